Source: an optimization exercise on an open RTL-to-GDS flow (aim: small area and a short achievable clock period). Production flows keep margins and buffers that such runs may drop.
At most, simulation tests tie the RTL to the original design; equivalence was not proved.
Runs are listed by start time; runs that overlapped did not see each other's results, and the first one shown may already differ from the original design.
Some runs may be left out. An edit can pass the tests and still lose a function that they never use.
The RTL of runs 2 to 4, 15, 19, 27, 28, 32 and 34 was laid out without a check of its function.
Power figures rest on the tool's default switching activity, not on a simulated workload.

## flow/config.mk

```make
export PLATFORM = sky130hd
export DESIGN_NAME = MIPS_cpu
export DESIGN_NICKNAME = MIPS_cpu
export VERILOG_FILES = /design/flow/design.v
export SDC_FILE = /design/flow/constraint.sdc
export NUM_CORES = 8
export LEC_CHECK = 0
export CAP_MARGIN = 30
export CORE_MARGIN = 2
export CORE_UTILIZATION = 35
export SLEW_MARGIN = 30
```

## flow/constraint.sdc

```tcl
create_clock -name core_clock -period 8.0 [get_ports {clock}]
set_input_delay 1.6000 -clock core_clock [delete_from_list [all_inputs] [get_ports {clock}]]
set_output_delay 1.6000 -clock core_clock [all_outputs]
set_load 0.01 [all_outputs]
```

## flow/design.v

```verilog
`timescale 1ns / 1ps
module MIPS_cpu(
    input clock,
    input reset,
    output [31:0] imem_addr,
    input [31:0] imem_rdata,
    output [31:0] dmem_addr,
    output [31:0] dmem_wdata,
    output dmem_we,
    input [31:0] dmem_rdata,
    output wb_en,
    output [4:0] wb_addr,
    output [31:0] wb_data
    );
    reg [31:0] pc1, pc2, pc3;
    reg [31:0] instr_reg;
    reg [21:0] control_signal1;
    reg [7:0] control_signal2;
    reg [31:0] valA_reg, valB_reg;
    reg [64:0] func_unit_reg;
    reg [3:0] status_bit_reg;
    wire [31:0] instr_wire, data_mem_out, func_unit_out, muxD_out, branch_add_out;
    wire [31:0] regFileA_out, regFileB_out, const_unit_out, muxA_out, muxB_out, muxC_out, pc1_to_2;
    wire [4:0] addrA_wire, addrB_wire, addrD_wire, fs;
    wire [1:0] muxD_wire, muxC_sel, bs;
    wire muxC_lsb, cs, rw, ps, mw, n_xor_v_status, muxA_sig_wire, muxB_sig_wire, z_out_wire, c_out_wire, n_out_wire, v_out_wire;
    assign imem_addr = pc1;
    assign instr_wire = imem_rdata;
    assign dmem_addr = valA_reg;
    assign dmem_wdata = valB_reg;
    assign dmem_we = control_signal1[10];
    assign data_mem_out = dmem_rdata;
    assign wb_en = control_signal2[7];
    assign wb_addr = control_signal2[6:2];
    assign wb_data = muxD_out;
    MIPS_constant_unit constant_unit(cs, instr_reg[14:0], const_unit_out);
    MIPS_Instr_Decode instr_decode(instr_reg, muxA_sig_wire, muxB_sig_wire, addrA_wire, addrB_wire, cs, rw,
                                   addrD_wire, muxD_wire, bs, ps, mw, fs);
    MIPS_function_unit func_unit(control_signal1[4:0], control_signal1[9:5], valA_reg, valB_reg, status_bit_reg[0],
                                 z_out_wire, n_out_wire, c_out_wire, v_out_wire, n_xor_v_status, func_unit_out);
    MIPS_registerFile reg_file(clock, reset, addrA_wire, addrB_wire, control_signal2[7], control_signal2[6:2],
                               muxD_out, regFileA_out, regFileB_out);
    mux_2_to_1_32bit muxA(regFileA_out, pc2, muxA_sig_wire, muxA_out),
                     muxB(regFileB_out, const_unit_out, muxB_sig_wire, muxB_out);
    mux_4_to_1_32bit muxC(pc1_to_2, branch_add_out, valA_reg, branch_add_out, muxC_sel, muxC_out),
                     muxD(func_unit_reg[63:32], func_unit_reg[31:0], {31'b0, func_unit_reg[64]}, {32'b0},
                          control_signal2[1:0], muxD_out);
    assign pc1_to_2 = pc1 + 32'b1;
    assign branch_add_out = pc3 + valB_reg;
    assign muxC_lsb = ((control_signal1[11] ^ z_out_wire) | control_signal1[13]) & control_signal1[12];
    assign muxC_sel = {control_signal1[13], muxC_lsb};
    always@(posedge clock) begin
        if(reset)
            {pc1, pc2, pc3, instr_reg, control_signal1, control_signal2, valA_reg, valB_reg, func_unit_reg} <= 0;
        else begin
            pc1 <= muxC_out;
            pc2 <= pc1_to_2;
            pc3 <= pc2;
            instr_reg <= instr_wire;
            control_signal1 <= {rw, addrD_wire, muxD_wire, bs, ps, mw, fs, instr_reg[4:0]};
            control_signal2 <= control_signal1[21:14];
            valA_reg <= muxA_out;
            valB_reg <= muxB_out;
            func_unit_reg <= {n_xor_v_status, func_unit_out, data_mem_out};
            status_bit_reg <= {z_out_wire, v_out_wire, n_out_wire, c_out_wire};
        end
    end
endmodule
`timescale 1ns / 1ps
module MIPS_Instr_Decode(
    input [31:0] instruction,
    output reg mux_A,
    output reg mux_B,
    output reg [4:0] addr_A,
    output reg [4:0] addr_B,
    output reg const_Select,
    output reg reg_Write,
    output reg [4:0] addr_D,
    output reg [1:0] mux_D,
    output reg [1:0] branch_Select,
    output reg polarity_Select,
    output reg mem_Write,
    output reg [4:0] func_Select
    );
    always @ (*) begin
        case(instruction[31:25])
            0:  begin
                    {reg_Write, mux_D, branch_Select, polarity_Select, mem_Write, func_Select, mux_B, mux_A, const_Select, addr_A, addr_B, addr_D} = 0;
                end
            1:  begin
                    addr_A = instruction[19:15];
                    addr_B = instruction[14:10];
                    addr_D = instruction[24:20];
                    mem_Write = 1;
                    {func_Select, reg_Write, mux_D, branch_Select, polarity_Select, mux_B, mux_A, const_Select} = 0; 
                end
            2:  begin
                    reg_Write = 1;
                    func_Select = 2;
                    addr_A = instruction[19:15];
                    addr_B = instruction[14:10];
                    addr_D = instruction[24:20];
                    {mux_D, branch_Select, polarity_Select, mem_Write, mux_B, mux_A, const_Select} = 0;
                end
            5:  begin
                    reg_Write = 1;
                    func_Select = 5;
                    addr_A = instruction[19:15];
                    addr_B = instruction[14:10];
                    addr_D = instruction[24:20];
                    {mux_D, branch_Select, polarity_Select, mem_Write, mux_B, mux_A, const_Select} = 0; 
                end
            7:  begin
                    addr_A = instruction[19:15];
                    addr_B = instruction[14:10];
                    addr_D = instruction[24:20];
                    branch_Select = 3;
                    mux_B = 1;
                    mux_A = 1;
                    const_Select = 1;
                    func_Select = 7;
                    reg_Write = 1;
                    {mem_Write, mux_D, polarity_Select} = 0;
                end
            8:  begin
                    reg_Write = 1;
                    func_Select = 8;
                    addr_A = instruction[19:15];
                    addr_B = instruction[14:10];
                    addr_D = instruction[24:20];
                    {mux_D, branch_Select, polarity_Select, mem_Write, mux_B, mux_A, const_Select} = 0;
                end
            10: begin
                    reg_Write = 1;
                    func_Select = 10;
                    addr_A = instruction[19:15];
                    addr_B = instruction[14:10];
                    addr_D = instruction[24:20];
                    {mux_D, branch_Select, polarity_Select, mem_Write, mux_B, mux_A, const_Select} = 0;
                end
            12: begin
                    reg_Write = 1;
                    func_Select = 12;
                    addr_A = instruction[19:15];
                    addr_B = instruction[14:10];
                    addr_D = instruction[24:20];
                    {mux_D, branch_Select, polarity_Select, mem_Write, mux_B, mux_A, const_Select} = 0;
                end
            32: begin
                    addr_A = instruction[19:15];
                    addr_B = instruction[14:10];
                    addr_D = instruction[24:20];
                    branch_Select = 1;
                    mux_B = 1;
                    const_Select = 1;
                    {mem_Write, mux_D, polarity_Select, mux_A, reg_Write, func_Select} = 0;
                end    
            33: begin
                    reg_Write = 1;
                    mux_D = 1;
                    addr_A = instruction[19:15];
                    addr_B = instruction[14:10];
                    addr_D = instruction[24:20];
                    {func_Select, branch_Select, polarity_Select, mem_Write, mux_B, mux_A, const_Select} = 0; 
                end
            34: begin
                    reg_Write = 1;
                    func_Select = 2;
                    mux_B = 1;
                    const_Select = 1;
                    addr_A = instruction[19:15];
                    addr_B = instruction[14:10];
                    addr_D = instruction[24:20];
                    {mux_D, branch_Select, polarity_Select, mem_Write, mux_A} = 0; 
                end
            35: begin
                    reg_Write = 1;
                    func_Select = 3;
                    mux_B = 1;
                    const_Select = 1;
                    addr_A = instruction[19:15];
                    addr_B = instruction[14:10];
                    addr_D = instruction[24:20];
                    {mux_D, branch_Select, polarity_Select, mem_Write, mux_A} = 0;
                end
            37: begin
                    reg_Write = 1;
                    func_Select = 5;
                    mux_B = 1;
                    const_Select = 1;
                    addr_A = instruction[19:15];
                    addr_B = instruction[14:10];
                    addr_D = instruction[24:20];
                    {mux_D, branch_Select, polarity_Select, mem_Write, mux_A} = 0; 
                end
            40: begin
                    reg_Write = 1;
                    func_Select = 8;
                    mux_B = 1;
                    addr_A = instruction[19:15];
                    addr_B = instruction[14:10];
                    addr_D = instruction[24:20];
                    {mux_D, branch_Select, polarity_Select, mem_Write, mux_A, const_Select} = 0;
                end
            42: begin
                    reg_Write = 1;
                    func_Select = 10;
                    mux_B = 1;
                    addr_A = instruction[19:15];
                    addr_B = instruction[14:10];
                    addr_D = instruction[24:20];
                    {mux_D, branch_Select, polarity_Select, mem_Write, mux_A, const_Select} = 0;
                end
            44: begin
                    reg_Write = 1;
                    func_Select = 12;
                    mux_B = 1;
                    addr_A = instruction[19:15];
                    addr_B = instruction[14:10];
                    addr_D = instruction[24:20];
                    {mux_D, branch_Select, polarity_Select, mem_Write, mux_A, const_Select} = 0;
                end  
            46: begin
                    reg_Write = 1;
                    func_Select = 14;
                    addr_A = instruction[19:15];
                    addr_B = instruction[14:10];
                    addr_D = instruction[24:20];
                    {mux_D, branch_Select, polarity_Select, mem_Write, mux_B, mux_A, const_Select} = 0;
                end
            48: begin
                    addr_A = instruction[19:15];
                    addr_B = instruction[14:10];
                    addr_D = instruction[24:20];
                    reg_Write = 1;
                    func_Select = 16;
                    {mem_Write, mux_D, branch_Select, polarity_Select, mux_B, mux_A, const_Select} = 0;
                end
            49: begin
                    addr_A = instruction[19:15];
                    addr_B = instruction[14:10];
                    addr_D = instruction[24:20];
                    reg_Write = 1;
                    func_Select = 17;
                    {mem_Write, mux_D, branch_Select, polarity_Select, mux_B, mux_A, const_Select} = 0;
                end
            50: begin
                    addr_A = instruction[19:15];
                    addr_B = instruction[14:10];
                    addr_D = instruction[24:20];
                    reg_Write = 1;
                    func_Select = 18;
                    {mem_Write, mux_D, branch_Select, polarity_Select, mux_B, mux_A, const_Select} = 0;
                end
            51: begin
                    addr_A = instruction[19:15];
                    addr_B = instruction[14:10];
                    addr_D = instruction[24:20];
                    reg_Write = 1;
                    func_Select = 19;
                    {mem_Write, mux_D, branch_Select, polarity_Select, mux_B, mux_A, const_Select} = 0;
                end   
            64: begin
                    addr_A = instruction[19:15];
                    addr_B = instruction[14:10];
                    addr_D = instruction[24:20];
                    reg_Write = 1;
                    {func_Select, mem_Write, mux_D, branch_Select, polarity_Select, mux_B, mux_A, const_Select} = 0; 
                end
            68: begin
                    addr_A = instruction[19:15];
                    addr_B = instruction[14:10];
                    addr_D = instruction[24:20];
                    branch_Select = 3;
                    mux_B = 1;
                    const_Select = 1;
                    {polarity_Select, reg_Write, func_Select, mem_Write, mux_D, mux_A} = 0;
                end     
            69: begin
                    reg_Write = 1;
                    func_Select = 5;
                    mux_B = 1;
                    addr_A = instruction[19:15];
                    addr_B = instruction[14:10];
                    addr_D = instruction[24:20];
                    {mux_D, branch_Select, polarity_Select, mem_Write, mux_A, const_Select} = 0;
                end
            96: begin
                    addr_A = instruction[19:15];
                    addr_B = instruction[14:10];
                    addr_D = instruction[24:20];
                    polarity_Select = 1;
                    branch_Select = 1;
                    mux_B = 1;
                    const_Select = 1;
                    {reg_Write, func_Select, mem_Write, mux_D, mux_A} = 0;
                end
            97: begin
                    addr_A = instruction[19:15];
                    addr_B = instruction[14:10];
                    addr_D = instruction[24:20];
                    branch_Select = 2;
                    {mem_Write, mux_D, func_Select, reg_Write, polarity_Select, mux_B, mux_A, const_Select} = 0;
                end     
            98: begin
                    reg_Write = 1;
                    func_Select = 2;
                    mux_B = 1;
                    addr_A = instruction[19:15];
                    addr_B = instruction[14:10];
                    addr_D = instruction[24:20];
                    {mux_D, branch_Select, polarity_Select, mem_Write, mux_A, const_Select} = 0;
                end   
            101:
                begin
                    reg_Write = 1;
                    func_Select = 5;
                    addr_A = instruction[19:15];
                    addr_B = instruction[14:10];
                    addr_D = instruction[24:20];
                    mux_D = 2;
                    {branch_Select, polarity_Select, mem_Write, mux_B, mux_A, const_Select} = 0;
                end
            127:
                begin
                    reg_Write = 1;
                    func_Select = 31;
                    addr_A = instruction[19:15];
                    addr_B = instruction[14:10];
                    addr_D = instruction[24:20];
                    mux_A = 1;
                    mux_B = 1;
                    const_Select = 1;
                    {mux_D, branch_Select, polarity_Select, mem_Write} = 0;
                end
            default:
                begin
                    {reg_Write, mux_D, branch_Select, polarity_Select, mem_Write, func_Select, mux_B, mux_A, const_Select, addr_A, addr_B, addr_D} = 0;
                end
        endcase
    end
endmodule
`timescale 1ns / 1ps
module MIPS_constant_unit(
    input const_sign,
    input [14:0] const_in,
    output reg [31:0] const_out
    );
    always @ (*) begin
        if (const_sign & const_in[14])
            const_out = {{17{1'b1}}, const_in};
        else
            const_out = {17'b0, const_in};
        end
endmodule
`timescale 1ns / 1ps
module MIPS_function_unit(
    input [4:0] shift,
    input [4:0] func_sel,
    input [31:0] in_A,
    input [31:0] in_B,
    input c_in,
    output z,
    output reg n,
    output reg c_out,
    output reg v,
    output n_xor_v_or_z,
    output reg [31:0] func_out
    );
    reg [31:0] not_B;
    reg [63:0] shift_right;
    always @ (*) begin
        v = 0;
        c_out = 0;
        shift_right = 64'b0;
        not_B = ~in_B + 1;
        if((!func_sel[4] & !func_sel[3] & func_sel[2] & func_sel[1] & func_sel[0]) | (~(|func_sel))) begin
            func_out = in_A;
            n = func_out[31];
        end
        else begin
            case(func_sel)  
                2:  begin
                        func_out = in_A + in_B;
                        v = (in_A[31] & in_B[31] & !func_out[31]) ? 1 :
                            (!in_A[31] & !in_B[31] & func_out[31]) ? 1 : 0;
                        c_out = ((in_A[31] | in_B[31]) & !func_out[31]) ? 1 : 0;
                        n = func_out[31];
                    end
                3:  begin
                        func_out = in_A + in_B + c_in;
                        v = (in_A[31] & in_B[31] & !func_out[31]) ? 1 :
                            (!in_A[31] & !in_B[31] & func_out[31]) ? 1 : 0;
                        c_out = ((in_A[31] | in_B[31]) & !func_out[31]) ? 1 : 0;
                        n = func_out[31];
                    end
                5:  begin
                        func_out = in_A + not_B;
                        n = func_out[31];
                        v = (in_A[31] & not_B[31] & !func_out[31]) ? 1 :
                            (!in_A[31] & !not_B[31] & func_out[31]) ? 1 : 0;
                        if(in_B[31] & (~(|in_B[30:0]))) begin
                            if(in_A[31])
                                v = 0;
                            else begin
                                v = 1;
                            end
                        end
                    end
                8:  begin
                        func_out = in_A & in_B;
                        n = func_out[31];
                    end 
                10: begin
                        func_out = in_A | in_B;
                        n = func_out[31];
                    end
                12: begin
                        func_out = in_A ^ in_B;
                        n = func_out[31];
                    end
                14: begin
                        func_out = ~in_A;
                        n = func_out[31];
                    end
                16: begin
                        shift_right = {32'b0, in_A} << shift;
                        c_out = shift_right[32];
                        func_out = shift_right[31:0];
                        n = func_out[31];
                    end
                17: begin
                        shift_right = {32'b0, in_A} << (6'd32 - shift);
                        c_out = shift_right[31];
                        func_out = shift_right[63:32];
                        n = func_out[31];
                    end
                18: begin
                        c_out = in_A[31];
                        func_out = {in_A[30:0], c_in};
                        n = func_out[31];
                    end
                19: begin
                        c_out = in_A[0];
                        func_out = {c_in, in_A[31:1]};
                        n = func_out[31];
                    end
                31: begin
                        func_out = in_A + in_B;
                        n = func_out[31];
                    end
                default:
                    begin
                        func_out = in_A;
                        n = func_out[31];
                    end
            endcase
        end
    end
    assign n_xor_v_or_z = (n ^ v) | z;
    assign z = !(|func_out);
endmodule
`timescale 1ns / 1ps
module MIPS_registerFile(
    input clk,
    input reset,
    input [4:0] aReg_select,
    input [4:0] bReg_select,
    input load_enable,
    input [4:0] dest_select,
    input [31:0] reg_data,
    output [31:0] operandA,
    output [31:0] operandB
    );
    wire [31:0] output_data [31:0];
    wire [31:0] load_split = {32{load_enable}};
    wire [31:0] load_signals = load_split & (32'b1 << dest_select);
    register_32bit register0 (clk, reset, load_signals[0] & 1'b0, reg_data, output_data[0]),
                   register1 (clk, reset, load_signals[1], reg_data, output_data[1]),
                   register2 (clk, reset, load_signals[2], reg_data, output_data[2]),
                   register3 (clk, reset, load_signals[3], reg_data, output_data[3]),
                   register4 (clk, reset, load_signals[4], reg_data, output_data[4]),
                   register5 (clk, reset, load_signals[5], reg_data, output_data[5]),
                   register6 (clk, reset, load_signals[6], reg_data, output_data[6]),
                   register7 (clk, reset, load_signals[7], reg_data, output_data[7]),
                   register8 (clk, reset, load_signals[8], reg_data, output_data[8]),
                   register9 (clk, reset, load_signals[9], reg_data, output_data[9]),
                   register10 (clk, reset, load_signals[10], reg_data, output_data[10]),
                   register11 (clk, reset, load_signals[11], reg_data, output_data[11]),
                   register12 (clk, reset, load_signals[12], reg_data, output_data[12]),
                   register13 (clk, reset, load_signals[13], reg_data, output_data[13]),
                   register14 (clk, reset, load_signals[14], reg_data, output_data[14]),
                   register15 (clk, reset, load_signals[15], reg_data, output_data[15]),
                   register16 (clk, reset, load_signals[16], reg_data, output_data[16]),
                   register17 (clk, reset, load_signals[17], reg_data, output_data[17]),
                   register18 (clk, reset, load_signals[18], reg_data, output_data[18]),
                   register19 (clk, reset, load_signals[19], reg_data, output_data[19]),
                   register20 (clk, reset, load_signals[20], reg_data, output_data[20]),
                   register21 (clk, reset, load_signals[21], reg_data, output_data[21]),
                   register22 (clk, reset, load_signals[22], reg_data, output_data[22]),
                   register23 (clk, reset, load_signals[23], reg_data, output_data[23]),
                   register24 (clk, reset, load_signals[24], reg_data, output_data[24]),
                   register25 (clk, reset, load_signals[25], reg_data, output_data[25]),
                   register26 (clk, reset, load_signals[26], reg_data, output_data[26]),
                   register27 (clk, reset, load_signals[27], reg_data, output_data[27]),
                   register28 (clk, reset, load_signals[28], reg_data, output_data[28]),
                   register29 (clk, reset, load_signals[29], reg_data, output_data[29]),
                   register30 (clk, reset, load_signals[30], reg_data, output_data[30]),
                   register31 (clk, reset, load_signals[31], reg_data, output_data[31]);
    wire bypassA = load_enable & (dest_select != 5'd0) & (dest_select == aReg_select);
    wire bypassB = load_enable & (dest_select != 5'd0) & (dest_select == bReg_select);
    assign operandA = bypassA ? reg_data : output_data[aReg_select];
    assign operandB = bypassB ? reg_data : output_data[bReg_select];
endmodule
`timescale 1ns / 1ps
module register_32bit(
    input clk,
    input reset,
    input write_enable,
    input [31:0] in_data,
    output reg [31:0] out_data
    );
    always @ (posedge clk) begin
        if(reset)
            out_data <= 0;
        else begin
            if(write_enable)
                out_data <= in_data;
        end
    end              
endmodule
`timescale 1ns / 1ps
module mux_2_to_1_32bit(
    input [31:0] r0,
    input [31:0] r1,
    input select,
    output [31:0] operand
    );
     assign operand = select ? r1 : r0;
endmodule
`timescale 1ns / 1ps
module mux_4_to_1_32bit(
    input [31:0] r0,
    input [31:0] r1,
    input [31:0] r2,
    input [31:0] r3,
    input [1:0] select,
    output [31:0] operand
    );
     assign operand = (select[1] & select[0]) ? r3 : 
                      (select[1] & !select[0]) ? r2 :
                      (!select[1] & select[0]) ? r1 : r0;
endmodule
```

## flow/run.sh

```bash
#!/bin/bash
# synth_recipe.tcl (not shown) runs the flow's synth.tcl, then flattens the netlist and writes it again
# the make line also repeats each setting of config.mk as NAME=value (left out here)
make -C /OpenROAD-flow-scripts/flow DESIGN_CONFIG=/design/flow/config.mk WORK_HOME=/design/flow/orfs CLKGATE_MAP_FILE= SYNTH_SCRIPT=/design/flow/synth_recipe.tcl finish
```

==> results.txt, run 1 <==
* CP Cell Sequence: inv_1 -> ha_1 -> nand4_1 -> or4_1 -> or4_1 -> or4_1 -> nand3b_1 -> xnor2_1 -> ha_1 -> inv_1 -> and3_1 -> a31oi_1 -> o2111ai_1 -> nor4_1 -> o31ai_1 -> a21oi_1 -> o21ai_0 -> o22ai_1 -> nand4_1 -> or4_1 -> nand3_4 -> o221ai_1
* Mean cell area of the mapped netlist at 7.59 um2
* Initial antenna violation count at 28
* Number of cells in the finished layout apart from fillers at 11700
* Status: complete, no violations
* Final hold violation count at 0
* Cell repeated most along the worst path: sky130_fd_sc_hd__or4_1
* Clk network pwr share at 0.468
* Count of filler cells inserted in the layout at 20000
* GR Overflow Total at 0
* Wire length on met1 at 134 mm
* Worst-path fanout max at 14
* Post-synth top area share at 0.369
* Net switching fraction of the power at 0.264
* Start-to-end type of the worst setup path: reg -> reg
* Number of maximum-capacitance constraint violations at 0
* Routed length on met2 at 159 mm
* Number of placed I/O pins at 201
* Worst ir drop on vdd at 151 uV
* Placed wire-length estimate after detailed placement at 243 mm
* Util after Layout at 0.407
* Vias at 77900
* Full die area at 0.202 mm2
* Slowest-stage cell, CP: sky130_fd_sc_hd__or4_1
* Most common cell after layout, fill and taps aside: sky130_fd_sc_hd__nand2_1
* Fraction of layout cells with a size suffix above 1 at 0.0945
* Mux cell area share after synthesis at 0.0359
* Placed instance count at 11500
* Highest routed layer: met5
* Compound-Gate Fraction of Synth Area at 0.276
* Global-route wire length before repair at 532 mm
* Worst-Margin Slew at 1.15 ns
* Synth top area cells: sky130_fd_sc_hd__dfxtp_1 (37%), sky130_fd_sc_hd__nand2_1 (12%), sky130_fd_sc_hd__a21oi_1 (8.5%)
* Number of warnings reported in the yosys synthesis log at 6
* Final setup fails at 0
* Signal arrival time at the worst endpoint at 8.36 ns
* Site Rows at 163
* Category of cells accounting for the largest share of critical-path delay: simple AND/OR/NAND/NOR gates
* Delay of the slowest cell on the worst path at 0.87 ns
* Area of the core at 0.197 mm2
* Final critical-path required period at 7.68 ns
* Distinct cell type count of the synthesized netlist at 94
* Seq pwr share at 0.450
* Overall track demand over capacity in global routing at 0.359
* Synth Instances at 9138
* Wire length after detailed routing at 384 mm
* Sequential share of the synthesized area at 0.370
* Final max-slew violation count at 0
* Cell Area, Synth at 0.0693 mm2
* Lkg Pwr at 25.9 nW
* Dominant synthesized flop cell: sky130_fd_sc_hd__dfxtp_1
* Count of flip-flops with a built-in enable after synthesis at 1
* I/O Buffers at 200
* Clock tree from TritonCTS: done
* Critical path endpoint category: flip-flop
* Fin nets at 9192
* PwrDens at 180 mW/mm2
* Residual DRC count at 0
* Maximum clock path buffer count at 3
* Nature of the critical path startpoint: flip-flop
* Data required time of the worst path at 8.68 ns
* Min setup slack post-route at 0.318 ns
* Clock-pin slew of the registers on the worst-case setup and hold paths at 0.06 ns
* Relative area change from synthesis to final layout at 15.5%
* Main combinational cell family by area after synthesis: compound AO/OA/AOI/OAI gates
* Clk_skew at 0.0378 ns
* ANT nets after route at 0
* Vertical die dimension at 449 um
* Die Wd at 449 um
* Setup TNS after final layout at 0 ns
* Synth Register Bits at 1280
* Met3 Routed Length at 53.8 mm
* Largest net degree at the start of global routing at 200
* Root Buffer: sky130_fd_sc_hd__clkbuf_16
* Inserted Clock Buffers at 143
* Number of H-tree branching levels at 4
* Slew HR at 0.228
* Path type of the worst min-delay path: reg -> reg
* Basic-gate share of the synthesized area counting and, or, nand and nor cells at 0.219
* Number of flip-flops under the largest register name at 65
* Top library cells by usage in the layout, fill and taps aside: sky130_fd_sc_hd__nand2_1 (2217), sky130_fd_sc_hd__dfxtp_1 (1272), sky130_fd_sc_hd__a21oi_1 (1177)
* Number of global-route vias before repair at 72300
* Combinational group share of total power at 0.082
* Initial standard-cell utilization of the core at 0.352
* Detailed Routing Iterations Pass 1 at 10
* Final clock period utilization by the worst path at 0.960
* FFs w/ async S/R, synth at 0
* Insertion delay to the later sink of the worst-skew pair at 0.83 ns
* Number of nets in the synthesized netlist at 9350
* Number of vias per cell at 6.64
* Adder-cell share of the synthesized area at 0.0267
* Total net switching power at 3.80 mW
* Buffer count from post-CTS setup fixing at 0
* XOR/XNOR share of the synthesized area at 0.0190
* Crit path buffers/inverters at 2
* Worst setup slack before clock tree synthesis at 0.314 ns
* Average routed wire per standard cell at 32.7 um
* Final Wtd Congestion at 1.05
* Peak clock frequency supported by timing at 0.130 GHz
* Total number of clock tree sinks at 1280
* Int Pwr at 10.6 mW
* Most area-hungry cell type in the Yosys netlist: sky130_fd_sc_hd__dfxtp_1
* First-iteration detailed-routing DRC count at 14800
final timing paths:
path / from / endpoint / slack [ns] / depth (start not counted)
worst max-delay path: valB_reg[1] / pc1[26] / 0.32 / 22
worst min-delay path: control_signal1[16] / control_signal2[2] / 0.44 / 1
worst max register to register: valB_reg[1] / pc1[26] / 0.32 / 22
worst min register to register: control_signal1[16] / control_signal2[2] / 0.44 / 1
power by group through the flow:
stage | clock network, mW | logic [mW] | registers [mW]
final | 6.74 | 1.18 | 6.48
after global routing | 7.01 | 1.23 | 6.48
after CTS | 6.75 | 1.13 | 6.48
after detailed placement | 0 | 1.12 | 6.62
after global placement | 0 | 1.12 | 6.62
after floorplan | 0 | 0.713 | 6.58
routing by layer:
layer	track usage	up-vias
li1	-	32600
met1	0.423	36600
met2	0.533	6703
met3	0.129	2032
met4	0.272	24
met5	0.00189	-
cell families (layout without fill, tap and decap cells):
family | after synthesis | count (layout)
simple gates | 3519 | 3520
compound gates | 2879 | 2879
flops | 1280 | 1280
buf+inv | 966 | 908
mux | 198 | 198
xor+xnor | 150 | 150
fa+ha+maj | 146 | 146
other cells | 0 | 11
synth_stat cells, types with 32 or more instances:
| library cell | instances |
|---|---|
| sky130_fd_sc_hd__mux2_2 | 43 |
| sky130_fd_sc_hd__mux2i_1 | 119 |
| sky130_fd_sc_hd__a221oi_1 | 200 |
| sky130_fd_sc_hd__dfxtp_1 | 1279 |
| sky130_fd_sc_hd__and2_1 | 34 |
| sky130_fd_sc_hd__xor2_1 | 59 |
| sky130_fd_sc_hd__a21oi_1 | 1177 |
| sky130_fd_sc_hd__a22oi_1 | 567 |
| sky130_fd_sc_hd__a2bb2oi_1 | 32 |
| sky130_fd_sc_hd__o22ai_1 | 35 |
| sky130_fd_sc_hd__buf_1 | 39 |
| sky130_fd_sc_hd__a22o_1 | 190 |
| sky130_fd_sc_hd__a222oi_1 | 63 |
| sky130_fd_sc_hd__nand2_1 | 2231 |
| sky130_fd_sc_hd__mux4_2 | 35 |
| sky130_fd_sc_hd__o21ai_0 | 173 |
| sky130_fd_sc_hd__nand4_1 | 134 |
| sky130_fd_sc_hd__nor2_1 | 400 |
| sky130_fd_sc_hd__a21o_1 | 32 |
| sky130_fd_sc_hd__inv_1 | 131 |
| sky130_fd_sc_hd__nor2b_1 | 137 |
| sky130_fd_sc_hd__a31oi_1 | 67 |
| sky130_fd_sc_hd__nand3_1 | 177 |
| sky130_fd_sc_hd__nor4_1 | 76 |
| sky130_fd_sc_hd__nor3_1 | 155 |
| sky130_fd_sc_hd__and3_1 | 39 |
| sky130_fd_sc_hd__xnor2_1 | 91 |
| sky130_fd_sc_hd__a211oi_1 | 78 |
| sky130_fd_sc_hd__clkbuf_1 | 759 |
| sky130_fd_sc_hd__ha_1 | 143 |
layout make-up:
| cell class | count | area, um2 | area share |
|---|---|---|---|
| clock buffers | 198 | 4090 | 0.0510 |
| clock inverters | 48 | 626 | 0.00781 |
| diodes | 11 | 27.5 | 0.000344 |
| well taps | 2640 | 3300 | 0.0412 |
| flip-flops and latches | 1280 | 25600 | 0.320 |
| inverters | 133 | 499 | 0.00623 |
| repair buffers | 529 | 4850 | 0.0605 |
| multi-input cells | 6893 | 41100 | 0.513 |
worst reg2reg max path, cell delays in order, from the launching register on:
cell,delay (ns)
sky130_fd_sc_hd__dfxtp_1,0.36
sky130_fd_sc_hd__inv_1,0.20
sky130_fd_sc_hd__ha_1,0.24
sky130_fd_sc_hd__nand4_1,0.20
sky130_fd_sc_hd__or4_1,0.59
sky130_fd_sc_hd__or4_1,0.64
sky130_fd_sc_hd__or4_1,0.57
sky130_fd_sc_hd__nand3b_1,0.29
sky130_fd_sc_hd__xnor2_1,0.17
sky130_fd_sc_hd__ha_1,0.36
sky130_fd_sc_hd__inv_1,0.11
sky130_fd_sc_hd__and3_1,0.17
sky130_fd_sc_hd__a31oi_1,0.20
sky130_fd_sc_hd__o2111ai_1,0.27
sky130_fd_sc_hd__nor4_1,0.34
sky130_fd_sc_hd__o31ai_1,0.12
sky130_fd_sc_hd__a21oi_1,0.32
sky130_fd_sc_hd__o21ai_0,0.31
sky130_fd_sc_hd__o22ai_1,0.28
sky130_fd_sc_hd__nand4_1,0.43
sky130_fd_sc_hd__or4_1,0.87
sky130_fd_sc_hd__nand3_4,0.30
sky130_fd_sc_hd__o221ai_1,0.19
repair_timing:
action,4_1_cts,5_1_grt
setup endpoints to repair,0,29
resized for setup,0,4
hold buffers,0,0
per-stage QoR:
| step | power (mW) | hold WS (ns) | instance area (um2) |
|---|---|---|---|
| floorplan | 7.29 | 0.414 | 69300 |
| global placement | 7.74 | 0.415 | 74900 |
| detailed placement | 7.75 | 0.426 | 75100 |
| CTS | 14.4 | 0.435 | 79900 |
| global route | 14.7 | 0.449 | 80100 |
| finish | 14.4 | 0.436 | 80100 |
==> run 2, diff against run 1 <==
==> flow/design.v (replaced) <==
`timescale 1ns / 1ps
module MIPS_cpu(
    input clock,
    input reset,
    output [31:0] imem_addr,
    input [31:0] imem_rdata,
    output [31:0] dmem_addr,
    output [31:0] dmem_wdata,
    output dmem_we,
    input [31:0] dmem_rdata,
    output wb_en,
    output [4:0] wb_addr,
    output [31:0] wb_data
    );
    reg  [31:0] pc;           
    reg  [31:0] pc_d;         
    reg  [31:0] ir;           
    wire [31:0] pc_inc = pc + 32'd1;
    wire [31:0] pc_next;
    reg  [31:0] a_q, b_q;     
    reg         z_q;          
    reg  [4:0]  k_q;          
    reg         x_rw, x_we, x_ld, x_add, x_slt, x_cg, x_c1, x_cc;
    reg  [3:0]  x_tt;         
    reg         x_shl, x_shr, x_slc, x_src;
    reg         x_bz, x_bnz, x_jmp, x_jmr;
    reg  [4:0]  x_wa;
    reg         carry_q;
    reg         wb_en_q;
    reg  [4:0]  wb_addr_q;
    reg  [31:0] wb_data_q;
    assign imem_addr  = pc;
    assign dmem_addr  = a_q;
    assign dmem_wdata = b_q;
    assign dmem_we    = x_we;
    assign wb_en      = wb_en_q;
    assign wb_addr    = wb_addr_q;
    assign wb_data    = wb_data_q;
    always @(posedge clock) begin
        if (reset) begin
            pc <= 32'd0;
            ir <= 32'd0;
        end else begin
            pc <= pc_next;
            ir <= imem_rdata;
        end
        pc_d <= pc_inc;
    end
    wire [6:0]  op  = ir[31:25];
    wire [4:0]  fd  = ir[24:20];
    wire [4:0]  fa  = ir[19:15];
    wire [4:0]  fb  = ir[14:10];
    wire [14:0] imm = ir[14:0];
    wire o_st   = op == 7'd1;
    wire o_add  = op == 7'd2;
    wire o_sub  = op == 7'd5;
    wire o_jml  = op == 7'd7;
    wire o_and  = op == 7'd8;
    wire o_or   = op == 7'd10;
    wire o_xor  = op == 7'd12;
    wire o_bz   = op == 7'd32;
    wire o_ld   = op == 7'd33;
    wire o_adi  = op == 7'd34;
    wire o_adci = op == 7'd35;
    wire o_sbi  = op == 7'd37;
    wire o_ani  = op == 7'd40;
    wire o_ori  = op == 7'd42;
    wire o_xri  = op == 7'd44;
    wire o_not  = op == 7'd46;
    wire o_lsl  = op == 7'd48;
    wire o_lsr  = op == 7'd49;
    wire o_shlc = op == 7'd50;
    wire o_shrc = op == 7'd51;
    wire o_mov  = op == 7'd64;
    wire o_jmp  = op == 7'd68;
    wire o_siu  = op == 7'd69;
    wire o_bnz  = op == 7'd96;
    wire o_jmr  = op == 7'd97;
    wire o_aiu  = op == 7'd98;
    wire o_slt  = op == 7'd101;
    wire o_pcst = op == 7'd127;
    wire d_and = o_and | o_ani;
    wire d_or  = o_or  | o_ori;
    wire d_xor = o_xor | o_xri;
    wire d_pass = o_mov | o_jml;
    wire d_rw  = o_add | o_sub | o_jml | d_and | d_or | d_xor | o_ld | o_adi |
                 o_adci | o_sbi | o_not | o_lsl | o_lsr | o_shlc | o_shrc |
                 o_mov | o_siu | o_aiu | o_slt | o_pcst;
    wire use_pc  = o_jml | o_pcst | o_bz | o_bnz | o_jmp;
    wire imm_se  = o_jml | o_pcst | o_bz | o_bnz | o_jmp | o_adi | o_adci | o_sbi;
    wire use_imm = imm_se | o_ani | o_ori | o_xri | o_siu | o_aiu;
    wire inv_b   = o_sub | o_sbi | o_siu | o_slt;
    wire [31:0] immx = {{17{imm_se & imm[14]}}, imm};
    wire [31:0] rfa, rfb;
    MIPS_registerFile rf(clock, reset, fa, fb, wb_en_q, wb_addr_q, wb_data_q, rfa, rfb);
    wire byp_a = wb_en_q & (wb_addr_q != 5'd0) & (wb_addr_q == fa);
    wire byp_b = wb_en_q & (wb_addr_q != 5'd0) & (wb_addr_q == fb);
    wire [31:0] ra_v = byp_a ? wb_data_q : rfa;
    wire [31:0] rb_v = byp_b ? wb_data_q : rfb;
    wire [4:0] sh = imm[4:0];
    always @(posedge clock) begin
        a_q  <= use_pc ? pc_d : ra_v;
        b_q  <= (use_imm ? immx : rb_v) ^ {32{inv_b}};
        z_q  <= ~|ra_v;
        k_q  <= o_lsl ? sh : o_lsr ? (5'd0 - sh) : o_shlc ? 5'd1 : 5'd31;
        x_wa <= fd;
        if (reset) begin
            {x_rw, x_we, x_ld, x_add, x_slt, x_cg, x_c1, x_cc} <= 8'd0;
            x_tt <= 4'd0;
            {x_shl, x_shr, x_slc, x_src} <= 4'd0;
            {x_bz, x_bnz, x_jmp, x_jmr} <= 4'd0;
        end else begin
            x_rw  <= d_rw;
            x_we  <= o_st;
            x_ld  <= o_ld;
            x_add <= o_add | o_sub | o_adi | o_adci | o_sbi | o_siu | o_aiu | o_pcst;
            x_slt <= o_slt;
            x_cg  <= o_add | o_adi | o_adci | o_aiu;
            x_c1  <= o_sub | o_sbi | o_siu;
            x_cc  <= o_adci;
            x_tt  <= {d_and | d_or | d_pass, d_or | d_xor | d_pass, d_or | d_xor | o_not, o_not};
            x_shl <= o_lsl;
            x_shr <= o_lsr;
            x_slc <= o_shlc;
            x_src <= o_shrc;
            x_bz  <= o_bz;
            x_bnz <= o_bnz;
            x_jmp <= o_jmp | o_jml;
            x_jmr <= o_jmr;
        end
    end
    wire cin = x_c1 | (x_cc & carry_q);
    wire [33:0] s34 = {a_q[31], a_q, 1'b1} + {b_q[31], b_q, cin};
    wire [31:0] sum = s34[32:1];
    wire        le  = s34[33];    
    reg [31:0] lres;
    integer i;
    always @(*)
        for (i = 0; i < 32; i = i + 1)
            lres[i] = x_tt[{a_q[i], b_q[i]}];
    wire [31:0] r1  = k_q[0] ? {a_q[30:0], a_q[31]}    : a_q;
    wire [31:0] r2  = k_q[1] ? {r1[29:0],  r1[31:30]}  : r1;
    wire [31:0] r4  = k_q[2] ? {r2[27:0],  r2[31:28]}  : r2;
    wire [31:0] r8  = k_q[3] ? {r4[23:0],  r4[31:24]}  : r4;
    wire [31:0] rot = k_q[4] ? {r8[15:0],  r8[31:16]}  : r8;
    wire kz = k_q == 5'd0;
    reg [31:0] mask;
    always @(*)
        for (i = 0; i < 32; i = i + 1)
            mask[i] = x_shl ? (i >= k_q) : x_shr ? (kz | (i < k_q)) : (x_slc | x_src);
    wire [31:0] shm = rot & mask;
    wire [31:0] shres = {x_src ? carry_q : shm[31], shm[30:1], x_slc ? carry_q : shm[0]};
    wire x_sh = x_shl | x_shr | x_slc | x_src;
    wire [31:0] res = ({32{x_add}} & sum) | lres | ({32{x_sh}} & shres) | {31'd0, x_slt & le};
    wire cout = (x_cg & (a_q[31] | b_q[31]) & ~sum[31]) |
                (((x_shl | x_slc) & rot[0]) | ((x_shr | x_src) & rot[31])) & ~kz;
    wire taken = x_jmp | (x_bz & z_q) | (x_bnz & ~z_q);
    assign pc_next = taken ? sum : x_jmr ? a_q : pc_inc;
    always @(posedge clock) begin
        carry_q   <= cout;
        wb_addr_q <= x_wa;
        wb_data_q <= x_ld ? dmem_rdata : res;
        if (reset)
            wb_en_q <= 1'b0;
        else
            wb_en_q <= x_rw;
    end
endmodule
`timescale 1ns / 1ps
module MIPS_registerFile(
    input clk,
    input reset,
    input [4:0] aReg_select,
    input [4:0] bReg_select,
    input load_enable,
    input [4:0] dest_select,
    input [31:0] reg_data,
    output reg [31:0] operandA,
    output reg [31:0] operandB
    );
    wire [31:0] wdata = reg_data & {32{~reset}};
    wire [31:0] regs [0:31];
    assign regs[0] = 32'd0;
    genvar i;
    generate
        for (i = 1; i < 32; i = i + 1) begin : r
            reg [31:0] q;
            always @(posedge clk)
                if (reset | (load_enable & (dest_select == i)))
                    q <= wdata;
            assign regs[i] = q;
        end
    endgenerate
    integer j;
    always @(*) begin
        operandA = 32'd0;
        operandB = 32'd0;
        for (j = 1; j < 32; j = j + 1) begin
            operandA = operandA | (regs[j] & {32{aReg_select == j}});
            operandB = operandB | (regs[j] & {32{bReg_select == j}});
        end
    end
endmodule
--- a/flow/config.mk
+++ b/flow/config.mk
@@ -7,5 +7,6 @@
 export LEC_CHECK = 0
 export CAP_MARGIN = 30
 export CORE_MARGIN = 2
-export CORE_UTILIZATION = 35
+export CORE_UTILIZATION = 50
+export SETUP_SLACK_MARGIN = 4.5
 export SLEW_MARGIN = 30
==> results.txt, run 2 <==
* Synth Instances at 4257
* Die Wd at 336 um
* Synth Register Bits at 1222
* Most common cell after layout, fill and taps aside: sky130_fd_sc_hd__edfxtp_1
* Post-synth top area share at 0.540
* Start-to-end type of the worst setup path: reg -> reg
* Number of global-route vias before repair at 44500
* Cell repeated most along the worst path: sky130_fd_sc_hd__nand4_1
* Final max-slew violation count at 0
* Peak clock frequency supported by timing at 0.265 GHz
* Global-route wire length before repair at 372 mm
* Relative area change from synthesis to final layout at 18.5%
* Mux cell area share after synthesis at 0.0433
* Number of H-tree branching levels at 4
* ANT nets after route at 0
* Top library cells by usage in the layout, fill and taps aside: sky130_fd_sc_hd__edfxtp_1 (992), sky130_fd_sc_hd__a22oi_1 (421), sky130_fd_sc_hd__a221oi_1 (242)
* Met1 usage in global routing at 0.585
* Overall track demand over capacity in global routing at 0.483
* Residual DRC count at 0
* CP Cell Sequence: or3b_2 -> nor2_4 -> buf_6 -> a22o_1 -> a221oi_1 -> nand4_1 -> nor3_1 -> a21oi_1 -> nor4_2 -> nand4_1 -> nor2_1
* Data required time of the worst path at 8.64 ns
* Insertion delay to the later sink of the worst-skew pair at 0.79 ns
* Synth top area cells: sky130_fd_sc_hd__edfxtp_1 (54%), sky130_fd_sc_hd__dfxtp_1 (8.3%), sky130_fd_sc_hd__a22oi_1 (5.7%)
* First-iteration detailed-routing DRC count at 11800
* Slowest-stage cell, CP: sky130_fd_sc_hd__or3b_2
* PwrDens at 242 mW/mm2
* Nature of the critical path startpoint: flip-flop
* Placed wire-length estimate after detailed placement at 158 mm
* Fraction of layout cells with a size suffix above 1 at 0.178
* Full die area at 0.113 mm2
* Count of flip-flops with a built-in enable after synthesis at 992
* Compound-Gate Fraction of Synth Area at 0.199
* Power Total at 15.9 mW
* Worst-path fanout max at 22
* Cell with the most instances after synthesis: sky130_fd_sc_hd__edfxtp_1
* Initial standard-cell utilization of the core at 0.506
* Final critical-path required period at 3.78 ns
* Sequential share of the synthesized area at 0.623
* Detailed Routing Iterations Pass 1 at 13
* Worst reg-to-reg path cell count at 11
* Vertical die dimension at 336 um
* Maximum clock path buffer count at 3
* Lkg Pwr at 23.0 nW
* Final setup fails at 0
* Cts-stage hold buffer count at 0
* Clk_skew at 0.0323 ns
* Number of placed I/O pins at 201
* FFs w/ async S/R, synth at 0
* Root Buffer: sky130_fd_sc_hd__clkbuf_16
* Distinct cell type count of the synthesized netlist at 78
* Area of the core at 0.109 mm2
* Vias at 48100
* Setup TNS after final layout at 0 ns
* Worst-Margin Slew at 1.12 ns
* Setup repair after global routing missed its margin: yes
* Global-route track usage on met2 at 0.675
* Mean cell area of the mapped netlist at 13.0 um2
* Slew HR at 0.251
* Initial antenna violation count at 12
* Critical path endpoint category: flip-flop
* Worst ir drop on vdd at 207 uV
* Number of nets in the synthesized netlist at 4359
* Number of flip-flops under the largest register name at 992
* I/O Buffers at 200
* Worst hold path cell count at 0
* Adder-cell share of the synthesized area at 0.00848
* Dominant synthesized flop cell: sky130_fd_sc_hd__edfxtp_1
* Basic-gate share of the synthesized area counting and, or, nand and nor cells at 0.0837
* XOR/XNOR share of the synthesized area at 0.0155
* Fin nets at 4570
* Final clock period utilization by the worst path at 0.472
* Highest-utilization routing layer at the global route stage: met2
* Clock-pin slew of the registers on the worst-case setup and hold paths at 0.06 ns
* Average routed wire per standard cell at 45.8 um
* Total number of clock tree sinks at 1222
* Number of maximum-capacitance constraint violations at 0
* Main combinational cell family by area after synthesis: compound AO/OA/AOI/OAI gates
* Number of vias per cell at 7.94
* Cell Area, Synth at 0.0552 mm2
* Most common library cells after synthesis: sky130_fd_sc_hd__edfxtp_1 (992), sky130_fd_sc_hd__a22oi_1 (421), sky130_fd_sc_hd__clkbuf_1 (260), sky130_fd_sc_hd__a221oi_1 (244), sky130_fd_sc_hd__a22o_1 (241)
* Most area-hungry cell type in the Yosys netlist: sky130_fd_sc_hd__edfxtp_1
* Clock tree from TritonCTS: done
* Largest net degree at the start of global routing at 74
* Path type of the worst min-delay path: reg -> reg
* Signal arrival time at the worst endpoint at 4.42 ns
* Wire length after detailed routing at 277 mm
* Site Rows at 121
* Number of warnings reported in the yosys synthesis log at 2
* Delay of the slowest cell on the worst path at 0.61 ns
* Met3 Use GR at 0.239
* Final hold violation count at 0
* Inserted Clock Buffers at 132
* Util after Layout at 0.600
* Final Wtd Congestion at 0.997
* GR Overflow Total at 0
* Status: complete, no violations
==> run 2: cell count changes after synthesis, moves of 66 or more <==
cell and change:
sky130_fd_sc_hd__nand3_1 -66, sky130_fd_sc_hd__nor2_1 -173, sky130_fd_sc_hd__ha_1 -108, sky130_fd_sc_hd__nor3_1 -78
sky130_fd_sc_hd__nand2_1 -2085, sky130_fd_sc_hd__clkbuf_1 -499, sky130_fd_sc_hd__a21oi_1 -996, sky130_fd_sc_hd__edfxtp_1 +991
sky130_fd_sc_hd__mux2i_1 -78, sky130_fd_sc_hd__dfxtp_1 -1049, sky130_fd_sc_hd__inv_1 -84, sky130_fd_sc_hd__a22oi_1 -146
==> run 2: repair_timing <==
item                                    4_1_cts  5_1_grt
gates resized for setup                     154       81
setup buffers                                40        9
endpoints found under the setup margin      146       71
pin swaps                                    15        7
==> run 2: kinds of logic (layout without fill, tap and decap cells) <==
kind of cell             Yosys count  count (layout)
adder cells (fa/ha/maj)           37              37
flip-flops                      1222            1222
XOR/XNOR                          98              98
buffers and inverters            380             695
other                              0               9
multiplexers                     153             153
AND/OR/NAND/NOR                  917             917
AO/OA/AOI/OAI                   1450            1450
==> run 2: worst paths after layout <==
| check | slack (ns) | start | to |
|---|---|---|---|
| max | 4.22 | ir[17] | z_q |
| max reg2reg | 4.22 | ir[17] | z_q |
| min | 0.32 | x_wa[0] | wb_addr_q[0] |
| min reg2reg | 0.32 | x_wa[0] | wb_addr_q[0] |
==> run 2: area by class of cell <==
cell class	count	area, um2
antenna	9	22.5
clock buffer	163	3520
clock inverter	75	803
fill	8558	43700
inverter	48	180
multi-input combinational	2655	20700
sequential	1222	34500
tap	1476	1850
timing repair buffer	409	3790
==> run 2: per-layer routing <==
| metal | up-vias | share of wire |
|---|---|---|
| met3 | 1647 | 0.18 |
| met2 | 5538 | 0.40 |
| li1 | 17900 | - |
| met4 | 12 | 0.092 |
| met1 | 23000 | 0.33 |
| met5 | - | 0.00083 |
==> run 2: through the flow <==
stage	area (um2)	std cells	setup WS, ns	hold WS [ns]
finish	65400	6057	4.22	0.322
global route	65400	6048	4.34	0.321
CTS	65000	6039	4.25	0.315
detailed placement	59900	5761	3.21	0.312
global placement	59800	5760	3.23	0.310
floorplan	55200	4257	4.08	0.310
==> run 2: critical path: cells and delay by family (launching register included) <==
family / cells / cell delay (ns)
AND/OR/NAND/NOR: 7 / 1.89
flip-flops: 1 / 0.44
buffers and inverters: 1 / 0.48
AO/OA/AOI/OAI: 3 / 0.81
==> run 2: report_power, final <==
group	switching [mW]	internal [mW]
combinational	1.22	0.649
sequential	0.451	7.30
clock	2.66	3.57
==> run 3, diff against run 2 <==
--- a/flow/design.v
+++ b/flow/design.v
@@ -18,7 +18,6 @@
     wire [31:0] pc_inc = pc + 32'd1;
     wire [31:0] pc_next;
     reg  [31:0] a_q, b_q;     
-    reg         z_q;          
     reg  [4:0]  k_q;          
     reg         x_rw, x_we, x_ld, x_add, x_slt, x_cg, x_c1, x_cc;
     reg  [3:0]  x_tt;         
@@ -86,7 +85,8 @@
     wire d_rw  = o_add | o_sub | o_jml | d_and | d_or | d_xor | o_ld | o_adi |
                  o_adci | o_sbi | o_not | o_lsl | o_lsr | o_shlc | o_shrc |
                  o_mov | o_siu | o_aiu | o_slt | o_pcst;
-    wire use_pc  = o_jml | o_pcst | o_bz | o_bnz | o_jmp;
+    wire use_pc  = o_jml;
+    wire use_tgt = o_jml | o_pcst | o_bz | o_bnz | o_jmp;
     wire imm_se  = o_jml | o_pcst | o_bz | o_bnz | o_jmp | o_adi | o_adci | o_sbi;
     wire use_imm = imm_se | o_ani | o_ori | o_xri | o_siu | o_aiu;
     wire inv_b   = o_sub | o_sbi | o_siu | o_slt;
@@ -98,10 +98,10 @@
     wire [31:0] ra_v = byp_a ? wb_data_q : rfa;
     wire [31:0] rb_v = byp_b ? wb_data_q : rfb;
     wire [4:0] sh = imm[4:0];
+    wire [31:0] tgt = pc_d + immx;
     always @(posedge clock) begin
         a_q  <= use_pc ? pc_d : ra_v;
-        b_q  <= (use_imm ? immx : rb_v) ^ {32{inv_b}};
-        z_q  <= ~|ra_v;
+        b_q  <= use_tgt ? tgt : (use_imm ? immx : rb_v) ^ {32{inv_b}};
         k_q  <= o_lsl ? sh : o_lsr ? (5'd0 - sh) : o_shlc ? 5'd1 : 5'd31;
         x_wa <= fd;
         if (reset) begin
@@ -113,12 +113,12 @@
             x_rw  <= d_rw;
             x_we  <= o_st;
             x_ld  <= o_ld;
-            x_add <= o_add | o_sub | o_adi | o_adci | o_sbi | o_siu | o_aiu | o_pcst;
+            x_add <= o_add | o_sub | o_adi | o_adci | o_sbi | o_siu | o_aiu;
             x_slt <= o_slt;
             x_cg  <= o_add | o_adi | o_adci | o_aiu;
             x_c1  <= o_sub | o_sbi | o_siu;
             x_cc  <= o_adci;
-            x_tt  <= {d_and | d_or | d_pass, d_or | d_xor | d_pass, d_or | d_xor | o_not, o_not};
+            x_tt  <= {d_and | d_or | d_pass | o_pcst, d_or | d_xor | d_pass, d_or | d_xor | o_not | o_pcst, o_not};
             x_shl <= o_lsl;
             x_shr <= o_lsr;
             x_slc <= o_shlc;
@@ -154,8 +154,9 @@
     wire [31:0] res = ({32{x_add}} & sum) | lres | ({32{x_sh}} & shres) | {31'd0, x_slt & le};
     wire cout = (x_cg & (a_q[31] | b_q[31]) & ~sum[31]) |
                 (((x_shl | x_slc) & rot[0]) | ((x_shr | x_src) & rot[31])) & ~kz;
-    wire taken = x_jmp | (x_bz & z_q) | (x_bnz & ~z_q);
-    assign pc_next = taken ? sum : x_jmr ? a_q : pc_inc;
+    wire z = ~|a_q;
+    wire taken = x_jmp | (x_bz & z) | (x_bnz & ~z);
+    assign pc_next = taken ? b_q : x_jmr ? a_q : pc_inc;
     always @(posedge clock) begin
         carry_q   <= cout;
         wb_addr_q <= x_wa;
--- a/flow/config.mk
+++ b/flow/config.mk
@@ -8,5 +8,5 @@
 export CAP_MARGIN = 30
 export CORE_MARGIN = 2
 export CORE_UTILIZATION = 50
-export SETUP_SLACK_MARGIN = 4.5
+export SETUP_SLACK_MARGIN = 5
 export SLEW_MARGIN = 30
==> results.txt, run 3 <==
* Mean cell area of the mapped netlist at 12.3 um2
* Critical path endpoint category: flip-flop
* Maximum clock path buffer count at 3
* Number of maximum-capacitance constraint violations at 0
* Worst ir drop on vdd at 218 uV
* Peak clock frequency supported by timing at 0.285 GHz
* Nature of the critical path startpoint: flip-flop
* Synth Instances at 4688
* Area of the core at 0.115 mm2
* Slew HR at 0.221
* Top library cells by usage in the layout, fill and taps aside: sky130_fd_sc_hd__edfxtp_1 (992), sky130_fd_sc_hd__a22oi_1 (592), sky130_fd_sc_hd__buf_4 (286)
* Synth Register Bits at 1221
* Die Wd at 344 um
* Lkg Pwr at 25.9 nW
* Cell Area, Synth at 0.0579 mm2
* Signal arrival time at the worst endpoint at 4.16 ns
* Sequential share of the synthesized area at 0.594
* I/O Buffers at 200
* Delay of the slowest cell on the worst path at 0.42 ns
* Relative area change from synthesis to final layout at 22.9%
* Wire length after detailed routing at 300 mm
* Placed instance count at 6194
* Largest net degree at the start of global routing at 65
* Count of flip-flops with a built-in enable after synthesis at 992
* Number of flip-flops under the largest register name at 992
* Inserted Clock Buffers at 134
* Worst-path fanout max at 7
* Final clock period utilization by the worst path at 0.438
* Dominant synthesized flop cell: sky130_fd_sc_hd__edfxtp_1
* Final hold violation count at 0
* Number of cells in the finished layout apart from fillers at 6697
* Full die area at 0.118 mm2
* Setup TNS after final layout at 0 ns
* Vias at 52600
* Clk_skew at 0.0238 ns
* Residual DRC count at 0
* Number of warnings reported in the yosys synthesis log at 2
* ANT nets after route at 0
* Status: complete, no violations
* Initial antenna violation count at 34
* Number of placed I/O pins at 201
* Fin nets at 5200
* Root Buffer: sky130_fd_sc_hd__clkbuf_16
* Cell repeated most along the worst path: sky130_fd_sc_hd__a21oi_2
* Number of nets in the synthesized netlist at 4822
* Initial standard-cell utilization of the core at 0.505
* Site Rows at 124
* Final setup fails at 0
* Most common library cells after synthesis: sky130_fd_sc_hd__edfxtp_1 (992), sky130_fd_sc_hd__a22oi_1 (593), sky130_fd_sc_hd__nand2_1 (285), sky130_fd_sc_hd__dfxtp_1 (229), sky130_fd_sc_hd__nor2_1 (226)
* FFs w/ async S/R, synth at 0
* First-iteration detailed-routing DRC count at 12100
* Synth top area cells: sky130_fd_sc_hd__edfxtp_1 (51%), sky130_fd_sc_hd__dfxtp_1 (7.9%), sky130_fd_sc_hd__a22oi_1 (7.7%)
* Worst-Margin Slew at 1.17 ns
* Area of the multi-input gates at 0.0241 mm2
* Total number of clock tree sinks at 1221
* Most common cell after layout, fill and taps aside: sky130_fd_sc_hd__edfxtp_1
* Detailed Routing Iterations Pass 1 at 13
* Final Wtd Congestion at 1.02
* Number of vias per cell at 7.86
* Slowest-stage cell, CP: sky130_fd_sc_hd__or3_4
* Clock-pin slew of the registers on the worst-case setup and hold paths at 0.07 ns
* Most area-hungry cell type in the Yosys netlist: sky130_fd_sc_hd__edfxtp_1
* Average routed wire per standard cell at 44.8 um
* CP Cell Sequence: or3_4 -> nor3_4 -> a311oi_4 -> buf_12 -> o31ai_4 -> and2_4 -> buf_12 -> ha_4 -> a21o_1 -> a21o_1 -> a21oi_2 -> o21ai_2 -> a21oi_2 -> a21oi_2 -> o41ai_2 -> xor2_1 -> mux2i_1
* Fraction of layout cells with a size suffix above 1 at 0.255
* Distinct cell type count of the synthesized netlist at 94
* Start-to-end type of the worst setup path: reg -> reg
* GR Overflow Total at 0
* Final max-slew violation count at 0
* Placed wire-length estimate after detailed placement at 162 mm
* Data required time of the worst path at 8.65 ns
* Post-synth top area share at 0.515
* Overall track demand over capacity in global routing at 0.492
* Count of filler cells inserted in the layout at 8822
* Util after Layout at 0.621
* Setup repair after global routing missed its margin: yes
* Sequential cell area at 0.0349 mm2
* Final critical-path required period at 3.50 ns
* Number of global-route vias before repair at 48600
* Cell with the most instances after synthesis: sky130_fd_sc_hd__edfxtp_1
* Number of H-tree branching levels at 4
* Clock tree from TritonCTS: done
* Vertical die dimension at 344 um
* Insertion delay to the later sink of the worst-skew pair at 0.77 ns
* Path type of the worst min-delay path: reg -> reg
* Global-route wire length before repair at 398 mm
* PwrDens at 228 mW/mm2
## run 3: cell count changes in the layout (fill, tap and decap cells not counted), sizes merged, moves of 36 or more
cell	before	now
a221oi	245	128
clkdlybuf4s50	184	64
nand2	146	285
a31oi	13	50
a22o	241	131
buf	210	461
mux2i	41	77
a22oi	421	593
nand3	111	181
clkdlybuf4s15	0	54
o21ai	123	165
## run 3: area by class of cell
cell class / instances / share of cell area
flip-flops and latches: 1221 / 0.490
multi-input cells: 3058 / 0.339
repair buffers: 597 / 0.0789
clock buffers: 169 / 0.0506
well taps: 1512 / 0.0266
clock inverters: 71 / 0.0110
inverters: 54 / 0.00297
diodes: 15 / 0.000528
## run 3: path summary, 6_finish.rpt
| path | slack (ns) | startpoint | endpoint | cells past startpoint |
|---|---|---|---|---|
| max | 4.50 | ir[27] | b_q[28] | 17 |
| min | 0.32 | x_wa[1] | wb_addr_q[1] | 0 |
| max reg2reg | 4.50 | ir[27] | b_q[28] | 17 |
| min reg2reg | 0.32 | x_wa[1] | wb_addr_q[1] | 0 |
## run 3: through the flow
step | worst slack (ns) | power [mW] | hold WS [ns] | cell area, um2
final | 4.50 | 16.2 | 0.323 | 71100
after global routing | 4.42 | 16.5 | 0.329 | 71100
after CTS | 4.55 | 16.0 | 0.325 | 69900
after detailed placement | 3.34 | 9.59 | 0.312 | 62300
after global placement | 3.12 | 9.59 | 0.310 | 62200
after floorplan | 4.19 | 8.56 | 0.310 | 58300
## run 3: per-layer routing
metal,global-route usage,part of all wire,vias to the layer above
li1,-,-,19700
met1,0.585,0.32,25200
met2,0.687,0.40,5864
met3,0.226,0.17,1848
met4,0.386,0.10,28
met5,0.00962,0.0012,-
## run 3: repair_timing
action / 4_1_cts / 5_1_grt
hold buffers: 0 / 0
endpoints found under the setup margin: 1341 / 497
gates resized for setup: 983 / 171
hold endpoints to repair: 0 / 0
buffers inserted: 202 / 36
gates cloned: 5 / 3
pin swaps: 62 / 41
## run 3: where the power goes
part	switching, mW	leakage [nW]	total [mW]	internal (mW)
combinational	1.49	11.6	2.32	0.831
sequential	0.354	12.2	7.65	7.30
clock	2.70	2.13	6.27	3.57
total	4.54	25.9	16.2	11.7
## run 3: cells by family (layout without fill, tap and decap cells)
| kind of cell | Yosys count | count (layout) | share of synthesized area |
|---|---|---|---|
| and+or+nand+nor | 1213 | 1216 | 0.105 |
| muxes | 184 | 184 | 0.0484 |
| DFF | 1221 | 1221 | 0.594 |
| other | 0 | 15 | 0 |
| adders and majority gates | 69 | 69 | 0.0151 |
| xor gates and xnor gates | 119 | 119 | 0.0181 |
| AOI/OAI and AO/OA | 1470 | 1470 | 0.188 |
| buffers and inverters | 412 | 891 | 0.0312 |
## run 3: worst max-delay path, delay by kind of cell, from the launching register on
kind / cells / cell delay (ns)
flip-flops: 1 / 0.36
adder cells (fa/ha/maj): 1 / 0.23
buffers and inverters: 2 / 0.29
AO/OA/AOI/OAI: 9 / 1.40
multiplexers: 1 / 0.08
XOR/XNOR: 1 / 0.17
AND/OR/NAND/NOR: 3 / 0.85
==> run 4, diff against run 3 <==
--- a/flow/design.v
+++ b/flow/design.v
@@ -15,16 +15,18 @@
     reg  [31:0] pc;           
     reg  [31:0] pc_d;         
     reg  [31:0] ir;           
+    reg         byp_a, byp_b;  
     wire [31:0] pc_inc = pc + 32'd1;
     wire [31:0] pc_next;
     reg  [31:0] a_q, b_q;     
     reg  [4:0]  k_q;          
-    reg         x_rw, x_we, x_ld, x_add, x_slt, x_cg, x_c1, x_cc;
+    reg         x_rw, x_we, x_ld, x_add, x_slt, x_cg;
     reg  [3:0]  x_tt;         
     reg         x_shl, x_shr, x_slc, x_src;
     reg         x_bz, x_bnz, x_jmp, x_jmr;
     reg  [4:0]  x_wa;
     reg         carry_q;
+    reg         cin_q;        
     reg         wb_en_q;
     reg  [4:0]  wb_addr_q;
     reg  [31:0] wb_data_q;
@@ -39,9 +41,13 @@
         if (reset) begin
             pc <= 32'd0;
             ir <= 32'd0;
+            byp_a <= 1'b0;
+            byp_b <= 1'b0;
         end else begin
             pc <= pc_next;
             ir <= imem_rdata;
+            byp_a <= x_rw & (x_wa != 5'd0) & (x_wa == imem_rdata[19:15]);
+            byp_b <= x_rw & (x_wa != 5'd0) & (x_wa == imem_rdata[14:10]);
         end
         pc_d <= pc_inc;
     end
@@ -91,21 +97,19 @@
     wire use_imm = imm_se | o_ani | o_ori | o_xri | o_siu | o_aiu;
     wire inv_b   = o_sub | o_sbi | o_siu | o_slt;
     wire [31:0] immx = {{17{imm_se & imm[14]}}, imm};
-    wire [31:0] rfa, rfb;
-    MIPS_registerFile rf(clock, reset, fa, fb, wb_en_q, wb_addr_q, wb_data_q, rfa, rfb);
-    wire byp_a = wb_en_q & (wb_addr_q != 5'd0) & (wb_addr_q == fa);
-    wire byp_b = wb_en_q & (wb_addr_q != 5'd0) & (wb_addr_q == fb);
-    wire [31:0] ra_v = byp_a ? wb_data_q : rfa;
-    wire [31:0] rb_v = byp_b ? wb_data_q : rfb;
+    wire        use_rb  = ~use_tgt & ~use_imm;
+    wire [31:0] ra_v, rb_v;
+    MIPS_registerFile rf(clock, reset, fa, fb, byp_a, byp_b, wb_en_q, wb_addr_q, wb_data_q, ra_v, rb_v);
     wire [4:0] sh = imm[4:0];
-    wire [31:0] tgt = pc_d + immx;
+    wire [31:0] tgt = pc_d + {{17{imm[14]}}, imm};
+    wire [31:0] b_other = use_tgt ? tgt : immx ^ {32{inv_b}};
     always @(posedge clock) begin
         a_q  <= use_pc ? pc_d : ra_v;
-        b_q  <= use_tgt ? tgt : (use_imm ? immx : rb_v) ^ {32{inv_b}};
+        b_q  <= use_rb ? rb_v ^ {32{inv_b}} : b_other;
         k_q  <= o_lsl ? sh : o_lsr ? (5'd0 - sh) : o_shlc ? 5'd1 : 5'd31;
         x_wa <= fd;
         if (reset) begin
-            {x_rw, x_we, x_ld, x_add, x_slt, x_cg, x_c1, x_cc} <= 8'd0;
+            {x_rw, x_we, x_ld, x_add, x_slt, x_cg} <= 6'd0;
             x_tt <= 4'd0;
             {x_shl, x_shr, x_slc, x_src} <= 4'd0;
             {x_bz, x_bnz, x_jmp, x_jmr} <= 4'd0;
@@ -116,8 +120,6 @@
             x_add <= o_add | o_sub | o_adi | o_adci | o_sbi | o_siu | o_aiu;
             x_slt <= o_slt;
             x_cg  <= o_add | o_adi | o_adci | o_aiu;
-            x_c1  <= o_sub | o_sbi | o_siu;
-            x_cc  <= o_adci;
             x_tt  <= {d_and | d_or | d_pass | o_pcst, d_or | d_xor | d_pass, d_or | d_xor | o_not | o_pcst, o_not};
             x_shl <= o_lsl;
             x_shr <= o_lsr;
@@ -129,7 +131,7 @@
             x_jmr <= o_jmr;
         end
     end
-    wire cin = x_c1 | (x_cc & carry_q);
+    wire cin = cin_q;
     wire [33:0] s34 = {a_q[31], a_q, 1'b1} + {b_q[31], b_q, cin};
     wire [31:0] sum = s34[32:1];
     wire        le  = s34[33];    
@@ -155,12 +157,14 @@
     wire cout = (x_cg & (a_q[31] | b_q[31]) & ~sum[31]) |
                 (((x_shl | x_slc) & rot[0]) | ((x_shr | x_src) & rot[31])) & ~kz;
     wire z = ~|a_q;
+    wire [31:0] wbd = x_ld ? dmem_rdata : res;
     wire taken = x_jmp | (x_bz & z) | (x_bnz & ~z);
     assign pc_next = taken ? b_q : x_jmr ? a_q : pc_inc;
     always @(posedge clock) begin
         carry_q   <= cout;
+        cin_q     <= (o_sub | o_sbi | o_siu) | (o_adci & cout);
         wb_addr_q <= x_wa;
-        wb_data_q <= x_ld ? dmem_rdata : res;
+        wb_data_q <= wbd;
         if (reset)
             wb_en_q <= 1'b0;
         else
@@ -173,6 +177,8 @@
     input reset,
     input [4:0] aReg_select,
     input [4:0] bReg_select,
+    input bypA,                 
+    input bypB,                 
     input load_enable,
     input [4:0] dest_select,
     input [31:0] reg_data,
@@ -181,24 +187,27 @@
     );
     wire [31:0] wdata = reg_data & {32{~reset}};
     wire [31:0] regs [0:31];
+    wire [31:0] wen;
     assign regs[0] = 32'd0;
+    assign wen[0] = 1'b0;
     genvar i;
     generate
         for (i = 1; i < 32; i = i + 1) begin : r
             reg [31:0] q;
+            assign wen[i] = load_enable & (dest_select == i);
             always @(posedge clk)
-                if (reset | (load_enable & (dest_select == i)))
+                if (reset | wen[i])
                     q <= wdata;
             assign regs[i] = q;
         end
     endgenerate
     integer j;
     always @(*) begin
-        operandA = 32'd0;
-        operandB = 32'd0;
+        operandA = reg_data & {32{bypA}};
+        operandB = reg_data & {32{bypB}};
         for (j = 1; j < 32; j = j + 1) begin
-            operandA = operandA | (regs[j] & {32{aReg_select == j}});
-            operandB = operandB | (regs[j] & {32{bReg_select == j}});
+            operandA = operandA | (regs[j] & {32{(aReg_select == j) & ~bypA}});
+            operandB = operandB | (regs[j] & {32{(bReg_select == j) & ~bypB}});
         end
     end
 endmodule
--- a/flow/config.mk
+++ b/flow/config.mk
@@ -7,6 +7,8 @@
 export LEC_CHECK = 0
 export CAP_MARGIN = 30
 export CORE_MARGIN = 2
-export CORE_UTILIZATION = 50
+export CORE_UTILIZATION = 45
+export CTS_CLUSTER_DIAMETER = 100
+export CTS_CLUSTER_SIZE = 20
 export SETUP_SLACK_MARGIN = 5
 export SLEW_MARGIN = 30
==> results.txt, run 4 <==
* Initial antenna violation count at 16
* Synth Instances at 4569
* Worst setup slack before clock tree synthesis at 3.63 ns
* I/O Buffers at 200
* Root Buffer: sky130_fd_sc_hd__clkbuf_16
* Count of filler cells inserted in the layout at 10500
* Detailed Routing Iterations Pass 1 at 12
* Cts-stage hold buffer count at 0
* Wire length after detailed routing at 298 mm
* Mean cell area of the mapped netlist at 12.5 um2
* Final Wtd Congestion at 1.01
* Cell with the most instances after synthesis: sky130_fd_sc_hd__edfxtp_1
* Overall track demand over capacity in global routing at 0.444
* ANT nets after route at 0
* Worst hold slack after final layout at 0.330 ns
* CP Cell Sequence: buf_4 -> nor4b_4 -> and3_4 -> buf_6 -> buf_6 -> a22oi_1 -> nand3_1 -> nor3_1 -> a31oi_2 -> xnor2_1 -> mux2i_1
* Clock-pin slew of the registers on the worst-case setup and hold paths at 0.10 ns
* Largest net degree at the start of global routing at 68
* Maximum clock path buffer count at 3
* Number of nets in the synthesized netlist at 4703
* Final clock period utilization by the worst path at 0.396
* Die Wd at 360 um
* FFs w/ async S/R, synth at 0
* Distinct cell type count of the synthesized netlist at 79
* Number of warnings reported in the yosys synthesis log at 2
* Setup TNS after final layout at 0 ns
* Placed wire-length estimate after detailed placement at 173 mm
* Slew HR at 0.271
* Final hold violation count at 0
* Slowest-stage cell, CP: sky130_fd_sc_hd__a31oi_2
* Vertical die dimension at 360 um
* Number of H-tree branching levels at 3
* Most area-hungry cell type in the Yosys netlist: sky130_fd_sc_hd__edfxtp_1
* Most common library cells after synthesis: sky130_fd_sc_hd__edfxtp_1 (992), sky130_fd_sc_hd__a22oi_1 (684), sky130_fd_sc_hd__nand2_1 (309), sky130_fd_sc_hd__clkbuf_1 (262), sky130_fd_sc_hd__dfxtp_1 (230)
* Synth top area cells: sky130_fd_sc_hd__edfxtp_1 (52%), sky130_fd_sc_hd__a22oi_1 (9.0%), sky130_fd_sc_hd__dfxtp_1 (8.1%)
* Fin nets at 4961
* Total number of clock tree sinks at 1222
* Final critical-path required period at 3.17 ns
* Cell Area, Synth at 0.0571 mm2
* Number of cells in the finished layout apart from fillers at 6516
* Lkg Pwr at 24.4 nW
* Inserted Clock Buffers at 73
* Min setup slack post-route at 4.83 ns
* Fraction of layout cells with a size suffix above 1 at 0.213
* Number of vias per cell at 7.94
* Top library cells by usage in the layout, fill and taps aside: sky130_fd_sc_hd__edfxtp_1 (992), sky130_fd_sc_hd__a22oi_1 (679), sky130_fd_sc_hd__nand2_1 (287)
* Vias at 51700
* Number of maximum-capacitance constraint violations at 0
* PwrDens at 206 mW/mm2
* Worst-path fanout max at 14
* Number of placed I/O pins at 201
* Dpl cell area at 0.0617 mm2
* Residual DRC count at 0
* Cell repeated most along the worst path: sky130_fd_sc_hd__buf_6
* Clk_skew at 0.0367 ns
* Post-route cell area at 0.0677 mm2
* First-iteration detailed-routing DRC count at 11000
* Clock tree from TritonCTS: done
* Insertion delay to the later sink of the worst-skew pair at 0.72 ns
* Final setup fails at 0
* Worst ir drop on vdd at 143 uV
* Number of global-route vias before repair at 47700
* Average routed wire per standard cell at 45.8 um
* Worst-Margin Slew at 1.09 ns
* Delay of the slowest cell on the worst path at 0.56 ns
* Full die area at 0.130 mm2
* Initial standard-cell utilization of the core at 0.454
* Crit path buffers/inverters at 3
* Most common cell after layout, fill and taps aside: sky130_fd_sc_hd__edfxtp_1
* Util after Layout at 0.538
* Site Rows at 130
* Placed instance count at 6219
* Sequential share of the synthesized area at 0.602
* Status: complete, no violations
* Area of the core at 0.126 mm2
* Power Total at 13.9 mW
* Relative area change from synthesis to final layout at 18.5%
* Dominant synthesized flop cell: sky130_fd_sc_hd__edfxtp_1
* Critical path endpoint category: flip-flop
* Start-to-end type of the worst setup path: reg -> reg
* Final max-slew violation count at 0
* Category of cells accounting for the largest share of critical-path delay: simple AND/OR/NAND/NOR gates
* Synth Register Bits at 1222
* Path type of the worst min-delay path: reg -> reg
* Nature of the critical path startpoint: flip-flop
* GR Overflow Total at 0
* Data required time of the worst path at 8.58 ns
* Post-synth top area share at 0.522
* Number of flip-flops under the largest register name at 992
* Count of flip-flops with a built-in enable after synthesis at 992
* Setup repair after global routing missed its margin: yes
* Peak clock frequency supported by timing at 0.315 GHz
* Signal arrival time at the worst endpoint at 3.75 ns
* Global-route wire length before repair at 398 mm
## run 4: cell count changes after synthesis, moves of 22 or more
cell | before | now
sky130_fd_sc_hd__a221oi_1 | 128 | 187
sky130_fd_sc_hd__a222oi_1 | 61 | 0
sky130_fd_sc_hd__a22oi_1 | 593 | 684
sky130_fd_sc_hd__a31oi_1 | 50 | 28
sky130_fd_sc_hd__buf_1 | 21 | 43
sky130_fd_sc_hd__buf_2 | 128 | 42
sky130_fd_sc_hd__clkbuf_1 | 190 | 262
sky130_fd_sc_hd__mux2i_1 | 76 | 50
sky130_fd_sc_hd__nand2_1 | 285 | 309
sky130_fd_sc_hd__nand3_1 | 179 | 91
sky130_fd_sc_hd__nor3_1 | 103 | 46
sky130_fd_sc_hd__nor4_1 | 27 | 58
sky130_fd_sc_hd__o21ai_0 | 149 | 82
sky130_fd_sc_hd__o32a_1 | 0 | 28
## run 4: path summary, 6_finish.rpt
check,start,to,slack (ns),cells after the start
setup / recovery,byp_b,b_q[6],4.83,11
hold reg to reg,ir[22],x_wa[2],0.33,0
setup reg to reg,byp_b,b_q[6],4.83,11
hold / removal,ir[22],x_wa[2],0.33,0
## run 4: layout make-up
cell class              instances  area [um2]  area share
inverters                      47         179     0.00264
multi-input cells            2954       23500       0.346
flip-flops and latches       1222       34900       0.515
clock buffers                  90        1940      0.0287
clock inverters                11         166     0.00246
repair buffers                529        4960      0.0733
diodes                         13        32.5    0.000481
well taps                    1650        2060      0.0305
## run 4: report_power, final
group | total (mW) | leakage (nW) | switching (mW) | internal (mW)
sequential | 7.72 | 12.2 | 0.417 | 7.30
combinational | 2.19 | 11.1 | 1.41 | 0.781
clock | 4.04 | 1.02 | 2.26 | 1.78
total | 13.9 | 24.4 | 4.09 | 9.86
## run 4: logic make-up after synthesis
family	after synthesis	share of synthesized area
DFF	1222	0.602
buffers and inverters	394	0.0268
muxes	147	0.0425
xor gates and xnor gates	123	0.0189
AOI/OAI and AO/OA	1520	0.199
and+or+nand+nor	1095	0.0949
adders and majority gates	68	0.0152
## run 4: repair_timing
action                      CTS  global route
pin swaps                    52            67
gates cloned                  1             1
setup endpoints to repair  1628           572
setup buffers               126            55
resized for setup           750           203
## run 4: metal layers
layer | wire (um) | up-vias | GRT usage
li1 | - | 19000 | -
met1 | 96100 | 25000 | 0.521
met2 | 121000 | 5919 | 0.635
met3 | 52600 | 1808 | 0.223
met4 | 27800 | 19 | 0.297
met5 | 663 | - | 0.0178
==> run 5, diff against run 4 <==
--- a/flow/design.v
+++ b/flow/design.v
@@ -16,7 +16,14 @@
     reg  [31:0] pc_d;         
     reg  [31:0] ir;           
     reg         byp_a, byp_b;  
-    wire [31:0] pc_inc = pc + 32'd1;
+    reg  [31:0] ones;         
+    integer n;
+    always @(*) begin
+        ones = {pc[30:0], 1'b1};
+        for (n = 1; n < 32; n = n * 2)
+            ones = ones & ((ones << n) | ((32'd1 << n) - 32'd1));
+    end
+    wire [31:0] pc_inc = pc ^ ones;
     wire [31:0] pc_next;
     reg  [31:0] a_q, b_q;     
     reg  [4:0]  k_q;          
@@ -98,8 +105,10 @@
     wire inv_b   = o_sub | o_sbi | o_siu | o_slt;
     wire [31:0] immx = {{17{imm_se & imm[14]}}, imm};
     wire        use_rb  = ~use_tgt & ~use_imm;
-    wire [31:0] ra_v, rb_v;
-    MIPS_registerFile rf(clock, reset, fa, fb, byp_a, byp_b, wb_en_q, wb_addr_q, wb_data_q, ra_v, rb_v);
+    wire [31:0] ra_n, rb_n;
+    MIPS_registerFile rf(clock, reset, fa, fb, byp_a, byp_b, wb_en_q, wb_addr_q, wb_data_q, ra_n, rb_n);
+    wire [31:0] ra_v = ~ra_n;
+    wire [31:0] rb_v = ~rb_n;
     wire [4:0] sh = imm[4:0];
     wire [31:0] tgt = pc_d + {{17{imm[14]}}, imm};
     wire [31:0] b_other = use_tgt ? tgt : immx ^ {32{inv_b}};
@@ -153,11 +162,11 @@
     wire [31:0] shm = rot & mask;
     wire [31:0] shres = {x_src ? carry_q : shm[31], shm[30:1], x_slc ? carry_q : shm[0]};
     wire x_sh = x_shl | x_shr | x_slc | x_src;
-    wire [31:0] res = ({32{x_add}} & sum) | lres | ({32{x_sh}} & shres) | {31'd0, x_slt & le};
+    wire [31:0] res_other = lres | ({32{x_sh}} & shres) | {31'd0, x_slt & le};
     wire cout = (x_cg & (a_q[31] | b_q[31]) & ~sum[31]) |
                 (((x_shl | x_slc) & rot[0]) | ((x_shr | x_src) & rot[31])) & ~kz;
     wire z = ~|a_q;
-    wire [31:0] wbd = x_ld ? dmem_rdata : res;
+    wire [31:0] wbd = x_add ? sum : x_ld ? dmem_rdata : res_other;
     wire taken = x_jmp | (x_bz & z) | (x_bnz & ~z);
     assign pc_next = taken ? b_q : x_jmr ? a_q : pc_inc;
     always @(posedge clock) begin
@@ -177,37 +186,74 @@
     input reset,
     input [4:0] aReg_select,
     input [4:0] bReg_select,
-    input bypA,                 
-    input bypB,                 
+    input bypA,
+    input bypB,
     input load_enable,
     input [4:0] dest_select,
     input [31:0] reg_data,
-    output reg [31:0] operandA,
-    output reg [31:0] operandB
+    output [31:0] operandA_n,
+    output [31:0] operandB_n
     );
     wire [31:0] wdata = reg_data & {32{~reset}};
-    wire [31:0] regs [0:31];
-    wire [31:0] wen;
-    assign regs[0] = 32'd0;
-    assign wen[0] = 1'b0;
-    genvar i;
+    wire [31:0] regs [1:31];
+    genvar i, b;
     generate
         for (i = 1; i < 32; i = i + 1) begin : r
             reg [31:0] q;
-            assign wen[i] = load_enable & (dest_select == i);
             always @(posedge clk)
-                if (reset | wen[i])
+                if (reset | (load_enable & (dest_select == i)))
                     q <= wdata;
             assign regs[i] = q;
         end
     endgenerate
-    integer j;
-    always @(*) begin
-        operandA = reg_data & {32{bypA}};
-        operandB = reg_data & {32{bypB}};
-        for (j = 1; j < 32; j = j + 1) begin
-            operandA = operandA | (regs[j] & {32{(aReg_select == j) & ~bypA}});
-            operandB = operandB | (regs[j] & {32{(bReg_select == j) & ~bypB}});
-        end
-    end
-endmodule
+    wire [31:0] sa, sb;
+    generate
+        for (i = 1; i < 32; i = i + 1) begin : s
+            assign sa[i-1] = (aReg_select == i) & ~bypA;
+            assign sb[i-1] = (bReg_select == i) & ~bypB;
+        end
+    endgenerate
+    assign sa[31] = bypA;
+    assign sb[31] = bypB;
+    generate
+        for (b = 0; b < 32; b = b + 1) begin : rd
+            wire [31:0] col;
+            for (i = 1; i < 32; i = i + 1) begin : c
+                assign col[i-1] = regs[i][b];
+            end
+            assign col[31] = reg_data[b];
+            rf_read32 pa(col, sa, operandA_n[b]);
+            rf_read32 pb(col, sb, operandB_n[b]);
+        end
+    endgenerate
+endmodule
+module rf_read32(input [31:0] d, input [31:0] s, output yn);
+    wire [10:0] n;
+    genvar k;
+    generate
+        for (k = 0; k < 10; k = k + 1) begin : g
+            rf_aoi222 a(d[3*k], s[3*k], d[3*k+1], s[3*k+1], d[3*k+2], s[3*k+2], n[k]);
+        end
+    endgenerate
+    rf_aoi22 l(d[30], s[30], d[31], s[31], n[10]);
+    wire o1, o2, o3;
+    rf_nand4 x1(n[0], n[1], n[2], n[3], o1);
+    rf_nand4 x2(n[4], n[5], n[6], n[7], o2);
+    rf_nand3 x3(n[8], n[9], n[10], o3);
+    rf_nor3  x4(o1, o2, o3, yn);
+endmodule
+module rf_aoi222(input a1, input a2, input b1, input b2, input c1, input c2, output y);
+    assign y = ~((a1 & a2) | (b1 & b2) | (c1 & c2));
+endmodule
+module rf_aoi22(input a1, input a2, input b1, input b2, output y);
+    assign y = ~((a1 & a2) | (b1 & b2));
+endmodule
+module rf_nand4(input a, input b, input c, input d, output y);
+    assign y = ~(a & b & c & d);
+endmodule
+module rf_nand3(input a, input b, input c, output y);
+    assign y = ~(a & b & c);
+endmodule
+module rf_nor3(input a, input b, input c, output y);
+    assign y = ~(a | b | c);
+endmodule
--- a/flow/config.mk
+++ b/flow/config.mk
@@ -12,3 +12,4 @@
 export CTS_CLUSTER_SIZE = 20
 export SETUP_SLACK_MARGIN = 5
 export SLEW_MARGIN = 30
+export SYNTH_HIERARCHICAL = 1
==> results.txt, run 5 <==
* Number of flip-flops under the largest register name at 992
* Count of filler cells inserted in the layout at 10300
* Initial antenna violation count at 18
* Insertion delay to the later sink of the worst-skew pair at 0.72 ns
* Number of nets in the synthesized netlist at 4139
* Inserted Clock Buffers at 72
* Number of warnings reported in the yosys synthesis log at 8
* Fraction of layout cells with a size suffix above 1 at 0.234
* Worst setup slack before clock tree synthesis at 4.00 ns
* Average routed wire per standard cell at 42.5 um
* Total number of clock tree sinks at 1222
* Residual DRC count at 0
* GR Overflow Total at 0
* Path type of the worst min-delay path: reg -> reg
* Worst flop-to-flop path endpoint: b_q[11]
* Final critical-path required period at 3.09 ns
* Number of vias per cell at 7.78
* Number of H-tree branching levels at 3
* Clk network pwr share at 0.286
* Data required time of the worst path at 8.60 ns
* Routed length on met2 at 109 mm
* Relative area change from synthesis to final layout at 18.4%
* FFs w/ async S/R, synth at 0
* Maximum clock path buffer count at 3
* Post-synth top area share at 0.534
* Combinational group share of total power at 0.161
* Cell Area, Synth at 0.0558 mm2
* Slowest-stage cell, CP: sky130_fd_sc_hd__a222oi_1
* Lkg Pwr at 23.0 nW
* Signal arrival time at the worst endpoint at 3.69 ns
* Overall track demand over capacity in global routing at 0.397
* Slew HR at 0.294
* Fin nets at 4601
* Number of placed I/O pins at 201
* Seq pwr share at 0.552
* Cell repeated most along the worst path: sky130_fd_sc_hd__nor2_2
* Number of maximum-capacitance constraint violations at 0
* Wire length after detailed routing at 262 mm
* Status: complete, no violations
* Die Wd at 356 um
* Worst-path fanout max at 22
* Reg-to-reg setup timing slack at 4.91 ns
* Delay of the slowest cell on the worst path at 0.50 ns
* Worst R2R Start: ir[12]
* CP Cell Sequence: nand4bb_2 -> nor2_2 -> buf_4 -> buf_6 -> a222oi_1 -> nand4_1 -> nor3_4 -> nor2_2 -> a21oi_2 -> xnor2_1 -> o21ai_0
* Final max-slew violation count at 0
* Vias at 48000
* Start-to-end type of the worst setup path: reg -> reg
* PwrDens at 210 mW/mm2
* Clk_skew at 0.0508 ns
* Synth Instances at 4005
* I/O Buffers at 200
* ANT nets after route at 0
* Final clock period utilization by the worst path at 0.387
* Int Pwr at 9.86 mW
* Final hold violation count at 0
* Sequential cell area at 0.0348 mm2
* Detailed Routing Iterations Pass 1 at 17
* Synth Register Bits at 1222
* Area of the multi-input gates at 0.0222 mm2
* Clock-pin slew of the registers on the worst-case setup and hold paths at 0.09 ns
* Worst-Margin Slew at 1.05 ns
* Total net switching power at 4.02 mW
* Global-route wire length before repair at 349 mm
* Setup TNS after final layout at 0 ns
* Highest routed layer: met5
* Mean cell area of the mapped netlist at 13.9 um2
* First-iteration detailed-routing DRC count at 12500
* Dominant synthesized flop cell: sky130_fd_sc_hd__edfxtp_1
* Min setup slack post-route at 4.91 ns
* Root Buffer: sky130_fd_sc_hd__clkbuf_16
* Wire length on met1 at 86.2 mm
* Largest net degree at the start of global routing at 77
* Most common cell after layout, fill and taps aside: sky130_fd_sc_hd__edfxtp_1
* Top library cells by usage in the layout, fill and taps aside: sky130_fd_sc_hd__edfxtp_1 (992), sky130_fd_sc_hd__a222oi_1 (640), sky130_fd_sc_hd__buf_4 (266)
* Peak clock frequency supported by timing at 0.323 GHz
* Synth top area cells: sky130_fd_sc_hd__edfxtp_1 (53%), sky130_fd_sc_hd__a222oi_1 (11%), sky130_fd_sc_hd__dfxtp_1 (8.3%)
* Site Rows at 129
* Most area-hungry cell type in the Yosys netlist: sky130_fd_sc_hd__edfxtp_1
* Distinct cell type count of the synthesized netlist at 89
* Met3 Routed Length at 43.4 mm
* Full die area at 0.127 mm2
* Net switching fraction of the power at 0.290
* Count of flip-flops with a built-in enable after synthesis at 992
* Worst reg-to-reg path cell count at 11
* Vertical die dimension at 356 um
* Nature of the critical path startpoint: flip-flop
* Worst hold path cell count at 0
* Clock tree from TritonCTS: done
* Number of global-route vias before repair at 44800
* Placed wire-length estimate after detailed placement at 147 mm
* Post-route cell area at 0.0661 mm2
* Sequential share of the synthesized area at 0.616
* Capturing instance or port of the critical path: b_q[11]
* Setup repair after global routing missed its margin: yes
* Final Wtd Congestion at 0.942
* Origin of the worst setup path: ir[12]
* Area of the core at 0.123 mm2
* Most common library cells after synthesis: sky130_fd_sc_hd__edfxtp_1 (992), sky130_fd_sc_hd__a222oi_1 (640), sky130_fd_sc_hd__nor2_1 (244), sky130_fd_sc_hd__dfxtp_1 (230), sky130_fd_sc_hd__a21oi_1 (185)
* Cell with the most instances after synthesis: sky130_fd_sc_hd__edfxtp_1
* Dpl cell area at 0.0610 mm2
* Worst ir drop on vdd at 172 uV
* Critical path endpoint category: flip-flop
* Initial standard-cell utilization of the core at 0.452
* Final setup fails at 0
## run 5: changes by cell type after synthesis, moves of 65 or more
cell                       previous run  this run
sky130_fd_sc_hd__nand2_1            309       153
sky130_fd_sc_hd__a222oi_1             0       640
sky130_fd_sc_hd__nor3_2               0        65
sky130_fd_sc_hd__a22o_1             152         2
sky130_fd_sc_hd__clkbuf_1           262       102
sky130_fd_sc_hd__a221oi_1           187         8
sky130_fd_sc_hd__a22oi_1            684         2
## run 5: through the flow
stage                     instances  hold WS (ns)  power [mW]   util
after floorplan                4005         0.310        8.57      -
after global placement         5839         0.310        9.58  0.494
after CTS                      6114         0.329        13.7  0.528
final                          6163         0.330        13.9  0.536
after global routing           6157         0.335        14.1  0.536
after detailed placement       5839         0.315        9.59  0.495
## run 5: worst max-delay path: cells and delay by family (launching register included)
kind | cells | cell delay (ns)
compound gates | 3 | 0.77
xor+xnor | 1 | 0.13
buf+inv | 2 | 0.46
flops | 1 | 0.47
simple gates | 5 | 1.12
## run 5: what timing repair did
| action | CTS | global route |
|---|---|---|
| hold buffers | 0 | 0 |
| setup endpoints to repair | 253 | 123 |
| buffers inserted | 150 | 38 |
| pin swaps | 19 | 44 |
| gates resized for setup | 550 | 153 |
| hold endpoints to repair | 0 | 0 |
| cloned | 1 | 2 |
## run 5: worst min path at each step
stage / startpoint / endpoint / slack, ns
floorplan: ir[20] / x_wa[0] / 0.31
global placement: ir[24] / x_wa[4] / 0.31
detailed placement: ir[22] / x_wa[2] / 0.32
CTS: ir[24] / x_wa[4] / 0.33
global route: ir[24] / x_wa[4] / 0.33
finish: ir[24] / x_wa[4] / 0.33
## run 5: power by group through the flow
stage               Combinational [mW]  Clock (mW)  Sequential [mW]
CTS                               2.06        3.96             7.64
finish                            2.24        3.98             7.66
floorplan                        0.905           0             7.66
detailed placement                1.70           0             7.89
global placement                  1.69           0             7.88
global route                      2.27        4.19             7.68
## run 5: area by class of cell
class,instances,area share
clock inverter,8,0.00206
clock buffer,116,0.0304
timing repair buffer,528,0.0705
timing repair inverter,1,0.0000757
inverter,54,0.00312
antenna,9,0.000341
multi-input combinational,2588,0.336
tap,1637,0.0310
sequential,1222,0.527
## run 5: Yosys stat by module (local to each module, per instance), excerpt
module | times used | area (um2) | flops+latches | cells inside
rf_nand3 | 64 | 5.00 | 0 | 1
MIPS_cpu | 1 | 15900 | 230 | 1874
MIPS_registerFile | 1 | 30900 | 992 | 1171
rf_nand4 | 128 | 6.26 | 0 | 1
rf_aoi222 | 640 | 10.0 | 0 | 1
rf_aoi22 | 64 | 12.5 | 0 | 1
rf_nor3 | 64 | 10.0 | 0 | 1
## run 5: cells by family (layout without fill, tap and decap cells)
logic type / Yosys count / count (layout) / share of synthesized area
simple gates: 982 / 982 / 0.0965
compound gates: 1257 / 1257 / 0.192
xor+xnor: 117 / 117 / 0.0184
flops: 1222 / 1222 / 0.616
fa+ha+maj: 68 / 68 / 0.0155
other cells: 0 / 9 / 0
mux: 164 / 164 / 0.0466
buf+inv: 195 / 707 / 0.0145
## run 5: metal layers
| metal | track usage | vias to the layer above |
|---|---|---|
| li1 | - | 18400 |
| met1 | 0.494 | 23400 |
| met2 | 0.574 | 4894 |
| met3 | 0.146 | 1248 |
| met4 | 0.277 | 20 |
| met5 | 0.00630 | - |
==> run 6, diff against run 5 <==
--- a/flow/design.v
+++ b/flow/design.v
@@ -15,7 +15,7 @@
     reg  [31:0] pc;           
     reg  [31:0] pc_d;         
     reg  [31:0] ir;           
-    reg         byp_a, byp_b;  
+    reg  [31:0] sel_a, sel_b;  
     reg  [31:0] ones;         
     integer n;
     always @(*) begin
@@ -44,24 +44,32 @@
     assign wb_en      = wb_en_q;
     assign wb_addr    = wb_addr_q;
     assign wb_data    = wb_data_q;
+    function [31:0] onehot(input [4:0] r);
+        reg byp;
+        integer k;
+        begin
+            byp = x_rw & (x_wa != 5'd0) & (x_wa == r);
+            for (k = 1; k < 32; k = k + 1)
+                onehot[k-1] = (r == k) & ~byp;
+            onehot[31] = byp;
+        end
+    endfunction
     always @(posedge clock) begin
         if (reset) begin
             pc <= 32'd0;
             ir <= 32'd0;
-            byp_a <= 1'b0;
-            byp_b <= 1'b0;
+            sel_a <= 32'd0;
+            sel_b <= 32'd0;
         end else begin
             pc <= pc_next;
             ir <= imem_rdata;
-            byp_a <= x_rw & (x_wa != 5'd0) & (x_wa == imem_rdata[19:15]);
-            byp_b <= x_rw & (x_wa != 5'd0) & (x_wa == imem_rdata[14:10]);
+            sel_a <= onehot(imem_rdata[19:15]);
+            sel_b <= onehot(imem_rdata[14:10]);
         end
         pc_d <= pc_inc;
     end
     wire [6:0]  op  = ir[31:25];
     wire [4:0]  fd  = ir[24:20];
-    wire [4:0]  fa  = ir[19:15];
-    wire [4:0]  fb  = ir[14:10];
     wire [14:0] imm = ir[14:0];
     wire o_st   = op == 7'd1;
     wire o_add  = op == 7'd2;
@@ -106,7 +114,7 @@
     wire [31:0] immx = {{17{imm_se & imm[14]}}, imm};
     wire        use_rb  = ~use_tgt & ~use_imm;
     wire [31:0] ra_n, rb_n;
-    MIPS_registerFile rf(clock, reset, fa, fb, byp_a, byp_b, wb_en_q, wb_addr_q, wb_data_q, ra_n, rb_n);
+    MIPS_registerFile rf(clock, reset, sel_a, sel_b, wb_en_q, wb_addr_q, wb_data_q, ra_n, rb_n);
     wire [31:0] ra_v = ~ra_n;
     wire [31:0] rb_v = ~rb_n;
     wire [4:0] sh = imm[4:0];
@@ -184,10 +192,8 @@
 module MIPS_registerFile(
     input clk,
     input reset,
-    input [4:0] aReg_select,
-    input [4:0] bReg_select,
-    input bypA,
-    input bypB,
+    input [31:0] selA,
+    input [31:0] selB,
     input load_enable,
     input [4:0] dest_select,
     input [31:0] reg_data,
@@ -206,15 +212,6 @@
             assign regs[i] = q;
         end
     endgenerate
-    wire [31:0] sa, sb;
-    generate
-        for (i = 1; i < 32; i = i + 1) begin : s
-            assign sa[i-1] = (aReg_select == i) & ~bypA;
-            assign sb[i-1] = (bReg_select == i) & ~bypB;
-        end
-    endgenerate
-    assign sa[31] = bypA;
-    assign sb[31] = bypB;
     generate
         for (b = 0; b < 32; b = b + 1) begin : rd
             wire [31:0] col;
@@ -222,8 +219,8 @@
                 assign col[i-1] = regs[i][b];
             end
             assign col[31] = reg_data[b];
-            rf_read32 pa(col, sa, operandA_n[b]);
-            rf_read32 pb(col, sb, operandB_n[b]);
+            rf_read32 pa(col, selA, operandA_n[b]);
+            rf_read32 pb(col, selB, operandB_n[b]);
         end
     endgenerate
 endmodule
==> flow/flow/run.sh (new file) <==
#!/bin/bash
# Layout flow: the standard flow (standard.sh), run in two parts.
#  1. synthesis, unchanged;
#  2. floorplan to final layout with the delay cells (dlygate*, clkdlybuf*,
#     dlymetal*) added to the platform's don't-use list, so that port
#     buffers and repair buffers are plain buffers that timing repair can
#     resize.
# Each part's full output goes to its own log file here.
set -euo pipefail
DU="$(cat flow/dont_use.txt)"
bash standard.sh synth > synth.log 2>&1
bash standard.sh "DONT_USE_CELLS=$DU" finish > layout.log 2>&1
==> flow/flow/dont_use.txt (new file) <==
sky130_fd_sc_hd__probe_p_8 sky130_fd_sc_hd__probec_p_8 sky130_fd_sc_hd__lpflow_bleeder_1 sky130_fd_sc_hd__lpflow_clkbufkapwr_1 sky130_fd_sc_hd__lpflow_clkbufkapwr_16 sky130_fd_sc_hd__lpflow_clkbufkapwr_2 sky130_fd_sc_hd__lpflow_clkbufkapwr_4 sky130_fd_sc_hd__lpflow_clkbufkapwr_8 sky130_fd_sc_hd__lpflow_clkinvkapwr_1 sky130_fd_sc_hd__lpflow_clkinvkapwr_16 sky130_fd_sc_hd__lpflow_clkinvkapwr_2 sky130_fd_sc_hd__lpflow_clkinvkapwr_4 sky130_fd_sc_hd__lpflow_clkinvkapwr_8 sky130_fd_sc_hd__lpflow_decapkapwr_12 sky130_fd_sc_hd__lpflow_decapkapwr_3 sky130_fd_sc_hd__lpflow_decapkapwr_4 sky130_fd_sc_hd__lpflow_decapkapwr_6 sky130_fd_sc_hd__lpflow_decapkapwr_8 sky130_fd_sc_hd__lpflow_inputiso0n_1 sky130_fd_sc_hd__lpflow_inputiso0p_1 sky130_fd_sc_hd__lpflow_inputiso1n_1 sky130_fd_sc_hd__lpflow_inputiso1p_1 sky130_fd_sc_hd__lpflow_inputisolatch_1 sky130_fd_sc_hd__lpflow_isobufsrc_1 sky130_fd_sc_hd__lpflow_isobufsrc_16 sky130_fd_sc_hd__lpflow_isobufsrc_2 sky130_fd_sc_hd__lpflow_isobufsrc_4 sky130_fd_sc_hd__lpflow_isobufsrc_8 sky130_fd_sc_hd__lpflow_isobufsrckapwr_16 sky130_fd_sc_hd__lpflow_lsbuf_lh_hl_isowell_tap_1 sky130_fd_sc_hd__lpflow_lsbuf_lh_hl_isowell_tap_2 sky130_fd_sc_hd__lpflow_lsbuf_lh_hl_isowell_tap_4 sky130_fd_sc_hd__lpflow_lsbuf_lh_isowell_4 sky130_fd_sc_hd__lpflow_lsbuf_lh_isowell_tap_1 sky130_fd_sc_hd__lpflow_lsbuf_lh_isowell_tap_2 sky130_fd_sc_hd__lpflow_lsbuf_lh_isowell_tap_4 sky130_fd_sc_hd__clkdlybuf4s15_1 sky130_fd_sc_hd__clkdlybuf4s15_2 sky130_fd_sc_hd__clkdlybuf4s18_1 sky130_fd_sc_hd__clkdlybuf4s18_2 sky130_fd_sc_hd__clkdlybuf4s25_1 sky130_fd_sc_hd__clkdlybuf4s25_2 sky130_fd_sc_hd__clkdlybuf4s50_1 sky130_fd_sc_hd__clkdlybuf4s50_2 sky130_fd_sc_hd__dlygate4sd1_1 sky130_fd_sc_hd__dlygate4sd2_1 sky130_fd_sc_hd__dlygate4sd3_1 sky130_fd_sc_hd__dlymetal6s2s_1 sky130_fd_sc_hd__dlymetal6s4s_1 sky130_fd_sc_hd__dlymetal6s6s_1
==> flow/standard.sh (new file) <==
#!/bin/bash
# synth_recipe.tcl (not shown) runs the flow's synth.tcl, then flattens the netlist and writes it again
# the make line also repeats each setting of config.mk as NAME=value (left out here)
make -C /OpenROAD-flow-scripts/flow DESIGN_CONFIG=/design/flow/config.mk WORK_HOME=/design/flow/orfs CLKGATE_MAP_FILE= SYNTH_SCRIPT=/design/flow/synth_recipe.tcl "${@:-finish}"
removed: flow/run.sh
==> results.txt, run 6 <==
* Status: complete, no violations
* Overall track demand over capacity in global routing at 0.338
* Final setup fails at 0
* Seq pwr share at 0.602
* Full die area at 0.129 mm2
* Data required time of the worst path at 8.60 ns
* I/O Buffers at 200
* Slew HR at 0.255
* Number of H-tree branching levels at 3
* Number of global-route vias before repair at 41500
* Site Rows at 130
* Cell Area, Synth at 0.0567 mm2
* ANT nets after route at 0
* Clk_skew at 0.0449 ns
* Peak clock frequency supported by timing at 0.321 GHz
* Clk network pwr share at 0.303
* Synth top area cells: sky130_fd_sc_hd__edfxtp_1 (52%), sky130_fd_sc_hd__a222oi_1 (11%), sky130_fd_sc_hd__dfxtp_1 (10%)
* Number of vias per cell at 7.33
* Detailed Routing Iterations Pass 1 at 14
* Start-to-end type of the worst setup path: in -> reg
* Setup TNS after final layout at 0 ns
* Most area-hungry cell type in the Yosys netlist: sky130_fd_sc_hd__edfxtp_1
* Area of the core at 0.125 mm2
* PwrDens at 207 mW/mm2
* Util after Layout at 0.509
* Initial standard-cell utilization of the core at 0.452
* Root Buffer: sky130_fd_sc_hd__clkbuf_16
* Lkg Pwr at 21.8 nW
* Combinational group share of total power at 0.096
* Total number of clock tree sinks at 1279
* Synth Register Bits at 1279
* Cts-stage hold buffer count at 0
* Residual DRC count at 0
* Placed instance count at 5950
* Relative area change from synthesis to final layout at 12.4%
* Power Total at 13.2 mW
* Int Pwr at 9.73 mW
* Worst-path fanout max at 46
* Worst-Margin Slew at 1.12 ns
* Number of placed I/O pins at 201
* Number of flip-flops under the largest register name at 992
* Mean cell area of the mapped netlist at 13.8 um2
* Most common cell after layout, fill and taps aside: sky130_fd_sc_hd__edfxtp_1
* Number of cells in the finished layout apart from fillers at 6167
* Post-synth top area share at 0.525
* Synth Instances at 4103
* Distinct cell type count of the synthesized netlist at 91
* Average routed wire per standard cell at 36.9 um
* Initial antenna violation count at 19
* First-iteration detailed-routing DRC count at 10200
* Number of warnings reported in the yosys synthesis log at 8
* Signal arrival time at the worst endpoint at 3.71 ns
* Placed wire-length estimate after detailed placement at 151 mm
* Count of flip-flops with a built-in enable after synthesis at 992
* GR Overflow Total at 0
* Net switching fraction of the power at 0.264
* Wire length after detailed routing at 228 mm
* Total net switching power at 3.50 mW
* Final max-slew violation count at 0
* Final hold violation count at 0
* Final critical-path required period at 3.11 ns
* Fraction of layout cells with a size suffix above 1 at 0.172
* Maximum clock path buffer count at 3
* Final Wtd Congestion at 0.976
* Vias at 45200
* Path type of the worst min-delay path: reg -> reg
* FFs w/ async S/R, synth at 0
* Inserted Clock Buffers at 74
* Global-route wire length before repair at 313 mm
* Die Wd at 359 um
* Number of nets in the synthesized netlist at 4237
* Clock-pin slew of the registers on the worst-case setup and hold paths at 0.08 ns
* Top library cells by usage in the layout, fill and taps aside: sky130_fd_sc_hd__edfxtp_1 (992), sky130_fd_sc_hd__a222oi_1 (640), sky130_fd_sc_hd__nand2_1 (264)
* Final clock period utilization by the worst path at 0.389
* Critical path endpoint category: flip-flop
* Setup repair after global routing missed its margin: yes
* Worst ir drop on vdd at 152 uV
* Cell with the most instances after synthesis: sky130_fd_sc_hd__edfxtp_1
* Insertion delay to the later sink of the worst-skew pair at 0.70 ns
* Vertical die dimension at 359 um
* Clock tree from TritonCTS: done
* Nature of the critical path startpoint: primary input
* Fin nets at 4595
* Number of maximum-capacitance constraint violations at 0
* Largest net degree at the start of global routing at 92
* Most common library cells after synthesis: sky130_fd_sc_hd__edfxtp_1 (992), sky130_fd_sc_hd__a222oi_1 (640), sky130_fd_sc_hd__dfxtp_1 (287), sky130_fd_sc_hd__nand2_1 (266), sky130_fd_sc_hd__nor2_1 (208)
* Sequential share of the synthesized area at 0.626
* Dominant synthesized flop cell: sky130_fd_sc_hd__edfxtp_1
run 6: cell count changes in the layout (fill, tap and decap cells not counted), sizes merged, moves of 11 or more:
cell | previous run | this run
xor2 | 26 | 39
a211oi | 31 | 44
a21oi | 185 | 172
o21bai | 21 | 7
nand2 | 153 | 266
clkbuf | 126 | 139
dlygate4sd2 | 69 | 0
clkdlybuf4s15 | 43 | 0
o21ai | 113 | 164
nor2 | 248 | 209
dfxtp | 230 | 287
mux2 | 35 | 24
buf | 342 | 395
clkdlybuf4s50 | 64 | 0
run 6: cells by family after synthesis:
logic type      share of synthesized area
compound gates                      0.186
xor+xnor                           0.0187
fa+ha+maj                          0.0153
buf+inv                            0.0136
flops                               0.626
mux                                0.0419
simple gates                       0.0983
run 6: per-stage QoR:
step	hold WS (ns)	worst slack, ns	cell area [um2]
6_report	0.333	4.89	63800
5_1_grt	0.334	4.95	63800
4_1_cts	0.332	4.82	63200
3_5_place_dp	0.313	3.07	60100
3_3_place_gp	0.315	3.07	59900
2_1_floorplan	0.310	4.42	56800
run 6: worst max-delay path, stage by stage:
cell,delay [ns]
sky130_fd_sc_hd__clkbuf_8,0.28
sky130_fd_sc_hd__buf_16,0.26
sky130_fd_sc_hd__nor2b_2,0.73
sky130_fd_sc_hd__nand3_1,0.18
sky130_fd_sc_hd__or2_2,0.33
sky130_fd_sc_hd__nor3_1,0.15
run 6: path summary, 6_finish.rpt:
check	startpoint	end	slack [ns]	cells past startpoint
worst max-delay path	reset	sel_b[27]	4.89	6
worst min-delay path	ir[22]	x_wa[2]	0.33	0
worst max register to register	a_q[1]	wb_data_q[10]	4.98	9
worst min register to register	ir[22]	x_wa[2]	0.33	0
run 6: per-layer routing:
layer,GRT usage,wire [um],part of all wire
met5,0.00333,105,0.00046
met4,0.188,14400,0.063
met3,0.0794,31300,0.14
met2,0.489,96000,0.42
met1,0.469,86000,0.38
run 6: final cells by class:
class,instances,area [um2]
diodes,4,10.0
clock buffers,121,2060
clock inverters,7,100
fillers,10700,61600
inverters,49,191
multi-input cells,2643,21300
flip-flops and latches,1279,35900
well taps,1650,2060
repair buffers,413,2130
repair inverters,1,5.00
run 6: power by group through the flow:
stage	clock [mW]	combinational [mW]	sequential, mW
final	4.00	1.26	7.96
after global routing	4.26	1.33	7.98
after detailed placement	0	1.14	8.08
after floorplan	0	0.669	7.89
after global placement	0	1.13	8.07
after CTS	4.02	1.21	7.93
run 6: what timing repair did:
action	in CTS	in global routing
pin swaps	11	17
gates resized for setup	302	78
setup endpoints to repair	1548	238
buffers inserted	37	33
cloned	8	3
run 6: per-module statistics from Yosys (local to each module, per instance), a selection:
| module | cells | times used | area, um2 | flip-flops and latches |
|---|---|---|---|---|
| rf_aoi222 | 1 | 640 | 10.0 | 0 |
| rf_aoi22 | 1 | 64 | 12.5 | 0 |
| rf_nand3 | 1 | 64 | 5.00 | 0 |
| rf_nor3 | 1 | 64 | 10.0 | 0 |
| MIPS_registerFile | 1086 | 1 | 30400 | 992 |
| MIPS_cpu | 2057 | 1 | 17400 | 287 |
==> run 7, diff against run 6 <==
--- a/flow/design.v
+++ b/flow/design.v
@@ -57,15 +57,14 @@
     always @(posedge clock) begin
         if (reset) begin
             pc <= 32'd0;
-            ir <= 32'd0;
-            sel_a <= 32'd0;
-            sel_b <= 32'd0;
+            ir[31:25] <= 7'd0;
         end else begin
             pc <= pc_next;
-            ir <= imem_rdata;
-            sel_a <= onehot(imem_rdata[19:15]);
-            sel_b <= onehot(imem_rdata[14:10]);
-        end
+            ir[31:25] <= imem_rdata[31:25];
+        end
+        ir[24:0] <= imem_rdata[24:0];
+        sel_a <= onehot(imem_rdata[19:15]);
+        sel_b <= onehot(imem_rdata[14:10]);
         pc_d <= pc_inc;
     end
     wire [6:0]  op  = ir[31:25];
==> results.txt, run 7 <==
* Status: complete, no violations
* Synth top area cells: sky130_fd_sc_hd__edfxtp_1 (53%), sky130_fd_sc_hd__a222oi_1 (11%), sky130_fd_sc_hd__dfxtp_1 (10%)
* Slowest-stage cell, CP: sky130_fd_sc_hd__dfxtp_1
* Synth Register Bits at 1279
* Worst flop-to-flop path endpoint: b_q[23]
* Data required time of the worst path at 8.59 ns
* Cts-stage hold buffer count at 0
* PwrDens at 220 mW/mm2
* Most common cell after layout, fill and taps aside: sky130_fd_sc_hd__edfxtp_1
* Power Total at 13.9 mW
* Worst-path fanout max at 17
* Delay of the slowest cell on the worst path at 0.61 ns
* Sequential share of the synthesized area at 0.632
* Worst hold path cell count at 0
* First-iteration detailed-routing DRC count at 9705
* Inserted Clock Buffers at 75
* Cell Area, Synth at 0.0562 mm2
* Distinct cell type count of the synthesized netlist at 88
* Insertion delay to the later sink of the worst-skew pair at 0.70 ns
* Final setup fails at 0
* Number of vias per cell at 7.26
* Critical path endpoint category: flip-flop
* Site Rows at 129
* Top library cells by usage in the layout, fill and taps aside: sky130_fd_sc_hd__edfxtp_1 (992), sky130_fd_sc_hd__a222oi_1 (640), sky130_fd_sc_hd__buf_1 (225)
* Path type of the worst min-delay path: reg -> reg
* Area of the core at 0.124 mm2
* Count of flip-flops with a built-in enable after synthesis at 992
* Average routed wire per standard cell at 37.0 um
* Signal arrival time at the worst endpoint at 3.64 ns
* CP Cell Sequence: clkbuf_4 -> a222oi_1 -> nand4_1 -> nor3_4 -> xnor2_1 -> nor2_1 -> a211oi_1
* Residual DRC count at 0
* Initial antenna violation count at 11
* Worst-Margin Slew at 1.03 ns
* Nature of the critical path startpoint: flip-flop
* Detailed Routing Iterations Pass 1 at 14
* Number of global-route vias before repair at 41500
* Cell with the most instances after synthesis: sky130_fd_sc_hd__edfxtp_1
* Worst R2R Start: sel_b[17]
* Number of flip-flops under the largest register name at 992
* Setup TNS after final layout at 0 ns
* Mean cell area of the mapped netlist at 14.1 um2
* Clock-pin slew of the registers on the worst-case setup and hold paths at 0.08 ns
* Die Wd at 357 um
* Vertical die dimension at 357 um
* Reg-to-reg setup timing slack at 4.95 ns
* Synth Instances at 3999
* Initial standard-cell utilization of the core at 0.454
* Full die area at 0.128 mm2
* Number of placed I/O pins at 201
* Endpoint, Worst Hold: x_wa[0]
* GR Overflow Total at 0
* Dominant synthesized flop cell: sky130_fd_sc_hd__edfxtp_1
* Number of maximum-capacitance constraint violations at 0
* Most common library cells after synthesis: sky130_fd_sc_hd__edfxtp_1 (992), sky130_fd_sc_hd__a222oi_1 (640), sky130_fd_sc_hd__dfxtp_1 (287), sky130_fd_sc_hd__nor2_1 (214), sky130_fd_sc_hd__nand2_1 (200)
* Vias at 44000
* Overall track demand over capacity in global routing at 0.338
* Maximum clock path buffer count at 3
* Most area-hungry cell type in the Yosys netlist: sky130_fd_sc_hd__edfxtp_1
* Final max-slew violation count at 0
* Final clock period utilization by the worst path at 0.381
* FFs w/ async S/R, synth at 0
* Placed wire-length estimate after detailed placement at 154 mm
* I/O Buffers at 200
* Peak clock frequency supported by timing at 0.328 GHz
* Util after Layout at 0.511
* Setup repair after global routing missed its margin: yes
* Number of warnings reported in the yosys synthesis log at 8
* Largest net degree at the start of global routing at 65
* Clk_skew at 0.0355 ns
* Global-route wire length before repair at 308 mm
* Start-to-end type of the worst setup path: reg -> reg
* Post-synth top area share at 0.530
* Relative area change from synthesis to final layout at 12.4%
* Final hold violation count at 0
* Slew HR at 0.311
* Worst reg-to-reg path cell count at 7
* Fin nets at 4500
* Number of nets in the synthesized netlist at 4133
* Final Wtd Congestion at 1.03
* Lkg Pwr at 21.6 nW
* Number of H-tree branching levels at 3
* Wire length after detailed routing at 224 mm
* Final critical-path required period at 3.05 ns
* Fraction of layout cells with a size suffix above 1 at 0.173
* Worst ir drop on vdd at 161 uV
* ANT nets after route at 0
* Worst hold path startpoint: ir[20]
* Total number of clock tree sinks at 1279
* Root Buffer: sky130_fd_sc_hd__clkbuf_16
* Clock tree from TritonCTS: done
-- run 7: worst max-delay path by stage --
stage	start	endpoint	slack, ns	depth (start not counted)
2_1_floorplan	wb_addr_q[3]	rf.r[26].q[0]	4.42	3
3_3_place_gp	reset	rf.r[14].q[0]	3.41	4
3_5_place_dp	reset	rf.r[17].q[4]	3.24	4
4_1_cts	a_q[3]	pc[24]	4.95	9
5_1_grt	reset	rf.r[15].q[6]	4.96	5
6_report	sel_b[17]	b_q[23]	4.95	7
-- run 7: final cells by class --
cell class / count / area, um2
Antenna cell: 2 / 5.00
Clock buffer: 119 / 2080
Clock inverter: 9 / 109
Fill cell: 10600 / 60600
Inverter: 43 / 171
Multi-Input combinational cell: 2556 / 20900
Sequential cell: 1279 / 35800
Tap cell: 1637 / 2050
Timing Repair Buffer: 410 / 2110
Timing Repair inverter: 1 / 5.00
-- run 7: metal layers --
| metal | wire length, um | vias up | GRT usage |
|---|---|---|---|
| li1 | - | 18200 | - |
| met1 | 80000 | 22100 | 0.430 |
| met2 | 101000 | 3220 | 0.525 |
| met3 | 27700 | 545 | 0.0780 |
| met4 | 16000 | 6 | 0.210 |
| met5 | 41 | - | 0 |
-- run 7: cells by family (layout without fill, tap and decap cells) --
kind of cell / count (synthesis) / after routing / share of synthesized area
adder cells (fa/ha/maj): 69 / 69 / 0.0156
buffers and inverters: 170 / 582 / 0.0127
flip-flops: 1279 / 1279 / 0.632
other: 0 / 2 / 0
AO/OA/AOI/OAI: 1230 / 1236 / 0.186
multiplexers: 189 / 189 / 0.0455
XOR/XNOR: 128 / 128 / 0.0199
AND/OR/NAND/NOR: 934 / 934 / 0.0882
-- run 7: per-stage QoR --
stage	instance area, um2	setup slack (ns)	cells	hold slack (ns)
after floorplan	56300	4.42	3999	0.310
after global placement	59500	3.41	5853	0.311
after detailed placement	59800	3.24	5863	0.314
after CTS	62800	4.95	6022	0.334
after global routing	63200	4.96	6054	0.336
final	63200	4.95	6056	0.331
-- run 7: per-module statistics from Yosys (local to each module, per instance), excerpt --
module	area [um2]	cells
rf_aoi22	12.5	1
rf_nand3	5.00	1
rf_aoi222	10.0	1
MIPS_cpu	16800	1953
MIPS_registerFile	30400	1086
rf_nor3	10.0	1
rf_nand4	6.26	1
-- run 7: timing repair --
action | in CTS | in global routing
setup endpoints to repair | 1028 | 274
gates cloned | 2 | 5
setup buffers | 29 | 27
pin swaps | 13 | 23
resized for setup | 295 | 83
-- run 7: critical path, delay by kind of cell, from the launching register on --
kind	cells	cell delay, ns
buffers and inverters	1	0.45
XOR/XNOR	1	0.16
flip-flops	1	0.61
AO/OA/AOI/OAI	2	0.71
AND/OR/NAND/NOR	3	1.01
-- run 7: where the power goes --
group          internal, mW  switching, mW  total [mW]
Combinational         0.597           1.22        1.82
Clock                  1.82           2.23        4.06
Sequential             7.60          0.454        8.05
==> run 8, diff against run 7 <==
==> flow/flow/run.sh (replaced) <==
#!/bin/bash
# Layout flow: the standard flow (standard.sh), run in two parts.
#  1. synthesis, unchanged;
#  2. floorplan to final layout, with
#     - the delay cells (dlygate*, clkdlybuf*, dlymetal*) added to the
#       platform's don't-use list, so that port buffers and repair buffers
#       are plain buffers that timing repair can resize;
#     - flow/downsize.tcl run right after the netlist is loaded: every
#       combinational cell is set to the smallest drive strength of its
#       family, and the flow's timing repair upsizes only what needs it.
# Each part's full output goes to its own log file here.
set -euo pipefail
DU="$(cat flow/dont_use.txt)"
bash standard.sh synth > synth.log 2>&1
bash standard.sh "DONT_USE_CELLS=$DU" "PRE_FLOORPLAN_TCL=$PWD/flow/downsize.tcl" finish > layout.log 2>&1
==> flow/flow/downsize.tcl (new file) <==
# Downsize every combinational cell to the smallest cell of its family
# (same function and pins); timing repair later upsizes what needs it.
set db [ord::get_db]
set block [ord::get_db_block]
array set best {}
foreach lib [$db getLibs] {
  foreach m [$lib getMasters] {
    set n [$m getName]
    if {[regexp {^(sky130_fd_sc_hd__[a-z0-9]+)_([0-9]+)$} $n -> fam sz]} {
      set a [expr {[$m getWidth] * [$m getHeight]}]
      if {![info exists best($fam)] || $a < [lindex $best($fam) 1]} {
        set best($fam) [list $n $a]
      }
    }
  }
}
set cnt 0
foreach inst [$block getInsts] {
  set n [[$inst getMaster] getName]
  if {![regexp {^(sky130_fd_sc_hd__[a-z0-9]+)_([0-9]+)$} $n -> fam sz]} { continue }
  if {[regexp {__(df|edf|sdf|dl|conb|tap|fill|decap|clk)} $fam]} { continue }
  set b [lindex $best($fam) 0]
  if {$b ne $n} {
    replace_cell [get_cells [$inst getName]] [get_lib_cells $b]
    incr cnt
  }
}
puts "downsize: replaced $cnt cells"
==> results.txt, run 8 <==
* Status: complete, no violations
* Initial standard-cell utilization of the core at 0.455
* Routed length on met2 at 96.1 mm
* Slowest-stage cell, CP: sky130_fd_sc_hd__dfxtp_1
* GR Overflow Total at 0
* Sequential cell area at 0.0358 mm2
* Worst-path fanout max at 17
* Maximum clock path buffer count at 3
* Wire length on met1 at 80.0 mm
* Global-route wire length before repair at 302 mm
* Area of the core at 0.122 mm2
* Root Buffer: sky130_fd_sc_hd__clkbuf_16
* Final clock period utilization by the worst path at 0.386
* First-iteration detailed-routing DRC count at 10200
* Worst-Margin Slew at 1.12 ns
* Signal arrival time at the worst endpoint at 3.70 ns
* Vias at 44100
* Highest routed layer: met5
* Number of flip-flops under the largest register name at 992
* Net switching fraction of the power at 0.276
* Placed wire-length estimate after detailed placement at 147 mm
* Path type of the worst min-delay path: reg -> reg
* Top library cells by usage in the layout, fill and taps aside: sky130_fd_sc_hd__edfxtp_1 (992), sky130_fd_sc_hd__a222oi_1 (640), sky130_fd_sc_hd__buf_1 (217)
* Fin nets at 4463
* Synth Instances at 3999
* Vertical die dimension at 355 um
* Met3 Routed Length at 32.0 mm
* Most common cell after layout, fill and taps aside: sky130_fd_sc_hd__edfxtp_1
* Number of global-route vias before repair at 40600
* Full die area at 0.126 mm2
* Site Rows at 128
* Int Pwr at 10.0 mW
* Initial antenna violation count at 10
* Slew HR at 0.251
* Wire length after detailed routing at 218 mm
* Number of vias per cell at 7.33
* Total net switching power at 3.83 mW
* I/O Buffers at 200
* Worst ir drop on vdd at 153 uV
* CP Cell Sequence: buf_2 -> a222oi_1 -> nand4_1 -> nor3_1 -> xnor2_1 -> nor2_1 -> a211oi_1
* Final hold violation count at 0
* Final Wtd Congestion at 1.00
* Total number of clock tree sinks at 1279
* Insertion delay to the later sink of the worst-skew pair at 0.70 ns
* Number of nets in the synthesized netlist at 4133
* Final critical-path required period at 3.09 ns
* Detailed Routing Iterations Pass 1 at 14
* Fraction of layout cells with a size suffix above 1 at 0.131
* Average routed wire per standard cell at 36.3 um
* Start-to-end type of the worst setup path: reg -> reg
* PwrDens at 222 mW/mm2
* Clk_skew at 0.0325 ns
* Number of maximum-capacitance constraint violations at 0
* Data required time of the worst path at 8.61 ns
* Area of the multi-input gates at 0.0202 mm2
* Number of placed I/O pins at 201
* Die Wd at 355 um
* Seq pwr share at 0.583
* Largest net degree at the start of global routing at 54
* Worst hold slack after final layout at 0.331 ns
* Residual DRC count at 0
* Clk network pwr share at 0.298
* Final setup fails at 0
* ANT nets after route at 0
* Peak clock frequency supported by timing at 0.324 GHz
* Setup repair after global routing missed its margin: yes
* Final max-slew violation count at 0
* Clock-pin slew of the registers on the worst-case setup and hold paths at 0.10 ns
* Lkg Pwr at 21.4 nW
* Count of filler cells inserted in the layout at 10500
* Cts-stage hold buffer count at 0
* Inserted Clock Buffers at 75
* Delay of the slowest cell on the worst path at 0.67 ns
* Number of warnings reported in the yosys synthesis log at 8
* Setup TNS after final layout at 0 ns
* Nature of the critical path startpoint: flip-flop
* Combinational group share of total power at 0.119
* Critical path endpoint category: flip-flop
* Overall track demand over capacity in global routing at 0.333
* Number of H-tree branching levels at 3
* Clock tree from TritonCTS: done
==> run 8: final timing paths <==
| kind | start | to | slack, ns | depth (start not counted) |
|---|---|---|---|---|
| hold / removal | ir[20] | x_wa[0] | 0.33 | 0 |
| setup / recovery | sel_b[17] | b_q[19] | 4.91 | 7 |
| hold reg to reg | ir[20] | x_wa[0] | 0.33 | 0 |
| setup reg to reg | sel_b[17] | b_q[19] | 4.91 | 7 |
==> run 8: critical path, delay by kind of cell (launching register included) <==
family | cells | cell delay [ns]
AOI/OAI and AO/OA | 2 | 0.82
xor gates and xnor gates | 1 | 0.18
buffers and inverters | 1 | 0.46
DFF | 1 | 0.67
and+or+nand+nor | 3 | 0.87
==> run 8: final cells by class <==
cell class                 count  area share
multi-input combinational   2550       0.323
clock buffer                 120      0.0334
timing repair buffer         380      0.0318
tap                         1625      0.0325
sequential                  1279       0.574
antenna                        7    0.000280
inverter                      43     0.00276
clock inverter                11     0.00264
==> run 8: per-layer routing <==
layer | track usage | up-vias
met4 | 0.126 | 6
met1 | 0.447 | 22100
met3 | 0.103 | 493
met2 | 0.507 | 3419
li1 | - | 18100
met5 | 0 | -
==> run 8: timing repair <==
action,in CTS,in global routing
gates resized for setup,254,100
pin swaps,16,25
hold endpoints to repair,0,0
buffers inserted,32,11
endpoints found under the setup margin,1252,197
==> run 8: power groups by stage <==
| stage | Clock (mW) | Sequential, mW | Combinational, mW |
|---|---|---|---|
| final | 4.13 | 8.10 | 1.65 |
| after global routing | 4.38 | 8.12 | 1.75 |
| after CTS | 4.14 | 8.07 | 1.59 |
| after floorplan | 0 | 8.01 | 0.895 |
| after detailed placement | 0 | 8.21 | 1.52 |
| after global placement | 0 | 8.19 | 1.50 |
==> run 8: metrics by stage <==
stage	power, mW	std cells	setup slack, ns	utilization	cell area (um2)
finish	13.9	6015	4.91	0.512	62500
global route	14.3	6012	4.95	0.512	62500
detailed placement	9.73	5834	2.94	0.484	59100
CTS	13.8	5997	4.94	0.509	62100
floorplan	8.90	3999	4.55	-	55700
global placement	9.69	5823	2.71	0.482	58800
==> run 9, diff against run 8 <==
==> flow/flow/run.sh (replaced) <==
#!/bin/bash
# Layout flow: the standard flow (standard.sh), run in three parts.
#  1. synthesis, unchanged;
#  2. floorplan to clock tree, with the delay cells (dlygate*, clkdlybuf*,
#     dlymetal*) added to the platform's don't-use list, so that port
#     buffers and repair buffers are plain buffers that timing repair can
#     resize;
#  3. global route to final layout, the same, with the setup margin of the
#     repair after global routing raised a little (5.15 ns instead of 5),
#     for the parasitics of the final routing, which are a little worse than
#     global routing's estimate.
# Each part's full output goes to its own log file here.
set -euo pipefail
DU="$(cat flow/dont_use.txt)"
bash standard.sh synth > synth.log 2>&1
bash standard.sh "DONT_USE_CELLS=$DU" cts > layout_cts.log 2>&1
bash standard.sh "DONT_USE_CELLS=$DU" SETUP_SLACK_MARGIN=5.15 finish > layout_route.log 2>&1
removed: flow/flow/downsize.tcl
==> results.txt, run 9 <==
* Worst-Margin Slew at 1.05 ns
* Nature of the critical path startpoint: flip-flop
* Count of filler cells inserted in the layout at 10500
* Placed wire-length estimate after detailed placement at 154 mm
* I/O Buffers at 200
* Vertical die dimension at 357 um
* Peak clock frequency supported by timing at 0.331 GHz
* Insertion delay to the later sink of the worst-skew pair at 0.70 ns
* Initial standard-cell utilization of the core at 0.454
* Synth Register Bits at 1279
* Root Buffer: sky130_fd_sc_hd__clkbuf_16
* Number of vias per cell at 7.19
* Delay of the slowest cell on the worst path at 0.54 ns
* Number of H-tree branching levels at 3
* GR Overflow Total at 0
* Number of flip-flops under the largest register name at 992
* Setup TNS after final layout at 0 ns
* Fraction of layout cells with a size suffix above 1 at 0.218
* Worst ir drop on vdd at 161 uV
* Number of warnings reported in the yosys synthesis log at 8
* Slew HR at 0.301
* Inserted Clock Buffers at 75
* Synth top area cells: sky130_fd_sc_hd__edfxtp_1 (53%), sky130_fd_sc_hd__a222oi_1 (11%), sky130_fd_sc_hd__dfxtp_1 (10%)
* Final max-slew violation count at 0
* Detailed Routing Iterations Pass 1 at 13
* ANT nets after route at 0
* Vias at 44800
* Sequential cell area at 0.0361 mm2
* Dominant synthesized flop cell: sky130_fd_sc_hd__edfxtp_1
* Category of cells accounting for the largest share of critical-path delay: multiplexers
* Sequential share of the synthesized area at 0.632
* Path type of the worst min-delay path: reg -> reg
* CP Cell Sequence: buf_12 -> buf_1 -> mux2_2 -> mux2i_1 -> mux2i_1 -> mux2i_2 -> mux2i_1 -> a21oi_1 -> o21ai_0 -> mux2_2
* Most common cell after layout, fill and taps aside: sky130_fd_sc_hd__edfxtp_1
* Overall track demand over capacity in global routing at 0.338
* Initial antenna violation count at 8
* Cell Area, Synth at 0.0562 mm2
* Util after Layout at 0.526
* Final critical-path required period at 3.02 ns
* Final hold violation count at 0
* Full die area at 0.128 mm2
* Final Wtd Congestion at 1.03
* Lkg Pwr at 22.5 nW
* Global-route wire length before repair at 308 mm
* Clock tree from TritonCTS: done
* Worst-path fanout max at 4
* Status: complete, no violations
* Average routed wire per standard cell at 36.5 um
* Wire length after detailed routing at 227 mm
* Cell with the most instances after synthesis: sky130_fd_sc_hd__edfxtp_1
* Number of nets in the synthesized netlist at 4133
* Final clock period utilization by the worst path at 0.377
* Fin nets at 4674
* Largest net degree at the start of global routing at 65
* Slowest-stage cell, CP: sky130_fd_sc_hd__mux2i_2
* Residual DRC count at 0
* Number of global-route vias before repair at 41500
* Top library cells by usage in the layout, fill and taps aside: sky130_fd_sc_hd__edfxtp_1 (992), sky130_fd_sc_hd__a222oi_1 (640), sky130_fd_sc_hd__buf_1 (252)
* Worst hold slack after final layout at 0.330 ns
* PwrDens at 217 mW/mm2
* Most common library cells after synthesis: sky130_fd_sc_hd__edfxtp_1 (992), sky130_fd_sc_hd__a222oi_1 (640), sky130_fd_sc_hd__dfxtp_1 (287), sky130_fd_sc_hd__nor2_1 (214), sky130_fd_sc_hd__nand2_1 (200)
* Signal arrival time at the worst endpoint at 3.59 ns
* Start-to-end type of the worst setup path: reg -> reg
* Clk_skew at 0.0343 ns
* Most area-hungry cell type in the Yosys netlist: sky130_fd_sc_hd__edfxtp_1
* Synth Instances at 3999
* Die Wd at 357 um
* Cell repeated most along the worst path: sky130_fd_sc_hd__mux2i_1
* Post-synth top area share at 0.530
* First-iteration detailed-routing DRC count at 9566
* Area of the core at 0.124 mm2
* Number of maximum-capacitance constraint violations at 0
* Area of the multi-input gates at 0.0212 mm2
* Site Rows at 129
* Critical path endpoint category: flip-flop
* Mean cell area of the mapped netlist at 14.1 um2
* Relative area change from synthesis to final layout at 15.9%
* Data required time of the worst path at 8.57 ns
* Count of flip-flops with a built-in enable after synthesis at 992
* Setup repair after global routing missed its margin: yes
* Total number of clock tree sinks at 1279
* Clock-pin slew of the registers on the worst-case setup and hold paths at 0.09 ns
* Maximum clock path buffer count at 3
* Distinct cell type count of the synthesized netlist at 88
* FFs w/ async S/R, synth at 0
* Crit path buffers/inverters at 2
* Number of placed I/O pins at 201
* Final setup fails at 0
run 9: routing by layer:
| metal | global-route usage | vias up | share of wire |
|---|---|---|---|
| li1 | - | 18500 | - |
| met3 | 0.0780 | 570 | 0.12 |
| met2 | 0.525 | 3307 | 0.45 |
| met4 | 0.210 | 6 | 0.073 |
| met5 | 0 | - | 0.00018 |
| met1 | 0.430 | 22400 | 0.36 |
run 9: power by group:
part / internal (mW) / switching [mW] / total [mW] / leakage (nW)
combinational: 0.747 / 1.35 / 2.09 / 8.74
sequential: 7.60 / 0.409 / 8.01 / 12.7
clock: 1.82 / 2.23 / 4.05 / 1.05
total: 10.2 / 3.98 / 14.2 / 22.5
run 9: cell type report:
cell class                      instances  share of cell area
Antenna cell                            1           0.0000384
Timing Repair Buffer                  581              0.0530
Tap cell                             1637              0.0314
Clock buffer                          119              0.0320
Inverter                               43             0.00271
Sequential cell                      1279               0.553
Timing Repair inverter                  1           0.0000768
Clock inverter                          9             0.00167
Multi-Input combinational cell       2559               0.326
run 9: repair_timing:
item	in CTS	in global routing
pin swaps	13	46
resized for setup	295	591
setup buffers	29	197
cloned	2	9
setup endpoints to repair	1028	663
hold buffers	0	0
run 9: final timing paths:
check / startpoint / endpoint / slack [ns] / depth (start not counted)
worst max-delay path: a_q[6] / wb_data_q[25] / 4.98 / 10
worst min-delay path: ir[20] / x_wa[0] / 0.33 / 0
worst min register to register: ir[20] / x_wa[0] / 0.33 / 0
worst max register to register: a_q[6] / wb_data_q[25] / 4.98 / 10
run 9: modules after synthesis, one instance, submodules excluded, excerpt:
module | flip-flops and latches | times used
rf_nor3 | 0 | 64
rf_nand3 | 0 | 64
MIPS_cpu | 287 | 1
MIPS_registerFile | 992 | 1
rf_nand4 | 0 | 128
rf_aoi22 | 0 | 64
rf_aoi222 | 0 | 640
run 9: kinds of logic after synthesis:
logic type      after synthesis  synth area share
xor+xnor                    128            0.0199
simple gates                934            0.0882
mux                         189            0.0455
compound gates             1230             0.186
flops                      1279             0.632
fa+ha+maj                    69            0.0156
buf+inv                     170            0.0127
run 9: stage by stage:
| step | setup WS [ns] | instances | area (um2) | power (mW) |
|---|---|---|---|---|
| after global placement | 3.41 | 5853 | 59500 | 9.79 |
| after detailed placement | 3.24 | 5863 | 59800 | 9.83 |
| final | 4.98 | 6229 | 65200 | 14.2 |
| after CTS | 4.95 | 6022 | 62800 | 13.8 |
| after floorplan | 4.42 | 3999 | 56300 | 8.94 |
| after global routing | 4.97 | 6228 | 65200 | 14.5 |
==> run 10, diff against run 9 <==
==> flow/flow/run.sh (replaced) <==
#!/bin/bash
# Layout flow: the standard flow (standard.sh), run in two parts.
#  1. synthesis, unchanged;
#  2. floorplan to final layout with the delay cells (dlygate*, clkdlybuf*,
#     dlymetal*) added to the platform's don't-use list, so that port
#     buffers and repair buffers are plain buffers that timing repair can
#     resize.
# Each part's full output goes to its own log file here.
set -euo pipefail
DU="$(cat flow/dont_use.txt)"
bash standard.sh synth > synth.log 2>&1
bash standard.sh "DONT_USE_CELLS=$DU" finish > layout.log 2>&1
--- a/flow/config.mk
+++ b/flow/config.mk
@@ -7,7 +7,7 @@
 export LEC_CHECK = 0
 export CAP_MARGIN = 30
 export CORE_MARGIN = 2
-export CORE_UTILIZATION = 45
+export CORE_UTILIZATION = 55
 export CTS_CLUSTER_DIAMETER = 100
 export CTS_CLUSTER_SIZE = 20
 export SETUP_SLACK_MARGIN = 5
==> results.txt, run 10 <==
* Status: complete, no violations
* Final critical-path required period at 3.05 ns
* Most common cell after layout, fill and taps aside: sky130_fd_sc_hd__edfxtp_1
* Slew HR at 0.263
* Setup repair after global routing missed its margin: yes
* Final setup fails at 0
* Number of flip-flops under the largest register name at 992
* Lkg Pwr at 21.9 nW
* Clock-pin slew of the registers on the worst-case setup and hold paths at 0.08 ns
* Peak clock frequency supported by timing at 0.328 GHz
* Area of the core at 0.102 mm2
* Most area-hungry cell type in the Yosys netlist: sky130_fd_sc_hd__edfxtp_1
* Start-to-end type of the worst setup path: reg -> reg
* Wire length after detailed routing at 228 mm
* Largest net degree at the start of global routing at 47
* Die Wd at 324 um
* Root Buffer: sky130_fd_sc_hd__clkbuf_16
* Synth top area cells: sky130_fd_sc_hd__edfxtp_1 (53%), sky130_fd_sc_hd__a222oi_1 (11%), sky130_fd_sc_hd__dfxtp_1 (10%)
* Initial standard-cell utilization of the core at 0.553
* Worst-Margin Slew at 1.10 ns
* Signal arrival time at the worst endpoint at 3.60 ns
* Final hold violation count at 0
* Count of flip-flops with a built-in enable after synthesis at 992
* Top library cells by usage in the layout, fill and taps aside: sky130_fd_sc_hd__edfxtp_1 (992), sky130_fd_sc_hd__a222oi_1 (640), sky130_fd_sc_hd__buf_1 (239)
* Number of maximum-capacitance constraint violations at 0
* Maximum clock path buffer count at 3
* ANT nets after route at 0
* Power Total at 14.0 mW
* Final clock period utilization by the worst path at 0.382
* Number of H-tree branching levels at 3
* Total number of clock tree sinks at 1279
* Worst reg-to-reg path cell count at 5
* Worst R2R Start: sel_a[3]
* Path type of the worst min-delay path: reg -> reg
* Vias at 44800
* Cell with the most instances after synthesis: sky130_fd_sc_hd__edfxtp_1
* Inserted Clock Buffers at 75
* Post-synth top area share at 0.530
* Setup TNS after final layout at 0 ns
* Placed wire-length estimate after detailed placement at 156 mm
* Final max-slew violation count at 0
* Clk_skew at 0.0338 ns
* Synth Instances at 3999
* Sequential share of the synthesized area at 0.632
* Detailed Routing Iterations Pass 1 at 13
* Number of vias per cell at 7.69
* Number of placed I/O pins at 201
* Overall track demand over capacity in global routing at 0.425
* Site Rows at 117
* Insertion delay to the later sink of the worst-skew pair at 0.69 ns
* Global-route wire length before repair at 312 mm
* Relative area change from synthesis to final layout at 13.1%
* Mean cell area of the mapped netlist at 14.1 um2
* First-iteration detailed-routing DRC count at 9782
* Data required time of the worst path at 8.55 ns
* FFs w/ async S/R, synth at 0
* Nature of the critical path startpoint: flip-flop
* Cell Area, Synth at 0.0562 mm2
* Worst-path fanout max at 17
* Initial antenna violation count at 15
* Most common library cells after synthesis: sky130_fd_sc_hd__edfxtp_1 (992), sky130_fd_sc_hd__a222oi_1 (640), sky130_fd_sc_hd__dfxtp_1 (287), sky130_fd_sc_hd__nor2_1 (214), sky130_fd_sc_hd__nand2_1 (200)
* Capturing instance or port of the critical path: a_q[24]
* Number of nets in the synthesized netlist at 4133
* Number of warnings reported in the yosys synthesis log at 8
* Number of global-route vias before repair at 41400
* Worst hold path startpoint: ir[21]
* Worst ir drop on vdd at 174 uV
* Reg-to-reg setup timing slack at 4.95 ns
* Dominant synthesized flop cell: sky130_fd_sc_hd__edfxtp_1
* Full die area at 0.105 mm2
* Average routed wire per standard cell at 39.2 um
* Fraction of layout cells with a size suffix above 1 at 0.183
* Vertical die dimension at 324 um
* Fin nets at 4536
* GR Overflow Total at 0
* Distinct cell type count of the synthesized netlist at 88
* Synth Register Bits at 1279
* Worst hold slack after final layout at 0.331 ns
* Final Wtd Congestion at 0.999
* I/O Buffers at 200
* Residual DRC count at 0
* Clock tree from TritonCTS: done
* Origin of the worst setup path: sel_a[3]
* Worst flop-to-flop path endpoint: a_q[24]
* Critical path endpoint category: flip-flop
* PwrDens at 221 mW/mm2
## run 10: cell counts after synthesis
Identical to the previous run, type by type.
## run 10: cells by family (layout without fill, tap and decap cells)
kind of cell / count (synthesis) / in the layout / share of synthesized area
xor+xnor: 128 / 128 / 0.0199
simple gates: 934 / 934 / 0.0882
other cells: 0 / 6 / 0
fa+ha+maj: 69 / 69 / 0.0156
compound gates: 1230 / 1232 / 0.186
flops: 1279 / 1279 / 0.632
mux: 189 / 189 / 0.0455
buf+inv: 170 / 623 / 0.0127
## run 10: how the worst min path moves through the flow
stage                     endpoint  cells past startpoint
after floorplan            x_wa[0]                      0
after global placement     x_wa[3]                      0
after detailed placement   x_wa[1]                      0
after CTS                  x_wa[1]                      0
after global routing       x_wa[0]                      0
final                      x_wa[1]                      0
## run 10: routing by layer
| layer | share of wire | vias to the layer above | track usage |
|---|---|---|---|
| met5 | 0.0010 | - | 0 |
| met4 | 0.079 | 10 | 0.280 |
| met3 | 0.14 | 629 | 0.123 |
| met2 | 0.43 | 3518 | 0.633 |
| met1 | 0.35 | 22400 | 0.543 |
| li1 | - | 18200 | - |
## run 10: worst max-delay path: stages, from the launching register on
cell	delay, ns
sky130_fd_sc_hd__dfxtp_2	0.51
sky130_fd_sc_hd__buf_2	0.37
sky130_fd_sc_hd__a222oi_1	0.39
sky130_fd_sc_hd__nand4_1	0.89
sky130_fd_sc_hd__nor3_2	0.57
sky130_fd_sc_hd__o21ai_0	0.15
## run 10: modules after synthesis (local to each module, per instance), a selection
module / copies in the design / flops+latches / cell area [um2]
MIPS_registerFile: 1 / 992 / 30400
MIPS_cpu: 1 / 287 / 16800
rf_aoi22: 64 / 0 / 12.5
rf_aoi222: 640 / 0 / 10.0
rf_nor3: 64 / 0 / 10.0
rf_nand4: 128 / 0 / 6.26
rf_nand3: 64 / 0 / 5.00
## run 10: area by class of cell
type / instances / area [um2]
Sequential cell: 1279 / 35800
Multi-Input combinational cell: 2552 / 21000
Antenna cell: 6 / 15.0
Tap cell: 1368 / 1710
Clock buffer: 119 / 2070
Fill cell: 7949 / 38000
Inverter: 43 / 171
Clock inverter: 10 / 156
Timing Repair inverter: 1 / 5.00
Timing Repair Buffer: 450 / 2630
## run 10: power by group
group	switching, mW	internal, mW	leakage, nW
Sequential	0.456	7.60	12.7
Clock	2.25	1.83	1.06
Combinational	1.27	0.636	8.14
## run 10: timing repair
item	4_1_cts	5_1_grt
gates resized for setup	311	146
buffers inserted	44	54
pin swaps	26	29
hold buffers	0	0
endpoints found under the setup margin	1318	244
endpoints found under the hold margin	0	0
cloned	3	1
## run 10: metrics by stage
stage | instance area, um2 | instances | setup WS, ns | utilization
after global placement | 59100 | 5575 | 3.08 | 0.582
after floorplan | 56300 | 3999 | 4.42 | -
after global routing | 63600 | 5822 | 4.91 | 0.626
after CTS | 62800 | 5765 | 4.94 | 0.618
after detailed placement | 59600 | 5589 | 3.06 | 0.586
final | 63600 | 5828 | 4.95 | 0.626
==> run 11, diff against run 10 <==
--- a/flow/config.mk
+++ b/flow/config.mk
@@ -7,9 +7,10 @@
 export LEC_CHECK = 0
 export CAP_MARGIN = 30
 export CORE_MARGIN = 2
-export CORE_UTILIZATION = 55
+export CORE_UTILIZATION = 45
 export CTS_CLUSTER_DIAMETER = 100
 export CTS_CLUSTER_SIZE = 20
+export PLACE_DENSITY = 0.75
 export SETUP_SLACK_MARGIN = 5
 export SLEW_MARGIN = 30
 export SYNTH_HIERARCHICAL = 1
==> results.txt, run 11 <==
* Cell with the most instances after synthesis: sky130_fd_sc_hd__edfxtp_1
* Category of cells accounting for the largest share of critical-path delay: simple AND/OR/NAND/NOR gates
* Path type of the worst min-delay path: reg -> reg
* Clock-pin slew of the registers on the worst-case setup and hold paths at 0.09 ns
* Cell Area, Synth at 0.0562 mm2
* Peak clock frequency supported by timing at 0.313 GHz
* PwrDens at 220 mW/mm2
* Final Wtd Congestion at 1.04
* Final max-slew violation count at 0
* Post-synth top area share at 0.530
* Largest net degree at the start of global routing at 61
* Top library cells by usage in the layout, fill and taps aside: sky130_fd_sc_hd__edfxtp_1 (992), sky130_fd_sc_hd__a222oi_1 (640), sky130_fd_sc_hd__buf_1 (234)
* Detailed Routing Iterations Pass 1 at 17
* Vertical die dimension at 357 um
* Wire length after detailed routing at 214 mm
* Number of global-route vias before repair at 42000
* Final setup fails at 0
* Average routed wire per standard cell at 35.7 um
* Worst-Margin Slew at 1.12 ns
* Worst ir drop on vdd at 185 uV
* Final hold violation count at 0
* Total number of clock tree sinks at 1279
* Residual DRC count at 0
* Full die area at 0.128 mm2
* Worst-path fanout max at 17
* FFs w/ async S/R, synth at 0
* Capturing instance or port of the critical path: b_q[25]
* Final clock period utilization by the worst path at 0.400
* Cts-stage hold buffer count at 0
* ANT nets after route at 0
* Initial antenna violation count at 17
* Clk_skew at 0.0537 ns
* Data required time of the worst path at 8.52 ns
* CP Cell Sequence: buf_4 -> a222oi_1 -> nand4_1 -> nor3_4 -> xor2_1 -> o21ai_0 -> nor2_1 -> o311ai_0
* I/O Buffers at 200
* Sequential share of the synthesized area at 0.632
* Most common cell after layout, fill and taps aside: sky130_fd_sc_hd__edfxtp_1
* Setup TNS after final layout at 0 ns
* Status: complete, no violations
* Signal arrival time at the worst endpoint at 3.72 ns
* Fraction of layout cells with a size suffix above 1 at 0.162
* Synth top area cells: sky130_fd_sc_hd__edfxtp_1 (53%), sky130_fd_sc_hd__a222oi_1 (11%), sky130_fd_sc_hd__dfxtp_1 (10%)
* Number of warnings reported in the yosys synthesis log at 8
* Number of maximum-capacitance constraint violations at 0
* Insertion delay to the later sink of the worst-skew pair at 0.70 ns
* Setup repair after global routing missed its margin: yes
* Global-route wire length before repair at 299 mm
* Vias at 45100
* Synth Register Bits at 1279
* Site Rows at 129
* Slew HR at 0.254
* Most common library cells after synthesis: sky130_fd_sc_hd__edfxtp_1 (992), sky130_fd_sc_hd__a222oi_1 (640), sky130_fd_sc_hd__dfxtp_1 (287), sky130_fd_sc_hd__nor2_1 (214), sky130_fd_sc_hd__nand2_1 (200)
* Inserted Clock Buffers at 74
* Number of flip-flops under the largest register name at 992
* Initial standard-cell utilization of the core at 0.454
* Nature of the critical path startpoint: flip-flop
* Reg-to-reg setup timing slack at 4.80 ns
* Area of the core at 0.124 mm2
* First-iteration detailed-routing DRC count at 11500
* Worst flop-to-flop path endpoint: b_q[25]
* Die Wd at 357 um
* Worst hold path cell count at 0
* Crit path buffers/inverters at 1
* Mean cell area of the mapped netlist at 14.1 um2
* Number of H-tree branching levels at 3
* Fin nets at 4466
* Final critical-path required period at 3.20 ns
* Worst reg-to-reg path cell count at 8
* Count of flip-flops with a built-in enable after synthesis at 992
* Overall track demand over capacity in global routing at 0.323
* Number of nets in the synthesized netlist at 4133
* Root Buffer: sky130_fd_sc_hd__clkbuf_16
* Most area-hungry cell type in the Yosys netlist: sky130_fd_sc_hd__edfxtp_1
* Start-to-end type of the worst setup path: reg -> reg
* Number of placed I/O pins at 201
* GR Overflow Total at 0
* Dominant synthesized flop cell: sky130_fd_sc_hd__edfxtp_1
* Slowest-stage cell, CP: sky130_fd_sc_hd__nor3_4
* Placed wire-length estimate after detailed placement at 147 mm
* Delay of the slowest cell on the worst path at 0.59 ns
* Worst R2R Start: sel_b[15]
* Origin of the worst setup path: sel_b[15]
* Number of vias per cell at 7.50
* Synth Instances at 3999
* Maximum clock path buffer count at 3
* Relative area change from synthesis to final layout at 12.2%
* Util after Layout at 0.510
* Number of cells on the critical path at 8
* Clock tree from TritonCTS: done
* Distinct cell type count of the synthesized netlist at 88
* Critical path endpoint category: flip-flop
* Lkg Pwr at 21.5 nW
-- run 11: changes by cell type in the layout (fill, tap and decap cells not counted), sizes merged --
cell	change
diode	-4
a21oi	+1
inv	-2
clkinv	-1
clkinvlp	-2
buf	-78
o21ai	-2
-- run 11: final cells by class --
cell class                 count  area [um2]
multi-input combinational   2551       20800
tap                         1637        2050
timing repair buffer         383        2080
inverter                      43         168
fill                       10300       60700
sequential                  1279       35900
antenna                        2        5.00
clock buffer                 108        2020
clock inverter                 6         133
-- run 11: per-stage QoR --
| step | worst slack [ns] | hold slack [ns] | power, mW | std cells | cell area (um2) |
|---|---|---|---|---|---|
| 2_1_floorplan | 4.42 | 0.310 | 8.94 | 3999 | 56300 |
| 3_3_place_gp | 2.99 | 0.310 | 9.74 | 5830 | 59300 |
| 3_5_place_dp | 3.14 | 0.314 | 9.82 | 5849 | 59800 |
| 4_1_cts | 4.96 | 0.333 | 13.7 | 5989 | 62700 |
| 5_1_grt | 4.88 | 0.337 | 14.2 | 6008 | 63100 |
| 6_report | 4.80 | 0.331 | 13.9 | 6009 | 63100 |
-- run 11: how the worst min path moves through the flow --
| stage | startpoint | to | slack [ns] |
|---|---|---|---|
| final | ir[20] | x_wa[0] | 0.33 |
| after global routing | ir[20] | x_wa[0] | 0.34 |
| after CTS | ir[22] | x_wa[2] | 0.33 |
| after detailed placement | ir[22] | x_wa[2] | 0.31 |
| after global placement | ir[23] | x_wa[3] | 0.31 |
| after floorplan | ir[20] | x_wa[0] | 0.31 |
-- run 11: timing repair --
| item | in CTS | in global routing |
|---|---|---|
| resized for setup | 265 | 77 |
| endpoints found under the setup margin | 1400 | 131 |
| setup buffers | 25 | 15 |
| pin swaps | 14 | 13 |
| cloned | 1 | 0 |
-- run 11: cells by family (layout without fill, tap and decap cells) --
group	after synthesis	count (layout)	synth area share
AOI/OAI and AO/OA	1230	1231	0.186
adders and majority gates	69	69	0.0156
muxes	189	189	0.0455
DFF	1279	1279	0.632
xor gates and xnor gates	128	128	0.0199
and+or+nand+nor	934	934	0.0882
buffers and inverters	170	540	0.0127
other	0	2	0
-- run 11: Yosys stat by module (local to each module, per instance), a selection --
module | copies in the design | area [um2] | cells | flops+latches
rf_aoi222 | 640 | 10.0 | 1 | 0
rf_aoi22 | 64 | 12.5 | 1 | 0
rf_nand3 | 64 | 5.00 | 1 | 0
MIPS_cpu | 1 | 16800 | 1953 | 287
MIPS_registerFile | 1 | 30400 | 1086 | 992
rf_nor3 | 64 | 10.0 | 1 | 0
rf_nand4 | 128 | 6.26 | 1 | 0
-- run 11: power by group --
group          switching [mW]  internal [mW]  total (mW)  leakage [nW]
clock                    2.19           1.79        3.98          1.03
sequential              0.524           7.60        8.12          12.7
combinational            1.17          0.594        1.76          7.80
-- run 11: routing by layer --
layer / global-route usage / routed length [um] / up-vias
met5: 0 / 258 / -
met4: 0.192 / 17200 / 24
met3: 0.118 / 35900 / 831
met2: 0.484 / 91200 / 4346
met1: 0.401 / 69900 / 21800
li1: - / - / 18000
==> run 12, diff against run 11 <==
--- a/flow/config.mk
+++ b/flow/config.mk
@@ -10,7 +10,7 @@
 export CORE_UTILIZATION = 45
 export CTS_CLUSTER_DIAMETER = 100
 export CTS_CLUSTER_SIZE = 20
-export PLACE_DENSITY = 0.75
+export PLACE_DENSITY = 0.5
 export SETUP_SLACK_MARGIN = 5
 export SLEW_MARGIN = 30
 export SYNTH_HIERARCHICAL = 1
==> results.txt, run 12 <==
* Lkg Pwr at 21.7 nW
* Main combinational cell family by area after synthesis: compound AO/OA/AOI/OAI gates
* Util after Layout at 0.513
* Mean cell area of the mapped netlist at 14.1 um2
* Fin nets at 4507
* Final critical-path required period at 3.12 ns
* Dominant synthesized flop cell: sky130_fd_sc_hd__edfxtp_1
* Global-route track usage on met2 at 0.559
* Number of cells on the critical path at 5
* Synth top area cells: sky130_fd_sc_hd__edfxtp_1 (53%), sky130_fd_sc_hd__a222oi_1 (11%), sky130_fd_sc_hd__dfxtp_1 (10%)
* Area of the core at 0.124 mm2
* Area of the multi-input gates at 0.0209 mm2
* PwrDens at 220 mW/mm2
* Final setup fails at 0
* Number of warnings reported in the yosys synthesis log at 8
* Largest net degree at the start of global routing at 44
* Count of filler cells inserted in the layout at 10800
* Inserted Clock Buffers at 75
* Average routed wire per standard cell at 39.4 um
* Number of maximum-capacitance constraint violations at 0
* Overall track demand over capacity in global routing at 0.366
* Final max-slew violation count at 0
* Worst flop-to-flop path endpoint: a_q[0]
* Site Rows at 129
* Category of cells accounting for the largest share of critical-path delay: compound AO/OA/AOI/OAI gates
* Placed instance count at 5842
* Cell Area, Synth at 0.0562 mm2
* Adder-cell share of the synthesized area at 0.0156
* Global-route wire length before repair at 326 mm
* Dpl cell area at 0.0597 mm2
* Wire length after detailed routing at 239 mm
* Initial antenna violation count at 19
* Peak clock frequency supported by timing at 0.320 GHz
* Top library cells by usage in the layout, fill and taps aside: sky130_fd_sc_hd__edfxtp_1 (992), sky130_fd_sc_hd__a222oi_1 (640), sky130_fd_sc_hd__buf_1 (235)
* Data required time of the worst path at 8.55 ns
* XOR/XNOR share of the synthesized area at 0.0199
* Setup repair after global routing missed its margin: yes
* Power Total at 14.0 mW
* Fraction of layout cells with a size suffix above 1 at 0.184
* Worst reg-to-reg path cell count at 5
* Basic-gate share of the synthesized area counting and, or, nand and nor cells at 0.0882
* ANT nets after route at 0
* Number of nets in the synthesized netlist at 4133
* Number of flip-flops under the largest register name at 992
* Nature of the critical path startpoint: flip-flop
* Met1 usage in global routing at 0.482
* GR Overflow Total at 0
* Residual DRC count at 0
* Final clock period utilization by the worst path at 0.390
* Capturing instance or port of the critical path: a_q[0]
* Worst-path fanout max at 18
* Post-route cell area at 0.0635 mm2
* Number of vias per cell at 7.22
* Met3 Use GR at 0.0812
* Worst hold slack after final layout at 0.331 ns
* Root Buffer: sky130_fd_sc_hd__clkbuf_16
* Number of placed I/O pins at 201
* Die Wd at 357 um
* Detailed Routing Iterations Pass 1 at 14
* Sequential share of the synthesized area at 0.632
* I/O Buffers at 200
* Number of H-tree branching levels at 3
* Vertical die dimension at 357 um
* Sequential cell area at 0.0360 mm2
* Relative area change from synthesis to final layout at 12.9%
* Compound-Gate Fraction of Synth Area at 0.186
* Status: complete, no violations
* Slowest-stage cell, CP: sky130_fd_sc_hd__a222oi_1
* Highest-utilization routing layer at the global route stage: met2
* Slew HR at 0.254
* Worst R2R Start: sel_a[15]
* Final Wtd Congestion at 0.959
* Clk_skew at 0.0524 ns
* Signal arrival time at the worst endpoint at 3.68 ns
* Maximum clock path buffer count at 3
* Placed wire-length estimate after detailed placement at 165 mm
* Delay of the slowest cell on the worst path at 0.78 ns
* Reg-to-reg setup timing slack at 4.88 ns
* Worst setup slack before clock tree synthesis at 3.11 ns
* Min setup slack post-route at 4.88 ns
* Clock tree from TritonCTS: done
* Final hold violation count at 0
* Worst-Margin Slew at 1.11 ns
* Most common cell after layout, fill and taps aside: sky130_fd_sc_hd__edfxtp_1
* Mux cell area share after synthesis at 0.0455
* Distinct cell type count of the synthesized netlist at 88
* CP Cell Sequence: buf_2 -> a222oi_1 -> nand4_1 -> nor3_2 -> o21ai_0
* Post-synth top area share at 0.530
* Start-to-end type of the worst setup path: reg -> reg
* Most common library cells after synthesis: sky130_fd_sc_hd__edfxtp_1 (992), sky130_fd_sc_hd__a222oi_1 (640), sky130_fd_sc_hd__dfxtp_1 (287), sky130_fd_sc_hd__nor2_1 (214), sky130_fd_sc_hd__nand2_1 (200)
* FFs w/ async S/R, synth at 0
* Setup TNS after final layout at 0 ns
* Crit path buffers/inverters at 1
* Most area-hungry cell type in the Yosys netlist: sky130_fd_sc_hd__edfxtp_1
* Cell with the most instances after synthesis: sky130_fd_sc_hd__edfxtp_1
* Clock-pin slew of the registers on the worst-case setup and hold paths at 0.08 ns
* Number of global-route vias before repair at 41200
* Insertion delay to the later sink of the worst-skew pair at 0.74 ns
* Number of cells in the finished layout apart from fillers at 6059
* Synth Register Bits at 1279
* Vias at 43800
* Initial standard-cell utilization of the core at 0.454
* Total number of clock tree sinks at 1279
* Critical path endpoint category: flip-flop
* Origin of the worst setup path: sel_a[15]
* Count of flip-flops with a built-in enable after synthesis at 992
* Synth Instances at 3999
* First-iteration detailed-routing DRC count at 8691
* Worst ir drop on vdd at 175 uV
* Full die area at 0.128 mm2
* Path type of the worst min-delay path: reg -> reg
==> run 12: area by class of cell <==
cell class / instances / share of cell area
sequential: 1279 / 0.566
multi-input combinational: 2551 / 0.329
timing repair buffer: 423 / 0.0352
tap: 1637 / 0.0323
clock buffer: 114 / 0.0322
inverter: 43 / 0.00274
clock inverter: 8 / 0.00219
antenna: 4 / 0.000158
==> run 12: worst min path at each step <==
stage	start	endpoint	slack [ns]	depth (start not counted)
floorplan	ir[20]	x_wa[0]	0.31	0
global placement	ir[20]	x_wa[0]	0.31	0
detailed placement	ir[20]	x_wa[0]	0.31	0
CTS	ir[20]	x_wa[0]	0.33	0
global route	ir[21]	x_wa[1]	0.34	0
finish	ir[20]	x_wa[0]	0.33	0
==> run 12: repair_timing <==
item                       in CTS  in global routing
pin swaps                      35                 23
setup endpoints to repair    1050                203
hold buffers                    0                  0
resized for setup             363                 87
cloned                          1                  0
setup buffers                  79                 10
==> run 12: per-module statistics from Yosys, one instance, submodules excluded, a selection <==
| module | cells | copies in the design | area [um2] | flip-flops and latches |
|---|---|---|---|---|
| rf_nor3 | 1 | 64 | 10.0 | 0 |
| MIPS_registerFile | 1086 | 1 | 30400 | 992 |
| rf_nand4 | 1 | 128 | 6.26 | 0 |
| MIPS_cpu | 1953 | 1 | 16800 | 287 |
| rf_nand3 | 1 | 64 | 5.00 | 0 |
| rf_aoi22 | 1 | 64 | 12.5 | 0 |
| rf_aoi222 | 1 | 640 | 10.0 | 0 |
==> run 12: worst reg2reg max path, cell delays in order, from the launching register on <==
cell and delay (ns):
sky130_fd_sc_hd__dfxtp_1 0.59, sky130_fd_sc_hd__buf_2 0.49, sky130_fd_sc_hd__a222oi_1 0.82, sky130_fd_sc_hd__nand4_1 0.49
sky130_fd_sc_hd__nor3_2 0.34, sky130_fd_sc_hd__o21ai_0 0.23
==> run 12: kinds of logic after synthesis <==
kind of cell,count (synthesis)
xor+xnor,128
buf+inv,170
fa+ha+maj,69
compound gates,1230
simple gates,934
mux,189
flops,1279
==> run 12: routing by layer <==
metal	vias up	wire [um]
met5	-	63
met4	10	15900
met3	476	25300
met2	2790	106000
met1	22300	91500
li1	18200	-
==> run 12: power breakdown <==
| part | total, mW | internal, mW | switching, mW |
|---|---|---|---|
| clock network | 4.12 | 1.83 | 2.29 |
| logic | 1.75 | 0.585 | 1.17 |
| registers | 8.11 | 7.60 | 0.515 |
| total | 14.0 | 10.0 | 3.98 |
==> run 13, diff against run 12 <==
==> flow/config.mk (replaced) <==
export PLATFORM = sky130hd
export DESIGN_NAME = MIPS_cpu
export DESIGN_NICKNAME = MIPS_cpu
export VERILOG_FILES = /design/flow/design.v
export SDC_FILE = /design/flow/constraint.sdc
export NUM_CORES = 8
export LEC_CHECK = 0
export CAP_MARGIN = 10
export CORE_MARGIN = 2
export CORE_UTILIZATION = 45
export CTS_CLUSTER_DIAMETER = 100
export CTS_CLUSTER_SIZE = 20
export SETUP_SLACK_MARGIN = 5
export SLEW_MARGIN = 10
export SYNTH_HIERARCHICAL = 1
==> results.txt, run 13 <==
* Number of H-tree branching levels at 3
* Clk_skew at 0.0265 ns
* Synth Instances at 3999
* Final setup fails at 0
* FFs w/ async S/R, synth at 0
* Post-synth top area share at 0.530
* Vertical die dimension at 357 um
* I/O Buffers at 200
* Maximum clock path buffer count at 3
* Worst-Margin Slew at 1.30 ns
* Worst-path fanout max at 17
* Nature of the critical path startpoint: flip-flop
* Overall track demand over capacity in global routing at 0.341
* Number of nets in the synthesized netlist at 4133
* Synth Register Bits at 1279
* Setup TNS after final layout at 0 ns
* Relative area change from synthesis to final layout at 12.3%
* Initial standard-cell utilization of the core at 0.454
* First-iteration detailed-routing DRC count at 9576
* Most common library cells after synthesis: sky130_fd_sc_hd__edfxtp_1 (992), sky130_fd_sc_hd__a222oi_1 (640), sky130_fd_sc_hd__dfxtp_1 (287), sky130_fd_sc_hd__nor2_1 (214), sky130_fd_sc_hd__nand2_1 (200)
* Wire length after detailed routing at 225 mm
* Initial antenna violation count at 9
* Synth top area cells: sky130_fd_sc_hd__edfxtp_1 (53%), sky130_fd_sc_hd__a222oi_1 (11%), sky130_fd_sc_hd__dfxtp_1 (10%)
* Worst ir drop on vdd at 145 uV
* Final hold violation count at 0
* Residual DRC count at 0
* Signal arrival time at the worst endpoint at 3.71 ns
* Start-to-end type of the worst setup path: reg -> reg
* Final clock period utilization by the worst path at 0.398
* Placed instance count at 5853
* Fin nets at 4490
* Detailed Routing Iterations Pass 1 at 14
* Number of maximum-capacitance constraint violations at 0
* Critical path endpoint category: flip-flop
* Site Rows at 129
* Sequential share of the synthesized area at 0.632
* Mean cell area of the mapped netlist at 14.1 um2
* Number of cells in the finished layout apart from fillers at 6051
* Cell Area, Synth at 0.0562 mm2
* Peak clock frequency supported by timing at 0.314 GHz
* Insertion delay to the later sink of the worst-skew pair at 0.69 ns
* Final critical-path required period at 3.18 ns
* Fraction of layout cells with a size suffix above 1 at 0.169
* Number of placed I/O pins at 201
* Slew HR at 0.135
* Inserted Clock Buffers at 75
* Placed wire-length estimate after detailed placement at 153 mm
* Full die area at 0.128 mm2
* ANT nets after route at 0
* Number of warnings reported in the yosys synthesis log at 8
* Status: complete, no violations
* Global-route wire length before repair at 311 mm
* Die Wd at 357 um
* Largest net degree at the start of global routing at 65
* PwrDens at 221 mW/mm2
* Cell with the most instances after synthesis: sky130_fd_sc_hd__edfxtp_1
* Area of the core at 0.124 mm2
* Dominant synthesized flop cell: sky130_fd_sc_hd__edfxtp_1
* Data required time of the worst path at 8.53 ns
* Most area-hungry cell type in the Yosys netlist: sky130_fd_sc_hd__edfxtp_1
* Vias at 44300
* Count of flip-flops with a built-in enable after synthesis at 992
* Cts-stage hold buffer count at 0
* Most common cell after layout, fill and taps aside: sky130_fd_sc_hd__edfxtp_1
* Number of global-route vias before repair at 41800
* Number of vias per cell at 7.32
* Average routed wire per standard cell at 37.2 um
* Final max-slew violation count at 0
* Number of flip-flops under the largest register name at 992
* Lkg Pwr at 21.5 nW
* Root Buffer: sky130_fd_sc_hd__clkbuf_16
* Path type of the worst min-delay path: reg -> reg
* Clock tree from TritonCTS: done
* Top library cells by usage in the layout, fill and taps aside: sky130_fd_sc_hd__edfxtp_1 (992), sky130_fd_sc_hd__a222oi_1 (640), sky130_fd_sc_hd__buf_1 (226)
* GR Overflow Total at 0
* Distinct cell type count of the synthesized netlist at 88
* Clock-pin slew of the registers on the worst-case setup and hold paths at 0.08 ns
* Final Wtd Congestion at 1.03
* Setup repair after global routing missed its margin: yes
* Total number of clock tree sinks at 1279
run 13: where the power goes:
part,internal (mW),switching [mW],total [mW]
Clock,1.85,2.23,4.08
Combinational,0.594,1.22,1.82
Sequential,7.60,0.463,8.06
run 13: metal layers:
layer | up-vias | wire length (um) | GRT usage
met4 | 4 | 16900 | 0.211
met3 | 582 | 27600 | 0.0772
met2 | 3331 | 101000 | 0.531
met5 | - | 22 | 0
met1 | 22200 | 79500 | 0.433
li1 | 18200 | - | -
run 13: what timing repair did:
action / 4_1_cts / 5_1_grt
pin swaps: 22 / 21
setup endpoints to repair: 1123 / 308
gates resized for setup: 295 / 108
cloned: 6 / 7
setup buffers: 42 / 5
run 13: final cells by class:
class                      instances  area, um2
fill                           10700      60600
sequential                      1279      35800
multi-input combinational       2562      20900
clock buffer                     121       2110
tap                             1637       2050
timing repair buffer             394       2010
inverter                          43        171
clock inverter                    10        109
antenna                            4       10.0
timing repair inverter             1       5.00
run 13: critical path: stages (launching register included):
cell,delay (ns)
sky130_fd_sc_hd__dfxtp_1,0.69
sky130_fd_sc_hd__buf_2,0.45
sky130_fd_sc_hd__a222oi_1,0.40
sky130_fd_sc_hd__nand4_1,0.54
sky130_fd_sc_hd__nor3_2,0.75
sky130_fd_sc_hd__o21ai_0,0.18
run 13: worst paths after layout:
check | endpoint | slack (ns) | depth (start not counted) | startpoint
setup / recovery | a_q[24] | 4.82 | 5 | sel_a[17]
hold / removal | x_wa[4] | 0.33 | 0 | ir[24]
setup reg to reg | a_q[24] | 4.82 | 5 | sel_a[17]
hold reg to reg | x_wa[4] | 0.33 | 0 | ir[24]
run 13: stage by stage:
stage               hold WS, ns  power [mW]  setup WS, ns  area [um2]  utilization
floorplan                 0.310        8.94          4.42       56300            -
global placement          0.311        9.79          3.41       59500        0.480
detailed placement        0.314        9.82          3.32       59500        0.480
CTS                       0.333        13.9          4.88       62700        0.506
global route              0.337        14.3          4.97       63200        0.510
finish                    0.330        14.0          4.82       63200        0.510
run 13: Yosys stat by module, one instance, submodules excluded, excerpt:
module             copies in the design  flip-flops and latches  cells inside
rf_nand4                            128                       0             1
rf_nand3                             64                       0             1
MIPS_cpu                              1                     287          1953
rf_aoi222                           640                       0             1
MIPS_registerFile                     1                     992          1086
rf_aoi22                             64                       0             1
rf_nor3                              64                       0             1
run 13: cells by family (layout without fill, tap and decap cells):
logic type	after synthesis	in the layout	synth area share
DFF	1279	1279	0.632
muxes	189	189	0.0455
adders and majority gates	69	69	0.0156
AOI/OAI and AO/OA	1230	1241	0.186
other	0	4	0
xor gates and xnor gates	128	128	0.0199
buffers and inverters	170	569	0.0127
and+or+nand+nor	934	935	0.0882
==> run 14, diff against run 13 <==
--- a/flow/design.v
+++ b/flow/design.v
@@ -26,6 +26,7 @@
     wire [31:0] pc_inc = pc ^ ones;
     wire [31:0] pc_next;
     reg  [31:0] a_q, b_q;     
+    reg         z_q;          
     reg  [4:0]  k_q;          
     reg         x_rw, x_we, x_ld, x_add, x_slt, x_cg;
     reg  [3:0]  x_tt;         
@@ -105,23 +106,23 @@
     wire d_rw  = o_add | o_sub | o_jml | d_and | d_or | d_xor | o_ld | o_adi |
                  o_adci | o_sbi | o_not | o_lsl | o_lsr | o_shlc | o_shrc |
                  o_mov | o_siu | o_aiu | o_slt | o_pcst;
-    wire use_pc  = o_jml;
-    wire use_tgt = o_jml | o_pcst | o_bz | o_bnz | o_jmp;
+    wire use_pc  = o_jml | o_pcst | o_bz | o_bnz | o_jmp;
     wire imm_se  = o_jml | o_pcst | o_bz | o_bnz | o_jmp | o_adi | o_adci | o_sbi;
     wire use_imm = imm_se | o_ani | o_ori | o_xri | o_siu | o_aiu;
     wire inv_b   = o_sub | o_sbi | o_siu | o_slt;
     wire [31:0] immx = {{17{imm_se & imm[14]}}, imm};
-    wire        use_rb  = ~use_tgt & ~use_imm;
+    wire        use_rb  = ~use_imm;
     wire [31:0] ra_n, rb_n;
-    MIPS_registerFile rf(clock, reset, sel_a, sel_b, wb_en_q, wb_addr_q, wb_data_q, ra_n, rb_n);
+    wire        ra_zero;
+    MIPS_registerFile rf(clock, reset, sel_a, sel_b, wb_en_q, wb_addr_q, wb_data_q, ra_n, rb_n, ra_zero);
     wire [31:0] ra_v = ~ra_n;
     wire [31:0] rb_v = ~rb_n;
     wire [4:0] sh = imm[4:0];
-    wire [31:0] tgt = pc_d + {{17{imm[14]}}, imm};
-    wire [31:0] b_other = use_tgt ? tgt : immx ^ {32{inv_b}};
+    wire [31:0] b_other = immx ^ {32{inv_b}};
     always @(posedge clock) begin
         a_q  <= use_pc ? pc_d : ra_v;
         b_q  <= use_rb ? rb_v ^ {32{inv_b}} : b_other;
+        z_q  <= ra_zero;
         k_q  <= o_lsl ? sh : o_lsr ? (5'd0 - sh) : o_shlc ? 5'd1 : 5'd31;
         x_wa <= fd;
         if (reset) begin
@@ -133,10 +134,10 @@
             x_rw  <= d_rw;
             x_we  <= o_st;
             x_ld  <= o_ld;
-            x_add <= o_add | o_sub | o_adi | o_adci | o_sbi | o_siu | o_aiu;
+            x_add <= o_add | o_sub | o_adi | o_adci | o_sbi | o_siu | o_aiu | o_pcst;
             x_slt <= o_slt;
             x_cg  <= o_add | o_adi | o_adci | o_aiu;
-            x_tt  <= {d_and | d_or | d_pass | o_pcst, d_or | d_xor | d_pass, d_or | d_xor | o_not | o_pcst, o_not};
+            x_tt  <= {d_and | d_or | d_pass, d_or | d_xor | d_pass, d_or | d_xor | o_not, o_not};
             x_shl <= o_lsl;
             x_shr <= o_lsr;
             x_slc <= o_shlc;
@@ -172,10 +173,9 @@
     wire [31:0] res_other = lres | ({32{x_sh}} & shres) | {31'd0, x_slt & le};
     wire cout = (x_cg & (a_q[31] | b_q[31]) & ~sum[31]) |
                 (((x_shl | x_slc) & rot[0]) | ((x_shr | x_src) & rot[31])) & ~kz;
-    wire z = ~|a_q;
     wire [31:0] wbd = x_add ? sum : x_ld ? dmem_rdata : res_other;
-    wire taken = x_jmp | (x_bz & z) | (x_bnz & ~z);
-    assign pc_next = taken ? b_q : x_jmr ? a_q : pc_inc;
+    wire taken = x_jmp | (x_bz & z_q) | (x_bnz & ~z_q);
+    assign pc_next = taken ? sum : x_jmr ? a_q : pc_inc;
     always @(posedge clock) begin
         carry_q   <= cout;
         cin_q     <= (o_sub | o_sbi | o_siu) | (o_adci & cout);
@@ -197,20 +197,33 @@
     input [4:0] dest_select,
     input [31:0] reg_data,
     output [31:0] operandA_n,
-    output [31:0] operandB_n
+    output [31:0] operandB_n,
+    output reg zeroA            
     );
     wire [31:0] wdata = reg_data & {32{~reset}};
+    wire        wzero = ~|wdata;
     wire [31:0] regs [1:31];
+    wire [31:1] zf;             
     genvar i, b;
     generate
         for (i = 1; i < 32; i = i + 1) begin : r
             reg [31:0] q;
+            reg z;
             always @(posedge clk)
-                if (reset | (load_enable & (dest_select == i)))
+                if (reset | (load_enable & (dest_select == i))) begin
                     q <= wdata;
+                    z <= wzero;
+                end
             assign regs[i] = q;
+            assign zf[i] = z;
         end
     endgenerate
+    integer j;
+    always @(*) begin
+        zeroA = ~|selA | (selA[31] & ~|reg_data);
+        for (j = 1; j < 32; j = j + 1)
+            zeroA = zeroA | (selA[j-1] & zf[j]);
+    end
     generate
         for (b = 0; b < 32; b = b + 1) begin : rd
             wire [31:0] col;
--- a/flow/config.mk
+++ b/flow/config.mk
@@ -5,11 +5,11 @@
 export SDC_FILE = /design/flow/constraint.sdc
 export NUM_CORES = 8
 export LEC_CHECK = 0
-export CAP_MARGIN = 10
+export CAP_MARGIN = 30
 export CORE_MARGIN = 2
 export CORE_UTILIZATION = 45
 export CTS_CLUSTER_DIAMETER = 100
 export CTS_CLUSTER_SIZE = 20
 export SETUP_SLACK_MARGIN = 5
-export SLEW_MARGIN = 10
+export SLEW_MARGIN = 30
 export SYNTH_HIERARCHICAL = 1
==> results.txt, run 14 <==
* Number of nets in the synthesized netlist at 3883
* Sequential share of the synthesized area at 0.655
* Peak clock frequency supported by timing at 0.328 GHz
* Relative area change from synthesis to final layout at 11.8%
* Site Rows at 129
* Area of the core at 0.123 mm2
* Detailed Routing Iterations Pass 1 at 13
* Final clock period utilization by the worst path at 0.382
* Category of cells accounting for the largest share of critical-path delay: compound AO/OA/AOI/OAI gates
* Final critical-path required period at 3.05 ns
* Overall track demand over capacity in global routing at 0.331
* Worst ir drop on vdd at 176 uV
* Crit path buffers/inverters at 1
* Placed wire-length estimate after detailed placement at 144 mm
* Global-route track usage on met2 at 0.502
* Slew HR at 0.300
* Wire length after detailed routing at 217 mm
* Inserted Clock Buffers at 77
* Delay of the slowest cell on the worst path at 0.40 ns
* Final hold violation count at 0
* Dominant synthesized flop cell: sky130_fd_sc_hd__edfxtp_1
* Fraction of layout cells with a size suffix above 1 at 0.172
* Highest-utilization routing layer at the global route stage: met2
* Worst R2R Start: a_q[22]
* Number of flip-flops under the largest register name at 992
* Residual DRC count at 0
* Nature of the critical path startpoint: flip-flop
* I/O Buffers at 200
* GR Overflow Total at 0
* CP Cell Sequence: buf_1 -> ha_1 -> nand2_1 -> o21ai_0 -> nor2_1 -> a32o_1 -> a31o_2 -> o21ai_4 -> xor2_1 -> o41ai_1
* Util after Layout at 0.505
* Worst-path fanout max at 6
* Setup TNS after final layout at 0 ns
* Vertical die dimension at 356 um
* Average routed wire per standard cell at 37.4 um
* Slowest-stage cell, CP: sky130_fd_sc_hd__dfxtp_4
* Global-route wire length before repair at 299 mm
* Full die area at 0.127 mm2
* Synth Instances at 3781
* Setup repair after global routing missed its margin: yes
* Worst-Margin Slew at 1.05 ns
* Distinct cell type count of the synthesized netlist at 80
* Initial antenna violation count at 9
* Capturing instance or port of the critical path: cin_q
* Maximum clock path buffer count at 3
* Cell with the most instances after synthesis: sky130_fd_sc_hd__edfxtp_1
* Path type of the worst min-delay path: reg -> reg
* Clk_skew at 0.0396 ns
* Vias at 42700
* Cell Area, Synth at 0.0557 mm2
* Insertion delay to the later sink of the worst-skew pair at 0.70 ns
* Met1 usage in global routing at 0.456
* FFs w/ async S/R, synth at 0
* Root Buffer: sky130_fd_sc_hd__clkbuf_16
* Worst reg-to-reg path cell count at 10
* Mean cell area of the mapped netlist at 14.7 um2
* Post-synth top area share at 0.551
* Number of maximum-capacitance constraint violations at 0
* ANT nets after route at 0
* Worst flop-to-flop path endpoint: cin_q
* Number of global-route vias before repair at 39300
* Worst hold slack after final layout at 0.322 ns
* Most area-hungry cell type in the Yosys netlist: sky130_fd_sc_hd__edfxtp_1
* PwrDens at 231 mW/mm2
* Most common cell after layout, fill and taps aside: sky130_fd_sc_hd__edfxtp_1
* Start-to-end type of the worst setup path: reg -> reg
* Final setup fails at 0
* Lkg Pwr at 20.8 nW
* Number of vias per cell at 7.37
* Status: complete, no violations
* Final Wtd Congestion at 0.961
* Most common library cells after synthesis: sky130_fd_sc_hd__edfxtp_1 (1023), sky130_fd_sc_hd__a222oi_1 (641), sky130_fd_sc_hd__dfxtp_1 (288), sky130_fd_sc_hd__nor2_1 (169), sky130_fd_sc_hd__nand2_1 (163)
* Number of placed I/O pins at 201
* Die Wd at 356 um
* First-iteration detailed-routing DRC count at 9391
* Total number of clock tree sinks at 1311
* Largest net degree at the start of global routing at 54
* Cts-stage hold buffer count at 0
* Fin nets at 4208
* Clock-pin slew of the registers on the worst-case setup and hold paths at 0.09 ns
* Data required time of the worst path at 8.58 ns
* Final max-slew violation count at 0
* Reg-to-reg setup timing slack at 4.95 ns
* Synth Register Bits at 1311
* Signal arrival time at the worst endpoint at 3.63 ns
* Clock tree from TritonCTS: done
* Synth top area cells: sky130_fd_sc_hd__edfxtp_1 (55%), sky130_fd_sc_hd__a222oi_1 (12%), sky130_fd_sc_hd__dfxtp_1 (10%)
* Number of cells on the critical path at 10
* Initial standard-cell utilization of the core at 0.452
* Critical path endpoint category: flip-flop
* Number of H-tree branching levels at 3
* Origin of the worst setup path: a_q[22]
* Count of flip-flops with a built-in enable after synthesis at 1023
* Top library cells by usage in the layout, fill and taps aside: sky130_fd_sc_hd__edfxtp_1 (1023), sky130_fd_sc_hd__a222oi_1 (641), sky130_fd_sc_hd__buf_1 (227)
* Number of warnings reported in the yosys synthesis log at 8
* Met3 Use GR at 0.0916
==> run 14: routing by layer <==
| metal | part of all wire | wire length [um] | vias up |
|---|---|---|---|
| met5 | 0.00026 | 57 | - |
| met1 | 0.38 | 81800 | 21600 |
| met4 | 0.044 | 9580 | 8 |
| met3 | 0.14 | 30000 | 452 |
| li1 | - | - | 17300 |
| met2 | 0.44 | 95200 | 3312 |
==> run 14: Yosys stat by module, one instance, submodules excluded, a selection <==
module,area [um2],cells,flip-flops and latches,copies in the design
rf_nor3,10.0,1,0,64
MIPS_cpu,15200,1657,288,1
MIPS_registerFile,31600,1164,1023,1
rf_aoi222,10.0,1,0,640
rf_aoi22,12.5,1,0,64
rf_nand4,6.26,1,0,128
rf_nand3,5.00,1,0,64
==> run 14: power breakdown <==
group	internal, mW	leakage (nW)	switching [mW]
logic	0.580	6.77	1.22
clock network	1.87	1.08	2.31
registers	7.86	13.0	0.529
total	10.3	20.8	4.06
==> run 14: how the worst min path moves through the flow <==
stage,start,to,cells after the start
floorplan,ir[20],x_wa[0],0
global placement,ir[24],x_wa[4],0
detailed placement,ir[24],x_wa[4],0
CTS,ir[20],x_wa[0],0
global route,ir[20],x_wa[0],0
finish,ir[20],x_wa[0],0
==> run 14: cell type report <==
cell class | count | area, um2
Fill cell | 10500 | 61000
Sequential cell | 1311 | 36800
Multi-Input combinational cell | 2313 | 19300
Clock buffer | 118 | 2110
Tap cell | 1637 | 2050
Timing Repair Buffer | 371 | 1750
Clock inverter | 8 | 154
Inverter | 31 | 131
Timing Repair inverter | 1 | 5.00
Antenna cell | 1 | 2.50
==> run 14: timing repair <==
item	in CTS	in global routing
setup endpoints to repair	1259	372
pin swaps	15	3
cloned	3	0
buffers inserted	32	3
resized for setup	214	68
==> run 14: logic make-up after synthesis <==
kind of cell / count (synthesis) / synth area share
AO/OA/AOI/OAI: 1162 / 0.182
XOR/XNOR: 104 / 0.0163
adder cells (fa/ha/maj): 37 / 0.00840
buffers and inverters: 159 / 0.0116
flip-flops: 1311 / 0.655
multiplexers: 144 / 0.0428
AND/OR/NAND/NOR: 864 / 0.0845
==> run 14: through the flow <==
stage | cell area (um2) | instances | total power [mW] | setup slack [ns]
6_report | 62300 | 5791 | 14.4 | 4.95
5_1_grt | 62300 | 5790 | 14.7 | 4.83
4_1_cts | 62100 | 5787 | 14.3 | 4.90
3_5_place_dp | 59200 | 5626 | 10.2 | 3.47
3_3_place_gp | 59000 | 5623 | 10.1 | 3.22
2_1_floorplan | 55900 | 3781 | 9.25 | 4.14
==> run 15, diff against run 14 <==
--- a/flow/design.v
+++ b/flow/design.v
@@ -31,7 +31,7 @@
     reg         x_rw, x_we, x_ld, x_add, x_slt, x_cg;
     reg  [3:0]  x_tt;         
     reg         x_shl, x_shr, x_slc, x_src;
-    reg         x_bz, x_bnz, x_jmp, x_jmr;
+    reg         x_bz, x_bnz, x_jmp;
     reg  [4:0]  x_wa;
     reg         carry_q;
     reg         cin_q;        
@@ -108,7 +108,7 @@
                  o_mov | o_siu | o_aiu | o_slt | o_pcst;
     wire use_pc  = o_jml | o_pcst | o_bz | o_bnz | o_jmp;
     wire imm_se  = o_jml | o_pcst | o_bz | o_bnz | o_jmp | o_adi | o_adci | o_sbi;
-    wire use_imm = imm_se | o_ani | o_ori | o_xri | o_siu | o_aiu;
+    wire use_imm = imm_se | o_ani | o_ori | o_xri | o_siu | o_aiu | o_jmr;
     wire inv_b   = o_sub | o_sbi | o_siu | o_slt;
     wire [31:0] immx = {{17{imm_se & imm[14]}}, imm};
     wire        use_rb  = ~use_imm;
@@ -118,7 +118,7 @@
     wire [31:0] ra_v = ~ra_n;
     wire [31:0] rb_v = ~rb_n;
     wire [4:0] sh = imm[4:0];
-    wire [31:0] b_other = immx ^ {32{inv_b}};
+    wire [31:0] b_other = (immx & {32{~o_jmr}}) ^ {32{inv_b}};
     always @(posedge clock) begin
         a_q  <= use_pc ? pc_d : ra_v;
         b_q  <= use_rb ? rb_v ^ {32{inv_b}} : b_other;
@@ -129,7 +129,7 @@
             {x_rw, x_we, x_ld, x_add, x_slt, x_cg} <= 6'd0;
             x_tt <= 4'd0;
             {x_shl, x_shr, x_slc, x_src} <= 4'd0;
-            {x_bz, x_bnz, x_jmp, x_jmr} <= 4'd0;
+            {x_bz, x_bnz, x_jmp} <= 3'd0;
         end else begin
             x_rw  <= d_rw;
             x_we  <= o_st;
@@ -144,8 +144,7 @@
             x_src <= o_shrc;
             x_bz  <= o_bz;
             x_bnz <= o_bnz;
-            x_jmp <= o_jmp | o_jml;
-            x_jmr <= o_jmr;
+            x_jmp <= o_jmp | o_jml | o_jmr;
         end
     end
     wire cin = cin_q;
@@ -175,7 +174,7 @@
                 (((x_shl | x_slc) & rot[0]) | ((x_shr | x_src) & rot[31])) & ~kz;
     wire [31:0] wbd = x_add ? sum : x_ld ? dmem_rdata : res_other;
     wire taken = x_jmp | (x_bz & z_q) | (x_bnz & ~z_q);
-    assign pc_next = taken ? sum : x_jmr ? a_q : pc_inc;
+    assign pc_next = taken ? sum : pc_inc;
     always @(posedge clock) begin
         carry_q   <= cout;
         cin_q     <= (o_sub | o_sbi | o_siu) | (o_adci & cout);
==> results.txt, run 15 <==
* Global-route wire length before repair at 302 mm
* Synth Instances at 3843
* Clock tree from TritonCTS: done
* Post-route cell area at 0.0628 mm2
* First-iteration detailed-routing DRC count at 9295
* Overall track demand over capacity in global routing at 0.330
* Path type of the worst min-delay path: reg -> reg
* FFs w/ async S/R, synth at 0
* Final critical-path required period at 3.12 ns
* Final hold violation count at 0
* Critical path endpoint category: flip-flop
* Setup TNS after final layout at 0 ns
* Maximum clock path buffer count at 3
* Average routed wire per standard cell at 37.0 um
* Number of global-route vias before repair at 40800
* Number of nets in the synthesized netlist at 3945
* Synth top area cells: sky130_fd_sc_hd__edfxtp_1 (55%), sky130_fd_sc_hd__a222oi_1 (11%), sky130_fd_sc_hd__dfxtp_1 (10%)
* Worst-Margin Slew at 1.11 ns
* Mean cell area of the mapped netlist at 14.6 um2
* Slowest-stage cell, CP: sky130_fd_sc_hd__a222oi_1
* Worst ir drop on vdd at 208 uV
* Worst-path fanout max at 23
* Count of filler cells inserted in the layout at 10600
* Inserted Clock Buffers at 76
* Vertical die dimension at 357 um
* Nature of the critical path startpoint: flip-flop
* Start-to-end type of the worst setup path: reg -> reg
* Total number of clock tree sinks at 1310
* Cts-stage hold buffer count at 0
* I/O Buffers at 200
* Synth Register Bits at 1310
* Cell Area, Synth at 0.0560 mm2
* Clk_skew at 0.0456 ns
* Lkg Pwr at 21.1 nW
* Vias at 43300
* Die Wd at 357 um
* Final max-slew violation count at 0
* PwrDens at 227 mW/mm2
* GR Overflow Total at 0
* Root Buffer: sky130_fd_sc_hd__clkbuf_16
* Status: complete, no violations
* Final setup fails at 0
* Post-synth top area share at 0.549
* Placed wire-length estimate after detailed placement at 145 mm
* Dominant synthesized flop cell: sky130_fd_sc_hd__edfxtp_1
* Distinct cell type count of the synthesized netlist at 80
* Number of maximum-capacitance constraint violations at 0
* Detailed Routing Iterations Pass 1 at 12
* ANT nets after route at 0
* Site Rows at 129
* Most common cell after layout, fill and taps aside: sky130_fd_sc_hd__edfxtp_1
* Full die area at 0.127 mm2
* Main combinational cell family by area after synthesis: compound AO/OA/AOI/OAI gates
* Number of H-tree branching levels at 3
* Clock-pin slew of the registers on the worst-case setup and hold paths at 0.08 ns
* Initial standard-cell utilization of the core at 0.453
* Cell with the most instances after synthesis: sky130_fd_sc_hd__edfxtp_1
* Number of placed I/O pins at 201
* Dpl cell area at 0.0595 mm2
* Largest net degree at the start of global routing at 44
* Number of flip-flops under the largest register name at 992
* Initial antenna violation count at 14
* Relative area change from synthesis to final layout at 12.2%
* Final Wtd Congestion at 0.954
* Number of warnings reported in the yosys synthesis log at 8
* Setup repair after global routing missed its margin: yes
* Adder-cell share of the synthesized area at 0.00818
* Mux cell area share after synthesis at 0.0416
* Fraction of layout cells with a size suffix above 1 at 0.175
* Number of vias per cell at 7.41
* Delay of the slowest cell on the worst path at 0.67 ns
* XOR/XNOR share of the synthesized area at 0.0144
* Final clock period utilization by the worst path at 0.391
* Crit path buffers/inverters at 1
* CP Cell Sequence: buf_2 -> a222oi_1 -> nand4_1 -> nor3_2 -> o21ai_0 -> xor2_1
* Fin nets at 4271
* Insertion delay to the later sink of the worst-skew pair at 0.72 ns
* Most area-hungry cell type in the Yosys netlist: sky130_fd_sc_hd__edfxtp_1
* Signal arrival time at the worst endpoint at 3.67 ns
* Category of cells accounting for the largest share of critical-path delay: simple AND/OR/NAND/NOR gates
* Count of flip-flops with a built-in enable after synthesis at 1023
* Most common library cells after synthesis: sky130_fd_sc_hd__edfxtp_1 (1023), sky130_fd_sc_hd__a222oi_1 (641), sky130_fd_sc_hd__dfxtp_1 (287), sky130_fd_sc_hd__nand2_1 (197), sky130_fd_sc_hd__nor2_1 (183)
* Sequential share of the synthesized area at 0.652
* Wire length after detailed routing at 217 mm
* Data required time of the worst path at 8.55 ns
* Compound-Gate Fraction of Synth Area at 0.182
* Top library cells by usage in the layout, fill and taps aside: sky130_fd_sc_hd__edfxtp_1 (1023), sky130_fd_sc_hd__a222oi_1 (641), sky130_fd_sc_hd__buf_1 (236)
* Basic-gate share of the synthesized area counting and, or, nand and nor cells at 0.0902
* Area of the core at 0.124 mm2
* Residual DRC count at 0
* Slew HR at 0.262
* Peak clock frequency supported by timing at 0.320 GHz
[run 15: changes by cell type after synthesis, sizes merged, moves of 9 or more]
cell / change
o21ai: -10
nor3: -9
mux2i: -18
nand2b: -13
nor2: +14
nand3: +32
nand2: +34
a21o: -13
xnor2: -15
clkbuf: +9
[run 15: metal layers]
metal | wire (um) | vias to the layer above | track usage
li1 | - | 17500 | -
met1 | 80800 | 21800 | 0.454
met2 | 96300 | 3425 | 0.506
met3 | 29400 | 527 | 0.0777
met4 | 10000 | 10 | 0.132
met5 | 67 | - | 0
[run 15: layout make-up]
cell class / instances / area [um2] / share of cell area
clock inverter: 11 / 203 / 0.00323
inverter: 34 / 139 / 0.00221
timing repair inverter: 1 / 7.51 / 0.000120
antenna: 3 / 7.51 / 0.000120
timing repair buffer: 381 / 1890 / 0.0302
clock buffer: 105 / 2010 / 0.0320
sequential: 1310 / 36800 / 0.586
tap: 1637 / 2050 / 0.0326
multi-input combinational: 2365 / 19700 / 0.313
[run 15: worst register-to-register path: stages (launching register included)]
cell and delay, ns:
sky130_fd_sc_hd__dfxtp_1 0.52, sky130_fd_sc_hd__buf_2 0.41, sky130_fd_sc_hd__a222oi_1 0.68, sky130_fd_sc_hd__nand4_1 0.53, sky130_fd_sc_hd__nor3_2 0.49, sky130_fd_sc_hd__o21ai_0 0.17
sky130_fd_sc_hd__xor2_1 0.16
[run 15: repair_timing]
action | CTS | global route
setup endpoints to repair | 1291 | 86
setup buffers | 31 | 15
resized for setup | 224 | 57
pin swaps | 20 | 9
cloned | 1 | 1
[run 15: worst paths after layout]
check,end,slack [ns],cells after the start,from
worst max register to register,b_q[23],4.88,6,sel_b[20]
worst min-delay path,x_wa[0],0.31,0,ir[20]
worst max-delay path,b_q[23],4.88,6,sel_b[20]
worst min register to register,x_wa[0],0.31,0,ir[20]
[run 15: through the flow]
stage / cells / power, mW / hold WS, ns / utilization / setup slack (ns)
after floorplan: 3843 / 9.18 / 0.310 / - / 4.14
after global placement: 5667 / 10.0 / 0.314 / 0.479 / 3.27
after detailed placement: 5677 / 10.1 / 0.318 / 0.481 / 3.10
after CTS: 5825 / 14.1 / 0.315 / 0.505 / 4.97
after global routing: 5845 / 14.6 / 0.325 / 0.508 / 4.95
final: 5847 / 14.2 / 0.311 / 0.508 / 4.88
[run 15: where the power goes]
part	leakage, nW	internal (mW)	switching [mW]
Clock	1.05	1.80	2.30
Sequential	13.0	7.83	0.522
Combinational	7.15	0.583	1.19
Total	21.1	10.2	4.01
[run 15: kinds of logic (layout without fill, tap and decap cells)]
group,count (synthesis),after routing
other,0,3
and+or+nand+nor,943,943
AOI/OAI and AO/OA,1159,1160
adders and majority gates,36,36
xor gates and xnor gates,92,92
muxes,134,134
DFF,1310,1310
buffers and inverters,169,532
[run 15: modules after synthesis (local to each module, per instance), excerpt]
module / flops+latches / copies in the design / area, um2
MIPS_registerFile: 1023 / 1 / 31600
MIPS_cpu: 287 / 1 / 15400
rf_aoi22: 0 / 64 / 12.5
rf_aoi222: 0 / 640 / 10.0
rf_nor3: 0 / 64 / 10.0
rf_nand4: 0 / 128 / 6.26
rf_nand3: 0 / 64 / 5.00
==> run 16, diff against run 15 <==
--- a/flow/design.v
+++ b/flow/design.v
@@ -31,7 +31,7 @@
     reg         x_rw, x_we, x_ld, x_add, x_slt, x_cg;
     reg  [3:0]  x_tt;         
     reg         x_shl, x_shr, x_slc, x_src;
-    reg         x_bz, x_bnz, x_jmp;
+    reg         x_bz, x_bnz, x_jmp, x_jmr;
     reg  [4:0]  x_wa;
     reg         carry_q;
     reg         cin_q;        
@@ -108,7 +108,7 @@
                  o_mov | o_siu | o_aiu | o_slt | o_pcst;
     wire use_pc  = o_jml | o_pcst | o_bz | o_bnz | o_jmp;
     wire imm_se  = o_jml | o_pcst | o_bz | o_bnz | o_jmp | o_adi | o_adci | o_sbi;
-    wire use_imm = imm_se | o_ani | o_ori | o_xri | o_siu | o_aiu | o_jmr;
+    wire use_imm = imm_se | o_ani | o_ori | o_xri | o_siu | o_aiu;
     wire inv_b   = o_sub | o_sbi | o_siu | o_slt;
     wire [31:0] immx = {{17{imm_se & imm[14]}}, imm};
     wire        use_rb  = ~use_imm;
@@ -118,7 +118,7 @@
     wire [31:0] ra_v = ~ra_n;
     wire [31:0] rb_v = ~rb_n;
     wire [4:0] sh = imm[4:0];
-    wire [31:0] b_other = (immx & {32{~o_jmr}}) ^ {32{inv_b}};
+    wire [31:0] b_other = immx ^ {32{inv_b}};
     always @(posedge clock) begin
         a_q  <= use_pc ? pc_d : ra_v;
         b_q  <= use_rb ? rb_v ^ {32{inv_b}} : b_other;
@@ -129,7 +129,7 @@
             {x_rw, x_we, x_ld, x_add, x_slt, x_cg} <= 6'd0;
             x_tt <= 4'd0;
             {x_shl, x_shr, x_slc, x_src} <= 4'd0;
-            {x_bz, x_bnz, x_jmp} <= 3'd0;
+            {x_bz, x_bnz, x_jmp, x_jmr} <= 4'd0;
         end else begin
             x_rw  <= d_rw;
             x_we  <= o_st;
@@ -144,7 +144,8 @@
             x_src <= o_shrc;
             x_bz  <= o_bz;
             x_bnz <= o_bnz;
-            x_jmp <= o_jmp | o_jml | o_jmr;
+            x_jmp <= o_jmp | o_jml;
+            x_jmr <= o_jmr;
         end
     end
     wire cin = cin_q;
@@ -174,7 +175,7 @@
                 (((x_shl | x_slc) & rot[0]) | ((x_shr | x_src) & rot[31])) & ~kz;
     wire [31:0] wbd = x_add ? sum : x_ld ? dmem_rdata : res_other;
     wire taken = x_jmp | (x_bz & z_q) | (x_bnz & ~z_q);
-    assign pc_next = taken ? sum : pc_inc;
+    assign pc_next = taken ? sum : x_jmr ? a_q : pc_inc;
     always @(posedge clock) begin
         carry_q   <= cout;
         cin_q     <= (o_sub | o_sbi | o_siu) | (o_adci & cout);
--- a/flow/config.mk
+++ b/flow/config.mk
@@ -9,7 +9,7 @@
 export CORE_MARGIN = 2
 export CORE_UTILIZATION = 45
 export CTS_CLUSTER_DIAMETER = 100
-export CTS_CLUSTER_SIZE = 20
+export CTS_CLUSTER_SIZE = 25
 export SETUP_SLACK_MARGIN = 5
 export SLEW_MARGIN = 30
 export SYNTH_HIERARCHICAL = 1
==> results.txt, run 16 <==
* Status: complete, no violations
* Wire length after detailed routing at 216 mm
* Lkg Pwr at 20.8 nW
* CP Cell Sequence: buf_6
* Final hold violation count at 0
* I/O Buffers at 200
* Most common library cells after synthesis: sky130_fd_sc_hd__edfxtp_1 (1023), sky130_fd_sc_hd__a222oi_1 (641), sky130_fd_sc_hd__dfxtp_1 (288), sky130_fd_sc_hd__nor2_1 (169), sky130_fd_sc_hd__nand2_1 (163)
* Site Rows at 129
* Worst-Margin Slew at 1.15 ns
* Die Wd at 356 um
* Detailed Routing Iterations Pass 1 at 14
* Number of global-route vias before repair at 39300
* Relative area change from synthesis to final layout at 11.9%
* Synth top area cells: sky130_fd_sc_hd__edfxtp_1 (55%), sky130_fd_sc_hd__a222oi_1 (12%), sky130_fd_sc_hd__dfxtp_1 (10%)
* Number of H-tree branching levels at 2
* Worst ir drop on vdd at 198 uV
* Worst hold path startpoint: ir[20]
* Initial standard-cell utilization of the core at 0.452
* Dpl cell area at 0.0592 mm2
* Signal arrival time at the worst endpoint at 1.43 ns
* Most common cell after layout, fill and taps aside: sky130_fd_sc_hd__edfxtp_1
* Capturing instance or port of the critical path: wb_data[12]
* Clock tree from TritonCTS: done
* Worst hold slack after final layout at 0.334 ns
* Worst flop-to-flop path endpoint: wb_data_q[18]
* Category of cells accounting for the largest share of critical-path delay: flip-flops
* Number of nets in the synthesized netlist at 3883
* Full die area at 0.127 mm2
* Setup repair after global routing missed its margin: yes
* Mean cell area of the mapped netlist at 14.7 um2
* Clk_skew at 0.0738 ns
* Total number of clock tree sinks at 1311
* Nature of the critical path startpoint: flip-flop
* Most area-hungry cell type in the Yosys netlist: sky130_fd_sc_hd__edfxtp_1
* Synth Instances at 3781
* Average routed wire per standard cell at 36.9 um
* Largest net degree at the start of global routing at 54
* Root Buffer: sky130_fd_sc_hd__clkbuf_16
* Dominant synthesized flop cell: sky130_fd_sc_hd__edfxtp_1
* Reg-to-reg setup timing slack at 4.99 ns
* Slowest-stage cell, CP: sky130_fd_sc_hd__dfxtp_4
* Fin nets at 4258
* Clk network pwr share at 0.270
* Number of maximum-capacitance constraint violations at 0
* Placed instance count at 5626
* Number of placed I/O pins at 201
* Final max-slew violation count at 0
* Overall track demand over capacity in global routing at 0.329
* Seq pwr share at 0.598
* Count of flip-flops with a built-in enable after synthesis at 1023
* Util after Layout at 0.505
* Area of the multi-input gates at 0.0193 mm2
* Path type of the worst min-delay path: reg -> reg
* Setup TNS after final layout at 0 ns
* Slew HR at 0.235
* Number of cells in the finished layout apart from fillers at 5847
* Top library cells by usage in the layout, fill and taps aside: sky130_fd_sc_hd__edfxtp_1 (1023), sky130_fd_sc_hd__a222oi_1 (641), sky130_fd_sc_hd__buf_1 (275)
* Peak clock frequency supported by timing at 0.330 GHz
* Post-synth top area share at 0.551
* Final critical-path required period at 3.03 ns
* Number of warnings reported in the yosys synthesis log at 8
* Global-route wire length before repair at 298 mm
* First-iteration detailed-routing DRC count at 9607
* Clock-pin slew of the registers on the worst-case setup and hold paths at 0.11 ns
* Placed wire-length estimate after detailed placement at 144 mm
* Start-to-end type of the worst setup path: reg -> out
* Origin of the worst setup path: wb_data_q[12]
* Residual DRC count at 0
* Sequential share of the synthesized area at 0.655
* FFs w/ async S/R, synth at 0
* Vertical die dimension at 356 um
* Data required time of the worst path at 6.40 ns
* Final setup fails at 0
* Number of vias per cell at 7.34
* Number of flip-flops under the largest register name at 992
* Combinational group share of total power at 0.131
* Initial antenna violation count at 10
* Net switching fraction of the power at 0.285
* GR Overflow Total at 0
* Count of filler cells inserted in the layout at 10600
* Distinct cell type count of the synthesized netlist at 80
* Delay of the slowest cell on the worst path at 0.52 ns
* Int Pwr at 10.0 mW
* Power Total at 14.0 mW
* Vias at 42900
* Insertion delay to the later sink of the worst-skew pair at 0.78 ns
* Worst setup slack before clock tree synthesis at 3.47 ns
* Fraction of layout cells with a size suffix above 1 at 0.174
* Synth Register Bits at 1311
* Critical path endpoint category: output pin
* Sequential cell area at 0.0369 mm2
* Final clock period utilization by the worst path at 0.378
* Post-route cell area at 0.0623 mm2
* Inserted Clock Buffers at 61
* Worst R2R Start: a_q[6]
* Final Wtd Congestion at 0.961
* Crit path buffers/inverters at 1
* Total net switching power at 3.99 mW
* Cell with the most instances after synthesis: sky130_fd_sc_hd__edfxtp_1
* Area of the core at 0.123 mm2
* Maximum clock path buffer count at 3
* Cell Area, Synth at 0.0557 mm2
* Number of cells on the critical path at 1
* PwrDens at 225 mW/mm2
* ANT nets after route at 0
* Worst reg-to-reg path cell count at 9
* Min setup slack post-route at 4.97 ns
* Worst-path fanout max at 5
-- run 16: changes by cell type in the layout (fill, tap and decap cells not counted), sizes merged, moves of 15 or more --
| cell | before | now |
|---|---|---|
| buf | 362 | 418 |
| nand2 | 197 | 163 |
| nand3 | 126 | 94 |
| mux2i | 38 | 56 |
| xnor2 | 44 | 59 |
-- run 16: worst min-delay path by stage --
stage                    to  slack (ns)  cells after the start
floorplan           x_wa[0]        0.31                      0
global placement    x_wa[4]        0.31                      0
detailed placement  x_wa[4]        0.31                      0
CTS                 x_wa[0]        0.33                      0
global route        x_wa[0]        0.34                      0
finish              x_wa[0]        0.33                      0
-- run 16: area by class of cell --
| type | instances | share of cell area |
|---|---|---|
| diodes | 2 | 0.0000803 |
| repair buffers | 437 | 0.0325 |
| clock buffers | 104 | 0.0274 |
| flip-flops and latches | 1311 | 0.592 |
| repair inverters | 1 | 0.0000803 |
| well taps | 1637 | 0.0329 |
| multi-input cells | 2313 | 0.310 |
| clock inverters | 11 | 0.00347 |
| inverters | 31 | 0.00207 |
-- run 16: repair_timing --
| action | CTS | global route |
|---|---|---|
| hold buffers | 0 | 0 |
| setup endpoints to repair | 1233 | 419 |
| gates resized for setup | 258 | 73 |
| pin swaps | 11 | 8 |
| cloned | 3 | 0 |
| setup buffers | 41 | 60 |
-- run 16: per-layer routing --
metal / global-route usage / vias to the layer above / routed length (um)
li1: - / 17400 / -
met1: 0.454 / 21700 / 81500
met2: 0.499 / 3309 / 95200
met3: 0.0883 / 428 / 29800
met4: 0.123 / 8 / 9150
met5: 0 / - / 58
-- run 16: modules after synthesis, one instance, submodules excluded, excerpt --
module,area [um2],times used,flops+latches
MIPS_registerFile,31600,1,1023
MIPS_cpu,15200,1,288
rf_aoi22,12.5,64,0
rf_aoi222,10.0,640,0
rf_nor3,10.0,64,0
rf_nand4,6.26,128,0
rf_nand3,5.00,64,0
-- run 16: power groups by stage --
stage	clock network, mW	registers (mW)	logic (mW)
2_1_floorplan	0	8.30	0.943
3_5_place_dp	0	8.51	1.66
4_1_cts	3.80	8.35	1.73
6_report	3.79	8.37	1.84
5_1_grt	4.03	8.40	1.93
3_3_place_gp	0	8.49	1.65
-- run 16: kinds of logic after synthesis --
kind of cell | after synthesis | share of synthesized area
simple gates | 864 | 0.0845
flops | 1311 | 0.655
compound gates | 1162 | 0.182
mux | 144 | 0.0428
buf+inv | 159 | 0.0116
xor+xnor | 104 | 0.0163
fa+ha+maj | 37 | 0.00840
==> run 17, diff against run 16 <==
--- a/flow/config.mk
+++ b/flow/config.mk
@@ -7,9 +7,9 @@
 export LEC_CHECK = 0
 export CAP_MARGIN = 30
 export CORE_MARGIN = 2
-export CORE_UTILIZATION = 45
+export CORE_UTILIZATION = 40
 export CTS_CLUSTER_DIAMETER = 100
-export CTS_CLUSTER_SIZE = 25
+export CTS_CLUSTER_SIZE = 20
 export SETUP_SLACK_MARGIN = 5
 export SLEW_MARGIN = 30
 export SYNTH_HIERARCHICAL = 1
==> results.txt, run 17 <==
* CP Cell Sequence: buf_2 -> a222oi_1 -> nand4_1 -> nor3_2 -> nor3_1 -> a21oi_1 -> xnor2_1
* Number of warnings reported in the yosys synthesis log at 8
* Site Rows at 136
* Fraction of layout cells with a size suffix above 1 at 0.179
* Vias at 43100
* Detailed Routing Iterations Pass 1 at 14
* Maximum clock path buffer count at 3
* Delay of the slowest cell on the worst path at 0.97 ns
* First-iteration detailed-routing DRC count at 9800
* Status: complete, no violations
* Placed instance count at 5773
* Util after Layout at 0.456
* Residual DRC count at 0
* Cell with the most instances after synthesis: sky130_fd_sc_hd__edfxtp_1
* Peak clock frequency supported by timing at 0.318 GHz
* Number of maximum-capacitance constraint violations at 0
* Category of cells accounting for the largest share of critical-path delay: flip-flops
* Initial standard-cell utilization of the core at 0.404
* Clk_skew at 0.0399 ns
* Full die area at 0.142 mm2
* Number of cells on the critical path at 7
* Average routed wire per standard cell at 36.9 um
* Cts-stage hold buffer count at 0
* Overall track demand over capacity in global routing at 0.297
* Top library cells by usage in the layout, fill and taps aside: sky130_fd_sc_hd__edfxtp_1 (1023), sky130_fd_sc_hd__a222oi_1 (641), sky130_fd_sc_hd__buf_1 (242)
* Final critical-path required period at 3.14 ns
* Insertion delay to the later sink of the worst-skew pair at 0.73 ns
* Synth top area cells: sky130_fd_sc_hd__edfxtp_1 (55%), sky130_fd_sc_hd__a222oi_1 (12%), sky130_fd_sc_hd__dfxtp_1 (10%)
* Total number of clock tree sinks at 1311
* Number of cells in the finished layout apart from fillers at 5971
* Synth Instances at 3781
* Count of flip-flops with a built-in enable after synthesis at 1023
* Int Pwr at 10.3 mW
* Global-route wire length before repair at 301 mm
* Nature of the critical path startpoint: flip-flop
* Mean cell area of the mapped netlist at 14.7 um2
* Root Buffer: sky130_fd_sc_hd__clkbuf_16
* Number of flip-flops under the largest register name at 992
* Sequential share of the synthesized area at 0.655
* Slowest-stage cell, CP: sky130_fd_sc_hd__dfxtp_1
* Setup TNS after final layout at 0 ns
* Start-to-end type of the worst setup path: reg -> reg
* Lkg Pwr at 20.9 nW
* Number of placed I/O pins at 201
* Synth Register Bits at 1311
* Worst setup slack before clock tree synthesis at 3.26 ns
* Final max-slew violation count at 0
* Number of H-tree branching levels at 3
* Combinational group share of total power at 0.128
* Post-synth top area share at 0.551
* I/O Buffers at 200
* FFs w/ async S/R, synth at 0
* Most area-hungry cell type in the Yosys netlist: sky130_fd_sc_hd__edfxtp_1
* Clk network pwr share at 0.289
* Most common library cells after synthesis: sky130_fd_sc_hd__edfxtp_1 (1023), sky130_fd_sc_hd__a222oi_1 (641), sky130_fd_sc_hd__dfxtp_1 (288), sky130_fd_sc_hd__nor2_1 (169), sky130_fd_sc_hd__nand2_1 (163)
* Area of the core at 0.138 mm2
* Worst reg-to-reg path cell count at 7
* Min setup slack post-route at 4.86 ns
* Number of vias per cell at 7.22
* Cell Area, Synth at 0.0557 mm2
* ANT nets after route at 0
* Placed wire-length estimate after detailed placement at 143 mm
* Wire length after detailed routing at 220 mm
* Worst-path fanout max at 18
* Number of global-route vias before repair at 39700
* Worst-Margin Slew at 1.13 ns
* Final setup fails at 0
* Largest net degree at the start of global routing at 65
* Fin nets at 4228
* Most common cell after layout, fill and taps aside: sky130_fd_sc_hd__edfxtp_1
* Distinct cell type count of the synthesized netlist at 80
* Clock-pin slew of the registers on the worst-case setup and hold paths at 0.08 ns
* Final hold violation count at 0
* Data required time of the worst path at 8.58 ns
* Clock tree from TritonCTS: done
* Setup repair after global routing missed its margin: yes
* Signal arrival time at the worst endpoint at 3.72 ns
* Inserted Clock Buffers at 77
* Final clock period utilization by the worst path at 0.392
* Die Wd at 377 um
* Slew HR at 0.245
* Path type of the worst min-delay path: reg -> reg
* Relative area change from synthesis to final layout at 12.8%
* Seq pwr share at 0.582
* Crit path buffers/inverters at 1
* Net switching fraction of the power at 0.283
* Worst hold path cell count at 0
* Initial antenna violation count at 6
* Total net switching power at 4.07 mW
* PwrDens at 229 mW/mm2
* Dominant synthesized flop cell: sky130_fd_sc_hd__edfxtp_1
* Power Total at 14.4 mW
* Critical path endpoint category: flip-flop
* Number of nets in the synthesized netlist at 3883
* GR Overflow Total at 0
* Worst ir drop on vdd at 159 uV
* Final Wtd Congestion at 0.965
* Vertical die dimension at 377 um
## run 17: cell types whose count changed in the layout (fill, tap and decap cells not counted), sizes merged
| cell | change |
|---|---|
| buf | -43 |
| clkbuf | +9 |
| inv | +4 |
| clkinv | -3 |
| bufinv | -2 |
| diode | +2 |
| nor2 | -1 |
| or2 | +1 |
## run 17: cell families (layout without fill, tap and decap cells)
| logic type | count (synthesis) | after routing | synth area share |
|---|---|---|---|
| other cells | 0 | 4 | 0 |
| buf+inv | 159 | 549 | 0.0116 |
| simple gates | 864 | 865 | 0.0845 |
| flops | 1311 | 1311 | 0.655 |
| xor+xnor | 104 | 104 | 0.0163 |
| compound gates | 1162 | 1163 | 0.182 |
| fa+ha+maj | 37 | 37 | 0.00840 |
| mux | 144 | 144 | 0.0428 |
## run 17: metrics by stage
stage | hold slack [ns] | instance area [um2]
after floorplan | 0.310 | 55900
after global placement | 0.313 | 59200
after detailed placement | 0.312 | 59400
after CTS | 0.331 | 62500
after global routing | 0.340 | 62800
final | 0.325 | 62900
## run 17: per-module statistics from Yosys (local to each module, per instance), a selection
| module | flip-flops and latches | cells | area [um2] |
|---|---|---|---|
| rf_nor3 | 0 | 1 | 10.0 |
| rf_aoi222 | 0 | 1 | 10.0 |
| rf_nand4 | 0 | 1 | 6.26 |
| rf_nand3 | 0 | 1 | 5.00 |
| MIPS_cpu | 288 | 1657 | 15200 |
| rf_aoi22 | 0 | 1 | 12.5 |
| MIPS_registerFile | 1023 | 1164 | 31600 |
## run 17: final timing paths
check             startpoint  slack (ns)  endpoint
setup reg to reg   sel_b[20]        4.86    b_q[9]
hold reg to reg       ir[20]        0.32   x_wa[0]
setup / recovery   sel_b[20]        4.86    b_q[9]
hold / removal        ir[20]        0.32   x_wa[0]
## run 17: area by class of cell
type / count / area (um2)
fillers: 12300 / 75000
well taps: 1794 / 2240
clock buffers: 115 / 2110
repair buffers: 392 / 1950
clock inverters: 11 / 155
flip-flops and latches: 1311 / 36900
diodes: 4 / 10.0
multi-input cells: 2313 / 19400
inverters: 31 / 131
## run 17: power by group through the flow
stage | Clock (mW) | Sequential [mW] | Combinational (mW)
after floorplan | 0 | 8.30 | 0.943
after global placement | 0 | 8.50 | 1.65
after detailed placement | 0 | 8.52 | 1.67
after CTS | 4.19 | 8.36 | 1.75
after global routing | 4.43 | 8.41 | 1.93
final | 4.17 | 8.39 | 1.85
## run 17: what timing repair did
| item | CTS | global route |
|---|---|---|
| setup buffers | 34 | 28 |
| resized for setup | 247 | 65 |
| setup endpoints to repair | 946 | 311 |
| gates cloned | 1 | 1 |
| pin swaps | 11 | 9 |
## run 17: per-layer routing
layer  track usage  wire, um  vias up
li1              -         -    17400
met2         0.455     97900     3450
met5       0.00412       129        -
met3        0.0863     31300      489
met4         0.117      9900       10
met1         0.398     80900    21800
==> run 18, diff against run 17 <==
==> flow/flow/run.sh (replaced) <==
#!/bin/bash
# Layout flow: the standard flow (standard.sh), run in two parts.
#  1. synthesis, unchanged;
#  2. floorplan to final layout, with
#     - the delay cells (dlygate*, clkdlybuf*, dlymetal*) added to the
#       platform's don't-use list, so that port buffers and repair buffers
#       are plain buffers that timing repair can resize;
#     - flow/downsize.tcl run right after the netlist is loaded: every
#       combinational cell is set to the smallest drive strength of its
#       family, and the flow's timing repair upsizes only what needs it.
# Each part's full output goes to its own log file here.
set -euo pipefail
DU="$(cat flow/dont_use.txt)"
bash standard.sh synth > synth.log 2>&1
bash standard.sh "DONT_USE_CELLS=$DU" "PRE_FLOORPLAN_TCL=$PWD/flow/downsize.tcl" finish > layout.log 2>&1
==> flow/flow/downsize.tcl (new file) <==
# Downsize every combinational cell (but the NOR3 / AOI22 cells, the last
# stages of the register file read trees, which drive long wires) to the smallest cell of its family
# (same function and pins); timing repair later upsizes what needs it.
set db [ord::get_db]
set block [ord::get_db_block]
array set best {}
foreach lib [$db getLibs] {
  foreach m [$lib getMasters] {
    set n [$m getName]
    if {[regexp {^(sky130_fd_sc_hd__[a-z0-9]+)_([0-9]+)$} $n -> fam sz]} {
      set a [expr {[$m getWidth] * [$m getHeight]}]
      if {![info exists best($fam)] || $a < [lindex $best($fam) 1]} {
        set best($fam) [list $n $a]
      }
    }
  }
}
set cnt 0
foreach inst [$block getInsts] {
  set n [[$inst getMaster] getName]
  if {![regexp {^(sky130_fd_sc_hd__[a-z0-9]+)_([0-9]+)$} $n -> fam sz]} { continue }
  if {[regexp {__(df|edf|sdf|dl|conb|tap|fill|decap|clk|nor3|a22oi)} $fam]} { continue }
  set b [lindex $best($fam) 0]
  if {$b ne $n} {
    replace_cell [get_cells [$inst getName]] [get_lib_cells $b]
    incr cnt
  }
}
puts "downsize: replaced $cnt cells"
--- a/flow/config.mk
+++ b/flow/config.mk
@@ -7,7 +7,7 @@
 export LEC_CHECK = 0
 export CAP_MARGIN = 30
 export CORE_MARGIN = 2
-export CORE_UTILIZATION = 40
+export CORE_UTILIZATION = 45
 export CTS_CLUSTER_DIAMETER = 100
 export CTS_CLUSTER_SIZE = 20
 export SETUP_SLACK_MARGIN = 5
==> results.txt, run 18 <==
* XOR/XNOR share of the synthesized area at 0.0163
* Worst hold path startpoint: ir[21]
* Most area-hungry cell type in the Yosys netlist: sky130_fd_sc_hd__edfxtp_1
* Critical path endpoint category: flip-flop
* Number of H-tree branching levels at 3
* Sequential share of the synthesized area at 0.655
* Peak clock frequency supported by timing at 0.322 GHz
* Site Rows at 128
* Final critical-path required period at 3.11 ns
* Main combinational cell family by area after synthesis: compound AO/OA/AOI/OAI gates
* Total cell area reported by yosys after synthesis at 0.0557 mm2
* Compound-Gate Fraction of Synth Area at 0.182
* Detailed Routing Iterations Pass 1 at 14
* Placed wire-length estimate after detailed placement at 144 mm
* Slew HR at 0.261
* ANT nets after route at 0
* Number of flip-flops under the largest register name at 992
* Status: complete, no violations
* Final Wtd Congestion at 0.972
* Worst hold path cell count at 0
* PwrDens at 231 mW/mm2
* Setup repair after global routing missed its margin: yes
* CP Cell Sequence: buf_2 -> a222oi_1 -> nand3_1 -> nor3_2 -> nor3_1 -> a21oi_1 -> xnor2_1
* Worst setup slack before clock tree synthesis at 3.12 ns
* Clock-pin slew of the registers on the worst-case setup and hold paths at 0.09 ns
* Category of cells accounting for the largest share of critical-path delay: flip-flops
* Overall track demand over capacity in global routing at 0.343
* Fraction of layout cells with a size suffix above 1 at 0.165
* Inserted Clock Buffers at 76
* Basic-gate share of the synthesized area counting and, or, nand and nor cells at 0.0845
* Die Wd at 356 um
* Origin of the worst setup path: sel_b[29]
* Worst-path fanout max at 18
* Most common library cells after synthesis: sky130_fd_sc_hd__edfxtp_1 (1023), sky130_fd_sc_hd__a222oi_1 (641), sky130_fd_sc_hd__dfxtp_1 (288), sky130_fd_sc_hd__nor2_1 (169), sky130_fd_sc_hd__nand2_1 (163)
* Worst-Margin Slew at 1.11 ns
* Number of cells in the finished layout apart from fillers at 5805
* Cell with the most instances after synthesis: sky130_fd_sc_hd__edfxtp_1
* Average routed wire per standard cell at 38.8 um
* Most common cell after layout, fill and taps aside: sky130_fd_sc_hd__edfxtp_1
* Maximum clock path buffer count at 3
* Number of cells on the critical path at 7
* Mean cell area of the mapped netlist at 14.7 um2
* Number of global-route vias before repair at 40700
* Area of the core at 0.122 mm2
* Dominant synthesized flop cell: sky130_fd_sc_hd__edfxtp_1
* Final clock period utilization by the worst path at 0.388
* Number of nets in the synthesized netlist at 3883
* Path type of the worst min-delay path: reg -> reg
* Final hold violation count at 0
* Clk_skew at 0.0481 ns
* Count of flip-flops with a built-in enable after synthesis at 1023
* Count of filler cells inserted in the layout at 10300
* Start-to-end type of the worst setup path: reg -> reg
* Number of vias per cell at 7.49
* Root Buffer: sky130_fd_sc_hd__clkbuf_16
* Data required time of the worst path at 8.53 ns
* Cts-stage hold buffer count at 0
* Final setup fails at 0
* Insertion delay to the later sink of the worst-skew pair at 0.70 ns
* Setup TNS after final layout at 0 ns
* Final max-slew violation count at 0
* Vias at 43500
* Clock tree from TritonCTS: done
* Fin nets at 4222
* Largest net degree at the start of global routing at 54
* Worst reg-to-reg path cell count at 7
* Placed instance count at 5616
* Synth top area cells: sky130_fd_sc_hd__edfxtp_1 (55%), sky130_fd_sc_hd__a222oi_1 (12%), sky130_fd_sc_hd__dfxtp_1 (10%)
* Full die area at 0.126 mm2
* FFs w/ async S/R, synth at 0
* Number of placed I/O pins at 201
* Cell Area, Synth at 0.0556 mm2
* Lkg Pwr at 20.8 nW
* Initial antenna violation count at 5
* Global-route wire length before repair at 309 mm
* Relative area change from synthesis to final layout at 12.2%
* Power Total at 14.4 mW
* Number of warnings reported in the yosys synthesis log at 8
* Synth Instances at 3781
* Adder-cell share of the synthesized area at 0.00840
* Top library cells by usage in the layout, fill and taps aside: sky130_fd_sc_hd__edfxtp_1 (1023), sky130_fd_sc_hd__a222oi_1 (641), sky130_fd_sc_hd__buf_1 (235)
* I/O Buffers at 200
* Crit path buffers/inverters at 1
* Distinct cell type count of the synthesized netlist at 80
* GR Overflow Total at 0
* Post-synth top area share at 0.551
* Worst R2R Start: sel_b[29]
* Number of maximum-capacitance constraint violations at 0
* Min setup slack post-route at 4.89 ns
* Initial standard-cell utilization of the core at 0.455
* Signal arrival time at the worst endpoint at 3.64 ns
* Worst ir drop on vdd at 209 uV
* Nature of the critical path startpoint: flip-flop
* Total number of clock tree sinks at 1311
* Vertical die dimension at 356 um
* First-iteration detailed-routing DRC count at 10100
* Residual DRC count at 0
* Wire length after detailed routing at 225 mm
* Slowest-stage cell, CP: sky130_fd_sc_hd__dfxtp_1
* Delay of the slowest cell on the worst path at 1.06 ns
* Synth Register Bits at 1311
* Mux cell area share after synthesis at 0.0428
## run 18: power by group
part           internal, mW  switching [mW]  leakage, nW
registers              7.86           0.510         13.0
logic                 0.586            1.26         6.80
clock network          1.90            2.28         1.09
total                  10.3            4.05         20.8
## run 18: cell type report
cell class | count | area [um2] | area share
flip-flops and latches | 1311 | 36800 | 0.589
multi-input cells | 2313 | 19300 | 0.310
clock buffers | 122 | 2140 | 0.0343
well taps | 1625 | 2030 | 0.0326
repair buffers | 386 | 1830 | 0.0293
clock inverters | 10 | 161 | 0.00259
inverters | 31 | 126 | 0.00202
diodes | 6 | 15.0 | 0.000241
repair inverters | 1 | 5.00 | 0.0000802
## run 18: metrics by stage
step / hold WS, ns / utilization / instance area, um2
CTS: 0.331 / 0.509 / 62100
global placement: 0.311 / 0.483 / 59000
finish: 0.331 / 0.511 / 62400
floorplan: 0.310 / - / 55700
detailed placement: 0.314 / 0.484 / 59200
global route: 0.339 / 0.511 / 62400
## run 18: cells by family (layout without fill, tap and decap cells)
logic type                 Yosys count  count (layout)
and+or+nand+nor                    864             864
other                                0               6
buffers and inverters              159             550
AOI/OAI and AO/OA                 1162            1164
adders and majority gates           37              37
DFF                               1311            1311
xor gates and xnor gates           104             104
muxes                              144             144
## run 18: worst paths after layout
kind / endpoint / slack [ns]
setup reg to reg: b_q[14] / 4.89
hold reg to reg: x_wa[1] / 0.33
hold / removal: x_wa[1] / 0.33
setup / recovery: b_q[14] / 4.89
## run 18: per-layer routing
layer  up-vias  part of all wire  GRT usage
met3       650              0.14      0.103
met2      3563              0.44      0.528
met1     21900              0.36      0.450
met4         2             0.057      0.153
met5         -          0.000031          0
li1      17400                 -          -
## run 18: timing repair
item | 4_1_cts | 5_1_grt
endpoints found under the setup margin | 1388 | 304
gates resized for setup | 199 | 59
setup buffers | 36 | 11
pin swaps | 12 | 7
gates cloned | 1 | 2
## run 18: modules after synthesis (local to each module, per instance), a selection
module             times used  cells  cell area [um2]  flip-flops and latches
MIPS_registerFile           1   1164            31600                    1023
MIPS_cpu                    1   1657            15200                     288
rf_nor3                    64      1             10.0                       0
rf_nand4                  128      1             6.26                       0
rf_aoi22                   64      1             12.5                       0
rf_nand3                   64      1             5.00                       0
rf_aoi222                 640      1             10.0                       0
==> run 19, diff against run 18 <==
--- a/flow/design.v
+++ b/flow/design.v
@@ -15,6 +15,7 @@
     reg  [31:0] pc;           
     reg  [31:0] pc_d;         
     reg  [31:0] ir;           
+    reg         imm_b;         
     reg  [31:0] sel_a, sel_b;  
     reg  [31:0] ones;         
     integer n;
@@ -55,6 +56,12 @@
             onehot[31] = byp;
         end
     endfunction
+    function b_imm(input [6:0] o);
+        b_imm = o == 7'd7  || o == 7'd32 || o == 7'd34 || o == 7'd35 ||
+                o == 7'd37 || o == 7'd40 || o == 7'd42 || o == 7'd44 ||
+                o == 7'd68 || o == 7'd69 || o == 7'd96 || o == 7'd98 ||
+                o == 7'd127;
+    endfunction
     always @(posedge clock) begin
         if (reset) begin
             pc <= 32'd0;
@@ -65,7 +72,8 @@
         end
         ir[24:0] <= imem_rdata[24:0];
         sel_a <= onehot(imem_rdata[19:15]);
-        sel_b <= onehot(imem_rdata[14:10]);
+        imm_b <= b_imm(imem_rdata[31:25]);
+        sel_b <= onehot(imem_rdata[14:10]) & {32{~b_imm(imem_rdata[31:25])}};
         pc_d <= pc_inc;
     end
     wire [6:0]  op  = ir[31:25];
@@ -108,20 +116,17 @@
                  o_mov | o_siu | o_aiu | o_slt | o_pcst;
     wire use_pc  = o_jml | o_pcst | o_bz | o_bnz | o_jmp;
     wire imm_se  = o_jml | o_pcst | o_bz | o_bnz | o_jmp | o_adi | o_adci | o_sbi;
-    wire use_imm = imm_se | o_ani | o_ori | o_xri | o_siu | o_aiu;
     wire inv_b   = o_sub | o_sbi | o_siu | o_slt;
     wire [31:0] immx = {{17{imm_se & imm[14]}}, imm};
-    wire        use_rb  = ~use_imm;
     wire [31:0] ra_n, rb_n;
     wire        ra_zero;
-    MIPS_registerFile rf(clock, reset, sel_a, sel_b, wb_en_q, wb_addr_q, wb_data_q, ra_n, rb_n, ra_zero);
+    MIPS_registerFile rf(clock, reset, sel_a, sel_b, imm_b, immx, wb_en_q, wb_addr_q, wb_data_q, ra_n, rb_n, ra_zero);
     wire [31:0] ra_v = ~ra_n;
     wire [31:0] rb_v = ~rb_n;
     wire [4:0] sh = imm[4:0];
-    wire [31:0] b_other = immx ^ {32{inv_b}};
     always @(posedge clock) begin
         a_q  <= use_pc ? pc_d : ra_v;
-        b_q  <= use_rb ? rb_v ^ {32{inv_b}} : b_other;
+        b_q  <= rb_v ^ {32{inv_b}};    
         z_q  <= ra_zero;
         k_q  <= o_lsl ? sh : o_lsr ? (5'd0 - sh) : o_shlc ? 5'd1 : 5'd31;
         x_wa <= fd;
@@ -193,6 +198,8 @@
     input reset,
     input [31:0] selA,
     input [31:0] selB,
+    input selB_ext,             
+    input [31:0] extB,
     input load_enable,
     input [4:0] dest_select,
     input [31:0] reg_data,
@@ -232,7 +239,7 @@
             end
             assign col[31] = reg_data[b];
             rf_read32 pa(col, selA, operandA_n[b]);
-            rf_read32 pb(col, selB, operandB_n[b]);
+            rf_read33 pb(col, selB, extB[b], selB_ext, operandB_n[b]);
         end
     endgenerate
 endmodule
@@ -251,6 +258,24 @@
     rf_nand3 x3(n[8], n[9], n[10], o3);
     rf_nor3  x4(o1, o2, o3, yn);
 endmodule
+module rf_read33(input [31:0] d, input [31:0] s, input e, input se, output yn);
+    wire [10:0] n;
+    genvar k;
+    generate
+        for (k = 0; k < 11; k = k + 1) begin : g
+            if (k < 10) begin : a
+                rf_aoi222 a(d[3*k], s[3*k], d[3*k+1], s[3*k+1], d[3*k+2], s[3*k+2], n[k]);
+            end else begin : b
+                rf_aoi222 a(d[30], s[30], d[31], s[31], e, se, n[k]);
+            end
+        end
+    endgenerate
+    wire o1, o2, o3;
+    rf_nand4 x1(n[0], n[1], n[2], n[3], o1);
+    rf_nand4 x2(n[4], n[5], n[6], n[7], o2);
+    rf_nand3 x3(n[8], n[9], n[10], o3);
+    rf_nor3  x4(o1, o2, o3, yn);
+endmodule
 module rf_aoi222(input a1, input a2, input b1, input b2, input c1, input c2, output y);
     assign y = ~((a1 & a2) | (b1 & b2) | (c1 & c2));
 endmodule
==> flow/flow/run.sh (replaced) <==
#!/bin/bash
# Layout flow: the standard flow (standard.sh), run in two parts.
#  1. synthesis, unchanged;
#  2. floorplan to final layout with the delay cells (dlygate*, clkdlybuf*,
#     dlymetal*) added to the platform's don't-use list, so that port
#     buffers and repair buffers are plain buffers that timing repair can
#     resize.
# Each part's full output goes to its own log file here.
set -euo pipefail
DU="$(cat flow/dont_use.txt)"
bash standard.sh synth > synth.log 2>&1
bash standard.sh "DONT_USE_CELLS=$DU" finish > layout.log 2>&1
removed: flow/flow/downsize.tcl
==> results.txt, run 19 <==
* Status: complete, no violations
* Number of nets in the synthesized netlist at 3845
* Placed wire-length estimate after detailed placement at 147 mm
* Area of the core at 0.123 mm2
* Wire length after detailed routing at 223 mm
* Clock tree from TritonCTS: done
* Die Wd at 356 um
* Net switching fraction of the power at 0.279
* I/O Buffers at 200
* Site Rows at 129
* Critical path endpoint category: flip-flop
* Sequential share of the synthesized area at 0.654
* Final hold violation count at 0
* ANT nets after route at 0
* Final max-slew violation count at 0
* Fraction of layout cells with a size suffix above 1 at 0.164
* Insertion delay to the later sink of the worst-skew pair at 0.71 ns
* Slowest-stage cell, CP: sky130_fd_sc_hd__nor3_2
* Relative area change from synthesis to final layout at 12.0%
* Synth Register Bits at 1312
* Clock-pin slew of the registers on the worst-case setup and hold paths at 0.09 ns
* Cell Area, Synth at 0.0558 mm2
* Seq pwr share at 0.584
* Global-route wire length before repair at 306 mm
* Number of warnings reported in the yosys synthesis log at 8
* Data required time of the worst path at 8.61 ns
* Clk network pwr share at 0.297
* Worst ir drop on vdd at 217 uV
* Final clock period utilization by the worst path at 0.378
* Worst hold path cell count at 0
* Detailed Routing Iterations Pass 1 at 15
* Number of placed I/O pins at 201
* Cell with the most instances after synthesis: sky130_fd_sc_hd__edfxtp_1
* Total number of clock tree sinks at 1312
* Number of flip-flops under the largest register name at 992
* Post-synth top area share at 0.551
* Number of maximum-capacitance constraint violations at 0
* Reg-to-reg setup timing slack at 4.97 ns
* Start-to-end type of the worst setup path: reg -> reg
* Signal arrival time at the worst endpoint at 3.63 ns
* Number of global-route vias before repair at 39500
* Full die area at 0.127 mm2
* Initial standard-cell utilization of the core at 0.453
* Nature of the critical path startpoint: flip-flop
* Overall track demand over capacity in global routing at 0.339
* Root Buffer: sky130_fd_sc_hd__clkbuf_16
* Fin nets at 4179
* Count of flip-flops with a built-in enable after synthesis at 1023
* Maximum clock path buffer count at 3
* Most area-hungry cell type in the Yosys netlist: sky130_fd_sc_hd__edfxtp_1
* Clk_skew at 0.0385 ns
* GR Overflow Total at 0
* Largest net degree at the start of global routing at 58
* Combinational group share of total power at 0.119
* Lkg Pwr at 20.7 nW
* CP Cell Sequence: buf_1 -> ha_1 -> a211o_1 -> a211oi_4 -> nor4_2 -> o2111ai_2 -> a311oi_2 -> nor3_2 -> o21ai_1 -> a221oi_2
* Synth top area cells: sky130_fd_sc_hd__edfxtp_1 (55%), sky130_fd_sc_hd__a222oi_1 (12%), sky130_fd_sc_hd__dfxtp_1 (10%)
* Vertical die dimension at 356 um
* Total net switching power at 3.98 mW
* PwrDens at 228 mW/mm2
* Worst-path fanout max at 3
* FFs w/ async S/R, synth at 0
* Initial antenna violation count at 12
* Inserted Clock Buffers at 78
* Vias at 43100
* Setup repair after global routing missed its margin: yes
* Worst reg-to-reg path cell count at 10
* Worst hold slack after final layout at 0.331 ns
* Cts-stage hold buffer count at 0
* Synth Instances at 3743
* Setup TNS after final layout at 0 ns
* Average routed wire per standard cell at 38.6 um
* Peak clock frequency supported by timing at 0.330 GHz
* Final setup fails at 0
* Top library cells by usage in the layout, fill and taps aside: sky130_fd_sc_hd__edfxtp_1 (1023), sky130_fd_sc_hd__a222oi_1 (673), sky130_fd_sc_hd__buf_1 (256)
* Final Wtd Congestion at 0.958
* First-iteration detailed-routing DRC count at 10000
* Distinct cell type count of the synthesized netlist at 84
* Final critical-path required period at 3.03 ns
* Number of H-tree branching levels at 3
* Path type of the worst min-delay path: reg -> reg
* Number of vias per cell at 7.46
* Mean cell area of the mapped netlist at 14.9 um2
* Most common cell after layout, fill and taps aside: sky130_fd_sc_hd__edfxtp_1
* Delay of the slowest cell on the worst path at 0.42 ns
* Most common library cells after synthesis: sky130_fd_sc_hd__edfxtp_1 (1023), sky130_fd_sc_hd__a222oi_1 (673), sky130_fd_sc_hd__dfxtp_1 (289), sky130_fd_sc_hd__nor2_1 (166), sky130_fd_sc_hd__nand2_1 (151)
* Residual DRC count at 0
* Slew HR at 0.251
* Worst-Margin Slew at 1.12 ns
* Int Pwr at 10.3 mW
* Dominant synthesized flop cell: sky130_fd_sc_hd__edfxtp_1
==> run 19: per-layer routing <==
layer	vias to the layer above	routed length [um]	global-route usage
met2	3357	99600	0.526
met3	497	31700	0.0987
li1	17300	-	-
met4	14	10500	0.130
met5	-	90	0
met1	21900	81000	0.451
==> run 19: worst paths after layout <==
| kind | endpoint | start |
|---|---|---|
| max | wb_data_q[0] | a_q[0] |
| min | x_wa[3] | ir[23] |
| max reg2reg | wb_data_q[0] | a_q[0] |
| min reg2reg | x_wa[3] | ir[23] |
==> run 19: kinds of logic (layout without fill, tap and decap cells) <==
| family | count (synthesis) | count (layout) | synth area share |
|---|---|---|---|
| other cells | 0 | 2 | 0 |
| fa+ha+maj | 36 | 36 | 0.00821 |
| buf+inv | 154 | 543 | 0.0116 |
| xor+xnor | 100 | 100 | 0.0157 |
| compound gates | 1099 | 1099 | 0.174 |
| mux | 202 | 202 | 0.0542 |
| simple gates | 840 | 840 | 0.0822 |
| flops | 1312 | 1312 | 0.654 |
==> run 19: worst max-delay path: cells and delay by family (launching register included) <==
kind | cells | cell delay [ns]
buffers and inverters | 1 | 0.11
AOI/OAI and AO/OA | 6 | 1.62
adders and majority gates | 1 | 0.30
and+or+nand+nor | 2 | 0.56
DFF | 1 | 0.36
==> run 19: what timing repair did <==
action | in CTS | in global routing
pin swaps | 12 | 8
setup buffers | 22 | 24
cloned | 1 | 0
setup endpoints to repair | 1578 | 106
resized for setup | 196 | 43
==> run 19: per-stage QoR <==
step	setup slack, ns	utilization	area [um2]	power, mW	cells
global route	4.94	0.507	62500	14.6	5769
floorplan	4.14	-	55900	9.14	3743
detailed placement	3.08	0.481	59300	10.0	5584
finish	4.97	0.507	62500	14.2	5771
global placement	3.17	0.480	59200	9.98	5582
CTS	4.97	0.504	62200	14.2	5742
==> run 19: power groups by stage <==
stage | clock (mW) | combinational, mW | sequential (mW)
CTS | 4.26 | 1.62 | 8.29
floorplan | 0 | 0.903 | 8.24
global placement | 0 | 1.56 | 8.43
global route | 4.48 | 1.77 | 8.34
detailed placement | 0 | 1.57 | 8.44
finish | 4.23 | 1.70 | 8.32
==> run 19: area by class of cell <==
class | count | area (um2)
Antenna cell | 2 | 5.00
Clock inverter | 11 | 174
Clock buffer | 124 | 2150
Sequential cell | 1312 | 36900
Timing Repair inverter | 1 | 7.51
Fill cell | 10600 | 60800
Inverter | 37 | 150
Multi-Input combinational cell | 2277 | 19400
Timing Repair Buffer | 370 | 1710
Tap cell | 1637 | 2050
==> run 19: per-module statistics from Yosys (local to each module, per instance), a selection <==
module	area (um2)	flip-flops and latches
rf_aoi22	12.5	0
rf_nand3	5.00	0
MIPS_registerFile	31600	1023
rf_nand4	6.26	0
rf_nor3	10.0	0
MIPS_cpu	15300	289
==> run 20, diff against run 19 <==
==> flow/design.v: back to that of run 14 <==
==> flow/flow/run.sh (replaced) <==
#!/bin/bash
# Layout flow: the standard flow (standard.sh), run in two parts.
#  1. synthesis, unchanged;
#  2. floorplan to final layout, with
#     - the delay cells (dlygate*, clkdlybuf*, dlymetal*) added to the
#       platform's don't-use list, so that port buffers and repair buffers
#       are plain buffers that timing repair can resize;
set -euo pipefail
DU="$(cat flow/dont_use.txt)"
bash standard.sh synth > synth.log 2>&1
bash standard.sh "DONT_USE_CELLS=$DU" SETUP_SLACK_MARGIN=5.15 finish > layout.log 2>&1
==> results.txt, run 20 <==
* Status: complete, no violations
* Wire length after detailed routing at 227 mm
* Number of nets in the synthesized netlist at 3883
* Initial standard-cell utilization of the core at 0.452
* Fraction of layout cells with a size suffix above 1 at 0.233
* Number of maximum-capacitance constraint violations at 0
* Cell Area, Synth at 0.0557 mm2
* Post-synth top area share at 0.551
* Clk_skew at 0.0631 ns
* Count of filler cells inserted in the layout at 10500
* Average routed wire per standard cell at 37.8 um
* Sequential share of the synthesized area at 0.655
* ANT nets after route at 0
* Data required time of the worst path at 8.44 ns
* Placed wire-length estimate after detailed placement at 146 mm
* Lkg Pwr at 22.0 nW
* Synth Register Bits at 1311
* Worst-Margin Slew at 1.06 ns
* Category of cells accounting for the largest share of critical-path delay: simple AND/OR/NAND/NOR gates
* Mean cell area of the mapped netlist at 14.7 um2
* Most common library cells after synthesis: sky130_fd_sc_hd__edfxtp_1 (1023), sky130_fd_sc_hd__a222oi_1 (641), sky130_fd_sc_hd__dfxtp_1 (288), sky130_fd_sc_hd__nor2_1 (169), sky130_fd_sc_hd__nand2_1 (163)
* Distinct cell type count of the synthesized netlist at 80
* Dpl cell area at 0.0593 mm2
* Worst hold path startpoint: ir[20]
* Dominant synthesized flop cell: sky130_fd_sc_hd__edfxtp_1
* Number of warnings reported in the yosys synthesis log at 8
* Slew HR at 0.290
* Detailed Routing Iterations Pass 1 at 12
* Delay of the slowest cell on the worst path at 0.89 ns
* Slowest-stage cell, CP: sky130_fd_sc_hd__nand4_1
* Count of flip-flops with a built-in enable after synthesis at 1023
* Cell with the most instances after synthesis: sky130_fd_sc_hd__edfxtp_1
* Number of H-tree branching levels at 3
* Worst hold slack after final layout at 0.331 ns
* Endpoint, Worst Hold: x_wa[0]
* Die Wd at 356 um
* Final Wtd Congestion at 1.01
* Util after Layout at 0.524
* Number of flip-flops under the largest register name at 992
* Worst R2R Start: wb_data_q[21]
* Final clock period utilization by the worst path at 0.376
* Power Total at 14.7 mW
* Peak clock frequency supported by timing at 0.333 GHz
* Inserted Clock Buffers at 76
* Worst flop-to-flop path endpoint: rf.r[23].z
* Worst reg-to-reg path cell count at 4
* Worst ir drop on vdd at 188 uV
* Nature of the critical path startpoint: flip-flop
* Fin nets at 4397
* Crit path buffers/inverters at 1
* Top library cells by usage in the layout, fill and taps aside: sky130_fd_sc_hd__edfxtp_1 (1023), sky130_fd_sc_hd__a222oi_1 (641), sky130_fd_sc_hd__buf_1 (198)
* GR Overflow Total at 0
* Area of the core at 0.123 mm2
* Post-route cell area at 0.0646 mm2
* Most common cell after layout, fill and taps aside: sky130_fd_sc_hd__edfxtp_1
* Root Buffer: sky130_fd_sc_hd__clkbuf_16
* Number of placed I/O pins at 201
* Final max-slew violation count at 0
* Start-to-end type of the worst setup path: reg -> reg
* Cts-stage hold buffer count at 0
* I/O Buffers at 200
* FFs w/ async S/R, synth at 0
* Path type of the worst min-delay path: reg -> reg
* Setup TNS after final layout at 0 ns
* Number of global-route vias before repair at 41300
* Final setup fails at 0
* Residual DRC count at 0
* CP Cell Sequence: buf_1 -> nor4_1 -> nand4_1 -> o21ai_4
* Reg-to-reg setup timing slack at 5.00 ns
* Maximum clock path buffer count at 3
* Final critical-path required period at 3.00 ns
* Critical path endpoint category: flip-flop
* Synth top area cells: sky130_fd_sc_hd__edfxtp_1 (55%), sky130_fd_sc_hd__a222oi_1 (12%), sky130_fd_sc_hd__dfxtp_1 (10%)
* Most area-hungry cell type in the Yosys netlist: sky130_fd_sc_hd__edfxtp_1
* First-iteration detailed-routing DRC count at 9364
* Clock tree from TritonCTS: done
* Largest net degree at the start of global routing at 45
* Final hold violation count at 0
* Vertical die dimension at 356 um
* Worst-path fanout max at 16
* Global-route wire length before repair at 313 mm
* Setup repair after global routing missed its margin: yes
* Total number of clock tree sinks at 1311
* Full die area at 0.127 mm2
* Insertion delay to the later sink of the worst-skew pair at 0.74 ns
* Synth Instances at 3781
* Number of vias per cell at 7.36
* Signal arrival time at the worst endpoint at 3.45 ns
* PwrDens at 228 mW/mm2
* Initial antenna violation count at 7
* Worst hold path cell count at 0
* Overall track demand over capacity in global routing at 0.348
* Clock-pin slew of the registers on the worst-case setup and hold paths at 0.08 ns
* Site Rows at 129
* Vias at 44100
* Relative area change from synthesis to final layout at 16.0%
[run 20: changes by cell type in the layout (fill, tap and decap cells not counted), moves of 21 or more]
cell / before / now
sky130_fd_sc_hd__buf_6: 3 / 98
sky130_fd_sc_hd__buf_1: 256 / 198
sky130_fd_sc_hd__a21oi_1: 72 / 101
sky130_fd_sc_hd__buf_2: 69 / 166
sky130_fd_sc_hd__buf_4: 21 / 58
sky130_fd_sc_hd__dfxtp_2: 90 / 57
sky130_fd_sc_hd__mux2i_1: 85 / 55
sky130_fd_sc_hd__dfxtp_4: 64 / 134
sky130_fd_sc_hd__xor2_1: 15 / 43
sky130_fd_sc_hd__a211oi_1: 8 / 29
sky130_fd_sc_hd__a22oi_2: 32 / 64
sky130_fd_sc_hd__a222oi_1: 673 / 641
sky130_fd_sc_hd__xnor2_1: 81 / 55
sky130_fd_sc_hd__dfxtp_1: 135 / 97
[run 20: repair_timing]
item / CTS / global route
endpoints found under the setup margin: 1519 / 294
gates resized for setup: 619 / 125
setup buffers: 164 / 51
gates cloned: 2 / 2
pin swaps: 27 / 33
[run 20: modules after synthesis, one instance, submodules excluded, a selection]
module             flops+latches  copies in the design
rf_aoi22                       0                    64
rf_nor3                        0                    64
rf_aoi222                      0                   640
MIPS_cpu                     288                     1
rf_nand4                       0                   128
MIPS_registerFile           1023                     1
rf_nand3                       0                    64
[run 20: cell type report]
type                            instances  area, um2  area share
Sequential cell                      1311      37100       0.573
Multi-Input combinational cell       2314      19600       0.304
Timing Repair Buffer                  560       3450      0.0534
Clock buffer                          130       2150      0.0332
Tap cell                             1637       2050      0.0317
Clock inverter                         10        166     0.00257
Inverter                               31        134     0.00207
Timing Repair inverter                  1       5.00   0.0000774
Antenna cell                            2       5.00   0.0000774
[run 20: power breakdown]
group	switching [mW]	leakage [nW]	total [mW]	internal (mW)
registers	0.414	13.0	8.28	7.86
clock network	2.30	1.10	4.20	1.90
logic	1.48	7.94	2.27	0.787
total	4.19	22.0	14.7	10.5
[run 20: worst reg2reg max path: stages, from the launching register on]
cell                      delay (ns)
sky130_fd_sc_hd__dfxtp_4        0.38
sky130_fd_sc_hd__buf_1          0.22
sky130_fd_sc_hd__nor4_1         0.41
sky130_fd_sc_hd__nand4_1        0.89
sky130_fd_sc_hd__o21ai_4        0.81
[run 20: worst max-delay path by stage]
stage | start | to | slack [ns] | cells after the start
after floorplan | reset | rf.r[21].q[0] | 4.72 | 3
after global placement | reset | rf.r[24].q[26] | 3.16 | 5
after detailed placement | reset | rf.r[20].q[15] | 3.24 | 5
after CTS | wb_data_q[11] | wb_data[11] | 4.98 | 1
after global routing | wb_data_q[11] | wb_data[11] | 5.00 | 1
final | wb_data_q[21] | rf.r[23].z | 5.00 | 4
[run 20: kinds of logic (layout without fill, tap and decap cells)]
family / count (synthesis) / in the layout / synth area share
and+or+nand+nor: 864 / 865 / 0.0845
other: 0 / 2 / 0
buffers and inverters: 159 / 732 / 0.0116
DFF: 1311 / 1311 / 0.655
xor gates and xnor gates: 104 / 104 / 0.0163
AOI/OAI and AO/OA: 1162 / 1164 / 0.182
muxes: 144 / 144 / 0.0428
adders and majority gates: 37 / 37 / 0.00840
[run 20: per-stage QoR]
step           cells  setup WS [ns]
2_1_floorplan   3781           4.72
3_3_place_gp    5625           3.16
3_5_place_dp    5635           3.24
4_1_cts         5941           4.98
5_1_grt         5994           5.00
6_report        5996           5.00
[run 20: metal layers]
layer,global-route usage,part of all wire,vias up
li1,-,-,17700
met1,0.457,0.36,22200
met2,0.533,0.44,3582
met3,0.110,0.15,608
met4,0.150,0.052,6
met5,0,0.00018,-
==> run 21, diff against run 20 <==
--- a/flow/flow/run.sh
+++ b/flow/flow/run.sh
@@ -8,4 +8,4 @@
 set -euo pipefail
 DU="$(cat flow/dont_use.txt)"
 bash standard.sh synth > synth.log 2>&1
-bash standard.sh "DONT_USE_CELLS=$DU" SETUP_SLACK_MARGIN=5.15 finish > layout.log 2>&1
+bash standard.sh "DONT_USE_CELLS=$DU" SETUP_SLACK_MARGIN=5.3 finish > layout.log 2>&1
==> results.txt, run 21 <==
* Setup repair after global routing missed its margin: yes
* Clock-pin slew of the registers on the worst-case setup and hold paths at 0.08 ns
* Fraction of layout cells with a size suffix above 1 at 0.251
* Number of maximum-capacitance constraint violations at 0
* Reg-to-reg setup timing slack at 5.17 ns
* Full die area at 0.127 mm2
* Number of placed I/O pins at 201
* Site Rows at 129
* Final clock period utilization by the worst path at 0.363
* Synth Register Bits at 1311
* Worst ir drop on vdd at 205 uV
* Data required time of the worst path at 6.40 ns
* Mean cell area of the mapped netlist at 14.7 um2
* Maximum clock path buffer count at 3
* Dominant synthesized flop cell: sky130_fd_sc_hd__edfxtp_1
* Final setup fails at 0
* Nature of the critical path startpoint: flip-flop
* Post-route cell area at 0.0657 mm2
* Number of global-route vias before repair at 41900
* Largest net degree at the start of global routing at 69
* Worst-path fanout max at 4
* Lkg Pwr at 22.2 nW
* Total number of clock tree sinks at 1311
* Cell with the most instances after synthesis: sky130_fd_sc_hd__edfxtp_1
* Worst hold path startpoint: ir[24]
* Synth Instances at 3781
* Number of warnings reported in the yosys synthesis log at 8
* Vias at 44600
* Number of vias per cell at 7.41
* I/O Buffers at 200
* Origin of the worst setup path: a_q[0]
* Residual DRC count at 0
* Number of flip-flops under the largest register name at 992
* Critical path endpoint category: output pin
* Cell repeated most along the worst path: sky130_fd_sc_hd__buf_6
* GR Overflow Total at 0
* Final Wtd Congestion at 1.02
* Adder-cell share of the synthesized area at 0.00840
* Delay of the slowest cell on the worst path at 0.37 ns
* Cts-stage hold buffer count at 0
* First-iteration detailed-routing DRC count at 10100
* Final critical-path required period at 2.90 ns
* Most common cell after layout, fill and taps aside: sky130_fd_sc_hd__edfxtp_1
* Sequential share of the synthesized area at 0.655
* Final max-slew violation count at 0
* Placed wire-length estimate after detailed placement at 143 mm
* Start-to-end type of the worst setup path: reg -> out
* Fin nets at 4425
* Worst R2R Start: a_q[0]
* Distinct cell type count of the synthesized netlist at 80
* Compound-Gate Fraction of Synth Area at 0.182
* Number of nets in the synthesized netlist at 3883
* Top library cells by usage in the layout, fill and taps aside: sky130_fd_sc_hd__edfxtp_1 (1023), sky130_fd_sc_hd__a222oi_1 (641), sky130_fd_sc_hd__buf_1 (216)
* FFs w/ async S/R, synth at 0
* XOR/XNOR share of the synthesized area at 0.0163
* Slew HR at 0.249
* Cell Area, Synth at 0.0557 mm2
* Vertical die dimension at 356 um
* Number of H-tree branching levels at 3
* Initial antenna violation count at 15
* CP Cell Sequence: buf_6 -> buf_6
* Most area-hungry cell type in the Yosys netlist: sky130_fd_sc_hd__edfxtp_1
* Detailed Routing Iterations Pass 1 at 13
* Inserted Clock Buffers at 77
* Worst-Margin Slew at 1.13 ns
* ANT nets after route at 0
* Count of flip-flops with a built-in enable after synthesis at 1023
* Main combinational cell family by area after synthesis: compound AO/OA/AOI/OAI gates
* Basic-gate share of the synthesized area counting and, or, nand and nor cells at 0.0845
* Status: complete, no violations
* Overall track demand over capacity in global routing at 0.352
* Area of the core at 0.123 mm2
* Global-route wire length before repair at 316 mm
* Relative area change from synthesis to final layout at 17.9%
* Die Wd at 356 um
* Signal arrival time at the worst endpoint at 1.30 ns
* Slowest-stage cell, CP: sky130_fd_sc_hd__dfxtp_4
* Final hold violation count at 0
* Wire length after detailed routing at 232 mm
* Peak clock frequency supported by timing at 0.344 GHz
* Path type of the worst min-delay path: reg -> reg
* Clk_skew at 0.0477 ns
* Most common library cells after synthesis: sky130_fd_sc_hd__edfxtp_1 (1023), sky130_fd_sc_hd__a222oi_1 (641), sky130_fd_sc_hd__dfxtp_1 (288), sky130_fd_sc_hd__nor2_1 (169), sky130_fd_sc_hd__nand2_1 (163)
* PwrDens at 227 mW/mm2
* Count of filler cells inserted in the layout at 10300
* Setup TNS after final layout at 0 ns
* Dpl cell area at 0.0592 mm2
* Root Buffer: sky130_fd_sc_hd__clkbuf_16
* Average routed wire per standard cell at 38.5 um
* Mux cell area share after synthesis at 0.0428
* Insertion delay to the later sink of the worst-skew pair at 0.71 ns
* Synth top area cells: sky130_fd_sc_hd__edfxtp_1 (55%), sky130_fd_sc_hd__a222oi_1 (12%), sky130_fd_sc_hd__dfxtp_1 (10%)
* Clock tree from TritonCTS: done
* Initial standard-cell utilization of the core at 0.452
* Post-synth top area share at 0.551
run 21: cell count changes in the layout (fill, tap and decap cells not counted), sizes merged, moves of 2 or more:
cell    before  now
buf        530  549
nor2b       51   53
o21ai      152  154
inv         31   37
clkinv       7    3
a21o        35   38
run 21: per-stage QoR:
step	setup WS (ns)	hold WS (ns)	total power [mW]	util	std cells
final	5.10	0.335	14.9	0.533	6023
after floorplan	4.72	0.310	9.26	-	3781
after CTS	5.06	0.334	14.6	0.523	5961
after global routing	4.99	0.340	15.3	0.533	6021
after detailed placement	3.57	0.315	10.2	0.480	5614
after global placement	3.09	0.317	10.2	0.479	5609
run 21: layer usage:
layer / GRT usage / up-vias / part of all wire
li1: - / 17800 / -
met1: 0.452 / 22300 / 0.35
met2: 0.546 / 3755 / 0.45
met3: 0.114 / 734 / 0.15
met4: 0.158 / 26 / 0.056
met5: 0 / - / 0.00094
run 21: cells by family after synthesis:
group                    count (synthesis)
AND/OR/NAND/NOR                        864
multiplexers                           144
flip-flops                            1311
AO/OA/AOI/OAI                         1162
adder cells (fa/ha/maj)                 37
XOR/XNOR                               104
buffers and inverters                  159
run 21: critical path: cells and delay by family, from the launching register on:
kind | cells | cell delay, ns
flops | 1 | 0.37
buf+inv | 2 | 0.24
run 21: final timing paths:
kind	end	cells past startpoint
max	dmem_addr[0]	2
min	x_wa[4]	0
max reg2reg	wb_data_q[31]	11
min reg2reg	x_wa[4]	0
run 21: timing repair:
item / 4_1_cts / 5_1_grt
gates cloned: 7 / 4
setup buffers: 200 / 55
gates resized for setup: 743 / 196
setup endpoints to repair: 1863 / 783
pin swaps: 39 / 66
run 21: layout make-up:
type | instances | area [um2] | area share
flip-flops and latches | 1311 | 37100 | 0.564
multi-input cells | 2321 | 20300 | 0.309
repair buffers | 580 | 3850 | 0.0586
clock buffers | 128 | 2120 | 0.0322
well taps | 1637 | 2050 | 0.0312
clock inverters | 12 | 156 | 0.00238
inverters | 31 | 143 | 0.00217
repair inverters | 1 | 5.00 | 0.0000762
diodes | 2 | 5.00 | 0.0000762
run 21: power breakdown:
group	total (mW)	switching, mW	internal (mW)
Combinational	2.47	1.57	0.896
Clock	4.17	2.31	1.86
Sequential	8.27	0.408	7.86
Total	14.9	4.29	10.6
run 21: Yosys stat by module (local to each module, per instance), a selection:
module,copies in the design,cell area [um2],cells
rf_nand4,128,6.26,1
rf_aoi22,64,12.5,1
MIPS_registerFile,1,31600,1164
rf_aoi222,640,10.0,1
rf_nor3,64,10.0,1
MIPS_cpu,1,15200,1657
rf_nand3,64,5.00,1
==> run 22, diff against run 21 <==
--- a/flow/design.v
+++ b/flow/design.v
@@ -17,7 +17,7 @@
     reg  [31:0] ir;           
     reg  [31:0] sel_a, sel_b;  
     reg  [31:0] ones;         
-    integer n;
+    integer n, g;
     always @(*) begin
         ones = {pc[30:0], 1'b1};
         for (n = 1; n < 32; n = n * 2)
@@ -26,7 +26,7 @@
     wire [31:0] pc_inc = pc ^ ones;
     wire [31:0] pc_next;
     reg  [31:0] a_q, b_q;     
-    reg         z_q;          
+    reg  [7:0]  nz_q;         
     reg  [4:0]  k_q;          
     reg         x_rw, x_we, x_ld, x_add, x_slt, x_cg;
     reg  [3:0]  x_tt;         
@@ -113,8 +113,7 @@
     wire [31:0] immx = {{17{imm_se & imm[14]}}, imm};
     wire        use_rb  = ~use_imm;
     wire [31:0] ra_n, rb_n;
-    wire        ra_zero;
-    MIPS_registerFile rf(clock, reset, sel_a, sel_b, wb_en_q, wb_addr_q, wb_data_q, ra_n, rb_n, ra_zero);
+    MIPS_registerFile rf(clock, reset, sel_a, sel_b, wb_en_q, wb_addr_q, wb_data_q, ra_n, rb_n);
     wire [31:0] ra_v = ~ra_n;
     wire [31:0] rb_v = ~rb_n;
     wire [4:0] sh = imm[4:0];
@@ -122,7 +121,8 @@
     always @(posedge clock) begin
         a_q  <= use_pc ? pc_d : ra_v;
         b_q  <= use_rb ? rb_v ^ {32{inv_b}} : b_other;
-        z_q  <= ra_zero;
+        for (g = 0; g < 8; g = g + 1)
+            nz_q[g] <= ~&ra_n[4*g +: 4];
         k_q  <= o_lsl ? sh : o_lsr ? (5'd0 - sh) : o_shlc ? 5'd1 : 5'd31;
         x_wa <= fd;
         if (reset) begin
@@ -174,7 +174,8 @@
     wire cout = (x_cg & (a_q[31] | b_q[31]) & ~sum[31]) |
                 (((x_shl | x_slc) & rot[0]) | ((x_shr | x_src) & rot[31])) & ~kz;
     wire [31:0] wbd = x_add ? sum : x_ld ? dmem_rdata : res_other;
-    wire taken = x_jmp | (x_bz & z_q) | (x_bnz & ~z_q);
+    wire z = ~|nz_q;          
+    wire taken = x_jmp | (x_bz & z) | (x_bnz & ~z);
     assign pc_next = taken ? sum : x_jmr ? a_q : pc_inc;
     always @(posedge clock) begin
         carry_q   <= cout;
@@ -197,33 +198,20 @@
     input [4:0] dest_select,
     input [31:0] reg_data,
     output [31:0] operandA_n,
-    output [31:0] operandB_n,
-    output reg zeroA            
+    output [31:0] operandB_n
     );
     wire [31:0] wdata = reg_data & {32{~reset}};
-    wire        wzero = ~|wdata;
     wire [31:0] regs [1:31];
-    wire [31:1] zf;             
     genvar i, b;
     generate
         for (i = 1; i < 32; i = i + 1) begin : r
             reg [31:0] q;
-            reg z;
             always @(posedge clk)
-                if (reset | (load_enable & (dest_select == i))) begin
+                if (reset | (load_enable & (dest_select == i)))
                     q <= wdata;
-                    z <= wzero;
-                end
             assign regs[i] = q;
-            assign zf[i] = z;
         end
     endgenerate
-    integer j;
-    always @(*) begin
-        zeroA = ~|selA | (selA[31] & ~|reg_data);
-        for (j = 1; j < 32; j = j + 1)
-            zeroA = zeroA | (selA[j-1] & zf[j]);
-    end
     generate
         for (b = 0; b < 32; b = b + 1) begin : rd
             wire [31:0] col;
==> results.txt, run 22 <==
* Average routed wire per standard cell at 38.6 um
* Residual DRC count at 0
* Area of the core at 0.122 mm2
* Status: complete, no violations
* Site Rows at 128
* Vertical die dimension at 354 um
* Number of placed I/O pins at 201
* Mean cell area of the mapped netlist at 14.4 um2
* Setup repair after global routing missed its margin: yes
* Most common cell after layout, fill and taps aside: sky130_fd_sc_hd__edfxtp_1
* Most common library cells after synthesis: sky130_fd_sc_hd__edfxtp_1 (992), sky130_fd_sc_hd__a222oi_1 (640), sky130_fd_sc_hd__dfxtp_1 (295), sky130_fd_sc_hd__nor2_1 (192), sky130_fd_sc_hd__nand2_1 (184)
* Number of flip-flops under the largest register name at 992
* Wire length after detailed routing at 235 mm
* PwrDens at 223 mW/mm2
* Worst hold path startpoint: ir[20]
* Worst-Margin Slew at 1.07 ns
* Insertion delay to the later sink of the worst-skew pair at 0.72 ns
* Number of nets in the synthesized netlist at 3914
* Data required time of the worst path at 6.40 ns
* Number of vias per cell at 7.35
* Cell with the most instances after synthesis: sky130_fd_sc_hd__edfxtp_1
* Clock tree from TritonCTS: done
* Critical path endpoint category: output pin
* Final hold violation count at 0
* Endpoint, Worst Hold: x_wa[0]
* Synth top area cells: sky130_fd_sc_hd__edfxtp_1 (54%), sky130_fd_sc_hd__a222oi_1 (12%), sky130_fd_sc_hd__dfxtp_1 (11%)
* Power Total at 14.6 mW
* Number of H-tree branching levels at 3
* Distinct cell type count of the synthesized netlist at 81
* Most area-hungry cell type in the Yosys netlist: sky130_fd_sc_hd__edfxtp_1
* Path type of the worst min-delay path: reg -> reg
* Worst reg-to-reg path cell count at 12
* Lkg Pwr at 22.5 nW
* Worst flop-to-flop path endpoint: pc[30]
* Clock-pin slew of the registers on the worst-case setup and hold paths at 0.09 ns
* Initial antenna violation count at 11
* Reg-to-reg setup timing slack at 5.09 ns
* Number of global-route vias before repair at 41100
* Clk_skew at 0.0546 ns
* Worst R2R Start: b_q[5]
* Total number of clock tree sinks at 1287
* Largest net degree at the start of global routing at 80
* Number of warnings reported in the yosys synthesis log at 8
* Setup TNS after final layout at 0 ns
* Count of flip-flops with a built-in enable after synthesis at 992
* CP Cell Sequence: buf_6
* Category of cells accounting for the largest share of critical-path delay: flip-flops
* Top library cells by usage in the layout, fill and taps aside: sky130_fd_sc_hd__edfxtp_1 (992), sky130_fd_sc_hd__a222oi_1 (640), sky130_fd_sc_hd__buf_1 (238)
* Post-synth top area share at 0.541
* ANT nets after route at 0
* Delay of the slowest cell on the worst path at 0.49 ns
* Worst hold path cell count at 0
* First-iteration detailed-routing DRC count at 10400
* Final max-slew violation count at 0
* Sequential share of the synthesized area at 0.649
* Start-to-end type of the worst setup path: reg -> out
* Peak clock frequency supported by timing at 0.340 GHz
* Signal arrival time at the worst endpoint at 1.34 ns
* Detailed Routing Iterations Pass 1 at 15
* Synth Instances at 3812
* Full die area at 0.125 mm2
* Die Wd at 354 um
* Worst ir drop on vdd at 225 uV
* Global-route wire length before repair at 320 mm
* Crit path buffers/inverters at 1
* Number of maximum-capacitance constraint violations at 0
* Global-route track usage on met2 at 0.541
* Met3 Use GR at 0.0926
* Cell Area, Synth at 0.0550 mm2
* Vias at 44600
* Dpl cell area at 0.0584 mm2
* Highest-utilization routing layer at the global route stage: met2
* GR Overflow Total at 0
* Met1 usage in global routing at 0.485
* Placed wire-length estimate after detailed placement at 148 mm
* Worst-path fanout max at 4
* Final setup fails at 0
* Slowest-stage cell, CP: sky130_fd_sc_hd__dfxtp_4
* Synth Register Bits at 1287
* FFs w/ async S/R, synth at 0
* I/O Buffers at 200
* Final critical-path required period at 2.94 ns
* Initial standard-cell utilization of the core at 0.453
* Root Buffer: sky130_fd_sc_hd__clkbuf_16
* Post-route cell area at 0.0652 mm2
* Fin nets at 4494
* Slew HR at 0.289
* Relative area change from synthesis to final layout at 18.6%
* Final Wtd Congestion at 0.973
* Final clock period utilization by the worst path at 0.367
* Nature of the critical path startpoint: flip-flop
* Dominant synthesized flop cell: sky130_fd_sc_hd__edfxtp_1
* Maximum clock path buffer count at 3
* Fraction of layout cells with a size suffix above 1 at 0.246
* Overall track demand over capacity in global routing at 0.360
* Inserted Clock Buffers at 76
-- run 22: cell types whose count changed after synthesis, moves of 19 or more --
cell                       delta
sky130_fd_sc_hd__o21ai_0     +31
sky130_fd_sc_hd__mux4_2      -23
sky130_fd_sc_hd__o21bai_1    +19
sky130_fd_sc_hd__a21oi_1     +26
sky130_fd_sc_hd__nor2_1      +23
sky130_fd_sc_hd__edfxtp_1    -31
sky130_fd_sc_hd__o21ai_1     -27
sky130_fd_sc_hd__nand2_1     +21
-- run 22: worst max-delay path by stage --
stage | start | endpoint | slack (ns) | cells past startpoint
finish | wb_data_q[11] | wb_data[11] | 5.06 | 1
global route | a_q[23] | pc[30] | 5.02 | 11
CTS | wb_data_q[11] | wb_data[11] | 5.05 | 1
detailed placement | reset | rf.r[7].q[17] | 3.71 | 4
global placement | reset | rf.r[7].q[17] | 3.73 | 4
floorplan | reset | rf.r[10].q[10] | 5.04 | 2
-- run 22: layout make-up --
class,count,area [um2]
antenna,3,7.51
clock buffer,118,2060
clock inverter,12,214
fill,10100,56300
inverter,35,144
multi-input combinational,2366,20200
sequential,1287,36200
tap,1625,2030
timing repair buffer,626,4360
-- run 22: cells by family (layout without fill, tap and decap cells) --
family                     after synthesis  count (layout)  synth area share
other                                    0               3                 0
and+or+nand+nor                        894             906            0.0876
buffers and inverters                  174             791            0.0144
adders and majority gates               37              37           0.00851
AOI/OAI and AO/OA                     1176            1179             0.183
xor gates and xnor gates               102             102            0.0162
muxes                                  142             142            0.0411
DFF                                   1287            1287             0.649
-- run 22: per-stage QoR --
| step | setup WS (ns) | util | std cells | hold WS (ns) |
|---|---|---|---|---|
| finish | 5.06 | 0.537 | 6072 | 0.330 |
| global route | 5.02 | 0.537 | 6070 | 0.342 |
| CTS | 5.05 | 0.527 | 5987 | 0.330 |
| detailed placement | 3.71 | 0.481 | 5636 | 0.313 |
| global placement | 3.73 | 0.479 | 5626 | 0.313 |
| floorplan | 5.04 | - | 3812 | 0.310 |
-- run 22: repair_timing --
action | CTS | global route
pin swaps | 55 | 69
endpoints found under the setup margin | 1356 | 697
buffers inserted | 208 | 77
hold buffers | 0 | 0
resized for setup | 848 | 221
cloned | 13 | 3
-- run 22: metal layers --
layer,part of all wire,vias up
met5,0.00043,-
met4,0.065,16
met3,0.14,598
met2,0.43,3734
met1,0.36,22500
li1,-,17800
-- run 22: power breakdown --
group          switching [mW]  internal (mW)
combinational            1.49          0.867
sequential              0.416           7.65
clock                    2.31           1.83
total                    4.21           10.3
-- run 22: per-module statistics from Yosys, one instance, submodules excluded, excerpt --
module | cells inside | area, um2 | flip-flops and latches
MIPS_cpu | 1766 | 15600 | 295
MIPS_registerFile | 1086 | 30400 | 992
rf_aoi22 | 1 | 12.5 | 0
rf_aoi222 | 1 | 10.0 | 0
rf_nand3 | 1 | 5.00 | 0
rf_nand4 | 1 | 6.26 | 0
rf_nor3 | 1 | 10.0 | 0
==> run 23, diff against run 22 <==
==> flow/flow/run.sh (replaced) <==
#!/bin/bash
# Layout flow: the standard flow (standard.sh), run in two parts.
#  1. synthesis, unchanged;
#  2. floorplan to final layout with the delay cells (dlygate*, clkdlybuf*,
#     dlymetal*) added to the platform's don't-use list, so that port
#     buffers and repair buffers are plain buffers that timing repair can
#     resize.
# Each part's full output goes to its own log file here.
set -euo pipefail
DU="$(cat flow/dont_use.txt)"
bash standard.sh synth > synth.log 2>&1
bash standard.sh "DONT_USE_CELLS=$DU" finish > layout.log 2>&1
==> results.txt, run 23 <==
* Clk network pwr share at 0.290
* Adder-cell share of the synthesized area at 0.00851
* Final hold violation count at 0
* Worst-Margin Slew at 1.08 ns
* Final critical-path required period at 3.00 ns
* PwrDens at 225 mW/mm2
* Top library cells by usage in the layout, fill and taps aside: sky130_fd_sc_hd__edfxtp_1 (992), sky130_fd_sc_hd__a222oi_1 (640), sky130_fd_sc_hd__buf_1 (252)
* Start-to-end type of the worst setup path: reg -> reg
* Data required time of the worst path at 8.59 ns
* Inserted Clock Buffers at 75
* Detailed Routing Iterations Pass 1 at 14
* CP Cell Sequence: buf_6 -> nor3_2 -> nand2_1 -> and2_2 -> buf_1 -> a211oi_1 -> a21oi_1 -> a211oi_1 -> o22ai_1 -> o21ai_0
* Total number of clock tree sinks at 1287
* Synth Register Bits at 1287
* Insertion delay to the later sink of the worst-skew pair at 0.68 ns
* Full die area at 0.125 mm2
* Synth top area cells: sky130_fd_sc_hd__edfxtp_1 (54%), sky130_fd_sc_hd__a222oi_1 (12%), sky130_fd_sc_hd__dfxtp_1 (11%)
* Basic-gate share of the synthesized area counting and, or, nand and nor cells at 0.0876
* Slowest-stage cell, CP: sky130_fd_sc_hd__a211oi_1
* Number of maximum-capacitance constraint violations at 0
* Worst reg-to-reg path cell count at 10
* Main combinational cell family by area after synthesis: compound AO/OA/AOI/OAI gates
* Number of flip-flops under the largest register name at 992
* Mean cell area of the mapped netlist at 14.4 um2
* Signal arrival time at the worst endpoint at 3.60 ns
* Average routed wire per standard cell at 36.4 um
* Mux cell area share after synthesis at 0.0411
* GR Overflow Total at 0
* Worst ir drop on vdd at 144 uV
* Int Pwr at 10.0 mW
* Origin of the worst setup path: k_q[2]
* Largest net degree at the start of global routing at 65
* Initial standard-cell utilization of the core at 0.453
* Path type of the worst min-delay path: reg -> reg
* Number of nets in the synthesized netlist at 3914
* Wire length after detailed routing at 212 mm
* Critical path endpoint category: flip-flop
* Setup repair after global routing missed its margin: yes
* Clk_skew at 0.0199 ns
* Post-synth top area share at 0.541
* Number of vias per cell at 7.32
* ANT nets after route at 0
* Min setup slack post-route at 5.00 ns
* Slew HR at 0.281
* Most common cell after layout, fill and taps aside: sky130_fd_sc_hd__edfxtp_1
* Final max-slew violation count at 0
* Cell repeated most along the worst path: sky130_fd_sc_hd__a211oi_1
* Combinational group share of total power at 0.127
* Reg-to-reg setup timing slack at 5.00 ns
* Placed wire-length estimate after detailed placement at 142 mm
* Global-route wire length before repair at 295 mm
* Status: complete, no violations
* Net switching fraction of the power at 0.278
* First-iteration detailed-routing DRC count at 9239
* Nature of the critical path startpoint: flip-flop
* Most area-hungry cell type in the Yosys netlist: sky130_fd_sc_hd__edfxtp_1
* Number of H-tree branching levels at 3
* Worst R2R Start: k_q[2]
* Cell Area, Synth at 0.0550 mm2
* Cell with the most instances after synthesis: sky130_fd_sc_hd__edfxtp_1
* Fraction of layout cells with a size suffix above 1 at 0.167
* Maximum clock path buffer count at 3
* Power Total at 13.9 mW
* Final Wtd Congestion at 0.962
* Number of placed I/O pins at 201
* Worst flop-to-flop path endpoint: wb_data_q[3]
* Clock-pin slew of the registers on the worst-case setup and hold paths at 0.09 ns
* Final clock period utilization by the worst path at 0.375
* Final setup fails at 0
* Vias at 42800
* Compound-Gate Fraction of Synth Area at 0.183
* Sequential share of the synthesized area at 0.649
* XOR/XNOR share of the synthesized area at 0.0162
* Number of warnings reported in the yosys synthesis log at 8
* Worst-path fanout max at 39
* FFs w/ async S/R, synth at 0
* Die Wd at 354 um
* Number of global-route vias before repair at 39400
* Clock tree from TritonCTS: done
* Initial antenna violation count at 6
* Capturing instance or port of the critical path: wb_data_q[3]
* Most common library cells after synthesis: sky130_fd_sc_hd__edfxtp_1 (992), sky130_fd_sc_hd__a222oi_1 (640), sky130_fd_sc_hd__dfxtp_1 (295), sky130_fd_sc_hd__nor2_1 (192), sky130_fd_sc_hd__nand2_1 (184)
* Vertical die dimension at 354 um
* Delay of the slowest cell on the worst path at 0.49 ns
* I/O Buffers at 200
* Overall track demand over capacity in global routing at 0.325
* Peak clock frequency supported by timing at 0.333 GHz
* Distinct cell type count of the synthesized netlist at 81
* Synth Instances at 3812
* Dominant synthesized flop cell: sky130_fd_sc_hd__edfxtp_1
* Setup TNS after final layout at 0 ns
* Site Rows at 128
* Area of the core at 0.122 mm2
* Lkg Pwr at 20.9 nW
* Count of flip-flops with a built-in enable after synthesis at 992
* Root Buffer: sky130_fd_sc_hd__clkbuf_16
* Seq pwr share at 0.584
* Relative area change from synthesis to final layout at 12.2%
* Fin nets at 4282
* Total net switching power at 3.87 mW
* Worst setup slack before clock tree synthesis at 2.88 ns
* Residual DRC count at 0
run 23: worst min-delay path by stage:
stage / from / to / slack [ns] / depth (start not counted)
2_1_floorplan: ir[20] / x_wa[0] / 0.31 / 0
3_3_place_gp: ir[20] / x_wa[0] / 0.32 / 0
3_5_place_dp: ir[20] / x_wa[0] / 0.31 / 0
4_1_cts: ir[20] / x_wa[0] / 0.32 / 0
5_1_grt: ir[20] / x_wa[0] / 0.35 / 0
6_report: ir[20] / x_wa[0] / 0.32 / 0
run 23: layout make-up:
cell class / instances / area (um2)
clock inverters: 7 / 100
repair buffers: 426 / 2110
fillers: 10400 / 59800
diodes: 2 / 5.00
multi-input cells: 2355 / 19300
well taps: 1625 / 2030
flip-flops and latches: 1287 / 35900
inverters: 35 / 143
clock buffers: 106 / 2050
run 23: through the flow:
step | cells | hold WS, ns | instance area (um2) | utilization
after floorplan | 3812 | 0.310 | 55100 | -
after global placement | 5627 | 0.315 | 58100 | 0.478
after detailed placement | 5629 | 0.312 | 58300 | 0.479
after CTS | 5780 | 0.320 | 61100 | 0.503
after global routing | 5841 | 0.348 | 61700 | 0.508
final | 5843 | 0.317 | 61700 | 0.508
run 23: cells by family after synthesis:
| family | after synthesis |
|---|---|
| compound gates | 1176 |
| xor+xnor | 102 |
| fa+ha+maj | 37 |
| buf+inv | 174 |
| flops | 1287 |
| mux | 142 |
| simple gates | 894 |
run 23: critical path, delay by kind of cell, from the launching register on:
family / cells / cell delay [ns]
flops: 1 / 0.32
buf+inv: 2 / 0.49
simple gates: 3 / 0.84
compound gates: 5 / 1.26
run 23: timing repair:
item / in CTS / in global routing
hold buffers: 0 / 0
gates resized for setup: 213 / 63
endpoints found under the setup margin: 1062 / 194
buffers inserted: 36 / 55
hold endpoints to repair: 0 / 0
pin swaps: 20 / 16
cloned: 2 / 2
run 23: power by group through the flow:
stage / clock (mW) / sequential, mW / combinational [mW]
3_5_place_dp: 0 / 8.23 / 1.58
6_report: 4.02 / 8.11 / 1.76
3_3_place_gp: 0 / 8.22 / 1.57
4_1_cts: 4.05 / 8.08 / 1.67
5_1_grt: 4.27 / 8.13 / 1.84
2_1_floorplan: 0 / 8.06 / 0.896
run 23: per-module statistics from Yosys, one instance, submodules excluded, excerpt:
module | cell area [um2] | flops+latches
MIPS_registerFile | 30400 | 992
rf_aoi22 | 12.5 | 0
rf_nand3 | 5.00 | 0
rf_nor3 | 10.0 | 0
rf_nand4 | 6.26 | 0
MIPS_cpu | 15600 | 295
rf_aoi222 | 10.0 | 0
run 23: layer usage:
metal | track usage | vias to the layer above | routed length, um | share of wire
li1 | - | 17400 | - | -
met1 | 0.442 | 21600 | 78500 | 0.37
met2 | 0.509 | 3383 | 95700 | 0.45
met3 | 0.0773 | 465 | 28800 | 0.14
met4 | 0.121 | 4 | 9460 | 0.044
met5 | 0 | - | 27 | 0.00013
==> run 24, diff against run 23 <==
==> flow/flow/run.sh (replaced) <==
#!/bin/bash
# Layout flow: the standard flow (standard.sh), run in two parts.
#  1. synthesis, unchanged;
#  2. floorplan to final layout, with
#     - the delay cells (dlygate*, clkdlybuf*, dlymetal*) added to the
#       platform's don't-use list, so that port buffers and repair buffers
#       are plain buffers that timing repair can resize;
set -euo pipefail
DU="$(cat flow/dont_use.txt)"
bash standard.sh synth > synth.log 2>&1
bash standard.sh "DONT_USE_CELLS=$DU" SETUP_SLACK_MARGIN=5.15 finish > layout.log 2>&1
==> results.txt, run 24 <==
* Crit path buffers/inverters at 1
* Most common library cells after synthesis: sky130_fd_sc_hd__edfxtp_1 (992), sky130_fd_sc_hd__a222oi_1 (640), sky130_fd_sc_hd__dfxtp_1 (295), sky130_fd_sc_hd__nor2_1 (192), sky130_fd_sc_hd__nand2_1 (184)
* Critical path endpoint category: output pin
* Final critical-path required period at 2.95 ns
* Clock tree from TritonCTS: done
* Setup repair after global routing missed its margin: yes
* Fraction of layout cells with a size suffix above 1 at 0.219
* Sequential cell area at 0.0362 mm2
* Number of vias per cell at 7.32
* Nature of the critical path startpoint: flip-flop
* First-iteration detailed-routing DRC count at 9906
* Synth Register Bits at 1287
* Insertion delay to the later sink of the worst-skew pair at 0.69 ns
* Worst hold slack after final layout at 0.314 ns
* Average routed wire per standard cell at 37.4 um
* Mean cell area of the mapped netlist at 14.4 um2
* Final setup fails at 0
* Final max-slew violation count at 0
* Start-to-end type of the worst setup path: reg -> out
* Signal arrival time at the worst endpoint at 1.35 ns
* Data required time of the worst path at 6.40 ns
* CP Cell Sequence: buf_6
* Count of filler cells inserted in the layout at 10200
* Number of cells in the finished layout apart from fillers at 5969
* Area of the core at 0.122 mm2
* Die Wd at 354 um
* Number of flip-flops under the largest register name at 992
* Synth top area cells: sky130_fd_sc_hd__edfxtp_1 (54%), sky130_fd_sc_hd__a222oi_1 (12%), sky130_fd_sc_hd__dfxtp_1 (11%)
* Dominant synthesized flop cell: sky130_fd_sc_hd__edfxtp_1
* Status: complete, no violations
* Util after Layout at 0.520
* Root Buffer: sky130_fd_sc_hd__clkbuf_16
* Total number of clock tree sinks at 1287
* Placed instance count at 5646
* Setup TNS after final layout at 0 ns
* PwrDens at 224 mW/mm2
* Final Wtd Congestion at 0.998
* Number of H-tree branching levels at 3
* Sequential share of the synthesized area at 0.649
* Residual DRC count at 0
* Placed wire-length estimate after detailed placement at 144 mm
* Vertical die dimension at 354 um
* Worst-Margin Slew at 1.10 ns
* Area of the multi-input gates at 0.0196 mm2
* Worst ir drop on vdd at 192 uV
* Final clock period utilization by the worst path at 0.369
* Inserted Clock Buffers at 76
* Slew HR at 0.267
* Initial antenna violation count at 8
* Most common cell after layout, fill and taps aside: sky130_fd_sc_hd__edfxtp_1
* Number of maximum-capacitance constraint violations at 0
* Lkg Pwr at 21.8 nW
* FFs w/ async S/R, synth at 0
* Distinct cell type count of the synthesized netlist at 81
* GR Overflow Total at 0
* Full die area at 0.125 mm2
* Vias at 43700
* Count of flip-flops with a built-in enable after synthesis at 992
* Top library cells by usage in the layout, fill and taps aside: sky130_fd_sc_hd__edfxtp_1 (992), sky130_fd_sc_hd__a222oi_1 (640), sky130_fd_sc_hd__buf_1 (213)
* Site Rows at 128
* Initial standard-cell utilization of the core at 0.453
* Global-route wire length before repair at 307 mm
* Cell Area, Synth at 0.0550 mm2
* Final hold violation count at 0
* ANT nets after route at 0
* Cell with the most instances after synthesis: sky130_fd_sc_hd__edfxtp_1
* Largest net degree at the start of global routing at 53
* Slowest-stage cell, CP: sky130_fd_sc_hd__dfxtp_4
* Clk_skew at 0.0265 ns
* I/O Buffers at 200
* Delay of the slowest cell on the worst path at 0.50 ns
* Maximum clock path buffer count at 3
* Most area-hungry cell type in the Yosys netlist: sky130_fd_sc_hd__edfxtp_1
* Synth Instances at 3812
* Wire length after detailed routing at 223 mm
* Number of warnings reported in the yosys synthesis log at 8
* Detailed Routing Iterations Pass 1 at 14
* Overall track demand over capacity in global routing at 0.343
* Number of global-route vias before repair at 40200
* Relative area change from synthesis to final layout at 14.9%
* Path type of the worst min-delay path: reg -> reg
* Post-synth top area share at 0.541
* Category of cells accounting for the largest share of critical-path delay: flip-flops
* Number of placed I/O pins at 201
* Worst-path fanout max at 4
* Number of nets in the synthesized netlist at 3914
* Fin nets at 4390
* Clock-pin slew of the registers on the worst-case setup and hold paths at 0.09 ns
* Peak clock frequency supported by timing at 0.339 GHz
-- run 24: cell counts after synthesis --
Identical to the previous run, type by type.
-- run 24: path summary, 6_finish.rpt --
kind	depth (start not counted)	slack [ns]	endpoint	start
max	1	5.05	wb_data[12]	wb_data_q[12]
min	0	0.31	x_wa[0]	ir[20]
max reg2reg	5	5.07	nz_q[3]	sel_a[3]
min reg2reg	0	0.31	x_wa[0]	ir[20]
-- run 24: final cells by class --
type,count,area share
Sequential cell,1287,0.573
Multi-Input combinational cell,2358,0.311
Timing Repair Buffer,530,0.0464
Clock buffer,123,0.0337
Tap cell,1625,0.0322
Inverter,35,0.00222
Clock inverter,8,0.00184
Antenna cell,3,0.000119
-- run 24: logic make-up after synthesis --
logic type / Yosys count / share of synthesized area
simple gates: 894 / 0.0876
buf+inv: 174 / 0.0144
flops: 1287 / 0.649
compound gates: 1176 / 0.183
fa+ha+maj: 37 / 0.00851
xor+xnor: 102 / 0.0162
mux: 142 / 0.0411
-- run 24: report_power, final --
part | total, mW | switching (mW) | internal (mW)
registers | 8.05 | 0.404 | 7.65
logic | 2.02 | 1.34 | 0.683
clock network | 4.11 | 2.25 | 1.86
-- run 24: metal layers --
layer / GRT usage / up-vias / share of wire
li1: - / 17600 / -
met1: 0.453 / 21900 / 0.36
met2: 0.528 / 3585 / 0.44
met3: 0.0999 / 571 / 0.15
met4: 0.151 / 8 / 0.056
met5: 0 / - / 0.00073
-- run 24: Yosys stat by module, one instance, submodules excluded, a selection --
module             cell area (um2)  flip-flops and latches  cells inside
MIPS_cpu                     15600                     295          1766
rf_aoi22                      12.5                       0             1
rf_aoi222                     10.0                       0             1
MIPS_registerFile            30400                     992          1086
rf_nand4                      6.26                       0             1
rf_nand3                      5.00                       0             1
rf_nor3                       10.0                       0             1
-- run 24: metrics by stage --
step	setup slack [ns]	power, mW	cell area (um2)
final	5.05	14.2	63200
after global routing	5.04	14.5	63200
after CTS	5.04	14.0	62500
after detailed placement	3.01	9.81	58300
after global placement	2.98	9.79	58100
after floorplan	4.70	8.96	55200
-- run 24: timing repair --
| item | in CTS | in global routing |
|---|---|---|
| gates resized for setup | 515 | 132 |
| setup buffers | 132 | 45 |
| setup endpoints to repair | 1435 | 273 |
| hold buffers | 0 | 0 |
| pin swaps | 31 | 38 |
| hold endpoints to repair | 0 | 0 |
| cloned | 7 | 2 |
==> run 25, diff against run 24 <==
--- a/flow/config.mk
+++ b/flow/config.mk
@@ -10,6 +10,7 @@
 export CORE_UTILIZATION = 45
 export CTS_CLUSTER_DIAMETER = 100
 export CTS_CLUSTER_SIZE = 20
+export GPL_ROUTABILITY_DRIVEN = 0
 export SETUP_SLACK_MARGIN = 5
 export SLEW_MARGIN = 30
 export SYNTH_HIERARCHICAL = 1
==> results.txt, run 25 <==
* Status: complete, no violations
* Number of placed I/O pins at 201
* Number of maximum-capacitance constraint violations at 0
* Clock-pin slew of the registers on the worst-case setup and hold paths at 0.09 ns
* Highest routed layer: met5
* Initial antenna violation count at 12
* Overall track demand over capacity in global routing at 0.344
* Final clock period utilization by the worst path at 0.395
* Distinct cell type count of the synthesized netlist at 81
* Post-synth top area share at 0.541
* Worst reg-to-reg path cell count at 25
* Mean cell area of the mapped netlist at 14.4 um2
* Path type of the worst min-delay path: reg -> reg
* Worst hold path startpoint: ir[23]
* Vertical die dimension at 354 um
* Synth Instances at 3812
* Most common cell after layout, fill and taps aside: sky130_fd_sc_hd__edfxtp_1
* Top library cells by usage in the layout, fill and taps aside: sky130_fd_sc_hd__edfxtp_1 (992), sky130_fd_sc_hd__a222oi_1 (640), sky130_fd_sc_hd__buf_2 (235)
* Fin nets at 4446
* Worst flop-to-flop path endpoint: pc[2]
* FFs w/ async S/R, synth at 0
* Most common library cells after synthesis: sky130_fd_sc_hd__edfxtp_1 (992), sky130_fd_sc_hd__a222oi_1 (640), sky130_fd_sc_hd__dfxtp_1 (295), sky130_fd_sc_hd__nor2_1 (192), sky130_fd_sc_hd__nand2_1 (184)
* Worst hold slack after final layout at 0.326 ns
* Count of flip-flops with a built-in enable after synthesis at 992
* Post-route cell area at 0.0636 mm2
* Global-route wire length before repair at 308 mm
* Fraction of layout cells with a size suffix above 1 at 0.229
* Critical path endpoint category: flip-flop
* Clk_skew at 0.0330 ns
* Cell with the most instances after synthesis: sky130_fd_sc_hd__edfxtp_1
* Maximum clock path buffer count at 3
* GR Overflow Total at 0
* Final critical-path required period at 3.16 ns
* Largest net degree at the start of global routing at 49
* Average routed wire per standard cell at 37.5 um
* Synth top area cells: sky130_fd_sc_hd__edfxtp_1 (54%), sky130_fd_sc_hd__a222oi_1 (12%), sky130_fd_sc_hd__dfxtp_1 (11%)
* Placed wire-length estimate after detailed placement at 142 mm
* Relative area change from synthesis to final layout at 15.7%
* Inserted Clock Buffers at 76
* Initial standard-cell utilization of the core at 0.453
* Final max-slew violation count at 0
* ANT nets after route at 0
* Number of flip-flops under the largest register name at 992
* Signal arrival time at the worst endpoint at 3.72 ns
* Number of H-tree branching levels at 3
* Insertion delay to the later sink of the worst-skew pair at 0.70 ns
* First-iteration detailed-routing DRC count at 10200
* Dpl cell area at 0.0583 mm2
* Met3 Routed Length at 33.2 mm
* Wire length on met1 at 78.3 mm
* Vias at 44200
* Root Buffer: sky130_fd_sc_hd__clkbuf_16
* Lkg Pwr at 22.1 nW
* Min setup slack post-route at 4.84 ns
* Setup TNS after final layout at 0 ns
* Synth Register Bits at 1287
* Detailed Routing Iterations Pass 1 at 13
* Peak clock frequency supported by timing at 0.317 GHz
* Slew HR at 0.254
* Number of nets in the synthesized netlist at 3914
* Most area-hungry cell type in the Yosys netlist: sky130_fd_sc_hd__edfxtp_1
* Worst-Margin Slew at 1.12 ns
* Area of the core at 0.122 mm2
* Nature of the critical path startpoint: flip-flop
* Residual DRC count at 0
* Total number of clock tree sinks at 1287
* Number of vias per cell at 7.34
* Die Wd at 354 um
* Number of warnings reported in the yosys synthesis log at 8
* I/O Buffers at 200
* Worst R2R Start: a_q[0]
* Full die area at 0.125 mm2
* Sequential share of the synthesized area at 0.649
* Number of global-route vias before repair at 40800
* Data required time of the worst path at 8.57 ns
* Worst ir drop on vdd at 186 uV
* Reg-to-reg setup timing slack at 4.84 ns
* Worst hold path cell count at 0
* Endpoint, Worst Hold: x_wa[3]
* Setup repair after global routing missed its margin: yes
* Dominant synthesized flop cell: sky130_fd_sc_hd__edfxtp_1
* Cell Area, Synth at 0.0550 mm2
* Wire length after detailed routing at 226 mm
* Final setup fails at 0
* Start-to-end type of the worst setup path: reg -> reg
* Site Rows at 128
* PwrDens at 224 mW/mm2
* Routed length on met2 at 99.8 mm
* Worst setup slack before clock tree synthesis at 3.35 ns
* Final hold violation count at 0
* Worst-path fanout max at 2
* Clock tree from TritonCTS: done
-- run 25: cell types whose count changed in the layout (fill, tap and decap cells not counted), moves of 5 or more --
cell                       delta
sky130_fd_sc_hd__buf_2       +40
sky130_fd_sc_hd__dfxtp_2     -10
sky130_fd_sc_hd__dfxtp_1      +7
sky130_fd_sc_hd__clkbuf_2    -10
sky130_fd_sc_hd__buf_6        +6
sky130_fd_sc_hd__buf_4       +19
sky130_fd_sc_hd__nor3_4       -5
-- run 25: repair_timing --
action                                  CTS  global route
gates cloned                             10             4
resized for setup                       543           148
buffers inserted                        154            84
endpoints found under the hold margin     0             0
pin swaps                                28            50
setup endpoints to repair              1721           338
hold buffers                              0             0
-- run 25: how the worst max path moves through the flow --
| stage | start | to | slack, ns | cells past startpoint |
|---|---|---|---|---|
| 2_1_floorplan | reset | rf.r[26].q[0] | 4.70 | 3 |
| 3_3_place_gp | reset | rf.r[24].q[28] | 3.09 | 5 |
| 3_5_place_dp | reset | rf.r[11].q[17] | 3.35 | 5 |
| 4_1_cts | a_q[0] | dmem_addr[0] | 5.09 | 2 |
| 5_1_grt | a_q[0] | pc[2] | 4.67 | 25 |
| 6_report | a_q[0] | pc[2] | 4.84 | 25 |
-- run 25: stage by stage --
stage                util  instances  total power, mW
global placement    0.478       5635             9.77
detailed placement  0.479       5639             9.80
finish              0.523       6024             14.3
CTS                 0.516       5932             14.1
floorplan               -       3812             8.96
global route        0.523       6020             14.6
-- run 25: final cells by class --
type / count / area, um2
fillers: 10200 / 57900
flip-flops and latches: 1287 / 36200
multi-input cells: 2363 / 19700
repair buffers: 579 / 3200
clock buffers: 121 / 2130
well taps: 1625 / 2030
inverters: 35 / 149
clock inverters: 8 / 143
repair inverters: 2 / 10.0
diodes: 4 / 10.0
-- run 25: modules after synthesis, one instance, submodules excluded, a selection --
module | copies in the design | cells inside | flops+latches | area, um2
MIPS_registerFile | 1 | 1086 | 992 | 30400
MIPS_cpu | 1 | 1766 | 295 | 15600
rf_aoi22 | 64 | 1 | 0 | 12.5
rf_aoi222 | 640 | 1 | 0 | 10.0
rf_nor3 | 64 | 1 | 0 | 10.0
rf_nand4 | 128 | 1 | 0 | 6.26
rf_nand3 | 64 | 1 | 0 | 5.00
-- run 25: worst max-delay path: stages (launching register included) --
cell and delay, ns:
sky130_fd_sc_hd__dfxtp_4 0.36, sky130_fd_sc_hd__buf_8 0.12, sky130_fd_sc_hd__ha_4 0.22, sky130_fd_sc_hd__a21o_1 0.20
sky130_fd_sc_hd__buf_1 0.10, sky130_fd_sc_hd__buf_1 0.08, sky130_fd_sc_hd__buf_1 0.08, sky130_fd_sc_hd__buf_1 0.09
sky130_fd_sc_hd__buf_1 0.09, sky130_fd_sc_hd__buf_1 0.08, sky130_fd_sc_hd__buf_2 0.12, sky130_fd_sc_hd__buf_1 0.08
sky130_fd_sc_hd__buf_1 0.08, sky130_fd_sc_hd__buf_1 0.08, sky130_fd_sc_hd__buf_1 0.09, sky130_fd_sc_hd__buf_1 0.09
sky130_fd_sc_hd__buf_2 0.12, sky130_fd_sc_hd__buf_1 0.09, sky130_fd_sc_hd__buf_2 0.12, sky130_fd_sc_hd__buf_2 0.11
sky130_fd_sc_hd__buf_1 0.08, sky130_fd_sc_hd__buf_2 0.12, sky130_fd_sc_hd__a21oi_4 0.14, sky130_fd_sc_hd__xnor2_2 0.08
sky130_fd_sc_hd__a21oi_1 0.15, sky130_fd_sc_hd__nor2_1 0.06
-- run 25: metal layers --
metal | GRT usage | vias up
met2 | 0.530 | 3760
met4 | 0.175 | 8
met1 | 0.444 | 22000
met5 | 0 | -
met3 | 0.101 | 664
li1 | - | 17800
-- run 25: cells by family (layout without fill, tap and decap cells) --
| logic type | after synthesis | in the layout | share of synthesized area |
|---|---|---|---|
| flip-flops | 1287 | 1287 | 0.649 |
| AO/OA/AOI/OAI | 1176 | 1181 | 0.183 |
| AND/OR/NAND/NOR | 894 | 901 | 0.0876 |
| buffers and inverters | 174 | 745 | 0.0144 |
| multiplexers | 142 | 142 | 0.0411 |
| XOR/XNOR | 102 | 102 | 0.0162 |
| adder cells (fa/ha/maj) | 37 | 37 | 0.00851 |
| other | 0 | 4 | 0 |
-- run 25: power by group --
part	leakage [nW]	switching [mW]	internal (mW)	total, mW
Combinational	8.23	1.38	0.708	2.09
Sequential	12.8	0.390	7.65	8.04
Clock	1.09	2.25	1.90	4.15
==> run 26, diff against run 25 <==
--- a/flow/config.mk
+++ b/flow/config.mk
@@ -10,7 +10,7 @@
 export CORE_UTILIZATION = 45
 export CTS_CLUSTER_DIAMETER = 100
 export CTS_CLUSTER_SIZE = 20
-export GPL_ROUTABILITY_DRIVEN = 0
+export GPL_TIMING_DRIVEN = 0
 export SETUP_SLACK_MARGIN = 5
 export SLEW_MARGIN = 30
 export SYNTH_HIERARCHICAL = 1
==> results.txt, run 26 <==
* Status: complete, no violations
* Cell Area, Synth at 0.0550 mm2
* Mean cell area of the mapped netlist at 14.4 um2
* Data required time of the worst path at 8.54 ns
* Start-to-end type of the worst setup path: reg -> reg
* Worst flop-to-flop path endpoint: wb_data_q[0]
* Fin nets at 4484
* Dominant synthesized flop cell: sky130_fd_sc_hd__edfxtp_1
* Root Buffer: sky130_fd_sc_hd__clkbuf_16
* Post-synth top area share at 0.541
* Residual DRC count at 0
* Final Wtd Congestion at 1.04
* Clk network pwr share at 0.287
* Int Pwr at 10.4 mW
* Overall track demand over capacity in global routing at 0.369
* Top library cells by usage in the layout, fill and taps aside: sky130_fd_sc_hd__edfxtp_1 (992), sky130_fd_sc_hd__a222oi_1 (640), sky130_fd_sc_hd__nor2_1 (188)
* Slowest-stage cell, CP: sky130_fd_sc_hd__o211ai_1
* Vias at 44500
* Sequential share of the synthesized area at 0.649
* Highest-utilization routing layer at the global route stage: met2
* Lkg Pwr at 22.6 nW
* Reg-to-reg setup timing slack at 4.95 ns
* Number of global-route vias before repair at 41500
* Endpoint, Worst Hold: x_wa[3]
* Initial antenna violation count at 9
* Compound-Gate Fraction of Synth Area at 0.183
* Most common cell after layout, fill and taps aside: sky130_fd_sc_hd__edfxtp_1
* Nature of the critical path startpoint: flip-flop
* Wire length after detailed routing at 239 mm
* Seq pwr share at 0.555
* Number of vias per cell at 7.34
* Worst hold slack after final layout at 0.318 ns
* Cts-stage hold buffer count at 0
* Worst-Margin Slew at 1.03 ns
* Global-route wire length before repair at 327 mm
* Peak clock frequency supported by timing at 0.328 GHz
* Placed wire-length estimate after detailed placement at 159 mm
* Count of flip-flops with a built-in enable after synthesis at 992
* Critical path endpoint category: flip-flop
* Distinct cell type count of the synthesized netlist at 81
* Maximum clock path buffer count at 3
* Number of H-tree branching levels at 3
* Met1 usage in global routing at 0.481
* Met3 Use GR at 0.110
* Worst-path fanout max at 6
* Synth top area cells: sky130_fd_sc_hd__edfxtp_1 (54%), sky130_fd_sc_hd__a222oi_1 (12%), sky130_fd_sc_hd__dfxtp_1 (11%)
* Final hold violation count at 0
* Global-route track usage on met2 at 0.547
* Full die area at 0.125 mm2
* Mux cell area share after synthesis at 0.0411
* Slew HR at 0.317
* Vertical die dimension at 354 um
* Net switching fraction of the power at 0.286
* Number of placed I/O pins at 201
* Number of nets in the synthesized netlist at 3914
* Detailed Routing Iterations Pass 1 at 14
* Worst hold path cell count at 0
* Delay of the slowest cell on the worst path at 0.68 ns
* Worst R2R Start: a_q[0]
* Inserted Clock Buffers at 76
* PwrDens at 221 mW/mm2
* Number of warnings reported in the yosys synthesis log at 8
* Final max-slew violation count at 0
* Setup repair after global routing missed its margin: yes
* Clock tree from TritonCTS: done
* Most area-hungry cell type in the Yosys netlist: sky130_fd_sc_hd__edfxtp_1
* Insertion delay to the later sink of the worst-skew pair at 0.71 ns
* Main combinational cell family by area after synthesis: compound AO/OA/AOI/OAI gates
* Fraction of layout cells with a size suffix above 1 at 0.246
* Setup TNS after final layout at 0 ns
* Largest net degree at the start of global routing at 33
* Total net switching power at 4.16 mW
* Total number of clock tree sinks at 1287
* Synth Register Bits at 1287
* Number of flip-flops under the largest register name at 992
* Worst reg-to-reg path cell count at 12
* I/O Buffers at 197
* Clk_skew at 0.0278 ns
* Path type of the worst min-delay path: reg -> reg
* Adder-cell share of the synthesized area at 0.00851
* FFs w/ async S/R, synth at 0
* Average routed wire per standard cell at 39.4 um
* Worst hold path startpoint: ir[23]
* Combinational group share of total power at 0.158
* Final critical-path required period at 3.05 ns
* First-iteration detailed-routing DRC count at 10000
* Number of maximum-capacitance constraint violations at 0
* Cell with the most instances after synthesis: sky130_fd_sc_hd__edfxtp_1
* GR Overflow Total at 0
* Basic-gate share of the synthesized area counting and, or, nand and nor cells at 0.0876
* Final clock period utilization by the worst path at 0.381
* Synth Instances at 3812
* Most common library cells after synthesis: sky130_fd_sc_hd__edfxtp_1 (992), sky130_fd_sc_hd__a222oi_1 (640), sky130_fd_sc_hd__dfxtp_1 (295), sky130_fd_sc_hd__nor2_1 (192), sky130_fd_sc_hd__nand2_1 (184)
* CP Cell Sequence: buf_2 -> ha_4 -> a21o_1 -> nand4_1 -> nand3_4 -> a221o_2 -> o211ai_1 -> buf_4 -> a21oi_4 -> nor2_4 -> o211ai_1 -> a21oi_1
* Signal arrival time at the worst endpoint at 3.59 ns
* XOR/XNOR share of the synthesized area at 0.0162
* Relative area change from synthesis to final layout at 19.6%
* Final setup fails at 0
* Area of the core at 0.122 mm2
* Die Wd at 354 um
* Worst ir drop on vdd at 208 uV
* Site Rows at 128
* Clock-pin slew of the registers on the worst-case setup and hold paths at 0.09 ns
* Initial standard-cell utilization of the core at 0.453
* Cell repeated most along the worst path: sky130_fd_sc_hd__o211ai_1
* ANT nets after route at 0
[run 26: repair_timing]
item                                     CTS  global route
resized for setup                        609           163
cloned                                     5             0
buffers inserted                         141            45
endpoints found under the hold margin      0             0
endpoints found under the setup margin  1461           230
pin swaps                                 34            36
[run 26: per-module statistics from Yosys, one instance, submodules excluded, excerpt]
module | times used | cells | cell area [um2] | flip-flops and latches
MIPS_registerFile | 1 | 1086 | 30400 | 992
MIPS_cpu | 1 | 1766 | 15600 | 295
rf_aoi22 | 64 | 1 | 12.5 | 0
rf_aoi222 | 640 | 1 | 10.0 | 0
rf_nor3 | 64 | 1 | 10.0 | 0
rf_nand4 | 128 | 1 | 6.26 | 0
rf_nand3 | 64 | 1 | 5.00 | 0
[run 26: worst max-delay path: cells and delay by family (launching register included)]
| kind | cells | cell delay, ns |
|---|---|---|
| buffers and inverters | 2 | 0.33 |
| AO/OA/AOI/OAI | 6 | 1.58 |
| flip-flops | 1 | 0.38 |
| adder cells (fa/ha/maj) | 1 | 0.25 |
| AND/OR/NAND/NOR | 3 | 0.32 |
[run 26: metal layers]
metal  part of all wire  wire, um
met2               0.43    102000
met1               0.35     84400
met5            0.00024        58
met4              0.074     17700
met3               0.14     34600
[run 26: worst max path at each step]
stage	startpoint	end	slack, ns	depth (start not counted)
floorplan	reset	rf.r[26].q[0]	4.70	3
detailed placement	a_q[0]	wb_data_q[25]	3.54	11
global route	a_q[0]	wb_data_q[0]	4.94	12
CTS	a_q[0]	wb_data_q[25]	5.03	13
global placement	reset	rf.r[30].q[22]	2.78	4
finish	a_q[0]	wb_data_q[0]	4.95	12
[run 26: metrics by stage]
stage | util | cell area (um2) | instances | setup WS, ns | total power [mW]
final | 0.541 | 65800 | 6068 | 4.95 | 14.5
after detailed placement | 0.497 | 60500 | 5738 | 3.54 | 9.93
after global placement | 0.477 | 58000 | 5634 | 2.78 | 9.84
after CTS | 0.535 | 65100 | 6022 | 5.03 | 14.3
after global routing | 0.541 | 65800 | 6067 | 4.94 | 14.8
after floorplan | - | 55200 | 3812 | 4.70 | 8.96
[run 26: logic make-up after synthesis]
kind of cell,Yosys count
AOI/OAI and AO/OA,1176
xor gates and xnor gates,102
adders and majority gates,37
buffers and inverters,174
DFF,1287
muxes,142
and+or+nand+nor,894
[run 26: final cells by class]
cell class                      count  area, um2
Fill cell                       10000      55800
Sequential cell                  1287      36300
Multi-Input combinational cell   2356      20100
Timing Repair Buffer              487       4210
Clock buffer                      130       2190
Tap cell                         1625       2030
Buffer                            139        759
Inverter                           35        144
Clock inverter                      8        111
Antenna cell                        1       2.50
[run 26: power groups by stage]
stage	Clock, mW	Combinational (mW)	Sequential, mW
final	4.17	2.29	8.07
after global routing	4.41	2.35	8.09
after CTS	4.17	2.10	8.03
after detailed placement	0	1.69	8.24
after global placement	0	1.56	8.28
after floorplan	0	0.903	8.06
==> run 27, diff against run 26 <==
--- a/flow/design.v
+++ b/flow/design.v
@@ -35,6 +35,7 @@
     reg  [4:0]  x_wa;
     reg         carry_q;
     reg         cin_q;        
+    reg         rf_clear;     
     reg         wb_en_q;
     reg  [4:0]  wb_addr_q;
     reg  [31:0] wb_data_q;
@@ -113,7 +114,7 @@
     wire [31:0] immx = {{17{imm_se & imm[14]}}, imm};
     wire        use_rb  = ~use_imm;
     wire [31:0] ra_n, rb_n;
-    MIPS_registerFile rf(clock, reset, sel_a, sel_b, wb_en_q, wb_addr_q, wb_data_q, ra_n, rb_n);
+    MIPS_registerFile rf(clock, rf_clear, sel_a, sel_b, wb_en_q, wb_addr_q, wb_data_q, ra_n, rb_n);
     wire [31:0] ra_v = ~ra_n;
     wire [31:0] rb_v = ~rb_n;
     wire [4:0] sh = imm[4:0];
@@ -178,6 +179,7 @@
     wire taken = x_jmp | (x_bz & z) | (x_bnz & ~z);
     assign pc_next = taken ? sum : x_jmr ? a_q : pc_inc;
     always @(posedge clock) begin
+        rf_clear  <= reset;
         carry_q   <= cout;
         cin_q     <= (o_sub | o_sbi | o_siu) | (o_adci & cout);
         wb_addr_q <= x_wa;
--- a/flow/config.mk
+++ b/flow/config.mk
@@ -10,7 +10,6 @@
 export CORE_UTILIZATION = 45
 export CTS_CLUSTER_DIAMETER = 100
 export CTS_CLUSTER_SIZE = 20
-export GPL_TIMING_DRIVEN = 0
 export SETUP_SLACK_MARGIN = 5
 export SLEW_MARGIN = 30
 export SYNTH_HIERARCHICAL = 1
==> results.txt, run 27 <==
* ANT nets after route at 0
* Vertical die dimension at 354 um
* Clk_skew at 0.0292 ns
* Total net switching power at 4.02 mW
* Detailed Routing Iterations Pass 1 at 14
* Wire length after detailed routing at 228 mm
* Most common library cells after synthesis: sky130_fd_sc_hd__edfxtp_1 (992), sky130_fd_sc_hd__a222oi_1 (640), sky130_fd_sc_hd__dfxtp_1 (296), sky130_fd_sc_hd__nor2_1 (197), sky130_fd_sc_hd__nand4_1 (150)
* Cell with the most instances after synthesis: sky130_fd_sc_hd__edfxtp_1
* Setup repair after global routing missed its margin: yes
* Largest net degree at the start of global routing at 65
* Nature of the critical path startpoint: flip-flop
* Crit path buffers/inverters at 1
* Delay of the slowest cell on the worst path at 0.70 ns
* Maximum clock path buffer count at 3
* Overall track demand over capacity in global routing at 0.347
* Relative area change from synthesis to final layout at 14.7%
* FFs w/ async S/R, synth at 0
* Global-route wire length before repair at 310 mm
* Placed wire-length estimate after detailed placement at 143 mm
* Util after Layout at 0.519
* Final critical-path required period at 2.94 ns
* Number of warnings reported in the yosys synthesis log at 8
* Full die area at 0.125 mm2
* Number of global-route vias before repair at 40400
* Top library cells by usage in the layout, fill and taps aside: sky130_fd_sc_hd__edfxtp_1 (992), sky130_fd_sc_hd__a222oi_1 (640), sky130_fd_sc_hd__buf_1 (211)
* Slowest-stage cell, CP: sky130_fd_sc_hd__dfxtp_1
* Int Pwr at 10.2 mW
* Status: complete, no violations
* I/O Buffers at 200
* Dominant synthesized flop cell: sky130_fd_sc_hd__edfxtp_1
* Sequential share of the synthesized area at 0.648
* Peak clock frequency supported by timing at 0.340 GHz
* First-iteration detailed-routing DRC count at 10400
* Total number of clock tree sinks at 1288
* Insertion delay to the later sink of the worst-skew pair at 0.71 ns
* Net switching fraction of the power at 0.283
* Lkg Pwr at 21.5 nW
* Synth Register Bits at 1288
* Synth Instances at 3771
* Area of the core at 0.122 mm2
* Min setup slack post-route at 5.06 ns
* Setup TNS after final layout at 0 ns
* Critical path endpoint category: flip-flop
* Post-synth top area share at 0.540
* PwrDens at 225 mW/mm2
* Die Wd at 354 um
* Site Rows at 128
* Cell Area, Synth at 0.0551 mm2
* Vias at 43900
* Data required time of the worst path at 8.55 ns
* Final Wtd Congestion at 0.979
* Distinct cell type count of the synthesized netlist at 91
* Average routed wire per standard cell at 38.4 um
* Area of the multi-input gates at 0.0196 mm2
* Worst ir drop on vdd at 151 uV
* Worst setup slack before clock tree synthesis at 4.23 ns
* Count of filler cells inserted in the layout at 10300
* Cts-stage hold buffer count at 0
* Synth top area cells: sky130_fd_sc_hd__edfxtp_1 (54%), sky130_fd_sc_hd__a222oi_1 (12%), sky130_fd_sc_hd__dfxtp_1 (11%)
* Combinational group share of total power at 0.144
* Start-to-end type of the worst setup path: reg -> reg
* Most common cell after layout, fill and taps aside: sky130_fd_sc_hd__edfxtp_1
* Worst hold slack after final layout at 0.331 ns
* Signal arrival time at the worst endpoint at 3.49 ns
* Root Buffer: sky130_fd_sc_hd__clkbuf_16
* Number of maximum-capacitance constraint violations at 0
* Final setup fails at 0
* Final max-slew violation count at 0
* Path type of the worst min-delay path: reg -> reg
* Clock tree from TritonCTS: done
* Number of nets in the synthesized netlist at 3873
* CP Cell Sequence: buf_2 -> a222oi_1 -> nand4_1 -> nor3_2 -> nand4_1
* Final clock period utilization by the worst path at 0.367
* Count of flip-flops with a built-in enable after synthesis at 992
* Inserted Clock Buffers at 76
* Fin nets at 4354
* Number of H-tree branching levels at 3
* Seq pwr share at 0.565
* Slew HR at 0.223
* GR Overflow Total at 0
* Number of flip-flops under the largest register name at 992
* Sequential cell area at 0.0363 mm2
* Worst-Margin Slew at 1.16 ns
* Number of placed I/O pins at 201
* Mean cell area of the mapped netlist at 14.6 um2
* Clock-pin slew of the registers on the worst-case setup and hold paths at 0.08 ns
* Initial antenna violation count at 14
* Final hold violation count at 0
* Most area-hungry cell type in the Yosys netlist: sky130_fd_sc_hd__edfxtp_1
* Cell repeated most along the worst path: sky130_fd_sc_hd__nand4_1
* Clk network pwr share at 0.291
* Initial standard-cell utilization of the core at 0.453
* Worst-path fanout max at 17
* Residual DRC count at 0
* Number of vias per cell at 7.40
* Fraction of layout cells with a size suffix above 1 at 0.229
* Category of cells accounting for the largest share of critical-path delay: simple AND/OR/NAND/NOR gates
run 27: cell count changes after synthesis, sizes merged, moves of 6 or more:
| cell | previous run | this run |
|---|---|---|
| a21oi | 133 | 107 |
| nor2 | 192 | 198 |
| xnor2 | 61 | 53 |
| o21ai | 155 | 166 |
| o21bai | 23 | 4 |
| buf | 48 | 41 |
| nand2 | 184 | 132 |
| a211oi | 33 | 25 |
| mux4 | 62 | 69 |
| mux2 | 17 | 43 |
run 27: cells by family (layout without fill, tap and decap cells):
logic type,after synthesis,after routing,share of synthesized area
flip-flops,1288,1288,0.648
AO/OA/AOI/OAI,1143,1144,0.180
AND/OR/NAND/NOR,866,867,0.0871
multiplexers,173,173,0.0480
buffers and inverters,166,693,0.0127
XOR/XNOR,98,98,0.0156
adder cells (fa/ha/maj),37,37,0.00849
other,0,7,0
run 27: path summary, 6_finish.rpt:
check                               start      end  slack (ns)  cells after the start
worst max-delay path            sel_a[21]  nz_q[3]        5.06                      5
worst min-delay path               ir[22]  x_wa[2]        0.33                      0
worst max register to register  sel_a[21]  nz_q[3]        5.06                      5
worst min register to register     ir[22]  x_wa[2]        0.33                      0
run 27: per-module statistics from Yosys (local to each module, per instance), excerpt:
module | cells inside | copies in the design
MIPS_registerFile | 1086 | 1
MIPS_cpu | 1725 | 1
rf_aoi22 | 1 | 64
rf_aoi222 | 1 | 640
rf_nor3 | 1 | 64
rf_nand4 | 1 | 128
rf_nand3 | 1 | 64
run 27: area by class of cell:
cell class,instances,area share
sequential,1288,0.573
multi-input combinational,2319,0.310
timing repair buffer,534,0.0469
clock buffer,111,0.0322
tap,1625,0.0322
clock inverter,15,0.00311
inverter,33,0.00196
antenna,7,0.000277
run 27: layer usage:
layer / wire length, um / vias up / share of wire / GRT usage
met5: 62 / - / 0.00027 / 0
met4: 12600 / 10 / 0.055 / 0.160
met3: 36700 / 577 / 0.16 / 0.116
met2: 98300 / 3780 / 0.43 / 0.517
met1: 80100 / 21900 / 0.35 / 0.459
li1: - / 17600 / - / -
run 27: what timing repair did:
| item | CTS | global route |
|---|---|---|
| setup buffers | 143 | 38 |
| pin swaps | 9 | 28 |
| gates resized for setup | 479 | 118 |
| hold endpoints to repair | 0 | 0 |
| gates cloned | 1 | 1 |
| endpoints found under the setup margin | 486 | 179 |
run 27: per-stage QoR:
step	instance area, um2	instances	total power [mW]
2_1_floorplan	55200	3771	8.99
3_3_place_gp	58300	5606	9.81
3_5_place_dp	58600	5613	9.84
4_1_cts	62500	5883	14.0
5_1_grt	63200	5927	14.6
6_report	63200	5932	14.2
run 27: power by group through the flow:
stage / Combinational (mW) / Clock (mW) / Sequential, mW
6_report: 2.05 / 4.13 / 8.04
5_1_grt: 2.12 / 4.38 / 8.07
4_1_cts: 1.88 / 4.14 / 8.01
3_5_place_dp: 1.60 / 0 / 8.24
3_3_place_gp: 1.59 / 0 / 8.22
2_1_floorplan: 0.922 / 0 / 8.07
==> run 28, diff against run 27 <==
--- a/flow/flow/run.sh
+++ b/flow/flow/run.sh
@@ -8,4 +8,4 @@
 set -euo pipefail
 DU="$(cat flow/dont_use.txt)"
 bash standard.sh synth > synth.log 2>&1
-bash standard.sh "DONT_USE_CELLS=$DU" SETUP_SLACK_MARGIN=5.15 finish > layout.log 2>&1
+bash standard.sh "DONT_USE_CELLS=$DU" SETUP_SLACK_MARGIN=5.3 finish > layout.log 2>&1
==> results.txt, run 28 <==
* Synth top area cells: sky130_fd_sc_hd__edfxtp_1 (54%), sky130_fd_sc_hd__a222oi_1 (12%), sky130_fd_sc_hd__dfxtp_1 (11%)
* Fraction of layout cells with a size suffix above 1 at 0.251
* Number of flip-flops under the largest register name at 992
* First-iteration detailed-routing DRC count at 10900
* Nature of the critical path startpoint: flip-flop
* Wire length after detailed routing at 226 mm
* ANT nets after route at 0
* PwrDens at 223 mW/mm2
* Worst ir drop on vdd at 156 uV
* Clk_skew at 0.0329 ns
* Power Total at 14.5 mW
* Final max-slew violation count at 0
* Final critical-path required period at 2.97 ns
* Count of flip-flops with a built-in enable after synthesis at 992
* Vias at 44400
* Largest net degree at the start of global routing at 65
* Inserted Clock Buffers at 77
* Dpl cell area at 0.0586 mm2
* Path type of the worst min-delay path: reg -> reg
* I/O Buffers at 200
* Worst hold slack after final layout at 0.318 ns
* Worst-Margin Slew at 1.12 ns
* Worst-path fanout max at 5
* Average routed wire per standard cell at 37.6 um
* Sequential cell area at 0.0363 mm2
* Top library cells by usage in the layout, fill and taps aside: sky130_fd_sc_hd__edfxtp_1 (992), sky130_fd_sc_hd__a222oi_1 (640), sky130_fd_sc_hd__buf_1 (243)
* Number of maximum-capacitance constraint violations at 0
* Worst flop-to-flop path endpoint: b_q[16]
* Final hold violation count at 0
* Count of filler cells inserted in the layout at 10100
* Clock tree from TritonCTS: done
* Final Wtd Congestion at 0.958
* Lkg Pwr at 22.1 nW
* Worst R2R Start: sel_b[9]
* Insertion delay to the later sink of the worst-skew pair at 0.70 ns
* Site Rows at 128
* Number of warnings reported in the yosys synthesis log at 8
* Most common cell after layout, fill and taps aside: sky130_fd_sc_hd__edfxtp_1
* Start-to-end type of the worst setup path: reg -> out
* Slew HR at 0.250
* Category of cells accounting for the largest share of critical-path delay: flip-flops
* Clock-pin slew of the registers on the worst-case setup and hold paths at 0.08 ns
* Synth Instances at 3771
* Relative area change from synthesis to final layout at 17.7%
* Die Wd at 354 um
* Slowest-stage cell, CP: sky130_fd_sc_hd__dfxtp_4
* Area of the multi-input gates at 0.0199 mm2
* GR Overflow Total at 0
* Total number of clock tree sinks at 1288
* Initial standard-cell utilization of the core at 0.453
* Vertical die dimension at 354 um
* Global-route wire length before repair at 309 mm
* Residual DRC count at 0
* Final clock period utilization by the worst path at 0.371
* Worst setup slack before clock tree synthesis at 4.24 ns
* Post-synth top area share at 0.540
* Post-route cell area at 0.0649 mm2
* Sequential share of the synthesized area at 0.648
* FFs w/ async S/R, synth at 0
* Number of vias per cell at 7.37
* Number of placed I/O pins at 201
* Peak clock frequency supported by timing at 0.337 GHz
* Cell with the most instances after synthesis: sky130_fd_sc_hd__edfxtp_1
* Delay of the slowest cell on the worst path at 0.53 ns
* Final setup fails at 0
* Overall track demand over capacity in global routing at 0.346
* Critical path endpoint category: output pin
* Fin nets at 4451
* Capturing instance or port of the critical path: wb_data[14]
* Maximum clock path buffer count at 3
* Data required time of the worst path at 6.40 ns
* Number of H-tree branching levels at 3
* Signal arrival time at the worst endpoint at 1.37 ns
* Min setup slack post-route at 5.03 ns
* Initial antenna violation count at 15
* Detailed Routing Iterations Pass 1 at 12
* Most common library cells after synthesis: sky130_fd_sc_hd__edfxtp_1 (992), sky130_fd_sc_hd__a222oi_1 (640), sky130_fd_sc_hd__dfxtp_1 (296), sky130_fd_sc_hd__nor2_1 (197), sky130_fd_sc_hd__nand4_1 (150)
* Number of global-route vias before repair at 40700
* Number of nets in the synthesized netlist at 3873
* Status: complete, no violations
* Number of cells on the critical path at 1
* Reg-to-reg setup timing slack at 5.19 ns
* Dominant synthesized flop cell: sky130_fd_sc_hd__edfxtp_1
* Synth Register Bits at 1288
* Crit path buffers/inverters at 1
* Setup TNS after final layout at 0 ns
* Distinct cell type count of the synthesized netlist at 91
* CP Cell Sequence: buf_6
* Mean cell area of the mapped netlist at 14.6 um2
* Full die area at 0.125 mm2
* Origin of the worst setup path: wb_data_q[14]
* Placed wire-length estimate after detailed placement at 145 mm
* Most area-hungry cell type in the Yosys netlist: sky130_fd_sc_hd__edfxtp_1
* Worst reg-to-reg path cell count at 6
* Setup repair after global routing missed its margin: yes
* Cell Area, Synth at 0.0551 mm2
* Cts-stage hold buffer count at 0
* Area of the core at 0.122 mm2
* Root Buffer: sky130_fd_sc_hd__clkbuf_16
run 28: changes by cell type in the layout (fill, tap and decap cells not counted), moves of 6 or more:
cell | previous run | this run
sky130_fd_sc_hd__a21oi_2 | 6 | 12
sky130_fd_sc_hd__buf_1 | 211 | 243
sky130_fd_sc_hd__buf_2 | 193 | 125
sky130_fd_sc_hd__buf_4 | 55 | 46
sky130_fd_sc_hd__buf_6 | 43 | 163
sky130_fd_sc_hd__clkbuf_2 | 16 | 25
sky130_fd_sc_hd__clkbuf_4 | 6 | 13
sky130_fd_sc_hd__dfxtp_1 | 118 | 110
sky130_fd_sc_hd__ha_1 | 19 | 12
sky130_fd_sc_hd__nor2b_2 | 22 | 30
sky130_fd_sc_hd__nor2b_4 | 12 | 4
sky130_fd_sc_hd__nor3_4 | 4 | 10
sky130_fd_sc_hd__o21ai_2 | 2 | 8
run 28: worst min-delay path by stage:
stage	startpoint	endpoint	slack, ns	cells past startpoint
final	ir[20]	x_wa[0]	0.32	0
after floorplan	ir[20]	x_wa[0]	0.31	0
after CTS	ir[20]	x_wa[0]	0.32	0
after global placement	ir[21]	x_wa[1]	0.31	0
after global routing	ir[20]	x_wa[0]	0.33	0
after detailed placement	ir[20]	x_wa[0]	0.31	0
run 28: stage by stage:
stage | instances | utilization
after global placement | 5610 | 0.479
after global routing | 6020 | 0.533
after floorplan | 3771 | -
final | 6024 | 0.533
after detailed placement | 5622 | 0.481
after CTS | 5930 | 0.523
run 28: repair_timing:
item                                    4_1_cts  5_1_grt
setup buffers                               183       86
pin swaps                                    25       57
resized for setup                           718      208
cloned                                        1        0
endpoints found under the setup margin      601      355
run 28: area by class of cell:
class,count,share of cell area
diodes,5,0.000193
clock buffers,114,0.0328
clock inverters,10,0.00237
inverters,33,0.00199
multi-input cells,2318,0.307
flip-flops and latches,1288,0.559
well taps,1625,0.0313
repair buffers,631,0.0654
run 28: kinds of logic after synthesis:
| logic type | Yosys count | share of synthesized area |
|---|---|---|
| adders and majority gates | 37 | 0.00849 |
| AOI/OAI and AO/OA | 1143 | 0.180 |
| DFF | 1288 | 0.648 |
| buffers and inverters | 166 | 0.0127 |
| muxes | 173 | 0.0480 |
| and+or+nand+nor | 866 | 0.0871 |
| xor gates and xnor gates | 98 | 0.0156 |
run 28: power breakdown:
group / leakage, nW / switching, mW / internal (mW)
Clock: 1.10 / 2.26 / 1.91
Combinational: 8.22 / 1.43 / 0.848
Sequential: 12.8 / 0.391 / 7.65
Total: 22.1 / 4.08 / 10.4
run 28: per-module statistics from Yosys, one instance, submodules excluded, excerpt:
module             cells  area (um2)
rf_aoi222              1        10.0
rf_aoi22               1        12.5
MIPS_registerFile   1086       30400
rf_nand3               1        5.00
MIPS_cpu            1725       15700
rf_nor3                1        10.0
rf_nand4               1        6.26
run 28: per-layer routing:
layer	share of wire	global-route usage	wire length, um
met4	0.065	0.180	14600
met3	0.15	0.0994	33900
met5	0.00017	0	39
met2	0.43	0.509	96900
met1	0.36	0.465	80800
==> run 29, diff against run 28 <==
--- a/flow/design.v
+++ b/flow/design.v
@@ -16,6 +16,7 @@
     reg  [31:0] pc_d;         
     reg  [31:0] ir;           
     reg  [31:0] sel_a, sel_b;  
+    reg         pc_a;          
     reg  [31:0] ones;         
     integer n, g;
     always @(*) begin
@@ -56,6 +57,9 @@
             onehot[31] = byp;
         end
     endfunction
+    wire [6:0] f_op = imem_rdata[31:25];
+    wire f_bcond  = (f_op == 7'd32) | (f_op == 7'd96);                 
+    wire f_use_pc = f_bcond | (f_op == 7'd7) | (f_op == 7'd127) | (f_op == 7'd68);
     always @(posedge clock) begin
         if (reset) begin
             pc <= 32'd0;
@@ -65,8 +69,9 @@
             ir[31:25] <= imem_rdata[31:25];
         end
         ir[24:0] <= imem_rdata[24:0];
-        sel_a <= onehot(imem_rdata[19:15]);
-        sel_b <= onehot(imem_rdata[14:10]);
+        pc_a  <= f_use_pc;
+        sel_a <= onehot(imem_rdata[19:15]) & {32{~f_use_pc}};
+        sel_b <= onehot(f_bcond ? imem_rdata[19:15] : imem_rdata[14:10]);
         pc_d <= pc_inc;
     end
     wire [6:0]  op  = ir[31:25];
@@ -107,23 +112,22 @@
     wire d_rw  = o_add | o_sub | o_jml | d_and | d_or | d_xor | o_ld | o_adi |
                  o_adci | o_sbi | o_not | o_lsl | o_lsr | o_shlc | o_shrc |
                  o_mov | o_siu | o_aiu | o_slt | o_pcst;
-    wire use_pc  = o_jml | o_pcst | o_bz | o_bnz | o_jmp;
     wire imm_se  = o_jml | o_pcst | o_bz | o_bnz | o_jmp | o_adi | o_adci | o_sbi;
     wire use_imm = imm_se | o_ani | o_ori | o_xri | o_siu | o_aiu;
     wire inv_b   = o_sub | o_sbi | o_siu | o_slt;
     wire [31:0] immx = {{17{imm_se & imm[14]}}, imm};
     wire        use_rb  = ~use_imm;
     wire [31:0] ra_n, rb_n;
-    MIPS_registerFile rf(clock, rf_clear, sel_a, sel_b, wb_en_q, wb_addr_q, wb_data_q, ra_n, rb_n);
+    MIPS_registerFile rf(clock, rf_clear, sel_a, pc_a, pc_d, sel_b, wb_en_q, wb_addr_q, wb_data_q, ra_n, rb_n);
     wire [31:0] ra_v = ~ra_n;
     wire [31:0] rb_v = ~rb_n;
     wire [4:0] sh = imm[4:0];
     wire [31:0] b_other = immx ^ {32{inv_b}};
     always @(posedge clock) begin
-        a_q  <= use_pc ? pc_d : ra_v;
+        a_q  <= ra_v;                  
         b_q  <= use_rb ? rb_v ^ {32{inv_b}} : b_other;
         for (g = 0; g < 8; g = g + 1)
-            nz_q[g] <= ~&ra_n[4*g +: 4];
+            nz_q[g] <= ~&rb_n[4*g +: 4];
         k_q  <= o_lsl ? sh : o_lsr ? (5'd0 - sh) : o_shlc ? 5'd1 : 5'd31;
         x_wa <= fd;
         if (reset) begin
@@ -195,6 +199,8 @@
     input clk,
     input reset,
     input [31:0] selA,
+    input selA_ext,             
+    input [31:0] extA,
     input [31:0] selB,
     input load_enable,
     input [4:0] dest_select,
@@ -221,7 +227,7 @@
                 assign col[i-1] = regs[i][b];
             end
             assign col[31] = reg_data[b];
-            rf_read32 pa(col, selA, operandA_n[b]);
+            rf_read33 pa(col, selA, extA[b], selA_ext, operandA_n[b]);
             rf_read32 pb(col, selB, operandB_n[b]);
         end
     endgenerate
@@ -241,6 +247,21 @@
     rf_nand3 x3(n[8], n[9], n[10], o3);
     rf_nor3  x4(o1, o2, o3, yn);
 endmodule
+module rf_read33(input [31:0] d, input [31:0] s, input e, input se, output yn);
+    wire [10:0] n;
+    genvar k;
+    generate
+        for (k = 0; k < 10; k = k + 1) begin : g
+            rf_aoi222 a(d[3*k], s[3*k], d[3*k+1], s[3*k+1], d[3*k+2], s[3*k+2], n[k]);
+        end
+    endgenerate
+    rf_aoi222 l(d[30], s[30], d[31], s[31], e, se, n[10]);
+    wire o1, o2, o3;
+    rf_nand4 x1(n[0], n[1], n[2], n[3], o1);
+    rf_nand4 x2(n[4], n[5], n[6], n[7], o2);
+    rf_nand3 x3(n[8], n[9], n[10], o3);
+    rf_nor3  x4(o1, o2, o3, yn);
+endmodule
 module rf_aoi222(input a1, input a2, input b1, input b2, input c1, input c2, output y);
     assign y = ~((a1 & a2) | (b1 & b2) | (c1 & c2));
 endmodule
--- a/flow/flow/run.sh
+++ b/flow/flow/run.sh
@@ -8,4 +8,4 @@
 set -euo pipefail
 DU="$(cat flow/dont_use.txt)"
 bash standard.sh synth > synth.log 2>&1
-bash standard.sh "DONT_USE_CELLS=$DU" SETUP_SLACK_MARGIN=5.3 finish > layout.log 2>&1
+bash standard.sh "DONT_USE_CELLS=$DU" SETUP_SLACK_MARGIN=5.15 finish > layout.log 2>&1
==> results.txt, run 29 <==
* Final setup fails at 0
* Root Buffer: sky130_fd_sc_hd__clkbuf_16
* Final critical-path required period at 2.92 ns
* Signal arrival time at the worst endpoint at 1.32 ns
* Wire length on met1 at 78.3 mm
* Nature of the critical path startpoint: flip-flop
* Clock-pin slew of the registers on the worst-case setup and hold paths at 0.09 ns
* Data required time of the worst path at 6.40 ns
* Detailed Routing Iterations Pass 1 at 14
* Number of cells in the finished layout apart from fillers at 5904
* Number of vias per cell at 7.26
* Mean cell area of the mapped netlist at 14.5 um2
* Start-to-end type of the worst setup path: reg -> out
* Maximum clock path buffer count at 3
* Final max-slew violation count at 0
* PwrDens at 225 mW/mm2
* Area of the multi-input gates at 0.0194 mm2
* Setup TNS after final layout at 0 ns
* Sequential share of the synthesized area at 0.650
* Int Pwr at 10.2 mW
* Fin nets at 4337
* Synth top area cells: sky130_fd_sc_hd__edfxtp_1 (54%), sky130_fd_sc_hd__a222oi_1 (12%), sky130_fd_sc_hd__dfxtp_1 (11%)
* Endpoint, Worst Hold: x_wa[2]
* Most common library cells after synthesis: sky130_fd_sc_hd__edfxtp_1 (992), sky130_fd_sc_hd__a222oi_1 (672), sky130_fd_sc_hd__dfxtp_1 (297), sky130_fd_sc_hd__nand2_1 (197), sky130_fd_sc_hd__nor2_1 (191)
* Status: complete, no violations
* Number of flip-flops under the largest register name at 992
* Slew HR at 0.273
* Top library cells by usage in the layout, fill and taps aside: sky130_fd_sc_hd__edfxtp_1 (992), sky130_fd_sc_hd__a222oi_1 (672), sky130_fd_sc_hd__nand2_1 (191)
* Post-synth top area share at 0.542
* Distinct cell type count of the synthesized netlist at 93
* Combinational group share of total power at 0.144
* GR Overflow Total at 0
* Area of the core at 0.122 mm2
* Net switching fraction of the power at 0.279
* Full die area at 0.125 mm2
* I/O Buffers at 200
* Worst-Margin Slew at 1.09 ns
* Clock tree from TritonCTS: done
* Count of filler cells inserted in the layout at 10200
* Number of H-tree branching levels at 3
* Global-route wire length before repair at 297 mm
* Power Total at 14.1 mW
* Number of maximum-capacitance constraint violations at 0
* Number of nets in the synthesized netlist at 3898
* Vertical die dimension at 354 um
* Met3 Routed Length at 28.8 mm
* Number of placed I/O pins at 201
* Placed wire-length estimate after detailed placement at 140 mm
* Placed instance count at 5633
* Worst reg-to-reg path cell count at 12
* Synth Register Bits at 1289
* Relative area change from synthesis to final layout at 14.3%
* Die Wd at 354 um
* Lkg Pwr at 22.0 nW
* Peak clock frequency supported by timing at 0.342 GHz
* Most common cell after layout, fill and taps aside: sky130_fd_sc_hd__edfxtp_1
* Worst R2R Start: a_q[5]
* Reg-to-reg setup timing slack at 5.09 ns
* Clk network pwr share at 0.285
* Average routed wire per standard cell at 36.2 um
* Setup repair after global routing missed its margin: yes
* Vias at 42900
* Insertion delay to the later sink of the worst-skew pair at 0.70 ns
* Inserted Clock Buffers at 75
* Sequential cell area at 0.0362 mm2
* Synth Instances at 3796
* Worst hold path startpoint: ir[22]
* Total net switching power at 3.95 mW
* Fraction of layout cells with a size suffix above 1 at 0.209
* Category of cells accounting for the largest share of critical-path delay: flip-flops
* Wire length after detailed routing at 214 mm
* First-iteration detailed-routing DRC count at 9021
* Worst ir drop on vdd at 138 uV
* Final hold violation count at 0
* FFs w/ async S/R, synth at 0
* Number of warnings reported in the yosys synthesis log at 8
* Initial antenna violation count at 7
* Residual DRC count at 0
* Largest net degree at the start of global routing at 51
* Cell Area, Synth at 0.0550 mm2
* Final clock period utilization by the worst path at 0.366
* Path type of the worst min-delay path: reg -> reg
* CP Cell Sequence: buf_8 -> buf_6
* Slowest-stage cell, CP: sky130_fd_sc_hd__dfxtp_4
* Overall track demand over capacity in global routing at 0.328
* Initial standard-cell utilization of the core at 0.452
* Worst hold path cell count at 0
* Routed length on met2 at 96.8 mm
* Total number of clock tree sinks at 1289
* Worst flop-to-flop path endpoint: cin_q
* ANT nets after route at 0
* Number of global-route vias before repair at 40100
* Most area-hungry cell type in the Yosys netlist: sky130_fd_sc_hd__edfxtp_1
* Seq pwr share at 0.570
* Delay of the slowest cell on the worst path at 0.40 ns
* Worst-path fanout max at 2
* Crit path buffers/inverters at 2
* Count of flip-flops with a built-in enable after synthesis at 992
* Dominant synthesized flop cell: sky130_fd_sc_hd__edfxtp_1
* Final Wtd Congestion at 1.00
* Critical path endpoint category: output pin
* Site Rows at 128
* Cell with the most instances after synthesis: sky130_fd_sc_hd__edfxtp_1
* Clk_skew at 0.0332 ns
* Highest routed layer: met5
==> run 29: power groups by stage <==
stage	sequential [mW]	clock [mW]	combinational [mW]
2_1_floorplan	8.12	0	0.954
5_1_grt	8.10	4.29	2.12
6_report	8.06	4.03	2.04
3_3_place_gp	8.22	0	1.66
3_5_place_dp	8.24	0	1.67
4_1_cts	8.05	4.07	1.92
==> run 29: timing repair <==
| action | in CTS | in global routing |
|---|---|---|
| hold buffers | 0 | 0 |
| gates cloned | 2 | 1 |
| pin swaps | 27 | 21 |
| setup buffers | 126 | 20 |
| gates resized for setup | 522 | 103 |
| endpoints found under the setup margin | 597 | 146 |
==> run 29: cells by family (layout without fill, tap and decap cells) <==
| logic type | Yosys count | count (layout) | synth area share |
|---|---|---|---|
| DFF | 1289 | 1289 | 0.650 |
| AOI/OAI and AO/OA | 1129 | 1131 | 0.179 |
| and+or+nand+nor | 899 | 900 | 0.0881 |
| buffers and inverters | 195 | 673 | 0.0152 |
| muxes | 149 | 149 | 0.0434 |
| xor gates and xnor gates | 98 | 98 | 0.0156 |
| adders and majority gates | 37 | 37 | 0.00851 |
| other | 0 | 2 | 0 |
==> run 29: worst max path at each step <==
| stage | slack [ns] | cells past startpoint | to | start |
|---|---|---|---|---|
| 2_1_floorplan | 4.44 | 3 | rf.r[24].q[0] | wb_addr_q[3] |
| 3_3_place_gp | 3.84 | 11 | sel_b[2] | imem_rdata[28] |
| 3_5_place_dp | 3.85 | 11 | sel_b[2] | imem_rdata[28] |
| 4_1_cts | 5.06 | 2 | dmem_addr[30] | a_q[30] |
| 5_1_grt | 5.00 | 12 | cin_q | a_q[16] |
| 6_report | 5.08 | 2 | dmem_addr[30] | a_q[30] |
==> run 29: layer usage <==
metal / GRT usage / up-vias
met5: 0 / -
met4: 0.133 / 6
met3: 0.0820 / 497
met2: 0.512 / 3374
met1: 0.438 / 21500
li1: - / 17500
==> run 29: area by class of cell <==
class	instances	area share
flip-flops and latches	1289	0.576
well taps	1625	0.0323
clock buffers	112	0.0327
multi-input cells	2315	0.308
inverters	72	0.00442
clock inverters	7	0.00155
repair buffers	482	0.0443
diodes	2	0.0000796
==> run 29: through the flow <==
| stage | util | hold WS (ns) | setup slack [ns] | cell area [um2] |
|---|---|---|---|---|
| floorplan | - | 0.310 | 4.44 | 55100 |
| global placement | 0.478 | 0.312 | 3.84 | 58100 |
| detailed placement | 0.481 | 0.312 | 3.85 | 58500 |
| CTS | 0.513 | 0.331 | 5.06 | 62400 |
| global route | 0.517 | 0.338 | 5.00 | 62900 |
| finish | 0.517 | 0.330 | 5.08 | 62900 |
==> run 29: per-module statistics from Yosys (local to each module, per instance), excerpt <==
module             area [um2]  flip-flops and latches  times used  cells inside
MIPS_cpu                15700                     297           1          1750
MIPS_registerFile       30400                     992           1          1086
rf_aoi22                 12.5                       0          32             1
rf_aoi222                10.0                       0         672             1
rf_nand3                 5.00                       0          64             1
rf_nand4                 6.26                       0         128             1
rf_nor3                  10.0                       0          64             1
==> run 30, diff against run 29 <==
--- a/flow/flow/run.sh
+++ b/flow/flow/run.sh
@@ -8,4 +8,4 @@
 set -euo pipefail
 DU="$(cat flow/dont_use.txt)"
 bash standard.sh synth > synth.log 2>&1
-bash standard.sh "DONT_USE_CELLS=$DU" SETUP_SLACK_MARGIN=5.15 finish > layout.log 2>&1
+bash standard.sh "DONT_USE_CELLS=$DU" SETUP_SLACK_MARGIN=5.3 finish > layout.log 2>&1
==> results.txt, run 30 <==
* Number of warnings reported in the yosys synthesis log at 8
* Clock-pin slew of the registers on the worst-case setup and hold paths at 0.09 ns
* Nature of the critical path startpoint: flip-flop
* Mean cell area of the mapped netlist at 14.5 um2
* Initial standard-cell utilization of the core at 0.452
* PwrDens at 225 mW/mm2
* Number of flip-flops under the largest register name at 992
* Most common cell after layout, fill and taps aside: sky130_fd_sc_hd__edfxtp_1
* Fin nets at 4499
* Final critical-path required period at 3.01 ns
* GR Overflow Total at 0
* Number of H-tree branching levels at 3
* Peak clock frequency supported by timing at 0.332 GHz
* Antenna Cells at 0
* Top library cells by usage in the layout, fill and taps aside: sky130_fd_sc_hd__edfxtp_1 (992), sky130_fd_sc_hd__a222oi_1 (672), sky130_fd_sc_hd__buf_1 (230)
* ANT nets after route at 0
* Cell Area, Synth at 0.0550 mm2
* Count of flip-flops with a built-in enable after synthesis at 992
* Number of nets in the synthesized netlist at 3898
* Signal arrival time at the worst endpoint at 3.60 ns
* Wire length on met1 at 81.2 mm
* Worst reg-to-reg path cell count at 17
* Residual DRC count at 0
* First-iteration detailed-routing DRC count at 9957
* Cts-stage hold buffer count at 0
* Final setup fails at 0
* Area of the core at 0.122 mm2
* FFs w/ async S/R, synth at 0
* Placed wire-length estimate after detailed placement at 146 mm
* Placed instance count at 5651
* Root Buffer: sky130_fd_sc_hd__clkbuf_16
* Largest net degree at the start of global routing at 40
* Synth Register Bits at 1289
* Number of maximum-capacitance constraint violations at 0
* Distinct cell type count of the synthesized netlist at 93
* Sequential cell area at 0.0363 mm2
* Final clock period utilization by the worst path at 0.376
* Final max-slew violation count at 0
* Slowest-stage cell, CP: sky130_fd_sc_hd__dfxtp_4
* Site Rows at 128
* Path type of the worst min-delay path: reg -> reg
* Vias at 44400
* Final Wtd Congestion at 0.968
* Number of cells on the critical path at 17
* Most area-hungry cell type in the Yosys netlist: sky130_fd_sc_hd__edfxtp_1
* Total number of clock tree sinks at 1289
* Die Wd at 354 um
* Crit path buffers/inverters at 8
* Routed length on met2 at 100 mm
* Setup repair after global routing missed its margin: yes
* Number of global-route vias before repair at 41200
* Worst ir drop on vdd at 191 uV
* Maximum clock path buffer count at 3
* Sequential share of the synthesized area at 0.650
* Full die area at 0.125 mm2
* Average routed wire per standard cell at 37.4 um
* Data required time of the worst path at 8.59 ns
* Post-synth top area share at 0.542
* Cell repeated most along the worst path: sky130_fd_sc_hd__buf_1
* Global-route wire length before repair at 313 mm
* Worst hold path cell count at 0
* Critical path endpoint category: flip-flop
* Number of placed I/O pins at 201
* I/O Buffers at 200
* Delay of the slowest cell on the worst path at 0.42 ns
* Start-to-end type of the worst setup path: reg -> reg
* Count of filler cells inserted in the layout at 10100
* Slew HR at 0.204
* Status: complete, no violations
* Wire length after detailed routing at 227 mm
* Clock tree from TritonCTS: done
* Number of cells in the finished layout apart from fillers at 6073
* Most common library cells after synthesis: sky130_fd_sc_hd__edfxtp_1 (992), sky130_fd_sc_hd__a222oi_1 (672), sky130_fd_sc_hd__dfxtp_1 (297), sky130_fd_sc_hd__nand2_1 (197), sky130_fd_sc_hd__nor2_1 (191)
* Inserted Clock Buffers at 76
* Dominant synthesized flop cell: sky130_fd_sc_hd__edfxtp_1
* Detailed Routing Iterations Pass 1 at 14
* Cell with the most instances after synthesis: sky130_fd_sc_hd__edfxtp_1
* Category of cells accounting for the largest share of critical-path delay: compound AO/OA/AOI/OAI gates
* Initial antenna violation count at 11
* CP Cell Sequence: inv_2 -> fa_2 -> and2b_1 -> o2111ai_2 -> a31o_4 -> o21ai_4 -> buf_1 -> buf_1 -> buf_1 -> buf_1 -> buf_1 -> buf_1 -> buf_4 -> a21o_4 -> a21oi_4 -> xnor2_2 -> a22o_1
* Lkg Pwr at 22.9 nW
* Worst-Margin Slew at 1.19 ns
* Synth top area cells: sky130_fd_sc_hd__edfxtp_1 (54%), sky130_fd_sc_hd__a222oi_1 (12%), sky130_fd_sc_hd__dfxtp_1 (11%)
* Clk_skew at 0.0389 ns
* Area of the multi-input gates at 0.0201 mm2
* Fraction of layout cells with a size suffix above 1 at 0.243
* Overall track demand over capacity in global routing at 0.349
* Setup TNS after final layout at 0 ns
* Met3 Routed Length at 33.7 mm
* Insertion delay to the later sink of the worst-skew pair at 0.69 ns
* Final hold violation count at 0
* Worst-path fanout max at 3
* Number of vias per cell at 7.31
* Highest routed layer: met5
* Relative area change from synthesis to final layout at 18.7%
* Vertical die dimension at 354 um
* Synth Instances at 3796
-- run 30: cell types whose count changed in the layout (fill, tap and decap cells not counted), sizes merged, moves of 2 or more --
cell / previous run / this run
buf: 460 / 607
diode: 2 / 0
clkbuf: 134 / 160
clkinv: 3 / 1
-- run 30: cell families after synthesis --
logic type | Yosys count | synth area share
multiplexers | 149 | 0.0434
XOR/XNOR | 98 | 0.0156
adder cells (fa/ha/maj) | 37 | 0.00851
flip-flops | 1289 | 0.650
AO/OA/AOI/OAI | 1129 | 0.179
AND/OR/NAND/NOR | 899 | 0.0881
buffers and inverters | 195 | 0.0152
-- run 30: path summary, 6_finish.rpt --
check             startpoint      end  slack, ns
setup / recovery      a_q[0]   pc[13]       4.99
setup reg to reg      a_q[0]   pc[13]       4.99
hold reg to reg       ir[22]  x_wa[2]       0.33
hold / removal        ir[22]  x_wa[2]       0.33
-- run 30: worst reg2reg max path, stage by stage (launching register included) --
cell	delay, ns
sky130_fd_sc_hd__dfxtp_4	0.42
sky130_fd_sc_hd__inv_2	0.06
sky130_fd_sc_hd__fa_2	0.35
sky130_fd_sc_hd__and2b_1	0.24
sky130_fd_sc_hd__o2111ai_2	0.13
sky130_fd_sc_hd__a31o_4	0.29
sky130_fd_sc_hd__o21ai_4	0.16
sky130_fd_sc_hd__buf_1	0.13
sky130_fd_sc_hd__buf_1	0.12
sky130_fd_sc_hd__buf_1	0.10
sky130_fd_sc_hd__buf_1	0.09
sky130_fd_sc_hd__buf_1	0.08
sky130_fd_sc_hd__buf_1	0.10
sky130_fd_sc_hd__buf_4	0.13
sky130_fd_sc_hd__a21o_4	0.12
sky130_fd_sc_hd__a21oi_4	0.05
sky130_fd_sc_hd__xnor2_2	0.14
sky130_fd_sc_hd__a22o_1	0.21
-- run 30: metal layers --
layer  GRT usage  vias up
met5      0.0117        -
met4       0.151       16
met3       0.108      589
met2       0.526     3638
met1       0.464    22300
li1            -    17800
-- run 30: final cells by class --
| type | instances | share of cell area |
|---|---|---|
| clock buffer | 124 | 0.0329 |
| clock inverter | 5 | 0.000997 |
| sequential | 1289 | 0.556 |
| multi-input combinational | 2315 | 0.308 |
| tap | 1625 | 0.0312 |
| inverter | 72 | 0.00428 |
| timing repair buffer | 643 | 0.0671 |
-- run 30: timing repair --
item                       in CTS  in global routing
setup buffers                 221                 67
pin swaps                      42                 87
gates resized for setup       790                216
setup endpoints to repair     822                447
cloned                          2                  1
-- run 30: report_power, final --
group / switching [mW] / leakage (nW) / total (mW) / internal, mW
clock network: 2.26 / 1.06 / 4.12 / 1.86
logic: 1.55 / 9.07 / 2.50 / 0.952
registers: 0.390 / 12.8 / 8.08 / 7.69
total: 4.20 / 22.9 / 14.7 / 10.5
-- run 30: per-stage QoR --
step	utilization	instance area (um2)	setup slack (ns)	hold WS, ns	power, mW
2_1_floorplan	-	55100	4.44	0.310	9.07
3_3_place_gp	0.479	58200	3.61	0.311	9.95
3_5_place_dp	0.482	58500	3.58	0.312	9.98
4_1_cts	0.527	64100	5.01	0.331	14.4
5_1_grt	0.537	65300	4.93	0.336	15.1
6_report	0.537	65300	4.99	0.331	14.7
-- run 30: Yosys stat by module, one instance, submodules excluded, excerpt --
module / cell area [um2] / cells / times used / flops+latches
rf_nand3: 5.00 / 1 / 64 / 0
MIPS_registerFile: 30400 / 1086 / 1 / 992
MIPS_cpu: 15700 / 1750 / 1 / 297
rf_nor3: 10.0 / 1 / 64 / 0
rf_aoi222: 10.0 / 1 / 672 / 0
rf_aoi22: 12.5 / 1 / 32 / 0
rf_nand4: 6.26 / 1 / 128 / 0
==> run 31, diff against run 30 <==
==> flow/flow/run.sh (replaced) <==
#!/bin/bash
# Layout flow: the standard flow (standard.sh), run in two parts.
#  1. synthesis, unchanged;
#  2. floorplan to final layout with the delay cells (dlygate*, clkdlybuf*,
#     dlymetal*) added to the platform's don't-use list, so that port
#     buffers and repair buffers are plain buffers that timing repair can
#     resize.
# Each part's full output goes to its own log file here.
set -euo pipefail
DU="$(cat flow/dont_use.txt)"
bash standard.sh synth > synth.log 2>&1
bash standard.sh "DONT_USE_CELLS=$DU" finish > layout.log 2>&1
==> results.txt, run 31 <==
* Mean cell area of the mapped netlist at 14.5 um2
* Worst-path fanout max at 22
* Util after Layout at 0.506
* Final max-slew violation count at 0
* Final hold violation count at 0
* Synth Register Bits at 1289
* Reg-to-reg setup timing slack at 4.82 ns
* FFs w/ async S/R, synth at 0
* Count of flip-flops with a built-in enable after synthesis at 992
* Residual DRC count at 0
* Final Wtd Congestion at 0.992
* Most common library cells after synthesis: sky130_fd_sc_hd__edfxtp_1 (992), sky130_fd_sc_hd__a222oi_1 (672), sky130_fd_sc_hd__dfxtp_1 (297), sky130_fd_sc_hd__nand2_1 (197), sky130_fd_sc_hd__nor2_1 (191)
* Detailed Routing Iterations Pass 1 at 13
* Maximum clock path buffer count at 3
* First-iteration detailed-routing DRC count at 9586
* Number of warnings reported in the yosys synthesis log at 8
* Average routed wire per standard cell at 36.9 um
* Status: complete, no violations
* Power Total at 14.1 mW
* Count of filler cells inserted in the layout at 10300
* Worst-Margin Slew at 1.19 ns
* Wire length after detailed routing at 214 mm
* Number of flip-flops under the largest register name at 992
* Path type of the worst min-delay path: reg -> reg
* Peak clock frequency supported by timing at 0.315 GHz
* Site Rows at 128
* Worst hold slack after final layout at 0.331 ns
* Global-route wire length before repair at 297 mm
* Worst hold path startpoint: ir[22]
* Worst flop-to-flop path endpoint: b_q[14]
* Slew HR at 0.209
* Lkg Pwr at 21.3 nW
* Setup repair after global routing missed its margin: yes
* Full die area at 0.125 mm2
* Root Buffer: sky130_fd_sc_hd__clkbuf_16
* Number of H-tree branching levels at 3
* Min setup slack post-route at 4.82 ns
* Initial antenna violation count at 9
* Fin nets at 4238
* Most area-hungry cell type in the Yosys netlist: sky130_fd_sc_hd__edfxtp_1
* ANT nets after route at 0
* Signal arrival time at the worst endpoint at 3.70 ns
* Inserted Clock Buffers at 76
* Setup TNS after final layout at 0 ns
* Final clock period utilization by the worst path at 0.397
* Synth top area cells: sky130_fd_sc_hd__edfxtp_1 (54%), sky130_fd_sc_hd__a222oi_1 (12%), sky130_fd_sc_hd__dfxtp_1 (11%)
* Number of placed I/O pins at 201
* Final critical-path required period at 3.18 ns
* Area of the core at 0.122 mm2
* Initial standard-cell utilization of the core at 0.452
* Placed wire-length estimate after detailed placement at 141 mm
* Distinct cell type count of the synthesized netlist at 93
* Sequential share of the synthesized area at 0.650
* Overall track demand over capacity in global routing at 0.328
* PwrDens at 228 mW/mm2
* Endpoint, Worst Hold: x_wa[2]
* Nature of the critical path startpoint: flip-flop
* Fraction of layout cells with a size suffix above 1 at 0.161
* Cell Area, Synth at 0.0550 mm2
* Worst R2R Start: sel_b[23]
* Clk_skew at 0.0314 ns
* Data required time of the worst path at 8.52 ns
* Number of nets in the synthesized netlist at 3898
* I/O Buffers at 200
* Clock-pin slew of the registers on the worst-case setup and hold paths at 0.09 ns
* Die Wd at 354 um
* Cell with the most instances after synthesis: sky130_fd_sc_hd__edfxtp_1
* Critical path endpoint category: flip-flop
* Total number of clock tree sinks at 1289
* Clock tree from TritonCTS: done
* Worst ir drop on vdd at 167 uV
* Largest net degree at the start of global routing at 46
* Insertion delay to the later sink of the worst-skew pair at 0.68 ns
* Post-synth top area share at 0.542
* Dominant synthesized flop cell: sky130_fd_sc_hd__edfxtp_1
* Number of maximum-capacitance constraint violations at 0
* Relative area change from synthesis to final layout at 11.9%
* Worst reg-to-reg path cell count at 7
* Top library cells by usage in the layout, fill and taps aside: sky130_fd_sc_hd__edfxtp_1 (992), sky130_fd_sc_hd__a222oi_1 (672), sky130_fd_sc_hd__buf_1 (218)
* Start-to-end type of the worst setup path: reg -> reg
* Cts-stage hold buffer count at 0
* Number of vias per cell at 7.37
* Worst setup slack before clock tree synthesis at 3.87 ns
* Final setup fails at 0
* Number of global-route vias before repair at 39800
* Most common cell after layout, fill and taps aside: sky130_fd_sc_hd__edfxtp_1
* Synth Instances at 3796
* Vias at 42700
* Vertical die dimension at 354 um
* Worst hold path cell count at 0
* GR Overflow Total at 0
-- run 31: changes by cell type in the layout (fill, tap and decap cells not counted), sizes merged --
cell,delta
buf,-232
clkbuf,-40
diode,+2
o21ai,-2
bufinv,+1
inv,-1
o31a,-1
-- run 31: per-stage QoR --
| step | std cells | area [um2] |
|---|---|---|
| floorplan | 3796 | 55100 |
| global placement | 5633 | 58200 |
| detailed placement | 5638 | 58400 |
| CTS | 5784 | 61300 |
| global route | 5798 | 61500 |
| finish | 5800 | 61500 |
-- run 31: cell type report --
class	instances	area [um2]	area share
Antenna cell	2	5.00	0.0000813
Clock buffer	110	2100	0.0342
Sequential cell	1289	35900	0.584
Timing Repair Buffer	385	1900	0.0309
Inverter	72	274	0.00445
Tap cell	1625	2030	0.0330
Multi-Input combinational cell	2312	19200	0.312
Clock inverter	5	91.3	0.00148
-- run 31: repair_timing --
action | in CTS | in global routing
resized for setup | 167 | 53
buffers inserted | 31 | 12
endpoints found under the setup margin | 455 | 79
pin swaps | 17 | 21
-- run 31: where the power goes --
part	internal, mW	switching (mW)
Clock	1.88	2.21
Sequential	7.68	0.446
Combinational	0.600	1.24
Total	10.2	3.89
-- run 31: Yosys stat by module (local to each module, per instance), a selection --
module | cell area [um2] | cells | flip-flops and latches | times used
MIPS_registerFile | 30400 | 1086 | 992 | 1
rf_nand4 | 6.26 | 1 | 0 | 128
MIPS_cpu | 15700 | 1750 | 297 | 1
rf_aoi222 | 10.0 | 1 | 0 | 672
rf_aoi22 | 12.5 | 1 | 0 | 32
rf_nor3 | 10.0 | 1 | 0 | 64
rf_nand3 | 5.00 | 1 | 0 | 64
-- run 31: worst max path at each step --
stage,startpoint,end,slack [ns],depth (start not counted)
global placement,k_q[0],wb_data_q[16],3.90,10
floorplan,wb_addr_q[3],rf.r[24].q[0],4.44,3
detailed placement,imem_rdata[28],sel_b[0],3.87,11
CTS,a_q[28],dmem_addr[28],5.00,2
global route,sel_b[15],b_q[14],4.94,7
finish,sel_b[23],b_q[14],4.82,7
-- run 31: per-layer routing --
| layer | vias to the layer above | routed length [um] | GRT usage |
|---|---|---|---|
| met5 | - | 50 | 0 |
| met4 | 10 | 10600 | 0.152 |
| met3 | 514 | 28700 | 0.0772 |
| met2 | 3485 | 97400 | 0.513 |
| met1 | 21400 | 77200 | 0.435 |
| li1 | 17300 | - | - |
-- run 31: cell families (layout without fill, tap and decap cells) --
group,Yosys count,after routing,share of synthesized area
flip-flops,1289,1289,0.650
buffers and inverters,195,572,0.0152
XOR/XNOR,98,98,0.0156
other,0,2,0
AO/OA/AOI/OAI,1129,1129,0.179
adder cells (fa/ha/maj),37,37,0.00851
AND/OR/NAND/NOR,899,899,0.0881
multiplexers,149,149,0.0434
-- run 31: worst max-delay path, stage by stage, from the launching register on --
cell and delay (ns):
sky130_fd_sc_hd__dfxtp_1 0.60, sky130_fd_sc_hd__buf_4 0.41, sky130_fd_sc_hd__a222oi_1 0.36, sky130_fd_sc_hd__nand4_1 0.43
sky130_fd_sc_hd__nor3_4 0.46, sky130_fd_sc_hd__nor2_1 0.11, sky130_fd_sc_hd__a21oi_1 0.16, sky130_fd_sc_hd__xor2_1 0.47
==> run 32, diff against run 31 <==
--- a/flow/design.v
+++ b/flow/design.v
@@ -47,14 +47,15 @@
     assign wb_en      = wb_en_q;
     assign wb_addr    = wb_addr_q;
     assign wb_data    = wb_data_q;
-    function [31:0] onehot(input [4:0] r);
-        reg byp;
+    function byp(input [4:0] r);
+        byp = x_rw & (x_wa != 5'd0) & (x_wa == r);
+    endfunction
+    function [31:0] onehot(input [4:0] r, input b);
         integer k;
         begin
-            byp = x_rw & (x_wa != 5'd0) & (x_wa == r);
             for (k = 1; k < 32; k = k + 1)
-                onehot[k-1] = (r == k) & ~byp;
-            onehot[31] = byp;
+                onehot[k-1] = (r == k) & ~b;
+            onehot[31] = b;
         end
     endfunction
     wire [6:0] f_op = imem_rdata[31:25];
@@ -70,8 +71,9 @@
         end
         ir[24:0] <= imem_rdata[24:0];
         pc_a  <= f_use_pc;
-        sel_a <= onehot(imem_rdata[19:15]) & {32{~f_use_pc}};
-        sel_b <= onehot(f_bcond ? imem_rdata[19:15] : imem_rdata[14:10]);
+        sel_a <= onehot(imem_rdata[19:15], byp(imem_rdata[19:15])) & {32{~f_use_pc}};
+        sel_b <= onehot(f_bcond ? imem_rdata[19:15] : imem_rdata[14:10],
+                        f_bcond ? byp(imem_rdata[19:15]) : byp(imem_rdata[14:10]));
         pc_d <= pc_inc;
     end
     wire [6:0]  op  = ir[31:25];
@@ -154,9 +156,11 @@
         end
     end
     wire cin = cin_q;
-    wire [33:0] s34 = {a_q[31], a_q, 1'b1} + {b_q[31], b_q, cin};
-    wire [31:0] sum = s34[32:1];
-    wire        le  = s34[33];    
+    wire [32:0] s33 = {1'b0, a_q[30:0], 1'b1} + {1'b0, b_q[30:0], cin};
+    wire        c31 = s33[32];
+    wire        p31 = a_q[31] ^ b_q[31];
+    wire [31:0] sum = {p31 ^ c31, s33[31:1]};
+    wire        le  = p31 ^ ((a_q[31] & b_q[31]) | (p31 & c31));
     reg [31:0] lres;
     integer i;
     always @(*)
@@ -176,7 +180,8 @@
     wire [31:0] shres = {x_src ? carry_q : shm[31], shm[30:1], x_slc ? carry_q : shm[0]};
     wire x_sh = x_shl | x_shr | x_slc | x_src;
     wire [31:0] res_other = lres | ({32{x_sh}} & shres) | {31'd0, x_slt & le};
-    wire cout = (x_cg & (a_q[31] | b_q[31]) & ~sum[31]) |
+    wire cadd = (a_q[31] & b_q[31] & ~c31) | (p31 & c31);
+    wire cout = (x_cg & cadd) |
                 (((x_shl | x_slc) & rot[0]) | ((x_shr | x_src) & rot[31])) & ~kz;
     wire [31:0] wbd = x_add ? sum : x_ld ? dmem_rdata : res_other;
     wire z = ~|nz_q;          
==> flow/flow/run.sh (replaced) <==
#!/bin/bash
# Layout flow: the standard flow (standard.sh), run in two parts.
#  1. synthesis, unchanged;
#  2. floorplan to final layout, with
#     - the delay cells (dlygate*, clkdlybuf*, dlymetal*) added to the
#       platform's don't-use list, so that port buffers and repair buffers
#       are plain buffers that timing repair can resize;
set -euo pipefail
DU="$(cat flow/dont_use.txt)"
bash standard.sh synth > synth.log 2>&1
bash standard.sh "DONT_USE_CELLS=$DU" SETUP_SLACK_MARGIN=5.15 finish > layout.log 2>&1
==> results.txt, run 32 <==
* Status: complete, no violations
* Setup repair after global routing missed its margin: yes
* Relative area change from synthesis to final layout at 16.4%
* Fin nets at 4321
* Number of vias per cell at 7.27
* Clock tree from TritonCTS: done
* Number of placed I/O pins at 201
* FFs w/ async S/R, synth at 0
* Final setup fails at 0
* Synth top area cells: sky130_fd_sc_hd__edfxtp_1 (55%), sky130_fd_sc_hd__a222oi_1 (12%), sky130_fd_sc_hd__dfxtp_1 (11%)
* Worst R2R Start: a_q[0]
* Cell with the most instances after synthesis: sky130_fd_sc_hd__edfxtp_1
* Setup TNS after final layout at 0 ns
* Number of H-tree branching levels at 3
* Full die area at 0.124 mm2
* Peak clock frequency supported by timing at 0.299 GHz
* Top library cells by usage in the layout, fill and taps aside: sky130_fd_sc_hd__edfxtp_1 (992), sky130_fd_sc_hd__a222oi_1 (672), sky130_fd_sc_hd__buf_1 (197)
* Most common cell after layout, fill and taps aside: sky130_fd_sc_hd__edfxtp_1
* Distinct cell type count of the synthesized netlist at 78
* Synth Instances at 3713
* Cell Area, Synth at 0.0545 mm2
* Worst-path fanout max at 2
* Site Rows at 127
* ANT nets after route at 0
* Vias at 42800
* Mean cell area of the mapped netlist at 14.7 um2
* Clock-pin slew of the registers on the worst-case setup and hold paths at 0.09 ns
* Clk_skew at 0.0443 ns
* Final Wtd Congestion at 0.950
* Placed wire-length estimate after detailed placement at 141 mm
* Average routed wire per standard cell at 36.9 um
* Initial standard-cell utilization of the core at 0.454
* Slew HR at 0.259
* Detailed Routing Iterations Pass 1 at 13
* Area of the core at 0.120 mm2
* Lkg Pwr at 22.0 nW
* Worst setup slack before clock tree synthesis at 4.16 ns
* Worst hold path startpoint: ir[21]
* Wire length after detailed routing at 217 mm
* Worst-Margin Slew at 1.11 ns
* Initial antenna violation count at 6
* Signal arrival time at the worst endpoint at 3.89 ns
* Number of warnings reported in the yosys synthesis log at 8
* Count of flip-flops with a built-in enable after synthesis at 992
* Root Buffer: sky130_fd_sc_hd__clkbuf_16
* Synth Register Bits at 1289
* Antenna Cells at 0
* Most area-hungry cell type in the Yosys netlist: sky130_fd_sc_hd__edfxtp_1
* Worst ir drop on vdd at 164 uV
* Inserted Clock Buffers at 76
* Vertical die dimension at 352 um
* Most common library cells after synthesis: sky130_fd_sc_hd__edfxtp_1 (992), sky130_fd_sc_hd__a222oi_1 (672), sky130_fd_sc_hd__dfxtp_1 (297), sky130_fd_sc_hd__nor2_1 (184), sky130_fd_sc_hd__nand2_1 (153)
* Number of maximum-capacitance constraint violations at 0
* GR Overflow Total at 0
* Reg-to-reg setup timing slack at 4.66 ns
* Number of global-route vias before repair at 40000
* Maximum clock path buffer count at 3
* Insertion delay to the later sink of the worst-skew pair at 0.72 ns
* Total number of clock tree sinks at 1289
* Critical path endpoint category: flip-flop
* PwrDens at 228 mW/mm2
* I/O Buffers at 200
* Worst hold slack after final layout at 0.331 ns
* Cts-stage hold buffer count at 0
* Start-to-end type of the worst setup path: reg -> reg
* Power Total at 14.5 mW
* Path type of the worst min-delay path: reg -> reg
* Fraction of layout cells with a size suffix above 1 at 0.223
* Global-route wire length before repair at 302 mm
* Sequential share of the synthesized area at 0.655
* Origin of the worst setup path: a_q[0]
* Die Wd at 352 um
* Overall track demand over capacity in global routing at 0.336
* Final clock period utilization by the worst path at 0.418
* Final max-slew violation count at 0
* Dominant synthesized flop cell: sky130_fd_sc_hd__edfxtp_1
* Largest net degree at the start of global routing at 56
* Number of nets in the synthesized netlist at 3815
* Min setup slack post-route at 4.66 ns
* Nature of the critical path startpoint: flip-flop
* Number of flip-flops under the largest register name at 992
* Final critical-path required period at 3.34 ns
* Residual DRC count at 0
* Data required time of the worst path at 8.54 ns
* First-iteration detailed-routing DRC count at 9802
* Final hold violation count at 0
* Post-synth top area share at 0.546
[run 32: final cells by class]
| cell class | count | area, um2 |
|---|---|---|
| tap | 1612 | 2020 |
| multi-input combinational | 2248 | 19400 |
| sequential | 1289 | 36200 |
| inverter | 66 | 251 |
| timing repair buffer | 538 | 3300 |
| fill | 10100 | 56700 |
| clock buffer | 115 | 2130 |
| clock inverter | 9 | 180 |
[run 32: report_power, final]
| part | internal, mW | switching [mW] |
|---|---|---|
| Combinational | 0.806 | 1.38 |
| Sequential | 7.67 | 0.382 |
| Clock | 1.92 | 2.30 |
| Total | 10.4 | 4.06 |
[run 32: per-module statistics from Yosys (local to each module, per instance), a selection]
module	cell area, um2	cells inside	copies in the design
MIPS_cpu	15200	1667	1
rf_nand3	5.00	1	64
rf_nand4	6.26	1	128
rf_aoi22	12.5	1	32
rf_aoi222	10.0	1	672
MIPS_registerFile	30400	1086	1
rf_nor3	10.0	1	64
[run 32: per-layer routing]
layer | global-route usage | vias to the layer above | part of all wire
li1 | - | 17400 | -
met1 | 0.450 | 21400 | 0.37
met2 | 0.523 | 3448 | 0.45
met3 | 0.0902 | 482 | 0.14
met4 | 0.129 | 8 | 0.045
met5 | 0 | - | 0.00023
[run 32: metrics by stage]
stage	area [um2]	std cells	utilization
2_1_floorplan	54600	3713	-
3_3_place_gp	57800	5547	0.481
3_5_place_dp	58100	5557	0.484
4_1_cts	62700	5829	0.522
5_1_grt	63500	5877	0.528
6_report	63500	5877	0.528
[run 32: final timing paths]
kind	endpoint	depth (start not counted)
setup / recovery	wb_data_q[0]	13
hold / removal	x_wa[1]	0
setup reg to reg	wb_data_q[0]	13
hold reg to reg	x_wa[1]	0
[run 32: worst max-delay path, stage by stage (launching register included)]
cell and delay (ns):
sky130_fd_sc_hd__dfxtp_4 0.36, sky130_fd_sc_hd__inv_2 0.04, sky130_fd_sc_hd__fa_2 0.39, sky130_fd_sc_hd__nor2b_2 0.13, sky130_fd_sc_hd__o21ai_2 0.07, sky130_fd_sc_hd__a211o_1 0.34
sky130_fd_sc_hd__a21oi_4 0.25, sky130_fd_sc_hd__nor2_4 0.07, sky130_fd_sc_hd__o31a_1 0.34, sky130_fd_sc_hd__o21a_4 0.27, sky130_fd_sc_hd__fa_2 0.34, sky130_fd_sc_hd__a211o_1 0.29
sky130_fd_sc_hd__a2111oi_4 0.24, sky130_fd_sc_hd__a211oi_1 0.07
[run 32: timing repair]
item | in CTS | in global routing
pin swaps | 34 | 37
buffers inserted | 145 | 47
hold endpoints to repair | 0 | 0
resized for setup | 580 | 142
gates cloned | 3 | 0
setup endpoints to repair | 629 | 266
[run 32: cell families after synthesis]
group                    Yosys count  synth area share
adder cells (fa/ha/maj)           37           0.00872
multiplexers                     148            0.0441
buffers and inverters            179            0.0134
XOR/XNOR                          99            0.0159
flip-flops                      1289             0.655
AND/OR/NAND/NOR                  851            0.0853
AO/OA/AOI/OAI                   1110             0.177
==> run 33, diff against run 32 <==
--- a/flow/design.v
+++ b/flow/design.v
@@ -156,11 +156,9 @@
         end
     end
     wire cin = cin_q;
-    wire [32:0] s33 = {1'b0, a_q[30:0], 1'b1} + {1'b0, b_q[30:0], cin};
-    wire        c31 = s33[32];
-    wire        p31 = a_q[31] ^ b_q[31];
-    wire [31:0] sum = {p31 ^ c31, s33[31:1]};
-    wire        le  = p31 ^ ((a_q[31] & b_q[31]) | (p31 & c31));
+    wire [33:0] s34 = {a_q[31], a_q, 1'b1} + {b_q[31], b_q, cin};
+    wire [31:0] sum = s34[32:1];
+    wire        le  = s34[33];    
     reg [31:0] lres;
     integer i;
     always @(*)
@@ -180,8 +178,7 @@
     wire [31:0] shres = {x_src ? carry_q : shm[31], shm[30:1], x_slc ? carry_q : shm[0]};
     wire x_sh = x_shl | x_shr | x_slc | x_src;
     wire [31:0] res_other = lres | ({32{x_sh}} & shres) | {31'd0, x_slt & le};
-    wire cadd = (a_q[31] & b_q[31] & ~c31) | (p31 & c31);
-    wire cout = (x_cg & cadd) |
+    wire cout = (x_cg & (a_q[31] | b_q[31]) & ~sum[31]) |
                 (((x_shl | x_slc) & rot[0]) | ((x_shr | x_src) & rot[31])) & ~kz;
     wire [31:0] wbd = x_add ? sum : x_ld ? dmem_rdata : res_other;
     wire z = ~|nz_q;          
==> results.txt, run 33 <==
* Area of the core at 0.121 mm2
* Status: complete, no violations
* Area of the multi-input gates at 0.0194 mm2
* Placed wire-length estimate after detailed placement at 143 mm
* Final hold violation count at 0
* Cell Area, Synth at 0.0549 mm2
* Top library cells by usage in the layout, fill and taps aside: sky130_fd_sc_hd__edfxtp_1 (992), sky130_fd_sc_hd__a222oi_1 (673), sky130_fd_sc_hd__buf_2 (199)
* Start-to-end type of the worst setup path: reg -> out
* Data required time of the worst path at 6.40 ns
* Setup TNS after final layout at 0 ns
* Number of placed I/O pins at 201
* Final Wtd Congestion at 0.959
* Die Wd at 353 um
* Clock tree from TritonCTS: done
* Worst hold slack after final layout at 0.331 ns
* Detailed Routing Iterations Pass 1 at 14
* Clock-pin slew of the registers on the worst-case setup and hold paths at 0.09 ns
* Synth Register Bits at 1289
* Fin nets at 4322
* Crit path buffers/inverters at 1
* Most common library cells after synthesis: sky130_fd_sc_hd__edfxtp_1 (992), sky130_fd_sc_hd__a222oi_1 (673), sky130_fd_sc_hd__dfxtp_1 (297), sky130_fd_sc_hd__nor2_1 (184), sky130_fd_sc_hd__nand4_1 (149)
* Residual DRC count at 0
* Peak clock frequency supported by timing at 0.341 GHz
* PwrDens at 224 mW/mm2
* Worst ir drop on vdd at 156 uV
* Vertical die dimension at 353 um
* Number of global-route vias before repair at 40200
* Number of warnings reported in the yosys synthesis log at 8
* Final critical-path required period at 2.93 ns
* FFs w/ async S/R, synth at 0
* Worst-path fanout max at 2
* ANT nets after route at 0
* Maximum clock path buffer count at 3
* Final setup fails at 0
* Category of cells accounting for the largest share of critical-path delay: flip-flops
* I/O Buffers at 200
* Inserted Clock Buffers at 75
* Cts-stage hold buffer count at 0
* Overall track demand over capacity in global routing at 0.339
* Vias at 43500
* Count of flip-flops with a built-in enable after synthesis at 992
* Lkg Pwr at 21.9 nW
* Sequential share of the synthesized area at 0.650
* Distinct cell type count of the synthesized netlist at 86
* Nature of the critical path startpoint: flip-flop
* Delay of the slowest cell on the worst path at 0.50 ns
* Final clock period utilization by the worst path at 0.367
* Dominant synthesized flop cell: sky130_fd_sc_hd__edfxtp_1
* Cell with the most instances after synthesis: sky130_fd_sc_hd__edfxtp_1
* Signal arrival time at the worst endpoint at 1.33 ns
* Wire length after detailed routing at 220 mm
* Critical path endpoint category: output pin
* Number of vias per cell at 7.38
* Site Rows at 128
* Global-route wire length before repair at 305 mm
* Fraction of layout cells with a size suffix above 1 at 0.217
* Count of filler cells inserted in the layout at 10300
* Most common cell after layout, fill and taps aside: sky130_fd_sc_hd__edfxtp_1
* Largest net degree at the start of global routing at 48
* Most area-hungry cell type in the Yosys netlist: sky130_fd_sc_hd__edfxtp_1
* Sequential cell area at 0.0362 mm2
* Total number of clock tree sinks at 1289
* Average routed wire per standard cell at 37.4 um
* Clk_skew at 0.0340 ns
* Initial antenna violation count at 9
* Insertion delay to the later sink of the worst-skew pair at 0.71 ns
* Final max-slew violation count at 0
* Number of nets in the synthesized netlist at 3858
* First-iteration detailed-routing DRC count at 10200
* Worst-Margin Slew at 1.10 ns
* Root Buffer: sky130_fd_sc_hd__clkbuf_16
* Full die area at 0.125 mm2
* CP Cell Sequence: buf_6
* Synth top area cells: sky130_fd_sc_hd__edfxtp_1 (54%), sky130_fd_sc_hd__a222oi_1 (12%), sky130_fd_sc_hd__dfxtp_1 (11%)
* Highest-utilization routing layer at the global route stage: met2
* Slowest-stage cell, CP: sky130_fd_sc_hd__dfxtp_4
* Number of flip-flops under the largest register name at 992
* GR Overflow Total at 0
* Initial standard-cell utilization of the core at 0.453
* Number of H-tree branching levels at 3
* Global-route track usage on met2 at 0.521
* Path type of the worst min-delay path: reg -> reg
* Post-synth top area share at 0.542
* Met3 Use GR at 0.0943
* Slew HR at 0.265
* Number of maximum-capacitance constraint violations at 0
* Mean cell area of the mapped netlist at 14.6 um2
* Relative area change from synthesis to final layout at 14.8%
* Met1 usage in global routing at 0.447
* Synth Instances at 3756
* Setup repair after global routing missed its margin: yes
==> run 33: cell count changes in the layout (fill, tap and decap cells not counted), moves of 11 or more <==
cell,before,now
sky130_fd_sc_hd__clkbuf_2,18,7
sky130_fd_sc_hd__xnor2_1,67,52
sky130_fd_sc_hd__buf_1,197,175
sky130_fd_sc_hd__a211oi_1,12,24
sky130_fd_sc_hd__inv_1,57,68
sky130_fd_sc_hd__xor2_1,23,38
sky130_fd_sc_hd__buf_6,77,52
sky130_fd_sc_hd__buf_2,180,199
sky130_fd_sc_hd__buf_4,40,54
sky130_fd_sc_hd__buf_8,16,1
==> run 33: layout make-up <==
class                           instances  share of cell area
Tap cell                             1625              0.0323
Timing Repair Buffer                  506              0.0465
Sequential cell                      1289               0.575
Clock inverter                          8             0.00149
Antenna cell                            5            0.000198
Clock buffer                          106              0.0326
Multi-Input combinational cell       2273               0.308
Inverter                               75             0.00460
==> run 33: kinds of logic after synthesis <==
| kind of cell | after synthesis | synth area share |
|---|---|---|
| AOI/OAI and AO/OA | 1133 | 0.181 |
| adders and majority gates | 36 | 0.00834 |
| xor gates and xnor gates | 96 | 0.0153 |
| DFF | 1289 | 0.650 |
| and+or+nand+nor | 861 | 0.0860 |
| muxes | 144 | 0.0443 |
| buffers and inverters | 197 | 0.0150 |
==> run 33: final timing paths <==
check,start,endpoint,slack (ns),cells past startpoint
max,wb_data_q[15],wb_data[15],5.07,1
min,ir[22],x_wa[2],0.33,0
max reg2reg,sel_b[7],b_q[15],5.08,6
min reg2reg,ir[22],x_wa[2],0.33,0
==> run 33: report_power, final <==
part | internal (mW) | switching (mW)
Combinational | 0.704 | 1.37
Clock | 1.81 | 2.22
Sequential | 7.67 | 0.370
==> run 33: per-stage QoR <==
stage          area, um2  total power, mW  setup WS (ns)   util  instances
3_3_place_gp       58200             9.85           4.13  0.479       5598
5_1_grt            63000             14.5           5.07  0.519       5882
4_1_cts            62400             14.0           4.94  0.514       5844
6_report           63000             14.1           5.07  0.519       5887
3_5_place_dp       58400             9.87           4.08  0.481       5603
2_1_floorplan      55000             9.00           4.44      -       3756
==> run 33: layer usage <==
layer	up-vias	part of all wire	routed length, um
li1	17500	-	-
met1	21700	0.36	78600
met2	3644	0.44	97700
met3	598	0.14	31700
met4	8	0.055	12000
met5	-	0.00022	49
==> run 33: timing repair <==
item / 4_1_cts / 5_1_grt
endpoints found under the hold margin: 0 / 0
resized for setup: 494 / 86
endpoints found under the setup margin: 527 / 137
buffers inserted: 124 / 35
cloned: 3 / 0
pin swaps: 18 / 30
==> run 33: per-module statistics from Yosys (local to each module, per instance), excerpt <==
module             cells inside  area [um2]  flip-flops and latches
rf_nor3                       1        10.0                       0
rf_aoi222                     1        10.0                       0
rf_nand4                      1        6.26                       0
MIPS_cpu                   1710       15600                     297
rf_aoi22                      1        12.5                       0
MIPS_registerFile          1086       30400                     992
rf_nand3                      1        5.00                       0
==> run 34, diff against run 33 <==
--- a/flow/design.v
+++ b/flow/design.v
@@ -32,7 +32,7 @@
     reg         x_rw, x_we, x_ld, x_add, x_slt, x_cg;
     reg  [3:0]  x_tt;         
     reg         x_shl, x_shr, x_slc, x_src;
-    reg         x_bz, x_bnz, x_jmp, x_jmr;
+    reg         x_bz, x_bnz, x_jmp;
     reg  [4:0]  x_wa;
     reg         carry_q;
     reg         cin_q;        
@@ -115,7 +115,7 @@
                  o_adci | o_sbi | o_not | o_lsl | o_lsr | o_shlc | o_shrc |
                  o_mov | o_siu | o_aiu | o_slt | o_pcst;
     wire imm_se  = o_jml | o_pcst | o_bz | o_bnz | o_jmp | o_adi | o_adci | o_sbi;
-    wire use_imm = imm_se | o_ani | o_ori | o_xri | o_siu | o_aiu;
+    wire use_imm = imm_se | o_ani | o_ori | o_xri | o_siu | o_aiu | o_jmr;
     wire inv_b   = o_sub | o_sbi | o_siu | o_slt;
     wire [31:0] immx = {{17{imm_se & imm[14]}}, imm};
     wire        use_rb  = ~use_imm;
@@ -124,7 +124,7 @@
     wire [31:0] ra_v = ~ra_n;
     wire [31:0] rb_v = ~rb_n;
     wire [4:0] sh = imm[4:0];
-    wire [31:0] b_other = immx ^ {32{inv_b}};
+    wire [31:0] b_other = (immx & {32{~o_jmr}}) ^ {32{inv_b}};
     always @(posedge clock) begin
         a_q  <= ra_v;                  
         b_q  <= use_rb ? rb_v ^ {32{inv_b}} : b_other;
@@ -136,7 +136,7 @@
             {x_rw, x_we, x_ld, x_add, x_slt, x_cg} <= 6'd0;
             x_tt <= 4'd0;
             {x_shl, x_shr, x_slc, x_src} <= 4'd0;
-            {x_bz, x_bnz, x_jmp, x_jmr} <= 4'd0;
+            {x_bz, x_bnz, x_jmp} <= 3'd0;
         end else begin
             x_rw  <= d_rw;
             x_we  <= o_st;
@@ -151,8 +151,7 @@
             x_src <= o_shrc;
             x_bz  <= o_bz;
             x_bnz <= o_bnz;
-            x_jmp <= o_jmp | o_jml;
-            x_jmr <= o_jmr;
+            x_jmp <= o_jmp | o_jml | o_jmr;
         end
     end
     wire cin = cin_q;
@@ -183,7 +182,7 @@
     wire [31:0] wbd = x_add ? sum : x_ld ? dmem_rdata : res_other;
     wire z = ~|nz_q;          
     wire taken = x_jmp | (x_bz & z) | (x_bnz & ~z);
-    assign pc_next = taken ? sum : x_jmr ? a_q : pc_inc;
+    assign pc_next = taken ? sum : pc_inc;
     always @(posedge clock) begin
         rf_clear  <= reset;
         carry_q   <= cout;
==> results.txt, run 34 <==
* Insertion delay to the later sink of the worst-skew pair at 0.70 ns
* Count of filler cells inserted in the layout at 10200
* Area of the multi-input gates at 0.0191 mm2
* Synth top area cells: sky130_fd_sc_hd__edfxtp_1 (55%), sky130_fd_sc_hd__a222oi_1 (12%), sky130_fd_sc_hd__dfxtp_1 (11%)
* Main combinational cell family by area after synthesis: compound AO/OA/AOI/OAI gates
* First-iteration detailed-routing DRC count at 10100
* Most area-hungry cell type in the Yosys netlist: sky130_fd_sc_hd__edfxtp_1
* Initial standard-cell utilization of the core at 0.455
* Number of maximum-capacitance constraint violations at 0
* Final Wtd Congestion at 0.964
* Die Wd at 353 um
* Vias at 43600
* Lkg Pwr at 22.2 nW
* Worst ir drop on vdd at 162 uV
* Dpl cell area at 0.0582 mm2
* I/O Buffers at 200
* Number of flip-flops under the largest register name at 992
* Int Pwr at 10.4 mW
* Net switching fraction of the power at 0.285
* Final critical-path required period at 2.97 ns
* Top library cells by usage in the layout, fill and taps aside: sky130_fd_sc_hd__edfxtp_1 (992), sky130_fd_sc_hd__a222oi_1 (672), sky130_fd_sc_hd__buf_1 (218)
* Mux cell area share after synthesis at 0.0434
* Initial antenna violation count at 11
* Root Buffer: sky130_fd_sc_hd__clkbuf_16
* Sequential cell area at 0.0362 mm2
* Basic-gate share of the synthesized area counting and, or, nand and nor cells at 0.0878
* Final max-slew violation count at 0
* Detailed Routing Iterations Pass 1 at 12
* Total net switching power at 4.13 mW
* Data required time of the worst path at 8.56 ns
* PwrDens at 230 mW/mm2
* Residual DRC count at 0
* Post-synth top area share at 0.545
* Slew HR at 0.256
* Most common cell after layout, fill and taps aside: sky130_fd_sc_hd__edfxtp_1
* Signal arrival time at the worst endpoint at 3.53 ns
* Number of vias per cell at 7.34
* Total number of clock tree sinks at 1288
* Cts-stage hold buffer count at 0
* Peak clock frequency supported by timing at 0.337 GHz
* Number of placed I/O pins at 201
* Final setup fails at 0
* Distinct cell type count of the synthesized netlist at 82
* Clk network pwr share at 0.286
* XOR/XNOR share of the synthesized area at 0.0160
* Synth Instances at 3764
* Number of warnings reported in the yosys synthesis log at 8
* Setup repair after global routing missed its margin: yes
* Maximum clock path buffer count at 3
* Clock tree from TritonCTS: done
* Full die area at 0.124 mm2
* Dominant synthesized flop cell: sky130_fd_sc_hd__edfxtp_1
* Delay of the slowest cell on the worst path at 0.62 ns
* Adder-cell share of the synthesized area at 0.00838
* Nature of the critical path startpoint: flip-flop
* Worst hold slack after final layout at 0.328 ns
* Overall track demand over capacity in global routing at 0.346
* Cell with the most instances after synthesis: sky130_fd_sc_hd__edfxtp_1
* GR Overflow Total at 0
* Clock-pin slew of the registers on the worst-case setup and hold paths at 0.09 ns
* Synth Register Bits at 1288
* Wire length after detailed routing at 223 mm
* Critical path endpoint category: flip-flop
* Global-route wire length before repair at 309 mm
* Number of global-route vias before repair at 40500
* ANT nets after route at 0
* Number of nets in the synthesized netlist at 3866
* Number of H-tree branching levels at 3
* Start-to-end type of the worst setup path: reg -> reg
* Post-route cell area at 0.0630 mm2
* Site Rows at 127
* Fraction of layout cells with a size suffix above 1 at 0.218
* Inserted Clock Buffers at 76
* Seq pwr share at 0.562
* Most common library cells after synthesis: sky130_fd_sc_hd__edfxtp_1 (992), sky130_fd_sc_hd__a222oi_1 (672), sky130_fd_sc_hd__dfxtp_1 (296), sky130_fd_sc_hd__nor2_1 (215), sky130_fd_sc_hd__nand2_1 (186)
* Clk_skew at 0.0400 ns
* Largest net degree at the start of global routing at 59
* CP Cell Sequence: buf_2 -> a222oi_1 -> nand4_1 -> nor3_2 -> mux2i_1 -> xnor2_1
* FFs w/ async S/R, synth at 0
* Cell Area, Synth at 0.0547 mm2
* Worst-Margin Slew at 1.12 ns
* Vertical die dimension at 353 um
* Average routed wire per standard cell at 37.6 um
* Setup TNS after final layout at 0 ns
* Final hold violation count at 0
* Mean cell area of the mapped netlist at 14.5 um2
* Placed wire-length estimate after detailed placement at 146 mm
* Slowest-stage cell, CP: sky130_fd_sc_hd__nor3_2
* Fin nets at 4377
* Compound-Gate Fraction of Synth Area at 0.176
* Combinational group share of total power at 0.153
* Worst-path fanout max at 20
* Path type of the worst min-delay path: reg -> reg
* Relative area change from synthesis to final layout at 15.4%
* Final clock period utilization by the worst path at 0.371
* Status: complete, no violations
* Sequential share of the synthesized area at 0.653
* Count of flip-flops with a built-in enable after synthesis at 992
* Util after Layout at 0.525
* Area of the core at 0.120 mm2
[run 34: cell types whose count changed in the layout (fill, tap and decap cells not counted), sizes merged, moves of 7 or more]
| cell | before | now |
|---|---|---|
| o22ai | 16 | 3 |
| nor3 | 86 | 97 |
| nor2b | 55 | 48 |
| nand2 | 147 | 186 |
| or2 | 15 | 4 |
| buf | 489 | 531 |
| a21oi | 86 | 101 |
| nor2 | 185 | 215 |
| xnor2 | 55 | 64 |
| clkbuf | 123 | 147 |
| o211ai | 25 | 10 |
| nand2b | 30 | 15 |
[run 34: cell families (layout without fill, tap and decap cells)]
kind of cell             Yosys count  count (layout)
buffers and inverters            198             754
flip-flops                      1288            1288
other                              0               3
multiplexers                     139             139
AO/OA/AOI/OAI                   1103            1104
AND/OR/NAND/NOR                  900             900
adder cells (fa/ha/maj)           36              36
XOR/XNOR                         100             100
[run 34: power by group through the flow]
stage,registers (mW),logic [mW],clock network [mW]
4_1_cts,8.13,2.03,4.14
5_1_grt,8.18,2.30,4.37
3_5_place_dp,8.35,1.74,0
3_3_place_gp,8.33,1.72,0
6_report,8.15,2.21,4.14
2_1_floorplan,8.17,0.992,0
[run 34: layout make-up]
type	instances	area share
clock buffers	115	0.0338
inverters	67	0.00413
clock inverters	9	0.00179
flip-flops and latches	1288	0.574
diodes	3	0.000119
repair buffers	563	0.0506
multi-input cells	2279	0.303
well taps	1612	0.0320
[run 34: path summary, 6_finish.rpt]
kind                            endpoint  cells after the start  startpoint  slack (ns)
worst max-delay path              b_q[9]                      6   sel_b[13]        5.03
worst min-delay path             x_wa[3]                      0      ir[23]        0.33
worst max register to register    b_q[9]                      6   sel_b[13]        5.03
worst min register to register   x_wa[3]                      0      ir[23]        0.33
[run 34: per-stage QoR]
stage          setup WS [ns]  instances  power [mW]
4_1_cts                 5.10       5868        14.3
6_report                5.03       5936        14.5
3_3_place_gp            3.72       5592        10.0
5_1_grt                 5.04       5933        14.9
2_1_floorplan           4.44       3764        9.16
3_5_place_dp            3.69       5601        10.1
[run 34: per-layer routing]
layer  GRT usage  routed length [um]
met2       0.527               98500
met1       0.458               80600
met3       0.108               33000
met5           0                  69
met4       0.144               11200
[run 34: repair_timing]
item                                   CTS  global route
setup endpoints to repair              523           301
endpoints found under the hold margin    0             0
pin swaps                               13            19
setup buffers                          142            64
cloned                                   1             1
gates resized for setup                464           143
[run 34: worst max-delay path, delay by kind of cell, from the launching register on]
family,cells,cell delay [ns]
buffers and inverters,1,0.48
and+or+nand+nor,2,0.92
muxes,1,0.29
AOI/OAI and AO/OA,1,0.38
DFF,1,0.58
xor gates and xnor gates,1,0.18
[run 34: per-module statistics from Yosys, one instance, submodules excluded, excerpt]
module | cell area, um2 | cells inside
rf_aoi222 | 10.0 | 1
rf_nand4 | 6.26 | 1
rf_aoi22 | 12.5 | 1
MIPS_registerFile | 30400 | 1086
MIPS_cpu | 15400 | 1718
rf_nand3 | 5.00 | 1
rf_nor3 | 10.0 | 1
==> run 35, diff against run 34 <==
--- a/flow/design.v
+++ b/flow/design.v
@@ -32,7 +32,7 @@
     reg         x_rw, x_we, x_ld, x_add, x_slt, x_cg;
     reg  [3:0]  x_tt;         
     reg         x_shl, x_shr, x_slc, x_src;
-    reg         x_bz, x_bnz, x_jmp;
+    reg         x_bz, x_bnz, x_jmp, x_jmr;
     reg  [4:0]  x_wa;
     reg         carry_q;
     reg         cin_q;        
@@ -115,7 +115,7 @@
                  o_adci | o_sbi | o_not | o_lsl | o_lsr | o_shlc | o_shrc |
                  o_mov | o_siu | o_aiu | o_slt | o_pcst;
     wire imm_se  = o_jml | o_pcst | o_bz | o_bnz | o_jmp | o_adi | o_adci | o_sbi;
-    wire use_imm = imm_se | o_ani | o_ori | o_xri | o_siu | o_aiu | o_jmr;
+    wire use_imm = imm_se | o_ani | o_ori | o_xri | o_siu | o_aiu;
     wire inv_b   = o_sub | o_sbi | o_siu | o_slt;
     wire [31:0] immx = {{17{imm_se & imm[14]}}, imm};
     wire        use_rb  = ~use_imm;
@@ -124,7 +124,7 @@
     wire [31:0] ra_v = ~ra_n;
     wire [31:0] rb_v = ~rb_n;
     wire [4:0] sh = imm[4:0];
-    wire [31:0] b_other = (immx & {32{~o_jmr}}) ^ {32{inv_b}};
+    wire [31:0] b_other = immx ^ {32{inv_b}};
     always @(posedge clock) begin
         a_q  <= ra_v;                  
         b_q  <= use_rb ? rb_v ^ {32{inv_b}} : b_other;
@@ -136,7 +136,7 @@
             {x_rw, x_we, x_ld, x_add, x_slt, x_cg} <= 6'd0;
             x_tt <= 4'd0;
             {x_shl, x_shr, x_slc, x_src} <= 4'd0;
-            {x_bz, x_bnz, x_jmp} <= 3'd0;
+            {x_bz, x_bnz, x_jmp, x_jmr} <= 4'd0;
         end else begin
             x_rw  <= d_rw;
             x_we  <= o_st;
@@ -151,7 +151,8 @@
             x_src <= o_shrc;
             x_bz  <= o_bz;
             x_bnz <= o_bnz;
-            x_jmp <= o_jmp | o_jml | o_jmr;
+            x_jmp <= o_jmp | o_jml;
+            x_jmr <= o_jmr;
         end
     end
     wire cin = cin_q;
@@ -182,7 +183,7 @@
     wire [31:0] wbd = x_add ? sum : x_ld ? dmem_rdata : res_other;
     wire z = ~|nz_q;          
     wire taken = x_jmp | (x_bz & z) | (x_bnz & ~z);
-    assign pc_next = taken ? sum : pc_inc;
+    assign pc_next = taken ? sum : x_jmr ? a_q : pc_inc;
     always @(posedge clock) begin
         rf_clear  <= reset;
         carry_q   <= cout;
--- a/flow/flow/run.sh
+++ b/flow/flow/run.sh
@@ -8,4 +8,4 @@
 set -euo pipefail
 DU="$(cat flow/dont_use.txt)"
 bash standard.sh synth > synth.log 2>&1
-bash standard.sh "DONT_USE_CELLS=$DU" SETUP_SLACK_MARGIN=5.15 finish > layout.log 2>&1
+bash standard.sh "DONT_USE_CELLS=$DU" SETUP_SLACK_MARGIN=5.3 finish > layout.log 2>&1
==> results.txt, run 35 <==
* Status: complete, no violations
* Category of cells accounting for the largest share of critical-path delay: compound AO/OA/AOI/OAI gates
* Global-route wire length before repair at 305 mm
* Slowest-stage cell, CP: sky130_fd_sc_hd__dfxtp_4
* Critical path endpoint category: flip-flop
* Total number of clock tree sinks at 1289
* Distinct cell type count of the synthesized netlist at 86
* Synth Instances at 3756
* Setup TNS after final layout at 0 ns
* Peak clock frequency supported by timing at 0.332 GHz
* Number of global-route vias before repair at 40700
* FFs w/ async S/R, synth at 0
* Largest net degree at the start of global routing at 54
* Vias at 43900
* Insertion delay to the later sink of the worst-skew pair at 0.70 ns
* Relative area change from synthesis to final layout at 18.1%
* Root Buffer: sky130_fd_sc_hd__clkbuf_16
* Cts-stage hold buffer count at 0
* Highest-utilization routing layer at the global route stage: met2
* Final clock period utilization by the worst path at 0.376
* Inserted Clock Buffers at 75
* Number of warnings reported in the yosys synthesis log at 8
* Min setup slack post-route at 4.99 ns
* Clock tree from TritonCTS: done
* Data required time of the worst path at 8.53 ns
* First-iteration detailed-routing DRC count at 9640
* Count of flip-flops with a built-in enable after synthesis at 992
* I/O Buffers at 200
* GR Overflow Total at 0
* Worst ir drop on vdd at 149 uV
* Number of placed I/O pins at 201
* Met1 usage in global routing at 0.441
* Initial antenna violation count at 12
* PwrDens at 222 mW/mm2
* Placed wire-length estimate after detailed placement at 139 mm
* Final setup fails at 0
* Overall track demand over capacity in global routing at 0.339
* Placed instance count at 5607
* Most common cell after layout, fill and taps aside: sky130_fd_sc_hd__edfxtp_1
* Util after Layout at 0.534
* Number of cells in the finished layout apart from fillers at 6009
* Sequential share of the synthesized area at 0.650
* Final hold violation count at 0
* Mean cell area of the mapped netlist at 14.6 um2
* Path type of the worst min-delay path: reg -> reg
* Most area-hungry cell type in the Yosys netlist: sky130_fd_sc_hd__edfxtp_1
* CP Cell Sequence: buf_6 -> buf_1 -> buf_6 -> ha_4 -> a21o_1 -> nand4_1 -> a211o_1 -> a211oi_4 -> buf_2 -> a21o_4 -> buf_1 -> a31oi_2 -> xnor2_2 -> a21oi_1
* Crit path buffers/inverters at 5
* Clk_skew at 0.0469 ns
* Wire length after detailed routing at 221 mm
* Lkg Pwr at 22.6 nW
* Met3 Use GR at 0.108
* Synth top area cells: sky130_fd_sc_hd__edfxtp_1 (54%), sky130_fd_sc_hd__a222oi_1 (12%), sky130_fd_sc_hd__dfxtp_1 (11%)
* Signal arrival time at the worst endpoint at 3.54 ns
* ANT nets after route at 0
* Cell Area, Synth at 0.0549 mm2
* Nature of the critical path startpoint: flip-flop
* Dominant synthesized flop cell: sky130_fd_sc_hd__edfxtp_1
* Fin nets at 4447
* Setup repair after global routing missed its margin: yes
* Final Wtd Congestion at 0.998
* Slew HR at 0.243
* Delay of the slowest cell on the worst path at 0.37 ns
* Residual DRC count at 0
* Site Rows at 128
* Top library cells by usage in the layout, fill and taps aside: sky130_fd_sc_hd__edfxtp_1 (992), sky130_fd_sc_hd__a222oi_1 (673), sky130_fd_sc_hd__buf_1 (219)
* Full die area at 0.125 mm2
* Vertical die dimension at 353 um
* Number of nets in the synthesized netlist at 3858
* Global-route track usage on met2 at 0.525
* Start-to-end type of the worst setup path: reg -> reg
* Average routed wire per standard cell at 36.8 um
* Fraction of layout cells with a size suffix above 1 at 0.246
* Worst setup slack before clock tree synthesis at 3.98 ns
* Number of H-tree branching levels at 3
* Clock-pin slew of the registers on the worst-case setup and hold paths at 0.09 ns
* Number of maximum-capacitance constraint violations at 0
* Initial standard-cell utilization of the core at 0.453
* Most common library cells after synthesis: sky130_fd_sc_hd__edfxtp_1 (992), sky130_fd_sc_hd__a222oi_1 (673), sky130_fd_sc_hd__dfxtp_1 (297), sky130_fd_sc_hd__nor2_1 (184), sky130_fd_sc_hd__nand4_1 (149)
* Cell with the most instances after synthesis: sky130_fd_sc_hd__edfxtp_1
* Synth Register Bits at 1289
* Number of vias per cell at 7.30
* Final max-slew violation count at 0
* Area of the core at 0.121 mm2
* Die Wd at 353 um
* Detailed Routing Iterations Pass 1 at 15
* Final critical-path required period at 3.01 ns
* Number of flip-flops under the largest register name at 992
* Worst-path fanout max at 4
* Post-synth top area share at 0.542
* Worst-Margin Slew at 1.13 ns
* Maximum clock path buffer count at 3
==> run 35: Yosys stat by module, one instance, submodules excluded, excerpt <==
| module | flip-flops and latches | cells | area [um2] |
|---|---|---|---|
| MIPS_registerFile | 992 | 1086 | 30400 |
| rf_nand4 | 0 | 1 | 6.26 |
| rf_nor3 | 0 | 1 | 10.0 |
| rf_aoi22 | 0 | 1 | 12.5 |
| MIPS_cpu | 297 | 1710 | 15600 |
| rf_aoi222 | 0 | 1 | 10.0 |
| rf_nand3 | 0 | 1 | 5.00 |
==> run 35: timing repair <==
action / CTS / global route
setup endpoints to repair: 591 / 388
gates cloned: 2 / 2
gates resized for setup: 733 / 171
setup buffers: 223 / 59
pin swaps: 40 / 64
==> run 35: worst reg2reg max path, stage by stage (launching register included) <==
cell and delay (ns):
sky130_fd_sc_hd__dfxtp_4 0.37, sky130_fd_sc_hd__buf_6 0.13, sky130_fd_sc_hd__buf_1 0.10, sky130_fd_sc_hd__buf_6 0.12
sky130_fd_sc_hd__ha_4 0.24, sky130_fd_sc_hd__a21o_1 0.15, sky130_fd_sc_hd__nand4_1 0.15, sky130_fd_sc_hd__a211o_1 0.34
sky130_fd_sc_hd__a211oi_4 0.37, sky130_fd_sc_hd__buf_2 0.19, sky130_fd_sc_hd__a21o_4 0.17, sky130_fd_sc_hd__buf_1 0.12
sky130_fd_sc_hd__a31oi_2 0.12, sky130_fd_sc_hd__xnor2_2 0.20, sky130_fd_sc_hd__a21oi_1 0.11
==> run 35: worst paths after layout <==
kind	start	endpoint	slack, ns	cells past startpoint
setup / recovery	a_q[0]	wb_data_q[24]	4.99	14
setup reg to reg	a_q[0]	wb_data_q[24]	4.99	14
hold reg to reg	ir[21]	x_wa[1]	0.33	0
hold / removal	ir[21]	x_wa[1]	0.33	0
==> run 35: cell families after synthesis <==
logic type	count (synthesis)	share of synthesized area
flip-flops	1289	0.650
multiplexers	144	0.0443
adder cells (fa/ha/maj)	36	0.00834
buffers and inverters	197	0.0150
AND/OR/NAND/NOR	861	0.0860
XOR/XNOR	96	0.0153
AO/OA/AOI/OAI	1133	0.181
==> run 35: power by group <==
part           leakage [nW]  switching [mW]  total [mW]  internal [mW]
registers              12.8           0.342        8.01           7.66
logic                  8.79            1.46        2.33          0.862
clock network          1.04            2.23        4.04           1.81
==> run 35: metal layers <==
metal / up-vias / share of wire
li1: 17700 / -
met1: 21800 / 0.35
met2: 3751 / 0.45
met3: 539 / 0.15
met4: 16 / 0.048
met5: - / 0.00046
==> run 35: layout make-up <==
class	count	area, um2
inverter	75	287
multi-input combinational	2273	19800
sequential	1289	36300
clock inverter	8	103
clock buffer	107	2060
fill	10000	56500
timing repair buffer	631	4320
antenna	1	2.50
tap	1625	2030
==> run 35: stage by stage <==
| stage | cell area [um2] | total power [mW] | hold WS, ns |
|---|---|---|---|
| final | 64900 | 14.4 | 0.333 |
| after global routing | 64900 | 14.7 | 0.337 |
| after CTS | 63900 | 14.1 | 0.333 |
| after detailed placement | 58500 | 9.84 | 0.313 |
| after global placement | 58200 | 9.82 | 0.311 |
| after floorplan | 55100 | 9.00 | 0.310 |

==> port drivers added, routing unchanged <==
No port has a modelled driver above. Below, the same layouts with a new extraction and two added sets of constraints.
Step 1 sets driving cells, clkbuf_16 on the clock port and buf_2 on the other inputs (assumed; they add their load-dependent delay and slew).
Step 2 times the ports against the registers' clock, not the clock port: input delays grow and output delays shrink by t, the midpoint of the rising clock arrivals with the driver on.
Three values: ideal ports, drivers, drivers and shift; two values: the first two.
run | shift t [ns] | setup slack, ns | clock arrival spread, ns | worst slew at a driven data input, ns
run 1 | 0.903 | 0.318 / 0.318 / 0.318 | 0.043 / 0.043 | 0.07
run 2 | 0.849 | 4.222 / 4.222 / 3.639 | 0.037 / 0.037 | 0.09
run 3 | 0.835 | 4.495 / 4.495 / 4.158 | 0.029 / 0.029 | 0.14
run 4 | 0.776 | 4.829 / 4.829 / 4.214 | 0.039 / 0.039 | 0.06
run 5 | 0.775 | 4.907 / 4.907 / 4.249 | 0.053 / 0.052 | 0.07
run 6 | 0.753 | 4.888 / 4.918 / 4.179 | 0.046 / 0.046 | 0.13
run 7 | 0.756 | 4.948 / 4.922 / 4.290 | 0.040 / 0.040 | 0.11
run 8 | 0.755 | 4.911 / 4.900 / 4.317 | 0.036 / 0.036 | 0.11
run 9 | 0.750 | 4.981 / 4.978 / 4.290 | 0.040 / 0.041 | 0.11
run 10 | 0.754 | 4.947 / 4.938 / 4.271 | 0.038 / 0.038 | 0.07
run 11 | 0.752 | 4.803 / 4.803 / 4.245 | 0.059 / 0.058 | 0.06
run 12 | 0.793 | 4.876 / 4.876 / 4.318 | 0.052 / 0.052 | 0.10
run 13 | 0.761 | 4.819 / 4.819 / 4.284 | 0.029 / 0.028 | 0.12
run 14 | 0.759 | 4.947 / 4.880 / 4.175 | 0.040 / 0.040 | 0.15
run 15 | 0.772 | 4.876 / 4.876 / 4.197 | 0.045 / 0.046 | 0.11
run 16 | 0.811 | 4.974 / 4.904 / 4.132 | 0.074 / 0.074 | 0.16
run 17 | 0.795 | 4.860 / 4.860 / 4.132 | 0.040 / 0.040 | 0.12
run 18 | 0.753 | 4.894 / 4.868 / 4.275 | 0.049 / 0.050 | 0.09
run 19 | 0.764 | 4.973 / 4.936 / 4.285 | 0.040 / 0.041 | 0.11
run 20 | 0.785 | 4.995 / 4.939 / 4.417 | 0.065 / 0.065 | 0.05
run 21 | 0.760 | 5.097 / 5.021 / 4.412 | 0.048 / 0.047 | 0.15
run 22 | 0.769 | 5.062 / 4.987 / 4.516 | 0.060 / 0.060 | 0.06
run 23 | 0.746 | 4.996 / 4.946 / 4.281 | 0.023 / 0.023 | 0.07
run 24 | 0.746 | 5.047 / 4.977 / 4.329 | 0.031 / 0.030 | 0.11
run 25 | 0.757 | 4.841 / 4.841 / 4.322 | 0.036 / 0.036 | 0.05
run 26 | 0.775 | 4.949 / 4.882 / 4.419 | 0.031 / 0.032 | 0.07
run 27 | 0.770 | 5.061 / 5.000 / 4.622 | 0.039 / 0.038 | 0.11
run 28 | 0.763 | 5.032 / 4.957 / 4.669 | 0.036 / 0.036 | 0.12
run 29 | 0.764 | 5.075 / 4.993 / 4.384 | 0.035 / 0.035 | 0.06
run 30 | 0.747 | 4.991 / 4.986 / 4.295 | 0.042 / 0.042 | 0.09
run 31 | 0.747 | 4.822 / 4.822 / 4.345 | 0.032 / 0.032 | 0.04
run 32 | 0.765 | 4.658 / 4.658 / 4.522 | 0.065 / 0.066 | 0.08
run 33 | 0.768 | 5.067 / 4.987 / 4.611 | 0.042 / 0.043 | 0.05
run 34 | 0.761 | 5.032 / 5.002 / 4.531 | 0.040 / 0.040 | 0.11
run 35 | 0.754 | 4.989 / 4.932 / 4.556 | 0.047 / 0.047 | 0.07
After both steps every run listed still meets setup and hold. For run 16, which loses most, drivers alone change the setup slack by -0.070 ns; drivers and shift together by -0.842 ns.
